Background: an optimization exercise with open tools, aiming at small area and a short achievable clock period. Do not read the settings as production practice. Where RTL was checked, it was by simulation tests only, not by an equivalence proof against the original. Order is by start time. A run may have started before the one above it ended, and the first run may already hold edits. Not every run is shown, and edits may drop behaviour that the tests do not exercise. Function not checked in runs 5 to 7, 9 to 12, 17, 24, 27 to 30, 40 and 41: the RTL went through the layout flow alone. In runs 34 to 53 the design's own scripts or RTL, not TritonCTS, make the clock network. No driver is modelled on the clock port, so clock power and skew are understated where the tree is cut down; a real chip needs a root buffer or a tree. Power and IR drop assume default switching activity.

<file path="flow/config.mk">
export PLATFORM = sky130hd
export DESIGN_NAME = alu
export DESIGN_NICKNAME = alu
export VERILOG_FILES = /design/flow/design.v
export SDC_FILE = /design/flow/constraint.sdc
export NUM_CORES = 4
export LEC_CHECK = 0
export CAP_MARGIN = 20
export CORE_MARGIN = 2
export CORE_UTILIZATION = 45
export SLEW_MARGIN = 20
</file>
<file path="flow/constraint.sdc">
create_clock -name core_clock -period 9.5 [get_ports {clk}]
set_input_delay 1.9000 -clock core_clock [delete_from_list [all_inputs] [get_ports {clk}]]
set_output_delay 1.9000 -clock core_clock [all_outputs]
set_load 0.01 [all_outputs]
</file>
<file path="flow/design.v">
module alu #(parameter DATA_WIDTH = 32, OP = 3)
(
    input wire start,
    input wire clk,
    input wire reset_n,
    input wire [DATA_WIDTH - 1 : 0] A,
    input wire [DATA_WIDTH - 1 : 0] B,
    input wire [OP - 1 : 0] op,
    output reg [DATA_WIDTH - 1 : 0] result,
    output reg done
);
  localparam AND = 3'b000;   
  localparam OR  = 3'b001;   
  localparam ADD = 3'b010;   
  localparam NOP = 3'b011;   
  localparam SUB = 3'b100;   
  localparam MUL = 3'b101;   
  localparam SLT = 3'b110;   
  reg done_reg;
  reg [DATA_WIDTH - 1 : 0] result_reg;
  always @(posedge clk or negedge reset_n) begin
    if (!reset_n) begin
      result_reg <= 32'h00000000;
    end
    else begin
      if(start) begin
        case (op)
          AND: result_reg <=  A & B;
          OR : result_reg <=  A | B;
          ADD: result_reg <=  A + B;
          SUB: result_reg <=  A - B;
          MUL: result_reg <=  A * B;
          SLT: result_reg <= (A < B) ? 32'b1 : 32'b0;
          default: result_reg <= 32'h00000000;
        endcase
      end
    end
  end
  always @(posedge clk or negedge reset_n) begin
    if(!reset_n) begin
      done_reg <= 1'b0;
    end
    else begin
      if(start && (op != NOP)) begin
        done_reg <= 1'b1;
      end
      else begin
        done_reg <= 1'b0;
      end
    end
  end
  always @(posedge clk or negedge reset_n) begin
    if (!reset_n) begin
      done <= 1'b0;
    end
    else begin
      done <= done_reg;
    end
  end
  always @(posedge clk or negedge reset_n) begin
    if (!reset_n) begin
      result <= 32'h00000000;
    end
    else begin
      result <= result_reg;
    end
  end
endmodule
</file>
<file path="flow/run.sh">
#!/bin/bash
# synth_recipe.tcl (not shown) runs the flow's synth.tcl, then flattens the netlist and writes it again
# the make line also repeats each setting of config.mk as NAME=value (left out here)
make -C /OpenROAD-flow-scripts/flow DESIGN_CONFIG=/design/flow/config.mk WORK_HOME=/design/flow/orfs CLKGATE_MAP_FILE= SYNTH_SCRIPT=/design/flow/synth_recipe.tcl finish
</file>
==> results.sh, run 1 <==
export IMPL_hp_start="done_reg"
export IMPL_crit_buf_inv=5
export IMPL_antenna_found_initial=3
export IMPL_final_nets=3484
export IMPL_die_x_um=225.0
export IMPL_syn_avg_cell_area_um2=8.388
export IMPL_placed_cell_area_um2=24710
export IMPL_report_final_slew_viol_count=0
export IMPL_cp_top_family="adder cells"
export IMPL_dieHeight_um=225.0
export IMPL_wirelength_um=87820
export IMPL_drt_vias_per_instance=5.825
export IMPL_synth_area_leaders="fa_1 37%, ha_1 12%, inv_1 7.8%, dfrtp_1 7.5%, nor2_1 6.6%"
export IMPL_yosysUniqueCellTypes=80
export IMPL_status="no timing/DRC/antenna violations"
export IMPL_rsz0062_at_grt="no"
export IMPL_setup_violations=0
export IMPL_r2r_end="result_reg[31]"
export IMPL_portBuffers=102
export IMPL_max_slew_margin=0.1994
export IMPL_io_pins=103
export IMPL_endpoint_kind="flop"
export IMPL_yosys_area_top_type="fa_1"
export IMPL_grt_remaining_overflow=0
export IMPL_clk_path_buf_depth=2
export IMPL_drive_above_1_share=0.08280
export IMPL_grt_first_pass_wirelength_um=132300
export IMPL_placementRows=81
export IMPL_crit_top_cell="fa_1"
export IMPL_n_fill_cell=4660
export IMPL_layout_commonest_cell="inv_1"
export IMPL_ys_ff_latch=66
export IMPL_grt_max_degree=67
export IMPL_postCtsHoldBufs=0
export IMPL_ant_nets=0
export IMPL_clkSinkCount=66
export IMPL_ff2ff_path_depth=6
export IMPL_syn_inst=2621
export IMPL_yosysWarnings=1
export IMPL_worstSetupPathType="input port to flop"
export IMPL_maxCapViolCount=0
export IMPL_place_congestion=1.030
export IMPL_slowest_delay_ns=0.57
export IMPL_area_delta_synth_final_pct=13.82
export IMPL_synth_edf_count=0
export IMPL_htree_levels=3
export IMPL_num_vias=19870
export IMPL_holdPathStages=0
export IMPL_whs_endpoint="done"
export IMPL_crit_path_start_kind="input port"
export IMPL_worstPathCellList="clkdlybuf4s50_1 -> inv_1 -> buf_4 -> nor2_1 -> fa_1 -> fa_1 -> fa_1 -> inv_1 -> fa_1 -> inv_1 -> fa_1 -> fa_1 -> fa_1 -> fa_1 -> ha_1 -> a211oi_1 -> o21ai_0 -> a211oi_1 -> o31ai_1 -> a211o_1 -> and3_1 -> or3_1 -> a31oi_1 -> a32oi_1"
export IMPL_postSynth_asyncResetShare=1.000
export IMPL_layout_setup_ws_ns=0.3879
export IMPL_hold_viol_final=0
export IMPL_tritoncts="yes"
export IMPL_yosys_area_top_type_share=0.3733
export IMPL_cp_max_fo=9
export IMPL_r2r_start="result_reg[31]"
export IMPL_layout_common_cells="457 x inv_1, 410 x fa_1, 384 x nor2_1"
export IMPL_period_needed_ns=9.112
export IMPL_arrival_ns=9.30
export IMPL_clock_latency_ns=0.35
export IMPL_drc=0
export IMPL_hpwl_um=73630
export IMPL_min_period_over_period=0.9592
export IMPL_place_ws_ns=-0.1203
export IMPL_track_usage=0.3573
export IMPL_clk_root_buffer_cell="clkbuf_16"
export IMPL_fin_tns_setup_ns=0
export IMPL_tightestPinTransition_ns=1.197
export IMPL_antenna_cells=0
export IMPL_fin_area_um2=25030
export IMPL_ys_seq_area_frac=0.07512
export IMPL_holdCritPathClass="flop to flop"
export IMPL_core_area_um2=48550
export IMPL_grt_pass1_vias=21080
export IMPL_fmaxAchievable_mhz=109.7
export IMPL_cp_required_ns=9.68
export IMPL_cts_buffers=9
export IMPL_path_clk_slew_ns=0.06
export IMPL_syn_cell_area_um2=21990
export IMPL_die_area_um2=50640
export IMPL_crit_path_top_delay_cell="fa_1"
export IMPL_largest_reg_flops=64
export IMPL_first_pass_iters=5
export IMPL_r2r_slack_ns=7.89
export IMPL_start_util=0.4529
export IMPL_synth_ff_type="dfrtp_1"
export IMPL_finClkSkew_ns=0.01307
export IMPL_wl_per_cell_um=25.74
export IMPL_drt_iter0_markers=1850
==> Yosys cell counts (11+ instances only) <==
cell	instances
a211oi_1	18
a21o_1	21
a21oi_1	99
a221oi_1	11
a22oi_1	20
and3_1	13
buf_1	16
clkbuf_1	104
clkinv_1	13
dfrtp_1	66
fa_1	410
ha_1	219
inv_1	457
nand2_1	289
nand3_1	22
nor2_1	384
nor2b_1	13
nor3_1	25
o211ai_1	11
o21a_1	11
o21ai_0	76
o221ai_1	11
o22ai_1	13
xnor2_1	71
xor2_1	25
==> kinds of logic (layout without fill, tap and decap cells) <==
logic type | after synthesis | count (layout) | share of synthesized area
muxes | 13 | 13 | 0.006089
DFF | 66 | 66 | 0.07512
and+or+nand+nor | 810 | 810 | 0.1533
buffers and inverters | 605 | 774 | 0.1041
xor gates and xnor gates | 96 | 96 | 0.03824
adders and majority gates | 629 | 629 | 0.4980
AOI/OAI and AO/OA | 402 | 402 | 0.1252
==> worst max-delay path by stage <==
stage | startpoint | end | slack, ns | depth (start not counted)
floorplan | B[2] | result_reg[23] | 0.58 | 26
global placement | A[8] | result_reg[25] | 0.04 | 25
detailed placement | A[8] | result_reg[31] | -0.12 | 25
CTS | A[8] | result_reg[31] | 0.21 | 25
global route | B[7] | result_reg[31] | 0.06 | 25
finish | B[5] | result_reg[30] | 0.39 | 24
==> repair_timing <==
item,4_1_cts,5_1_grt
setup buffers,0,0
gates resized for setup,0,3
setup endpoints to repair,0,4
==> area by class of cell <==
cell class | count | area [um^2] | area share
clock buffer | 12 | 256.5 | 0.01025
clock inverter | 4 | 50.05 | 0.002000
inverter | 476 | 1787 | 0.07140
multi-input combinational | 1950 | 18060 | 0.7215
sequential | 66 | 1652 | 0.06600
tap | 622 | 778.2 | 0.03110
timing repair buffer | 282 | 2446 | 0.09775
==> metrics by stage <==
stage / std cells / util / hold WS [ns]
global placement: 3395 / 0.5088 / 0.3331
detailed placement: 3396 / 0.5090 / 0.3484
finish: 3412 / 0.5155 / 0.3559
global route: 3412 / 0.5155 / 0.3602
CTS: 3412 / 0.5153 / 0.3600
floorplan: 2621 / - / 0.3312
==> worst reg2reg max path, cell delays in order, from the launching register on <==
cell and delay, ns:
dfrtp_1 0.40, nor2b_1 0.17, a221oi_1 0.28, o221ai_1 0.17, a21oi_1 0.15, a31o_2 0.20
o311ai_1 0.10
==> routing by layer <==
layer  GRT usage  vias to the layer above  part of all wire
met5           0                        -           0.00015
met4      0.1737                        2             0.058
met3     0.06206                      235             0.081
met2      0.5872                      983              0.47
met1      0.4572                    10080              0.39
li1            -                     8570                 -
Power of run 1 is left out: the tool's default activity adds up to more than one toggle a clock period on the data nets, which glitch-free logic cannot reach.
--- run 2: outline of the changes from run 1 ---
flow/design.v: 68 -> 1321 lines; modules unchanged: 0
  alu: edited, 68 -> 1321 lines, shown in part
==> module alu, changes in run 2, first 28 of 1366 lines <==
@@ -8,61 +8,1314 @@
     input wire [OP - 1 : 0] op,
-    output reg [DATA_WIDTH - 1 : 0] result,
+    output wire [DATA_WIDTH - 1 : 0] result,
     output reg done
 );
-  localparam AND = 3'b000;   
-  localparam OR  = 3'b001;   
-  localparam ADD = 3'b010;   
-  localparam NOP = 3'b011;   
-  localparam SUB = 3'b100;   
-  localparam MUL = 3'b101;   
-  localparam SLT = 3'b110;   
-  reg done_reg;
-  reg [DATA_WIDTH - 1 : 0] result_reg;
-  always @(posedge clk or negedge reset_n) begin
-    if (!reset_n) begin
-      result_reg <= 32'h00000000;
-    end
-    else begin
-      if(start) begin
-        case (op)
-          AND: result_reg <=  A & B;
-          OR : result_reg <=  A | B;
-          ADD: result_reg <=  A + B;
-          SUB: result_reg <=  A - B;
-          MUL: result_reg <=  A * B;
-          SLT: result_reg <= (A < B) ? 32'b1 : 32'b0;
==> results.sh, run 2 <==
export IMPL_wl_per_cell_um=26.48
export IMPL_core_area_um2=48750
export IMPL_rsz0062_at_grt="no"
export IMPL_hpwl_um=68140
export IMPL_crit_path_start_kind="flop"
export IMPL_die_x_um=226.0
export IMPL_cts_repair_resize_count=0
export IMPL_endpoint_kind="flop"
export IMPL_num_vias=23250
export IMPL_holdCritPathClass="flop to flop"
export IMPL_register_area_um2=2679
export IMPL_area_delta_synth_final_pct=8.557
export IMPL_synth_edf_count=0
export IMPL_grt_pass1_vias=21350
export IMPL_cp_max_fo=19
export IMPL_status="no timing/DRC/antenna violations"
export IMPL_grt_first_pass_wirelength_um=139500
export IMPL_yosys_area_top_type="fa_1"
export IMPL_maxCapViolCount=0
export IMPL_top_regs="a_r x32, b_r x32, p_r x32"
export IMPL_ant_nets=0
export IMPL_report_final_slew_viol_count=0
export IMPL_powerDensity_nw_per_um2=305.0
export IMPL_pwr_share_clk=0.097
export IMPL_drt_iter0_markers=3587
export IMPL_finish_utilization=0.4936
export IMPL_seq_power_share=0.112
export IMPL_dieHeight_um=226.0
export IMPL_max_slew_margin=0.2663
export IMPL_drive_above_1_share=0.05533
export IMPL_syn_avg_cell_area_um2=7.335
export IMPL_drt_vias_per_instance=6.504
export IMPL_drc=0
export IMPL_place_congestion=0.9870
export IMPL_min_period_over_period=0.7535
export IMPL_placementRows=81
export IMPL_layout_commonest_cell="a21oi_1"
export IMPL_switching_share=0.5176
export IMPL_worstSetupPathType="flop to flop"
export IMPL_htree_levels=4
export IMPL_tritoncts="yes"
export IMPL_first_pass_iters=9
export IMPL_slowest_delay_ns=0.79
export IMPL_grt_remaining_overflow=0
export IMPL_crit_path_top_delay_cell="clkinv_1"
export IMPL_grt_max_degree=81
export IMPL_portBuffers=102
export IMPL_worstPathCellList="clkinv_1 -> nor2_1 -> a22oi_1 -> o221ai_1 -> fa_1 -> fa_1 -> fa_1 -> inv_1 -> fa_1 -> inv_1 -> fa_1 -> fa_1 -> inv_1 -> ha_1 -> xor2_1 -> xnor2_1 -> xnor2_1 -> xnor2_1 -> xnor2_1 -> xnor2_1 -> xnor2_1 -> a31o_2"
export IMPL_n_fill_cell=4763
export IMPL_synth_area_leaders="fa_1 18%, dfxtp_1 12%, ha_1 8.8%, a21oi_1 7.2%, o21ai_0 6.2%"
export IMPL_path_clk_slew_ns=0.08
export IMPL_syn_cell_area_um2=22170
export IMPL_clk_root_buffer_cell="clkbuf_16"
export IMPL_yosys_area_top_type_share=0.1770
export IMPL_postCtsHoldBufs=0
export IMPL_postSynth_asyncResetShare=0.01515
export IMPL_die_area_um2=51050
export IMPL_yosysMostFrequentCell="a21oi_1"
export IMPL_antenna_cells=0
export IMPL_power_switching_uw=3799
export IMPL_cp_required_ns=9.86
export IMPL_yosysWarnings=1
export IMPL_vdd_drop_max_v=0.0002903
export IMPL_power_leakage_uw=0.01010
export IMPL_start_util=0.4547
export IMPL_clock_latency_ns=0.47
export IMPL_fin_tns_setup_ns=0
export IMPL_syn_inst=3022
export IMPL_setup_violations=0
export IMPL_combPwrFrac=0.791
export IMPL_cts_buffers=17
export IMPL_ys_seq_area_frac=0.1197
export IMPL_yosysUniqueCellTypes=68
export IMPL_arrival_ns=7.51
export IMPL_multi_input_area_um2=17160
export IMPL_ys_ff_latch=132
export IMPL_synth_ff_type="dfxtp_1"
export IMPL_post_cts_buffers=0
export IMPL_p_int_uw=3541
export IMPL_clk_path_buf_depth=2
export IMPL_wirelength_um=94630
export IMPL_finClkSkew_ns=0.02640
export IMPL_io_pins=103
export IMPL_clkSinkCount=132
export IMPL_antenna_found_initial=2
export IMPL_final_nets=3319
export IMPL_tightestPinTransition_ns=1.100
export IMPL_layout_common_cells="317 x a21oi_1, 283 x inv_1, 276 x o21ai_0"
export IMPL_synth_common_cells="317 x a21oi_1, 284 x inv_1, 276 x o21ai_0"
export IMPL_fmaxAchievable_mhz=139.7
export IMPL_period_needed_ns=7.158
export IMPL_track_usage=0.3673
export IMPL_hold_viol_final=0
==> run 2: logic make-up (layout without fill, tap and decap cells) <==
group / after synthesis / after routing / share of synthesized area
buffers and inverters: 628 / 516 / 0.1067
flip-flops: 132 / 132 / 0.1197
AO/OA/AOI/OAI: 1177 / 1177 / 0.3398
multiplexers: 40 / 40 / 0.01817
XOR/XNOR: 106 / 106 / 0.04188
adder cells (fa/ha/maj): 353 / 353 / 0.2655
AND/OR/NAND/NOR: 586 / 586 / 0.1082
==> run 2: layer usage <==
metal,global-route usage,part of all wire,vias to the layer above
met4,0.1923,0.061,4
li1,-,-,10320
met3,0.09160,0.12,316
met1,0.4954,0.40,11020
met5,0,0.00069,-
met2,0.5403,0.42,1583
==> run 2: final timing paths <==
path	from	end	slack, ns	depth (start not counted)
max in group asynchronous	reset_n	done	7.77	1
hold reg to reg	done_reg	done	0.36	0
setup reg to reg	b_r[18]	p_r[31]	2.34	22
min in group asynchronous	reset_n	done_reg	1.61	1
hold / removal	done_reg	done	0.36	0
setup / recovery	b_r[18]	p_r[31]	2.34	22
==> run 2: power groups by stage <==
stage	logic [uW]	clock network (uW)	registers (uW)
after detailed placement	5610	0	827
after global routing	6370	738	832
after CTS	5680	721	814
after floorplan	3590	0	739
after global placement	5580	0	823
final	5810	712	819
==> run 2: worst max-delay path: cells and delay by family, from the launching register on <==
kind | cells | cell delay, ns
fa+ha+maj | 7 | 2.69
xor+xnor | 7 | 1.07
buf+inv | 4 | 0.97
compound gates | 3 | 0.85
flops | 1 | 0.77
simple gates | 1 | 0.69
==> run 2: final cells by class <==
class	instances	area share
Clock buffer	18	0.01825
Tap cell	664	0.03452
Inverter	301	0.04695
Clock inverter	14	0.007279
Sequential cell	132	0.1113
Multi-Input combinational cell	2262	0.7132
Timing Repair Buffer	183	0.06853
==> run 2: metrics by stage <==
stage          area, um^2  worst slack, ns  hold WS [ns]  power [uW]  cells
5_1_grt             24060            2.005        0.3664        7939   3574
3_3_place_gp        23420            2.531        0.3362        6402   3541
3_5_place_dp        23420            2.521        0.3471        6437   3541
4_1_cts             24040            2.552        0.3614        7217   3573
2_1_floorplan       22170            3.496        0.3312        4327   3022
6_report            24060            2.342        0.3554        7340   3574
==> run 3, diff against run 2 <==
--- a/flow/config.mk
+++ b/flow/config.mk
@@ -10,2 +10,3 @@
 export CORE_UTILIZATION = 45
+export SETUP_SLACK_MARGIN = 5
 export SLEW_MARGIN = 20
==> results.sh, run 3 <==
export IMPL_synth_common_cells="317 x a21oi_1, 284 x inv_1, 276 x o21ai_0"
export IMPL_cts_buffers=17
export IMPL_grt_first_pass_wirelength_um=156300
export IMPL_slowest_delay_ns=0.57
export IMPL_drt_vias_per_instance=6.686
export IMPL_pg_seq_uw=821
export IMPL_syn_inst=3022
export IMPL_grt_max_degree=77
export IMPL_dieHeight_um=226.0
export IMPL_fin_tns_setup_ns=0
export IMPL_power_leakage_uw=0.01168
export IMPL_synth_ff_type="dfxtp_1"
export IMPL_cp_max_fo=15
export IMPL_synth_edf_count=0
export IMPL_status="no timing/DRC/antenna violations"
export IMPL_top_power_group="combinational cells"
export IMPL_final_nets=3498
export IMPL_layout_commonest_cell="a21oi_1"
export IMPL_first_pass_iters=8
export IMPL_clk_root_buffer_cell="clkbuf_16"
export IMPL_grt_pass1_vias=23410
export IMPL_cp_required_ns=9.88
export IMPL_tightestPinTransition_ns=0.9906
export IMPL_core_area_um2=48750
export IMPL_endpoint_kind="flop"
export IMPL_hpwl_um=67650
export IMPL_io_pins=103
export IMPL_vdd_drop_max_v=0.0009670
export IMPL_syn_cell_area_um2=22170
export IMPL_portBuffers=102
export IMPL_syn_avg_cell_area_um2=7.335
export IMPL_yosysUniqueCellTypes=68
export IMPL_p_int_uw=5182
export IMPL_report_final_slew_viol_count=0
export IMPL_min_period_over_period=0.5904
export IMPL_max_slew_margin=0.3381
export IMPL_switching_share=0.4825
export IMPL_path_clk_slew_ns=0.07
export IMPL_pwr_share_clk=0.072
export IMPL_finClkSkew_ns=0.03022
export IMPL_p_comb_uw=8470
export IMPL_worstPathCellList="buf_12 -> nand2_2 -> o22ai_1 -> a21oi_1 -> nor2_1 -> a221oi_2 -> fa_1 -> inv_1 -> fa_1 -> fa_1 -> fa_1 -> fa_1 -> inv_2 -> ha_4 -> xor2_1 -> xnor2_1 -> xnor2_1 -> xnor2_1 -> xnor2_1 -> xnor2_1 -> xnor2_1 -> a31o_2"
export IMPL_die_area_um2=51050
export IMPL_yosysMostFrequentCell="a21oi_1"
export IMPL_die_x_um=226.0
export IMPL_rsz0062_at_grt="yes"
export IMPL_wirelength_um=108300
export IMPL_crit_top_cell="xnor2_1"
export IMPL_finish_utilization=0.5874
export IMPL_period_needed_ns=5.609
export IMPL_tritoncts="yes"
export IMPL_setup_violations=0
export IMPL_postCtsHoldBufs=0
export IMPL_maxCapViolCount=0
export IMPL_seq_power_share=0.082
export IMPL_clk_path_buf_depth=2
export IMPL_grt_remaining_overflow=0
export IMPL_top_regs="a_r x32, b_r x32, p_r x32"
export IMPL_holdCritPathClass="flop to flop"
export IMPL_powerDensity_nw_per_um2=349.7
export IMPL_clock_latency_ns=0.50
export IMPL_yosys_area_top_type_share=0.1770
export IMPL_place_congestion=0.9756
export IMPL_htree_levels=4
export IMPL_clkSinkCount=132
export IMPL_track_usage=0.4198
export IMPL_postSynth_asyncResetShare=0.01515
export IMPL_drt_iter0_markers=3920
export IMPL_start_util=0.4547
export IMPL_yosysWarnings=1
export IMPL_ys_seq_area_frac=0.1197
export IMPL_placementRows=81
export IMPL_arrival_ns=5.99
export IMPL_crit_buf_inv=3
export IMPL_area_delta_synth_final_pct=29.18
export IMPL_layout_common_cells="301 x a21oi_1, 232 x nand2_1, 219 x nor2_1"
export IMPL_crit_path_start_kind="flop"
export IMPL_yosys_area_top_type="fa_1"
export IMPL_synth_area_leaders="fa_1 18%, dfxtp_1 12%, ha_1 8.8%, a21oi_1 7.2%, o21ai_0 6.2%"
export IMPL_ant_nets=0
export IMPL_fmaxAchievable_mhz=178.3
export IMPL_antenna_found_initial=4
export IMPL_wl_per_cell_um=28.85
export IMPL_power_switching_uw=4832
export IMPL_cp_top_family="adder cells"
export IMPL_hold_viol_final=0
export IMPL_combPwrFrac=0.846
export IMPL_crit_path_top_delay_cell="fa_1"
export IMPL_drive_above_1_share=0.2502
export IMPL_drc=0
export IMPL_num_vias=25100
export IMPL_ys_ff_latch=132
export IMPL_pg_clk_uw=720
export IMPL_worstSetupPathType="flop to flop"
[run 3: cell types whose count changed in the layout (fill, tap and decap cells not counted), sizes merged, moves of 4 or more]
| cell | change |
|---|---|
| buf | +175 |
| clkdlybuf4s50 | -23 |
| bufbuf | +18 |
| clkinvlp | +10 |
| inv | -7 |
| dlygate4sd2 | +4 |
[run 3: metal layers]
| metal | global-route usage | routed length [um] |
|---|---|---|
| met5 | 0 | 27 |
| met4 | 0.2425 | 7650 |
| met3 | 0.1547 | 15570 |
| met2 | 0.6087 | 44480 |
| met1 | 0.5333 | 40560 |
[run 3: timing repair]
item | 4_1_cts | 5_1_grt
buffers inserted | 149 | 22
resized for setup | 656 | 132
pin swaps | 163 | 121
cloned | 22 | 1
setup endpoints to repair | 70 | 57
[run 3: cell type report]
type | count | area [um^2]
clock buffers | 17 | 425.4
repair buffers | 360 | 4086
diodes | 1 | 2.502
inverters | 301 | 1281
clock inverters | 15 | 185.2
flip-flops and latches | 132 | 2828
fillers | 4355 | 20110
well taps | 664 | 830.8
multi-input cells | 2264 | 19000
[run 3: cell families (layout without fill, tap and decap cells)]
family	count (synthesis)	in the layout	share of synthesized area
muxes	40	40	0.01817
buffers and inverters	628	693	0.1067
other	0	1	0
adders and majority gates	353	353	0.2655
xor gates and xnor gates	106	106	0.04188
and+or+nand+nor	586	588	0.1082
DFF	132	132	0.1197
AOI/OAI and AO/OA	1177	1177	0.3398
[run 3: final timing paths]
kind                            depth (start not counted)  endpoint      from  slack (ns)
worst max-delay path                                   22   p_r[31]    b_r[1]        3.89
worst max register to register                         22   p_r[31]    b_r[1]        3.89
worst min-delay path                                    0      done  done_reg        0.36
min in group asynchronous                               1      done   reset_n        1.58
worst min register to register                          0      done  done_reg        0.36
max in group asynchronous                               1  done_reg   reset_n        7.80
[run 3: metrics by stage]
stage | instance area (um^2) | setup WS, ns | cells | hold WS (ns) | total power [uW]
2_1_floorplan | 22570 | 4.199 | 3022 | 0.3312 | 4406
5_1_grt | 28630 | 3.766 | 3753 | 0.3659 | 10650
4_1_cts | 27940 | 3.947 | 3730 | 0.3618 | 9120
6_report | 28640 | 3.891 | 3754 | 0.3581 | 10010
3_3_place_gp | 23440 | 2.805 | 3527 | 0.3371 | 6446
3_5_place_dp | 23440 | 2.713 | 3527 | 0.3457 | 6480
==> run 4, diff against run 3 <==
--- a/flow/config.mk
+++ b/flow/config.mk
@@ -10,3 +10,3 @@
 export CORE_UTILIZATION = 45
-export SETUP_SLACK_MARGIN = 5
+export SETUP_SLACK_MARGIN = 3
 export SLEW_MARGIN = 20
==> results.sh, run 4 <==
export IMPL_dieHeight_um=226.0
export IMPL_yosysMostFrequentCell="a21oi_1"
export IMPL_synth_ff_type="dfxtp_1"
export IMPL_portBuffers=102
export IMPL_drive_above_1_share=0.07231
export IMPL_combPwrFrac=0.793
export IMPL_worst_path_stages=20
export IMPL_wirelength_um=95600
export IMPL_yosys_area_top_type_share=0.1770
export IMPL_io_pins=103
export IMPL_layout_common_cells="317 x a21oi_1, 279 x inv_1, 276 x o21ai_0"
export IMPL_hpwl_um=68140
export IMPL_crit_top_cell="xnor2_1"
export IMPL_fmaxAchievable_mhz=160.3
export IMPL_drt_iter0_markers=3643
export IMPL_cp_max_fo=29
export IMPL_power_switching_uw=3812
export IMPL_placementRows=81
export IMPL_synth_fa_ha_area_frac=0.2655
export IMPL_holdWs_ns=0.3551
export IMPL_slowest_delay_ns=0.58
export IMPL_first_pass_iters=6
export IMPL_antenna_found_initial=2
export IMPL_htree_levels=4
export IMPL_synth_mux_area_frac=0.01817
export IMPL_status="no timing/DRC/antenna violations"
export IMPL_cp_required_ns=9.85
export IMPL_crit_buf_inv=3
export IMPL_final_nets=3341
export IMPL_vdd_drop_max_v=0.0002967
export IMPL_drc=0
export IMPL_synth_compound_area_share=0.3398
export IMPL_power_uw=7367
export IMPL_n_fill_cell=4754
export IMPL_yosys_area_share_simple=0.1082
export IMPL_worstPathCellList="buf_4 -> inv_2 -> nor2_2 -> a22oi_1 -> o221ai_1 -> fa_1 -> fa_1 -> fa_1 -> fa_1 -> fa_1 -> inv_1 -> ha_1 -> xor2_1 -> xnor2_1 -> xnor2_1 -> xnor2_1 -> xnor2_1 -> xnor2_1 -> xnor2_1 -> a31o_2"
export IMPL_worstSetupPathType="flop to flop"
export IMPL_finClkSkew_ns=0.02319
export IMPL_wl_per_cell_um=26.58
export IMPL_fin_tns_setup_ns=0
export IMPL_r2r_slack_ns=3.26
export IMPL_clk_root_buffer_cell="clkbuf_16"
export IMPL_p_int_uw=3555
export IMPL_tritoncts="yes"
export IMPL_start_util=0.4547
export IMPL_clock_latency_ns=0.46
export IMPL_num_vias=23430
export IMPL_seq_power_share=0.111
export IMPL_core_area_um2=48750
export IMPL_min_period_over_period=0.6565
export IMPL_layout_commonest_cell="a21oi_1"
export IMPL_power_leakage_uw=0.01022
export IMPL_die_area_um2=51050
export IMPL_arrival_ns=6.59
export IMPL_max_slew_margin=0.3445
export IMPL_ys_ff_latch=132
export IMPL_grt_pass1_vias=21360
export IMPL_track_usage=0.3682
export IMPL_r2r_end="p_r[31]"
export IMPL_ys_seq_area_frac=0.1197
export IMPL_crit_path_start_kind="flop"
export IMPL_syn_avg_cell_area_um2=7.335
export IMPL_synth_edf_count=0
export IMPL_path_clk_slew_ns=0.07
export IMPL_syn_inst=3022
export IMPL_grt_max_degree=81
export IMPL_crit_path_end="p_r[31]"
export IMPL_cp_startpoint="b_r[12]"
export IMPL_drt_vias_per_instance=6.516
export IMPL_instances_no_fill=3596
export IMPL_area_delta_synth_final_pct=10.01
export IMPL_synth_top_family_by_area="compound AO/OA/AOI/OAI gates"
export IMPL_r2r_start="b_r[12]"
export IMPL_period_needed_ns=6.237
export IMPL_setup_violations=0
export IMPL_pwr_share_clk=0.096
export IMPL_ff2ff_path_depth=20
export IMPL_tightestPinTransition_ns=0.9796
export IMPL_antenna_cells=0
export IMPL_switching_share=0.5175
export IMPL_postSynth_asyncResetShare=0.01515
export IMPL_yosysUniqueCellTypes=68
export IMPL_placedCellCount=3541
export IMPL_powerDensity_nw_per_um2=302.1
export IMPL_rsz0062_at_grt="no"
export IMPL_endpoint_kind="flop"
export IMPL_die_x_um=226.0
export IMPL_synth_area_leaders="fa_1 18%, dfxtp_1 12%, ha_1 8.8%, a21oi_1 7.2%, o21ai_0 6.2%"
export IMPL_grt_remaining_overflow=0
export IMPL_maxCapViolCount=0
export IMPL_report_final_slew_viol_count=0
export IMPL_hold_viol_final=0
export IMPL_top_regs="a_r x32, b_r x32, p_r x32"
export IMPL_crit_path_top_delay_cell="fa_1"
export IMPL_synth_common_cells="317 x a21oi_1, 284 x inv_1, 276 x o21ai_0"
export IMPL_ant_nets=0
export IMPL_syn_cell_area_um2=22170
export IMPL_grt_first_pass_wirelength_um=139800
export IMPL_yosys_area_top_type="fa_1"
export IMPL_cp_top_family="adder cells"
export IMPL_holdCritPathClass="flop to flop"
export IMPL_place_congestion=0.9870
export IMPL_cts_buffers=17
export IMPL_yosysWarnings=1
export IMPL_clk_path_buf_depth=2
export IMPL_clkSinkCount=132
export IMPL_synth_xor_area_share=0.04188
run 4: cell counts after synthesis:
Identical to the previous run, type by type.
run 4: cells by family after synthesis:
family | after synthesis
fa+ha+maj | 353
simple gates | 586
compound gates | 1177
xor+xnor | 106
buf+inv | 628
mux | 40
flops | 132
run 4: cell type report:
cell class	count	area [um^2]	area share
multi-input combinational	2262	17200	0.7053
inverter	301	1167	0.04787
clock buffer	18	439.2	0.01801
sequential	132	2700	0.1107
timing repair inverter	1	5.005	0.0002052
timing repair buffer	204	1869	0.07665
tap	664	830.8	0.03407
clock inverter	14	175.2	0.007183
run 4: what timing repair did:
item | CTS | global route
endpoints found under the hold margin | 0 | 0
setup endpoints to repair | 2 | 4
cloned | 1 | 0
pin swaps | 0 | 0
buffers inserted | 2 | 20
gates resized for setup | 14 | 42
hold buffers | 0 | 0
run 4: through the flow:
step | cell area (um^2) | setup WS, ns | utilization
after floorplan | 22170 | 3.496 | -
after global placement | 23420 | 2.531 | 0.4805
after detailed placement | 23420 | 2.521 | 0.4805
after CTS | 24090 | 3.005 | 0.4942
after global routing | 24390 | 3.005 | 0.5002
final | 24390 | 3.263 | 0.5002
run 4: metal layers:
layer,wire (um),GRT usage
met5,56,0
met4,5709,0.1820
met3,11130,0.09055
met2,40600,0.5475
met1,38100,0.4966
run 4: how the worst min path moves through the flow:
| stage | start | depth (start not counted) | slack (ns) | end |
|---|---|---|---|---|
| 2_1_floorplan | done_reg | 0 | 0.33 | done |
| 6_report | done_reg | 0 | 0.36 | done |
| 5_1_grt | done_reg | 0 | 0.37 | done |
| 3_5_place_dp | done_reg | 0 | 0.35 | done |
| 4_1_cts | done_reg | 0 | 0.36 | done |
| 3_3_place_gp | done_reg | 0 | 0.34 | done |
run 4: power groups by stage:
stage                     clock [uW]  sequential [uW]  combinational, uW
after detailed placement           0              827               5610
after floorplan                    0              739               3590
after CTS                        721              813               5680
after global placement             0              823               5580
after global routing             738              829               6390
final                            711              817               5840
--- run 5: outline of the changes from run 4 ---
flow/design.v: 1321 -> 1140 lines; modules unchanged: 0
  alu: edited, 1321 -> 64 lines, not shown
  mul_cs: new, 820 lines, shown in part
  csa_fa: new, 4 lines
  pfx_add: new, 252 lines, not shown
==> module mul_cs as of run 5, first 7 of 820 lines <==
module mul_cs (input wire [31:0] a, input wire [15:0] bone, input wire [15:0] btwo,
               input wire [15:0] nneg, output wire [31:0] g, output wire [31:0] p);
  wire [31:0] pn0;
  assign pn0[0] = (bone[0] & a[0]) ^ nneg[0];
  assign pn0[1] = ((bone[0] & a[1]) | (btwo[0] & a[0])) ^ nneg[0];
  assign pn0[2] = ((bone[0] & a[2]) | (btwo[0] & a[1])) ^ nneg[0];
  assign pn0[3] = ((bone[0] & a[3]) | (btwo[0] & a[2])) ^ nneg[0];
==> module csa_fa as of run 5 <==
module csa_fa (input wire a, input wire b, input wire c, output wire s, output wire co);
  assign s  = a ^ b ^ c;
  assign co = (a & b) | (a & c) | (b & c);
endmodule
--- a/flow/config.mk
+++ b/flow/config.mk
@@ -12 +12,3 @@
 export SLEW_MARGIN = 20
+export SYNTH_HIERARCHICAL = 1
+export SYNTH_MINIMUM_KEEP_SIZE = 0
==> results.sh, run 5 <==
export IMPL_status="no timing/DRC/antenna violations"
export IMPL_postCtsHoldBufs=0
export IMPL_num_vias=15480
export IMPL_drive_above_1_share=0.05542
export IMPL_syn_inst=2017
export IMPL_worstPathCellList="a22oi_1 -> xnor2_1 -> fa_1 -> fa_1 -> fa_1 -> fa_1 -> fa_1 -> fa_1 -> inv_1 -> ha_1 -> xnor2_1 -> xnor2_1 -> xnor2_1 -> xnor3_1 -> xnor3_1 -> nand2_1 -> o211ai_1 -> o21ai_1 -> o21ai_1"
export IMPL_crit_path_top_delay_cell="dfxtp_1"
export IMPL_use_met3=0.04746
export IMPL_period_needed_ns=6.077
export IMPL_finClkSkew_ns=0.01459
export IMPL_tightestPinTransition_ns=1.067
export IMPL_start_util=0.4536
export IMPL_cp_required_ns=9.83
export IMPL_hold_viol_final=0
export IMPL_htree_levels=4
export IMPL_setup_violations=0
export IMPL_yosysWarnings=7
export IMPL_wl_per_cell_um=25.45
export IMPL_place_congestion=0.9067
export IMPL_syn_avg_cell_area_um2=9.141
export IMPL_tritoncts="yes"
export IMPL_path_clk_slew_ns=0.07
export IMPL_post_cts_buffers=0
export IMPL_syn_cell_area_um2=18440
export IMPL_worstSetupPathType="flop to flop"
export IMPL_grt_met2_usage=0.4944
export IMPL_r2r_start="btwo_r[0]"
export IMPL_holdCritPathClass="flop to flop"
export IMPL_n_fill_cell=3752
export IMPL_grt_max_degree=82
export IMPL_clkSinkCount=148
export IMPL_cp_top_family="adder cells"
export IMPL_slowest_delay_ns=0.88
export IMPL_hp_start="done_reg"
export IMPL_max_slew_margin=0.2868
export IMPL_antenna_cells=0
export IMPL_grt_remaining_overflow=0
export IMPL_cts_buffers=17
export IMPL_drt_vias_per_instance=6.063
export IMPL_clk_root_buffer_cell="clkbuf_16"
export IMPL_clock_latency_ns=0.46
export IMPL_crit_path_start_kind="flop"
export IMPL_die_x_um=206.4
export IMPL_cp_max_fo=19
export IMPL_grt_first_pass_wirelength_um=98010
export IMPL_report_final_slew_viol_count=0
export IMPL_wirelength_um=64980
export IMPL_cp_startpoint="btwo_r[0]"
export IMPL_top_regs="a_r x32, p_r x32, g_r x31"
export IMPL_drt_iter0_markers=1831
export IMPL_fin_tns_setup_ns=0
export IMPL_rsz0062_at_grt="no"
export IMPL_grt_pass1_vias=15230
export IMPL_area_delta_synth_final_pct=10.35
export IMPL_cts_repair_resize_count=0
export IMPL_grt_use_met1=0.4249
export IMPL_io_pins=103
export IMPL_layout_commonest_cell="xnor2_1"
export IMPL_crit_buf_inv=1
export IMPL_layout_common_cells="315 x xnor2_1, 256 x a22oi_1, 196 x fa_1"
export IMPL_clk_path_buf_depth=2
export IMPL_first_pass_iters=6
export IMPL_endpoint_kind="flop"
export IMPL_dieHeight_um=206.4
export IMPL_min_period_over_period=0.6397
export IMPL_portBuffers=102
export IMPL_final_nets=2429
export IMPL_die_area_um2=42610
export IMPL_ant_nets=0
export IMPL_hpwl_um=47020
export IMPL_fmaxAchievable_mhz=164.6
export IMPL_busiest_layer="met2"
export IMPL_placementRows=74
export IMPL_antenna_found_initial=0
export IMPL_crit_top_cell="fa_1"
export IMPL_core_area_um2=40650
export IMPL_drc=0
export IMPL_track_usage=0.3123
export IMPL_arrival_ns=6.40
export IMPL_maxCapViolCount=0
-- run 5: final cells by class --
cell class | count | area [um^2] | area share
Sequential cell | 148 | 2983 | 0.1466
Clock buffer | 17 | 425.4 | 0.02091
Clock inverter | 15 | 163.9 | 0.008056
Multi-Input combinational cell | 1537 | 14150 | 0.6956
Timing Repair Buffer | 149 | 1374 | 0.06752
Tap cell | 532 | 665.6 | 0.03272
Inverter | 155 | 581.8 | 0.02860
-- run 5: worst reg2reg max path: stages (launching register included) --
cell,delay (ns)
dfxtp_1,0.88
a22oi_1,0.20
xnor2_1,0.20
fa_1,0.54
fa_1,0.45
fa_1,0.45
fa_1,0.41
fa_1,0.48
fa_1,0.50
inv_1,0.04
ha_1,0.18
xnor2_1,0.13
xnor2_1,0.14
xnor2_1,0.25
xnor3_1,0.38
xnor3_1,0.35
nand2_1,0.08
o211ai_1,0.10
o21ai_1,0.12
o21ai_1,0.07
-- run 5: routing by layer --
| layer | part of all wire | routed length (um) |
|---|---|---|
| met5 | 0 | 0 |
| met4 | 0.040 | 2597 |
| met3 | 0.075 | 4871 |
| met2 | 0.46 | 30120 |
| met1 | 0.42 | 27390 |
-- run 5: path summary, 6_finish.rpt --
check	slack (ns)	end	cells after the start
worst max-delay path	3.42	p_r[31]	19
worst min-delay path	0.36	done	0
worst max register to register	3.42	p_r[31]	19
worst min register to register	0.36	done	0
max in group asynchronous	7.78	done_reg	1
min in group asynchronous	1.60	done	1
-- run 5: metrics by stage --
stage	cell area (um^2)	hold slack [ns]	instances	util	worst slack, ns
2_1_floorplan	18440	0.3312	2017	-	3.881
3_3_place_gp	19760	0.3369	2521	0.4861	3.503
6_report	20350	0.3633	2553	0.5006	3.423
4_1_cts	20350	0.3706	2553	0.5006	3.445
5_1_grt	20350	0.3724	2553	0.5006	3.170
3_5_place_dp	19760	0.3547	2521	0.4861	3.463
Power of run 5 is not shown: the default activity estimate is doubtful for this run.
==> run 6: too many edits to list; what changed since run 5 <==
flow/design.v: 1140 -> 1225 lines; modules unchanged: 1
  alu: edited, 64 -> 64 lines, not shown
  mul_cs: edited, 820 -> 892 lines, shown in part
  csa_fx: new, 4 lines, not shown
  csa_x2: new, 3 lines
  csa_xn: new, 3 lines
  pfx_add: edited, 252 -> 255 lines, not shown
==> module mul_cs as of run 6, first 5 of 892 lines <==
module mul_cs (input wire [31:0] a, input wire [15:0] bone, input wire [15:0] btwo,
               input wire [15:0] nneg, output wire [31:0] xn, output wire [31:0] yn);
  wire [31:0] pn0;
  assign pn0[0] = (bone[0] & a[0]) ^ nneg[0];
  assign pn0[1] = ((bone[0] & a[1]) | (btwo[0] & a[0])) ^ nneg[0];
==> module csa_x2 as of run 6 <==
module csa_x2 (input wire a, input wire b, output wire y);
  assign y = a ^ b;
endmodule
==> module csa_xn as of run 6 <==
module csa_xn (input wire a, input wire b, output wire y);
  assign y = ~(a ^ b);
endmodule
--- a/flow/config.mk
+++ b/flow/config.mk
@@ -10,3 +10,3 @@
 export CORE_UTILIZATION = 45
-export SETUP_SLACK_MARGIN = 3
+export SETUP_SLACK_MARGIN = 4.5
 export SLEW_MARGIN = 20
==> results.sh, run 6 <==
export IMPL_status="no timing/DRC/antenna violations"
export IMPL_clkSinkCount=150
export IMPL_r2r_end="x_r[31]"
export IMPL_grt_max_degree=39
export IMPL_crit_buf_inv=3
export IMPL_hold_viol_final=0
export IMPL_wirelength_um=62340
export IMPL_n_fill_cell=3865
export IMPL_maxCapViolCount=0
export IMPL_core_area_um2=41020
export IMPL_rsz0062_at_grt="yes"
export IMPL_wl_per_cell_um=25.91
export IMPL_synth_common_cells="375 x xnor2_1, 203 x a22oi_1, 198 x fa_1"
export IMPL_cts_buffers=17
export IMPL_crit_top_cell="fa_2"
export IMPL_portBuffers=102
export IMPL_area_delta_synth_final_pct=6.807
export IMPL_path_clk_slew_ns=0.06
export IMPL_syn_cell_area_um2=18820
export IMPL_ant_nets=0
export IMPL_report_final_slew_viol_count=0
export IMPL_ys_ff_latch=150
export IMPL_top_regs="a_r x32, x_r x32, y_r x32"
export IMPL_clk_root_buffer_cell="clkbuf_16"
export IMPL_grt_remaining_overflow=0
export IMPL_drt_iter0_markers=1697
export IMPL_grt_first_pass_wirelength_um=93940
export IMPL_clock_latency_ns=0.47
export IMPL_tightestPinTransition_ns=1.125
export IMPL_grt_pass1_vias=15690
export IMPL_finish_utilization=0.4901
export IMPL_max_slew_margin=0.2488
export IMPL_ff2ff_path_depth=10
export IMPL_die_x_um=208.5
export IMPL_yosysUniqueCellTypes=68
export IMPL_yosysWarnings=7
export IMPL_cp_top_family="compound AO/OA/AOI/OAI gates"
export IMPL_postSynth_asyncResetShare=0.01333
export IMPL_num_vias=15280
export IMPL_fmaxAchievable_mhz=193.8
export IMPL_antenna_cells=0
export IMPL_ys_seq_area_frac=0.1601
export IMPL_holdPathStages=0
export IMPL_syn_avg_cell_area_um2=9.808
export IMPL_layout_commonest_cell="xnor2_1"
export IMPL_setup_violations=0
export IMPL_whs_endpoint="done"
export IMPL_start_util=0.4589
export IMPL_dieHeight_um=208.5
export IMPL_yosysMostFrequentCell="xnor2_1"
export IMPL_cp_max_fo=3
export IMPL_first_pass_iters=13
export IMPL_hpwl_um=40320
export IMPL_placementRows=74
export IMPL_drc=0
export IMPL_holdCritPathClass="flop to flop"
export IMPL_drt_vias_per_instance=6.350
export IMPL_postCtsHoldBufs=0
export IMPL_tritoncts="yes"
export IMPL_layout_common_cells="374 x xnor2_1, 203 x a22oi_1, 196 x fa_1"
export IMPL_synth_ff_type="dfxtp_1"
export IMPL_worstSetupPathType="flop to output port"
export IMPL_clk_path_buf_depth=2
export IMPL_worstPathCellList="fa_2 -> fa_2 -> a21o_1 -> a221o_2 -> o211ai_4 -> o211a_1 -> buf_4 -> buf_6 -> nor4_2 -> nor3_2 -> xnor2_1 -> buf_2"
export IMPL_r2r_start="bone_r[7]"
export IMPL_synth_area_leaders="fa_1 21%, xnor2_1 17%, dfxtp_1 16%, a22oi_1 8.1%, ha_1 6.1%"
export IMPL_cp_required_ns=7.60
export IMPL_crit_path_top_delay_cell="fa_2"
export IMPL_htree_levels=4
export IMPL_yosys_area_top_type_share=0.2106
export IMPL_arrival_ns=3.26
export IMPL_endpoint_kind="output port"
export IMPL_yosys_area_top_type="fa_1"
export IMPL_io_pins=103
export IMPL_track_usage=0.2847
export IMPL_slowest_delay_ns=0.40
export IMPL_min_period_over_period=0.5432
export IMPL_syn_inst=1919
export IMPL_final_nets=2221
export IMPL_r2r_slack_ns=4.69
export IMPL_crit_path_start_kind="flop"
export IMPL_synth_edf_count=0
export IMPL_hp_start="done_reg"
export IMPL_antenna_found_initial=0
export IMPL_fin_tns_setup_ns=0
export IMPL_period_needed_ns=5.160
export IMPL_place_congestion=0.8867
export IMPL_finClkSkew_ns=0.02349
export IMPL_die_area_um2=43480
export IMPL_drive_above_1_share=0.1371
## run 6: area by class of cell
type | instances | area [um^2] | area share
multi-input combinational | 1459 | 14080 | 0.7006
tap | 532 | 665.6 | 0.03311
clock inverter | 12 | 166.4 | 0.008278
clock buffer | 20 | 456.7 | 0.02272
inverter | 74 | 277.8 | 0.01382
sequential | 150 | 3023 | 0.1504
timing repair buffer | 159 | 1430 | 0.07114
## run 6: through the flow
step	instance area (um^2)	setup WS [ns]	hold WS, ns	cells
after floorplan	18820	4.980	0.3312	1919
after global placement	19290	4.284	0.3368	2362
after detailed placement	19290	4.268	0.3465	2362
after CTS	20000	4.292	0.3618	2401
after global routing	20100	4.234	0.3707	2406
final	20100	4.340	0.3583	2406
## run 6: worst reg2reg max path, cell delays in order (launching register included)
cell	delay, ns
dfxtp_1	1.05
a22oi_1	0.25
xnor2_1	0.20
fa_1	0.48
fa_1	0.53
fa_1	0.39
fa_1	0.39
fa_1	0.51
fa_1	0.47
or2_2	0.33
a21oi_1	0.13
## run 6: what timing repair did
action                                  CTS  global route
setup buffers                             7             5
pin swaps                                10            13
gates cloned                              0             0
resized for setup                        45            30
endpoints found under the setup margin   19            21
## run 6: worst max path at each step
| stage | start | depth (start not counted) | slack (ns) | end |
|---|---|---|---|---|
| CTS | y_r[0] | 8 | 4.29 | result[10] |
| finish | y_r[0] | 12 | 4.34 | result[26] |
| detailed placement | y_r[0] | 9 | 4.27 | result[30] |
| floorplan | y_r[0] | 8 | 4.98 | result[30] |
| global placement | y_r[0] | 10 | 4.28 | result[24] |
| global route | y_r[0] | 12 | 4.23 | result[26] |
## run 6: kinds of logic (layout without fill, tap and decap cells)
group / after synthesis / count (layout) / share of synthesized area
other: 1 / 1 / 0.0001992
adders and majority gates: 290 / 290 / 0.2718
AOI/OAI and AO/OA: 561 / 561 / 0.2299
and+or+nand+nor: 214 / 214 / 0.05557
buffers and inverters: 310 / 265 / 0.09878
DFF: 150 / 150 / 0.1601
xor gates and xnor gates: 393 / 393 / 0.1837
## run 6: layer usage
metal	vias to the layer above	GRT usage	wire [um]
li1	6461	-	-
met5	-	0	0
met4	0	0.1248	2704
met1	7576	0.3650	24700
met2	1012	0.4535	28200
met3	230	0.07321	6729
## run 6: per-module statistics from Yosys (local to each module, per instance)
module / cell area [um^2] / times used / flip-flops and latches
alu: 6436 / 1 / 150
csa_fa: 20.02 / 196 / 0
csa_xn: 8.758 / 58 / 0
mul_cs: 6198 / 1 / 0
pfx_add: 1755 / 1 / 0
Power of run 6 is not shown: the default activity estimate is doubtful for this run.
==> run 7, diff against run 6 <==
--- a/flow/config.mk
+++ b/flow/config.mk
@@ -10,3 +10,3 @@
 export CORE_UTILIZATION = 45
-export SETUP_SLACK_MARGIN = 4.5
+export SETUP_SLACK_MARGIN = 5
 export SLEW_MARGIN = 20
==> results.sh, run 7 <==
export IMPL_fin_tns_setup_ns=0
export IMPL_antenna_cells=0
export IMPL_clk_path_buf_depth=2
export IMPL_setup_violations=0
export IMPL_wl_per_cell_um=25.85
export IMPL_yosysUniqueCellTypes=68
export IMPL_finish_utilization=0.4992
export IMPL_ys_ff_latch=150
export IMPL_layout_commonest_cell="xnor2_1"
export IMPL_syn_avg_cell_area_um2=9.808
export IMPL_hold_viol_final=0
export IMPL_grt_remaining_overflow=0
export IMPL_drt_vias_per_instance=6.271
export IMPL_track_usage=0.2878
export IMPL_first_pass_iters=6
export IMPL_synth_area_leaders="fa_1 21%, xnor2_1 17%, dfxtp_1 16%, a22oi_1 8.1%, ha_1 6.1%"
export IMPL_synth_common_cells="375 x xnor2_1, 203 x a22oi_1, 198 x fa_1"
export IMPL_tritoncts="yes"
export IMPL_syn_inst=1919
export IMPL_arrival_ns=3.21
export IMPL_drc=0
export IMPL_min_period_over_period=0.5375
export IMPL_max_slew_margin=0.2820
export IMPL_antenna_found_initial=1
export IMPL_postSynth_asyncResetShare=0.01333
export IMPL_area_delta_synth_final_pct=8.781
export IMPL_htree_levels=4
export IMPL_clkSinkCount=150
export IMPL_yosys_area_top_type_share=0.2106
export IMPL_fmaxAchievable_mhz=195.8
export IMPL_postCtsHoldBufs=0
export IMPL_holdWs_ns=0.3540
export IMPL_wirelength_um=62550
export IMPL_die_area_um2=43480
export IMPL_top_regs="a_r x32, x_r x32, y_r x32"
export IMPL_n_fill_cell=3812
export IMPL_hpwl_um=40820
export IMPL_holdCritPathClass="flop to flop"
export IMPL_maxCapViolCount=0
export IMPL_placementRows=74
export IMPL_synth_ff_type="dfxtp_1"
export IMPL_dieHeight_um=208.5
export IMPL_syn_cell_area_um2=18820
export IMPL_drive_above_1_share=0.1743
export IMPL_yosysMostFrequentCell="xnor2_1"
export IMPL_place_congestion=0.8971
export IMPL_portBuffers=102
export IMPL_status="no timing/DRC/antenna violations"
export IMPL_synth_edf_count=0
export IMPL_grt_first_pass_wirelength_um=94800
export IMPL_yosys_area_top_type="fa_1"
export IMPL_die_x_um=208.5
export IMPL_fin_area_um2=20470
export IMPL_cp_max_fo=3
export IMPL_placed_cell_area_um2=19300
export IMPL_ys_seq_area_frac=0.1601
export IMPL_period_needed_ns=5.106
export IMPL_path_clk_slew_ns=0.07
export IMPL_clk_root_buffer_cell="clkbuf_16"
export IMPL_ant_nets=0
export IMPL_clock_latency_ns=0.48
export IMPL_crit_path_start_kind="flop"
export IMPL_grt_max_degree=39
export IMPL_rsz0062_at_grt="yes"
export IMPL_finClkSkew_ns=0.01394
export IMPL_core_area_um2=41020
export IMPL_tightestPinTransition_ns=1.077
export IMPL_grt_pass1_vias=15450
export IMPL_cts_buffers=17
export IMPL_endpoint_kind="output port"
export IMPL_num_vias=15180
export IMPL_layout_common_cells="373 x xnor2_1, 203 x a22oi_1, 196 x fa_1"
export IMPL_drt_iter0_markers=1659
export IMPL_worstSetupPathType="flop to output port"
export IMPL_report_final_slew_viol_count=0
export IMPL_io_pins=103
export IMPL_start_util=0.4589
export IMPL_final_nets=2235
export IMPL_cp_required_ns=7.60
export IMPL_yosysWarnings=7
==> run 7: cell counts after synthesis <==
No cell type changed its count.
==> run 7: kinds of logic after synthesis <==
logic type | share of synthesized area
compound gates | 0.2299
xor+xnor | 0.1837
fa+ha+maj | 0.2718
buf+inv | 0.09878
flops | 0.1601
other cells | 0.0001992
simple gates | 0.05557
==> run 7: worst paths after layout <==
path / start / endpoint / slack (ns) / cells past startpoint
worst min-delay path: done_reg / done / 0.35 / 0
max in group asynchronous: reset_n / done / 7.79 / 1
min in group asynchronous: reset_n / done_reg / 1.59 / 1
worst max-delay path: y_r[0] / result[30] / 4.39 / 11
worst min register to register: done_reg / done / 0.35 / 0
worst max register to register: bone_r[7] / x_r[31] / 5.08 / 10
==> run 7: area by class of cell <==
type	count	area [um^2]	share of cell area
multi-input cells	1459	14320	0.6996
clock buffers	17	425.4	0.02078
clock inverters	15	162.7	0.007944
inverters	74	277.8	0.01357
well taps	532	665.6	0.03251
flip-flops and latches	150	3054	0.1492
repair buffers	173	1565	0.07645
==> run 7: what timing repair did <==
action / CTS / global route
pin swaps: 26 / 18
endpoints found under the setup margin: 34 / 30
resized for setup: 142 / 67
setup buffers: 17 / 10
==> run 7: stage by stage <==
| step | std cells | setup WS, ns |
|---|---|---|
| finish | 2420 | 4.394 |
| floorplan | 1919 | 5.044 |
| global placement | 2360 | 4.273 |
| detailed placement | 2361 | 4.262 |
| CTS | 2410 | 4.330 |
| global route | 2420 | 4.254 |
==> run 7: layer usage <==
layer | part of all wire | up-vias | GRT usage | routed length [um]
met5 | 0.00019 | - | 0 | 12
met4 | 0.046 | 2 | 0.1322 | 2886
met3 | 0.095 | 219 | 0.06219 | 5928
met2 | 0.46 | 940 | 0.4611 | 28660
met1 | 0.40 | 7530 | 0.3719 | 25060
li1 | - | 6486 | - | -
==> run 7: worst max-delay path, cell delays in order, from the launching register on <==
cell,delay (ns)
dfxtp_2,0.33
fa_2,0.40
fa_2,0.35
a21o_1,0.19
a221o_2,0.37
o211ai_4,0.23
o211a_1,0.24
buf_6,0.12
nor4_4,0.04
a211oi_2,0.25
a221oi_2,0.05
buf_2,0.15
==> run 7: modules after synthesis, one instance, submodules excluded <==
module,flops+latches,copies in the design
mul_cs,0,1
pfx_add,0,1
csa_xn,0,58
csa_fa,0,196
alu,150,1
Power of run 7 is not shown: the default activity estimate is doubtful for this run.
==> run 8: too many edits to list; what changed since run 7 <==
flow/design.v: 1225 -> 1527 lines; modules unchanged: 5
  alu: edited, 64 -> 63 lines, not shown
  pfx_add: edited, 255 -> 540 lines, shown in part
  pfx_nand: new, 3 lines
  pfx_nor: new, 3 lines
  pfx_xnor: new, 3 lines, not shown
  pfx_inv: new, 3 lines
  pfx_aoi: new, 3 lines, not shown
  pfx_oai: new, 3 lines, not shown
==> module pfx_add as of run 8, first 9 of 540 lines <==
module pfx_add (input wire [31:0] x, input wire [31:0] y, input wire cinn, input wire lt,
                output wire [31:0] s);
  wire [31:0] gn, pn;
  genvar gi;
  generate for (gi = 0; gi < 32; gi = gi + 1) begin : bitgp
    pfx_nand u_g (.a(x[gi]), .b(y[gi]), .y(gn[gi]));
    pfx_xnor u_p (.a(x[gi]), .b(y[gi]), .y(pn[gi]));
  end endgenerate
  wire G0_0;
==> module pfx_nand as of run 8 <==
module pfx_nand (input wire a, input wire b, output wire y);
  assign y = ~(a & b);
endmodule
==> module pfx_nor as of run 8 <==
module pfx_nor (input wire a, input wire b, output wire y);
  assign y = ~(a | b);
endmodule
==> module pfx_inv as of run 8 <==
module pfx_inv (input wire a, output wire y);
  assign y = ~a;
endmodule
==> results.sh, run 8 <==
export IMPL_placed_cell_area_um2=18700
export IMPL_antenna_cells=0
export IMPL_hpwl_um=41100
export IMPL_crit_path_end="result[28]"
export IMPL_clk_root_buffer_cell="clkbuf_16"
export IMPL_drt_iter0_markers=1907
export IMPL_yosysMostFrequentCell="xnor2_1"
export IMPL_status="no timing/DRC/antenna violations"
export IMPL_num_vias=15520
export IMPL_htree_levels=4
export IMPL_yosysUniqueCellTypes=44
export IMPL_cp_required_ns=7.60
export IMPL_period_needed_ns=4.583
export IMPL_clk_path_buf_depth=2
export IMPL_dieHeight_um=205.5
export IMPL_cp_startpoint="x_r[25]"
export IMPL_place_congestion=0.9499
export IMPL_synth_common_cells="386 x xnor2_1, 202 x a22oi_1, 196 x fa_1"
export IMPL_rsz0062_at_grt="yes"
export IMPL_tightestPinTransition_ns=1.048
export IMPL_layout_common_cells="352 x xnor2_1, 196 x a22oi_1, 191 x fa_1"
export IMPL_layout_commonest_cell="xnor2_1"
export IMPL_fmaxAchievable_mhz=218.2
export IMPL_start_util=0.4576
export IMPL_grt_remaining_overflow=0
export IMPL_drc=0
export IMPL_wirelength_um=64900
export IMPL_antenna_found_initial=1
export IMPL_tritoncts="yes"
export IMPL_ant_nets=0
export IMPL_synth_area_leaders="fa_1 21%, xnor2_1 19%, dfxtp_1 16%, a22oi_1 8.3%, a22oi_2 3.7%"
export IMPL_cts_repair_resize_count=196
export IMPL_ff2ff_path_depth=13
export IMPL_path_clk_slew_ns=0.08
export IMPL_final_nets=2224
export IMPL_cts_buffers=17
export IMPL_clock_latency_ns=0.46
export IMPL_drt_vias_per_instance=6.218
export IMPL_cp_max_fo=4
export IMPL_finClkSkew_ns=0.01517
export IMPL_report_final_slew_viol_count=0
export IMPL_min_period_over_period=0.4824
export IMPL_post_cts_buffers=36
export IMPL_grt_pass1_vias=15760
export IMPL_io_pins=103
export IMPL_endpoint_kind="output port"
export IMPL_die_area_um2=42220
export IMPL_ys_seq_area_frac=0.1661
export IMPL_postSynth_asyncResetShare=0.01325
export IMPL_holdPathStages=0
export IMPL_track_usage=0.2976
export IMPL_holdCritPathClass="flop to flop"
export IMPL_placementRows=73
export IMPL_setup_violations=0
export IMPL_hp_start="done_reg"
export IMPL_wl_per_cell_um=26.00
export IMPL_die_x_um=205.5
export IMPL_arrival_ns=2.68
export IMPL_yosys_area_top_type="fa_1"
export IMPL_n_fill_cell=3516
export IMPL_r2r_end="y_r[30]"
export IMPL_postCtsHoldBufs=0
export IMPL_synth_ff_type="dfxtp_1"
export IMPL_syn_cell_area_um2=18270
export IMPL_fin_tns_setup_ns=0
export IMPL_max_slew_margin=0.2999
export IMPL_top_regs="a_r x32, x_r x32, y_r x32"
export IMPL_hold_viol_final=0
export IMPL_portBuffers=102
export IMPL_fin_area_um2=21580
export IMPL_synth_edf_count=0
export IMPL_grt_first_pass_wirelength_um=93870
export IMPL_r2r_start="bone_r[1]"
export IMPL_clkSinkCount=151
export IMPL_core_area_um2=39910
export IMPL_syn_avg_cell_area_um2=9.343
export IMPL_worstSetupPathType="flop to output port"
export IMPL_whs_endpoint="done"
export IMPL_crit_path_start_kind="flop"
export IMPL_yosysWarnings=7
export IMPL_r2r_slack_ns=5.07
export IMPL_area_delta_synth_final_pct=18.17
export IMPL_yosys_area_top_type_share=0.2148
export IMPL_first_pass_iters=6
export IMPL_maxCapViolCount=0
export IMPL_syn_inst=1955
export IMPL_drive_above_1_share=0.2618
export IMPL_grt_max_degree=67
export IMPL_ys_ff_latch=151
## run 8: cell count changes after synthesis, sizes merged, moves of 22 or more
| cell | before | now |
|---|---|---|
| o22ai | 34 | 0 |
| nand2 | 89 | 174 |
| a221oi | 23 | 0 |
| mux2i | 0 | 32 |
| ha | 92 | 0 |
| nor2 | 37 | 119 |
| xor2 | 18 | 40 |
| a21oi | 117 | 89 |
| or3 | 5 | 36 |
| o21ai | 57 | 110 |
| inv | 74 | 16 |
## run 8: layer usage
layer / GRT usage / wire length, um
met1: 0.3693 / 24860
met2: 0.4832 / 30030
met5: 0.001190 / 0
met4: 0.1557 / 3259
met3: 0.06747 / 6751
## run 8: cells by family after synthesis
family	count (synthesis)	synth area share
AO/OA/AOI/OAI	519	0.2153
adder cells (fa/ha/maj)	196	0.2148
buffers and inverters	253	0.08946
XOR/XNOR	426	0.2051
multiplexers	32	0.01754
AND/OR/NAND/NOR	377	0.09152
other	1	0.0002053
flip-flops	151	0.1661
## run 8: worst max-delay path: stages, from the launching register on
cell and delay, ns:
dfxtp_1 0.51, xnor2_4 0.14, nor2_2 0.18, nand2_1 0.12
nor2_1 0.21, nand2_1 0.10, o21ai_2 0.12, xor2_1 0.31
nor2_4 0.05, clkdlybuf4s50_1 0.48
## run 8: through the flow
step                      hold slack [ns]  std cells  utilization  setup slack [ns]
final                              0.3642       2496       0.5408             4.917
after CTS                          0.3649       2453       0.5120             4.871
after global routing               0.3760       2496       0.5408             4.779
after detailed placement           0.3492       2385       0.4684             4.469
after floorplan                    0.3312       1955            -             5.113
after global placement             0.3415       2385       0.4684             4.507
## run 8: Yosys stat by module, one instance, submodules excluded
module,cells,copies in the design,cell area [um^2],flops+latches
alu,543,1,5413,151
csa_fa,1,196,20.02,0
csa_xn,1,58,8.758,0
mul_cs,776,1,6198,0
pfx_add,69,1,504.2,0
pfx_aoi,1,57,8.758,0
pfx_inv,1,11,3.754,0
pfx_nand,1,78,3.754,0
pfx_nor,1,57,3.754,0
pfx_oai,1,78,5.005,0
pfx_xnor,1,32,8.758,0
## run 8: final cells by class
| class | count | area (um^2) | share of cell area |
|---|---|---|---|
| clock buffer | 17 | 425.4 | 0.01971 |
| inverter | 16 | 60.06 | 0.002782 |
| multi-input combinational | 1551 | 14580 | 0.6754 |
| timing repair buffer | 221 | 2509 | 0.1162 |
| clock inverter | 15 | 162.7 | 0.007536 |
| tap | 525 | 656.9 | 0.03043 |
| sequential | 151 | 3193 | 0.1479 |
Power of run 8 is not shown: the default activity estimate is doubtful for this run.
## Run 9: large edit since run 8, in outline
flow/design.v: 1527 -> 1357 lines; modules unchanged: 11
  alu: edited, 63 -> 71 lines, not shown
  row_mux4: new, 3 lines
  mul_cs: edited, 892 -> 689 lines, shown in part
  csa_or: new, 3 lines
  booth_pp1: new, 4 lines, not shown
  booth_pp3: new, 4 lines, not shown
  booth_pp4: new, 4 lines, not shown
  booth_pp5: new, 4 lines, not shown
  booth_pp04: new, 3 lines, not shown
==> module row_mux4 as of run 9 <==
module row_mux4 (input wire [3:0] seln, input wire [3:0] an, input wire [3:0] bn, output wire [3:0] y);
  assign y = ~((seln | an) & bn);
endmodule
==> module mul_cs as of run 9, first 4 of 689 lines <==
module mul_cs (input wire [31:0] a, input wire [15:0] bone, input wire [15:0] btwo,
               input wire [15:0] nneg, output wire [31:0] xn, output wire [31:0] yn);
  wire [31:0] pn0;
  booth_pp4 u_pp0_1 (.one({4{bone[0]}}), .two({4{btwo[0]}}), .a(a[4:0]), .nneg({4{nneg[0]}}), .ppn(pn0[4:1]));
==> module csa_or as of run 9 <==
module csa_or (input wire a, input wire b, output wire y);
  assign y = a | b;
endmodule
==> results.sh, run 9 <==
export IMPL_yosysUniqueCellTypes=38
export IMPL_worstSetupPathType="flop to output port"
export IMPL_endpoint_kind="output port"
export IMPL_crit_path_start_kind="flop"
export IMPL_final_nets=2137
export IMPL_cp_required_ns=7.60
export IMPL_drive_above_1_share=0.3296
export IMPL_slowest_delay_ns=0.53
export IMPL_grt_first_pass_wirelength_um=91650
export IMPL_rsz0062_at_grt="yes"
export IMPL_synth_common_cells="389 x xnor2_1, 256 x a22oi_2, 196 x fa_1"
export IMPL_core_area_um2=39640
export IMPL_wl_per_cell_um=24.65
export IMPL_first_pass_iters=5
export IMPL_clk_path_buf_depth=2
export IMPL_top_regs="a_r x32, x_r x32, y_r x32"
export IMPL_fin_tns_setup_ns=0
export IMPL_setup_violations=0
export IMPL_tritoncts="yes"
export IMPL_cts_buffers=17
export IMPL_track_usage=0.2909
export IMPL_synth_edf_count=0
export IMPL_drt_vias_per_instance=5.965
export IMPL_clk_root_buffer_cell="clkbuf_16"
export IMPL_vdd_drop_max_v=0.0004047
export IMPL_crit_buf_inv=2
export IMPL_power_leakage_uw=0.007016
export IMPL_yosysWarnings=7
export IMPL_crit_path_top_delay_cell="clkdlybuf4s50_1"
export IMPL_placementRows=73
export IMPL_hpwl_um=39190
export IMPL_arrival_ns=2.77
export IMPL_ys_seq_area_frac=0.1684
export IMPL_path_clk_slew_ns=0.07
export IMPL_drt_iter0_markers=1206
export IMPL_tightestPinTransition_ns=0.9447
export IMPL_die_area_um2=41650
export IMPL_r2r_slack_ns=5.10
export IMPL_io_pins=103
export IMPL_fin_area_um2=21240
export IMPL_wirelength_um=59410
export IMPL_ys_ff_latch=151
export IMPL_layout_setup_ws_ns=4.828
export IMPL_layout_commonest_cell="xnor2_1"
export IMPL_finClkSkew_ns=0.02210
export IMPL_start_util=0.4544
export IMPL_cp_top_family="compound AO/OA/AOI/OAI gates"
export IMPL_ant_nets=0
export IMPL_portBuffers=102
export IMPL_place_ws_ns=4.764
export IMPL_synth_area_leaders="fa_1 22%, xnor2_1 19%, a22oi_2 18%, dfxtp_1 17%, o21ai_1 3.9%"
export IMPL_grt_pass1_vias=15120
export IMPL_clkSinkCount=151
export IMPL_yosys_area_top_type="fa_1"
export IMPL_holdCritPathClass="flop to flop"
export IMPL_placed_cell_area_um2=19330
export IMPL_antenna_found_initial=2
export IMPL_place_congestion=0.8909
export IMPL_placedCellCount=2329
export IMPL_drc=0
export IMPL_min_period_over_period=0.4918
export IMPL_instances_no_fill=2410
export IMPL_syn_cell_area_um2=18010
export IMPL_grt_max_degree=68
export IMPL_maxCapViolCount=0
export IMPL_status="no timing/DRC/antenna violations"
export IMPL_fmaxAchievable_mhz=214.1
export IMPL_postSynth_asyncResetShare=0.01325
export IMPL_powerDensity_nw_per_um2=415.7
export IMPL_num_vias=14380
export IMPL_worstPathCellList="xnor2_2 -> o21ai_2 -> a21oi_2 -> buf_4 -> o21ai_2 -> a21oi_2 -> o21ai_4 -> xor2_4 -> nor2_4 -> clkdlybuf4s50_1"
export IMPL_area_delta_synth_final_pct=17.91
export IMPL_hold_viol_final=0
export IMPL_report_final_slew_viol_count=0
export IMPL_die_x_um=204.1
export IMPL_layout_common_cells="360 x xnor2_1, 256 x a22oi_2, 196 x fa_1"
export IMPL_max_slew_margin=0.3687
export IMPL_yosysMostFrequentCell="xnor2_1"
export IMPL_syn_avg_cell_area_um2=10.28
export IMPL_synth_ff_type="dfxtp_1"
export IMPL_period_needed_ns=4.672
export IMPL_cp_max_fo=4
export IMPL_yosys_area_top_type_share=0.2178
export IMPL_grt_remaining_overflow=0
export IMPL_htree_levels=4
export IMPL_syn_inst=1753
export IMPL_clock_latency_ns=0.46
export IMPL_dieHeight_um=204.1
## run 9: cell type report
class | instances | area (um^2)
fillers | 3539 | 18400
diodes | 1 | 2.502
multi-input cells | 1487 | 15030
inverters | 28 | 105.1
repair buffers | 186 | 1748
flip-flops and latches | 151 | 3117
clock inverters | 13 | 133.9
clock buffers | 19 | 442.9
well taps | 525 | 656.9
## run 9: metal layers
layer,wire length [um],track usage,up-vias,share of wire
li1,-,-,6319,-
met1,24620,0.3738,7254,0.41
met2,28220,0.4829,642,0.47
met3,4314,0.05724,161,0.073
met4,2261,0.1128,0,0.038
met5,0,0,-,0
## run 9: path summary, 6_finish.rpt
kind                            from         end  depth (start not counted)
min in group asynchronous    reset_n        done                          1
setup reg to reg           bone_r[5]     x_r[31]                         10
hold / removal              done_reg        done                          0
max in group asynchronous    reset_n    done_reg                          1
hold reg to reg             done_reg        done                          0
setup / recovery              y_r[2]  result[25]                         10
## run 9: kinds of logic (layout without fill, tap and decap cells)
kind of cell	after synthesis	after routing	share of synthesized area
AO/OA/AOI/OAI	551	551	0.2875
XOR/XNOR	426	426	0.2071
AND/OR/NAND/NOR	313	313	0.07578
adder cells (fa/ha/maj)	196	196	0.2178
flip-flops	151	151	0.1684
buffers and inverters	115	246	0.04320
other	1	2	0.0002082
## run 9: power breakdown
part | leakage, uW | internal, uW | switching, uW
Clock | 0.000274 | 375 | 320
Sequential | 0.00128 | 768 | 232
Combinational | 0.00546 | 3520 | 3610
## run 9: Yosys stat by module, one instance, submodules excluded, excerpt
module,flops+latches,cell area [um^2],cells
row_mux4,0,20.02,4
pfx_oai,0,5.005,1
pfx_nor,0,3.754,1
alu,151,4751,418
pfx_aoi,0,8.758,1
csa_or,0,6.256,1
booth_pp4,0,85.08,8
booth_pp04,0,50.05,8
csa_xn,0,8.758,1
pfx_nand,0,3.754,1
## run 9: stage by stage
step,utilization,total power (uW),hold slack (ns)
final,0.5358,8829,0.3605
after floorplan,-,8089,0.3312
after global routing,0.5357,9632,0.3643
after CTS,0.5234,8651,0.3633
after global placement,0.4875,7607,0.3393
after detailed placement,0.4876,7702,0.3478
## run 9: what timing repair did
action,4_1_cts,5_1_grt
resized for setup,131,91
pin swaps,29,22
endpoints found under the setup margin,34,28
buffers inserted,33,15
endpoints found under the hold margin,0,0
hold buffers,0,0
gates cloned,0,0
--- run 10: outline of the changes from run 9 ---
flow/design.v: 1357 -> 1349 lines; modules unchanged: 14
  mul_cs: edited, 689 -> 636 lines, not shown
  booth_row2: new, 4 lines, not shown
  booth_row4: new, 4 lines, not shown
  booth_row6: new, 4 lines, not shown
  booth_row8: new, 4 lines, not shown
  booth_row10: new, 4 lines, not shown
  booth_row12: new, 4 lines, not shown
  booth_row14: new, 4 lines, not shown
  booth_row16: new, 4 lines, not shown
  booth_row18: new, 4 lines, not shown
  booth_row20: new, 4 lines, not shown
  booth_row22: new, 4 lines, not shown
  booth_row24: new, 4 lines, not shown
  booth_row26: new, 4 lines, not shown
  booth_row28: new, 4 lines, not shown
  booth_row30: new, 4 lines, not shown
  booth_row32: new, 4 lines, not shown
  removed: booth_pp1, booth_pp3, booth_pp4, booth_pp5, booth_pp04
==> results.sh, run 10 <==
export IMPL_grt_pass1_vias=15220
export IMPL_grt_max_degree=69
export IMPL_track_usage=0.2852
export IMPL_drt_iter0_markers=1263
export IMPL_die_x_um=205.0
export IMPL_synth_ff_type="dfxtp_1"
export IMPL_die_area_um2=42030
export IMPL_endpoint_kind="output port"
export IMPL_crit_top_cell="o21ai_2"
export IMPL_min_period_over_period=0.4891
export IMPL_cp_required_ns=7.60
export IMPL_setup_violations=0
export IMPL_slowest_delay_ns=0.53
export IMPL_worst_path_stages=10
export IMPL_synth_compound_area_share=0.2519
export IMPL_ys_ff_latch=151
export IMPL_crit_buf_inv=2
export IMPL_portBuffers=102
export IMPL_rsz0062_at_grt="yes"
export IMPL_num_vias=14490
export IMPL_n_fill_cell=3758
export IMPL_holdPathStages=0
export IMPL_postSynth_asyncResetShare=0.01325
export IMPL_placementRows=73
export IMPL_final_nets=2144
export IMPL_worstSetupPathType="flop to output port"
export IMPL_grt_remaining_overflow=0
export IMPL_worstPathCellList="xnor2_2 -> buf_4 -> o21ai_2 -> a21oi_2 -> o21ai_2 -> a21oi_2 -> o21ai_2 -> xor2_2 -> nor2_4 -> clkdlybuf4s50_1"
export IMPL_layout_common_cells="358 x xnor2_1, 196 x fa_1, 146 x nand2_1"
export IMPL_syn_avg_cell_area_um2=9.903
export IMPL_dieHeight_um=205.0
export IMPL_holdWs_ns=0.3526
export IMPL_clkSinkCount=151
export IMPL_yosys_area_share_simple=0.07508
export IMPL_grt_first_pass_wirelength_um=90090
export IMPL_cp_max_fo=3
export IMPL_finClkSkew_ns=0.01082
export IMPL_arrival_ns=2.75
export IMPL_area_delta_synth_final_pct=12.86
export IMPL_drc=0
export IMPL_finish_utilization=0.5153
export IMPL_yosys_area_top_type_share=0.2158
export IMPL_synth_top_family_by_area="compound AO/OA/AOI/OAI gates"
export IMPL_syn_cell_area_um2=18180
export IMPL_postCtsHoldBufs=0
export IMPL_wirelength_um=59090
export IMPL_tritoncts="yes"
export IMPL_period_needed_ns=4.647
export IMPL_ant_nets=0
export IMPL_wl_per_cell_um=24.46
export IMPL_clk_root_buffer_cell="clkbuf_16"
export IMPL_top_regs="a_r x32, x_r x32, y_r x32"
export IMPL_clk_path_buf_depth=2
export IMPL_hpwl_um=39890
export IMPL_core_area_um2=39820
export IMPL_ff2ff_path_depth=10
export IMPL_status="no timing/DRC/antenna violations"
export IMPL_ys_seq_area_frac=0.1668
export IMPL_report_final_slew_viol_count=0
export IMPL_placed_cell_area_um2=18760
export IMPL_fin_area_um2=20520
export IMPL_synth_mux_area_frac=0
export IMPL_synth_common_cells="389 x xnor2_1, 196 x fa_1, 155 x nand2_1"
export IMPL_crit_path_top_delay_cell="clkdlybuf4s50_1"
export IMPL_yosysMostFrequentCell="xnor2_1"
export IMPL_synth_area_leaders="fa_1 22%, xnor2_1 19%, dfxtp_1 16%, a22oi_2 9.0%, a22oi_1 5.1%"
export IMPL_place_congestion=0.9296
export IMPL_layout_commonest_cell="xnor2_1"
export IMPL_max_slew_margin=0.3242
export IMPL_hold_viol_final=0
export IMPL_yosys_area_top_type="fa_1"
export IMPL_holdCritPathClass="flop to flop"
export IMPL_path_clk_slew_ns=0.07
export IMPL_yosysWarnings=7
export IMPL_syn_inst=1836
export IMPL_drive_above_1_share=0.2554
export IMPL_tightestPinTransition_ns=1.011
export IMPL_cp_top_family="compound AO/OA/AOI/OAI gates"
export IMPL_drt_vias_per_instance=5.996
export IMPL_antenna_found_initial=0
export IMPL_antenna_cells=0
export IMPL_fmaxAchievable_mhz=215.2
export IMPL_crit_path_start_kind="flop"
export IMPL_htree_levels=4
export IMPL_io_pins=103
export IMPL_clock_latency_ns=0.47
export IMPL_maxCapViolCount=0
export IMPL_cts_buffers=17
export IMPL_fin_tns_setup_ns=0
export IMPL_first_pass_iters=6
export IMPL_synth_fa_ha_area_frac=0.2158
export IMPL_yosysUniqueCellTypes=41
export IMPL_synth_xor_area_share=0.2052
export IMPL_start_util=0.4565
export IMPL_synth_edf_count=0
==> run 10: cell types whose count changed in the layout (fill, tap and decap cells not counted), moves of 4 or more <==
cell     previous run  this run
a22oi_1             0       123
a22oi_2           256       131
buf_4              73        87
dfxtp_1           100       120
dfxtp_2            40        29
dfxtp_4             9         0
nor2_2             37        33
==> run 10: per-module statistics from Yosys, one instance, submodules excluded, excerpt <==
| module | cell area (um^2) | flip-flops and latches | times used |
|---|---|---|---|
| booth_row18 | 412.9 | 0 | 1 |
| booth_row6 | 103.8 | 0 | 1 |
| booth_row30 | 605.6 | 0 | 1 |
| booth_row32 | 590.6 | 0 | 1 |
| pfx_oai | 5.005 | 0 | 78 |
| booth_row12 | 261.5 | 0 | 1 |
| booth_row2 | 33.78 | 0 | 1 |
| booth_row4 | 76.32 | 0 | 1 |
==> run 10: path summary, 6_finish.rpt <==
check	startpoint	slack [ns]	endpoint
worst min register to register	done_reg	0.35	done
worst max register to register	bone_r[4]	5.06	x_r[24]
worst max-delay path	y_r[13]	4.85	result[24]
worst min-delay path	done_reg	0.35	done
max in group asynchronous	reset_n	7.80	done_reg
min in group asynchronous	reset_n	1.59	done
==> run 10: cells by family (layout without fill, tap and decap cells) <==
group / Yosys count / in the layout
other: 1 / 1
AOI/OAI and AO/OA: 551 / 551
xor gates and xnor gates: 426 / 426
adders and majority gates: 196 / 196
and+or+nand+nor: 313 / 313
buffers and inverters: 198 / 253
DFF: 151 / 151
==> run 10: timing repair <==
action / CTS / global route
buffers inserted: 26 / 21
resized for setup: 109 / 96
pin swaps: 24 / 30
setup endpoints to repair: 35 / 26
==> run 10: layer usage <==
metal,global-route usage,wire length (um),up-vias
li1,-,-,6330
met1,0.3608,23560,7272
met2,0.4835,28730,708
met3,0.03691,4324,176
met4,0.1328,2481,0
met5,0,0,-
==> run 10: cell type report <==
type                    instances  area [um^2]  share of cell area
repair buffers                193         1718             0.08372
flip-flops and latches        151         3069              0.1496
multi-input cells            1487        14400              0.7018
well taps                     525        656.9             0.03201
clock inverters                14        141.4            0.006890
inverters                      28        105.1            0.005122
clock buffers                  18        429.2             0.02091
==> run 10: stage by stage <==
step | cells | worst slack, ns
floorplan | 1836 | 5.017
finish | 2416 | 4.854
CTS | 2395 | 4.800
detailed placement | 2337 | 4.889
global route | 2416 | 4.789
global placement | 2337 | 4.917
Power of run 10 is not shown: the default activity estimate is doubtful for this run.
==> run 11, diff against run 10 <==
==> flow/flow/run.sh (new file) <==
#!/bin/bash
# The standard layout flow (standard.sh, ORFS with the standard flow's config), with two changes:
#  - the ports are buffered with buf_2 cells (ORFS would pick clkdlybuf4s50_1 delay cells);
#  - repair_timing aims at a setup slack margin of 5 ns.
export BUFFER_PORTS_ARGS="-buffer_cell sky130_fd_sc_hd__buf_2"
bash standard.sh SETUP_SLACK_MARGIN=5 finish > standard.log 2>&1
==> flow/standard.sh (new file) <==
#!/bin/bash
# synth_recipe.tcl (not shown) runs the flow's synth.tcl, then flattens the netlist and writes it again
# the make line also repeats each setting of config.mk as NAME=value (left out here)
make -C /OpenROAD-flow-scripts/flow DESIGN_CONFIG=/design/flow/config.mk WORK_HOME=/design/flow/orfs CLKGATE_MAP_FILE= SYNTH_SCRIPT=/design/flow/synth_recipe.tcl "${@:-finish}"
removed: flow/run.sh
==> results.sh, run 11 <==
export IMPL_drt_vias_per_instance=5.957
export IMPL_finClkSkew_ns=0.01523
export IMPL_grt_max_degree=70
export IMPL_r2r_end="x_r[30]"
export IMPL_start_util=0.4565
export IMPL_yosysMostFrequentCell="xnor2_1"
export IMPL_synth_area_leaders="fa_1 22%, xnor2_1 19%, dfxtp_1 16%, a22oi_2 9.0%, a22oi_1 5.1%"
export IMPL_yosys_area_top_type="fa_1"
export IMPL_yosysWarnings=7
export IMPL_grt_remaining_overflow=0
export IMPL_synth_edf_count=0
export IMPL_crit_path_start_kind="flop"
export IMPL_yosys_area_top_type_share=0.2158
export IMPL_clkSinkCount=151
export IMPL_rsz0062_at_grt="yes"
export IMPL_wl_per_cell_um=24.11
export IMPL_drt_iter0_markers=1296
export IMPL_die_x_um=205.0
export IMPL_setup_violations=0
export IMPL_yosysUniqueCellTypes=41
export IMPL_wirelength_um=57160
export IMPL_clock_latency_ns=0.45
export IMPL_dieHeight_um=205.0
export IMPL_ant_nets=0
export IMPL_crit_path_end="result[30]"
export IMPL_place_ws_ns=5.008
export IMPL_ys_ff_latch=151
export IMPL_fin_tns_setup_ns=0
export IMPL_synth_common_cells="389 x xnor2_1, 196 x fa_1, 155 x nand2_1"
export IMPL_drive_above_1_share=0.2428
export IMPL_area_delta_synth_final_pct=5.292
export IMPL_hpwl_um=39390
export IMPL_grt_pass1_vias=14650
export IMPL_register_area_um2=3057
export IMPL_postSynth_asyncResetShare=0.01325
export IMPL_status="no timing/DRC/antenna violations"
export IMPL_r2r_start="btwo_r[2]"
export IMPL_layout_common_cells="362 x xnor2_1, 196 x fa_1, 155 x nand2_1"
export IMPL_io_pins=103
export IMPL_die_area_um2=42030
export IMPL_num_vias=14120
export IMPL_max_slew_margin=0.4000
export IMPL_cts_buffers=17
export IMPL_syn_avg_cell_area_um2=9.903
export IMPL_clk_root_buffer_cell="clkbuf_16"
export IMPL_report_final_slew_viol_count=0
export IMPL_min_period_over_period=0.4640
export IMPL_postCtsHoldBufs=0
export IMPL_fmaxAchievable_mhz=226.8
export IMPL_holdCritPathClass="flop to flop"
export IMPL_tritoncts="yes"
export IMPL_n_fill_cell=3877
export IMPL_core_area_um2=39820
export IMPL_path_clk_slew_ns=0.08
export IMPL_maxCapViolCount=0
export IMPL_finish_utilization=0.4807
export IMPL_cp_startpoint="y_r[21]"
export IMPL_htree_levels=4
export IMPL_layout_commonest_cell="xnor2_1"
export IMPL_r2r_slack_ns=5.17
export IMPL_top_regs="a_r x32, x_r x32, y_r x32"
export IMPL_layout_setup_ws_ns=5.092
export IMPL_portBuffers=102
export IMPL_clk_path_buf_depth=2
export IMPL_multi_input_area_um2=13880
export IMPL_endpoint_kind="output port"
export IMPL_tightestPinTransition_ns=0.8979
export IMPL_worstSetupPathType="flop to output port"
export IMPL_synth_ff_type="dfxtp_1"
export IMPL_cp_max_fo=4
export IMPL_syn_cell_area_um2=18180
export IMPL_first_pass_iters=5
export IMPL_placementRows=73
export IMPL_drc=0
export IMPL_antenna_found_initial=0
export IMPL_syn_inst=1836
export IMPL_ff2ff_path_depth=11
export IMPL_place_congestion=0.9130
export IMPL_placedCellCount=2338
export IMPL_arrival_ns=2.51
export IMPL_track_usage=0.2764
export IMPL_instances_no_fill=2371
export IMPL_grt_first_pass_wirelength_um=87610
export IMPL_period_needed_ns=4.408
export IMPL_post_cts_buffers=0
export IMPL_ys_seq_area_frac=0.1668
export IMPL_cp_required_ns=7.60
export IMPL_final_nets=2098
export IMPL_hold_viol_final=0
[run 11: cell counts after synthesis]
No cell type changed its count.
[run 11: routing by layer]
| layer | wire length [um] | vias up | track usage |
|---|---|---|---|
| met5 | 0 | - | 0 |
| met4 | 2235 | 0 | 0.1071 |
| met3 | 4555 | 155 | 0.05202 |
| met2 | 27340 | 707 | 0.4614 |
| met1 | 23030 | 7018 | 0.3537 |
| li1 | - | 6244 | - |
[run 11: critical path: stages (launching register included)]
cell     delay (ns)
dfxtp_1        0.32
xnor2_1        0.44
o21ai_1        0.23
a21oi_2        0.18
o21ai_1        0.14
a21oi_2        0.14
o21ai_1        0.10
xor2_1         0.34
nor2_4         0.04
buf_2          0.14
[run 11: how the worst min path moves through the flow]
| stage | from | endpoint | slack, ns | cells past startpoint |
|---|---|---|---|---|
| floorplan | done_reg | done | 0.33 | 0 |
| global placement | done_reg | done | 0.34 | 0 |
| detailed placement | done_reg | done | 0.35 | 0 |
| CTS | done_reg | done | 0.37 | 0 |
| global route | done_reg | done | 0.38 | 0 |
| finish | done_reg | done | 0.37 | 0 |
[run 11: Yosys stat by module (local to each module, per instance), excerpt]
module       flops+latches  times used  cell area, um^2  cells
alu                    151           1             4751    418
booth_row22              0           1            510.5     51
booth_row14              0           1            299.0     32
booth_row10              0           1            242.7     23
booth_row2               0           1            33.78      4
csa_xn                   0          58            8.758      1
pfx_nand                 0          78            3.754      1
[run 11: metrics by stage]
step                cell area [um^2]  hold WS (ns)
floorplan                      18180        0.3312
global placement               18260        0.3376
detailed placement             18260        0.3459
CTS                            18930        0.3721
global route                   19140        0.3825
finish                         19140        0.3677
[run 11: final cells by class]
cell class / instances / area share
multi-input cells: 1487 / 0.7252
flip-flops and latches: 151 / 0.1597
repair buffers: 147 / 0.04529
well taps: 525 / 0.03431
clock buffers: 18 / 0.02294
clock inverters: 14 / 0.006993
inverters: 28 / 0.005490
diodes: 1 / 0.0001307
[run 11: logic make-up after synthesis]
| kind of cell | synth area share |
|---|---|
| other cells | 0.0002063 |
| simple gates | 0.07508 |
| xor+xnor | 0.2052 |
| compound gates | 0.2519 |
| buf+inv | 0.08492 |
| fa+ha+maj | 0.2158 |
| flops | 0.1668 |
[run 11: what timing repair did]
action	4_1_cts	5_1_grt
endpoints found under the setup margin	10	25
gates resized for setup	15	47
cloned	0	0
Power of run 11 is not shown: the default activity estimate is doubtful for this run.
==> run 12, diff against run 11 <==
==> flow/flow/run.sh (replaced) <==
#!/bin/bash
# The standard layout flow (standard.sh, ORFS with the standard flow's config), with two changes:
#  - the ports are buffered with buf_2 cells (ORFS would pick clkdlybuf4s50_1 delay cells);
#  - repair_timing aims at a setup slack margin of 5.5 ns.
export BUFFER_PORTS_ARGS="-buffer_cell sky130_fd_sc_hd__buf_2"
bash standard.sh SETUP_SLACK_MARGIN=5.5 finish > standard.log 2>&1
==> results.sh, run 12 <==
export IMPL_placementRows=73
export IMPL_yosysUniqueCellTypes=41
export IMPL_status="no timing/DRC/antenna violations"
export IMPL_power_switching_uw=4433
export IMPL_tightestPinTransition_ns=0.9270
export IMPL_r2r_slack_ns=5.56
export IMPL_final_nets=2299
export IMPL_io_pins=103
export IMPL_layout_commonest_cell="xnor2_1"
export IMPL_maxCapViolCount=0
export IMPL_layout_common_cells="328 x xnor2_1, 170 x buf_4, 162 x fa_1"
export IMPL_drt_iter0_markers=1404
export IMPL_min_period_over_period=0.4443
export IMPL_drc=0
export IMPL_htree_levels=4
export IMPL_first_pass_iters=5
export IMPL_die_x_um=205.0
export IMPL_ff2ff_path_depth=12
export IMPL_crit_path_end="result[16]"
export IMPL_rsz0062_at_grt="yes"
export IMPL_syn_cell_area_um2=18180
export IMPL_die_area_um2=42030
export IMPL_ant_nets=0
export IMPL_crit_path_start_kind="flop"
export IMPL_cp_top_family="simple AND/OR/NAND/NOR gates"
export IMPL_synth_ff_type="dfxtp_1"
export IMPL_pwr_share_clk=0.074
export IMPL_powerDensity_nw_per_um2=407.2
export IMPL_p_int_uw=4981
export IMPL_power_leakage_uw=0.008332
export IMPL_worstPathCellList="xnor2_4 -> nor2_4 -> nand2_2 -> nor2_2 -> nand2_1 -> o21ai_2 -> xor2_1 -> nor2_1 -> buf_2"
export IMPL_syn_avg_cell_area_um2=9.903
export IMPL_switching_share=0.4709
export IMPL_slowest_delay_ns=0.35
export IMPL_core_area_um2=39820
export IMPL_synth_common_cells="389 x xnor2_1, 196 x fa_1, 155 x nand2_1"
export IMPL_tritoncts="yes"
export IMPL_wl_per_cell_um=25.87
export IMPL_synth_area_leaders="fa_1 22%, xnor2_1 19%, dfxtp_1 16%, a22oi_2 9.0%, a22oi_1 5.1%"
export IMPL_grt_first_pass_wirelength_um=97680
export IMPL_vdd_drop_max_v=0.0005846
export IMPL_yosysMostFrequentCell="xnor2_1"
export IMPL_clkSinkCount=151
export IMPL_top_regs="a_r x32, x_r x32, y_r x32"
export IMPL_ys_seq_area_frac=0.1668
export IMPL_num_vias=15530
export IMPL_antenna_found_initial=1
export IMPL_drt_vias_per_instance=6.035
export IMPL_crit_buf_inv=1
export IMPL_place_congestion=0.9298
export IMPL_syn_inst=1836
export IMPL_report_final_slew_viol_count=0
export IMPL_holdCritPathClass="flop to flop"
export IMPL_cp_required_ns=7.60
export IMPL_hold_viol_final=0
export IMPL_combPwrFrac=0.818
export IMPL_arrival_ns=2.32
export IMPL_area_delta_synth_final_pct=27.18
export IMPL_period_needed_ns=4.221
export IMPL_hpwl_um=40060
export IMPL_r2r_start="bone_r[2]"
export IMPL_clk_path_buf_depth=2
export IMPL_worst_path_stages=9
export IMPL_endpoint_kind="output port"
export IMPL_finClkSkew_ns=0.01319
export IMPL_drive_above_1_share=0.4560
export IMPL_wirelength_um=66580
export IMPL_yosysWarnings=7
export IMPL_fmaxAchievable_mhz=236.9
export IMPL_grt_pass1_vias=15840
export IMPL_yosys_area_top_type="fa_1"
export IMPL_grt_max_degree=70
export IMPL_cp_startpoint="x_r[15]"
export IMPL_grt_remaining_overflow=0
export IMPL_portBuffers=102
export IMPL_max_slew_margin=0.3805
export IMPL_cp_max_fo=4
export IMPL_ys_ff_latch=151
export IMPL_dieHeight_um=205.0
export IMPL_r2r_end="y_r[20]"
export IMPL_yosys_area_top_type_share=0.2158
export IMPL_clock_latency_ns=0.45
export IMPL_synth_edf_count=0
export IMPL_seq_power_share=0.108
export IMPL_track_usage=0.3136
export IMPL_fin_tns_setup_ns=0
export IMPL_path_clk_slew_ns=0.07
export IMPL_cts_buffers=17
export IMPL_holdWs_ns=0.3615
export IMPL_setup_violations=0
export IMPL_start_util=0.4565
export IMPL_crit_path_top_delay_cell="dfxtp_2"
export IMPL_worstSetupPathType="flop to output port"
export IMPL_clk_root_buffer_cell="clkbuf_16"
export IMPL_postSynth_asyncResetShare=0.01325
run 12: cell counts after synthesis:
No cell type changed its count.
run 12: per-layer routing:
metal  GRT usage  wire length [um]
met2      0.5141             31420
met4      0.1860              4091
met3     0.07397              6198
met5           0                17
met1      0.3745             24850
run 12: layout make-up:
type                            instances  area (um^2)
Fill cell                            3363        16700
Multi-Input combinational cell       1487        15240
Sequential cell                       151         3314
Timing Repair Buffer                  348         3223
Tap cell                              525        656.9
Clock buffer                           22        475.5
Clock inverter                         10        105.1
Inverter                               28        105.1
Antenna cell                            2        5.005
run 12: cell families (layout without fill, tap and decap cells):
group                      after synthesis  after routing  synth area share
xor gates and xnor gates               426            426            0.2052
buffers and inverters                  198            408           0.08492
AOI/OAI and AO/OA                      551            551            0.2519
DFF                                    151            151            0.1668
adders and majority gates              196            196            0.2158
other                                    1              3         0.0002063
and+or+nand+nor                        313            313           0.07508
run 12: power groups by stage:
stage               Clock, uW  Sequential [uW]  Combinational, uW
detailed placement          0              968               6580
global route              735             1030               8380
floorplan                   0              880               7250
global placement            0              964               6490
CTS                       704             1010               7170
finish                    698             1020               7700
run 12: metrics by stage:
step	setup WS [ns]	cell area (um^2)	power, uW	utilization	instances
after global routing	5.191	23120	10150	0.5805	2571
after CTS	5.265	21650	8881	0.5438	2477
after floorplan	5.467	18290	8126	-	1836
final	5.279	23120	9414	0.5806	2573
after detailed placement	5.034	18230	7553	0.4577	2321
after global placement	5.100	18230	7458	0.4577	2321
run 12: repair_timing:
action	4_1_cts	5_1_grt
hold buffers	0	0
pin swaps	53	105
setup endpoints to repair	54	45
cloned	8	2
resized for setup	348	160
buffers inserted	116	92
run 12: worst min-delay path by stage:
stage / slack (ns) / cells past startpoint / to / startpoint
global route: 0.38 / 0 / done / done_reg
finish: 0.36 / 0 / done / done_reg
detailed placement: 0.34 / 0 / done / done_reg
CTS: 0.36 / 0 / done / done_reg
floorplan: 0.33 / 0 / done / done_reg
global placement: 0.33 / 0 / done / done_reg
run 12: per-module statistics from Yosys, one instance, submodules excluded, a selection:
module	copies in the design	cells
alu	1	418
booth_row28	1	65
booth_row26	1	61
pfx_add	1	69
booth_row24	1	55
booth_row20	1	46
booth_row18	1	42
booth_row14	1	32
booth_row10	1	23
booth_row8	1	18
booth_row6	1	13
booth_row4	1	9
booth_row2	1	4
csa_fa	196	1
row_mux4	16	4
==> run 13, diff against run 12 <==
--- a/flow/design.v
+++ b/flow/design.v
@@ -38,4 +38,2 @@
   end endgenerate
-  wire [31:0] mxn, myn;
-  mul_cs u_mul (.a(a_r), .bone(bone_r), .btwo(btwo_r), .nneg(nneg_r), .xn(mxn), .yn(myn));
   wire is_and = (op_r == 3'b000);
@@ -53,7 +51,4 @@
   wire [31:0] nxn = ~nx, nyn = ~ny;
-  genvar gm;
-  generate for (gm = 0; gm < 32; gm = gm + 4) begin : rowmux
-    row_mux4 u_x (.seln({4{mul_n}}), .an(mxn[gm+3:gm]), .bn(nxn[gm+3:gm]), .y(xd[gm+3:gm]));
-    row_mux4 u_y (.seln({4{mul_n}}), .an(myn[gm+3:gm]), .bn(nyn[gm+3:gm]), .y(yd[gm+3:gm]));
-  end endgenerate
+  mul_cs u_mul (.a(a_r), .bone(bone_r), .btwo(btwo_r), .nneg(nneg_r), .seln(mul_n), .nxn(nxn), .nyn(nyn),
+                .xd(xd), .yd(yd));
   reg        cinn_r, lt_r;
@@ -71,7 +66,11 @@
 endmodule
-module row_mux4 (input wire [3:0] seln, input wire [3:0] an, input wire [3:0] bn, output wire [3:0] y);
-  assign y = ~((seln | an) & bn);
+module row_mux (input wire seln, input wire an, input wire otn, output wire y);
+  assign y = ~((seln | an) & otn);
+endmodule
+module row_mux_or (input wire seln, input wire an, input wire bn, input wire otn, output wire y);
+  assign y = ~((seln | an | bn) & otn);
 endmodule
 module mul_cs (input wire [31:0] a, input wire [15:0] bone, input wire [15:0] btwo,
-               input wire [15:0] nneg, output wire [31:0] xn, output wire [31:0] yn);
+               input wire [15:0] nneg, input wire seln, input wire [31:0] nxn, input wire [31:0] nyn,
+               output wire [31:0] xd, output wire [31:0] yd);
   wire [31:0] pn0;
@@ -110,3 +109,2 @@
   csa_xn u_hs2_0 (.a(nneg[1]), .b(pn0[2]), .y(hs2_0));
-  csa_or u_hc2_0 (.a(nneg[1]), .b(pn0[2]), .y(hc2_0));
   wire hs3_1, hc3_1;
@@ -137,3 +135,2 @@
   csa_xn u_hs7_11 (.a(fc6_7), .b(hc6_8), .y(hs7_11));
-  csa_or u_hc7_11 (.a(fc6_7), .b(hc6_8), .y(hc7_11));
   wire fs8_12, fc8_12;
@@ -155,3 +152,2 @@
   csa_xn u_hs9_19 (.a(fc8_14), .b(hc8_15), .y(hs9_19));
-  csa_or u_hc9_19 (.a(fc8_14), .b(hc8_15), .y(hc9_19));
   wire fs10_20, fc10_20;
@@ -166,3 +162,2 @@
   csa_xn u_hs10_24 (.a(fc9_18), .b(fs10_23), .y(hs10_24));
-  csa_or u_hc10_24 (.a(fc9_18), .b(fs10_23), .y(hc10_24));
   wire fs11_25, fc11_25;
@@ -177,3 +172,2 @@
   csa_xn u_hs11_29 (.a(fc10_23), .b(fs11_28), .y(hs11_29));
-  csa_or u_hc11_29 (.a(fc10_23), .b(fs11_28), .y(hc11_29));
   wire fs12_30, fc12_30;
@@ -203,3 +197,2 @@
   csa_xn u_hs13_41 (.a(fc12_34), .b(hc12_35), .y(hs13_41));
-  csa_or u_hc13_41 (.a(fc12_34), .b(hc12_35), .y(hc13_41));
   wire fs14_42, fc14_42;
@@ -218,3 +211,2 @@
   csa_xn u_hs14_48 (.a(fc13_40), .b(fs14_47), .y(hs14_48));
-  csa_or u_hc14_48 (.a(fc13_40), .b(fs14_47), .y(hc14_48));
   wire fs15_49, fc15_49;
@@ -233,3 +225,2 @@
   csa_xn u_hs15_55 (.a(fc14_47), .b(fs15_54), .y(hs15_55));
-  csa_or u_hc15_55 (.a(fc14_47), .b(fs15_54), .y(hc15_55));
   wire fs16_56, fc16_56;
@@ -250,3 +241,2 @@
   csa_xn u_hs16_63 (.a(fc15_54), .b(fs16_62), .y(hs16_63));
-  csa_or u_hc16_63 (.a(fc15_54), .b(fs16_62), .y(hc16_63));
   wire fs17_64, fc17_64;
@@ -267,3 +257,2 @@
   csa_xn u_hs17_71 (.a(fc16_62), .b(fs17_70), .y(hs17_71));
-  csa_or u_hc17_71 (.a(fc16_62), .b(fs17_70), .y(hc17_71));
   wire fs18_72, fc18_72;
@@ -305,3 +294,2 @@
   csa_xn u_hs19_89 (.a(fc18_79), .b(hc18_80), .y(hs19_89));
-  csa_or u_hc19_89 (.a(fc18_79), .b(hc18_80), .y(hc19_89));
   wire fs20_90, fc20_90;
@@ -326,3 +314,2 @@
   csa_xn u_hs20_99 (.a(fc19_88), .b(fs20_98), .y(hs20_99));
-  csa_or u_hc20_99 (.a(fc19_88), .b(fs20_98), .y(hc20_99));
   wire fs21_100, fc21_100;
@@ -347,3 +334,2 @@
   csa_xn u_hs21_109 (.a(fc20_98), .b(fs21_108), .y(hs21_109));
-  csa_or u_hc21_109 (.a(fc20_98), .b(fs21_108), .y(hc21_109));
   wire fs22_110, fc22_110;
@@ -370,3 +356,2 @@
   csa_xn u_hs22_120 (.a(fc21_108), .b(fs22_119), .y(hs22_120));
-  csa_or u_hc22_120 (.a(fc21_108), .b(fs22_119), .y(hc22_120));
   wire fs23_121, fc23_121;
@@ -393,3 +378,2 @@
   csa_xn u_hs23_131 (.a(fc22_119), .b(fs23_130), .y(hs23_131));
-  csa_or u_hc23_131 (.a(fc22_119), .b(fs23_130), .y(hc23_131));
   wire fs24_132, fc24_132;
@@ -418,3 +402,2 @@
   csa_xn u_hs24_143 (.a(fc23_130), .b(fs24_142), .y(hs24_143));
-  csa_or u_hc24_143 (.a(fc23_130), .b(fs24_142), .y(hc24_143));
   wire fs25_144, fc25_144;
@@ -443,3 +426,2 @@
   csa_xn u_hs25_155 (.a(fc24_142), .b(fs25_154), .y(hs25_155));
-  csa_or u_hc25_155 (.a(fc24_142), .b(fs25_154), .y(hc25_155));
   wire fs26_156, fc26_156;
@@ -470,3 +452,2 @@
   csa_xn u_hs26_168 (.a(fc25_154), .b(fs26_167), .y(hs26_168));
-  csa_or u_hc26_168 (.a(fc25_154), .b(fs26_167), .y(hc26_168));
   wire fs27_169, fc27_169;
@@ -526,3 +507,2 @@
   csa_xn u_hs28_195 (.a(fc27_180), .b(hc27_181), .y(hs28_195));
-  csa_or u_hc28_195 (.a(fc27_180), .b(hc27_181), .y(hc28_195));
   wire fs29_196, fc29_196;
@@ -555,3 +535,2 @@
   csa_xn u_hs29_209 (.a(fc28_194), .b(fs29_208), .y(hs29_209));
-  csa_or u_hc29_209 (.a(fc28_194), .b(fs29_208), .y(hc29_209));
   wire fs30_210, fc30_210;
@@ -586,3 +565,2 @@
   csa_xn u_hs30_224 (.a(fc29_208), .b(fs30_223), .y(hs30_224));
-  csa_or u_hc30_224 (.a(fc29_208), .b(fs30_223), .y(hc30_224));
   wire x31_225;
@@ -645,66 +623,66 @@
   csa_xn u_x31_253 (.a(x31_252), .b(fc30_223), .y(x31_253));
-  assign xn[0] = pn0[0];
-  assign yn[0] = nneg[0];
-  assign xn[1] = pn0[1];
-  assign yn[1] = 1'b1;
-  assign xn[2] = pn1[0];
-  assign yn[2] = hs2_0;
-  assign xn[3] = hc2_0;
-  assign yn[3] = hs3_1;
-  assign xn[4] = fs4_2;
-  assign yn[4] = hs4_3;
-  assign xn[5] = fs5_4;
-  assign yn[5] = hs5_5;
-  assign xn[6] = fs6_7;
-  assign yn[6] = hs6_8;
-  assign xn[7] = fs7_10;
-  assign yn[7] = hs7_11;
-  assign xn[8] = hc7_11;
-  assign yn[8] = hs8_15;
-  assign xn[9] = fs9_18;
-  assign yn[9] = hs9_19;
-  assign xn[10] = hc9_19;
-  assign yn[10] = hs10_24;
-  assign xn[11] = hc10_24;
-  assign yn[11] = hs11_29;
-  assign xn[12] = hc11_29;
-  assign yn[12] = hs12_35;
-  assign xn[13] = fs13_40;
-  assign yn[13] = hs13_41;
-  assign xn[14] = hc13_41;
-  assign yn[14] = hs14_48;
-  assign xn[15] = hc14_48;
-  assign yn[15] = hs15_55;
-  assign xn[16] = hc15_55;
-  assign yn[16] = hs16_63;
-  assign xn[17] = hc16_63;
-  assign yn[17] = hs17_71;
-  assign xn[18] = hc17_71;
-  assign yn[18] = hs18_80;
-  assign xn[19] = fs19_88;
-  assign yn[19] = hs19_89;
-  assign xn[20] = hc19_89;
-  assign yn[20] = hs20_99;
-  assign xn[21] = hc20_99;
-  assign yn[21] = hs21_109;
-  assign xn[22] = hc21_109;
-  assign yn[22] = hs22_120;
-  assign xn[23] = hc22_120;
-  assign yn[23] = hs23_131;
-  assign xn[24] = hc23_131;
-  assign yn[24] = hs24_143;
-  assign xn[25] = hc24_143;
-  assign yn[25] = hs25_155;
-  assign xn[26] = hc25_155;
-  assign yn[26] = hs26_168;
-  assign xn[27] = hc26_168;
-  assign yn[27] = hs27_181;
-  assign xn[28] = fs28_194;
-  assign yn[28] = hs28_195;
-  assign xn[29] = hc28_195;
-  assign yn[29] = hs29_209;
-  assign xn[30] = hc29_209;
-  assign yn[30] = hs30_224;
-  assign xn[31] = hc30_224;
-  assign yn[31] = x31_253;
+  row_mux u_xd0 (.seln(seln), .an(pn0[0]), .otn(nxn[0]), .y(xd[0]));
+  row_mux u_yd0 (.seln(seln), .an(nneg[0]), .otn(nyn[0]), .y(yd[0]));
+  row_mux u_xd1 (.seln(seln), .an(pn0[1]), .otn(nxn[1]), .y(xd[1]));
+  row_mux u_yd1 (.seln(seln), .an(1'b1), .otn(nyn[1]), .y(yd[1]));
+  row_mux u_xd2 (.seln(seln), .an(pn1[0]), .otn(nxn[2]), .y(xd[2]));
+  row_mux u_yd2 (.seln(seln), .an(hs2_0), .otn(nyn[2]), .y(yd[2]));
+  row_mux_or u_xd3 (.seln(seln), .an(nneg[1]), .bn(pn0[2]), .otn(nxn[3]), .y(xd[3]));
+  row_mux u_yd3 (.seln(seln), .an(hs3_1), .otn(nyn[3]), .y(yd[3]));
+  row_mux u_xd4 (.seln(seln), .an(fs4_2), .otn(nxn[4]), .y(xd[4]));
+  row_mux u_yd4 (.seln(seln), .an(hs4_3), .otn(nyn[4]), .y(yd[4]));
+  row_mux u_xd5 (.seln(seln), .an(fs5_4), .otn(nxn[5]), .y(xd[5]));
+  row_mux u_yd5 (.seln(seln), .an(hs5_5), .otn(nyn[5]), .y(yd[5]));
+  row_mux u_xd6 (.seln(seln), .an(fs6_7), .otn(nxn[6]), .y(xd[6]));
+  row_mux u_yd6 (.seln(seln), .an(hs6_8), .otn(nyn[6]), .y(yd[6]));
+  row_mux u_xd7 (.seln(seln), .an(fs7_10), .otn(nxn[7]), .y(xd[7]));
+  row_mux u_yd7 (.seln(seln), .an(hs7_11), .otn(nyn[7]), .y(yd[7]));
+  row_mux_or u_xd8 (.seln(seln), .an(fc6_7), .bn(hc6_8), .otn(nxn[8]), .y(xd[8]));
+  row_mux u_yd8 (.seln(seln), .an(hs8_15), .otn(nyn[8]), .y(yd[8]));
+  row_mux u_xd9 (.seln(seln), .an(fs9_18), .otn(nxn[9]), .y(xd[9]));
+  row_mux u_yd9 (.seln(seln), .an(hs9_19), .otn(nyn[9]), .y(yd[9]));
+  row_mux_or u_xd10 (.seln(seln), .an(fc8_14), .bn(hc8_15), .otn(nxn[10]), .y(xd[10]));
+  row_mux u_yd10 (.seln(seln), .an(hs10_24), .otn(nyn[10]), .y(yd[10]));
+  row_mux_or u_xd11 (.seln(seln), .an(fc9_18), .bn(fs10_23), .otn(nxn[11]), .y(xd[11]));
+  row_mux u_yd11 (.seln(seln), .an(hs11_29), .otn(nyn[11]), .y(yd[11]));
+  row_mux_or u_xd12 (.seln(seln), .an(fc10_23), .bn(fs11_28), .otn(nxn[12]), .y(xd[12]));
+  row_mux u_yd12 (.seln(seln), .an(hs12_35), .otn(nyn[12]), .y(yd[12]));
+  row_mux u_xd13 (.seln(seln), .an(fs13_40), .otn(nxn[13]), .y(xd[13]));
+  row_mux u_yd13 (.seln(seln), .an(hs13_41), .otn(nyn[13]), .y(yd[13]));
+  row_mux_or u_xd14 (.seln(seln), .an(fc12_34), .bn(hc12_35), .otn(nxn[14]), .y(xd[14]));
+  row_mux u_yd14 (.seln(seln), .an(hs14_48), .otn(nyn[14]), .y(yd[14]));
+  row_mux_or u_xd15 (.seln(seln), .an(fc13_40), .bn(fs14_47), .otn(nxn[15]), .y(xd[15]));
+  row_mux u_yd15 (.seln(seln), .an(hs15_55), .otn(nyn[15]), .y(yd[15]));
+  row_mux_or u_xd16 (.seln(seln), .an(fc14_47), .bn(fs15_54), .otn(nxn[16]), .y(xd[16]));
+  row_mux u_yd16 (.seln(seln), .an(hs16_63), .otn(nyn[16]), .y(yd[16]));
+  row_mux_or u_xd17 (.seln(seln), .an(fc15_54), .bn(fs16_62), .otn(nxn[17]), .y(xd[17]));
+  row_mux u_yd17 (.seln(seln), .an(hs17_71), .otn(nyn[17]), .y(yd[17]));
+  row_mux_or u_xd18 (.seln(seln), .an(fc16_62), .bn(fs17_70), .otn(nxn[18]), .y(xd[18]));
+  row_mux u_yd18 (.seln(seln), .an(hs18_80), .otn(nyn[18]), .y(yd[18]));
+  row_mux u_xd19 (.seln(seln), .an(fs19_88), .otn(nxn[19]), .y(xd[19]));
+  row_mux u_yd19 (.seln(seln), .an(hs19_89), .otn(nyn[19]), .y(yd[19]));
+  row_mux_or u_xd20 (.seln(seln), .an(fc18_79), .bn(hc18_80), .otn(nxn[20]), .y(xd[20]));
+  row_mux u_yd20 (.seln(seln), .an(hs20_99), .otn(nyn[20]), .y(yd[20]));
+  row_mux_or u_xd21 (.seln(seln), .an(fc19_88), .bn(fs20_98), .otn(nxn[21]), .y(xd[21]));
+  row_mux u_yd21 (.seln(seln), .an(hs21_109), .otn(nyn[21]), .y(yd[21]));
+  row_mux_or u_xd22 (.seln(seln), .an(fc20_98), .bn(fs21_108), .otn(nxn[22]), .y(xd[22]));
+  row_mux u_yd22 (.seln(seln), .an(hs22_120), .otn(nyn[22]), .y(yd[22]));
+  row_mux_or u_xd23 (.seln(seln), .an(fc21_108), .bn(fs22_119), .otn(nxn[23]), .y(xd[23]));
+  row_mux u_yd23 (.seln(seln), .an(hs23_131), .otn(nyn[23]), .y(yd[23]));
+  row_mux_or u_xd24 (.seln(seln), .an(fc22_119), .bn(fs23_130), .otn(nxn[24]), .y(xd[24]));
+  row_mux u_yd24 (.seln(seln), .an(hs24_143), .otn(nyn[24]), .y(yd[24]));
+  row_mux_or u_xd25 (.seln(seln), .an(fc23_130), .bn(fs24_142), .otn(nxn[25]), .y(xd[25]));
+  row_mux u_yd25 (.seln(seln), .an(hs25_155), .otn(nyn[25]), .y(yd[25]));
+  row_mux_or u_xd26 (.seln(seln), .an(fc24_142), .bn(fs25_154), .otn(nxn[26]), .y(xd[26]));
+  row_mux u_yd26 (.seln(seln), .an(hs26_168), .otn(nyn[26]), .y(yd[26]));
+  row_mux_or u_xd27 (.seln(seln), .an(fc25_154), .bn(fs26_167), .otn(nxn[27]), .y(xd[27]));
+  row_mux u_yd27 (.seln(seln), .an(hs27_181), .otn(nyn[27]), .y(yd[27]));
+  row_mux u_xd28 (.seln(seln), .an(fs28_194), .otn(nxn[28]), .y(xd[28]));
+  row_mux u_yd28 (.seln(seln), .an(hs28_195), .otn(nyn[28]), .y(yd[28]));
+  row_mux_or u_xd29 (.seln(seln), .an(fc27_180), .bn(hc27_181), .otn(nxn[29]), .y(xd[29]));
+  row_mux u_yd29 (.seln(seln), .an(hs29_209), .otn(nyn[29]), .y(yd[29]));
+  row_mux_or u_xd30 (.seln(seln), .an(fc28_194), .bn(fs29_208), .otn(nxn[30]), .y(xd[30]));
+  row_mux u_yd30 (.seln(seln), .an(hs30_224), .otn(nyn[30]), .y(yd[30]));
+  row_mux_or u_xd31 (.seln(seln), .an(fc29_208), .bn(fs30_223), .otn(nxn[31]), .y(xd[31]));
+  row_mux u_yd31 (.seln(seln), .an(x31_253), .otn(nyn[31]), .y(yd[31]));
 endmodule
==> flow/flow/run.sh (replaced) <==
#!/bin/bash
# The standard layout flow (standard.sh, ORFS with the standard flow's config), with two changes:
#  - the ports are buffered with buf_2 cells (ORFS would pick clkdlybuf4s50_1 delay cells);
#  - repair_timing aims at a setup slack margin of 4.6 ns.
export BUFFER_PORTS_ARGS="-buffer_cell sky130_fd_sc_hd__buf_2"
bash standard.sh SETUP_SLACK_MARGIN=4.6 finish > standard.log 2>&1
==> results.sh, run 13 <==
export IMPL_status="no timing/DRC/antenna violations"
export IMPL_rsz0062_at_grt="no"
export IMPL_syn_avg_cell_area_um2=10.12
export IMPL_max_slew_margin=0.2765
export IMPL_yosysMostFrequentCell="xnor2_1"
export IMPL_ys_ff_latch=151
export IMPL_report_final_slew_viol_count=0
export IMPL_maxCapViolCount=0
export IMPL_hold_viol_final=0
export IMPL_crit_path_top_delay_cell="o21ai_1"
export IMPL_r2r_slack_ns=4.97
export IMPL_synth_ff_type="dfxtp_1"
export IMPL_whs_endpoint="done"
export IMPL_drt_iter0_markers=1453
export IMPL_slowest_delay_ns=0.44
export IMPL_clk_path_buf_depth=2
export IMPL_ys_seq_area_frac=0.1709
export IMPL_antenna_found_initial=0
export IMPL_arrival_ns=2.65
export IMPL_final_nets=2075
export IMPL_yosysWarnings=7
export IMPL_place_congestion=0.9117
export IMPL_ff2ff_path_depth=10
export IMPL_cp_top_family="compound AO/OA/AOI/OAI gates"
export IMPL_wl_per_cell_um=24.93
export IMPL_die_x_um=202.6
export IMPL_synth_edf_count=0
export IMPL_io_pins=103
export IMPL_layout_commonest_cell="xnor2_1"
export IMPL_synth_common_cells="389 x xnor2_1, 196 x fa_1, 155 x nand2_1"
export IMPL_holdCritPathClass="flop to flop"
export IMPL_power_leakage_uw=0.006404
export IMPL_yosys_area_top_type="fa_1"
export IMPL_grt_remaining_overflow=0
export IMPL_first_pass_iters=6
export IMPL_num_vias=14020
export IMPL_path_clk_slew_ns=0.07
export IMPL_setup_violations=0
export IMPL_ant_nets=0
export IMPL_tritoncts="yes"
export IMPL_worstPathCellList="xnor2_1 -> o21ai_1 -> a21oi_2 -> o21ai_1 -> a21oi_2 -> o21ai_1 -> xor2_1 -> nor2_1 -> buf_2"
export IMPL_track_usage=0.2861
export IMPL_postCtsHoldBufs=0
export IMPL_worstSetupPathType="flop to output port"
export IMPL_core_area_um2=38830
export IMPL_yosys_area_top_type_share=0.2211
export IMPL_drive_above_1_share=0.2256
export IMPL_postSynth_asyncResetShare=0.01325
export IMPL_period_needed_ns=4.547
export IMPL_portBuffers=102
export IMPL_grt_max_degree=65
export IMPL_fmaxAchievable_mhz=219.9
export IMPL_placed_cell_area_um2=18270
export IMPL_r2r_end="y_r[29]"
export IMPL_grt_first_pass_wirelength_um=89860
export IMPL_post_cts_buffers=0
export IMPL_cts_buffers=17
export IMPL_powerDensity_nw_per_um2=427.8
export IMPL_n_fill_cell=3693
export IMPL_dieHeight_um=202.6
export IMPL_endpoint_kind="output port"
export IMPL_htree_levels=4
export IMPL_clk_root_buffer_cell="clkbuf_16"
export IMPL_synth_area_leaders="fa_1 22%, xnor2_1 19%, dfxtp_1 17%, a22oi_2 9.2%, a22oi_1 5.2%"
export IMPL_syn_cell_area_um2=17750
export IMPL_finClkSkew_ns=0.008647
export IMPL_min_period_over_period=0.4787
export IMPL_top_regs="a_r x32, x_r x32, y_r x32"
export IMPL_clock_latency_ns=0.44
export IMPL_cp_max_fo=5
export IMPL_crit_buf_inv=1
export IMPL_drc=0
export IMPL_die_area_um2=41050
export IMPL_r2r_start="bone_r[7]"
export IMPL_hp_start="done_reg"
export IMPL_holdPathStages=0
export IMPL_tightestPinTransition_ns=1.084
export IMPL_hpwl_um=39960
export IMPL_area_delta_synth_final_pct=5.943
export IMPL_crit_top_cell="o21ai_1"
export IMPL_placementRows=72
export IMPL_cp_required_ns=7.60
export IMPL_grt_pass1_vias=14850
export IMPL_clkSinkCount=151
export IMPL_fin_tns_setup_ns=0
export IMPL_fin_area_um2=18800
export IMPL_wirelength_um=58330
export IMPL_cts_repair_resize_count=0
export IMPL_syn_inst=1754
export IMPL_vdd_drop_max_v=0.0006526
export IMPL_layout_common_cells="389 x xnor2_1, 196 x fa_1, 155 x nand2_1"
export IMPL_drt_vias_per_instance=5.992
export IMPL_antenna_cells=0
export IMPL_start_util=0.4571
export IMPL_yosysUniqueCellTypes=42
export IMPL_crit_path_start_kind="flop"
## run 13: modules after synthesis (local to each module, per instance), a selection
module,area (um^2),flip-flops and latches,copies in the design,cells
booth_row22,510.5,0,1,51
booth_row32,590.6,0,1,74
csa_fa,20.02,0,196,1
pfx_aoi,8.758,0,57,1
row_mux,5.005,0,43,1
row_mux_or,12.51,0,21,1
## run 13: how the worst max path moves through the flow
stage,cells after the start,endpoint,from,slack (ns)
final,9,result[31],x_r[0],4.95
after global routing,9,result[30],y_r[1],4.80
after CTS,9,result[31],x_r[0],4.95
after detailed placement,10,y_r[29],bone_r[7],5.05
after global placement,11,y_r[29],a_r[13],5.07
after floorplan,10,y_r[30],a_r[4],5.13
## run 13: routing by layer
layer	vias up	part of all wire	GRT usage
met4	0	0.037	0.1077
met2	786	0.46	0.4606
met1	6936	0.41	0.3754
li1	6175	-	-
met5	-	0	0
met3	125	0.093	0.06501
## run 13: power breakdown
group	leakage (uW)	internal (uW)	switching (uW)
Combinational	0.00489	3060	3430
Sequential	0.00127	763	152
Clock	0.000242	338	301
## run 13: cell type report
| class | instances | area, um^2 | share of cell area |
|---|---|---|---|
| Multi-Input combinational cell | 1466 | 13650 | 0.7257 |
| Tap cell | 518 | 648.1 | 0.03447 |
| Timing Repair Buffer | 145 | 833.3 | 0.04431 |
| Clock inverter | 12 | 96.34 | 0.005123 |
| Sequential cell | 151 | 3039 | 0.1616 |
| Inverter | 28 | 105.1 | 0.005589 |
| Clock buffer | 20 | 436.7 | 0.02322 |
## run 13: per-stage QoR
stage          utilization  setup slack [ns]  hold WS, ns  total power [uW]  std cells
6_report            0.4843             4.953       0.3575              8044       2340
5_1_grt             0.4843             4.799       0.3681              8738       2340
4_1_cts             0.4843             4.949       0.3594              7991       2340
3_5_place_dp        0.4706             5.054       0.3460              7356       2308
3_3_place_gp        0.4705             5.070       0.3429              7271       2308
2_1_floorplan            -             5.129       0.3312              6105       1754
## run 13: cell families after synthesis
| kind of cell | Yosys count | synth area share |
|---|---|---|
| AOI/OAI and AO/OA | 551 | 0.2670 |
| xor gates and xnor gates | 426 | 0.2102 |
| adders and majority gates | 196 | 0.2211 |
| buffers and inverters | 137 | 0.06119 |
| DFF | 151 | 0.1709 |
| other | 1 | 0.0002113 |
| and+or+nand+nor | 292 | 0.06951 |
==> run 14, diff against run 13 <==
==> flow/flow/run.sh (replaced) <==
#!/bin/bash
# The standard layout flow (standard.sh, ORFS with the standard flow's config), with two changes:
#  - the ports are buffered with buf_2 cells (ORFS would pick clkdlybuf4s50_1 delay cells);
#  - repair_timing aims at a setup slack margin of 5.25 ns.
export BUFFER_PORTS_ARGS="-buffer_cell sky130_fd_sc_hd__buf_2"
bash standard.sh SETUP_SLACK_MARGIN=5.25 finish > standard.log 2>&1
==> results.sh, run 14 <==
export IMPL_status="no timing/DRC/antenna violations"
export IMPL_dieHeight_um=202.6
export IMPL_crit_buf_inv=1
export IMPL_synth_area_leaders="fa_1 22%, xnor2_1 19%, dfxtp_1 17%, a22oi_2 9.2%, a22oi_1 5.2%"
export IMPL_layout_common_cells="354 x xnor2_1, 196 x fa_1, 146 x nand2_1"
export IMPL_hpwl_um=40070
export IMPL_hold_viol_final=0
export IMPL_drt_iter0_markers=1544
export IMPL_worstSetupPathType="flop to output port"
export IMPL_grt_remaining_overflow=0
export IMPL_die_area_um2=41050
export IMPL_ant_nets=0
export IMPL_top_regs="a_r x32, x_r x32, y_r x32"
export IMPL_slowest_delay_ns=0.39
export IMPL_arrival_ns=2.30
export IMPL_start_util=0.4571
export IMPL_tritoncts="yes"
export IMPL_period_needed_ns=4.197
export IMPL_tightestPinTransition_ns=0.9479
export IMPL_final_nets=2104
export IMPL_portBuffers=102
export IMPL_die_x_um=202.6
export IMPL_io_pins=103
export IMPL_syn_cell_area_um2=17750
export IMPL_synth_common_cells="389 x xnor2_1, 196 x fa_1, 155 x nand2_1"
export IMPL_clk_root_buffer_cell="clkbuf_16"
export IMPL_endpoint_kind="output port"
export IMPL_fmaxAchievable_mhz=238.3
export IMPL_max_slew_margin=0.3666
export IMPL_fin_area_um2=20410
export IMPL_placementRows=72
export IMPL_placed_cell_area_um2=18300
export IMPL_yosysWarnings=7
export IMPL_core_area_um2=38830
export IMPL_place_congestion=0.8859
export IMPL_wl_per_cell_um=25.40
export IMPL_rsz0062_at_grt="yes"
export IMPL_ys_ff_latch=151
export IMPL_clkSinkCount=151
export IMPL_drc=0
export IMPL_antenna_cells=0
export IMPL_drt_vias_per_instance=6.079
export IMPL_cp_top_family="compound AO/OA/AOI/OAI gates"
export IMPL_area_delta_synth_final_pct=14.97
export IMPL_grt_first_pass_wirelength_um=91230
export IMPL_yosysMostFrequentCell="xnor2_1"
export IMPL_htree_levels=4
export IMPL_setup_violations=0
export IMPL_drive_above_1_share=0.3366
export IMPL_layout_setup_ws_ns=5.303
export IMPL_yosysUniqueCellTypes=42
export IMPL_path_clk_slew_ns=0.08
export IMPL_cts_buffers=17
export IMPL_cp_required_ns=7.60
export IMPL_clock_latency_ns=0.44
export IMPL_layout_commonest_cell="xnor2_1"
export IMPL_num_vias=14400
export IMPL_cp_max_fo=4
export IMPL_clk_path_buf_depth=2
export IMPL_grt_max_degree=65
export IMPL_min_period_over_period=0.4418
export IMPL_holdCritPathClass="flop to flop"
export IMPL_syn_avg_cell_area_um2=10.12
export IMPL_maxCapViolCount=0
export IMPL_report_final_slew_viol_count=0
export IMPL_r2r_slack_ns=5.31
export IMPL_yosys_area_top_type="fa_1"
export IMPL_track_usage=0.2915
export IMPL_postSynth_asyncResetShare=0.01325
export IMPL_grt_pass1_vias=15060
export IMPL_synth_edf_count=0
export IMPL_crit_path_start_kind="flop"
export IMPL_syn_inst=1754
export IMPL_ys_seq_area_frac=0.1709
export IMPL_crit_path_top_delay_cell="dfxtp_1"
export IMPL_holdWs_ns=0.3640
export IMPL_fin_tns_setup_ns=0
export IMPL_synth_ff_type="dfxtp_1"
export IMPL_first_pass_iters=6
export IMPL_worstPathCellList="xnor2_2 -> nor2_1 -> a21oi_2 -> o21ai_1 -> a21oi_2 -> o21ai_1 -> a21oi_2 -> nand2_1 -> o21ai_0 -> buf_2"
export IMPL_crit_top_cell="a21oi_2"
export IMPL_finClkSkew_ns=0.02128
export IMPL_antenna_found_initial=1
export IMPL_place_ws_ns=4.975
export IMPL_yosys_area_top_type_share=0.2211
export IMPL_wirelength_um=60170
-- run 14: cells by family after synthesis --
| logic type | count (synthesis) | share of synthesized area |
|---|---|---|
| AO/OA/AOI/OAI | 551 | 0.2670 |
| XOR/XNOR | 426 | 0.2102 |
| AND/OR/NAND/NOR | 292 | 0.06951 |
| adder cells (fa/ha/maj) | 196 | 0.2211 |
| flip-flops | 151 | 0.1709 |
| buffers and inverters | 137 | 0.06119 |
| other | 1 | 0.0002113 |
-- run 14: worst reg2reg max path: stages (launching register included) --
cell     delay [ns]
dfxtp_1        0.31
buf_4          0.38
a22oi_2        0.13
xnor2_1        0.16
fa_1           0.57
fa_1           0.53
fa_1           0.40
fa_1           0.53
fa_1           0.46
or2_1          0.29
xnor2_1        0.19
o21ai_1        0.11
-- run 14: path summary, 6_finish.rpt --
path	from	end	depth (start not counted)
setup / recovery	y_r[30]	result[0]	10
hold / removal	done_reg	done	0
setup reg to reg	btwo_r[5]	y_r[28]	11
hold reg to reg	done_reg	done	0
max in group asynchronous	reset_n	done_reg	1
min in group asynchronous	reset_n	done	1
-- run 14: timing repair --
item / 4_1_cts / 5_1_grt
endpoints found under the setup margin: 30 / 28
resized for setup: 81 / 216
cloned: 0 / 1
buffers inserted: 3 / 22
pin swaps: 3 / 34
hold buffers: 0 / 0
-- run 14: final cells by class --
cell class	instances	area, um^2
well taps	518	648.1
clock buffers	20	446.7
flip-flops and latches	151	3138
repair buffers	174	1306
multi-input cells	1466	14600
clock inverters	12	166.4
fillers	3494	18420
inverters	28	105.1
-- run 14: per-stage QoR --
stage               instances    util
floorplan                1754       -
global placement         2311  0.4713
detailed placement       2311  0.4713
CTS                      2346  0.4971
global route             2369  0.5256
finish                   2369  0.5256
-- run 14: Yosys stat by module (local to each module, per instance), a selection --
module / copies in the design / area (um^2) / cells inside / flip-flops and latches
booth_row22: 1 / 510.5 / 51 / 0
booth_row10: 1 / 242.7 / 23 / 0
booth_row4: 1 / 76.32 / 9 / 0
csa_or: 8 / 6.256 / 1 / 0
pfx_oai: 78 / 5.005 / 1 / 0
pfx_inv: 11 / 3.754 / 1 / 0
-- run 14: routing by layer --
| layer | track usage | part of all wire | vias up |
|---|---|---|---|
| met3 | 0.07191 | 0.10 | 137 |
| met2 | 0.4631 | 0.46 | 880 |
| met4 | 0.1105 | 0.031 | 2 |
| met1 | 0.3840 | 0.40 | 7149 |
| met5 | 0 | 0.00020 | - |
| li1 | - | - | 6233 |
Power of run 14 is not shown: the default activity estimate is doubtful for this run.
==> run 15, diff against run 14 <==
==> flow/flow/run.sh (replaced) <==
#!/bin/bash
# The standard layout flow (standard.sh, ORFS with the standard flow's config), with two changes:
#  - the ports are buffered with buf_2 cells (ORFS would pick clkdlybuf4s50_1 delay cells);
#  - repair_timing aims at a setup slack margin of 5 ns.
export BUFFER_PORTS_ARGS="-buffer_cell sky130_fd_sc_hd__buf_2"
bash standard.sh SETUP_SLACK_MARGIN=5 finish > standard.log 2>&1
--- a/flow/config.mk
+++ b/flow/config.mk
@@ -9,3 +9,3 @@
 export CORE_MARGIN = 2
-export CORE_UTILIZATION = 45
+export CORE_UTILIZATION = 60
 export SETUP_SLACK_MARGIN = 5
==> results.sh, run 15 <==
export IMPL_status="no timing/DRC/antenna violations"
export IMPL_placementRows=62
export IMPL_grt_max_degree=70
export IMPL_syn_avg_cell_area_um2=10.12
export IMPL_layout_common_cells="371 x xnor2_1, 196 x fa_1, 155 x nand2_1"
export IMPL_dieHeight_um=176.0
export IMPL_synth_common_cells="389 x xnor2_1, 196 x fa_1, 155 x nand2_1"
export IMPL_syn_cell_area_um2=17750
export IMPL_htree_levels=4
export IMPL_ant_nets=0
export IMPL_place_ws_ns=4.992
export IMPL_syn_inst=1754
export IMPL_crit_path_top_delay_cell="dfxtp_1"
export IMPL_yosysWarnings=7
export IMPL_yosysMostFrequentCell="xnor2_1"
export IMPL_yosys_area_top_type="fa_1"
export IMPL_ys_ff_latch=151
export IMPL_start_util=0.6134
export IMPL_grt_first_pass_wirelength_um=88980
export IMPL_arrival_ns=2.50
export IMPL_report_final_slew_viol_count=0
export IMPL_num_vias=14530
export IMPL_tightestPinTransition_ns=1.019
export IMPL_area_delta_synth_final_pct=6.288
export IMPL_finClkSkew_ns=0.008779
export IMPL_hpwl_um=39780
export IMPL_cts_buffers=17
export IMPL_ys_seq_area_frac=0.1709
export IMPL_n_fill_cell=2429
export IMPL_min_period_over_period=0.4636
export IMPL_slowest_delay_ns=0.43
export IMPL_clock_latency_ns=0.45
export IMPL_antenna_cells=0
export IMPL_clk_path_buf_depth=2
export IMPL_maxCapViolCount=0
export IMPL_synth_edf_count=0
export IMPL_post_cts_buffers=0
export IMPL_drive_above_1_share=0.2467
export IMPL_synth_area_leaders="fa_1 22%, xnor2_1 19%, dfxtp_1 17%, a22oi_2 9.2%, a22oi_1 5.2%"
export IMPL_drc=0
export IMPL_rsz0062_at_grt="yes"
export IMPL_layout_setup_ws_ns=5.096
export IMPL_layout_commonest_cell="xnor2_1"
export IMPL_final_nets=2077
export IMPL_crit_path_start_kind="flop"
export IMPL_io_pins=103
export IMPL_wirelength_um=58530
export IMPL_top_regs="a_r x32, x_r x32, y_r x32"
export IMPL_drt_vias_per_instance=6.580
export IMPL_yosys_area_top_type_share=0.2211
export IMPL_grt_remaining_overflow=0
export IMPL_cp_top_family="simple AND/OR/NAND/NOR gates"
export IMPL_hold_viol_final=0
export IMPL_period_needed_ns=4.404
export IMPL_die_x_um=176.0
export IMPL_cp_max_fo=4
export IMPL_wl_per_cell_um=26.51
export IMPL_synth_ff_type="dfxtp_1"
export IMPL_crit_buf_inv=1
export IMPL_tritoncts="yes"
export IMPL_setup_violations=0
export IMPL_max_slew_margin=0.3100
export IMPL_endpoint_kind="output port"
export IMPL_clk_root_buffer_cell="clkbuf_16"
export IMPL_path_clk_slew_ns=0.07
export IMPL_drt_iter0_markers=1687
export IMPL_antenna_found_initial=0
export IMPL_grt_pass1_vias=14880
export IMPL_worstPathCellList="xnor2_1 -> nor2_1 -> nand2_1 -> nor2_1 -> nand2_1 -> o21ai_1 -> xor2_1 -> nor2_2 -> buf_2"
export IMPL_core_area_um2=28940
export IMPL_holdCritPathClass="flop to flop"
export IMPL_portBuffers=102
export IMPL_first_pass_iters=6
export IMPL_postCtsHoldBufs=0
export IMPL_cp_required_ns=7.60
export IMPL_worstSetupPathType="flop to output port"
export IMPL_yosysUniqueCellTypes=42
export IMPL_fmaxAchievable_mhz=227.1
export IMPL_die_area_um2=30970
export IMPL_fin_tns_setup_ns=0
export IMPL_clkSinkCount=151
export IMPL_postSynth_asyncResetShare=0.01325
export IMPL_place_congestion=0.9493
export IMPL_track_usage=0.3822
-- run 15: cell families (layout without fill, tap and decap cells) --
group	Yosys count	after routing	share of synthesized area
other cells	1	1	0.0002113
simple gates	292	292	0.06951
compound gates	551	551	0.2670
buf+inv	137	207	0.06119
xor+xnor	426	426	0.2102
flops	151	151	0.1709
fa+ha+maj	196	196	0.2211
-- run 15: stage by stage --
stage	util	hold WS (ns)	instances	instance area (um^2)
2_1_floorplan	-	0.3312	1754	17750
3_3_place_gp	0.6260	0.3434	2176	18110
3_5_place_dp	0.6260	0.3386	2176	18110
4_1_cts	0.6469	0.3613	2208	18720
5_1_grt	0.6520	0.3656	2208	18870
6_report	0.6520	0.3595	2208	18870
-- run 15: per-layer routing --
layer | vias to the layer above | global-route usage | wire, um
li1 | 6189 | - | -
met1 | 7187 | 0.5072 | 23580
met2 | 978 | 0.5924 | 26370
met3 | 174 | 0.1118 | 6451
met4 | 0 | 0.1463 | 2129
met5 | - | 0 | 0
-- run 15: timing repair --
action | 4_1_cts | 5_1_grt
pin swaps | 0 | 0
gates resized for setup | 6 | 30
setup endpoints to repair | 8 | 20
-- run 15: cell type report --
cell class / instances / area, um^2 / area share
well taps: 384 / 480.5 / 0.02547
repair buffers: 147 / 852.1 / 0.04517
multi-input cells: 1466 / 13810 / 0.7322
clock buffers: 19 / 452.9 / 0.02401
inverters: 28 / 105.1 / 0.005571
flip-flops and latches: 151 / 3050 / 0.1617
clock inverters: 13 / 111.4 / 0.005903
-- run 15: Yosys stat by module (local to each module, per instance), a selection --
module / times used / flops+latches
alu: 1 / 151
booth_row10: 1 / 0
booth_row12: 1 / 0
booth_row14: 1 / 0
booth_row24: 1 / 0
booth_row4: 1 / 0
csa_fa: 196 / 0
csa_or: 8 / 0
mul_cs: 1 / 0
row_mux: 43 / 0
-- run 15: final timing paths --
| kind | start | to | slack [ns] | depth (start not counted) |
|---|---|---|---|---|
| setup / recovery | y_r[28] | result[29] | 5.10 | 9 |
| hold / removal | done_reg | done | 0.36 | 0 |
| setup reg to reg | a_r[22] | y_r[29] | 5.10 | 10 |
| hold reg to reg | done_reg | done | 0.36 | 0 |
| max in group asynchronous | reset_n | done | 8.18 | 1 |
| min in group asynchronous | reset_n | done_reg | 1.23 | 1 |
Power of run 15 is not shown: the default activity estimate is doubtful for this run.
==> run 16, diff against run 15 <==
--- a/flow/config.mk
+++ b/flow/config.mk
@@ -9,3 +9,3 @@
 export CORE_MARGIN = 2
-export CORE_UTILIZATION = 60
+export CORE_UTILIZATION = 45
 export SETUP_SLACK_MARGIN = 5
==> results.sh, run 16 <==
export IMPL_synth_compound_area_share=0.2670
export IMPL_drive_above_1_share=0.2437
export IMPL_holdPathStages=0
export IMPL_ff2ff_path_depth=9
export IMPL_place_congestion=0.9117
export IMPL_first_pass_iters=5
export IMPL_post_cts_buffers=0
export IMPL_start_util=0.4571
export IMPL_endpoint_kind="output port"
export IMPL_synth_top_family_by_area="compound AO/OA/AOI/OAI gates"
export IMPL_dieHeight_um=202.6
export IMPL_synth_fa_ha_area_frac=0.2211
export IMPL_clock_latency_ns=0.44
export IMPL_tritoncts="yes"
export IMPL_ys_ff_latch=151
export IMPL_hold_viol_final=0
export IMPL_drc=0
export IMPL_powerDensity_nw_per_um2=426.2
export IMPL_fin_tns_setup_ns=0
export IMPL_max_slew_margin=0.2819
export IMPL_drt_vias_per_instance=6.018
export IMPL_placedCellCount=2308
export IMPL_r2r_start="nneg_r[10]"
export IMPL_area_delta_synth_final_pct=6.830
export IMPL_yosysWarnings=7
export IMPL_yosys_area_top_type_share=0.2211
export IMPL_min_period_over_period=0.4633
export IMPL_holdCritPathClass="flop to flop"
export IMPL_core_area_um2=38830
export IMPL_cp_max_fo=4
export IMPL_fmaxAchievable_mhz=227.2
export IMPL_clkSinkCount=151
export IMPL_synth_common_cells="389 x xnor2_1, 196 x fa_1, 155 x nand2_1"
export IMPL_place_ws_ns=5.054
export IMPL_die_x_um=202.6
export IMPL_cp_required_ns=7.60
export IMPL_final_nets=2075
export IMPL_multi_input_area_um2=13780
export IMPL_cts_buffers=17
export IMPL_n_fill_cell=3688
export IMPL_grt_remaining_overflow=0
export IMPL_wl_per_cell_um=24.93
export IMPL_yosys_area_top_type="fa_1"
export IMPL_drt_iter0_markers=1478
export IMPL_clk_root_buffer_cell="clkbuf_16"
export IMPL_maxCapViolCount=0
export IMPL_die_area_um2=41050
export IMPL_period_needed_ns=4.401
export IMPL_placed_cell_area_um2=18270
export IMPL_antenna_found_initial=0
export IMPL_syn_inst=1754
export IMPL_cp_startpoint="y_r[2]"
export IMPL_power_leakage_uw=0.006488
export IMPL_syn_avg_cell_area_um2=10.12
export IMPL_holdWs_ns=0.3559
export IMPL_placementRows=72
export IMPL_register_area_um2=3055
export IMPL_layout_common_cells="373 x xnor2_1, 196 x fa_1, 155 x nand2_1"
export IMPL_num_vias=14080
export IMPL_path_clk_slew_ns=0.07
export IMPL_layout_setup_ws_ns=5.099
export IMPL_grt_pass1_vias=14850
export IMPL_synth_xor_area_share=0.2102
export IMPL_fin_area_um2=18960
export IMPL_tightestPinTransition_ns=1.076
export IMPL_wirelength_um=58340
export IMPL_rsz0062_at_grt="yes"
export IMPL_syn_cell_area_um2=17750
export IMPL_setup_violations=0
export IMPL_top_regs="a_r x32, x_r x32, y_r x32"
export IMPL_track_usage=0.2861
export IMPL_crit_path_start_kind="flop"
export IMPL_portBuffers=102
export IMPL_ant_nets=0
export IMPL_yosys_area_share_simple=0.06951
export IMPL_status="no timing/DRC/antenna violations"
export IMPL_synth_ff_type="dfxtp_1"
export IMPL_postSynth_asyncResetShare=0.01325
export IMPL_report_final_slew_viol_count=0
export IMPL_grt_max_degree=65
export IMPL_antenna_cells=0
export IMPL_hpwl_um=39960
export IMPL_postCtsHoldBufs=0
export IMPL_synth_edf_count=0
export IMPL_instances_no_fill=2340
export IMPL_io_pins=103
export IMPL_yosysMostFrequentCell="xnor2_1"
export IMPL_arrival_ns=2.50
export IMPL_finClkSkew_ns=0.009606
export IMPL_yosysUniqueCellTypes=42
export IMPL_grt_first_pass_wirelength_um=89890
export IMPL_worstSetupPathType="flop to output port"
export IMPL_vdd_drop_max_v=0.0006592
export IMPL_synth_area_leaders="fa_1 22%, xnor2_1 19%, dfxtp_1 17%, a22oi_2 9.2%, a22oi_1 5.2%"
export IMPL_clk_path_buf_depth=2
export IMPL_layout_commonest_cell="xnor2_1"
export IMPL_synth_mux_area_frac=0
export IMPL_htree_levels=4
export IMPL_ys_seq_area_frac=0.1709
export IMPL_hp_start="done_reg"
==> run 16: changes by cell type in the layout (fill, tap and decap cells not counted), moves of 2 or more <==
cell        change
dfxtp_1         -4
clkinvlp_4      +3
clkinv_4        -2
xnor2_2         -2
clkbuf_8        -2
dfxtp_2         +4
o21ai_2         -3
o21ai_1         +3
clkbuf_1        +3
xnor2_1         +2
buf_4           -3
==> run 16: cells by family (layout without fill, tap and decap cells) <==
| family | after synthesis | after routing |
|---|---|---|
| other | 1 | 1 |
| AND/OR/NAND/NOR | 292 | 292 |
| buffers and inverters | 137 | 205 |
| AO/OA/AOI/OAI | 551 | 551 |
| XOR/XNOR | 426 | 426 |
| flip-flops | 151 | 151 |
| adder cells (fa/ha/maj) | 196 | 196 |
==> run 16: layout make-up <==
cell class                 count  share of cell area
tap                          518             0.03418
multi-input combinational   1466              0.7267
clock inverter                12            0.005081
clock buffer                  20             0.02303
sequential                   151              0.1611
timing repair buffer         145             0.04434
inverter                      28            0.005543
==> run 16: metrics by stage <==
step | power [uW] | utilization
2_1_floorplan | 6105 | -
3_3_place_gp | 7271 | 0.4705
3_5_place_dp | 7356 | 0.4706
4_1_cts | 7991 | 0.4844
5_1_grt | 8774 | 0.4884
6_report | 8082 | 0.4884
==> run 16: final timing paths <==
check,slack (ns),endpoint
setup / recovery,5.10,result[28]
max in group asynchronous,8.17,done_reg
min in group asynchronous,1.23,done
hold reg to reg,0.36,done
hold / removal,0.36,done
setup reg to reg,5.10,y_r[30]
==> run 16: worst max-delay path: stages, from the launching register on <==
cell	delay (ns)
dfxtp_1	0.32
xnor2_1	0.33
nor2_1	0.15
a21oi_2	0.19
o21ai_1	0.17
a21oi_2	0.29
o21ai_1	0.16
xor2_1	0.27
nor2_4	0.04
buf_2	0.15
==> run 16: report_power, final <==
group | leakage (uW) | internal, uW | switching (uW) | total [uW]
Combinational | 0.00497 | 3080 | 3430 | 6510
Sequential | 0.00128 | 764 | 164 | 928
Clock | 0.000242 | 338 | 302 | 640
Total | 0.00649 | 4190 | 3900 | 8080
==> run 16: layer usage <==
layer	global-route usage	part of all wire
met5	0	0
met4	0.1069	0.036
met3	0.06517	0.096
met2	0.4609	0.46
met1	0.3755	0.41
==> run 16: what timing repair did <==
| action | in CTS | in global routing |
|---|---|---|
| pin swaps | 0 | 0 |
| setup endpoints to repair | 2 | 22 |
| gates resized for setup | 1 | 34 |
| hold endpoints to repair | 0 | 0 |
## Run 17: large edit since run 16, in outline
flow/design.v: 1327 -> 1381 lines; modules unchanged: 26
  alu: edited, 66 -> 65 lines, not shown
  mul_cs: edited, 616 -> 699 lines, not shown
  gen_mux2: new, 3 lines
  gen_mux3: new, 3 lines
  add_out: new, 513 lines, shown in part
  pfx_xor: new, 3 lines
  removed: row_mux_or, csa_fx, csa_x2, pfx_add
==> module gen_mux2 as of run 17 <==
module gen_mux2 (input wire seln, input wire [1:0] bn, input wire otn, output wire y);
  assign y = ~((seln | (|bn)) & otn);
endmodule
==> module gen_mux3 as of run 17 <==
module gen_mux3 (input wire seln, input wire [2:0] bn, input wire otn, output wire y);
  assign y = ~((seln | (|bn)) & otn);
endmodule
==> module add_out as of run 17, first 10 of 513 lines <==
module add_out (input wire [31:0] g, input wire [31:0] p, input wire lt, output wire [31:0] s);
  wire [31:0] gb, pb;
  genvar gi;
  assign gb = g;
  assign pb = p;
  wire G0_1;
  pfx_aoi u_G0_1 (.g(gb[1]), .p(pb[1]), .gl(gb[0]), .y(G0_1));
  wire G0_2;
  pfx_aoi u_G0_2 (.g(gb[2]), .p(pb[2]), .gl(gb[1]), .y(G0_2));
  wire P0_2;
==> module pfx_xor as of run 17 <==
module pfx_xor (input wire a, input wire b, output wire y);
  assign y = a ^ b;
endmodule
==> results.sh, run 17 <==
export IMPL_syn_cell_area_um2=19030
export IMPL_drt_iter0_markers=1141
export IMPL_synth_common_cells="388 x xnor2_1, 196 x fa_1, 148 x dfxtp_1"
export IMPL_synth_fa_ha_area_frac=0.2482
export IMPL_clock_latency_ns=0.46
export IMPL_crit_path_top_delay_cell="dfxtp_1"
export IMPL_drt_vias_per_instance=5.915
export IMPL_io_pins=103
export IMPL_die_x_um=209.7
export IMPL_tritoncts="yes"
export IMPL_antenna_found_initial=0
export IMPL_maxCapViolCount=0
export IMPL_endpoint_kind="output port"
export IMPL_ys_seq_area_frac=0.1583
export IMPL_synth_edf_count=0
export IMPL_synth_ff_type="dfxtp_1"
export IMPL_cp_top_family="compound AO/OA/AOI/OAI gates"
export IMPL_finClkSkew_ns=0.01240
export IMPL_area_delta_synth_final_pct=9.710
export IMPL_report_final_slew_viol_count=0
export IMPL_yosys_area_top_type="fa_1"
export IMPL_cp_max_fo=6
export IMPL_htree_levels=4
export IMPL_period_needed_ns=4.383
export IMPL_syn_avg_cell_area_um2=10.16
export IMPL_layout_commonest_cell="xnor2_1"
export IMPL_track_usage=0.2740
export IMPL_fmaxAchievable_mhz=228.2
export IMPL_yosys_area_share_simple=0.07521
export IMPL_yosysUniqueCellTypes=39
export IMPL_grt_first_pass_wirelength_um=92000
export IMPL_wirelength_um=60660
export IMPL_die_area_um2=43960
export IMPL_place_congestion=0.8740
export IMPL_synth_mux_area_frac=0.01795
export IMPL_rsz0062_at_grt="yes"
export IMPL_clk_path_buf_depth=2
export IMPL_max_slew_margin=0.3809
export IMPL_drc=0
export IMPL_ant_nets=0
export IMPL_cts_buffers=17
export IMPL_fin_tns_setup_ns=0
export IMPL_clkSinkCount=150
export IMPL_grt_max_degree=70
export IMPL_crit_buf_inv=1
export IMPL_hold_viol_final=0
export IMPL_start_util=0.4547
export IMPL_holdCritPathClass="flop to flop"
export IMPL_tightestPinTransition_ns=0.9286
export IMPL_r2r_slack_ns=5.14
export IMPL_worstPathCellList="a21oi_2 -> o21ai_2 -> a21oi_2 -> o21ai_1 -> a21oi_2 -> mux2_1 -> buf_2"
export IMPL_synth_compound_area_share=0.2417
export IMPL_portBuffers=102
export IMPL_drive_above_1_share=0.2537
export IMPL_min_period_over_period=0.4614
export IMPL_layout_common_cells="384 x xnor2_1, 194 x fa_1, 132 x nand2_1, 132 x a22oi_2, 122 x a22oi_1"
export IMPL_grt_pass1_vias=15340
export IMPL_yosysMostFrequentCell="xnor2_1"
export IMPL_grt_remaining_overflow=0
export IMPL_placementRows=75
export IMPL_crit_top_cell="a21oi_2"
export IMPL_core_area_um2=41850
export IMPL_setup_violations=0
export IMPL_slowest_delay_ns=0.53
export IMPL_yosys_area_top_type_share=0.2062
export IMPL_antenna_cells=0
export IMPL_ys_ff_latch=150
export IMPL_cp_required_ns=7.60
export IMPL_synth_area_leaders="fa_1 21%, xnor2_1 18%, dfxtp_1 16%, a22oi_2 8.6%, a22oi_1 4.9%"
export IMPL_path_clk_slew_ns=0.07
export IMPL_hpwl_um=41440
export IMPL_num_vias=14780
export IMPL_synth_xor_area_share=0.1951
export IMPL_worstSetupPathType="flop to output port"
export IMPL_postSynth_asyncResetShare=0.01333
export IMPL_crit_path_start_kind="flop"
export IMPL_syn_inst=1873
export IMPL_clk_root_buffer_cell="clkbuf_16"
export IMPL_status="no timing/DRC/antenna violations"
export IMPL_yosysWarnings=7
export IMPL_first_pass_iters=5
export IMPL_final_nets=2276
export IMPL_wl_per_cell_um=24.28
export IMPL_dieHeight_um=209.7
export IMPL_arrival_ns=2.48
export IMPL_synth_top_family_by_area="adder cells"
export IMPL_top_regs="a_r x32, g_r x32, p_r x32"
## run 17: cell count changes in the layout (fill, tap and decap cells not counted), moves of 32 or more
cell      delta
mux2i_1     +33
ha_1        +64
o21ai_1     -34
nand3b_1    +32
dfxtp_1     -32
a21o_1      -32
inv_1       +46
## run 17: final timing paths
check / start / end / cells past startpoint
max: g_r[0] / result[0] / 7
min: done_reg / done / 0
max reg2reg: a_r[20] / p_r[30] / 11
min reg2reg: done_reg / done / 0
max in group asynchronous: reset_n / done_reg / 1
min in group asynchronous: reset_n / done / 1
## run 17: per-module statistics from Yosys (local to each module, per instance), a selection
module | flip-flops and latches | cells inside
booth_row18 | 0 | 42
mul_cs | 0 | 1
gen_mux2 | 0 | 1
pfx_oai | 0 | 1
pfx_aoi | 0 | 1
booth_row24 | 0 | 55
csa_or | 0 | 1
## run 17: cell type report
class	instances	area (um^2)
clock buffers	17	425.4
clock inverters	15	161.4
fillers	3887	20970
inverters	74	277.8
multi-input cells	1539	14870
flip-flops and latches	150	3109
well taps	539	674.4
repair buffers	164	1360
## run 17: cell families (layout without fill, tap and decap cells)
group / Yosys count / count (layout)
AO/OA/AOI/OAI: 511 / 511
XOR/XNOR: 424 / 424
AND/OR/NAND/NOR: 309 / 309
adder cells (fa/ha/maj): 260 / 260
buffers and inverters: 184 / 270
flip-flops: 150 / 150
multiplexers: 34 / 34
other: 1 / 1
## run 17: routing by layer
| layer | up-vias | global-route usage | share of wire |
|---|---|---|---|
| met5 | - | 0 | 0 |
| met4 | 0 | 0.09709 | 0.033 |
| met3 | 141 | 0.04968 | 0.082 |
| met2 | 700 | 0.4433 | 0.46 |
| met1 | 7380 | 0.3685 | 0.43 |
| li1 | 6554 | - | - |
## run 17: per-stage QoR
| step | instances | util | setup slack [ns] | hold slack, ns | area [um^2] |
|---|---|---|---|---|---|
| 6_report | 2498 | 0.4989 | 5.117 | 0.3485 | 20880 |
| 5_1_grt | 2498 | 0.4989 | 4.994 | 0.3729 | 20880 |
| 4_1_cts | 2478 | 0.4857 | 5.007 | 0.3515 | 20330 |
| 3_5_place_dp | 2446 | 0.4691 | 4.651 | 0.3358 | 19630 |
| 3_3_place_gp | 2446 | 0.4691 | 4.683 | 0.3325 | 19630 |
| 2_1_floorplan | 1873 | - | 5.012 | 0.3312 | 19040 |
## run 17: repair_timing
action,4_1_cts,5_1_grt
pin swaps,0,5
setup buffers,0,15
gates resized for setup,43,96
endpoints found under the setup margin,18,9
cloned,0,5
hold buffers,0,0
Power of run 17 is not shown: the default activity estimate is doubtful for this run.
==> run 18, diff against run 17 <==
==> flow/design.v: back to that of run 13 <==
==> flow/flow/run.sh (replaced) <==
#!/bin/bash
# The standard layout flow (standard.sh, ORFS with the standard flow's config), with three changes:
#  - after floorplan, combinational cells are set to drive strength 1 (downsize.tcl), so that
#    the resizer, which sees the placement, chooses the sizes instead of synthesis;
#  - the ports are buffered with buf_2 cells (ORFS would pick clkdlybuf4s50_1 delay cells);
#  - repair_timing aims at a setup slack margin of 5.3 ns.
set -e
export BUFFER_PORTS_ARGS="-buffer_cell sky130_fd_sc_hd__buf_2"
bash standard.sh SETUP_SLACK_MARGIN=5.3 floorplan > standard_floorplan.log 2>&1
ODB_IN=$(ls -d orfs/results/*/alu/base)/2_floorplan.odb openroad -no_splash -exit flow/downsize.tcl > downsize.log 2>&1
bash standard.sh SETUP_SLACK_MARGIN=5.3 finish > standard.log 2>&1
==> flow/flow/downsize.tcl (new file) <==
# Set every combinational cell that synthesis gave a larger drive strength back to its
# drive-1 version; placement's repair_design and repair_timing then size cells for the
# actual loads and wires. Registers and other sequential cells are left as they are.
read_db $::env(ODB_IN)
set db [ord::get_db]
set n 0
foreach inst [[ord::get_db_block] getInsts] {
  set m [$inst getMaster]
  set name [$m getName]
  if {[$m isSequential]} { continue }
  if {[regexp {^(sky130_fd_sc_hd__[a-z0-9]+)_([0-9]+)$} $name -> base size] && $size > 1} {
    if {[string match "*df*" $base] || [string match "*dl*" $base] || [string match "*clk*" $base]} { continue }
    set new [$db findMaster ${base}_1]
    if {$new ne "NULL"} {
      $inst swapMaster $new
      incr n
    }
  }
}
puts "downsized $n instances"
write_db $::env(ODB_IN)
==> results.sh, run 18 <==
export IMPL_maxCapViolCount=0
export IMPL_clk_root_buffer_cell="clkbuf_16"
export IMPL_cts_buffers=17
export IMPL_clock_latency_ns=0.45
export IMPL_synth_edf_count=0
export IMPL_whs_endpoint="done"
export IMPL_area_delta_synth_final_pct=9.566
export IMPL_max_slew_margin=0.2734
export IMPL_antenna_cells=0
export IMPL_drive_above_1_share=0.2322
export IMPL_clk_path_buf_depth=2
export IMPL_instances_no_fill=2400
export IMPL_cp_max_fo=4
export IMPL_place_congestion=0.9641
export IMPL_tritoncts="yes"
export IMPL_top_layer="met4"
export IMPL_powerDensity_nw_per_um2=433.5
export IMPL_crit_path_start_kind="flop"
export IMPL_drt_iter0_markers=1570
export IMPL_syn_cell_area_um2=17750
export IMPL_use_met3=0.06388
export IMPL_ys_seq_area_frac=0.1709
export IMPL_die_x_um=202.6
export IMPL_yosys_area_top_type="fa_1"
export IMPL_yosysUniqueCellTypes=42
export IMPL_crit_top_cell="nor2_1"
export IMPL_wirelength_um=60260
export IMPL_worstSetupPathType="flop to output port"
export IMPL_synth_ff_type="dfxtp_1"
export IMPL_endpoint_kind="output port"
export IMPL_grt_remaining_overflow=0
export IMPL_final_nets=2135
export IMPL_crit_path_top_delay_cell="dfxtp_1"
export IMPL_drc=0
export IMPL_synth_common_cells="389 x xnor2_1, 196 x fa_1, 155 x nand2_1"
export IMPL_drt_vias_per_instance=6.079
export IMPL_arrival_ns=2.33
export IMPL_layout_common_cells="355 x xnor2_1, 255 x a22oi_1, 195 x fa_1"
export IMPL_cp_required_ns=7.60
export IMPL_grt_pass1_vias=14690
export IMPL_r2r_slack_ns=5.38
export IMPL_syn_inst=1754
export IMPL_antenna_found_initial=0
export IMPL_holdPathStages=0
export IMPL_r2r_start="nneg_r[5]"
export IMPL_synth_area_leaders="fa_1 22%, xnor2_1 19%, dfxtp_1 17%, a22oi_2 9.2%, a22oi_1 5.2%"
export IMPL_ff2ff_path_depth=10
export IMPL_portBuffers=102
export IMPL_postSynth_asyncResetShare=0.01325
export IMPL_wl_met2_um=28140
export IMPL_ant_nets=0
export IMPL_fmaxAchievable_mhz=236.2
export IMPL_grt_first_pass_wirelength_um=87900
export IMPL_period_needed_ns=4.233
export IMPL_hpwl_um=39540
export IMPL_track_usage=0.2819
export IMPL_min_period_over_period=0.4456
export IMPL_power_uw=8431
export IMPL_clkSinkCount=151
export IMPL_r2r_end="y_r[29]"
export IMPL_wl_per_cell_um=25.11
export IMPL_layout_commonest_cell="xnor2_1"
export IMPL_place_ws_ns=5.024
export IMPL_hold_viol_final=0
export IMPL_met3_length_um=6066
export IMPL_power_leakage_uw=0.006955
export IMPL_top_regs="a_r x32, x_r x32, y_r x32"
export IMPL_n_fill_cell=3658
export IMPL_finClkSkew_ns=0.01331
export IMPL_num_vias=14590
export IMPL_busiest_layer="met2"
export IMPL_syn_avg_cell_area_um2=10.12
export IMPL_yosys_area_top_type_share=0.2211
export IMPL_grt_max_degree=70
export IMPL_placedCellCount=2299
export IMPL_rsz0062_at_grt="yes"
export IMPL_io_pins=103
export IMPL_slowest_delay_ns=0.33
export IMPL_vdd_drop_max_v=0.0004407
export IMPL_layout_setup_ws_ns=5.267
export IMPL_grt_use_met1=0.3628
export IMPL_yosysWarnings=7
export IMPL_fin_tns_setup_ns=0
export IMPL_wl_met1_um=23540
export IMPL_dieHeight_um=202.6
export IMPL_setup_violations=0
export IMPL_holdCritPathClass="flop to flop"
export IMPL_report_final_slew_viol_count=0
export IMPL_core_area_um2=38830
export IMPL_die_area_um2=41050
export IMPL_hp_start="done_reg"
export IMPL_ys_ff_latch=151
export IMPL_htree_levels=4
export IMPL_cp_startpoint="y_r[14]"
export IMPL_status="no timing/DRC/antenna violations"
export IMPL_tightestPinTransition_ns=1.088
export IMPL_start_util=0.4571
export IMPL_worstPathCellList="xnor2_2 -> nor2_1 -> nand2_1 -> nor2_1 -> nand2_1 -> o21ai_1 -> xor2_1 -> nor2_1 -> buf_2"
export IMPL_postCtsHoldBufs=0
export IMPL_yosysMostFrequentCell="xnor2_1"
export IMPL_first_pass_iters=7
export IMPL_placementRows=72
export IMPL_grt_met2_usage=0.4582
export IMPL_path_clk_slew_ns=0.07
run 18: area by class of cell:
type                            instances  area [um^2]  share of cell area
Inverter                               28        105.1            0.005404
Clock inverter                         14        136.4            0.007013
Multi-Input combinational cell       1466        13350              0.6862
Clock buffer                           18        429.2             0.02207
Tap cell                              518        648.1             0.03333
Sequential cell                       151         3178              0.1634
Timing Repair Buffer                  205         1605             0.08255
run 18: report_power, final:
group	leakage [uW]	internal [uW]	switching, uW
sequential	0.00129	769	211
clock	0.000274	346	321
combinational	0.00539	3280	3500
run 18: cells by family (layout without fill, tap and decap cells):
| kind of cell | count (synthesis) | in the layout | share of synthesized area |
|---|---|---|---|
| AND/OR/NAND/NOR | 292 | 292 | 0.06951 |
| adder cells (fa/ha/maj) | 196 | 196 | 0.2211 |
| flip-flops | 151 | 151 | 0.1709 |
| buffers and inverters | 137 | 265 | 0.06119 |
| XOR/XNOR | 426 | 426 | 0.2102 |
| other | 1 | 1 | 0.0002113 |
| AO/OA/AOI/OAI | 551 | 551 | 0.2670 |
run 18: worst max path at each step:
stage	endpoint	slack (ns)
2_1_floorplan	y_r[30]	5.30
3_3_place_gp	x_r[23]	5.05
3_5_place_dp	y_r[29]	5.02
4_1_cts	result[27]	5.26
5_1_grt	result[0]	5.12
6_report	result[25]	5.27
run 18: Yosys stat by module (local to each module, per instance), excerpt:
module       flip-flops and latches  cells inside  times used
booth_row28                       0            65           1
booth_row22                       0            51           1
row_mux                           0             1          43
pfx_add                           0            69           1
booth_row24                       0            55           1
pfx_aoi                           0             1          57
row_mux_or                        0             1          21
run 18: repair_timing:
action,in CTS,in global routing
setup endpoints to repair,46,35
gates resized for setup,109,169
cloned,0,5
pin swaps,22,35
setup buffers,32,32
run 18: stage by stage:
| stage | area (um^2) | hold slack (ns) | util |
|---|---|---|---|
| 3_5_place_dp | 17110 | 0.3427 | 0.4406 |
| 6_report | 19450 | 0.3458 | 0.5009 |
| 5_1_grt | 19450 | 0.3617 | 0.5009 |
| 2_1_floorplan | 17760 | 0.3312 | - |
| 3_3_place_gp | 17110 | 0.3352 | 0.4406 |
| 4_1_cts | 18400 | 0.3509 | 0.4738 |
run 18: worst max-delay path: cells and delay by family (launching register included):
family	cells	cell delay, ns
AOI/OAI and AO/OA	1	0.20
xor gates and xnor gates	2	0.35
buffers and inverters	1	0.18
DFF	1	0.33
and+or+nand+nor	5	0.82
==> run 19, diff against run 18 <==
--- a/flow/flow/run.sh
+++ b/flow/flow/run.sh
@@ -5,7 +5,7 @@
 #  - the ports are buffered with buf_2 cells (ORFS would pick clkdlybuf4s50_1 delay cells);
-#  - repair_timing aims at a setup slack margin of 5.3 ns.
+#  - repair_timing aims at a setup slack margin of 5.15 ns.
 set -e
 export BUFFER_PORTS_ARGS="-buffer_cell sky130_fd_sc_hd__buf_2"
-bash standard.sh SETUP_SLACK_MARGIN=5.3 floorplan > standard_floorplan.log 2>&1
+bash standard.sh SETUP_SLACK_MARGIN=5.15 floorplan > standard_floorplan.log 2>&1
 ODB_IN=$(ls -d orfs/results/*/alu/base)/2_floorplan.odb openroad -no_splash -exit flow/downsize.tcl > downsize.log 2>&1
-bash standard.sh SETUP_SLACK_MARGIN=5.3 finish > standard.log 2>&1
+bash standard.sh SETUP_SLACK_MARGIN=5.15 finish > standard.log 2>&1
==> results.sh, run 19 <==
export IMPL_yosysUniqueCellTypes=42
export IMPL_clock_latency_ns=0.45
export IMPL_ys_seq_area_frac=0.1709
export IMPL_die_x_um=202.6
export IMPL_postSynth_asyncResetShare=0.01325
export IMPL_synth_common_cells="389 x xnor2_1, 196 x fa_1, 155 x nand2_1"
export IMPL_tightestPinTransition_ns=0.7567
export IMPL_finClkSkew_ns=0.007819
export IMPL_place_congestion=0.9236
export IMPL_layout_commonest_cell="xnor2_1"
export IMPL_holdCritPathClass="flop to flop"
export IMPL_drive_above_1_share=0.1813
export IMPL_ant_nets=0
export IMPL_wirelength_um=58430
export IMPL_cp_required_ns=7.60
export IMPL_synth_area_leaders="fa_1 22%, xnor2_1 19%, dfxtp_1 17%, a22oi_2 9.2%, a22oi_1 5.2%"
export IMPL_drt_iter0_markers=1822
export IMPL_rsz0062_at_grt="yes"
export IMPL_status="no timing/DRC/antenna violations"
export IMPL_setup_violations=0
export IMPL_dieHeight_um=202.6
export IMPL_placementRows=72
export IMPL_first_pass_iters=8
export IMPL_place_ws_ns=5.034
export IMPL_cts_repair_resize_count=55
export IMPL_antenna_cells=0
export IMPL_vdd_drop_max_v=0.0003798
export IMPL_drc=0
export IMPL_n_fill_cell=3726
export IMPL_top_regs="a_r x32, x_r x32, y_r x32"
export IMPL_syn_avg_cell_area_um2=10.12
export IMPL_ys_ff_latch=151
export IMPL_wl_per_cell_um=24.53
export IMPL_placedCellCount=2308
export IMPL_clk_root_buffer_cell="clkbuf_16"
export IMPL_arrival_ns=2.40
export IMPL_cts_buffers=17
export IMPL_path_clk_slew_ns=0.07
export IMPL_clkSinkCount=151
export IMPL_postCtsHoldBufs=0
export IMPL_layout_common_cells="357 x xnor2_1, 256 x a22oi_1, 196 x fa_1"
export IMPL_grt_first_pass_wirelength_um=88640
export IMPL_hold_viol_final=0
export IMPL_io_pins=103
export IMPL_yosys_area_top_type_share=0.2211
export IMPL_layout_setup_ws_ns=5.199
export IMPL_num_vias=14410
export IMPL_fmaxAchievable_mhz=232.5
export IMPL_hpwl_um=38900
export IMPL_power_leakage_uw=0.006708
export IMPL_cp_max_fo=3
export IMPL_antenna_found_initial=0
export IMPL_period_needed_ns=4.301
export IMPL_max_slew_margin=0.4955
export IMPL_track_usage=0.2846
export IMPL_synth_edf_count=0
export IMPL_portBuffers=102
export IMPL_finish_utilization=0.4821
export IMPL_area_delta_synth_final_pct=5.463
export IMPL_power_uw=8296
export IMPL_holdWs_ns=0.3589
export IMPL_placed_cell_area_um2=17160
export IMPL_fin_tns_setup_ns=0
export IMPL_min_period_over_period=0.4527
export IMPL_fin_area_um2=18720
export IMPL_maxCapViolCount=0
export IMPL_worstSetupPathType="flop to output port"
export IMPL_drt_vias_per_instance=6.050
export IMPL_start_util=0.4571
export IMPL_syn_cell_area_um2=17750
export IMPL_instances_no_fill=2382
export IMPL_grt_remaining_overflow=0
export IMPL_grt_pass1_vias=14730
export IMPL_tritoncts="yes"
export IMPL_report_final_slew_viol_count=0
export IMPL_core_area_um2=38830
export IMPL_endpoint_kind="output port"
export IMPL_clk_path_buf_depth=2
export IMPL_post_cts_buffers=8
export IMPL_yosysMostFrequentCell="xnor2_1"
export IMPL_powerDensity_nw_per_um2=443.2
export IMPL_synth_ff_type="dfxtp_1"
export IMPL_yosys_area_top_type="fa_1"
export IMPL_crit_path_start_kind="flop"
export IMPL_final_nets=2117
export IMPL_yosysWarnings=7
export IMPL_grt_max_degree=70
export IMPL_syn_inst=1754
export IMPL_htree_levels=4
export IMPL_die_area_um2=41050
[run 19: cell counts after synthesis]
Identical to the previous run, type by type.
[run 19: per-module statistics from Yosys, one instance, submodules excluded, excerpt]
| module | cells inside | flops+latches |
|---|---|---|
| booth_row28 | 65 | 0 |
| booth_row26 | 61 | 0 |
| booth_row30 | 70 | 0 |
| pfx_add | 69 | 0 |
| booth_row24 | 55 | 0 |
| booth_row20 | 46 | 0 |
| booth_row14 | 32 | 0 |
| booth_row12 | 27 | 0 |
| booth_row8 | 18 | 0 |
| booth_row6 | 13 | 0 |
| csa_fa | 1 | 0 |
| pfx_xnor | 1 | 0 |
| row_mux | 1 | 0 |
| pfx_inv | 1 | 0 |
| pfx_nand | 1 | 0 |
[run 19: area by class of cell]
class	count	area (um^2)	share of cell area
Tap cell	518	648.1	0.03462
Clock inverter	13	185.2	0.009892
Inverter	28	105.1	0.005615
Multi-Input combinational cell	1466	13080	0.6987
Sequential cell	151	3075	0.1643
Clock buffer	19	432.9	0.02313
Timing Repair Buffer	187	1194	0.06377
[run 19: kinds of logic (layout without fill, tap and decap cells)]
group / after synthesis / in the layout / share of synthesized area
buf+inv: 137 / 247 / 0.06119
simple gates: 292 / 292 / 0.06951
compound gates: 551 / 551 / 0.2670
xor+xnor: 426 / 426 / 0.2102
fa+ha+maj: 196 / 196 / 0.2211
flops: 151 / 151 / 0.1709
other cells: 1 / 1 / 0.0002113
[run 19: worst paths after layout]
path                       startpoint          to  slack [ns]  cells after the start
max                            y_r[7]  result[31]        5.20                     10
min                          done_reg        done        0.36                      0
max reg2reg                 nneg_r[2]     y_r[30]        5.27                     10
min reg2reg                  done_reg        done        0.36                      0
max in group asynchronous     reset_n    done_reg        8.19                      1
min in group asynchronous     reset_n        done        1.22                      1
[run 19: critical path: stages (launching register included)]
cell     delay, ns
dfxtp_1       0.33
xnor2_2       0.17
buf_4         0.16
nor2_2        0.16
nand2_1       0.17
nor2_1        0.24
a21oi_2       0.11
o21ai_2       0.23
xor2_1        0.16
nor2_1        0.05
buf_2         0.16
[run 19: metal layers]
metal  track usage  up-vias  routed length [um]
li1              -     6254                   -
met1        0.3707     7090               23380
met2        0.4545      904               27220
met3       0.05714      164                5565
met4        0.1348        0                2274
met5             0        -                   0
[run 19: power breakdown]
part / total, uW / leakage (uW) / internal [uW] / switching [uW]
sequential: 952 / 0.00128 / 767 / 185
clock: 731 / 0.000296 / 423 / 308
combinational: 6610 / 0.00513 / 3200 / 3420
==> run 20, diff against run 19 <==
==> flow/flow/run.sh (replaced) <==
#!/bin/bash
# The standard layout flow (standard.sh: ORFS with the standard flow's config and standard synthesis),
# with these changes:
#  - after floorplan, prep.tcl sets combinational cells to drive strength 1 and changes the
#    full adders on the slowest paths to the faster fah_1 cell;
#  - the ports are buffered with buf_2 cells (ORFS would pick clkdlybuf4s50_1 delay cells);
#  - repair_timing aims at a setup slack margin of 5 ns.
set -e
export BUFFER_PORTS_ARGS="-buffer_cell sky130_fd_sc_hd__buf_2"
bash standard.sh SETUP_SLACK_MARGIN=5 floorplan > standard_floorplan.log 2>&1
res=$(ls -d orfs/results/*/alu/base)
ODB_IN=$res/2_floorplan.odb SDC_IN=$res/2_floorplan.sdc \
  LIB_FILE=$FLOW_HOME/platforms/sky130hd/lib/sky130_fd_sc_hd__tt_025C_1v80.lib \
  FAH_WINDOW=0.3 FAH_ROUNDS=1 \
  openroad -no_splash -exit flow/prep.tcl > prep.log 2>&1
bash standard.sh SETUP_SLACK_MARGIN=5 finish > standard.log 2>&1
==> flow/flow/prep.tcl (new file) <==
# Runs on the floorplan database, before placement:
#  1. every combinational cell that synthesis gave a larger drive strength is set back to
#     its drive-1 version; the resizer, which sees the placement, sizes cells afterwards;
#  2. the full adders (fa_1) on the slowest register-to-register paths are changed to the
#     faster full-adder cell fah_1 (same function; its carry input pin is named CI).
# Registers and other sequential cells are left as they are.
read_db $::env(ODB_IN)
read_liberty $::env(LIB_FILE)
read_sdc $::env(SDC_IN)
set db [ord::get_db]
set block [ord::get_db_block]
set n 0
foreach inst [$block getInsts] {
  set m [$inst getMaster]
  set name [$m getName]
  if {[$m isSequential]} { continue }
  if {[regexp {^(sky130_fd_sc_hd__[a-z0-9]+)_([0-9]+)$} $name -> base size] && $size > 1} {
    if {[string match "*df*" $base] || [string match "*dl*" $base] || [string match "*clk*" $base]} { continue }
    set new [$db findMaster ${base}_1]
    if {$new ne "NULL"} { $inst swapMaster $new; incr n }
  }
}
puts "downsized $n instances"

proc fa_to_fah {inst} {
  set block [ord::get_db_block]
  set fahm [[ord::get_db] findMaster sky130_fd_sc_hd__fah_1]
  set name [$inst getName]
  set conns {}
  foreach it [$inst getITerms] {
    set net [$it getNet]
    if {$net ne "NULL"} { lappend conns [[$it getMTerm] getName] $net }
  }
  odb::dbInst_destroy $inst
  set new [odb::dbInst_create $block $fahm $name]
  foreach {mt net} $conns {
    if {$mt eq "CIN"} { set mt CI }
    [$new findITerm $mt] connect $net
  }
}
set window $::env(FAH_WINDOW)
set rounds $::env(FAH_ROUNDS)
set total 0
for {set r 0} {$r < $rounds} {incr r} {
  set fas {}
  foreach inst [$block getInsts] {
    if {[[$inst getMaster] getName] eq "sky130_fd_sc_hd__fa_1"} {
      set nm [$inst getName]
      set s [expr {min([get_property [get_pins $nm/SUM] slack_max], [get_property [get_pins $nm/COUT] slack_max])}]
      lappend fas [list $s $inst]
    }
  }
  if {[llength $fas] == 0} { break }
  set fas [lsort -real -index 0 $fas]
  set worst [lindex $fas 0 0]
  set k 0
  foreach e $fas {
    if {[lindex $e 0] < $worst + $window} { fa_to_fah [lindex $e 1]; incr k }
  }
  incr total $k
  puts "round $r: worst fa slack $worst, changed $k full adders"
}
puts "changed $total full adders to fah_1"
report_checks -from [all_registers -clock_pins] -to [all_registers -data_pins] -format end
report_design_area
write_db $::env(ODB_IN)
removed: flow/flow/downsize.tcl
==> results.sh, run 20 <==
export IMPL_ant_nets=0
export IMPL_postCtsHoldBufs=0
export IMPL_grt_met2_usage=0.4442
export IMPL_tightestPinTransition_ns=1.211
export IMPL_max_slew_margin=0.1918
export IMPL_synth_common_cells="389 x xnor2_1, 196 x fa_1, 155 x nand2_1"
export IMPL_drt_vias_per_instance=6.079
export IMPL_holdPathStages=0
export IMPL_placedCellCount=2307
export IMPL_fmaxAchievable_mhz=227.8
export IMPL_power_leakage_uw=0.007332
export IMPL_postSynth_asyncResetShare=0.01325
export IMPL_yosysWarnings=7
export IMPL_ys_seq_area_frac=0.1709
export IMPL_grt_max_degree=65
export IMPL_yosysUniqueCellTypes=42
export IMPL_ys_ff_latch=151
export IMPL_post_cts_buffers=0
export IMPL_layout_setup_ws_ns=5.110
export IMPL_cts_buffers=17
export IMPL_syn_avg_cell_area_um2=10.12
export IMPL_vdd_drop_max_v=0.0004106
export IMPL_die_x_um=202.6
export IMPL_top_regs="a_r x32, x_r x32, y_r x32"
export IMPL_core_area_um2=38830
export IMPL_portBuffers=102
export IMPL_clock_latency_ns=0.48
export IMPL_grt_remaining_overflow=0
export IMPL_hold_viol_final=0
export IMPL_hpwl_um=39240
export IMPL_layout_common_cells="364 x xnor2_1, 256 x a22oi_1, 156 x nand2_1"
export IMPL_wirelength_um=58400
export IMPL_fin_area_um2=19010
export IMPL_period_needed_ns=4.390
export IMPL_drive_above_1_share=0.1218
export IMPL_start_util=0.4571
export IMPL_powerDensity_nw_per_um2=469.5
export IMPL_place_congestion=0.9179
export IMPL_drc=0
export IMPL_fin_tns_setup_ns=0
export IMPL_num_vias=14230
export IMPL_r2r_end="y_r[22]"
export IMPL_report_final_slew_viol_count=0
export IMPL_yosysMostFrequentCell="xnor2_1"
export IMPL_crit_path_start_kind="flop"
export IMPL_placementRows=72
export IMPL_syn_cell_area_um2=17750
export IMPL_yosys_area_top_type="fa_1"
export IMPL_finish_utilization=0.4895
export IMPL_synth_edf_count=0
export IMPL_met3_length_um=5357
export IMPL_drt_iter0_markers=1501
export IMPL_yosys_area_top_type_share=0.2211
export IMPL_tritoncts="yes"
export IMPL_slowest_delay_ns=0.34
export IMPL_dieHeight_um=202.6
export IMPL_grt_pass1_vias=14790
export IMPL_arrival_ns=2.49
export IMPL_die_area_um2=41050
export IMPL_finClkSkew_ns=0.01565
export IMPL_use_met3=0.05570
export IMPL_grt_use_met1=0.3940
export IMPL_top_layer="met4"
export IMPL_htree_levels=4
export IMPL_status="no timing/DRC/antenna violations"
export IMPL_place_ws_ns=5.317
export IMPL_grt_first_pass_wirelength_um=89090
export IMPL_wl_met1_um=25090
export IMPL_endpoint_kind="output port"
export IMPL_first_pass_iters=6
export IMPL_crit_buf_inv=1
export IMPL_track_usage=0.2869
export IMPL_r2r_start="a_r[12]"
export IMPL_clkSinkCount=151
export IMPL_cp_top_family="compound AO/OA/AOI/OAI gates"
export IMPL_antenna_found_initial=2
export IMPL_crit_top_cell="o21ai_1"
export IMPL_r2r_slack_ns=5.26
export IMPL_placed_cell_area_um2=18110
export IMPL_area_delta_synth_final_pct=7.085
export IMPL_final_nets=2076
export IMPL_cp_required_ns=7.60
export IMPL_worstPathCellList="xnor2_2 -> o21ai_1 -> a21oi_1 -> o21ai_1 -> a21oi_1 -> o21ai_1 -> xor2_1 -> nor2_1 -> buf_2"
export IMPL_n_fill_cell=3623
export IMPL_instances_no_fill=2341
export IMPL_holdCritPathClass="flop to flop"
export IMPL_maxCapViolCount=0
export IMPL_min_period_over_period=0.4621
export IMPL_whs_endpoint="done"
export IMPL_syn_inst=1754
export IMPL_io_pins=103
export IMPL_rsz0062_at_grt="yes"
export IMPL_wl_met2_um=26020
export IMPL_crit_path_top_delay_cell="dfxtp_1"
export IMPL_layout_commonest_cell="xnor2_1"
export IMPL_cp_max_fo=4
export IMPL_synth_area_leaders="fa_1 22%, xnor2_1 19%, dfxtp_1 17%, a22oi_2 9.2%, a22oi_1 5.2%"
export IMPL_busiest_layer="met2"
export IMPL_synth_ff_type="dfxtp_1"
export IMPL_worstSetupPathType="flop to output port"
export IMPL_clk_root_buffer_cell="clkbuf_16"
export IMPL_path_clk_slew_ns=0.07
export IMPL_ff2ff_path_depth=9
export IMPL_hp_start="done_reg"
export IMPL_cts_repair_resize_count=12
export IMPL_antenna_cells=0
export IMPL_wl_per_cell_um=24.95
export IMPL_clk_path_buf_depth=2
export IMPL_setup_violations=0
-- run 20: cell counts after synthesis --
Identical to the previous run, type by type.
-- run 20: how the worst max path moves through the flow --
| stage | from | to | slack, ns | depth (start not counted) |
|---|---|---|---|---|
| CTS | y_r[14] | result[31] | 4.97 | 9 |
| floorplan | a_r[4] | y_r[30] | 5.13 | 10 |
| global placement | cinn_r | result[31] | 5.29 | 8 |
| finish | y_r[14] | result[31] | 5.11 | 9 |
| global route | y_r[9] | result[26] | 4.96 | 9 |
| detailed placement | cinn_r | result[31] | 5.32 | 8 |
-- run 20: cell type report --
class	instances	area (um^2)	area share
Clock buffer	17	425.4	0.02238
Clock inverter	15	191.4	0.01007
Inverter	28	105.1	0.005530
Multi-Input combinational cell	1466	13760	0.7237
Sequential cell	151	3040	0.1600
Tap cell	518	648.1	0.03410
Timing Repair Buffer	146	840.8	0.04424
-- run 20: through the flow --
stage	power, uW	hold WS [ns]
4_1_cts	8831	0.3558
2_1_floorplan	6105	0.3312
5_1_grt	9650	0.3706
3_5_place_dp	8072	0.3403
6_report	8923	0.3536
3_3_place_gp	7870	0.3375
-- run 20: cells by family (layout without fill, tap and decap cells) --
group / count (synthesis) / count (layout) / share of synthesized area
buffers and inverters: 137 / 206 / 0.06119
AO/OA/AOI/OAI: 551 / 551 / 0.2670
AND/OR/NAND/NOR: 292 / 292 / 0.06951
XOR/XNOR: 426 / 426 / 0.2102
flip-flops: 151 / 151 / 0.1709
other: 1 / 1 / 0.0002113
adder cells (fa/ha/maj): 196 / 196 / 0.2211
-- run 20: per-module statistics from Yosys (local to each module, per instance), a selection --
module / copies in the design / area [um^2] / cells / flip-flops and latches
booth_row30: 1 / 605.6 / 70 / 0
booth_row20: 1 / 434.2 / 46 / 0
booth_row8: 1 / 147.6 / 18 / 0
booth_row16: 1 / 369.1 / 37 / 0
pfx_oai: 78 / 5.005 / 1 / 0
mul_cs: 1 / 3.754 / 1 / 0
csa_or: 8 / 6.256 / 1 / 0
pfx_inv: 11 / 3.754 / 1 / 0
booth_row28: 1 / 654.4 / 65 / 0
booth_row4: 1 / 76.32 / 9 / 0
booth_row2: 1 / 33.78 / 4 / 0
-- run 20: where the power goes --
part	switching (uW)	internal, uW	leakage [uW]	total (uW)
Combinational	3390	3860	0.00576	7250
Sequential	171	763	0.00127	935
Clock	317	419	0.000302	736
Total	3880	5040	0.00733	8920
==> run 21, diff against run 20 <==
==> flow/flow/run.sh (replaced) <==
#!/bin/bash
# The standard layout flow (standard.sh, ORFS with the standard flow's config), with three changes:
#  - after floorplan, combinational cells are set to drive strength 1 (downsize.tcl), so that
#    the resizer, which sees the placement, chooses the sizes instead of synthesis;
#  - the ports are buffered with buf_2 cells (ORFS would pick clkdlybuf4s50_1 delay cells);
#  - repair_timing aims at a setup slack margin of 4.8 ns.
set -e
export BUFFER_PORTS_ARGS="-buffer_cell sky130_fd_sc_hd__buf_2"
bash standard.sh SETUP_SLACK_MARGIN=4.8 floorplan > standard_floorplan.log 2>&1
ODB_IN=$(ls -d orfs/results/*/alu/base)/2_floorplan.odb openroad -no_splash -exit flow/downsize.tcl > downsize.log 2>&1
bash standard.sh SETUP_SLACK_MARGIN=4.8 finish > standard.log 2>&1
==> flow/flow/downsize.tcl (new file) <==
# Set every combinational cell that synthesis gave a larger drive strength back to its
# drive-1 version; placement's repair_design and repair_timing then size cells for the
# actual loads and wires. Registers and other sequential cells are left as they are.
read_db $::env(ODB_IN)
set db [ord::get_db]
set n 0
foreach inst [[ord::get_db_block] getInsts] {
  set m [$inst getMaster]
  set name [$m getName]
  if {[$m isSequential]} { continue }
  if {[regexp {^(sky130_fd_sc_hd__[a-z0-9]+)_([0-9]+)$} $name -> base size] && $size > 1} {
    if {[string match "*df*" $base] || [string match "*dl*" $base] || [string match "*clk*" $base]} { continue }
    set new [$db findMaster ${base}_1]
    if {$new ne "NULL"} {
      $inst swapMaster $new
      incr n
    }
  }
}
puts "downsized $n instances"
write_db $::env(ODB_IN)
removed: flow/flow/prep.tcl
==> results.sh, run 21 <==
export IMPL_start_util=0.4571
export IMPL_clk_root_buffer_cell="clkbuf_16"
export IMPL_vdd_drop_max_v=0.0005383
export IMPL_endpoint_kind="output port"
export IMPL_portBuffers=102
export IMPL_antenna_found_initial=0
export IMPL_rsz0062_at_grt="yes"
export IMPL_synth_common_cells="389 x xnor2_1, 196 x fa_1, 155 x nand2_1"
export IMPL_yosysWarnings=7
export IMPL_num_vias=14180
export IMPL_area_delta_synth_final_pct=0.6343
export IMPL_grt_remaining_overflow=0
export IMPL_cts_buffers=17
export IMPL_powerDensity_nw_per_um2=446.0
export IMPL_fmaxAchievable_mhz=216.8
export IMPL_clock_latency_ns=0.46
export IMPL_setup_violations=0
export IMPL_syn_cell_area_um2=17750
export IMPL_instances_no_fill=2340
export IMPL_yosysMostFrequentCell="xnor2_1"
export IMPL_htree_levels=4
export IMPL_grt_max_degree=70
export IMPL_track_usage=0.2838
export IMPL_layout_common_cells="382 x xnor2_1, 256 x a22oi_1, 196 x fa_1"
export IMPL_max_slew_margin=0.2631
export IMPL_syn_avg_cell_area_um2=10.12
export IMPL_yosys_area_top_type_share=0.2211
export IMPL_arrival_ns=2.71
export IMPL_die_area_um2=41050
export IMPL_hold_viol_final=0
export IMPL_report_final_slew_viol_count=0
export IMPL_drc=0
export IMPL_period_needed_ns=4.613
export IMPL_status="no timing/DRC/antenna violations"
export IMPL_drt_vias_per_instance=6.062
export IMPL_postSynth_asyncResetShare=0.01325
export IMPL_tritoncts="yes"
export IMPL_syn_inst=1754
export IMPL_worstSetupPathType="flop to output port"
export IMPL_ys_seq_area_frac=0.1709
export IMPL_placementRows=72
export IMPL_drive_above_1_share=0.1065
export IMPL_crit_path_start_kind="flop"
export IMPL_dieHeight_um=202.6
export IMPL_power_leakage_uw=0.006341
export IMPL_clkSinkCount=151
export IMPL_synth_edf_count=0
export IMPL_r2r_slack_ns=5.03
export IMPL_layout_setup_ws_ns=4.887
export IMPL_hpwl_um=38740
export IMPL_finClkSkew_ns=0.01031
export IMPL_yosys_area_top_type="fa_1"
export IMPL_place_ws_ns=5.089
export IMPL_cp_max_fo=5
export IMPL_core_area_um2=38830
export IMPL_synth_ff_type="dfxtp_1"
export IMPL_n_fill_cell=3786
export IMPL_io_pins=103
export IMPL_holdCritPathClass="flop to flop"
export IMPL_fin_tns_setup_ns=0
export IMPL_final_nets=2075
export IMPL_postCtsHoldBufs=0
export IMPL_wirelength_um=57820
export IMPL_grt_first_pass_wirelength_um=87890
export IMPL_placedCellCount=2308
export IMPL_first_pass_iters=7
export IMPL_top_regs="a_r x32, x_r x32, y_r x32"
export IMPL_cts_repair_resize_count=2
export IMPL_antenna_cells=0
export IMPL_wl_per_cell_um=24.71
export IMPL_grt_pass1_vias=14420
export IMPL_post_cts_buffers=0
export IMPL_place_congestion=0.9498
export IMPL_min_period_over_period=0.4856
export IMPL_drt_iter0_markers=1567
export IMPL_holdWs_ns=0.3555
export IMPL_finish_utilization=0.4600
export IMPL_tightestPinTransition_ns=1.104
export IMPL_ys_ff_latch=151
export IMPL_cp_required_ns=7.60
export IMPL_clk_path_buf_depth=2
export IMPL_die_x_um=202.6
export IMPL_ant_nets=0
export IMPL_maxCapViolCount=0
export IMPL_yosysUniqueCellTypes=42
export IMPL_synth_area_leaders="fa_1 22%, xnor2_1 19%, dfxtp_1 17%, a22oi_2 9.2%, a22oi_1 5.2%"
export IMPL_path_clk_slew_ns=0.07
export IMPL_layout_commonest_cell="xnor2_1"
## run 21: cell counts after synthesis
No cell type changed its count.
## run 21: report_power, final
group / internal, uW / switching [uW]
logic: 2970 / 3340
clock network: 447 / 302
registers: 764 / 141
total: 4180 / 3780
## run 21: path summary, 6_finish.rpt
check	end	depth (start not counted)	start
max in group asynchronous	done_reg	1	reset_n
min in group asynchronous	done	1	reset_n
max reg2reg	x_r[24]	8	a_r[21]
max	result[31]	9	y_r[0]
min	done	0	done_reg
min reg2reg	done	0	done_reg
## run 21: cells by family after synthesis
| group | count (synthesis) | synth area share |
|---|---|---|
| flip-flops | 151 | 0.1709 |
| AND/OR/NAND/NOR | 292 | 0.06951 |
| adder cells (fa/ha/maj) | 196 | 0.2211 |
| XOR/XNOR | 426 | 0.2102 |
| buffers and inverters | 137 | 0.06119 |
| other | 1 | 0.0002113 |
| AO/OA/AOI/OAI | 551 | 0.2670 |
## run 21: layout make-up
| type | count | area [um^2] | share of cell area |
|---|---|---|---|
| clock inverters | 14 | 210.2 | 0.01177 |
| multi-input cells | 1466 | 12600 | 0.7052 |
| flip-flops and latches | 151 | 3039 | 0.1701 |
| clock buffers | 18 | 429.2 | 0.02403 |
| inverters | 28 | 105.1 | 0.005884 |
| repair buffers | 145 | 833.3 | 0.04665 |
| well taps | 518 | 648.1 | 0.03628 |
## run 21: metrics by stage
step	total power [uW]	area [um^2]
final	7966	17860
after global routing	8607	17860
after CTS	7886	17810
after detailed placement	7131	17160
after global placement	7036	17160
after floorplan	6105	17750
## run 21: worst max-delay path, stage by stage (launching register included)
cell and delay (ns):
dfxtp_1 0.32, xnor2_1 0.17, o21ai_1 0.39, a21oi_2 0.19, o21ai_1 0.32, a21oi_1 0.15, o21ai_1 0.32, xor2_1 0.20
nor2_1 0.05, buf_2 0.16
## run 21: per-layer routing
layer / GRT usage / vias up / wire, um
met1: 0.3699 / 6927 / 23230
met4: 0.1397 / 0 / 2905
met3: 0.07014 / 202 / 5782
met2: 0.4402 / 879 / 25900
met5: 0 / - / 0
li1: - / 6176 / -
==> run 22, diff against run 21 <==
--- a/flow/flow/run.sh
+++ b/flow/flow/run.sh
@@ -5,7 +5,7 @@
 #  - the ports are buffered with buf_2 cells (ORFS would pick clkdlybuf4s50_1 delay cells);
-#  - repair_timing aims at a setup slack margin of 4.8 ns.
+#  - repair_timing aims at a setup slack margin of 5 ns.
 set -e
 export BUFFER_PORTS_ARGS="-buffer_cell sky130_fd_sc_hd__buf_2"
-bash standard.sh SETUP_SLACK_MARGIN=4.8 floorplan > standard_floorplan.log 2>&1
+bash standard.sh SETUP_SLACK_MARGIN=5 floorplan > standard_floorplan.log 2>&1
 ODB_IN=$(ls -d orfs/results/*/alu/base)/2_floorplan.odb openroad -no_splash -exit flow/downsize.tcl > downsize.log 2>&1
-bash standard.sh SETUP_SLACK_MARGIN=4.8 finish > standard.log 2>&1
+bash standard.sh SETUP_SLACK_MARGIN=5 finish > standard.log 2>&1
==> results.sh, run 22 <==
export IMPL_io_pins=103
export IMPL_yosys_area_top_type="fa_1"
export IMPL_busiest_layer="met2"
export IMPL_placementRows=72
export IMPL_path_clk_slew_ns=0.07
export IMPL_synth_area_leaders="fa_1 22%, xnor2_1 19%, dfxtp_1 17%, a22oi_2 9.2%, a22oi_1 5.2%"
export IMPL_yosysMostFrequentCell="xnor2_1"
export IMPL_synth_edf_count=0
export IMPL_antenna_cells=0
export IMPL_power_leakage_uw=0.006490
export IMPL_drt_vias_per_instance=6.064
export IMPL_register_area_um2=3055
export IMPL_holdCritPathClass="flop to flop"
export IMPL_clk_path_buf_depth=2
export IMPL_multi_input_area_um2=12810
export IMPL_wl_per_cell_um=24.63
export IMPL_grt_pass1_vias=14470
export IMPL_report_final_slew_viol_count=0
export IMPL_yosysWarnings=7
export IMPL_hold_viol_final=0
export IMPL_vdd_drop_max_v=0.0005401
export IMPL_ys_seq_area_frac=0.1709
export IMPL_r2r_end="y_r[29]"
export IMPL_grt_met2_usage=0.4426
export IMPL_drive_above_1_share=0.1334
export IMPL_finish_utilization=0.4674
export IMPL_portBuffers=102
export IMPL_dieHeight_um=202.6
export IMPL_htree_levels=4
export IMPL_combPwrFrac=0.792
export IMPL_hpwl_um=38740
export IMPL_post_cts_buffers=0
export IMPL_top_regs="a_r x32, x_r x32, y_r x32"
export IMPL_clock_latency_ns=0.46
export IMPL_grt_use_met1=0.3696
export IMPL_endpoint_kind="output port"
export IMPL_fin_tns_setup_ns=0
export IMPL_grt_first_pass_wirelength_um=88130
export IMPL_tightestPinTransition_ns=0.9416
export IMPL_ant_nets=0
export IMPL_fmaxAchievable_mhz=228.0
export IMPL_yosysUniqueCellTypes=42
export IMPL_pwr_share_clk=0.093
export IMPL_power_switching_uw=3814
export IMPL_first_pass_iters=8
export IMPL_switching_share=0.4734
export IMPL_final_nets=2082
export IMPL_place_congestion=0.9498
export IMPL_core_area_um2=38830
export IMPL_min_period_over_period=0.4616
export IMPL_setup_violations=0
export IMPL_syn_cell_area_um2=17750
export IMPL_synth_ff_type="dfxtp_1"
export IMPL_tritoncts="yes"
export IMPL_max_slew_margin=0.3714
export IMPL_die_area_um2=41050
export IMPL_worstSetupPathType="flop to output port"
export IMPL_cp_required_ns=7.60
export IMPL_finClkSkew_ns=0.01047
export IMPL_crit_path_end="result[31]"
export IMPL_track_usage=0.2844
export IMPL_r2r_slack_ns=5.16
export IMPL_postCtsHoldBufs=0
export IMPL_syn_inst=1754
export IMPL_layout_commonest_cell="xnor2_1"
export IMPL_powerDensity_nw_per_um2=444.0
export IMPL_synth_common_cells="389 x xnor2_1, 196 x fa_1, 155 x nand2_1"
export IMPL_arrival_ns=2.49
export IMPL_power_uw=8058
export IMPL_maxCapViolCount=0
export IMPL_num_vias=14230
export IMPL_drt_iter0_markers=1669
export IMPL_syn_avg_cell_area_um2=10.12
export IMPL_cp_max_fo=2
export IMPL_clkSinkCount=151
export IMPL_ys_ff_latch=151
export IMPL_placedCellCount=2308
export IMPL_wirelength_um=57800
export IMPL_grt_max_degree=70
export IMPL_r2r_start="btwo_r[7]"
export IMPL_period_needed_ns=4.386
export IMPL_p_int_uw=4244
export IMPL_yosys_area_top_type_share=0.2211
export IMPL_crit_path_start_kind="flop"
export IMPL_start_util=0.4571
export IMPL_drc=0
export IMPL_instances_no_fill=2347
export IMPL_cp_startpoint="y_r[7]"
export IMPL_clk_root_buffer_cell="clkbuf_16"
export IMPL_antenna_found_initial=0
export IMPL_seq_power_share=0.115
export IMPL_n_fill_cell=3758
export IMPL_rsz0062_at_grt="yes"
export IMPL_use_met3=0.07111
export IMPL_cts_repair_resize_count=25
export IMPL_status="no timing/DRC/antenna violations"
export IMPL_die_x_um=202.6
export IMPL_grt_remaining_overflow=0
export IMPL_layout_common_cells="360 x xnor2_1, 256 x a22oi_1, 196 x fa_1"
export IMPL_cts_buffers=17
export IMPL_area_delta_synth_final_pct=2.249
export IMPL_postSynth_asyncResetShare=0.01325
export IMPL_ff2ff_path_depth=10
run 22: layout make-up:
class,count,share of cell area
clock buffer,18,0.02365
clock inverter,14,0.01158
inverter,28,0.005791
multi-input combinational,1466,0.7059
sequential,151,0.1684
tap,518,0.03571
timing repair buffer,152,0.04902
run 22: metrics by stage:
step | hold WS (ns) | area, um^2 | setup WS, ns
after floorplan | 0.3312 | 17750 | 5.129
after global placement | 0.3332 | 17160 | 5.122
after detailed placement | 0.3412 | 17160 | 5.089
after CTS | 0.3573 | 17970 | 4.975
after global routing | 0.3655 | 18150 | 4.935
final | 0.3555 | 18150 | 5.114
run 22: how the worst min path moves through the flow:
| stage | start | to | slack (ns) | depth (start not counted) |
|---|---|---|---|---|
| finish | done_reg | done | 0.36 | 0 |
| floorplan | done_reg | done | 0.33 | 0 |
| detailed placement | done_reg | done | 0.34 | 0 |
| global route | done_reg | done | 0.37 | 0 |
| CTS | done_reg | done | 0.36 | 0 |
| global placement | done_reg | done | 0.33 | 0 |
run 22: cells by family (layout without fill, tap and decap cells):
kind of cell               count (synthesis)  in the layout  share of synthesized area
xor gates and xnor gates                 426            426                     0.2102
AOI/OAI and AO/OA                        551            551                     0.2670
and+or+nand+nor                          292            292                    0.06951
buffers and inverters                    137            212                    0.06119
adders and majority gates                196            196                     0.2211
DFF                                      151            151                     0.1709
other                                      1              1                  0.0002113
run 22: per-module statistics from Yosys (local to each module, per instance), excerpt:
module	cells inside	times used	area (um^2)	flip-flops and latches
booth_row26	61	1	631.9	0
booth_row28	65	1	654.4	0
booth_row20	46	1	434.2	0
mul_cs	1	1	3.754	0
alu	418	1	4751	151
booth_row10	23	1	242.7	0
booth_row16	37	1	369.1	0
booth_row22	51	1	510.5	0
run 22: per-layer routing:
layer  up-vias  part of all wire
met5         -                 0
met4         0             0.048
met3       190             0.097
met2       851              0.45
met1      7001              0.40
li1       6191                 -
run 22: power groups by stage:
stage | combinational, uW | sequential (uW) | clock, uW
global placement | 6130 | 907 | 0
finish | 6380 | 926 | 750
detailed placement | 6220 | 911 | 0
floorplan | 5230 | 880 | 0
CTS | 6260 | 911 | 761
global route | 6960 | 941 | 791
run 22: worst max-delay path, stage by stage (launching register included):
cell and delay [ns]:
dfxtp_1 0.43, nand2_1 0.11, o21ai_1 0.35, a21oi_1 0.18, o21ai_1 0.22, a21oi_1 0.10, o21ai_2 0.24, xor2_1 0.18
nor2_1 0.05, buf_2 0.16
==> run 23, diff against run 22 <==
--- a/flow/config.mk
+++ b/flow/config.mk
@@ -10,2 +10,3 @@
 export CORE_UTILIZATION = 45
+export CTS_BUF_LIST = sky130_fd_sc_hd__clkbuf_4 sky130_fd_sc_hd__clkbuf_8
 export SETUP_SLACK_MARGIN = 5
==> results.sh, run 23 <==
export IMPL_instances_no_fill=2355
export IMPL_crit_path_start_kind="flop"
export IMPL_synth_area_leaders="fa_1 22%, xnor2_1 19%, dfxtp_1 17%, a22oi_2 9.2%, a22oi_1 5.2%"
export IMPL_wl_met1_um=23340
export IMPL_io_pins=103
export IMPL_clkSinkCount=151
export IMPL_grt_remaining_overflow=0
export IMPL_period_needed_ns=4.394
export IMPL_hp_start="done_reg"
export IMPL_place_congestion=0.9498
export IMPL_syn_inst=1754
export IMPL_yosysMostFrequentCell="xnor2_1"
export IMPL_vdd_drop_max_v=0.0005377
export IMPL_synth_compound_area_share=0.2670
export IMPL_top_layer="met4"
export IMPL_antenna_cells=0
export IMPL_drive_above_1_share=0.1421
export IMPL_fin_tns_setup_ns=0
export IMPL_postCtsHoldBufs=0
export IMPL_syn_cell_area_um2=17750
export IMPL_wl_met2_um=26550
export IMPL_arrival_ns=2.49
export IMPL_r2r_start="btwo_r[7]"
export IMPL_holdPathStages=0
export IMPL_cp_max_fo=3
export IMPL_area_delta_synth_final_pct=1.734
export IMPL_min_period_over_period=0.4626
export IMPL_track_usage=0.2833
export IMPL_htree_levels=4
export IMPL_ys_ff_latch=151
export IMPL_die_area_um2=41050
export IMPL_core_area_um2=38830
export IMPL_die_x_um=202.6
export IMPL_cp_top_family="compound AO/OA/AOI/OAI gates"
export IMPL_tightestPinTransition_ns=0.9498
export IMPL_yosysWarnings=7
export IMPL_syn_avg_cell_area_um2=10.12
export IMPL_setup_violations=0
export IMPL_ff2ff_path_depth=10
export IMPL_layout_common_cells="357 x xnor2_1, 256 x a22oi_1, 196 x fa_1"
export IMPL_drt_vias_per_instance=6.043
export IMPL_synth_common_cells="389 x xnor2_1, 196 x fa_1, 155 x nand2_1"
export IMPL_grt_first_pass_wirelength_um=88020
export IMPL_max_slew_margin=0.3659
export IMPL_maxCapViolCount=0
export IMPL_report_final_slew_viol_count=0
export IMPL_synth_edf_count=0
export IMPL_num_vias=14230
export IMPL_layout_commonest_cell="xnor2_1"
export IMPL_synth_ff_type="dfxtp_1"
export IMPL_yosys_area_top_type="fa_1"
export IMPL_synth_fa_ha_area_frac=0.2211
export IMPL_fmaxAchievable_mhz=227.6
export IMPL_whs_endpoint="done"
export IMPL_hpwl_um=38740
export IMPL_final_nets=2090
export IMPL_first_pass_iters=6
export IMPL_met3_length_um=5537
export IMPL_placedCellCount=2308
export IMPL_start_util=0.4571
export IMPL_ant_nets=0
export IMPL_holdCritPathClass="flop to flop"
export IMPL_yosys_area_share_simple=0.06951
export IMPL_path_clk_slew_ns=0.10
export IMPL_dieHeight_um=202.6
export IMPL_postSynth_asyncResetShare=0.01325
export IMPL_r2r_end="y_r[30]"
export IMPL_yosys_area_top_type_share=0.2211
export IMPL_top_regs="a_r x32, x_r x32, y_r x32"
export IMPL_crit_buf_inv=2
export IMPL_wl_per_cell_um=24.67
export IMPL_wirelength_um=58100
export IMPL_clock_latency_ns=0.50
export IMPL_n_fill_cell=3763
export IMPL_yosysUniqueCellTypes=42
export IMPL_finClkSkew_ns=0.02022
export IMPL_drc=0
export IMPL_grt_max_degree=70
export IMPL_status="no timing/DRC/antenna violations"
export IMPL_slowest_delay_ns=0.34
export IMPL_portBuffers=102
export IMPL_drt_iter0_markers=1500
export IMPL_tritoncts="yes"
export IMPL_crit_path_top_delay_cell="dfxtp_1"
export IMPL_synth_top_family_by_area="compound AO/OA/AOI/OAI gates"
export IMPL_cp_required_ns=7.60
export IMPL_r2r_slack_ns=5.17
export IMPL_clk_path_buf_depth=2
export IMPL_rsz0062_at_grt="yes"
export IMPL_cts_buffers=17
export IMPL_grt_pass1_vias=14480
export IMPL_hold_viol_final=0
export IMPL_antenna_found_initial=1
export IMPL_ys_seq_area_frac=0.1709
export IMPL_powerDensity_nw_per_um2=439.1
export IMPL_worstSetupPathType="flop to output port"
export IMPL_synth_mux_area_frac=0
export IMPL_placementRows=72
export IMPL_power_leakage_uw=0.006458
export IMPL_synth_xor_area_share=0.2102
export IMPL_clk_root_buffer_cell="clkbuf_8"
export IMPL_worstPathCellList="xnor2_2 -> buf_4 -> nor2_1 -> a21oi_1 -> o21ai_1 -> a21oi_1 -> o21ai_1 -> xor2_1 -> nor2_1 -> buf_2"
export IMPL_endpoint_kind="output port"
## run 23: changes by cell type in the layout (fill, tap and decap cells not counted), sizes merged
| cell | before | now |
|---|---|---|
| buf | 152 | 160 |
## run 23: worst reg2reg max path, stage by stage, from the launching register on
cell	delay, ns
dfxtp_1	0.89
a22oi_1	0.19
xnor2_1	0.19
fa_1	0.46
fa_1	0.50
fa_1	0.40
fa_1	0.39
fa_1	0.51
fa_1	0.45
xnor2_1	0.17
o21ai_1	0.08
## run 23: routing by layer
| metal | vias up | GRT usage |
|---|---|---|
| met5 | - | 0 |
| met4 | 0 | 0.1392 |
| met3 | 187 | 0.06308 |
| met2 | 895 | 0.4437 |
| met1 | 6949 | 0.3701 |
| li1 | 6200 | - |
## run 23: timing repair
item                       4_1_cts  5_1_grt
gates resized for setup         31       33
gates cloned                     0        0
buffers inserted                 1       14
setup endpoints to repair       18       25
pin swaps                        1       10
## run 23: how the worst max path moves through the flow
stage / from / depth (start not counted) / slack, ns / end
finish: x_r[6] / 10 / 5.11 / result[24]
floorplan: a_r[4] / 10 / 5.13 / y_r[30]
detailed placement: a_r[13] / 10 / 5.09 / y_r[30]
CTS: y_r[10] / 9 / 4.96 / result[31]
global route: x_r[6] / 10 / 4.95 / result[24]
global placement: a_r[13] / 10 / 5.12 / y_r[30]
## run 23: area by class of cell
class / instances / area, um^2 / share of cell area
inverters: 28 / 105.1 / 0.005820
clock inverters: 14 / 210.2 / 0.01164
flip-flops and latches: 151 / 3055 / 0.1692
repair buffers: 160 / 949.7 / 0.05259
well taps: 518 / 648.1 / 0.03589
clock buffers: 18 / 241.5 / 0.01337
multi-input cells: 1466 / 12850 / 0.7115
## run 23: cell families after synthesis
group,Yosys count
simple gates,292
flops,151
compound gates,551
fa+ha+maj,196
buf+inv,137
xor+xnor,426
other cells,1
## run 23: through the flow
stage	power [uW]	hold slack, ns	cell area (um^2)	setup WS [ns]	util
after floorplan	6105	0.3312	17750	5.129	-
after global placement	7036	0.3332	17160	5.122	0.4419
after detailed placement	7131	0.3412	17160	5.089	0.4419
after CTS	7760	0.3642	17820	4.957	0.4588
after global routing	8550	0.3729	18060	4.946	0.4651
final	7930	0.3629	18060	5.106	0.4651
## run 23: power by group
group	internal, uW	total (uW)	switching (uW)	leakage, uW
sequential	764	928	164	0.00128
clock	297	576	280	0.000223
combinational	3060	6430	3370	0.00496
--- run 24: outline of the changes from run 23 ---
flow/design.v: 1327 -> 1399 lines; modules unchanged: 26
  alu: edited, 66 -> 70 lines, not shown
  mul_cs: edited, 616 -> 699 lines, not shown
  gen_mux2: new, 3 lines, not shown
  gen_mux3: new, 3 lines, not shown
  add_out: new, 513 lines, shown in part
  pfx_xor: new, 3 lines
  nm_gp: new, 7 lines, not shown
  res0_mux: new, 3 lines, not shown
  res0_muxn: new, 3 lines, not shown
  removed: row_mux_or, csa_fx, csa_x2, pfx_add
==> module add_out as of run 24, first 8 of 513 lines <==
module add_out (input wire [31:0] g, input wire [31:0] p, input wire lt, output wire [31:0] s);
  wire [31:0] gb, pb;
  genvar gi;
  assign gb = g;
  assign pb = p;
  wire G0_1;
  pfx_aoi u_G0_1 (.g(gb[1]), .p(pb[1]), .gl(gb[0]), .y(G0_1));
  wire G0_2;
==> module pfx_xor as of run 24 <==
module pfx_xor (input wire a, input wire b, output wire y);
  assign y = a ^ b;
endmodule
--- a/flow/config.mk
+++ b/flow/config.mk
@@ -10,3 +10,2 @@
 export CORE_UTILIZATION = 45
-export CTS_BUF_LIST = sky130_fd_sc_hd__clkbuf_4 sky130_fd_sc_hd__clkbuf_8
 export SETUP_SLACK_MARGIN = 5
==> results.sh, run 24 <==
export IMPL_r2r_end="p_r[28]"
export IMPL_drive_above_1_share=0.1255
export IMPL_grt_first_pass_wirelength_um=86400
export IMPL_dieHeight_um=204.0
export IMPL_report_final_slew_viol_count=0
export IMPL_drt_vias_per_instance=6.020
export IMPL_drc=0
export IMPL_layout_common_cells="387 x xnor2_1, 286 x a22oi_1, 196 x fa_1"
export IMPL_grt_met2_usage=0.4372
export IMPL_postCtsHoldBufs=0
export IMPL_grt_pass1_vias=14320
export IMPL_clkSinkCount=150
export IMPL_start_util=0.4539
export IMPL_max_slew_margin=0.2811
export IMPL_met3_length_um=5562
export IMPL_die_area_um2=41600
export IMPL_clk_root_buffer_cell="clkbuf_16"
export IMPL_yosys_area_top_type="fa_1"
export IMPL_ys_seq_area_frac=0.1675
export IMPL_cts_repair_resize_count=15
export IMPL_yosys_area_top_type_share=0.2181
export IMPL_htree_levels=4
export IMPL_rsz0062_at_grt="yes"
export IMPL_worstSetupPathType="flop to flop"
export IMPL_wl_per_cell_um=24.51
export IMPL_status="no timing/DRC/antenna violations"
export IMPL_crit_path_start_kind="flop"
export IMPL_fin_tns_setup_ns=0
export IMPL_ys_ff_latch=150
export IMPL_portBuffers=102
export IMPL_whs_endpoint="done"
export IMPL_maxCapViolCount=0
export IMPL_fmaxAchievable_mhz=229.1
export IMPL_use_met3=0.05979
export IMPL_syn_avg_cell_area_um2=10.47
export IMPL_top_regs="a_r x32, g_r x32, p_r x32"
export IMPL_syn_cell_area_um2=17990
export IMPL_holdCritPathClass="flop to flop"
export IMPL_die_x_um=204.0
export IMPL_n_fill_cell=3862
export IMPL_ff2ff_path_depth=12
export IMPL_io_pins=103
export IMPL_tritoncts="yes"
export IMPL_antenna_cells=0
export IMPL_grt_max_degree=65
export IMPL_layout_commonest_cell="xnor2_1"
export IMPL_arrival_ns=4.68
export IMPL_cp_required_ns=9.81
export IMPL_cp_max_fo=28
export IMPL_area_delta_synth_final_pct=1.829
export IMPL_grt_remaining_overflow=0
export IMPL_yosysWarnings=7
export IMPL_yosysMostFrequentCell="xnor2_1"
export IMPL_wirelength_um=57000
export IMPL_syn_inst=1718
export IMPL_track_usage=0.2734
export IMPL_placementRows=73
export IMPL_hold_viol_final=0
export IMPL_cp_startpoint="a_r[5]"
export IMPL_synth_edf_count=0
export IMPL_period_needed_ns=4.365
export IMPL_path_clk_slew_ns=0.07
export IMPL_clock_latency_ns=0.45
export IMPL_hpwl_um=38730
export IMPL_core_area_um2=39640
export IMPL_num_vias=14000
export IMPL_hp_start="done_reg"
export IMPL_synth_ff_type="dfxtp_1"
export IMPL_final_nets=2087
export IMPL_postSynth_asyncResetShare=0.01333
export IMPL_ant_nets=0
export IMPL_post_cts_buffers=0
export IMPL_endpoint_kind="flop"
export IMPL_synth_area_leaders="fa_1 22%, xnor2_1 19%, dfxtp_1 16%, a22oi_2 11%, a22oi_1 5.1%"
export IMPL_holdPathStages=0
export IMPL_busiest_layer="met2"
export IMPL_min_period_over_period=0.4595
export IMPL_place_congestion=0.8842
export IMPL_setup_violations=0
export IMPL_tightestPinTransition_ns=1.078
export IMPL_clk_path_buf_depth=2
export IMPL_fin_area_um2=18320
export IMPL_first_pass_iters=7
export IMPL_antenna_found_initial=0
export IMPL_placed_cell_area_um2=17310
export IMPL_yosysUniqueCellTypes=40
export IMPL_wl_met1_um=23920
export IMPL_top_layer="met4"
export IMPL_wl_met2_um=26060
export IMPL_r2r_start="a_r[5]"
export IMPL_drt_iter0_markers=1764
export IMPL_finClkSkew_ns=0.01389
export IMPL_synth_common_cells="389 x xnor2_1, 196 x fa_1, 162 x a22oi_2"
export IMPL_cts_buffers=17
export IMPL_r2r_slack_ns=5.13
export IMPL_grt_use_met1=0.3701
[run 24: cell types whose count changed in the layout (fill, tap and decap cells not counted), moves of 20 or more]
cell,change
a21oi_1,+27
dfxtp_1,-27
xnor2_1,+30
a21o_1,-32
a22oi_1,+30
xnor2_2,-31
clkbuf_16,+20
nand2_1,-24
o311ai_1,-30
buf_4,-50
o21ai_1,-30
o41ai_1,+21
ha_1,+32
or2_1,+20
[run 24: kinds of logic (layout without fill, tap and decap cells)]
family,Yosys count,in the layout,share of synthesized area
fa+ha+maj,228,228,0.2404
compound gates,516,516,0.2659
other cells,1,1,0.0002084
flops,150,150,0.1675
xor+xnor,425,425,0.2069
simple gates,276,276,0.06530
mux,1,1,0.0005564
buf+inv,121,204,0.05327
[run 24: per-stage QoR]
| step | setup slack [ns] | util | instances | hold slack (ns) |
|---|---|---|---|---|
| after detailed placement | 4.905 | 0.4366 | 2291 | 0.3365 |
| after floorplan | 5.016 | - | 1718 | 0.3312 |
| after CTS | 5.005 | 0.4526 | 2322 | 0.3575 |
| after global placement | 4.933 | 0.4366 | 2291 | 0.3350 |
| after global routing | 4.990 | 0.4622 | 2326 | 0.3740 |
| final | 5.135 | 0.4622 | 2326 | 0.3608 |
[run 24: area by class of cell]
class / instances / area [um^2] / area share
Clock buffer: 19 / 442.9 / 0.02418
Clock inverter: 12 / 167.7 / 0.009152
Inverter: 29 / 108.9 / 0.005942
Multi-Input combinational cell: 1447 / 12740 / 0.6952
Sequential cell: 150 / 3093 / 0.1688
Tap cell: 525 / 656.9 / 0.03586
Timing Repair Buffer: 144 / 1115 / 0.06085
[run 24: critical path: stages, from the launching register on]
cell	delay, ns
dfxtp_2	0.32
buf_6	0.30
a22oi_1	0.14
xnor2_1	0.28
fa_1	0.51
fa_1	0.49
fa_1	0.40
fa_1	0.54
fa_1	0.44
or2_1	0.29
xnor2_1	0.25
xnor2_1	0.15
o21ai_1	0.08
[run 24: modules after synthesis, one instance, submodules excluded, excerpt]
module	cells	copies in the design
booth_row30	70	1
booth_row18	42	1
add_out	66	1
gen_mux2	1	11
csa_xn	1	89
booth_row10	23	1
row_mux	1	32
booth_row22	51	1
pfx_nand	1	54
[run 24: worst max path at each step]
stage	to	slack [ns]	cells after the start
after floorplan	p_r[30]	5.02	11
after global placement	p_r[30]	4.93	11
after detailed placement	p_r[29]	4.90	11
after CTS	p_r[29]	5.01	11
after global routing	g_r[30]	4.99	11
final	p_r[28]	5.13	12
Power of run 24 is not shown: the default activity estimate is doubtful for this run.
==> run 25, diff against run 24 <==
==> flow/design.v: back to that of run 13 <==
==> flow/flow/run.sh (replaced) <==
#!/bin/bash
# The standard layout flow (standard.sh: ORFS with the standard flow's config and standard synthesis),
# with these changes:
#  - after floorplan, prep.tcl sets combinational cells to drive strength 1 and changes the
#    full adders on the slowest paths to the faster fah_1 cell;
#  - the ports are buffered with buf_2 cells (ORFS would pick clkdlybuf4s50_1 delay cells);
#  - repair_timing aims at a setup slack margin of 5.15 ns.
set -e
export BUFFER_PORTS_ARGS="-buffer_cell sky130_fd_sc_hd__buf_2"
bash standard.sh SETUP_SLACK_MARGIN=5.15 floorplan > standard_floorplan.log 2>&1
res=$(ls -d orfs/results/*/alu/base)
ODB_IN=$res/2_floorplan.odb SDC_IN=$res/2_floorplan.sdc \
  LIB_FILE=$FLOW_HOME/platforms/sky130hd/lib/sky130_fd_sc_hd__tt_025C_1v80.lib \
  FAH_WINDOW=0.3 FAH_ROUNDS=1 \
  openroad -no_splash -exit flow/prep.tcl > prep.log 2>&1
bash standard.sh SETUP_SLACK_MARGIN=5.15 finish > standard.log 2>&1
==> flow/flow/prep.tcl (new file) <==
# Runs on the floorplan database, before placement:
#  1. every combinational cell that synthesis gave a larger drive strength is set back to
#     its drive-1 version; the resizer, which sees the placement, sizes cells afterwards;
#  2. the full adders (fa_1) on the slowest register-to-register paths are changed to the
#     faster full-adder cell fah_1 (same function; its carry input pin is named CI).
# Registers and other sequential cells are left as they are.
read_db $::env(ODB_IN)
read_liberty $::env(LIB_FILE)
read_sdc $::env(SDC_IN)
set db [ord::get_db]
set block [ord::get_db_block]
set n 0
foreach inst [$block getInsts] {
  set m [$inst getMaster]
  set name [$m getName]
  if {[$m isSequential]} { continue }
  if {[regexp {^(sky130_fd_sc_hd__[a-z0-9]+)_([0-9]+)$} $name -> base size] && $size > 1} {
    if {[string match "*df*" $base] || [string match "*dl*" $base] || [string match "*clk*" $base]} { continue }
    set new [$db findMaster ${base}_1]
    if {$new ne "NULL"} { $inst swapMaster $new; incr n }
  }
}
puts "downsized $n instances"

proc fa_to_fah {inst} {
  set block [ord::get_db_block]
  set fahm [[ord::get_db] findMaster sky130_fd_sc_hd__fah_1]
  set name [$inst getName]
  set conns {}
  foreach it [$inst getITerms] {
    set net [$it getNet]
    if {$net ne "NULL"} { lappend conns [[$it getMTerm] getName] $net }
  }
  odb::dbInst_destroy $inst
  set new [odb::dbInst_create $block $fahm $name]
  foreach {mt net} $conns {
    if {$mt eq "CIN"} { set mt CI }
    [$new findITerm $mt] connect $net
  }
}
set window $::env(FAH_WINDOW)
set rounds $::env(FAH_ROUNDS)
set total 0
for {set r 0} {$r < $rounds} {incr r} {
  set fas {}
  foreach inst [$block getInsts] {
    if {[[$inst getMaster] getName] eq "sky130_fd_sc_hd__fa_1"} {
      set nm [$inst getName]
      set s [expr {min([get_property [get_pins $nm/SUM] slack_max], [get_property [get_pins $nm/COUT] slack_max])}]
      lappend fas [list $s $inst]
    }
  }
  if {[llength $fas] == 0} { break }
  set fas [lsort -real -index 0 $fas]
  set worst [lindex $fas 0 0]
  set k 0
  foreach e $fas {
    if {[lindex $e 0] < $worst + $window} { fa_to_fah [lindex $e 1]; incr k }
  }
  incr total $k
  puts "round $r: worst fa slack $worst, changed $k full adders"
}
puts "changed $total full adders to fah_1"
report_checks -from [all_registers -clock_pins] -to [all_registers -data_pins] -format end
report_design_area
write_db $::env(ODB_IN)
--- a/flow/config.mk
+++ b/flow/config.mk
@@ -10,2 +10,3 @@
 export CORE_UTILIZATION = 45
+export CTS_BUF_LIST = sky130_fd_sc_hd__clkbuf_4 sky130_fd_sc_hd__clkbuf_8
 export SETUP_SLACK_MARGIN = 5
removed: flow/flow/downsize.tcl
==> results.sh, run 25 <==
export IMPL_ant_nets=0
export IMPL_clk_path_buf_depth=2
export IMPL_power_uw=9008
export IMPL_placed_cell_area_um2=18060
export IMPL_synth_fa_ha_area_frac=0.2211
export IMPL_r2r_end="y_r[22]"
export IMPL_layout_common_cells="359 x xnor2_1, 256 x a22oi_1, 143 x nand2_1"
export IMPL_grt_met2_usage=0.4190
export IMPL_antenna_found_initial=0
export IMPL_crit_path_start_kind="flop"
export IMPL_fmaxAchievable_mhz=232.6
export IMPL_use_met3=0.08026
export IMPL_grt_max_degree=65
export IMPL_cp_max_fo=4
export IMPL_maxCapViolCount=0
export IMPL_power_leakage_uw=0.007509
export IMPL_finClkSkew_ns=0.03109
export IMPL_antenna_cells=0
export IMPL_drc=0
export IMPL_wl_per_cell_um=24.07
export IMPL_grt_remaining_overflow=0
export IMPL_yosysUniqueCellTypes=42
export IMPL_status="no timing/DRC/antenna violations"
export IMPL_ff2ff_path_depth=9
export IMPL_setup_violations=0
export IMPL_worstSetupPathType="flop to output port"
export IMPL_core_area_um2=38830
export IMPL_rsz0062_at_grt="yes"
export IMPL_cp_startpoint="y_r[24]"
export IMPL_synth_edf_count=0
export IMPL_layout_commonest_cell="xnor2_1"
export IMPL_synth_xor_area_share=0.2102
export IMPL_portBuffers=102
export IMPL_dieHeight_um=202.6
export IMPL_htree_levels=4
export IMPL_r2r_slack_ns=5.24
export IMPL_die_area_um2=41050
export IMPL_layout_setup_ws_ns=5.200
export IMPL_track_usage=0.2760
export IMPL_period_needed_ns=4.300
export IMPL_synth_ff_type="dfxtp_1"
export IMPL_yosysWarnings=7
export IMPL_holdCritPathClass="flop to flop"
export IMPL_report_final_slew_viol_count=0
export IMPL_first_pass_iters=6
export IMPL_endpoint_kind="output port"
export IMPL_clock_latency_ns=0.51
export IMPL_num_vias=14120
export IMPL_grt_use_met1=0.3806
export IMPL_syn_cell_area_um2=17750
export IMPL_synth_top_family_by_area="compound AO/OA/AOI/OAI gates"
export IMPL_path_clk_slew_ns=0.12
export IMPL_grt_pass1_vias=14270
export IMPL_holdPathStages=0
export IMPL_vdd_drop_max_v=0.0004426
export IMPL_tightestPinTransition_ns=1.212
export IMPL_cts_buffers=17
export IMPL_area_delta_synth_final_pct=11.19
export IMPL_final_nets=2107
export IMPL_fin_area_um2=19740
export IMPL_postSynth_asyncResetShare=0.01325
export IMPL_tritoncts="yes"
export IMPL_clkSinkCount=151
export IMPL_powerDensity_nw_per_um2=456.4
export IMPL_syn_inst=1754
export IMPL_fin_tns_setup_ns=0
export IMPL_holdWs_ns=0.3558
export IMPL_clk_root_buffer_cell="clkbuf_8"
export IMPL_min_period_over_period=0.4526
export IMPL_cp_required_ns=7.60
export IMPL_arrival_ns=2.40
export IMPL_ys_ff_latch=151
export IMPL_io_pins=103
export IMPL_synth_mux_area_frac=0
export IMPL_max_slew_margin=0.1911
export IMPL_yosys_area_share_simple=0.06951
export IMPL_hold_viol_final=0
export IMPL_synth_common_cells="389 x xnor2_1, 196 x fa_1, 155 x nand2_1"
export IMPL_drive_above_1_share=0.2157
export IMPL_busiest_layer="met2"
export IMPL_wirelength_um=57100
export IMPL_placementRows=72
export IMPL_instances_no_fill=2372
export IMPL_finish_utilization=0.5083
export IMPL_yosys_area_top_type="fa_1"
export IMPL_synth_area_leaders="fa_1 22%, xnor2_1 19%, dfxtp_1 17%, a22oi_2 9.2%, a22oi_1 5.2%"
export IMPL_synth_compound_area_share=0.2670
export IMPL_place_congestion=0.9302
export IMPL_syn_avg_cell_area_um2=10.12
export IMPL_start_util=0.4571
export IMPL_die_x_um=202.6
export IMPL_r2r_start="bone_r[7]"
export IMPL_top_regs="a_r x32, x_r x32, y_r x32"
export IMPL_yosysMostFrequentCell="xnor2_1"
export IMPL_ys_seq_area_frac=0.1709
export IMPL_hpwl_um=38960
export IMPL_crit_path_end="result[25]"
export IMPL_yosys_area_top_type_share=0.2211
export IMPL_place_ws_ns=5.295
export IMPL_grt_first_pass_wirelength_um=85910
export IMPL_placedCellCount=2301
export IMPL_drt_iter0_markers=1572
export IMPL_postCtsHoldBufs=0
export IMPL_drt_vias_per_instance=5.953
-- run 25: cell count changes after synthesis, sizes merged, moves of 3 or more --
cell	previous run	this run
or2	29	9
nor2	91	105
o41ai	21	0
o311ai	0	32
buf	83	97
ha	32	0
a22oi	287	256
clkbuf	9	12
o31ai	12	21
o21ai	104	137
nand2	132	156
a21o	0	32
a21oi	75	57
-- run 25: Yosys stat by module (local to each module, per instance), a selection --
module,flip-flops and latches,cell area [um^2],cells,times used
booth_row20,0,434.2,46,1
booth_row26,0,631.9,61,1
booth_row30,0,605.6,70,1
booth_row32,0,590.6,74,1
booth_row4,0,76.32,9,1
csa_or,0,6.256,1,8
-- run 25: what timing repair did --
action | 4_1_cts | 5_1_grt
endpoints found under the setup margin | 26 | 25
gates resized for setup | 38 | 183
endpoints found under the hold margin | 0 | 0
pin swaps | 5 | 50
setup buffers | 4 | 35
-- run 25: kinds of logic (layout without fill, tap and decap cells) --
kind of cell | count (synthesis) | count (layout)
and+or+nand+nor | 292 | 292
buffers and inverters | 137 | 237
DFF | 151 | 151
other | 1 | 1
adders and majority gates | 196 | 196
xor gates and xnor gates | 426 | 426
AOI/OAI and AO/OA | 551 | 551
-- run 25: per-layer routing --
metal / vias up / part of all wire
met5: - / 0
met4: 0 / 0.026
met3: 117 / 0.090
met2: 674 / 0.45
met1: 7021 / 0.44
li1: 6309 / -
-- run 25: worst max-delay path: stages (launching register included) --
cell,delay (ns)
dfxtp_1,0.36
xnor2_2,0.29
nor2_1,0.12
a21oi_1,0.21
o21ai_1,0.12
a21oi_1,0.19
o21ai_2,0.11
xor2_1,0.22
nor2_1,0.08
buf_2,0.19
-- run 25: power breakdown --
| group | internal (uW) | switching [uW] | total [uW] |
|---|---|---|---|
| registers | 766 | 206 | 972 |
| logic | 4030 | 3490 | 7520 |
| clock network | 227 | 291 | 519 |
-- run 25: final cells by class --
type | count | area, um^2
tap | 518 | 648.1
timing repair buffer | 177 | 1086
fill | 3576 | 19090
sequential | 151 | 3069
multi-input combinational | 1466 | 14430
inverter | 28 | 105.1
clock inverter | 13 | 133.9
clock buffer | 19 | 261.5
-- run 25: how the worst min path moves through the flow --
| stage | to | start |
|---|---|---|
| floorplan | done | done_reg |
| global placement | done | done_reg |
| detailed placement | done | done_reg |
| CTS | done | done_reg |
| global route | done | done_reg |
| finish | done | done_reg |
==> run 26, diff against run 25 <==
--- a/flow/flow/run.sh
+++ b/flow/flow/run.sh
@@ -6,6 +6,6 @@
 #  - the ports are buffered with buf_2 cells (ORFS would pick clkdlybuf4s50_1 delay cells);
-#  - repair_timing aims at a setup slack margin of 5.15 ns.
+#  - repair_timing aims at a setup slack margin of 5.3 ns.
 set -e
 export BUFFER_PORTS_ARGS="-buffer_cell sky130_fd_sc_hd__buf_2"
-bash standard.sh SETUP_SLACK_MARGIN=5.15 floorplan > standard_floorplan.log 2>&1
+bash standard.sh SETUP_SLACK_MARGIN=5.3 floorplan > standard_floorplan.log 2>&1
 res=$(ls -d orfs/results/*/alu/base)
@@ -15,2 +15,2 @@
   openroad -no_splash -exit flow/prep.tcl > prep.log 2>&1
-bash standard.sh SETUP_SLACK_MARGIN=5.15 finish > standard.log 2>&1
+bash standard.sh SETUP_SLACK_MARGIN=5.3 finish > standard.log 2>&1
==> results.sh, run 26 <==
export IMPL_status="no timing/DRC/antenna violations"
export IMPL_hpwl_um=38910
export IMPL_postCtsHoldBufs=0
export IMPL_synth_compound_area_share=0.2670
export IMPL_dieHeight_um=202.6
export IMPL_synth_ff_type="dfxtp_1"
export IMPL_whs_endpoint="done"
export IMPL_core_area_um2=38830
export IMPL_num_vias=14510
export IMPL_worstSetupPathType="flop to output port"
export IMPL_r2r_start="a_r[8]"
export IMPL_powerDensity_nw_per_um2=456.1
export IMPL_fin_tns_setup_ns=0
export IMPL_hp_start="done_reg"
export IMPL_finClkSkew_ns=0.02691
export IMPL_clock_latency_ns=0.53
export IMPL_htree_levels=4
export IMPL_slowest_delay_ns=0.34
export IMPL_endpoint_kind="output port"
export IMPL_syn_avg_cell_area_um2=10.12
export IMPL_period_needed_ns=4.271
export IMPL_crit_path_start_kind="flop"
export IMPL_layout_common_cells="356 x xnor2_1, 256 x a22oi_1, 142 x nand2_1"
export IMPL_cp_top_family="compound AO/OA/AOI/OAI gates"
export IMPL_yosysUniqueCellTypes=42
export IMPL_synth_fa_ha_area_frac=0.2211
export IMPL_final_nets=2122
export IMPL_yosysWarnings=7
export IMPL_tritoncts="yes"
export IMPL_grt_remaining_overflow=0
export IMPL_ff2ff_path_depth=9
export IMPL_die_area_um2=41050
export IMPL_wirelength_um=58790
export IMPL_antenna_cells=0
export IMPL_report_final_slew_viol_count=0
export IMPL_grt_pass1_vias=14870
export IMPL_syn_inst=1754
export IMPL_holdPathStages=0
export IMPL_synth_common_cells="389 x xnor2_1, 196 x fa_1, 155 x nand2_1"
export IMPL_power_leakage_uw=0.007641
export IMPL_start_util=0.4571
export IMPL_holdCritPathClass="flop to flop"
export IMPL_power_uw=9126
export IMPL_synth_area_leaders="fa_1 22%, xnor2_1 19%, dfxtp_1 17%, a22oi_2 9.2%, a22oi_1 5.2%"
export IMPL_cp_required_ns=7.60
export IMPL_placementRows=72
export IMPL_cts_buffers=17
export IMPL_setup_violations=0
export IMPL_place_congestion=0.9235
export IMPL_arrival_ns=2.37
export IMPL_cp_startpoint="x_r[21]"
export IMPL_die_x_um=202.6
export IMPL_r2r_slack_ns=5.45
export IMPL_grt_first_pass_wirelength_um=89050
export IMPL_fmaxAchievable_mhz=234.1
export IMPL_crit_path_top_delay_cell="dfxtp_1"
export IMPL_synth_xor_area_share=0.2102
export IMPL_layout_setup_ws_ns=5.229
export IMPL_worstPathCellList="xnor2_2 -> nor2_1 -> a21oi_1 -> o21ai_1 -> a21oi_1 -> o21ai_1 -> xor2_1 -> nor2_1 -> buf_2"
export IMPL_hold_viol_final=0
export IMPL_r2r_end="y_r[22]"
export IMPL_drc=0
export IMPL_yosys_area_top_type="fa_1"
export IMPL_clkSinkCount=151
export IMPL_rsz0062_at_grt="yes"
export IMPL_io_pins=103
export IMPL_path_clk_slew_ns=0.08
export IMPL_ys_seq_area_frac=0.1709
export IMPL_first_pass_iters=5
export IMPL_maxCapViolCount=0
export IMPL_grt_max_degree=65
export IMPL_cp_max_fo=4
export IMPL_yosys_area_share_simple=0.06951
export IMPL_synth_top_family_by_area="compound AO/OA/AOI/OAI gates"
export IMPL_ys_ff_latch=151
export IMPL_top_regs="a_r x32, x_r x32, y_r x32"
export IMPL_ant_nets=0
export IMPL_drt_iter0_markers=1592
export IMPL_synth_edf_count=0
export IMPL_synth_mux_area_frac=0
export IMPL_tightestPinTransition_ns=1.019
export IMPL_place_ws_ns=5.303
export IMPL_drt_vias_per_instance=6.082
export IMPL_layout_commonest_cell="xnor2_1"
export IMPL_track_usage=0.2867
export IMPL_drive_above_1_share=0.2377
export IMPL_portBuffers=102
export IMPL_postSynth_asyncResetShare=0.01325
export IMPL_yosys_area_top_type_share=0.2211
export IMPL_wl_per_cell_um=24.64
export IMPL_antenna_found_initial=1
export IMPL_clk_root_buffer_cell="clkbuf_8"
export IMPL_syn_cell_area_um2=17750
export IMPL_vdd_drop_max_v=0.0004451
export IMPL_area_delta_synth_final_pct=12.74
export IMPL_crit_buf_inv=1
export IMPL_max_slew_margin=0.3199
export IMPL_min_period_over_period=0.4496
export IMPL_yosysMostFrequentCell="xnor2_1"
export IMPL_clk_path_buf_depth=2
-- run 26: metrics by stage --
step / std cells / utilization / hold WS [ns] / cell area (um^2)
CTS: 2379 / 0.5019 / 0.3678 / 19490
global placement: 2294 / 0.4641 / 0.3371 / 18020
global route: 2386 / 0.5154 / 0.3834 / 20010
finish: 2386 / 0.5154 / 0.3597 / 20010
detailed placement: 2294 / 0.4641 / 0.3478 / 18020
floorplan: 1754 / - / 0.3312 / 17760
-- run 26: report_power, final --
part / switching [uW] / internal (uW) / total (uW)
clock network: 283 / 238 / 520
logic: 3530 / 4090 / 7620
registers: 219 / 769 / 988
-- run 26: what timing repair did --
item,4_1_cts,5_1_grt
pin swaps,47,31
buffers inserted,54,7
gates resized for setup,156,112
endpoints found under the setup margin,31,43
-- run 26: cell type report --
class | instances | area (um^2)
fill | 3500 | 18820
multi-input combinational | 1466 | 14550
sequential | 151 | 3122
timing repair buffer | 192 | 1197
tap | 518 | 648.1
clock buffer | 18 | 241.5
clock inverter | 13 | 147.6
inverter | 28 | 105.1
-- run 26: worst max-delay path by stage --
stage	to	slack (ns)	cells after the start
after CTS	result[30]	5.24	10
final	result[30]	5.23	9
after global placement	x_r[25]	5.37	8
after floorplan	y_r[30]	5.30	10
after global routing	result[24]	5.08	9
after detailed placement	y_r[24]	5.30	9
-- run 26: layer usage --
layer / wire [um] / track usage
met3: 5607 / 0.07014
met1: 25200 / 0.3987
met4: 1714 / 0.09984
met5: 0 / 0
met2: 26270 / 0.4369
-- run 26: logic make-up after synthesis --
group / count (synthesis)
compound gates: 551
xor+xnor: 426
fa+ha+maj: 196
buf+inv: 137
flops: 151
other cells: 1
simple gates: 292
-- run 26: modules after synthesis, one instance, submodules excluded, excerpt --
| module | area (um^2) | flip-flops and latches | cells | copies in the design |
|---|---|---|---|---|
| alu | 4751 | 151 | 418 | 1 |
| booth_row28 | 654.4 | 0 | 65 | 1 |
| pfx_add | 504.2 | 0 | 69 | 1 |
| booth_row24 | 439.2 | 0 | 55 | 1 |
| booth_row14 | 299.0 | 0 | 32 | 1 |
| booth_row10 | 242.7 | 0 | 23 | 1 |
| booth_row6 | 103.8 | 0 | 13 | 1 |
| booth_row2 | 33.78 | 0 | 4 | 1 |
| csa_xn | 8.758 | 0 | 1 | 58 |
| pfx_xnor | 8.758 | 0 | 1 | 32 |
| row_mux | 5.005 | 0 | 1 | 43 |
| mul_cs | 3.754 | 0 | 1 | 1 |
| pfx_inv | 3.754 | 0 | 1 | 11 |
==> run 27, diff against run 26 <==
==> flow/design.v: back to that of run 24 <==
--- a/flow/flow/run.sh
+++ b/flow/flow/run.sh
@@ -6,6 +6,6 @@
 #  - the ports are buffered with buf_2 cells (ORFS would pick clkdlybuf4s50_1 delay cells);
-#  - repair_timing aims at a setup slack margin of 5.3 ns.
+#  - repair_timing aims at a setup slack margin of 5.2 ns.
 set -e
 export BUFFER_PORTS_ARGS="-buffer_cell sky130_fd_sc_hd__buf_2"
-bash standard.sh SETUP_SLACK_MARGIN=5.3 floorplan > standard_floorplan.log 2>&1
+bash standard.sh SETUP_SLACK_MARGIN=5.2 floorplan > standard_floorplan.log 2>&1
 res=$(ls -d orfs/results/*/alu/base)
@@ -15,2 +15,2 @@
   openroad -no_splash -exit flow/prep.tcl > prep.log 2>&1
-bash standard.sh SETUP_SLACK_MARGIN=5.3 finish > standard.log 2>&1
+bash standard.sh SETUP_SLACK_MARGIN=5.2 finish > standard.log 2>&1
==> results.sh, run 27 <==
export IMPL_layout_commonest_cell="xnor2_1"
export IMPL_placementRows=73
export IMPL_yosysUniqueCellTypes=40
export IMPL_use_met3=0.06537
export IMPL_clk_path_buf_depth=2
export IMPL_grt_pass1_vias=14190
export IMPL_synth_area_leaders="fa_1 22%, xnor2_1 19%, dfxtp_1 16%, a22oi_2 11%, a22oi_1 5.1%"
export IMPL_dieHeight_um=204.0
export IMPL_syn_cell_area_um2=17990
export IMPL_tritoncts="yes"
export IMPL_drive_above_1_share=0.1296
export IMPL_max_slew_margin=0.2749
export IMPL_track_usage=0.2767
export IMPL_first_pass_iters=6
export IMPL_r2r_end="g_r[21]"
export IMPL_hp_start="done_reg"
export IMPL_worstPathCellList="nand2_1 -> nor2_1 -> nand2_1 -> o21ai_2 -> a21oi_1 -> xor2_1 -> nor2_1 -> buf_2"
export IMPL_fin_tns_setup_ns=0
export IMPL_grt_max_degree=65
export IMPL_cp_required_ns=7.60
export IMPL_htree_levels=4
export IMPL_clk_root_buffer_cell="clkbuf_8"
export IMPL_portBuffers=102
export IMPL_worst_path_stages=8
export IMPL_path_clk_slew_ns=0.09
export IMPL_yosysWarnings=7
export IMPL_place_congestion=0.8846
export IMPL_clock_latency_ns=0.55
export IMPL_maxCapViolCount=0
export IMPL_slowest_delay_ns=0.47
export IMPL_hpwl_um=39560
export IMPL_grt_met2_usage=0.4155
export IMPL_holdPathStages=0
export IMPL_arrival_ns=2.27
export IMPL_synth_edf_count=0
export IMPL_grt_first_pass_wirelength_um=85970
export IMPL_drt_iter0_markers=1429
export IMPL_crit_buf_inv=1
export IMPL_crit_path_top_delay_cell="dfxtp_1"
export IMPL_synth_ff_type="dfxtp_1"
export IMPL_ant_nets=0
export IMPL_area_delta_synth_final_pct=4.180
export IMPL_final_nets=2068
export IMPL_holdCritPathClass="flop to flop"
export IMPL_die_area_um2=41600
export IMPL_ff2ff_path_depth=10
export IMPL_syn_inst=1718
export IMPL_postCtsHoldBufs=0
export IMPL_finClkSkew_ns=0.02088
export IMPL_cp_max_fo=4
export IMPL_ys_ff_latch=150
export IMPL_drt_vias_per_instance=6.016
export IMPL_die_x_um=204.0
export IMPL_min_period_over_period=0.4385
export IMPL_period_needed_ns=4.166
export IMPL_r2r_start="bone_r[1]"
export IMPL_cp_top_family="simple AND/OR/NAND/NOR gates"
export IMPL_r2r_slack_ns=5.34
export IMPL_yosysMostFrequentCell="xnor2_1"
export IMPL_rsz0062_at_grt="yes"
export IMPL_tightestPinTransition_ns=1.085
export IMPL_status="no timing/DRC/antenna violations"
export IMPL_clkSinkCount=150
export IMPL_synth_common_cells="389 x xnor2_1, 196 x fa_1, 162 x a22oi_2"
export IMPL_num_vias=13890
export IMPL_fmaxAchievable_mhz=240.0
export IMPL_worstSetupPathType="flop to output port"
export IMPL_yosys_area_top_type="fa_1"
export IMPL_busiest_layer="met2"
export IMPL_core_area_um2=39640
export IMPL_fin_area_um2=18740
export IMPL_drc=0
export IMPL_grt_remaining_overflow=0
export IMPL_layout_common_cells="388 x xnor2_1, 287 x a22oi_1, 132 x nand2_1"
export IMPL_placed_cell_area_um2=18120
export IMPL_antenna_cells=0
export IMPL_ys_seq_area_frac=0.1675
export IMPL_grt_use_met1=0.3846
export IMPL_syn_avg_cell_area_um2=10.47
export IMPL_endpoint_kind="output port"
export IMPL_crit_path_start_kind="flop"
export IMPL_postSynth_asyncResetShare=0.01333
export IMPL_wirelength_um=56530
export IMPL_hold_viol_final=0
export IMPL_antenna_found_initial=0
export IMPL_setup_violations=0
export IMPL_report_final_slew_viol_count=0
export IMPL_io_pins=103
export IMPL_cts_buffers=17
export IMPL_whs_endpoint="done"
export IMPL_wl_per_cell_um=24.49
export IMPL_yosys_area_top_type_share=0.2181
export IMPL_top_regs="a_r x32, g_r x32, p_r x32"
export IMPL_start_util=0.4539
==> run 27: worst max-delay path by stage <==
stage / slack [ns] / end / startpoint
detailed placement: 5.11 / g_r[24] / bone_r[6]
floorplan: 5.18 / p_r[30] / a_r[4]
finish: 5.33 / result[29] / p_r[10]
CTS: 5.17 / result[29] / p_r[2]
global route: 5.15 / result[25] / p_r[6]
global placement: 5.21 / p_r[24] / bone_r[6]
==> run 27: logic make-up after synthesis <==
kind of cell,share of synthesized area
fa+ha+maj,0.2404
flops,0.1675
other cells,0.0002084
xor+xnor,0.2069
simple gates,0.06530
mux,0.0005564
buf+inv,0.05327
compound gates,0.2659
==> run 27: layout make-up <==
type                            count  area [um^2]
Inverter                           29        108.9
Clock inverter                     15        156.4
Timing Repair Buffer              125        720.7
Clock buffer                       17        234.0
Multi-Input combinational cell   1447        13760
Sequential cell                   150         3107
Fill cell                        3804        20900
Tap cell                          525        656.9
==> run 27: modules after synthesis (local to each module, per instance), excerpt <==
module | cells inside | area, um^2 | flip-flops and latches
alu | 314 | 3991 | 150
booth_row14 | 32 | 299.0 | 0
booth_row12 | 27 | 261.5 | 0
booth_row10 | 23 | 242.7 | 0
nm_gp | 3 | 28.78 | 0
gen_mux3 | 1 | 16.27 | 0
res0_muxn | 2 | 8.758 | 0
csa_xn | 1 | 8.758 | 0
row_mux | 1 | 5.005 | 0
pfx_oai | 1 | 5.005 | 0
==> run 27: metrics by stage <==
stage | worst slack [ns] | utilization | hold WS (ns) | cells
4_1_cts | 5.168 | 0.4682 | 0.3685 | 2308
2_1_floorplan | 5.184 | - | 0.3312 | 1718
6_report | 5.334 | 0.4728 | 0.3617 | 2308
3_3_place_gp | 5.209 | 0.4570 | 0.3350 | 2276
3_5_place_dp | 5.108 | 0.4570 | 0.3465 | 2276
5_1_grt | 5.151 | 0.4728 | 0.3861 | 2308
==> run 27: routing by layer <==
metal / vias up / wire length (um) / share of wire
met5: - / 0 / 0
met4: 0 / 1872 / 0.033
met3: 150 / 5119 / 0.091
met2: 728 / 24930 / 0.44
met1: 6854 / 24600 / 0.44
li1: 6153 / - / -
==> run 27: timing repair <==
| action | in CTS | in global routing |
|---|---|---|
| setup buffers | 0 | 0 |
| gates resized for setup | 16 | 64 |
| setup endpoints to repair | 25 | 32 |
| gates cloned | 0 | 0 |
Power of run 27 is not shown: the default activity estimate is doubtful for this run.
==> run 28, diff against run 27 <==
--- a/flow/flow/run.sh
+++ b/flow/flow/run.sh
@@ -6,6 +6,6 @@
 #  - the ports are buffered with buf_2 cells (ORFS would pick clkdlybuf4s50_1 delay cells);
-#  - repair_timing aims at a setup slack margin of 5.2 ns.
+#  - repair_timing aims at a setup slack margin of 5 ns.
 set -e
 export BUFFER_PORTS_ARGS="-buffer_cell sky130_fd_sc_hd__buf_2"
-bash standard.sh SETUP_SLACK_MARGIN=5.2 floorplan > standard_floorplan.log 2>&1
+bash standard.sh SETUP_SLACK_MARGIN=5 floorplan > standard_floorplan.log 2>&1
 res=$(ls -d orfs/results/*/alu/base)
@@ -15,2 +15,2 @@
   openroad -no_splash -exit flow/prep.tcl > prep.log 2>&1
-bash standard.sh SETUP_SLACK_MARGIN=5.2 finish > standard.log 2>&1
+bash standard.sh SETUP_SLACK_MARGIN=5 finish > standard.log 2>&1
==> results.sh, run 28 <==
export IMPL_status="no timing/DRC/antenna violations"
export IMPL_path_clk_slew_ns=0.09
export IMPL_die_area_um2=41600
export IMPL_report_final_slew_viol_count=0
export IMPL_slowest_delay_ns=0.85
export IMPL_synth_edf_count=0
export IMPL_arrival_ns=4.84
export IMPL_dieHeight_um=204.0
export IMPL_wl_per_cell_um=24.24
export IMPL_instances_no_fill=2311
export IMPL_fin_area_um2=18610
export IMPL_clk_root_buffer_cell="clkbuf_8"
export IMPL_start_util=0.4539
export IMPL_htree_levels=4
export IMPL_syn_avg_cell_area_um2=10.47
export IMPL_ys_seq_area_frac=0.1675
export IMPL_tightestPinTransition_ns=1.086
export IMPL_place_ws_ns=5.090
export IMPL_syn_cell_area_um2=17990
export IMPL_io_pins=103
export IMPL_portBuffers=102
export IMPL_yosysMostFrequentCell="xnor2_1"
export IMPL_drt_iter0_markers=1495
export IMPL_maxCapViolCount=0
export IMPL_cp_top_family="adder cells"
export IMPL_tritoncts="yes"
export IMPL_cp_max_fo=28
export IMPL_worstPathCellList="a22oi_1 -> xnor2_1 -> fa_1 -> fa_1 -> fa_1 -> fa_1 -> fa_1 -> xnor2_1 -> o41ai_1"
export IMPL_layout_common_cells="388 x xnor2_1, 287 x a22oi_1, 132 x nand2_1"
export IMPL_top_regs="a_r x32, g_r x32, p_r x32"
export IMPL_track_usage=0.2741
export IMPL_drive_above_1_share=0.1058
export IMPL_crit_top_cell="fa_1"
export IMPL_synth_common_cells="389 x xnor2_1, 196 x fa_1, 162 x a22oi_2"
export IMPL_max_slew_margin=0.2763
export IMPL_area_delta_synth_final_pct=3.449
export IMPL_clk_path_buf_depth=2
export IMPL_crit_path_top_delay_cell="dfxtp_2"
export IMPL_placed_cell_area_um2=18130
export IMPL_drt_vias_per_instance=5.928
export IMPL_cp_required_ns=9.91
export IMPL_yosysUniqueCellTypes=40
export IMPL_finClkSkew_ns=0.02634
export IMPL_layout_setup_ws_ns=5.069
export IMPL_period_needed_ns=4.431
export IMPL_holdCritPathClass="flop to flop"
export IMPL_grt_first_pass_wirelength_um=85280
export IMPL_drc=0
export IMPL_rsz0062_at_grt="yes"
export IMPL_grt_remaining_overflow=0
export IMPL_hold_viol_final=0
export IMPL_placementRows=73
export IMPL_yosysWarnings=7
export IMPL_synth_ff_type="dfxtp_1"
export IMPL_num_vias=13700
export IMPL_wirelength_um=56010
export IMPL_clock_latency_ns=0.54
export IMPL_yosys_area_top_type_share=0.2181
export IMPL_grt_pass1_vias=14080
export IMPL_placedCellCount=2279
export IMPL_ys_ff_latch=150
export IMPL_ant_nets=0
export IMPL_synth_area_leaders="fa_1 22%, xnor2_1 19%, dfxtp_1 16%, a22oi_2 11%, a22oi_1 5.1%"
export IMPL_hpwl_um=39390
export IMPL_postSynth_asyncResetShare=0.01333
export IMPL_fin_tns_setup_ns=0
export IMPL_core_area_um2=39640
export IMPL_setup_violations=0
export IMPL_die_x_um=204.0
export IMPL_cts_buffers=17
export IMPL_endpoint_kind="flop"
export IMPL_clkSinkCount=150
export IMPL_holdWs_ns=0.3541
export IMPL_min_period_over_period=0.4664
export IMPL_fmaxAchievable_mhz=225.7
export IMPL_yosys_area_top_type="fa_1"
export IMPL_antenna_cells=0
export IMPL_crit_path_start_kind="flop"
export IMPL_crit_buf_inv=0
export IMPL_syn_inst=1718
export IMPL_place_congestion=0.9221
export IMPL_finish_utilization=0.4695
export IMPL_first_pass_iters=6
export IMPL_layout_commonest_cell="xnor2_1"
export IMPL_final_nets=2071
export IMPL_worstSetupPathType="flop to flop"
export IMPL_grt_max_degree=65
export IMPL_antenna_found_initial=0
==> run 28: layout make-up <==
cell class / instances / area [um^2]
inverter: 29 / 108.9
timing repair buffer: 128 / 705.7
tap: 525 / 656.9
sequential: 150 / 3050
multi-input combinational: 1447 / 13650
clock inverter: 15 / 207.7
clock buffer: 17 / 234.0
fill: 3783 / 21030
==> run 28: what timing repair did <==
action	CTS	global route
resized for setup	1	16
buffers inserted	0	0
setup endpoints to repair	1	25
pin swaps	0	0
hold buffers	0	0
==> run 28: kinds of logic (layout without fill, tap and decap cells) <==
kind of cell | after synthesis | in the layout | synth area share
compound gates | 516 | 516 | 0.2659
fa+ha+maj | 228 | 228 | 0.2404
mux | 1 | 1 | 0.0005564
flops | 150 | 150 | 0.1675
buf+inv | 121 | 189 | 0.05327
xor+xnor | 425 | 425 | 0.2069
other cells | 1 | 1 | 0.0002084
simple gates | 276 | 276 | 0.06530
==> run 28: per-module statistics from Yosys (local to each module, per instance), a selection <==
module,cells,area [um^2],copies in the design,flops+latches
nm_gp,3,28.78,31,0
booth_row24,55,439.2,1,0
mul_cs,1,3.754,1,0
booth_row18,42,412.9,1,0
booth_row32,74,590.6,1,0
booth_row16,37,369.1,1,0
pfx_nand,1,3.754,54,0
booth_row12,27,261.5,1,0
booth_row20,46,434.2,1,0
booth_row22,51,510.5,1,0
gen_mux2,1,12.51,11,0
gen_mux3,1,16.27,21,0
pfx_nor,1,3.754,44,0
pfx_inv,1,3.754,10,0
res0_muxn,2,8.758,1,0
booth_row28,65,654.4,1,0
==> run 28: layer usage <==
| layer | part of all wire | vias up | GRT usage | wire length [um] |
|---|---|---|---|---|
| met4 | 0.025 | 0 | 0.08411 | 1377 |
| met3 | 0.083 | 93 | 0.05804 | 4622 |
| li1 | - | 6162 | - | - |
| met5 | 0 | - | 0 | 0 |
| met1 | 0.44 | 6777 | 0.3820 | 24690 |
| met2 | 0.45 | 667 | 0.4277 | 25330 |
==> run 28: worst paths after layout <==
kind                           from        to  slack [ns]  cells after the start
setup reg to reg             a_r[5]   g_r[20]        5.07                      9
setup / recovery             a_r[5]   g_r[20]        5.07                      9
max in group asynchronous   reset_n  done_reg        8.26                      1
hold reg to reg            done_reg      done        0.35                      0
hold / removal             done_reg      done        0.35                      0
min in group asynchronous   reset_n      done        1.15                      1
Power of run 28 is not shown: the default activity estimate is doubtful for this run.
==> run 29, diff against run 28 <==
--- a/flow/flow/run.sh
+++ b/flow/flow/run.sh
@@ -6,6 +6,6 @@
 #  - the ports are buffered with buf_2 cells (ORFS would pick clkdlybuf4s50_1 delay cells);
-#  - repair_timing aims at a setup slack margin of 5 ns.
+#  - repair_timing aims at a setup slack margin of 5.35 ns.
 set -e
 export BUFFER_PORTS_ARGS="-buffer_cell sky130_fd_sc_hd__buf_2"
-bash standard.sh SETUP_SLACK_MARGIN=5 floorplan > standard_floorplan.log 2>&1
+bash standard.sh SETUP_SLACK_MARGIN=5.35 floorplan > standard_floorplan.log 2>&1
 res=$(ls -d orfs/results/*/alu/base)
@@ -15,2 +15,2 @@
   openroad -no_splash -exit flow/prep.tcl > prep.log 2>&1
-bash standard.sh SETUP_SLACK_MARGIN=5 finish > standard.log 2>&1
+bash standard.sh SETUP_SLACK_MARGIN=5.35 finish > standard.log 2>&1
==> results.sh, run 29 <==
export IMPL_status="no timing/DRC/antenna violations"
export IMPL_period_needed_ns=4.074
export IMPL_path_clk_slew_ns=0.10
export IMPL_layout_setup_ws_ns=5.426
export IMPL_antenna_found_initial=0
export IMPL_postCtsHoldBufs=0
export IMPL_synth_common_cells="389 x xnor2_1, 196 x fa_1, 162 x a22oi_2"
export IMPL_n_fill_cell=3735
export IMPL_placedCellCount=2275
export IMPL_place_congestion=0.9107
export IMPL_die_area_um2=41600
export IMPL_r2r_slack_ns=5.43
export IMPL_grt_first_pass_wirelength_um=86470
export IMPL_syn_cell_area_um2=17990
export IMPL_holdPathStages=0
export IMPL_num_vias=14020
export IMPL_ys_ff_latch=150
export IMPL_synth_area_leaders="fa_1 22%, xnor2_1 19%, dfxtp_1 16%, a22oi_2 11%, a22oi_1 5.1%"
export IMPL_instances_no_fill=2325
export IMPL_hpwl_um=39490
export IMPL_portBuffers=102
export IMPL_ant_nets=0
export IMPL_rsz0062_at_grt="yes"
export IMPL_yosysUniqueCellTypes=40
export IMPL_hp_start="done_reg"
export IMPL_setup_violations=0
export IMPL_core_area_um2=39640
export IMPL_drive_above_1_share=0.1878
export IMPL_grt_max_degree=65
export IMPL_layout_commonest_cell="xnor2_1"
export IMPL_place_ws_ns=5.032
export IMPL_slowest_delay_ns=0.58
export IMPL_final_nets=2085
export IMPL_worstPathCellList="buf_4 -> a22oi_1 -> xnor2_1 -> fa_1 -> fa_1 -> fa_1 -> fa_1 -> fa_1 -> or2_1 -> xnor2_1 -> o21ai_1"
export IMPL_cp_max_fo=23
export IMPL_drt_vias_per_instance=6.031
export IMPL_yosysWarnings=7
export IMPL_synth_edf_count=0
export IMPL_yosysMostFrequentCell="xnor2_1"
export IMPL_first_pass_iters=5
export IMPL_fin_tns_setup_ns=0
export IMPL_clkSinkCount=150
export IMPL_clock_latency_ns=0.53
export IMPL_max_slew_margin=0.2868
export IMPL_crit_path_top_delay_cell="fa_1"
export IMPL_clk_root_buffer_cell="clkbuf_8"
export IMPL_layout_common_cells="385 x xnor2_1, 287 x a22oi_1, 130 x nand2_1"
export IMPL_antenna_cells=0
export IMPL_min_period_over_period=0.4289
export IMPL_maxCapViolCount=0
export IMPL_drt_iter0_markers=1551
export IMPL_register_area_um2=3164
export IMPL_holdWs_ns=0.3624
export IMPL_crit_top_cell="fa_1"
export IMPL_wl_per_cell_um=25.55
export IMPL_crit_path_start_kind="flop"
export IMPL_report_final_slew_viol_count=0
export IMPL_wirelength_um=59390
export IMPL_clk_path_buf_depth=2
export IMPL_endpoint_kind="flop"
export IMPL_drc=0
export IMPL_ys_seq_area_frac=0.1675
export IMPL_r2r_end="p_r[25]"
export IMPL_tightestPinTransition_ns=1.070
export IMPL_grt_remaining_overflow=0
export IMPL_finClkSkew_ns=0.009889
export IMPL_yosys_area_top_type_share=0.2181
export IMPL_worstSetupPathType="flop to flop"
export IMPL_grt_pass1_vias=14100
export IMPL_yosys_area_top_type="fa_1"
export IMPL_io_pins=103
export IMPL_fmaxAchievable_mhz=245.4
export IMPL_syn_inst=1718
export IMPL_area_delta_synth_final_pct=8.652
export IMPL_start_util=0.4539
export IMPL_cts_buffers=17
export IMPL_postSynth_asyncResetShare=0.01333
export IMPL_arrival_ns=4.47
export IMPL_multi_input_area_um2=14130
export IMPL_die_x_um=204.0
export IMPL_hold_viol_final=0
export IMPL_ff2ff_path_depth=11
export IMPL_tritoncts="yes"
export IMPL_cp_required_ns=9.90
export IMPL_placementRows=73
export IMPL_dieHeight_um=204.0
export IMPL_htree_levels=4
export IMPL_top_regs="a_r x32, g_r x32, p_r x32"
export IMPL_syn_avg_cell_area_um2=10.47
export IMPL_track_usage=0.2787
export IMPL_r2r_start="btwo_r[4]"
export IMPL_holdCritPathClass="flop to flop"
export IMPL_whs_endpoint="done"
export IMPL_synth_ff_type="dfxtp_1"
run 29: cell counts after synthesis:
Identical to the previous run, type by type.
run 29: worst max-delay path by stage:
stage                       endpoint  startpoint  depth (start not counted)
after floorplan              p_r[30]   bone_r[3]                         13
after global placement       p_r[24]   bone_r[0]                         10
after detailed placement     g_r[22]   bone_r[0]                          9
after CTS                 result[31]      p_r[9]                          8
after global routing      result[30]      p_r[7]                          8
final                        p_r[25]   btwo_r[4]                         11
run 29: kinds of logic (layout without fill, tap and decap cells):
logic type	after synthesis	after routing	share of synthesized area
AND/OR/NAND/NOR	276	276	0.06530
flip-flops	150	150	0.1675
other	1	1	0.0002084
adder cells (fa/ha/maj)	228	228	0.2404
AO/OA/AOI/OAI	516	516	0.2659
XOR/XNOR	425	425	0.2069
multiplexers	1	1	0.0005564
buffers and inverters	121	203	0.05327
run 29: worst max-delay path: cells and delay by family, from the launching register on:
kind            cells  cell delay (ns)
simple gates        1             0.29
xor+xnor            2             0.40
flops               1             0.32
fa+ha+maj           5             2.35
compound gates      2             0.24
buf+inv             1             0.33
run 29: final cells by class:
type / instances / area share
clock inverter: 15 / 0.008897
clock buffer: 17 / 0.01197
timing repair buffer: 142 / 0.05543
inverter: 29 / 0.005569
multi-input combinational: 1447 / 0.7226
sequential: 150 / 0.1619
tap: 525 / 0.03360
run 29: repair_timing:
| action | CTS | global route |
|---|---|---|
| cloned | 0 | 1 |
| gates resized for setup | 69 | 124 |
| setup buffers | 5 | 12 |
| pin swaps | 5 | 11 |
| setup endpoints to repair | 50 | 34 |
run 29: Yosys stat by module, one instance, submodules excluded, a selection:
module	times used	area [um^2]	cells inside
booth_row16	1	369.1	37
booth_row24	1	439.2	55
booth_row30	1	605.6	70
booth_row4	1	76.32	9
csa_or	29	6.256	1
csa_xn	89	8.758	1
pfx_inv	10	3.754	1
pfx_nand	54	3.754	1
pfx_nor	44	3.754	1
run 29: stage by stage:
stage,instance area [um^2],utilization
final,19550,0.4931
after detailed placement,18180,0.4587
after floorplan,18100,-
after global routing,19550,0.4931
after CTS,18850,0.4754
after global placement,18180,0.4587
run 29: routing by layer:
| metal | part of all wire | vias to the layer above | routed length, um | global-route usage |
|---|---|---|---|---|
| met5 | 0 | - | 0 | 0 |
| met4 | 0.039 | 0 | 2304 | 0.1048 |
| met3 | 0.096 | 124 | 5715 | 0.06409 |
| met2 | 0.44 | 792 | 26050 | 0.4233 |
| met1 | 0.43 | 6920 | 25330 | 0.3874 |
| li1 | - | 6185 | - | - |
Power of run 29 is not shown: the default activity estimate is doubtful for this run.
==> run 30, diff against run 29 <==
--- a/flow/flow/run.sh
+++ b/flow/flow/run.sh
@@ -6,6 +6,8 @@
 #  - the ports are buffered with buf_2 cells (ORFS would pick clkdlybuf4s50_1 delay cells);
-#  - repair_timing aims at a setup slack margin of 5.35 ns.
+#  - clock tree synthesis uses clkbuf_4 / clkbuf_8 and adds no dummy loads;
+#  - repair_timing aims at a setup slack margin of 5.2 ns.
 set -e
 export BUFFER_PORTS_ARGS="-buffer_cell sky130_fd_sc_hd__buf_2"
-bash standard.sh SETUP_SLACK_MARGIN=5.35 floorplan > standard_floorplan.log 2>&1
+export CTS_ARGS="-sink_clustering_enable -repair_clock_nets -dont_use_dummy_load -buf_list {sky130_fd_sc_hd__clkbuf_4 sky130_fd_sc_hd__clkbuf_8}"
+bash standard.sh SETUP_SLACK_MARGIN=5.2 floorplan > standard_floorplan.log 2>&1
 res=$(ls -d orfs/results/*/alu/base)
@@ -15,2 +17,2 @@
   openroad -no_splash -exit flow/prep.tcl > prep.log 2>&1
-bash standard.sh SETUP_SLACK_MARGIN=5.35 finish > standard.log 2>&1
+bash standard.sh SETUP_SLACK_MARGIN=5.2 finish > standard.log 2>&1
==> results.sh, run 30 <==
export IMPL_status="no timing/DRC/antenna violations"
export IMPL_htree_levels=4
export IMPL_cp_startpoint="p_r[10]"
export IMPL_yosysWarnings=7
export IMPL_hold_viol_final=0
export IMPL_area_delta_synth_final_pct=3.109
export IMPL_hp_start="done_reg"
export IMPL_num_vias=13740
export IMPL_holdCritPathClass="flop to flop"
export IMPL_final_nets=2068
export IMPL_drive_above_1_share=0.1205
export IMPL_antenna_found_initial=0
export IMPL_layout_common_cells="388 x xnor2_1, 287 x a22oi_1, 132 x nand2_1"
export IMPL_syn_cell_area_um2=17990
export IMPL_synth_common_cells="389 x xnor2_1, 196 x fa_1, 162 x a22oi_2"
export IMPL_setup_violations=0
export IMPL_yosys_area_top_type="fa_1"
export IMPL_r2r_start="bone_r[0]"
export IMPL_placementRows=73
export IMPL_postCtsHoldBufs=0
export IMPL_clkSinkCount=150
export IMPL_dieHeight_um=204.0
export IMPL_tightestPinTransition_ns=1.127
export IMPL_synth_ff_type="dfxtp_1"
export IMPL_grt_pass1_vias=14130
export IMPL_drc=0
export IMPL_fmaxAchievable_mhz=239.2
export IMPL_worstSetupPathType="flop to output port"
export IMPL_io_pins=103
export IMPL_min_period_over_period=0.4402
export IMPL_synth_area_leaders="fa_1 22%, xnor2_1 19%, dfxtp_1 16%, a22oi_2 11%, a22oi_1 5.1%"
export IMPL_cp_required_ns=7.60
export IMPL_track_usage=0.2758
export IMPL_post_cts_buffers=0
export IMPL_tritoncts="yes"
export IMPL_postSynth_asyncResetShare=0.01333
export IMPL_register_area_um2=3097
export IMPL_antenna_cells=0
export IMPL_synth_edf_count=0
export IMPL_period_needed_ns=4.181
export IMPL_report_final_slew_viol_count=0
export IMPL_clk_path_buf_depth=2
export IMPL_place_congestion=0.8846
export IMPL_arrival_ns=2.28
export IMPL_yosys_area_top_type_share=0.2181
export IMPL_portBuffers=102
export IMPL_ys_ff_latch=150
export IMPL_wirelength_um=56370
export IMPL_first_pass_iters=5
export IMPL_maxCapViolCount=0
export IMPL_finClkSkew_ns=0.03113
export IMPL_die_area_um2=41600
export IMPL_top_regs="a_r x32, g_r x32, p_r x32"
export IMPL_yosysUniqueCellTypes=40
export IMPL_clock_latency_ns=0.53
export IMPL_yosysMostFrequentCell="xnor2_1"
export IMPL_core_area_um2=39640
export IMPL_hpwl_um=39560
export IMPL_die_x_um=204.0
export IMPL_grt_remaining_overflow=0
export IMPL_max_slew_margin=0.2488
export IMPL_rsz0062_at_grt="yes"
export IMPL_grt_max_degree=65
export IMPL_drt_iter0_markers=1381
export IMPL_syn_inst=1718
export IMPL_wl_per_cell_um=24.58
export IMPL_ant_nets=0
export IMPL_n_fill_cell=3813
export IMPL_drt_vias_per_instance=5.993
export IMPL_endpoint_kind="output port"
export IMPL_start_util=0.4539
export IMPL_fin_tns_setup_ns=0
export IMPL_cts_repair_resize_count=11
export IMPL_multi_input_area_um2=13740
export IMPL_clk_root_buffer_cell="clkbuf_8"
export IMPL_layout_commonest_cell="xnor2_1"
export IMPL_ys_seq_area_frac=0.1675
export IMPL_cp_max_fo=4
export IMPL_grt_first_pass_wirelength_um=85660
export IMPL_cts_buffers=17
export IMPL_syn_avg_cell_area_um2=10.47
export IMPL_crit_path_start_kind="flop"
export IMPL_path_clk_slew_ns=0.08
[run 30: Yosys stat by module, one instance, submodules excluded, a selection]
module	area, um^2	times used	flops+latches	cells inside
booth_row28	654.4	1	0	65
booth_row16	369.1	1	0	37
booth_row10	242.7	1	0	23
booth_row8	147.6	1	0	18
booth_row2	33.78	1	0	4
gen_mux2	12.51	11	0	1
csa_or	6.256	29	0	1
pfx_oai	5.005	54	0	1
mul_cs	3.754	1	0	1
[run 30: worst max-delay path, stage by stage, from the launching register on]
cell	delay (ns)
dfxtp_1	0.39
a21oi_1	0.25
o21ai_1	0.13
a21oi_1	0.23
o21ai_1	0.16
a21oi_1	0.23
xor2_1	0.16
nor2_1	0.05
buf_2	0.16
[run 30: cell type report]
type,count,share of cell area
Multi-Input combinational cell,1447,0.7407
Sequential cell,150,0.1669
Timing Repair Buffer,125,0.03845
Tap cell,525,0.03541
Clock buffer,17,0.01261
Inverter,29,0.005868
[run 30: routing by layer]
layer / vias to the layer above / global-route usage / wire length (um)
met3: 135 / 0.06138 / 4796
met4: 0 / 0.1071 / 1734
li1: 6131 / - / -
met5: - / 0 / 0
met1: 6789 / 0.3844 / 24900
met2: 687 / 0.4178 / 24940
[run 30: cells by family (layout without fill, tap and decap cells)]
kind of cell,Yosys count,after routing,share of synthesized area
multiplexers,1,1,0.0005564
AND/OR/NAND/NOR,276,276,0.06530
XOR/XNOR,425,425,0.2069
AO/OA/AOI/OAI,516,516,0.2659
flip-flops,150,150,0.1675
buffers and inverters,121,171,0.05327
other,1,1,0.0002084
adder cells (fa/ha/maj),228,228,0.2404
[run 30: through the flow]
| stage | setup slack (ns) | hold WS [ns] | instances | utilization | area [um^2] |
|---|---|---|---|---|---|
| floorplan | 5.184 | 0.3312 | 1718 | - | 18010 |
| global placement | 5.209 | 0.3350 | 2276 | 0.4570 | 18120 |
| detailed placement | 5.108 | 0.3465 | 2276 | 0.4570 | 18120 |
| CTS | 5.200 | 0.3629 | 2293 | 0.4637 | 18380 |
| global route | 5.156 | 0.3808 | 2293 | 0.4680 | 18550 |
| finish | 5.319 | 0.3562 | 2293 | 0.4680 | 18550 |
[run 30: final timing paths]
check / end / slack, ns / cells after the start
max in group asynchronous: done_reg / 8.25 / 1
min in group asynchronous: done / 1.15 / 1
setup reg to reg: g_r[24] / 5.35 / 10
hold reg to reg: done / 0.36 / 0
hold / removal: done / 0.36 / 0
setup / recovery: result[31] / 5.32 / 8
Power of run 30 is not shown: the default activity estimate is doubtful for this run.
==> run 31, diff against run 30 <==
==> flow/design.v: back to that of run 13 <==
==> flow/flow/run.sh (replaced) <==
#!/bin/bash
# The standard layout flow (standard.sh: ORFS with the standard flow's config and standard synthesis),
# with these changes:
#  - after floorplan, combinational cells are set to drive strength 1 (downsize.tcl), so that
#    the resizer, which sees the placement, chooses the sizes instead of synthesis;
#  - the ports are buffered with buf_2 cells (ORFS would pick clkdlybuf4s50_1 delay cells);
#  - clock tree synthesis uses clkbuf_4 / clkbuf_8 and adds no dummy loads;
#  - repair_timing aims at a setup slack margin of 5 ns.
set -e
export BUFFER_PORTS_ARGS="-buffer_cell sky130_fd_sc_hd__buf_2"
export CTS_ARGS="-sink_clustering_enable -repair_clock_nets -dont_use_dummy_load -buf_list {sky130_fd_sc_hd__clkbuf_4 sky130_fd_sc_hd__clkbuf_8}"
bash standard.sh SETUP_SLACK_MARGIN=5 floorplan > standard_floorplan.log 2>&1
ODB_IN=$(ls -d orfs/results/*/alu/base)/2_floorplan.odb openroad -no_splash -exit flow/downsize.tcl > downsize.log 2>&1
bash standard.sh SETUP_SLACK_MARGIN=5 finish > standard.log 2>&1
==> flow/flow/downsize.tcl (new file) <==
# Set every combinational cell that synthesis gave a larger drive strength back to its
# drive-1 version; placement's repair_design and repair_timing then size cells for the
# actual loads and wires. Registers and other sequential cells are left as they are.
read_db $::env(ODB_IN)
set db [ord::get_db]
set n 0
foreach inst [[ord::get_db_block] getInsts] {
  set m [$inst getMaster]
  set name [$m getName]
  if {[$m isSequential]} { continue }
  if {[regexp {^(sky130_fd_sc_hd__[a-z0-9]+)_([0-9]+)$} $name -> base size] && $size > 1} {
    if {[string match "*df*" $base] || [string match "*dl*" $base] || [string match "*clk*" $base]} { continue }
    set new [$db findMaster ${base}_1]
    if {$new ne "NULL"} {
      $inst swapMaster $new
      incr n
    }
  }
}
puts "downsized $n instances"
write_db $::env(ODB_IN)
--- a/flow/config.mk
+++ b/flow/config.mk
@@ -10,3 +10,2 @@
 export CORE_UTILIZATION = 45
-export CTS_BUF_LIST = sky130_fd_sc_hd__clkbuf_4 sky130_fd_sc_hd__clkbuf_8
 export SETUP_SLACK_MARGIN = 5
removed: flow/flow/prep.tcl
==> results.sh, run 31 <==
export IMPL_clkSinkCount=151
export IMPL_crit_top_cell="o21ai_2"
export IMPL_power_leakage_uw=0.006331
export IMPL_ys_ff_latch=151
export IMPL_grt_remaining_overflow=0
export IMPL_track_usage=0.2833
export IMPL_status="no timing/DRC/antenna violations"
export IMPL_path_clk_slew_ns=0.09
export IMPL_top_regs="a_r x32, x_r x32, y_r x32"
export IMPL_yosysWarnings=7
export IMPL_finClkSkew_ns=0.03078
export IMPL_hpwl_um=38740
export IMPL_die_area_um2=41050
export IMPL_cp_required_ns=7.60
export IMPL_finish_utilization=0.4585
export IMPL_tightestPinTransition_ns=0.9290
export IMPL_max_slew_margin=0.3798
export IMPL_area_delta_synth_final_pct=0.2889
export IMPL_holdCritPathClass="flop to flop"
export IMPL_holdPathStages=0
export IMPL_fin_area_um2=17800
export IMPL_yosys_area_top_type="fa_1"
export IMPL_layout_commonest_cell="xnor2_1"
export IMPL_wl_per_cell_um=24.73
export IMPL_die_x_um=202.6
export IMPL_drt_iter0_markers=1460
export IMPL_ant_nets=0
export IMPL_antenna_found_initial=1
export IMPL_min_period_over_period=0.4622
export IMPL_fin_tns_setup_ns=0
export IMPL_grt_max_degree=70
export IMPL_first_pass_iters=8
export IMPL_ys_seq_area_frac=0.1709
export IMPL_final_nets=2086
export IMPL_hold_viol_final=0
export IMPL_drt_vias_per_instance=6.080
export IMPL_grt_first_pass_wirelength_um=88000
export IMPL_syn_cell_area_um2=17750
export IMPL_placed_cell_area_um2=17160
export IMPL_dieHeight_um=202.6
export IMPL_postCtsHoldBufs=0
export IMPL_portBuffers=102
export IMPL_worstSetupPathType="flop to output port"
export IMPL_htree_levels=4
export IMPL_holdWs_ns=0.3610
export IMPL_tritoncts="yes"
export IMPL_r2r_end="y_r[29]"
export IMPL_wirelength_um=57790
export IMPL_arrival_ns=2.49
export IMPL_place_congestion=0.9498
export IMPL_instances_no_fill=2337
export IMPL_yosys_area_top_type_share=0.2211
export IMPL_report_final_slew_viol_count=0
export IMPL_clk_root_buffer_cell="clkbuf_8"
export IMPL_fmaxAchievable_mhz=227.7
export IMPL_postSynth_asyncResetShare=0.01325
export IMPL_syn_inst=1754
export IMPL_powerDensity_nw_per_um2=432.0
export IMPL_io_pins=103
export IMPL_rsz0062_at_grt="yes"
export IMPL_synth_area_leaders="fa_1 22%, xnor2_1 19%, dfxtp_1 17%, a22oi_2 9.2%, a22oi_1 5.2%"
export IMPL_clock_latency_ns=0.50
export IMPL_ff2ff_path_depth=10
export IMPL_start_util=0.4571
export IMPL_hp_start="done_reg"
export IMPL_whs_endpoint="done"
export IMPL_synth_common_cells="389 x xnor2_1, 196 x fa_1, 155 x nand2_1"
export IMPL_r2r_start="btwo_r[7]"
export IMPL_vdd_drop_max_v=0.0005379
export IMPL_drc=0
export IMPL_crit_path_start_kind="flop"
export IMPL_grt_pass1_vias=14470
export IMPL_crit_path_top_delay_cell="dfxtp_1"
export IMPL_placementRows=72
export IMPL_layout_common_cells="359 x xnor2_1, 256 x a22oi_1, 196 x fa_1"
export IMPL_cp_max_fo=5
export IMPL_worstPathCellList="xnor2_2 -> o21ai_2 -> inv_1 -> o21ai_2 -> a21oi_2 -> o21ai_1 -> xor2_1 -> nor2_1 -> buf_2"
export IMPL_r2r_slack_ns=5.21
export IMPL_num_vias=14210
export IMPL_period_needed_ns=4.391
export IMPL_synth_edf_count=0
export IMPL_clk_path_buf_depth=2
export IMPL_slowest_delay_ns=0.35
export IMPL_syn_avg_cell_area_um2=10.12
export IMPL_placedCellCount=2308
export IMPL_synth_ff_type="dfxtp_1"
export IMPL_yosysUniqueCellTypes=42
export IMPL_cts_buffers=17
export IMPL_endpoint_kind="output port"
export IMPL_yosysMostFrequentCell="xnor2_1"
export IMPL_setup_violations=0
export IMPL_core_area_um2=38830
export IMPL_drive_above_1_share=0.1337
export IMPL_maxCapViolCount=0
-- run 31: routing by layer --
metal  GRT usage  vias up  share of wire
met4      0.1416        2          0.047
met5           0        -        0.00014
met1      0.3676     6953           0.40
met3     0.06581      174           0.10
met2      0.4439      893           0.46
li1            -     6186              -
-- run 31: report_power, final --
group | internal, uW | total [uW] | switching [uW]
clock | 157 | 375 | 218
combinational | 3040 | 6390 | 3350
sequential | 764 | 926 | 162
total | 3960 | 7690 | 3730
-- run 31: final cells by class --
type | instances | area [um^2]
fillers | 3782 | 21030
diodes | 1 | 2.502
clock buffers | 17 | 234.0
well taps | 518 | 648.1
inverters | 28 | 105.1
multi-input cells | 1466 | 12840
flip-flops and latches | 151 | 3055
repair buffers | 156 | 919.6
-- run 31: timing repair --
action	4_1_cts	5_1_grt
resized for setup	31	33
gates cloned	0	0
hold endpoints to repair	0	0
setup buffers	1	10
pin swaps	1	10
setup endpoints to repair	18	18
-- run 31: worst max-delay path, delay by kind of cell, from the launching register on --
| kind | cells | cell delay [ns] |
|---|---|---|
| compound gates | 4 | 0.92 |
| xor+xnor | 2 | 0.39 |
| buf+inv | 2 | 0.27 |
| flops | 1 | 0.35 |
| simple gates | 1 | 0.06 |
-- run 31: worst max-delay path by stage --
stage	slack [ns]	cells after the start	from	endpoint
floorplan	5.13	10	a_r[4]	y_r[30]
global route	4.96	9	y_r[28]	result[31]
global placement	5.12	10	a_r[13]	y_r[30]
finish	5.11	9	y_r[0]	result[29]
detailed placement	5.09	10	a_r[13]	y_r[30]
CTS	4.97	9	y_r[10]	result[31]
-- run 31: cell families after synthesis --
family                     share of synthesized area
and+or+nand+nor                              0.06951
other                                      0.0002113
DFF                                           0.1709
buffers and inverters                        0.06119
adders and majority gates                     0.2211
AOI/OAI and AO/OA                             0.2670
xor gates and xnor gates                      0.2102
-- run 31: metrics by stage --
step,power [uW],setup slack [ns]
after floorplan,6105,5.129
after global placement,7036,5.122
after detailed placement,7131,5.089
after CTS,7561,4.968
after global routing,8324,4.962
final,7690,5.109
==> run 32, diff against run 31 <==
--- a/flow/flow/run.sh
+++ b/flow/flow/run.sh
@@ -6,3 +6,3 @@
 #  - the ports are buffered with buf_2 cells (ORFS would pick clkdlybuf4s50_1 delay cells);
-#  - clock tree synthesis uses clkbuf_4 / clkbuf_8 and adds no dummy loads;
+#  - clock tree synthesis: no dummy loads, other buffer list and sink clustering (CTS_ARGS);
 #  - repair_timing aims at a setup slack margin of 5 ns.
@@ -10,3 +10,3 @@
 export BUFFER_PORTS_ARGS="-buffer_cell sky130_fd_sc_hd__buf_2"
-export CTS_ARGS="-sink_clustering_enable -repair_clock_nets -dont_use_dummy_load -buf_list {sky130_fd_sc_hd__clkbuf_4 sky130_fd_sc_hd__clkbuf_8}"
+export CTS_ARGS="-sink_clustering_enable -repair_clock_nets -dont_use_dummy_load -buf_list {sky130_fd_sc_hd__clkbuf_8 sky130_fd_sc_hd__clkbuf_16} -sink_clustering_size 50 -sink_clustering_max_diameter 300"
 bash standard.sh SETUP_SLACK_MARGIN=5 floorplan > standard_floorplan.log 2>&1
==> results.sh, run 32 <==
export IMPL_status="no timing/DRC/antenna violations"
export IMPL_worstPathCellList="nand2_1 -> o21ai_1 -> a21oi_1 -> o21ai_1 -> a21oi_2 -> o21ai_2 -> xor2_1 -> nor2_1 -> buf_2"
export IMPL_wirelength_um=57610
export IMPL_setup_violations=0
export IMPL_die_area_um2=41050
export IMPL_tightestPinTransition_ns=0.9391
export IMPL_drt_iter0_markers=1548
export IMPL_ys_seq_area_frac=0.1709
export IMPL_clk_path_buf_depth=2
export IMPL_r2r_end="y_r[29]"
export IMPL_cp_top_family="compound AO/OA/AOI/OAI gates"
export IMPL_powerDensity_nw_per_um2=437.2
export IMPL_fmaxAchievable_mhz=229.6
export IMPL_finClkSkew_ns=0.02037
export IMPL_r2r_start="btwo_r[7]"
export IMPL_n_fill_cell=3763
export IMPL_layout_common_cells="360 x xnor2_1, 256 x a22oi_1, 196 x fa_1"
export IMPL_portBuffers=102
export IMPL_clock_latency_ns=0.45
export IMPL_top_regs="a_r x32, x_r x32, y_r x32"
export IMPL_syn_inst=1754
export IMPL_holdPathStages=0
export IMPL_yosys_area_top_type_share=0.2211
export IMPL_start_util=0.4571
export IMPL_endpoint_kind="output port"
export IMPL_min_period_over_period=0.4584
export IMPL_die_x_um=202.6
export IMPL_grt_remaining_overflow=0
export IMPL_syn_cell_area_um2=17750
export IMPL_cp_startpoint="y_r[7]"
export IMPL_yosysMostFrequentCell="xnor2_1"
export IMPL_place_ws_ns=5.089
export IMPL_power_leakage_uw=0.006393
export IMPL_io_pins=103
export IMPL_ant_nets=0
export IMPL_holdWs_ns=0.3552
export IMPL_synth_common_cells="389 x xnor2_1, 196 x fa_1, 155 x nand2_1"
export IMPL_postCtsHoldBufs=0
export IMPL_crit_top_cell="o21ai_1"
export IMPL_vdd_drop_max_v=0.0005380
export IMPL_core_area_um2=38830
export IMPL_placementRows=72
export IMPL_drt_vias_per_instance=6.094
export IMPL_synth_area_leaders="fa_1 22%, xnor2_1 19%, dfxtp_1 17%, a22oi_2 9.2%, a22oi_1 5.2%"
export IMPL_layout_setup_ws_ns=5.145
export IMPL_yosysWarnings=7
export IMPL_grt_max_degree=70
export IMPL_drive_above_1_share=0.1268
export IMPL_grt_pass1_vias=14500
export IMPL_report_final_slew_viol_count=0
export IMPL_synth_edf_count=0
export IMPL_whs_endpoint="done"
export IMPL_rsz0062_at_grt="no"
export IMPL_clkSinkCount=151
export IMPL_hp_start="done_reg"
export IMPL_layout_commonest_cell="xnor2_1"
export IMPL_fin_area_um2=17940
export IMPL_track_usage=0.2823
export IMPL_instances_no_fill=2333
export IMPL_cts_buffers=17
export IMPL_drc=0
export IMPL_crit_path_start_kind="flop"
export IMPL_place_congestion=0.9498
export IMPL_hold_viol_final=0
export IMPL_finish_utilization=0.4620
export IMPL_ff2ff_path_depth=10
export IMPL_final_nets=2082
export IMPL_holdCritPathClass="flop to flop"
export IMPL_postSynth_asyncResetShare=0.01325
export IMPL_period_needed_ns=4.355
export IMPL_path_clk_slew_ns=0.07
export IMPL_placedCellCount=2308
export IMPL_htree_levels=4
export IMPL_fin_tns_setup_ns=0
export IMPL_worstSetupPathType="flop to output port"
export IMPL_arrival_ns=2.45
export IMPL_ys_ff_latch=151
export IMPL_tritoncts="yes"
export IMPL_max_slew_margin=0.3731
export IMPL_antenna_found_initial=1
export IMPL_placed_cell_area_um2=17160
export IMPL_area_delta_synth_final_pct=1.057
export IMPL_cp_required_ns=7.60
export IMPL_yosys_area_top_type="fa_1"
export IMPL_crit_path_top_delay_cell="dfxtp_1"
export IMPL_clk_root_buffer_cell="clkbuf_16"
export IMPL_cp_max_fo=2
export IMPL_dieHeight_um=202.6
export IMPL_maxCapViolCount=0
export IMPL_r2r_slack_ns=5.15
export IMPL_yosysUniqueCellTypes=42
export IMPL_slowest_delay_ns=0.43
export IMPL_syn_avg_cell_area_um2=10.12
export IMPL_first_pass_iters=9
export IMPL_synth_ff_type="dfxtp_1"
export IMPL_num_vias=14220
export IMPL_crit_buf_inv=1
export IMPL_grt_first_pass_wirelength_um=87690
export IMPL_wl_per_cell_um=24.69
export IMPL_hpwl_um=38740
export IMPL_power_uw=7842
-- run 32: cell type report --
cell class / instances / area (um^2) / share of cell area
antenna: 1 / 2.502 / 0.0001395
clock buffer: 17 / 425.4 / 0.02372
inverter: 28 / 105.1 / 0.005859
multi-input combinational: 1466 / 12810 / 0.7142
sequential: 151 / 3055 / 0.1703
tap: 518 / 648.1 / 0.03613
timing repair buffer: 152 / 889.6 / 0.04960
-- run 32: how the worst max path moves through the flow --
stage	slack [ns]	depth (start not counted)	endpoint
after floorplan	5.13	10	y_r[30]
after global placement	5.12	10	y_r[30]
after detailed placement	5.09	10	y_r[30]
after CTS	4.98	9	result[31]
after global routing	4.96	9	result[29]
final	5.15	9	result[31]
-- run 32: worst reg2reg max path, delay by kind of cell, from the launching register on --
family,cells,cell delay (ns)
DFF,1,0.87
adders and majority gates,6,2.66
AOI/OAI and AO/OA,2,0.29
xor gates and xnor gates,2,0.40
-- run 32: cell families (layout without fill, tap and decap cells) --
kind of cell | Yosys count | count (layout) | share of synthesized area
AO/OA/AOI/OAI | 551 | 551 | 0.2670
other | 1 | 2 | 0.0002113
adder cells (fa/ha/maj) | 196 | 196 | 0.2211
XOR/XNOR | 426 | 426 | 0.2102
buffers and inverters | 137 | 197 | 0.06119
AND/OR/NAND/NOR | 292 | 292 | 0.06951
flip-flops | 151 | 151 | 0.1709
-- run 32: what timing repair did --
item                                   4_1_cts  5_1_grt
setup buffers                                0        7
setup endpoints to repair                   12       19
resized for setup                           19       37
endpoints found under the hold margin        0        0
pin swaps                                    0        6
-- run 32: routing by layer --
metal / global-route usage / share of wire
met5: 0 / 0.00016
met4: 0.1264 / 0.044
met3: 0.06661 / 0.099
met2: 0.4448 / 0.46
met1: 0.3689 / 0.40
-- run 32: per-module statistics from Yosys (local to each module, per instance), a selection --
module / copies in the design / cells / flip-flops and latches
booth_row8: 1 / 18 / 0
alu: 1 / 418 / 151
booth_row16: 1 / 37 / 0
mul_cs: 1 / 1 / 0
booth_row22: 1 / 51 / 0
booth_row28: 1 / 65 / 0
row_mux_or: 21 / 1 / 0
booth_row20: 1 / 46 / 0
pfx_add: 1 / 69 / 0
pfx_oai: 78 / 1 / 0
csa_xn: 58 / 1 / 0
csa_or: 8 / 1 / 0
booth_row26: 1 / 61 / 0
booth_row18: 1 / 42 / 0
booth_row24: 1 / 55 / 0
booth_row30: 1 / 70 / 0
-- run 32: power by group --
group          switching, uW  internal [uW]
sequential               161            766
clock                    237            309
combinational           3340           3030
==> run 33, diff against run 32 <==
--- a/flow/flow/run.sh
+++ b/flow/flow/run.sh
@@ -10,3 +10,3 @@
 export BUFFER_PORTS_ARGS="-buffer_cell sky130_fd_sc_hd__buf_2"
-export CTS_ARGS="-sink_clustering_enable -repair_clock_nets -dont_use_dummy_load -buf_list {sky130_fd_sc_hd__clkbuf_8 sky130_fd_sc_hd__clkbuf_16} -sink_clustering_size 50 -sink_clustering_max_diameter 300"
+export CTS_ARGS="-sink_clustering_enable -repair_clock_nets -dont_use_dummy_load -buf_list {sky130_fd_sc_hd__clkbuf_4 sky130_fd_sc_hd__clkbuf_8} -sink_clustering_size 30 -sink_clustering_max_diameter 150"
 bash standard.sh SETUP_SLACK_MARGIN=5 floorplan > standard_floorplan.log 2>&1
==> results.sh, run 33 <==
export IMPL_status="no timing/DRC/antenna violations"
export IMPL_clkSinkCount=151
export IMPL_pwr_share_clk=0.049
export IMPL_cts_buffers=17
export IMPL_synth_fa_ha_area_frac=0.2211
export IMPL_first_pass_iters=8
export IMPL_power_uw=7690
export IMPL_crit_path_top_delay_cell="dfxtp_1"
export IMPL_syn_avg_cell_area_um2=10.12
export IMPL_fin_tns_setup_ns=0
export IMPL_min_period_over_period=0.4622
export IMPL_track_usage=0.2833
export IMPL_syn_cell_area_um2=17750
export IMPL_core_area_um2=38830
export IMPL_combPwrFrac=0.831
export IMPL_n_fill_cell=3782
export IMPL_syn_inst=1754
export IMPL_wl_met1_um=22860
export IMPL_postSynth_asyncResetShare=0.01325
export IMPL_final_nets=2086
export IMPL_vdd_drop_max_v=0.0005379
export IMPL_worst_path_stages=9
export IMPL_synth_xor_area_share=0.2102
export IMPL_power_leakage_uw=0.006331
export IMPL_multi_input_area_um2=12840
export IMPL_clk_root_buffer_cell="clkbuf_8"
export IMPL_place_ws_ns=5.089
export IMPL_power_switching_uw=3728
export IMPL_area_delta_synth_final_pct=0.2889
export IMPL_clock_latency_ns=0.50
export IMPL_register_area_um2=3055
export IMPL_worstSetupPathType="flop to output port"
export IMPL_top_layer="met5"
export IMPL_holdCritPathClass="flop to flop"
export IMPL_postCtsHoldBufs=0
export IMPL_grt_pass1_vias=14470
export IMPL_ys_ff_latch=151
export IMPL_grt_first_pass_wirelength_um=88000
export IMPL_drt_iter0_markers=1460
export IMPL_arrival_ns=2.49
export IMPL_crit_buf_inv=2
export IMPL_worstPathCellList="xnor2_2 -> o21ai_2 -> inv_1 -> o21ai_2 -> a21oi_2 -> o21ai_1 -> xor2_1 -> nor2_1 -> buf_2"
export IMPL_drt_vias_per_instance=6.080
export IMPL_synth_common_cells="389 x xnor2_1, 196 x fa_1, 155 x nand2_1"
export IMPL_ys_seq_area_frac=0.1709
export IMPL_slowest_delay_ns=0.35
export IMPL_yosysWarnings=7
export IMPL_clk_path_buf_depth=2
export IMPL_max_slew_margin=0.3798
export IMPL_yosysUniqueCellTypes=42
export IMPL_cp_required_ns=7.60
export IMPL_tightestPinTransition_ns=0.9290
export IMPL_antenna_found_initial=1
export IMPL_grt_remaining_overflow=0
export IMPL_report_final_slew_viol_count=0
export IMPL_setup_violations=0
export IMPL_io_pins=103
export IMPL_wirelength_um=57790
export IMPL_drc=0
export IMPL_hold_viol_final=0
export IMPL_synth_compound_area_share=0.2670
export IMPL_period_needed_ns=4.391
export IMPL_placed_cell_area_um2=17160
export IMPL_synth_top_family_by_area="compound AO/OA/AOI/OAI gates"
export IMPL_place_congestion=0.9498
export IMPL_wl_per_cell_um=24.73
export IMPL_grt_max_degree=70
export IMPL_holdPathStages=0
export IMPL_num_vias=14210
export IMPL_synth_mux_area_frac=0
export IMPL_switching_share=0.4848
export IMPL_rsz0062_at_grt="yes"
export IMPL_die_x_um=202.6
export IMPL_dieHeight_um=202.6
export IMPL_finish_utilization=0.4585
export IMPL_ant_nets=0
export IMPL_p_int_uw=3962
export IMPL_ff2ff_path_depth=10
export IMPL_met3_length_um=5832
export IMPL_endpoint_kind="output port"
export IMPL_yosys_area_top_type="fa_1"
export IMPL_maxCapViolCount=0
export IMPL_placementRows=72
export IMPL_synth_edf_count=0
export IMPL_yosys_area_top_type_share=0.2211
export IMPL_layout_setup_ws_ns=5.109
export IMPL_finClkSkew_ns=0.03078
export IMPL_synth_area_leaders="fa_1 22%, xnor2_1 19%, dfxtp_1 17%, a22oi_2 9.2%, a22oi_1 5.2%"
export IMPL_crit_top_cell="o21ai_2"
export IMPL_die_area_um2=41050
export IMPL_cp_top_family="compound AO/OA/AOI/OAI gates"
export IMPL_powerDensity_nw_per_um2=432.0
export IMPL_synth_ff_type="dfxtp_1"
export IMPL_layout_common_cells="359 x xnor2_1, 256 x a22oi_1, 196 x fa_1"
export IMPL_hpwl_um=38740
export IMPL_start_util=0.4571
export IMPL_tritoncts="yes"
export IMPL_wl_met2_um=26400
export IMPL_fmaxAchievable_mhz=227.7
export IMPL_top_regs="a_r x32, x_r x32, y_r x32"
export IMPL_portBuffers=102
export IMPL_path_clk_slew_ns=0.09
export IMPL_fin_area_um2=17800
export IMPL_layout_commonest_cell="xnor2_1"
export IMPL_crit_path_start_kind="flop"
export IMPL_seq_power_share=0.120
export IMPL_htree_levels=4
export IMPL_r2r_slack_ns=5.21
export IMPL_cp_max_fo=5
export IMPL_yosys_area_share_simple=0.06951
export IMPL_drive_above_1_share=0.1337
export IMPL_yosysMostFrequentCell="xnor2_1"
run 33: changes by cell type in the layout (fill, tap and decap cells not counted), sizes merged:
cell | previous run | this run
buf | 152 | 156
run 33: Yosys stat by module (local to each module, per instance), excerpt:
module | area, um^2 | cells inside | copies in the design
booth_row16 | 369.1 | 37 | 1
booth_row32 | 590.6 | 74 | 1
booth_row2 | 33.78 | 4 | 1
booth_row6 | 103.8 | 13 | 1
booth_row18 | 412.9 | 42 | 1
alu | 4751 | 418 | 1
csa_or | 6.256 | 1 | 8
booth_row14 | 299.0 | 32 | 1
pfx_inv | 3.754 | 1 | 11
row_mux | 5.005 | 1 | 43
booth_row10 | 242.7 | 23 | 1
pfx_aoi | 8.758 | 1 | 57
row_mux_or | 12.51 | 1 | 21
pfx_xnor | 8.758 | 1 | 32
run 33: cell type report:
type | instances | share of cell area
antenna | 1 | 0.0001406
clock buffer | 17 | 0.01314
inverter | 28 | 0.005904
multi-input combinational | 1466 | 0.7211
sequential | 151 | 0.1716
tap | 518 | 0.03641
timing repair buffer | 156 | 0.05166
run 33: metrics by stage:
| step | hold slack (ns) | std cells |
|---|---|---|
| floorplan | 0.3312 | 1754 |
| global placement | 0.3332 | 2308 |
| detailed placement | 0.3412 | 2308 |
| CTS | 0.3634 | 2326 |
| global route | 0.3718 | 2336 |
| finish | 0.3610 | 2337 |
run 33: final timing paths:
path,from,end
min in group asynchronous,reset_n,done
min reg2reg,done_reg,done
min,done_reg,done
max,y_r[0],result[29]
max in group asynchronous,reset_n,done_reg
max reg2reg,btwo_r[7],y_r[29]
run 33: kinds of logic (layout without fill, tap and decap cells):
family	Yosys count	after routing
compound gates	551	551
xor+xnor	426	426
fa+ha+maj	196	196
buf+inv	137	201
flops	151	151
other cells	1	2
simple gates	292	292
run 33: routing by layer:
metal / vias up / track usage
met1: 6953 / 0.3676
met5: - / 0
met4: 2 / 0.1416
met2: 893 / 0.4439
li1: 6186 / -
met3: 174 / 0.06581
run 33: repair_timing:
action	4_1_cts	5_1_grt
hold endpoints to repair	0	0
setup endpoints to repair	18	18
buffers inserted	1	10
gates resized for setup	31	33
pin swaps	1	10
run 33: power groups by stage:
stage | clock [uW] | sequential (uW) | combinational, uW
floorplan | 0 | 880 | 5230
global placement | 0 | 907 | 6130
detailed placement | 0 | 911 | 6220
CTS | 386 | 912 | 6260
global route | 411 | 942 | 6970
finish | 375 | 926 | 6390
==> run 34, diff against run 33 <==
==> flow/flow/run.sh (replaced) <==
#!/bin/bash
# The standard layout flow (standard.sh: ORFS with the standard flow's config and standard synthesis),
# with these changes:
#  - after floorplan, prep.tcl sets combinational cells to drive strength 1 (and gives
#    registers with a large fanout a stronger drive), so that the resizer, which sees the
#    placement, chooses the sizes;
#  - the ports are buffered with buf_2 cells (ORFS would pick clkdlybuf4s50_1 delay cells);
#  - the clock tree is two levels of clkbuf_16 buffers: 4 driven by the clock port, 8 leaf
#    buffers each at the centre of a group of registers (clock_tree.tcl, run by ORFS's cts
#    step in place of TritonCTS);
#  - repair_timing aims at a setup slack margin of 5 ns.
set -e
export BUFFER_PORTS_ARGS="-buffer_cell sky130_fd_sc_hd__buf_2"
export PRE_CTS_TCL=$(pwd)/flow/clock_tree.tcl
export CLK_GROUPS=8
export CLK_ROOTS=4
bash standard.sh SETUP_SLACK_MARGIN=5 floorplan > standard_floorplan.log 2>&1
ODB_IN=$(ls -d orfs/results/*/alu/base)/2_floorplan.odb FLOP_FANOUT=8 openroad -no_splash -exit flow/prep.tcl > prep.log 2>&1
bash standard.sh SETUP_SLACK_MARGIN=5 finish > standard.log 2>&1
==> flow/flow/clock_tree.tcl (new file) <==
# Clock tree built directly, in two levels: the clock port drives CLK_ROOTS clkbuf_16
# buffers, which drive CLK_GROUPS clkbuf_16 leaf buffers, each placed at the centre of one
# group of registers (the registers split by position) and driving that group's clock pins.
# Used in place of TritonCTS through the PRE_CTS_TCL hook of ORFS's cts step; the rest of the
# step (placement legalization, timing repair) runs as usual.
rename clock_tree_synthesis __orfs_clock_tree_synthesis
proc split_groups {items n} {
  set groups [list $items]
  set axis 0
  while {[llength $groups] < $n} {
    set new {}
    foreach g $groups {
      set g [lsort -integer -index $axis $g]
      set h [expr {[llength $g] / 2}]
      lappend new [lrange $g 0 [expr {$h - 1}]] [lrange $g $h end]
    }
    set groups $new
    set axis [expr {1 - $axis}]
  }
  return $groups
}
proc centre {g} {
  set sx 0; set sy 0
  foreach s $g { incr sx [lindex $s 0]; incr sy [lindex $s 1] }
  return [list [expr {$sx / [llength $g]}] [expr {$sy / [llength $g]}]]
}
proc clock_tree_synthesis {args} {
  set block [ord::get_db_block]
  set bufm [[ord::get_db] findMaster sky130_fd_sc_hd__clkbuf_16]
  set clknet [$block findNet clk]
  set sinks {}
  foreach it [$clknet getITerms] {
    set bb [[$it getInst] getBBox]
    lappend sinks [list [expr {([$bb xMin] + [$bb xMax]) / 2}] [expr {([$bb yMin] + [$bb yMax]) / 2}] $it]
  }
  # leaf buffers
  set leaves {}
  set i 0
  foreach g [split_groups $sinks $::env(CLK_GROUPS)] {
    lassign [centre $g] cx cy
    set buf [odb::dbInst_create $block $bufm "clkbuf_leaf_$i"]
    $buf setLocation $cx $cy
    $buf setPlacementStatus PLACED
    set net [odb::dbNet_create $block "clknet_leaf_$i"]
    $net setSigType CLOCK
    [$buf findITerm X] connect $net
    foreach s $g {
      set it [lindex $s 2]
      $it disconnect
      $it connect $net
    }
    lappend leaves [list $cx $cy [$buf findITerm A]]
    puts "clock leaf $i: [llength $g] registers at $cx $cy"
    incr i
  }
  # root buffers, driven by the clock port
  set i 0
  foreach g [split_groups $leaves $::env(CLK_ROOTS)] {
    lassign [centre $g] cx cy
    set buf [odb::dbInst_create $block $bufm "clkbuf_root_$i"]
    $buf setLocation $cx $cy
    $buf setPlacementStatus PLACED
    set net [odb::dbNet_create $block "clknet_root_$i"]
    $net setSigType CLOCK
    [$buf findITerm A] connect $clknet
    [$buf findITerm X] connect $net
    foreach s $g { [lindex $s 2] connect $net }
    puts "clock root $i: [llength $g] leaf buffers at $cx $cy"
    incr i
  }
  $clknet setSigType CLOCK
  global_connect
}
==> flow/flow/prep.tcl (new file) <==
# Set every combinational cell that synthesis gave a larger drive strength back to its
# drive-1 version; placement's repair_design and repair_timing then size cells for the
# actual loads and wires. Registers and other sequential cells are left as they are.
read_db $::env(ODB_IN)
set db [ord::get_db]
set n 0
foreach inst [[ord::get_db_block] getInsts] {
  set m [$inst getMaster]
  set name [$m getName]
  if {[$m isSequential]} { continue }
  if {[regexp {^(sky130_fd_sc_hd__[a-z0-9]+)_([0-9]+)$} $name -> base size] && $size > 1} {
    if {[string match "*df*" $base] || [string match "*dl*" $base] || [string match "*clk*" $base]} { continue }
    set new [$db findMaster ${base}_1]
    if {$new ne "NULL"} {
      $inst swapMaster $new
      incr n
    }
  }
}
puts "downsized $n instances"
write_db $::env(ODB_IN)
removed: flow/flow/downsize.tcl
==> results.sh, run 34 <==
export IMPL_endpoint_kind="output port"
export IMPL_switching_share=0.4819
export IMPL_worstSetupPathType="flop to output port"
export IMPL_r2r_slack_ns=5.14
export IMPL_synth_ff_type="dfxtp_1"
export IMPL_seq_power_share=0.118
export IMPL_layout_common_cells="381 x xnor2_1, 256 x a22oi_1, 196 x fa_1"
export IMPL_drt_vias_per_instance=6.072
export IMPL_crit_path_start_kind="flop"
export IMPL_num_vias=14090
export IMPL_die_area_um2=41050
export IMPL_holdCritPathClass="flop to flop"
export IMPL_vdd_drop_max_v=0.0005375
export IMPL_wirelength_um=57660
export IMPL_r2r_start="btwo_r[7]"
export IMPL_synth_common_cells="389 x xnor2_1, 196 x fa_1, 155 x nand2_1"
export IMPL_antenna_found_initial=1
export IMPL_layout_commonest_cell="xnor2_1"
export IMPL_area_delta_synth_final_pct=-1.078
export IMPL_yosysMostFrequentCell="xnor2_1"
export IMPL_whs_endpoint="done"
export IMPL_place_congestion=0.9498
export IMPL_power_uw=7648
export IMPL_syn_inst=1754
export IMPL_r2r_end="y_r[30]"
export IMPL_path_clk_slew_ns=0.09
export IMPL_yosysWarnings=7
export IMPL_drt_iter0_markers=1496
export IMPL_report_final_slew_viol_count=0
export IMPL_yosysUniqueCellTypes=42
export IMPL_core_area_um2=38830
export IMPL_fmaxAchievable_mhz=228.9
export IMPL_dieHeight_um=202.6
export IMPL_min_period_over_period=0.4598
export IMPL_finClkSkew_ns=0.03365
export IMPL_yosys_area_top_type="fa_1"
export IMPL_die_x_um=202.6
export IMPL_postSynth_asyncResetShare=0.01325
export IMPL_wl_per_cell_um=24.86
export IMPL_holdPathStages=0
export IMPL_track_usage=0.2766
export IMPL_p_int_uw=3962
export IMPL_finish_utilization=0.4522
export IMPL_yosys_area_top_type_share=0.2211
export IMPL_first_pass_iters=6
export IMPL_ff2ff_path_depth=10
export IMPL_io_pins=103
export IMPL_arrival_ns=2.47
export IMPL_fin_tns_setup_ns=0
export IMPL_placed_cell_area_um2=17160
export IMPL_powerDensity_nw_per_um2=435.6
export IMPL_final_nets=2070
export IMPL_synth_area_leaders="fa_1 22%, xnor2_1 19%, dfxtp_1 17%, a22oi_2 9.2%, a22oi_1 5.2%"
export IMPL_max_slew_margin=0.3775
export IMPL_ys_seq_area_frac=0.1709
export IMPL_clock_latency_ns=0.30
export IMPL_cp_max_fo=4
export IMPL_ys_ff_latch=151
export IMPL_holdWs_ns=0.3486
export IMPL_maxCapViolCount=0
export IMPL_status="no timing/DRC/antenna violations"
export IMPL_fin_area_um2=17560
export IMPL_drc=0
export IMPL_period_needed_ns=4.368
export IMPL_power_switching_uw=3686
export IMPL_grt_max_degree=70
export IMPL_portBuffers=102
export IMPL_hp_start="done_reg"
export IMPL_tightestPinTransition_ns=0.9324
export IMPL_power_leakage_uw=0.006191
export IMPL_synth_edf_count=0
export IMPL_grt_first_pass_wirelength_um=87740
export IMPL_drive_above_1_share=0.1060
export IMPL_syn_cell_area_um2=17750
export IMPL_placementRows=72
export IMPL_grt_remaining_overflow=0
export IMPL_rsz0062_at_grt="yes"
export IMPL_setup_violations=0
export IMPL_ant_nets=0
export IMPL_syn_avg_cell_area_um2=10.12
export IMPL_hpwl_um=38740
export IMPL_antenna_cells=0
export IMPL_top_regs="a_r x32, x_r x32, y_r x32"
export IMPL_cp_required_ns=7.60
export IMPL_grt_pass1_vias=14380
export IMPL_hold_viol_final=0
export IMPL_combPwrFrac=0.825
export IMPL_start_util=0.4571
export IMPL_pwr_share_clk=0.056
run 34: cell counts after synthesis:
Identical to the previous run, type by type.
run 34: cells by family after synthesis:
| group | count (synthesis) | share of synthesized area |
|---|---|---|
| AO/OA/AOI/OAI | 551 | 0.2670 |
| XOR/XNOR | 426 | 0.2102 |
| AND/OR/NAND/NOR | 292 | 0.06951 |
| adder cells (fa/ha/maj) | 196 | 0.2211 |
| flip-flops | 151 | 0.1709 |
| buffers and inverters | 137 | 0.06119 |
| other | 1 | 0.0002113 |
run 34: final cells by class:
type | instances | area, um^2
Multi-Input combinational cell | 1466 | 12610
Buffer | 12 | 300.3
Inverter | 28 | 105.1
Timing Repair Buffer | 145 | 837.1
Tap cell | 518 | 648.1
Sequential cell | 151 | 3055
Fill cell | 3813 | 21270
run 34: repair_timing:
action | 4_1_cts | 5_1_grt
gates resized for setup | 0 | 27
buffers inserted | 0 | 0
endpoints found under the setup margin | 0 | 23
hold buffers | 0 | 0
run 34: worst max-delay path: stages (launching register included):
cell     delay [ns]
dfxtp_1        0.33
xnor2_1        0.45
nor2_1         0.16
a21oi_1        0.28
o21ai_1        0.14
a21oi_1        0.20
o21ai_1        0.18
xor2_1         0.20
nor2_1         0.11
buf_2          0.13
run 34: worst max-delay path by stage:
| stage | startpoint | to | cells past startpoint |
|---|---|---|---|
| after global placement | a_r[13] | y_r[30] | 10 |
| final | x_r[9] | result[31] | 9 |
| after floorplan | a_r[4] | y_r[30] | 10 |
| after detailed placement | a_r[13] | y_r[30] | 10 |
| after global routing | y_r[2] | result[31] | 9 |
| after CTS | a_r[13] | y_r[30] | 10 |
run 34: power groups by stage:
stage / Clock [uW] / Sequential (uW) / Combinational, uW
5_1_grt: 469 / 920 / 6890
4_1_cts: 341 / 911 / 6230
2_1_floorplan: 0 / 880 / 5230
6_report: 431 / 905 / 6310
3_3_place_gp: 0 / 907 / 6130
3_5_place_dp: 0 / 911 / 6220
run 34: routing by layer:
layer,routed length [um],up-vias,global-route usage,share of wire
met5,13,-,0,0.00023
met4,2533,2,0.1139,0.044
met2,26430,835,0.4446,0.46
met1,23220,6949,0.3668,0.40
li1,-,6146,-,-
met3,5468,154,0.05152,0.095
run 34: per-stage QoR:
stage / setup slack (ns) / cells
2_1_floorplan: 5.129 / 1754
3_3_place_gp: 5.122 / 2308
3_5_place_dp: 5.089 / 2308
4_1_cts: 5.088 / 2320
5_1_grt: 4.923 / 2320
6_report: 5.132 / 2320
==> run 35, diff against run 34 <==
--- a/flow/flow/run.sh
+++ b/flow/flow/run.sh
@@ -10,3 +10,3 @@
 #    step in place of TritonCTS);
-#  - repair_timing aims at a setup slack margin of 5 ns.
+#  - repair_timing aims at a setup slack margin of 5.2 ns.
 set -e
@@ -16,4 +16,4 @@
 export CLK_ROOTS=4
-bash standard.sh SETUP_SLACK_MARGIN=5 floorplan > standard_floorplan.log 2>&1
+bash standard.sh SETUP_SLACK_MARGIN=5.2 floorplan > standard_floorplan.log 2>&1
 ODB_IN=$(ls -d orfs/results/*/alu/base)/2_floorplan.odb FLOP_FANOUT=8 openroad -no_splash -exit flow/prep.tcl > prep.log 2>&1
-bash standard.sh SETUP_SLACK_MARGIN=5 finish > standard.log 2>&1
+bash standard.sh SETUP_SLACK_MARGIN=5.2 finish > standard.log 2>&1
==> flow/flow/prep.tcl (replaced) <==
# Runs on the floorplan database, before placement:
#  1. every combinational cell that synthesis gave a larger drive strength is set back to
#     its drive-1 version; the resizer, which sees the placement, sizes cells afterwards;
#  2. registers whose output drives more than FLOP_FANOUT pins get the drive-4 version of
#     their cell (same cell type, larger drive strength).
read_db $::env(ODB_IN)
set db [ord::get_db]
set block [ord::get_db_block]
set n 0
set f 0
foreach inst [$block getInsts] {
  set m [$inst getMaster]
  set name [$m getName]
  if {[$m isSequential]} {
    if {[regexp {^(sky130_fd_sc_hd__dfxtp)_([0-9]+)$} $name -> base size]} {
      set q [$inst findITerm Q]
      set net [$q getNet]
      if {$net ne "NULL" && [llength [$net getITerms]] - 1 > $::env(FLOP_FANOUT)} {
        $inst swapMaster [$db findMaster ${base}_4]
        incr f
      }
    }
    continue
  }
  if {[regexp {^(sky130_fd_sc_hd__[a-z0-9]+)_([0-9]+)$} $name -> base size] && $size > 1} {
    if {[string match "*df*" $base] || [string match "*dl*" $base] || [string match "*clk*" $base]} { continue }
    set new [$db findMaster ${base}_1]
    if {$new ne "NULL"} { $inst swapMaster $new; incr n }
  }
}
puts "downsized $n instances, upsized $f registers"
write_db $::env(ODB_IN)
==> results.sh, run 35 <==
export IMPL_status="no timing/DRC/antenna violations"
export IMPL_instances_no_fill=2317
export IMPL_clock_latency_ns=0.29
export IMPL_wl_met2_um=26580
export IMPL_antenna_cells=0
export IMPL_period_needed_ns=4.232
export IMPL_wirelength_um=56900
export IMPL_worstSetupPathType="flop to output port"
export IMPL_holdPathStages=0
export IMPL_grt_max_degree=70
export IMPL_die_area_um2=41050
export IMPL_multi_input_area_um2=12930
export IMPL_postSynth_asyncResetShare=0.01325
export IMPL_r2r_start="bone_r[2]"
export IMPL_endpoint_kind="output port"
export IMPL_crit_path_start_kind="flop"
export IMPL_synth_common_cells="389 x xnor2_1, 196 x fa_1, 155 x nand2_1"
export IMPL_powerDensity_nw_per_um2=424.6
export IMPL_yosysUniqueCellTypes=42
export IMPL_final_nets=2067
export IMPL_path_clk_slew_ns=0.09
export IMPL_layout_common_cells="357 x xnor2_1, 256 x a22oi_1, 196 x fa_1"
export IMPL_yosysWarnings=7
export IMPL_synth_ff_type="dfxtp_1"
export IMPL_grt_first_pass_wirelength_um=85480
export IMPL_arrival_ns=2.33
export IMPL_layout_commonest_cell="xnor2_1"
export IMPL_placementRows=72
export IMPL_track_usage=0.2667
export IMPL_max_slew_margin=0.3332
export IMPL_fin_tns_setup_ns=0
export IMPL_syn_inst=1754
export IMPL_drt_vias_per_instance=6.049
export IMPL_drc=0
export IMPL_top_layer="met4"
export IMPL_portBuffers=102
export IMPL_cp_max_fo=4
export IMPL_hold_viol_final=0
export IMPL_hp_start="done_reg"
export IMPL_placed_cell_area_um2=17140
export IMPL_drive_above_1_share=0.1429
export IMPL_dieHeight_um=202.6
export IMPL_synth_area_leaders="fa_1 22%, xnor2_1 19%, dfxtp_1 17%, a22oi_2 9.2%, a22oi_1 5.2%"
export IMPL_start_util=0.4571
export IMPL_rsz0062_at_grt="yes"
export IMPL_ys_seq_area_frac=0.1709
export IMPL_ys_ff_latch=151
export IMPL_power_leakage_uw=0.006380
export IMPL_syn_avg_cell_area_um2=10.12
export IMPL_holdCritPathClass="flop to flop"
export IMPL_num_vias=14020
export IMPL_yosys_area_top_type_share=0.2211
export IMPL_wl_met1_um=22510
export IMPL_yosysMostFrequentCell="xnor2_1"
export IMPL_yosys_area_top_type="fa_1"
export IMPL_synth_edf_count=0
export IMPL_maxCapViolCount=0
export IMPL_fmaxAchievable_mhz=236.3
export IMPL_holdWs_ns=0.3577
export IMPL_fin_area_um2=18110
export IMPL_cp_required_ns=7.60
export IMPL_met3_length_um=5361
export IMPL_cp_startpoint="y_r[11]"
export IMPL_syn_cell_area_um2=17750
export IMPL_place_congestion=0.9331
export IMPL_drt_iter0_markers=1376
export IMPL_first_pass_iters=6
export IMPL_io_pins=103
export IMPL_finClkSkew_ns=0.01962
export IMPL_hpwl_um=38720
export IMPL_ant_nets=0
export IMPL_die_x_um=202.6
export IMPL_antenna_found_initial=0
export IMPL_setup_violations=0
export IMPL_grt_remaining_overflow=0
export IMPL_postCtsHoldBufs=0
export IMPL_ff2ff_path_depth=11
export IMPL_register_area_um2=3158
export IMPL_placedCellCount=2291
export IMPL_wl_per_cell_um=24.56
export IMPL_tightestPinTransition_ns=0.9988
export IMPL_core_area_um2=38830
export IMPL_top_regs="a_r x32, x_r x32, y_r x32"
export IMPL_n_fill_cell=3667
export IMPL_min_period_over_period=0.4454
export IMPL_report_final_slew_viol_count=0
export IMPL_vdd_drop_max_v=0.0004189
export IMPL_area_delta_synth_final_pct=2.030
export IMPL_grt_pass1_vias=14240
[run 35: path summary, 6_finish.rpt]
kind	endpoint	slack [ns]
max in group asynchronous	done	8.02
min in group asynchronous	done_reg	1.39
min	done	0.36
max reg2reg	y_r[30]	5.35
min reg2reg	done	0.36
max	result[19]	5.27
[run 35: cell families (layout without fill, tap and decap cells)]
group | after synthesis | after routing | synth area share
compound gates | 551 | 551 | 0.2670
xor+xnor | 426 | 426 | 0.2102
simple gates | 292 | 292 | 0.06951
fa+ha+maj | 196 | 196 | 0.2211
flops | 151 | 151 | 0.1709
buf+inv | 137 | 182 | 0.06119
other cells | 1 | 1 | 0.0002113
[run 35: per-layer routing]
| layer | up-vias | global-route usage |
|---|---|---|
| li1 | 6152 | - |
| met5 | - | 0 |
| met2 | 816 | 0.4431 |
| met1 | 6888 | 0.3540 |
| met4 | 0 | 0.09750 |
| met3 | 159 | 0.03772 |
[run 35: repair_timing]
item / CTS / global route
setup endpoints to repair: 5 / 41
pin swaps: 0 / 7
gates resized for setup: 4 / 89
setup buffers: 0 / 14
[run 35: power breakdown]
| part | switching [uW] | leakage, uW | internal (uW) |
|---|---|---|---|
| Sequential | 222 | 0.00129 | 762 |
| Clock | 199 | 0.000148 | 226 |
| Combinational | 3220 | 0.00495 | 3070 |
| Total | 3640 | 0.00638 | 4050 |
[run 35: stage by stage]
| step | util | total power [uW] | worst slack [ns] |
|---|---|---|---|
| 6_report | 0.4664 | 7690 | 5.268 |
| 5_1_grt | 0.4664 | 8357 | 5.044 |
| 4_1_cts | 0.4492 | 7439 | 5.168 |
| 3_5_place_dp | 0.4414 | 7093 | 5.078 |
| 3_3_place_gp | 0.4414 | 7020 | 5.134 |
| 2_1_floorplan | - | 6106 | 5.207 |
[run 35: cell type report]
class                      count  area share
buffer                        12     0.01658
inverter                      28    0.005804
multi-input combinational   1466      0.7139
sequential                   151      0.1744
tap                          518     0.03579
timing repair buffer         142     0.05354
[run 35: Yosys stat by module, one instance, submodules excluded, excerpt]
module | cells | copies in the design
booth_row28 | 65 | 1
booth_row22 | 51 | 1
booth_row12 | 27 | 1
booth_row10 | 23 | 1
pfx_nand | 1 | 78
booth_row14 | 32 | 1
mul_cs | 1 | 1
[run 35: critical path: stages, from the launching register on]
cell and delay, ns:
dfxtp_1 0.34, xnor2_2 0.19, nor2_1 0.29, nand2_1 0.14
nor2_1 0.31, nand2_1 0.09, o21ai_1 0.27, xor2_1 0.18
nor2_1 0.05, buf_2 0.18
==> run 36, diff against run 35 <==
--- a/flow/flow/run.sh
+++ b/flow/flow/run.sh
@@ -10,3 +10,3 @@
 #    step in place of TritonCTS);
-#  - repair_timing aims at a setup slack margin of 5.2 ns.
+#  - repair_timing aims at a setup slack margin of 5.4 ns.
 set -e
@@ -16,4 +16,4 @@
 export CLK_ROOTS=4
-bash standard.sh SETUP_SLACK_MARGIN=5.2 floorplan > standard_floorplan.log 2>&1
+bash standard.sh SETUP_SLACK_MARGIN=5.4 floorplan > standard_floorplan.log 2>&1
 ODB_IN=$(ls -d orfs/results/*/alu/base)/2_floorplan.odb FLOP_FANOUT=8 openroad -no_splash -exit flow/prep.tcl > prep.log 2>&1
-bash standard.sh SETUP_SLACK_MARGIN=5.2 finish > standard.log 2>&1
+bash standard.sh SETUP_SLACK_MARGIN=5.4 finish > standard.log 2>&1
==> results.sh, run 36 <==
export IMPL_status="no timing/DRC/antenna violations"
export IMPL_track_usage=0.2705
export IMPL_synth_mux_area_frac=0
export IMPL_fin_area_um2=19690
export IMPL_hp_start="done_reg"
export IMPL_cts_repair_resize_count=32
export IMPL_min_period_over_period=0.4316
export IMPL_path_clk_slew_ns=0.08
export IMPL_crit_buf_inv=1
export IMPL_rsz0062_at_grt="yes"
export IMPL_n_fill_cell=3512
export IMPL_layout_common_cells="355 x xnor2_1, 250 x a22oi_1, 191 x fa_1"
export IMPL_whs_endpoint="done"
export IMPL_maxCapViolCount=0
export IMPL_yosys_area_top_type_share=0.2211
export IMPL_syn_avg_cell_area_um2=10.12
export IMPL_slowest_delay_ns=0.35
export IMPL_worst_path_stages=9
export IMPL_yosysUniqueCellTypes=42
export IMPL_synth_edf_count=0
export IMPL_num_vias=14590
export IMPL_portBuffers=102
export IMPL_grt_first_pass_wirelength_um=86420
export IMPL_yosysWarnings=7
export IMPL_period_needed_ns=4.100
export IMPL_yosysMostFrequentCell="xnor2_1"
export IMPL_synth_compound_area_share=0.2670
export IMPL_powerDensity_nw_per_um2=410.7
export IMPL_final_nets=2143
export IMPL_ff2ff_path_depth=12
export IMPL_layout_commonest_cell="xnor2_1"
export IMPL_core_area_um2=38830
export IMPL_finish_utilization=0.5070
export IMPL_top_regs="a_r x32, x_r x32, y_r x32"
export IMPL_drt_iter0_markers=1672
export IMPL_setup_violations=0
export IMPL_pwr_share_clk=0.053
export IMPL_placedCellCount=2291
export IMPL_grt_pass1_vias=14320
export IMPL_r2r_start="bone_r[0]"
export IMPL_synth_xor_area_share=0.2102
export IMPL_syn_cell_area_um2=17750
export IMPL_wl_per_cell_um=25.59
export IMPL_ys_ff_latch=151
export IMPL_r2r_end="y_r[20]"
export IMPL_yosys_area_top_type="fa_1"
export IMPL_yosys_area_share_simple=0.06951
export IMPL_syn_inst=1754
export IMPL_placementRows=72
export IMPL_switching_share=0.4720
export IMPL_grt_remaining_overflow=0
export IMPL_layout_setup_ws_ns=5.400
export IMPL_place_congestion=0.9331
export IMPL_holdWs_ns=0.3570
export IMPL_ys_seq_area_frac=0.1709
export IMPL_arrival_ns=2.20
export IMPL_fmaxAchievable_mhz=243.9
export IMPL_postCtsHoldBufs=0
export IMPL_hold_viol_final=0
export IMPL_seq_power_share=0.123
export IMPL_fin_tns_setup_ns=0
export IMPL_start_util=0.4571
export IMPL_hpwl_um=38720
export IMPL_postSynth_asyncResetShare=0.01325
export IMPL_power_leakage_uw=0.006993
export IMPL_finClkSkew_ns=0.02144
export IMPL_synth_top_family_by_area="compound AO/OA/AOI/OAI gates"
export IMPL_holdCritPathClass="flop to flop"
export IMPL_cp_max_fo=4
export IMPL_place_ws_ns=5.078
export IMPL_placed_cell_area_um2=17140
export IMPL_r2r_slack_ns=5.49
export IMPL_power_uw=8084
export IMPL_synth_fa_ha_area_frac=0.2211
export IMPL_dieHeight_um=202.6
export IMPL_cp_top_family="simple AND/OR/NAND/NOR gates"
export IMPL_area_delta_synth_final_pct=10.90
export IMPL_die_area_um2=41050
export IMPL_synth_area_leaders="fa_1 22%, xnor2_1 19%, dfxtp_1 17%, a22oi_2 9.2%, a22oi_1 5.2%"
export IMPL_drc=0
export IMPL_vdd_drop_max_v=0.0004233
export IMPL_die_x_um=202.6
export IMPL_drive_above_1_share=0.2453
export IMPL_grt_max_degree=70
export IMPL_clock_latency_ns=0.29
export IMPL_instances_no_fill=2393
export IMPL_tightestPinTransition_ns=1.046
export IMPL_ant_nets=0
export IMPL_report_final_slew_viol_count=0
export IMPL_drt_vias_per_instance=6.097
export IMPL_cp_required_ns=7.60
export IMPL_worstPathCellList="xnor2_2 -> nor2_2 -> nand2_1 -> nor2_1 -> nand2_1 -> o21ai_2 -> xor2_1 -> nor2_1 -> buf_2"
export IMPL_crit_path_start_kind="flop"
export IMPL_wirelength_um=61230
export IMPL_holdPathStages=0
export IMPL_max_slew_margin=0.3016
export IMPL_synth_ff_type="dfxtp_1"
export IMPL_io_pins=103
export IMPL_post_cts_buffers=4
export IMPL_p_int_uw=4268
export IMPL_power_switching_uw=3816
export IMPL_antenna_cells=0
export IMPL_combPwrFrac=0.824
export IMPL_antenna_found_initial=0
export IMPL_worstSetupPathType="flop to output port"
export IMPL_synth_common_cells="389 x xnor2_1, 196 x fa_1, 155 x nand2_1"
export IMPL_crit_path_top_delay_cell="dfxtp_1"
export IMPL_endpoint_kind="output port"
export IMPL_first_pass_iters=7
## run 36: cell count changes in the layout (fill, tap and decap cells not counted), sizes merged
cell,change
clkbuf,+10
buf,+66
## run 36: how the worst max path moves through the flow
stage,start,to,slack (ns)
final,x_r[4],result[16],5.40
after CTS,btwo_r[0],y_r[30],5.34
after global routing,x_r[4],result[16],5.26
after detailed placement,bone_r[7],y_r[30],5.08
after floorplan,a_r[14],y_r[28],5.41
after global placement,btwo_r[6],y_r[30],5.13
## run 36: final cells by class
| cell class | instances | area, um^2 | share of cell area |
|---|---|---|---|
| multi-input cells | 1466 | 13450 | 0.6833 |
| flip-flops and latches | 151 | 3241 | 0.1646 |
| plain buffers | 12 | 300.3 | 0.01525 |
| inverters | 28 | 105.1 | 0.005339 |
| well taps | 518 | 648.1 | 0.03292 |
| repair buffers | 218 | 1939 | 0.09852 |
## run 36: cell families after synthesis
group,Yosys count
AND/OR/NAND/NOR,292
AO/OA/AOI/OAI,551
XOR/XNOR,426
other,1
adder cells (fa/ha/maj),196
flip-flops,151
buffers and inverters,137
## run 36: power groups by stage
stage                     Combinational [uW]  Sequential [uW]  Clock, uW
after floorplan                         5230              881          0
after global placement                  6070              952          0
after detailed placement                6140              958          0
after CTS                               6160              959        341
after global routing                    7250             1010        458
final                                   6660              998        427
## run 36: Yosys stat by module, one instance, submodules excluded, a selection
module	cells inside	area, um^2	flip-flops and latches	copies in the design
row_mux	1	5.005	0	43
booth_row32	74	590.6	0	1
booth_row2	4	33.78	0	1
csa_xn	1	8.758	0	58
mul_cs	1	3.754	0	1
csa_or	1	6.256	0	8
csa_fa	1	20.02	0	196
booth_row24	55	439.2	0	1
booth_row22	51	510.5	0	1
pfx_inv	1	3.754	0	11
pfx_xnor	1	8.758	0	32
booth_row6	13	103.8	0	1
pfx_nand	1	3.754	0	78
pfx_oai	1	5.005	0	78
## run 36: worst register-to-register path, cell delays in order (launching register included)
cell	delay, ns
dfxtp_4	0.38
buf_12	0.15
buf_4	0.16
buf_4	0.15
a22oi_1	0.20
xnor2_1	0.13
fa_1	0.46
fa_1	0.40
fa_1	0.42
fa_1	0.53
fa_1	0.46
xnor2_1	0.17
o21ai_1	0.30
## run 36: metal layers
metal	GRT usage	part of all wire	vias to the layer above	wire, um
met1	0.3597	0.38	7077	23490
li1	-	-	6321	-
met4	0.1139	0.059	0	3630
met3	0.03804	0.099	225	6070
met5	0	0	-	0
met2	0.4419	0.46	966	28040
==> run 37, diff against run 36 <==
--- a/flow/flow/run.sh
+++ b/flow/flow/run.sh
@@ -10,3 +10,3 @@
 #    step in place of TritonCTS);
-#  - repair_timing aims at a setup slack margin of 5.4 ns.
+#  - repair_timing aims at a setup slack margin of 5.0 ns.
 set -e
@@ -16,4 +16,4 @@
 export CLK_ROOTS=4
-bash standard.sh SETUP_SLACK_MARGIN=5.4 floorplan > standard_floorplan.log 2>&1
+bash standard.sh SETUP_SLACK_MARGIN=5.0 floorplan > standard_floorplan.log 2>&1
 ODB_IN=$(ls -d orfs/results/*/alu/base)/2_floorplan.odb FLOP_FANOUT=8 openroad -no_splash -exit flow/prep.tcl > prep.log 2>&1
-bash standard.sh SETUP_SLACK_MARGIN=5.4 finish > standard.log 2>&1
+bash standard.sh SETUP_SLACK_MARGIN=5.0 finish > standard.log 2>&1
==> results.sh, run 37 <==
export IMPL_yosys_area_top_type_share=0.2211
export IMPL_hold_viol_final=0
export IMPL_maxCapViolCount=0
export IMPL_crit_path_start_kind="flop"
export IMPL_ant_nets=0
export IMPL_hpwl_um=38720
export IMPL_holdPathStages=0
export IMPL_report_final_slew_viol_count=0
export IMPL_tightestPinTransition_ns=1.008
export IMPL_synth_area_leaders="fa_1 22%, xnor2_1 19%, dfxtp_1 17%, a22oi_2 9.2%, a22oi_1 5.2%"
export IMPL_worstSetupPathType="flop to flop"
export IMPL_place_ws_ns=5.078
export IMPL_yosysUniqueCellTypes=42
export IMPL_core_area_um2=38830
export IMPL_drc=0
export IMPL_max_slew_margin=0.3268
export IMPL_synth_edf_count=0
export IMPL_yosys_area_top_type="fa_1"
export IMPL_grt_max_degree=70
export IMPL_track_usage=0.2667
export IMPL_yosysWarnings=7
export IMPL_r2r_start="bone_r[3]"
export IMPL_powerDensity_nw_per_um2=430.2
export IMPL_place_congestion=0.9331
export IMPL_syn_avg_cell_area_um2=10.12
export IMPL_final_nets=2053
export IMPL_drt_iter0_markers=1630
export IMPL_period_needed_ns=4.401
export IMPL_finish_utilization=0.4535
export IMPL_wirelength_um=55700
export IMPL_placedCellCount=2291
export IMPL_clock_latency_ns=0.29
export IMPL_endpoint_kind="flop"
export IMPL_holdCritPathClass="flop to flop"
export IMPL_ys_seq_area_frac=0.1709
export IMPL_first_pass_iters=8
export IMPL_postCtsHoldBufs=0
export IMPL_placementRows=72
export IMPL_top_regs="a_r x32, x_r x32, y_r x32"
export IMPL_fin_tns_setup_ns=0
export IMPL_finClkSkew_ns=0.02146
export IMPL_drt_vias_per_instance=5.991
export IMPL_synth_ff_type="dfxtp_1"
export IMPL_layout_common_cells="369 x xnor2_1, 256 x a22oi_1, 196 x fa_1"
export IMPL_rsz0062_at_grt="yes"
export IMPL_num_vias=13800
export IMPL_antenna_found_initial=0
export IMPL_r2r_slack_ns=5.10
export IMPL_syn_cell_area_um2=17750
export IMPL_fmaxAchievable_mhz=227.2
export IMPL_yosysMostFrequentCell="xnor2_1"
export IMPL_instances_no_fill=2303
export IMPL_ff2ff_path_depth=11
export IMPL_holdWs_ns=0.3562
export IMPL_io_pins=103
export IMPL_power_uw=7575
export IMPL_synth_common_cells="389 x xnor2_1, 196 x fa_1, 155 x nand2_1"
export IMPL_area_delta_synth_final_pct=-0.7894
export IMPL_grt_first_pass_wirelength_um=85570
export IMPL_wl_per_cell_um=24.18
export IMPL_fin_area_um2=17610
export IMPL_grt_pass1_vias=14260
export IMPL_start_util=0.4571
export IMPL_setup_violations=0
export IMPL_placed_cell_area_um2=17140
export IMPL_ys_ff_latch=151
export IMPL_power_leakage_uw=0.006177
export IMPL_layout_setup_ws_ns=5.099
export IMPL_portBuffers=102
export IMPL_post_cts_buffers=0
export IMPL_status="no timing/DRC/antenna violations"
export IMPL_hp_start="done_reg"
export IMPL_min_period_over_period=0.4632
export IMPL_drive_above_1_share=0.1143
export IMPL_cts_repair_resize_count=0
export IMPL_die_area_um2=41050
export IMPL_cp_required_ns=9.65
export IMPL_whs_endpoint="done"
export IMPL_cp_max_fo=19
export IMPL_path_clk_slew_ns=0.08
export IMPL_r2r_end="y_r[28]"
export IMPL_antenna_cells=0
export IMPL_die_x_um=202.6
export IMPL_vdd_drop_max_v=0.0004197
export IMPL_layout_commonest_cell="xnor2_1"
export IMPL_arrival_ns=4.55
export IMPL_dieHeight_um=202.6
export IMPL_syn_inst=1754
export IMPL_grt_remaining_overflow=0
export IMPL_postSynth_asyncResetShare=0.01325
## run 37: cell counts after synthesis
Identical to the previous run, type by type.
## run 37: where the power goes
| part | switching (uW) | internal (uW) |
|---|---|---|
| logic | 3190 | 2990 |
| clock network | 201 | 226 |
| registers | 207 | 761 |
## run 37: routing by layer
layer | vias up | part of all wire | routed length [um] | global-route usage
li1 | 6110 | - | - | -
met1 | 6761 | 0.40 | 22550 | 0.3537
met2 | 766 | 0.47 | 26170 | 0.4434
met3 | 160 | 0.087 | 4867 | 0.03868
met4 | 0 | 0.038 | 2112 | 0.09645
met5 | - | 0 | 0 | 0
## run 37: logic make-up after synthesis
| logic type | count (synthesis) | share of synthesized area |
|---|---|---|
| DFF | 151 | 0.1709 |
| adders and majority gates | 196 | 0.2211 |
| xor gates and xnor gates | 426 | 0.2102 |
| buffers and inverters | 137 | 0.06119 |
| AOI/OAI and AO/OA | 551 | 0.2670 |
| and+or+nand+nor | 292 | 0.06951 |
| other | 1 | 0.0002113 |
## run 37: worst max path at each step
| stage | startpoint | endpoint | cells after the start |
|---|---|---|---|
| 2_1_floorplan | a_r[4] | y_r[30] | 10 |
| 3_3_place_gp | btwo_r[6] | y_r[30] | 10 |
| 3_5_place_dp | bone_r[7] | y_r[30] | 10 |
| 4_1_cts | bone_r[7] | y_r[30] | 10 |
| 5_1_grt | y_r[4] | result[30] | 9 |
| 6_report | bone_r[3] | y_r[28] | 11 |
## run 37: area by class of cell
class	count	area (um^2)
flip-flops and latches	151	3147
fillers	3685	21220
multi-input cells	1466	12700
repair buffers	128	705.7
plain buffers	12	300.3
well taps	518	648.1
inverters	28	105.1
## run 37: worst max-delay path: stages, from the launching register on
cell and delay, ns:
dfxtp_1 0.67, buf_4 0.39, a22oi_1 0.15, xnor2_1 0.24, fa_1 0.48, fa_1 0.42, fa_1 0.43, fa_1 0.47
fa_1 0.50, or2_1 0.27, xnor2_1 0.16, o21ai_1 0.08
## run 37: per-module statistics from Yosys, one instance, submodules excluded, excerpt
module       cells inside  cell area [um^2]  flops+latches
csa_fa                  1             20.02              0
pfx_add                69             504.2              0
booth_row24            55             439.2              0
booth_row8             18             147.6              0
mul_cs                  1             3.754              0
booth_row16            37             369.1              0
booth_row12            27             261.5              0
==> run 38, diff against run 37 <==
--- a/flow/flow/run.sh
+++ b/flow/flow/run.sh
@@ -6,2 +6,3 @@
 #    placement, chooses the sizes;
+#    (prep.tcl also changes the full adders on the slowest paths to the faster fah_1 cell);
 #  - the ports are buffered with buf_2 cells (ORFS would pick clkdlybuf4s50_1 delay cells);
@@ -10,3 +11,3 @@
 #    step in place of TritonCTS);
-#  - repair_timing aims at a setup slack margin of 5.0 ns.
+#  - repair_timing aims at a setup slack margin of 5.1 ns.
 set -e
@@ -16,4 +17,6 @@
 export CLK_ROOTS=4
-bash standard.sh SETUP_SLACK_MARGIN=5.0 floorplan > standard_floorplan.log 2>&1
-ODB_IN=$(ls -d orfs/results/*/alu/base)/2_floorplan.odb FLOP_FANOUT=8 openroad -no_splash -exit flow/prep.tcl > prep.log 2>&1
-bash standard.sh SETUP_SLACK_MARGIN=5.0 finish > standard.log 2>&1
+bash standard.sh SETUP_SLACK_MARGIN=5.1 floorplan > standard_floorplan.log 2>&1
+res=$(ls -d orfs/results/*/alu/base)
+ODB_IN=$res/2_floorplan.odb SDC_IN=$res/2_floorplan.sdc FLOP_FANOUT=8 FAH_WINDOW=0.3 FAH_ROUNDS=1 \
+  LIB_FILE=$FLOW_HOME/platforms/sky130hd/lib/sky130_fd_sc_hd__tt_025C_1v80.lib openroad -no_splash -exit flow/prep.tcl > prep.log 2>&1
+bash standard.sh SETUP_SLACK_MARGIN=5.1 finish > standard.log 2>&1
--- a/flow/flow/prep.tcl
+++ b/flow/flow/prep.tcl
@@ -4,3 +4,5 @@
 #  2. registers whose output drives more than FLOP_FANOUT pins get the drive-4 version of
-#     their cell (same cell type, larger drive strength).
+#     their cell (same cell type, larger drive strength);
+#  3. the full adders (fa_1) on the slowest register-to-register paths are changed to the
+#     faster full-adder cell fah_1 (same function; its carry input pin is named CI).
 read_db $::env(ODB_IN)
@@ -31,2 +33,45 @@
 puts "downsized $n instances, upsized $f registers"
+read_liberty $::env(LIB_FILE)
+read_sdc $::env(SDC_IN)
+proc fa_to_fah {inst} {
+  set block [ord::get_db_block]
+  set fahm [[ord::get_db] findMaster sky130_fd_sc_hd__fah_1]
+  set name [$inst getName]
+  set conns {}
+  foreach it [$inst getITerms] {
+    set net [$it getNet]
+    if {$net ne "NULL"} { lappend conns [[$it getMTerm] getName] $net }
+  }
+  odb::dbInst_destroy $inst
+  set new [odb::dbInst_create $block $fahm $name]
+  foreach {mt net} $conns {
+    if {$mt eq "CIN"} { set mt CI }
+    [$new findITerm $mt] connect $net
+  }
+}
+set window $::env(FAH_WINDOW)
+set rounds $::env(FAH_ROUNDS)
+set total 0
+for {set r 0} {$r < $rounds} {incr r} {
+  set fas {}
+  foreach inst [$block getInsts] {
+    if {[[$inst getMaster] getName] eq "sky130_fd_sc_hd__fa_1"} {
+      set nm [$inst getName]
+      set s [expr {min([get_property [get_pins $nm/SUM] slack_max], [get_property [get_pins $nm/COUT] slack_max])}]
+      lappend fas [list $s $inst]
+    }
+  }
+  if {[llength $fas] == 0} { break }
+  set fas [lsort -real -index 0 $fas]
+  set worst [lindex $fas 0 0]
+  set k 0
+  foreach e $fas {
+    if {[lindex $e 0] < $worst + $window} { fa_to_fah [lindex $e 1]; incr k }
+  }
+  incr total $k
+  puts "round $r: worst fa slack $worst, changed $k full adders"
+}
+puts "changed $total full adders to fah_1"
+report_checks -from [all_registers -clock_pins] -to [all_registers -data_pins] -format end
+report_design_area
 write_db $::env(ODB_IN)
==> results.sh, run 38 <==
export IMPL_fmaxAchievable_mhz=232.4
export IMPL_ys_ff_latch=151
export IMPL_top_regs="a_r x32, x_r x32, y_r x32"
export IMPL_drc=0
export IMPL_vdd_drop_max_v=0.0003859
export IMPL_yosysUniqueCellTypes=42
export IMPL_report_final_slew_viol_count=0
export IMPL_power_uw=8537
export IMPL_wl_per_cell_um=24.81
export IMPL_cp_required_ns=7.60
export IMPL_die_area_um2=41050
export IMPL_yosysWarnings=7
export IMPL_io_pins=103
export IMPL_status="no timing/DRC/antenna violations"
export IMPL_n_fill_cell=3678
export IMPL_place_congestion=0.9311
export IMPL_track_usage=0.2760
export IMPL_drt_vias_per_instance=6.064
export IMPL_max_slew_margin=0.2492
export IMPL_syn_cell_area_um2=17750
export IMPL_area_delta_synth_final_pct=4.652
export IMPL_first_pass_iters=7
export IMPL_setup_violations=0
export IMPL_synth_ff_type="dfxtp_1"
export IMPL_arrival_ns=2.40
export IMPL_combPwrFrac=0.834
export IMPL_placementRows=72
export IMPL_die_x_um=202.6
export IMPL_ff2ff_path_depth=9
export IMPL_syn_inst=1754
export IMPL_yosys_area_top_type_share=0.2211
export IMPL_layout_commonest_cell="xnor2_1"
export IMPL_seq_power_share=0.113
export IMPL_postCtsHoldBufs=0
export IMPL_hpwl_um=39360
export IMPL_syn_avg_cell_area_um2=10.12
export IMPL_min_period_over_period=0.4530
export IMPL_synth_edf_count=0
export IMPL_maxCapViolCount=0
export IMPL_grt_use_met1=0.3930
export IMPL_final_nets=2052
export IMPL_grt_remaining_overflow=0
export IMPL_drt_iter0_markers=1434
export IMPL_crit_path_end="result[30]"
export IMPL_rsz0062_at_grt="yes"
export IMPL_switching_share=0.4369
export IMPL_clock_latency_ns=0.31
export IMPL_yosysMostFrequentCell="xnor2_1"
export IMPL_ant_nets=0
export IMPL_drive_above_1_share=0.1143
export IMPL_dieHeight_um=202.6
export IMPL_ys_seq_area_frac=0.1709
export IMPL_yosys_area_top_type="fa_1"
export IMPL_r2r_slack_ns=5.26
export IMPL_placed_cell_area_um2=18070
export IMPL_power_leakage_uw=0.007070
export IMPL_hp_start="done_reg"
export IMPL_portBuffers=102
export IMPL_tightestPinTransition_ns=1.125
export IMPL_num_vias=13960
export IMPL_busiest_layer="met2"
export IMPL_layout_common_cells="365 x xnor2_1, 256 x a22oi_1, 156 x nand2_1"
export IMPL_post_cts_buffers=0
export IMPL_worstSetupPathType="flop to output port"
export IMPL_p_int_uw=4807
export IMPL_wirelength_um=57110
export IMPL_period_needed_ns=4.304
export IMPL_holdCritPathClass="flop to flop"
export IMPL_antenna_cells=0
export IMPL_cts_repair_resize_count=0
export IMPL_r2r_end="y_r[22]"
export IMPL_core_area_um2=38830
export IMPL_antenna_found_initial=0
export IMPL_cp_max_fo=4
export IMPL_instances_no_fill=2302
export IMPL_fin_area_um2=18580
export IMPL_synth_common_cells="389 x xnor2_1, 196 x fa_1, 155 x nand2_1"
export IMPL_postSynth_asyncResetShare=0.01325
export IMPL_path_clk_slew_ns=0.09
export IMPL_grt_max_degree=65
export IMPL_fin_tns_setup_ns=0
export IMPL_use_met3=0.05570
export IMPL_placedCellCount=2290
export IMPL_grt_met2_usage=0.4286
export IMPL_grt_first_pass_wirelength_um=87330
export IMPL_hold_viol_final=0
export IMPL_crit_path_start_kind="flop"
export IMPL_powerDensity_nw_per_um2=459.6
export IMPL_finClkSkew_ns=0.03457
export IMPL_start_util=0.4571
export IMPL_cp_startpoint="y_r[1]"
export IMPL_pwr_share_clk=0.052
export IMPL_r2r_start="bone_r[7]"
export IMPL_power_switching_uw=3729
export IMPL_synth_area_leaders="fa_1 22%, xnor2_1 19%, dfxtp_1 17%, a22oi_2 9.2%, a22oi_1 5.2%"
export IMPL_grt_pass1_vias=14180
export IMPL_endpoint_kind="output port"
run 38: cell counts after synthesis:
No cell type changed its count.
run 38: final cells by class:
class / instances / area [um^2] / share of cell area
inverter: 28 / 105.1 / 0.005658
buffer: 12 / 300.3 / 0.01617
sequential: 151 / 3142 / 0.1691
multi-input combinational: 1466 / 13680 / 0.7366
tap: 518 / 648.1 / 0.03489
timing repair buffer: 127 / 698.2 / 0.03759
run 38: stage by stage:
step,hold slack [ns],utilization,setup WS (ns)
2_1_floorplan,0.3312,-,5.129
3_3_place_gp,0.3359,0.4655,5.342
3_5_place_dp,0.3458,0.4655,5.255
4_1_cts,0.3458,0.4732,5.258
5_1_grt,0.3752,0.4784,5.049
6_report,0.3558,0.4784,5.196
run 38: logic make-up after synthesis:
family                     synth area share
adders and majority gates            0.2211
other                             0.0002113
and+or+nand+nor                     0.06951
buffers and inverters               0.06119
DFF                                  0.1709
AOI/OAI and AO/OA                    0.2670
xor gates and xnor gates             0.2102
run 38: worst max-delay path, cell delays in order (launching register included):
cell     delay [ns]
dfxtp_1        0.34
xnor2_2        0.26
nor2_1         0.12
a21oi_2        0.27
o21ai_1        0.19
a21oi_1        0.30
o21ai_1        0.18
xor2_1         0.19
nor2_1         0.12
buf_2          0.15
run 38: worst min-delay path by stage:
stage / slack [ns] / depth (start not counted) / to
2_1_floorplan: 0.33 / 0 / done
3_3_place_gp: 0.34 / 0 / done
3_5_place_dp: 0.35 / 0 / done
4_1_cts: 0.35 / 0 / done
5_1_grt: 0.38 / 0 / done
6_report: 0.36 / 0 / done
run 38: routing by layer:
| metal | up-vias | part of all wire |
|---|---|---|
| met4 | 0 | 0.028 |
| li1 | 6179 | - |
| met2 | 780 | 0.44 |
| met3 | 118 | 0.10 |
| met1 | 6882 | 0.43 |
| met5 | - | 0 |
run 38: power groups by stage:
| stage | combinational, uW | clock, uW | sequential, uW |
|---|---|---|---|
| final | 7120 | 446 | 968 |
| after CTS | 7070 | 341 | 959 |
| after detailed placement | 7060 | 0 | 959 |
| after global routing | 7760 | 487 | 986 |
| after global placement | 6940 | 0 | 954 |
| after floorplan | 5230 | 0 | 880 |
==> run 39, diff against run 38 <==
--- a/flow/flow/run.sh
+++ b/flow/flow/run.sh
@@ -6,3 +6,2 @@
 #    placement, chooses the sizes;
-#    (prep.tcl also changes the full adders on the slowest paths to the faster fah_1 cell);
 #  - the ports are buffered with buf_2 cells (ORFS would pick clkdlybuf4s50_1 delay cells);
@@ -18,5 +17,3 @@
 bash standard.sh SETUP_SLACK_MARGIN=5.1 floorplan > standard_floorplan.log 2>&1
-res=$(ls -d orfs/results/*/alu/base)
-ODB_IN=$res/2_floorplan.odb SDC_IN=$res/2_floorplan.sdc FLOP_FANOUT=8 FAH_WINDOW=0.3 FAH_ROUNDS=1 \
-  LIB_FILE=$FLOW_HOME/platforms/sky130hd/lib/sky130_fd_sc_hd__tt_025C_1v80.lib openroad -no_splash -exit flow/prep.tcl > prep.log 2>&1
+ODB_IN=$(ls -d orfs/results/*/alu/base)/2_floorplan.odb FLOP_FANOUT=8 openroad -no_splash -exit flow/prep.tcl > prep.log 2>&1
 bash standard.sh SETUP_SLACK_MARGIN=5.1 finish > standard.log 2>&1
==> flow/flow/prep.tcl (replaced) <==
# Runs on the floorplan database, before placement:
#  1. every combinational cell that synthesis gave a larger drive strength is set back to
#     its drive-1 version; the resizer, which sees the placement, sizes cells afterwards;
#  2. registers whose output drives more than FLOP_FANOUT pins get the drive-4 version of
#     their cell (same cell type, larger drive strength).
read_db $::env(ODB_IN)
set db [ord::get_db]
set block [ord::get_db_block]
set n 0
set f 0
foreach inst [$block getInsts] {
  set m [$inst getMaster]
  set name [$m getName]
  if {[$m isSequential]} {
    if {[regexp {^(sky130_fd_sc_hd__dfxtp)_([0-9]+)$} $name -> base size]} {
      set q [$inst findITerm Q]
      set net [$q getNet]
      if {$net ne "NULL" && [llength [$net getITerms]] - 1 > $::env(FLOP_FANOUT)} {
        $inst swapMaster [$db findMaster ${base}_4]
        incr f
      }
    }
    continue
  }
  if {[regexp {^(sky130_fd_sc_hd__[a-z0-9]+)_([0-9]+)$} $name -> base size] && $size > 1} {
    if {[string match "*df*" $base] || [string match "*dl*" $base] || [string match "*clk*" $base]} { continue }
    set new [$db findMaster ${base}_1]
    if {$new ne "NULL"} { $inst swapMaster $new; incr n }
  }
}
puts "downsized $n instances, upsized $f registers"
write_db $::env(ODB_IN)
==> results.sh, run 39 <==
export IMPL_status="no timing/DRC/antenna violations"
export IMPL_min_period_over_period=0.4473
export IMPL_crit_top_cell="fa_1"
export IMPL_instances_no_fill=2303
export IMPL_layout_common_cells="358 x xnor2_1, 256 x a22oi_1, 196 x fa_1"
export IMPL_syn_cell_area_um2=17750
export IMPL_worst_path_stages=10
export IMPL_switching_share=0.4750
export IMPL_worstSetupPathType="flop to flop"
export IMPL_placedCellCount=2291
export IMPL_finClkSkew_ns=0.02124
export IMPL_p_int_uw=4001
export IMPL_endpoint_kind="flop"
export IMPL_dieHeight_um=202.6
export IMPL_core_area_um2=38830
export IMPL_period_needed_ns=4.249
export IMPL_ys_seq_area_frac=0.1709
export IMPL_place_congestion=0.9331
export IMPL_cp_required_ns=9.65
export IMPL_grt_pass1_vias=14260
export IMPL_pwr_share_clk=0.056
export IMPL_postCtsHoldBufs=0
export IMPL_drt_vias_per_instance=6.030
export IMPL_portBuffers=102
export IMPL_syn_inst=1754
export IMPL_syn_avg_cell_area_um2=10.12
export IMPL_antenna_cells=0
export IMPL_synth_common_cells="389 x xnor2_1, 196 x fa_1, 155 x nand2_1"
export IMPL_top_regs="a_r x32, x_r x32, y_r x32"
export IMPL_tightestPinTransition_ns=1.008
export IMPL_yosysUniqueCellTypes=42
export IMPL_clock_latency_ns=0.29
export IMPL_power_leakage_uw=0.006235
export IMPL_ff2ff_path_depth=10
export IMPL_grt_first_pass_wirelength_um=85570
export IMPL_antenna_found_initial=0
export IMPL_grt_remaining_overflow=0
export IMPL_drc=0
export IMPL_path_clk_slew_ns=0.08
export IMPL_n_fill_cell=3685
export IMPL_crit_buf_inv=0
export IMPL_powerDensity_nw_per_um2=429.9
export IMPL_seq_power_share=0.129
export IMPL_fin_tns_setup_ns=0
export IMPL_track_usage=0.2667
export IMPL_holdCritPathClass="flop to flop"
export IMPL_cp_max_fo=28
export IMPL_crit_path_start_kind="flop"
export IMPL_arrival_ns=4.40
export IMPL_post_cts_buffers=0
export IMPL_area_delta_synth_final_pct=-0.1337
export IMPL_cts_repair_resize_count=1
export IMPL_postSynth_asyncResetShare=0.01325
export IMPL_maxCapViolCount=0
export IMPL_cp_top_family="adder cells"
export IMPL_synth_ff_type="dfxtp_1"
export IMPL_ys_ff_latch=151
export IMPL_worstPathCellList="a22oi_1 -> xnor2_1 -> fa_1 -> fa_1 -> fa_1 -> fa_1 -> fa_1 -> fa_1 -> xnor2_1 -> o21ai_1"
export IMPL_r2r_slack_ns=5.25
export IMPL_combPwrFrac=0.816
export IMPL_rsz0062_at_grt="yes"
export IMPL_ant_nets=0
export IMPL_report_final_slew_viol_count=0
export IMPL_die_x_um=202.6
export IMPL_synth_edf_count=0
export IMPL_hpwl_um=38720
export IMPL_max_slew_margin=0.3269
export IMPL_placementRows=72
export IMPL_cp_startpoint="a_r[5]"
export IMPL_slowest_delay_ns=0.67
export IMPL_start_util=0.4571
export IMPL_die_area_um2=41050
export IMPL_vdd_drop_max_v=0.0004180
export IMPL_synth_area_leaders="fa_1 22%, xnor2_1 19%, dfxtp_1 17%, a22oi_2 9.2%, a22oi_1 5.2%"
export IMPL_drive_above_1_share=0.1244
export IMPL_yosys_area_top_type="fa_1"
export IMPL_layout_commonest_cell="xnor2_1"
export IMPL_io_pins=103
export IMPL_setup_violations=0
export IMPL_yosys_area_top_type_share=0.2211
export IMPL_wirelength_um=55650
export IMPL_r2r_start="a_r[5]"
export IMPL_first_pass_iters=6
export IMPL_finish_utilization=0.4565
export IMPL_hold_viol_final=0
export IMPL_grt_max_degree=70
export IMPL_drt_iter0_markers=1580
export IMPL_final_nets=2053
export IMPL_power_switching_uw=3619
export IMPL_hp_start="done_reg"
export IMPL_holdPathStages=0
export IMPL_wl_per_cell_um=24.16
export IMPL_register_area_um2=3154
export IMPL_fmaxAchievable_mhz=235.3
export IMPL_yosysWarnings=7
export IMPL_crit_path_top_delay_cell="dfxtp_4"
export IMPL_yosysMostFrequentCell="xnor2_1"
export IMPL_num_vias=13890
export IMPL_multi_input_area_um2=12800
[run 39: cell types whose count changed in the layout (fill, tap and decap cells not counted), moves of 2 or more]
cell,change
buf_4,-2
buf_6,+3
dfxtp_1,-10
dfxtp_2,+10
fa_1,+69
fah_1,-69
xnor2_1,-7
xnor2_2,+6
[run 39: Yosys stat by module, one instance, submodules excluded, a selection]
module       cells  times used
pfx_add         69           1
booth_row16     37           1
booth_row8      18           1
booth_row2       4           1
row_mux_or       1          21
pfx_oai          1          78
pfx_nand         1          78
[run 39: final cells by class]
cell class | count | share of cell area
Buffer | 12 | 0.01694
Tap cell | 518 | 0.03656
Timing Repair Buffer | 128 | 0.04045
Multi-Input combinational cell | 1466 | 0.7222
Sequential cell | 151 | 0.1779
Inverter | 28 | 0.005929
[run 39: worst paths after layout]
check	to
min in group asynchronous	done_reg
max reg2reg	y_r[29]
min	done
max	y_r[29]
min reg2reg	done
max in group asynchronous	done
[run 39: power groups by stage]
stage,Sequential (uW),Combinational (uW),Clock [uW]
2_1_floorplan,880,5230,0
3_3_place_gp,952,6070,0
3_5_place_dp,958,6140,0
4_1_cts,958,6140,341
5_1_grt,994,6810,457
6_report,980,6210,426
[run 39: metrics by stage]
| step | cell area (um^2) | power [uW] | hold slack, ns | worst slack [ns] |
|---|---|---|---|---|
| after floorplan | 17750 | 6105 | 0.3312 | 5.129 |
| after global placement | 17140 | 7020 | 0.3366 | 5.134 |
| after detailed placement | 17140 | 7093 | 0.3442 | 5.078 |
| after CTS | 17440 | 7439 | 0.3442 | 5.120 |
| after global routing | 17730 | 8261 | 0.3740 | 5.028 |
| final | 17730 | 7619 | 0.3561 | 5.251 |
[run 39: logic make-up (layout without fill, tap and decap cells)]
group / Yosys count / in the layout / synth area share
AO/OA/AOI/OAI: 551 / 551 / 0.2670
XOR/XNOR: 426 / 426 / 0.2102
adder cells (fa/ha/maj): 196 / 196 / 0.2211
buffers and inverters: 137 / 168 / 0.06119
flip-flops: 151 / 151 / 0.1709
other: 1 / 1 / 0.0002113
AND/OR/NAND/NOR: 292 / 292 / 0.06951
[run 39: per-layer routing]
layer,up-vias,wire (um),track usage
met2,814,26100,0.4434
met1,6793,22300,0.3537
li1,6115,-,-
met4,0,2165,0.09645
met5,-,0,0
met3,166,5083,0.03868
==> run 40, diff against run 39 <==
==> flow/design.v: back to that of run 24 <==
--- a/flow/flow/run.sh
+++ b/flow/flow/run.sh
@@ -6,2 +6,3 @@
 #    placement, chooses the sizes;
+#    (prep.tcl also changes the full adders on the slowest paths to the faster fah_1 cell);
 #  - the ports are buffered with buf_2 cells (ORFS would pick clkdlybuf4s50_1 delay cells);
@@ -17,3 +18,5 @@
 bash standard.sh SETUP_SLACK_MARGIN=5.1 floorplan > standard_floorplan.log 2>&1
-ODB_IN=$(ls -d orfs/results/*/alu/base)/2_floorplan.odb FLOP_FANOUT=8 openroad -no_splash -exit flow/prep.tcl > prep.log 2>&1
+res=$(ls -d orfs/results/*/alu/base)
+ODB_IN=$res/2_floorplan.odb SDC_IN=$res/2_floorplan.sdc FLOP_FANOUT=8 FAH_WINDOW=0.3 FAH_ROUNDS=1 \
+  LIB_FILE=$FLOW_HOME/platforms/sky130hd/lib/sky130_fd_sc_hd__tt_025C_1v80.lib openroad -no_splash -exit flow/prep.tcl > prep.log 2>&1
 bash standard.sh SETUP_SLACK_MARGIN=5.1 finish > standard.log 2>&1
--- a/flow/flow/prep.tcl
+++ b/flow/flow/prep.tcl
@@ -4,3 +4,5 @@
 #  2. registers whose output drives more than FLOP_FANOUT pins get the drive-4 version of
-#     their cell (same cell type, larger drive strength).
+#     their cell (same cell type, larger drive strength);
+#  3. the full adders (fa_1) on the slowest register-to-register paths are changed to the
+#     faster full-adder cell fah_1 (same function; its carry input pin is named CI).
 read_db $::env(ODB_IN)
@@ -31,2 +33,45 @@
 puts "downsized $n instances, upsized $f registers"
+read_liberty $::env(LIB_FILE)
+read_sdc $::env(SDC_IN)
+proc fa_to_fah {inst} {
+  set block [ord::get_db_block]
+  set fahm [[ord::get_db] findMaster sky130_fd_sc_hd__fah_1]
+  set name [$inst getName]
+  set conns {}
+  foreach it [$inst getITerms] {
+    set net [$it getNet]
+    if {$net ne "NULL"} { lappend conns [[$it getMTerm] getName] $net }
+  }
+  odb::dbInst_destroy $inst
+  set new [odb::dbInst_create $block $fahm $name]
+  foreach {mt net} $conns {
+    if {$mt eq "CIN"} { set mt CI }
+    [$new findITerm $mt] connect $net
+  }
+}
+set window $::env(FAH_WINDOW)
+set rounds $::env(FAH_ROUNDS)
+set total 0
+for {set r 0} {$r < $rounds} {incr r} {
+  set fas {}
+  foreach inst [$block getInsts] {
+    if {[[$inst getMaster] getName] eq "sky130_fd_sc_hd__fa_1"} {
+      set nm [$inst getName]
+      set s [expr {min([get_property [get_pins $nm/SUM] slack_max], [get_property [get_pins $nm/COUT] slack_max])}]
+      lappend fas [list $s $inst]
+    }
+  }
+  if {[llength $fas] == 0} { break }
+  set fas [lsort -real -index 0 $fas]
+  set worst [lindex $fas 0 0]
+  set k 0
+  foreach e $fas {
+    if {[lindex $e 0] < $worst + $window} { fa_to_fah [lindex $e 1]; incr k }
+  }
+  incr total $k
+  puts "round $r: worst fa slack $worst, changed $k full adders"
+}
+puts "changed $total full adders to fah_1"
+report_checks -from [all_registers -clock_pins] -to [all_registers -data_pins] -format end
+report_design_area
 write_db $::env(ODB_IN)
==> results.sh, run 40 <==
export IMPL_status="no timing/DRC/antenna violations"
export IMPL_synth_ff_type="dfxtp_1"
export IMPL_multi_input_area_um2=13630
export IMPL_core_area_um2=39640
export IMPL_track_usage=0.2683
export IMPL_io_pins=103
export IMPL_r2r_slack_ns=5.21
export IMPL_yosysMostFrequentCell="xnor2_1"
export IMPL_synth_mux_area_frac=0.0005564
export IMPL_first_pass_iters=6
export IMPL_postSynth_asyncResetShare=0.01333
export IMPL_tightestPinTransition_ns=1.056
export IMPL_synth_area_leaders="fa_1 22%, xnor2_1 19%, dfxtp_1 16%, a22oi_2 11%, a22oi_1 5.1%"
export IMPL_arrival_ns=4.44
export IMPL_crit_path_start_kind="flop"
export IMPL_synth_top_family_by_area="compound AO/OA/AOI/OAI gates"
export IMPL_min_period_over_period=0.4514
export IMPL_dieHeight_um=204.0
export IMPL_holdPathStages=0
export IMPL_grt_pass1_vias=14130
export IMPL_max_slew_margin=0.2953
export IMPL_layout_commonest_cell="xnor2_1"
export IMPL_yosys_area_top_type_share=0.2181
export IMPL_synth_common_cells="389 x xnor2_1, 196 x fa_1, 162 x a22oi_2"
export IMPL_start_util=0.4539
export IMPL_drt_vias_per_instance=5.976
export IMPL_syn_cell_area_um2=17990
export IMPL_holdCritPathClass="flop to flop"
export IMPL_fin_tns_setup_ns=0
export IMPL_ff2ff_path_depth=10
export IMPL_top_regs="a_r x32, g_r x32, p_r x32"
export IMPL_ys_ff_latch=150
export IMPL_register_area_um2=3118
export IMPL_antenna_cells=0
export IMPL_synth_xor_area_share=0.2069
export IMPL_period_needed_ns=4.288
export IMPL_r2r_end="g_r[21]"
export IMPL_yosys_area_share_simple=0.06530
export IMPL_synth_compound_area_share=0.2659
export IMPL_rsz0062_at_grt="no"
export IMPL_hold_viol_final=0
export IMPL_r2r_start="bone_r[1]"
export IMPL_cp_max_fo=31
export IMPL_whs_endpoint="done"
export IMPL_yosys_area_top_type="fa_1"
export IMPL_wirelength_um=56430
export IMPL_finClkSkew_ns=0.03684
export IMPL_placementRows=73
export IMPL_ys_seq_area_frac=0.1675
export IMPL_worstSetupPathType="flop to flop"
export IMPL_fmaxAchievable_mhz=233.2
export IMPL_yosysUniqueCellTypes=40
export IMPL_post_cts_buffers=0
export IMPL_grt_first_pass_wirelength_um=85730
export IMPL_layout_common_cells="387 x xnor2_1, 287 x a22oi_1, 132 x nand2_1"
export IMPL_antenna_found_initial=0
export IMPL_final_nets=2064
export IMPL_synth_edf_count=0
export IMPL_area_delta_synth_final_pct=2.893
export IMPL_path_clk_slew_ns=0.08
export IMPL_syn_inst=1718
export IMPL_yosysWarnings=7
export IMPL_place_congestion=0.9231
export IMPL_ant_nets=0
export IMPL_setup_violations=0
export IMPL_report_final_slew_viol_count=0
export IMPL_n_fill_cell=3804
export IMPL_endpoint_kind="flop"
export IMPL_maxCapViolCount=0
export IMPL_grt_max_degree=65
export IMPL_hpwl_um=39760
export IMPL_synth_fa_ha_area_frac=0.2404
export IMPL_drc=0
export IMPL_hp_start="done_reg"
export IMPL_die_x_um=204.0
export IMPL_clock_latency_ns=0.31
export IMPL_drt_iter0_markers=1508
export IMPL_num_vias=13680
export IMPL_wl_per_cell_um=24.65
export IMPL_drive_above_1_share=0.1015
export IMPL_die_area_um2=41600
export IMPL_syn_avg_cell_area_um2=10.47
export IMPL_postCtsHoldBufs=0
export IMPL_cts_repair_resize_count=0
export IMPL_grt_remaining_overflow=0
export IMPL_portBuffers=102
export IMPL_cp_required_ns=9.65
[run 40: cell types whose count changed in the layout (fill, tap and decap cells not counted), sizes merged, moves of 18 or more]
cell	change
a21o	-32
a21oi	+18
a22oi	+31
fa	-66
fah	+66
ha	+32
nand2	-24
o21ai	-33
o311ai	-32
o41ai	+21
or2	+20
[run 40: cell families (layout without fill, tap and decap cells)]
kind of cell,after synthesis,count (layout)
flops,150,150
mux,1,1
simple gates,276,276
buf+inv,121,167
other cells,1,1
compound gates,516,516
fa+ha+maj,228,228
xor+xnor,425,425
[run 40: modules after synthesis, one instance, submodules excluded, a selection]
module,copies in the design,flip-flops and latches,cells,cell area [um^2]
alu,1,150,314,3991
booth_row10,1,0,23,242.7
booth_row14,1,0,32,299.0
booth_row30,1,0,70,605.6
booth_row4,1,0,9,76.32
booth_row8,1,0,18,147.6
csa_fa,196,0,1,20.02
csa_xn,89,0,1,8.758
gen_mux3,21,0,1,16.27
pfx_aoi,75,0,1,8.758
[run 40: critical path: stages, from the launching register on]
cell     delay [ns]
dfxtp_1        0.31
buf_4          0.40
a22oi_1        0.20
xnor2_1        0.30
fa_1           0.49
fa_1           0.41
fa_1           0.44
fa_1           0.43
fa_1           0.53
xnor2_1        0.19
o41ai_1        0.43
[run 40: how the worst max path moves through the flow]
stage,startpoint,end,slack [ns],depth (start not counted)
finish,bone_r[1],g_r[21],5.21,10
global route,btwo_r[7],g_r[22],5.10,9
CTS,bone_r[0],g_r[22],5.14,10
detailed placement,bone_r[6],p_r[24],5.14,10
global placement,bone_r[6],p_r[25],5.24,10
floorplan,a_r[13],p_r[30],5.08,11
[run 40: per-layer routing]
metal  vias up  GRT usage  share of wire
li1       6121          -              -
met3       116    0.04416          0.089
met5         -          0              0
met2       684     0.4233           0.44
met4         0    0.06004          0.022
met1      6757     0.3869           0.44
[run 40: per-stage QoR]
stage          cells  cell area [um^2]  hold slack, ns    util  setup slack [ns]
3_5_place_dp    2277             18180          0.3411  0.4587             5.143
3_3_place_gp    2277             18180          0.3356  0.4587             5.237
2_1_floorplan   1718             18010          0.3312       -             5.076
4_1_cts         2289             18490          0.3411  0.4663             5.138
5_1_grt         2289             18510          0.3734  0.4670             5.101
6_report        2289             18510          0.3555  0.4670             5.212
[run 40: cell type report]
cell class | count | area share
Timing Repair Buffer | 126 | 0.03751
Multi-Input combinational cell | 1447 | 0.7365
Sequential cell | 150 | 0.1684
Tap cell | 525 | 0.03548
Inverter | 29 | 0.005880
Buffer | 12 | 0.01622
Power of run 40 is not shown: the default activity estimate is doubtful for this run.
==> run 41, diff against run 40 <==
--- a/flow/flow/run.sh
+++ b/flow/flow/run.sh
@@ -6,3 +6,2 @@
 #    placement, chooses the sizes;
-#    (prep.tcl also changes the full adders on the slowest paths to the faster fah_1 cell);
 #  - the ports are buffered with buf_2 cells (ORFS would pick clkdlybuf4s50_1 delay cells);
@@ -18,5 +17,3 @@
 bash standard.sh SETUP_SLACK_MARGIN=5.1 floorplan > standard_floorplan.log 2>&1
-res=$(ls -d orfs/results/*/alu/base)
-ODB_IN=$res/2_floorplan.odb SDC_IN=$res/2_floorplan.sdc FLOP_FANOUT=8 FAH_WINDOW=0.3 FAH_ROUNDS=1 \
-  LIB_FILE=$FLOW_HOME/platforms/sky130hd/lib/sky130_fd_sc_hd__tt_025C_1v80.lib openroad -no_splash -exit flow/prep.tcl > prep.log 2>&1
+ODB_IN=$(ls -d orfs/results/*/alu/base)/2_floorplan.odb FLOP_FANOUT=8 openroad -no_splash -exit flow/prep.tcl > prep.log 2>&1
 bash standard.sh SETUP_SLACK_MARGIN=5.1 finish > standard.log 2>&1
==> flow/flow/prep.tcl (replaced) <==
# Runs on the floorplan database, before placement:
#  1. every combinational cell that synthesis gave a larger drive strength is set back to
#     its drive-1 version; the resizer, which sees the placement, sizes cells afterwards;
#  2. registers whose output drives more than FLOP_FANOUT pins get the drive-4 version of
#     their cell (same cell type, larger drive strength).
read_db $::env(ODB_IN)
set db [ord::get_db]
set block [ord::get_db_block]
set n 0
set f 0
foreach inst [$block getInsts] {
  set m [$inst getMaster]
  set name [$m getName]
  if {[$m isSequential]} {
    if {[regexp {^(sky130_fd_sc_hd__dfxtp)_([0-9]+)$} $name -> base size]} {
      set q [$inst findITerm Q]
      set net [$q getNet]
      if {$net ne "NULL" && [llength [$net getITerms]] - 1 > $::env(FLOP_FANOUT)} {
        $inst swapMaster [$db findMaster ${base}_4]
        incr f
      }
    }
    continue
  }
  if {[regexp {^(sky130_fd_sc_hd__[a-z0-9]+)_([0-9]+)$} $name -> base size] && $size > 1} {
    if {[string match "*df*" $base] || [string match "*dl*" $base] || [string match "*clk*" $base]} { continue }
    set new [$db findMaster ${base}_1]
    if {$new ne "NULL"} { $inst swapMaster $new; incr n }
  }
}
puts "downsized $n instances, upsized $f registers"
write_db $::env(ODB_IN)
==> results.sh, run 41 <==
export IMPL_status="no timing/DRC/antenna violations"
export IMPL_area_delta_synth_final_pct=2.191
export IMPL_crit_buf_inv=1
export IMPL_ant_nets=0
export IMPL_synth_edf_count=0
export IMPL_synth_common_cells="389 x xnor2_1, 196 x fa_1, 162 x a22oi_2"
export IMPL_yosys_area_top_type="fa_1"
export IMPL_arrival_ns=4.48
export IMPL_core_area_um2=39640
export IMPL_yosys_area_top_type_share=0.2181
export IMPL_ys_seq_area_frac=0.1675
export IMPL_antenna_found_initial=0
export IMPL_placementRows=73
export IMPL_place_congestion=0.9133
export IMPL_postCtsHoldBufs=0
export IMPL_rsz0062_at_grt="yes"
export IMPL_final_nets=2101
export IMPL_register_area_um2=3142
export IMPL_period_needed_ns=4.321
export IMPL_hp_start="done_reg"
export IMPL_r2r_start="nneg_r[2]"
export IMPL_fin_area_um2=18390
export IMPL_drive_above_1_share=0.1299
export IMPL_hpwl_um=39030
export IMPL_io_pins=103
export IMPL_ff2ff_path_depth=11
export IMPL_r2r_slack_ns=5.18
export IMPL_antenna_cells=0
export IMPL_top_layer="met4"
export IMPL_path_clk_slew_ns=0.10
export IMPL_portBuffers=102
export IMPL_r2r_end="p_r[30]"
export IMPL_whs_endpoint="done"
export IMPL_synth_fa_ha_area_frac=0.2404
export IMPL_hold_viol_final=0
export IMPL_cp_required_ns=9.66
export IMPL_crit_top_cell="fa_1"
export IMPL_multi_input_area_um2=12740
export IMPL_die_area_um2=41600
export IMPL_wirelength_um=60530
export IMPL_fmaxAchievable_mhz=231.4
export IMPL_drc=0
export IMPL_worst_path_stages=11
export IMPL_met3_length_um=7056
export IMPL_endpoint_kind="flop"
export IMPL_holdPathStages=0
export IMPL_synth_xor_area_share=0.2069
export IMPL_finClkSkew_ns=0.02923
export IMPL_grt_first_pass_wirelength_um=87280
export IMPL_n_fill_cell=3832
export IMPL_synth_ff_type="dfxtp_1"
export IMPL_num_vias=14240
export IMPL_maxCapViolCount=0
export IMPL_tightestPinTransition_ns=1.008
export IMPL_drt_vias_per_instance=6.122
export IMPL_min_period_over_period=0.4548
export IMPL_instances_no_fill=2326
export IMPL_syn_cell_area_um2=17990
export IMPL_dieHeight_um=204.0
export IMPL_cp_max_fo=30
export IMPL_yosysMostFrequentCell="xnor2_1"
export IMPL_yosysWarnings=7
export IMPL_track_usage=0.2730
export IMPL_placed_cell_area_um2=17330
export IMPL_slowest_delay_ns=0.51
export IMPL_fin_tns_setup_ns=0
export IMPL_syn_avg_cell_area_um2=10.47
export IMPL_placedCellCount=2285
export IMPL_cp_top_family="adder cells"
export IMPL_syn_inst=1718
export IMPL_start_util=0.4539
export IMPL_report_final_slew_viol_count=0
export IMPL_wl_met2_um=27120
export IMPL_grt_pass1_vias=14460
export IMPL_ys_ff_latch=150
export IMPL_setup_violations=0
export IMPL_drt_iter0_markers=1663
export IMPL_max_slew_margin=0.3271
export IMPL_crit_path_end="p_r[30]"
export IMPL_yosysUniqueCellTypes=40
export IMPL_synth_top_family_by_area="compound AO/OA/AOI/OAI gates"
export IMPL_synth_compound_area_share=0.2659
export IMPL_layout_common_cells="386 x xnor2_1, 284 x a22oi_1, 194 x fa_1"
export IMPL_layout_commonest_cell="xnor2_1"
export IMPL_holdCritPathClass="flop to flop"
export IMPL_worstPathCellList="clkbuf_8 -> xnor2_1 -> fa_1 -> fa_1 -> fa_1 -> fa_1 -> fa_1 -> fa_1 -> or2_1 -> xnor2_1 -> o21ai_1"
export IMPL_first_pass_iters=7
export IMPL_yosys_area_share_simple=0.06530
export IMPL_crit_path_top_delay_cell="fa_1"
export IMPL_grt_remaining_overflow=0
export IMPL_worstSetupPathType="flop to flop"
export IMPL_top_regs="a_r x32, g_r x32, p_r x32"
export IMPL_cp_startpoint="nneg_r[2]"
export IMPL_synth_mux_area_frac=0.0005564
export IMPL_wl_per_cell_um=26.02
export IMPL_clock_latency_ns=0.30
export IMPL_wl_met1_um=23510
export IMPL_die_x_um=204.0
export IMPL_synth_area_leaders="fa_1 22%, xnor2_1 19%, dfxtp_1 16%, a22oi_2 11%, a22oi_1 5.1%"
export IMPL_postSynth_asyncResetShare=0.01333
export IMPL_grt_max_degree=65
export IMPL_crit_path_start_kind="flop"
[run 41: cell counts after synthesis]
No cell type changed its count.
[run 41: per-stage QoR]
step / util / setup WS, ns / hold WS [ns]
2_1_floorplan: - / 5.076 / 0.3312
3_3_place_gp: 0.4372 / 5.015 / 0.3334
3_5_place_dp: 0.4372 / 4.968 / 0.3425
4_1_cts: 0.4477 / 5.106 / 0.3425
5_1_grt: 0.4638 / 5.041 / 0.3590
6_report: 0.4638 / 5.179 / 0.3496
[run 41: timing repair]
| action | 4_1_cts | 5_1_grt |
|---|---|---|
| gates cloned | 0 | 7 |
| buffers inserted | 3 | 19 |
| endpoints found under the setup margin | 7 | 10 |
| resized for setup | 23 | 58 |
| pin swaps | 0 | 7 |
| hold endpoints to repair | 0 | 0 |
[run 41: area by class of cell]
cell class / instances / share of cell area
Timing Repair Buffer: 163 / 0.07799
Tap cell: 525 / 0.03573
Buffer: 12 / 0.01633
Sequential cell: 150 / 0.1709
Inverter: 29 / 0.005921
Multi-Input combinational cell: 1447 / 0.6931
[run 41: cells by family (layout without fill, tap and decap cells)]
logic type               after synthesis  after routing
other                                  1              1
flip-flops                           150            150
buffers and inverters                121            204
adder cells (fa/ha/maj)              228            228
multiplexers                           1              1
XOR/XNOR                             425            425
AND/OR/NAND/NOR                      276            276
AO/OA/AOI/OAI                        516            516
[run 41: routing by layer]
metal,vias to the layer above,GRT usage
li1,6135,-
met1,6973,0.3601
met2,931,0.4472
met3,200,0.05596
met4,0,0.09058
met5,-,0.001190
[run 41: per-module statistics from Yosys, one instance, submodules excluded, excerpt]
module | cells | cell area [um^2] | times used
booth_row12 | 27 | 261.5 | 1
booth_row14 | 32 | 299.0 | 1
booth_row16 | 37 | 369.1 | 1
booth_row18 | 42 | 412.9 | 1
booth_row2 | 4 | 33.78 | 1
booth_row20 | 46 | 434.2 | 1
booth_row22 | 51 | 510.5 | 1
booth_row30 | 70 | 605.6 | 1
booth_row32 | 74 | 590.6 | 1
csa_fa | 1 | 20.02 | 196
csa_or | 1 | 6.256 | 29
csa_xn | 1 | 8.758 | 89
mul_cs | 1 | 3.754 | 1
nm_gp | 3 | 28.78 | 31
pfx_inv | 1 | 3.754 | 10
pfx_nor | 1 | 3.754 | 44
Power of run 41 is not shown: the default activity estimate is doubtful for this run.
==> run 42, diff against run 41 <==
==> flow/design.v: back to that of run 13 <==
--- a/flow/flow/run.sh
+++ b/flow/flow/run.sh
@@ -7,3 +7,3 @@
 #  - the ports are buffered with buf_2 cells (ORFS would pick clkdlybuf4s50_1 delay cells);
-#  - the clock tree is two levels of clkbuf_16 buffers: 4 driven by the clock port, 8 leaf
+#  - the clock tree is two levels of clkbuf_16 buffers: 4 driven by the clock port, 12 leaf
 #    buffers each at the centre of a group of registers (clock_tree.tcl, run by ORFS's cts
@@ -14,3 +14,3 @@
 export PRE_CTS_TCL=$(pwd)/flow/clock_tree.tcl
-export CLK_GROUPS=8
+export CLK_GROUPS=12
 export CLK_ROOTS=4
==> results.sh, run 42 <==
export IMPL_die_area_um2=41050
export IMPL_max_slew_margin=0.3277
export IMPL_dieHeight_um=202.6
export IMPL_report_final_slew_viol_count=0
export IMPL_clock_latency_ns=0.30
export IMPL_drc=0
export IMPL_final_nets=2061
export IMPL_yosys_area_top_type_share=0.2211
export IMPL_portBuffers=102
export IMPL_setup_violations=0
export IMPL_yosysMostFrequentCell="xnor2_1"
export IMPL_grt_remaining_overflow=0
export IMPL_track_usage=0.2682
export IMPL_synth_common_cells="389 x xnor2_1, 196 x fa_1, 155 x nand2_1"
export IMPL_maxCapViolCount=0
export IMPL_layout_common_cells="358 x xnor2_1, 256 x a22oi_1, 196 x fa_1"
export IMPL_status="no timing/DRC/antenna violations"
export IMPL_ant_nets=0
export IMPL_period_needed_ns=4.245
export IMPL_hold_viol_final=0
export IMPL_crit_path_start_kind="flop"
export IMPL_drt_iter0_markers=1529
export IMPL_powerDensity_nw_per_um2=434.9
export IMPL_worstSetupPathType="flop to output port"
export IMPL_grt_first_pass_wirelength_um=85860
export IMPL_synth_ff_type="dfxtp_1"
export IMPL_synth_area_leaders="fa_1 22%, xnor2_1 19%, dfxtp_1 17%, a22oi_2 9.2%, a22oi_1 5.2%"
export IMPL_place_congestion=0.9331
export IMPL_area_delta_synth_final_pct=0.9796
export IMPL_postCtsHoldBufs=0
export IMPL_yosysWarnings=7
export IMPL_fmaxAchievable_mhz=235.6
export IMPL_core_area_um2=38830
export IMPL_path_clk_slew_ns=0.06
export IMPL_grt_max_degree=70
export IMPL_r2r_start="nneg_r[0]"
export IMPL_cp_required_ns=7.60
export IMPL_yosys_area_top_type="fa_1"
export IMPL_start_util=0.4571
export IMPL_drive_above_1_share=0.1272
export IMPL_r2r_slack_ns=5.27
export IMPL_min_period_over_period=0.4468
export IMPL_drt_vias_per_instance=5.994
export IMPL_vdd_drop_max_v=0.0004296
export IMPL_fin_tns_setup_ns=0
export IMPL_grt_pass1_vias=14310
export IMPL_arrival_ns=2.34
export IMPL_layout_setup_ws_ns=5.255
export IMPL_wl_per_cell_um=24.21
export IMPL_num_vias=13850
export IMPL_layout_commonest_cell="xnor2_1"
export IMPL_place_ws_ns=5.078
export IMPL_wirelength_um=55950
export IMPL_ys_seq_area_frac=0.1709
export IMPL_syn_inst=1754
export IMPL_syn_cell_area_um2=17750
export IMPL_ys_ff_latch=151
export IMPL_cp_startpoint="y_r[12]"
export IMPL_finClkSkew_ns=0.01838
export IMPL_yosysUniqueCellTypes=42
export IMPL_top_regs="a_r x32, x_r x32, y_r x32"
export IMPL_placementRows=72
export IMPL_holdCritPathClass="flop to flop"
export IMPL_postSynth_asyncResetShare=0.01325
export IMPL_antenna_cells=0
export IMPL_antenna_found_initial=0
export IMPL_tightestPinTransition_ns=1.007
export IMPL_cp_max_fo=4
export IMPL_rsz0062_at_grt="yes"
export IMPL_syn_avg_cell_area_um2=10.12
export IMPL_hpwl_um=38720
export IMPL_first_pass_iters=6
export IMPL_holdWs_ns=0.3513
export IMPL_synth_edf_count=0
export IMPL_io_pins=103
export IMPL_die_x_um=202.6
export IMPL_hp_start="done_reg"
export IMPL_endpoint_kind="output port"
export IMPL_power_leakage_uw=0.006333
export IMPL_finish_utilization=0.4616
## run 42: power by group
group | switching [uW] | internal, uW
registers | 218 | 764
logic | 3200 | 3010
clock network | 238 | 370
total | 3650 | 4140
## run 42: kinds of logic (layout without fill, tap and decap cells)
family	after synthesis	after routing	synth area share
XOR/XNOR	426	426	0.2102
flip-flops	151	151	0.1709
buffers and inverters	137	176	0.06119
AO/OA/AOI/OAI	551	551	0.2670
adder cells (fa/ha/maj)	196	196	0.2211
other	1	1	0.0002113
AND/OR/NAND/NOR	292	292	0.06951
## run 42: layout make-up
type                       count  area (um^2)
fill                        3682        20900
multi-input combinational   1466        12800
sequential                   151         3152
timing repair buffer         128        716.9
tap                          518        648.1
buffer                        20        500.5
inverter                      28        105.1
## run 42: layer usage
metal | vias to the layer above | part of all wire | global-route usage
met5 | - | 0 | 0
met4 | 0 | 0.043 | 0.1061
met3 | 183 | 0.093 | 0.04189
met2 | 774 | 0.46 | 0.4404
met1 | 6766 | 0.40 | 0.3549
li1 | 6129 | - | -
## run 42: stage by stage
stage	total power, uW	cells	area (um^2)
CTS	7606	2311	17640
detailed placement	7093	2291	17140
floorplan	6105	1754	17750
global placement	7020	2291	17140
global route	8453	2311	17920
finish	7795	2311	17920
## run 42: critical path: stages (launching register included)
cell     delay [ns]
dfxtp_1        0.33
xnor2_2        0.19
nor2_1         0.29
nand2_1        0.14
nor2_1         0.32
nand2_1        0.09
o21ai_1        0.27
xor2_1         0.18
nor2_1         0.05
buf_2          0.18
## run 42: final timing paths
| check | end | cells after the start |
|---|---|---|
| setup / recovery | result[19] | 9 |
| hold / removal | done | 0 |
| setup reg to reg | y_r[30] | 10 |
| hold reg to reg | done | 0 |
| max in group asynchronous | done | 1 |
| min in group asynchronous | done_reg | 1 |
## run 42: repair_timing
action	4_1_cts	5_1_grt
pin swaps	0	1
resized for setup	1	49
setup buffers	0	0
endpoints found under the setup margin	2	31
## run 42: Yosys stat by module (local to each module, per instance), a selection
module       cells  flops+latches
booth_row2       4              0
booth_row12     27              0
booth_row6      13              0
pfx_inv          1              0
csa_or           1              0
pfx_nor          1              0
booth_row14     32              0
pfx_nand         1              0
booth_row4       9              0
booth_row18     42              0
pfx_aoi          1              0
booth_row16     37              0
booth_row26     61              0
alu            418            151
==> run 43, diff against run 42 <==
--- a/flow/flow/run.sh
+++ b/flow/flow/run.sh
@@ -7,3 +7,3 @@
 #  - the ports are buffered with buf_2 cells (ORFS would pick clkdlybuf4s50_1 delay cells);
-#  - the clock tree is two levels of clkbuf_16 buffers: 4 driven by the clock port, 12 leaf
+#  - the clock tree is two levels of clkbuf_16 buffers: 4 driven by the clock port, 8 leaf
 #    buffers each at the centre of a group of registers (clock_tree.tcl, run by ORFS's cts
@@ -14,3 +14,3 @@
 export PRE_CTS_TCL=$(pwd)/flow/clock_tree.tcl
-export CLK_GROUPS=12
+export CLK_GROUPS=8
 export CLK_ROOTS=4
--- a/flow/config.mk
+++ b/flow/config.mk
@@ -9,3 +9,3 @@
 export CORE_MARGIN = 2
-export CORE_UTILIZATION = 45
+export CORE_UTILIZATION = 55
 export SETUP_SLACK_MARGIN = 5
==> results.sh, run 43 <==
export IMPL_yosysMostFrequentCell="xnor2_1"
export IMPL_layout_commonest_cell="xnor2_1"
export IMPL_wl_met1_um=22740
export IMPL_synth_edf_count=0
export IMPL_min_period_over_period=0.4530
export IMPL_largest_cell_class="multi-input combinational cells"
export IMPL_wl_met2_um=26620
export IMPL_drt_vias_per_instance=6.375
export IMPL_synth_ff_type="dfxtp_1"
export IMPL_area_delta_synth_final_pct=-0.7754
export IMPL_start_util=0.5610
export IMPL_max_slew_margin=0.3594
export IMPL_powerDensity_nw_per_um2=434.4
export IMPL_rsz0062_at_grt="yes"
export IMPL_holdWs_ns=0.3897
export IMPL_die_x_um=183.6
export IMPL_grt_met2_usage=0.5528
export IMPL_core_area_um2=31640
export IMPL_syn_cell_area_um2=17750
export IMPL_cp_required_ns=7.60
export IMPL_placementRows=65
export IMPL_power_leakage_uw=0.006224
export IMPL_cp_max_fo=4
export IMPL_endpoint_kind="output port"
export IMPL_die_area_um2=33730
export IMPL_grt_pass1_vias=14020
export IMPL_antenna_cells=0
export IMPL_grt_max_degree=70
export IMPL_busiest_layer="met2"
export IMPL_fmaxAchievable_mhz=232.4
export IMPL_track_usage=0.3319
export IMPL_top_regs="a_r x32, x_r x32, y_r x32"
export IMPL_fin_tns_setup_ns=0
export IMPL_vdd_drop_max_v=0.0004926
export IMPL_yosys_area_top_type_share=0.2211
export IMPL_seq_area_frac=0.1795
export IMPL_multi_input_area_share=0.7272
export IMPL_wirelength_um=56510
export IMPL_hpwl_um=39030
export IMPL_syn_avg_cell_area_um2=10.12
export IMPL_path_clk_slew_ns=0.10
export IMPL_report_final_slew_viol_count=0
export IMPL_num_vias=13940
export IMPL_io_pins=103
export IMPL_seq_cells=151
export IMPL_period_needed_ns=4.304
export IMPL_portBuffers=102
export IMPL_holdCritPathClass="flop to flop"
export IMPL_synth_area_leaders="fa_1 22%, xnor2_1 19%, dfxtp_1 17%, a22oi_2 9.2%, a22oi_1 5.2%"
export IMPL_maxCapViolCount=0
export IMPL_multi_input_area_um2=12810
export IMPL_multi_input_cells=1466
export IMPL_wl_per_cell_um=25.84
export IMPL_dieHeight_um=183.6
export IMPL_finClkSkew_ns=0.03585
export IMPL_grt_remaining_overflow=0
export IMPL_drive_above_1_share=0.1266
export IMPL_crit_path_start_kind="flop"
export IMPL_ys_ff_latch=151
export IMPL_tightestPinTransition_ns=0.9596
export IMPL_hold_viol_final=0
export IMPL_n_all_inverters=28
export IMPL_grt_use_met1=0.4307
export IMPL_ys_seq_area_frac=0.1709
export IMPL_place_congestion=0.9427
export IMPL_use_met3=0.05626
export IMPL_drt_iter0_markers=1377
export IMPL_yosysWarnings=7
export IMPL_register_area_um2=3161
export IMPL_tap_cells=402
export IMPL_syn_inst=1754
export IMPL_ant_nets=0
export IMPL_yosysUniqueCellTypes=42
export IMPL_met3_length_um=4818
export IMPL_final_nets=2053
export IMPL_postSynth_asyncResetShare=0.01325
export IMPL_n_fill_cell=2913
export IMPL_antenna_found_initial=0
export IMPL_status="no timing/DRC/antenna violations"
export IMPL_setup_violations=0
export IMPL_synth_common_cells="389 x xnor2_1, 196 x fa_1, 155 x nand2_1"
export IMPL_top_layer="met4"
export IMPL_grt_first_pass_wirelength_um=85250
export IMPL_arrival_ns=2.40
export IMPL_yosys_area_top_type="fa_1"
export IMPL_worstSetupPathType="flop to output port"
export IMPL_clock_latency_ns=0.30
export IMPL_first_pass_iters=6
export IMPL_layout_common_cells="362 x xnor2_1, 256 x a22oi_1, 196 x fa_1"
export IMPL_drc=0
## run 43: cell counts after synthesis
Identical to the previous run, type by type.
## run 43: where the power goes
group / total (uW) / switching, uW / internal, uW / leakage [uW]
clock: 437 / 211 / 226 / 0.000148
sequential: 975 / 213 / 762 / 0.00129
combinational: 6240 / 3240 / 3000 / 0.00479
## run 43: metrics by stage
stage	setup slack, ns	total power (uW)	area [um^2]	instances	util
2_1_floorplan	5.129	6105	17750	1754	-
3_3_place_gp	4.942	7025	16980	2174	0.5368
3_5_place_dp	4.985	7099	16980	2174	0.5368
4_1_cts	5.079	7445	17290	2186	0.5466
5_1_grt	5.078	8359	17610	2187	0.5567
6_report	5.196	7651	17610	2187	0.5567
## run 43: cell families after synthesis
kind of cell               Yosys count  synth area share
adders and majority gates          196            0.2211
AOI/OAI and AO/OA                  551            0.2670
xor gates and xnor gates           426            0.2102
buffers and inverters              137           0.06119
and+or+nand+nor                    292           0.06951
DFF                                151            0.1709
other                                1         0.0002113
## run 43: per-module statistics from Yosys (local to each module, per instance), excerpt
module       copies in the design  cell area [um^2]
pfx_xnor                       32             8.758
booth_row22                     1             510.5
pfx_aoi                        57             8.758
booth_row28                     1             654.4
booth_row32                     1             590.6
alu                             1              4751
booth_row24                     1             439.2
pfx_nand                       78             3.754
csa_xn                         58             8.758
mul_cs                          1             3.754
booth_row8                      1             147.6
booth_row12                     1             261.5
pfx_add                         1             504.2
booth_row14                     1             299.0
booth_row30                     1             605.6
pfx_inv                        11             3.754
## run 43: timing repair
action | in CTS | in global routing
pin swaps | 0 | 0
buffers inserted | 0 | 1
resized for setup | 3 | 59
setup endpoints to repair | 4 | 30
hold buffers | 0 | 0
cloned | 0 | 0
## run 43: worst max-delay path, stage by stage, from the launching register on
cell	delay, ns
dfxtp_1	0.35
xnor2_2	0.21
nor2_1	0.29
nand2_1	0.18
nor2_1	0.40
nand2_1	0.10
o21ai_1	0.20
xor2_1	0.16
nor2_1	0.04
buf_2	0.17
## run 43: final timing paths
| kind | start | slack (ns) | to | cells after the start |
|---|---|---|---|---|
| worst max-delay path | y_r[11] | 5.20 | result[17] | 9 |
| worst min-delay path | done_reg | 0.39 | done | 0 |
| worst max register to register | a_r[2] | 5.26 | y_r[30] | 10 |
| worst min register to register | done_reg | 0.39 | done | 0 |
| max in group asynchronous | reset_n | 8.00 | done | 1 |
| min in group asynchronous | reset_n | 1.40 | done_reg | 1 |
==> run 44, diff against run 43 <==
--- a/flow/design.v
+++ b/flow/design.v
@@ -771,3 +771,3 @@
                 output wire [31:0] s);
-  wire [31:0] gn, pn;
+  wire [31:0] gn, pn, tn;
   genvar gi;
@@ -776,129 +776,130 @@
     pfx_xnor u_p (.a(x[gi]), .b(y[gi]), .y(pn[gi]));
+    pfx_nor u_t (.a(x[gi]), .b(y[gi]), .y(tn[gi]));
   end endgenerate
   wire G0_0;
-  pfx_oai u_G0_0 (.gn(gn[0]), .pn(pn[0]), .gln(cinn), .y(G0_0));
+  pfx_oai u_G0_0 (.gn(gn[0]), .pn(tn[0]), .gln(cinn), .y(G0_0));
   wire G0_1;
-  pfx_oai u_G0_1 (.gn(gn[1]), .pn(pn[1]), .gln(gn[0]), .y(G0_1));
+  pfx_oai u_G0_1 (.gn(gn[1]), .pn(tn[1]), .gln(gn[0]), .y(G0_1));
   wire P0_1;
-  pfx_nor u_P0_1 (.a(pn[1]), .b(pn[0]), .y(P0_1));
+  pfx_nor u_P0_1 (.a(tn[1]), .b(tn[0]), .y(P0_1));
   wire G0_2;
-  pfx_oai u_G0_2 (.gn(gn[2]), .pn(pn[2]), .gln(gn[1]), .y(G0_2));
+  pfx_oai u_G0_2 (.gn(gn[2]), .pn(tn[2]), .gln(gn[1]), .y(G0_2));
   wire P0_2;
-  pfx_nor u_P0_2 (.a(pn[2]), .b(pn[1]), .y(P0_2));
+  pfx_nor u_P0_2 (.a(tn[2]), .b(tn[1]), .y(P0_2));
   wire G0_3;
-  pfx_oai u_G0_3 (.gn(gn[3]), .pn(pn[3]), .gln(gn[2]), .y(G0_3));
+  pfx_oai u_G0_3 (.gn(gn[3]), .pn(tn[3]), .gln(gn[2]), .y(G0_3));
   wire P0_3;
-  pfx_nor u_P0_3 (.a(pn[3]), .b(pn[2]), .y(P0_3));
+  pfx_nor u_P0_3 (.a(tn[3]), .b(tn[2]), .y(P0_3));
   wire G0_4;
-  pfx_oai u_G0_4 (.gn(gn[4]), .pn(pn[4]), .gln(gn[3]), .y(G0_4));
+  pfx_oai u_G0_4 (.gn(gn[4]), .pn(tn[4]), .gln(gn[3]), .y(G0_4));
   wire P0_4;
-  pfx_nor u_P0_4 (.a(pn[4]), .b(pn[3]), .y(P0_4));
+  pfx_nor u_P0_4 (.a(tn[4]), .b(tn[3]), .y(P0_4));
   wire G0_5;
-  pfx_oai u_G0_5 (.gn(gn[5]), .pn(pn[5]), .gln(gn[4]), .y(G0_5));
+  pfx_oai u_G0_5 (.gn(gn[5]), .pn(tn[5]), .gln(gn[4]), .y(G0_5));
   wire P0_5;
-  pfx_nor u_P0_5 (.a(pn[5]), .b(pn[4]), .y(P0_5));
+  pfx_nor u_P0_5 (.a(tn[5]), .b(tn[4]), .y(P0_5));
   wire G0_6;
-  pfx_oai u_G0_6 (.gn(gn[6]), .pn(pn[6]), .gln(gn[5]), .y(G0_6));
+  pfx_oai u_G0_6 (.gn(gn[6]), .pn(tn[6]), .gln(gn[5]), .y(G0_6));
   wire P0_6;
-  pfx_nor u_P0_6 (.a(pn[6]), .b(pn[5]), .y(P0_6));
+  pfx_nor u_P0_6 (.a(tn[6]), .b(tn[5]), .y(P0_6));
   wire G0_7;
-  pfx_oai u_G0_7 (.gn(gn[7]), .pn(pn[7]), .gln(gn[6]), .y(G0_7));
+  pfx_oai u_G0_7 (.gn(gn[7]), .pn(tn[7]), .gln(gn[6]), .y(G0_7));
   wire P0_7;
-  pfx_nor u_P0_7 (.a(pn[7]), .b(pn[6]), .y(P0_7));
+  pfx_nor u_P0_7 (.a(tn[7]), .b(tn[6]), .y(P0_7));
   wire G0_8;
-  pfx_oai u_G0_8 (.gn(gn[8]), .pn(pn[8]), .gln(gn[7]), .y(G0_8));
+  pfx_oai u_G0_8 (.gn(gn[8]), .pn(tn[8]), .gln(gn[7]), .y(G0_8));
   wire P0_8;
-  pfx_nor u_P0_8 (.a(pn[8]), .b(pn[7]), .y(P0_8));
+  pfx_nor u_P0_8 (.a(tn[8]), .b(tn[7]), .y(P0_8));
   wire G0_9;
-  pfx_oai u_G0_9 (.gn(gn[9]), .pn(pn[9]), .gln(gn[8]), .y(G0_9));
+  pfx_oai u_G0_9 (.gn(gn[9]), .pn(tn[9]), .gln(gn[8]), .y(G0_9));
   wire P0_9;
-  pfx_nor u_P0_9 (.a(pn[9]), .b(pn[8]), .y(P0_9));
+  pfx_nor u_P0_9 (.a(tn[9]), .b(tn[8]), .y(P0_9));
   wire G0_10;
-  pfx_oai u_G0_10 (.gn(gn[10]), .pn(pn[10]), .gln(gn[9]), .y(G0_10));
+  pfx_oai u_G0_10 (.gn(gn[10]), .pn(tn[10]), .gln(gn[9]), .y(G0_10));
   wire P0_10;
-  pfx_nor u_P0_10 (.a(pn[10]), .b(pn[9]), .y(P0_10));
+  pfx_nor u_P0_10 (.a(tn[10]), .b(tn[9]), .y(P0_10));
   wire G0_11;
-  pfx_oai u_G0_11 (.gn(gn[11]), .pn(pn[11]), .gln(gn[10]), .y(G0_11));
+  pfx_oai u_G0_11 (.gn(gn[11]), .pn(tn[11]), .gln(gn[10]), .y(G0_11));
   wire P0_11;
-  pfx_nor u_P0_11 (.a(pn[11]), .b(pn[10]), .y(P0_11));
+  pfx_nor u_P0_11 (.a(tn[11]), .b(tn[10]), .y(P0_11));
   wire G0_12;
-  pfx_oai u_G0_12 (.gn(gn[12]), .pn(pn[12]), .gln(gn[11]), .y(G0_12));
+  pfx_oai u_G0_12 (.gn(gn[12]), .pn(tn[12]), .gln(gn[11]), .y(G0_12));
   wire P0_12;
-  pfx_nor u_P0_12 (.a(pn[12]), .b(pn[11]), .y(P0_12));
+  pfx_nor u_P0_12 (.a(tn[12]), .b(tn[11]), .y(P0_12));
   wire G0_13;
-  pfx_oai u_G0_13 (.gn(gn[13]), .pn(pn[13]), .gln(gn[12]), .y(G0_13));
+  pfx_oai u_G0_13 (.gn(gn[13]), .pn(tn[13]), .gln(gn[12]), .y(G0_13));
   wire P0_13;
-  pfx_nor u_P0_13 (.a(pn[13]), .b(pn[12]), .y(P0_13));
+  pfx_nor u_P0_13 (.a(tn[13]), .b(tn[12]), .y(P0_13));
   wire G0_14;
-  pfx_oai u_G0_14 (.gn(gn[14]), .pn(pn[14]), .gln(gn[13]), .y(G0_14));
+  pfx_oai u_G0_14 (.gn(gn[14]), .pn(tn[14]), .gln(gn[13]), .y(G0_14));
   wire P0_14;
-  pfx_nor u_P0_14 (.a(pn[14]), .b(pn[13]), .y(P0_14));
+  pfx_nor u_P0_14 (.a(tn[14]), .b(tn[13]), .y(P0_14));
   wire G0_15;
-  pfx_oai u_G0_15 (.gn(gn[15]), .pn(pn[15]), .gln(gn[14]), .y(G0_15));
+  pfx_oai u_G0_15 (.gn(gn[15]), .pn(tn[15]), .gln(gn[14]), .y(G0_15));
   wire P0_15;
-  pfx_nor u_P0_15 (.a(pn[15]), .b(pn[14]), .y(P0_15));
+  pfx_nor u_P0_15 (.a(tn[15]), .b(tn[14]), .y(P0_15));
   wire G0_16;
-  pfx_oai u_G0_16 (.gn(gn[16]), .pn(pn[16]), .gln(gn[15]), .y(G0_16));
+  pfx_oai u_G0_16 (.gn(gn[16]), .pn(tn[16]), .gln(gn[15]), .y(G0_16));
   wire P0_16;
-  pfx_nor u_P0_16 (.a(pn[16]), .b(pn[15]), .y(P0_16));
+  pfx_nor u_P0_16 (.a(tn[16]), .b(tn[15]), .y(P0_16));
   wire G0_17;
-  pfx_oai u_G0_17 (.gn(gn[17]), .pn(pn[17]), .gln(gn[16]), .y(G0_17));
+  pfx_oai u_G0_17 (.gn(gn[17]), .pn(tn[17]), .gln(gn[16]), .y(G0_17));
   wire P0_17;
-  pfx_nor u_P0_17 (.a(pn[17]), .b(pn[16]), .y(P0_17));
+  pfx_nor u_P0_17 (.a(tn[17]), .b(tn[16]), .y(P0_17));
   wire G0_18;
-  pfx_oai u_G0_18 (.gn(gn[18]), .pn(pn[18]), .gln(gn[17]), .y(G0_18));
+  pfx_oai u_G0_18 (.gn(gn[18]), .pn(tn[18]), .gln(gn[17]), .y(G0_18));
   wire P0_18;
-  pfx_nor u_P0_18 (.a(pn[18]), .b(pn[17]), .y(P0_18));
+  pfx_nor u_P0_18 (.a(tn[18]), .b(tn[17]), .y(P0_18));
   wire G0_19;
-  pfx_oai u_G0_19 (.gn(gn[19]), .pn(pn[19]), .gln(gn[18]), .y(G0_19));
+  pfx_oai u_G0_19 (.gn(gn[19]), .pn(tn[19]), .gln(gn[18]), .y(G0_19));
   wire P0_19;
-  pfx_nor u_P0_19 (.a(pn[19]), .b(pn[18]), .y(P0_19));
+  pfx_nor u_P0_19 (.a(tn[19]), .b(tn[18]), .y(P0_19));
   wire G0_20;
-  pfx_oai u_G0_20 (.gn(gn[20]), .pn(pn[20]), .gln(gn[19]), .y(G0_20));
+  pfx_oai u_G0_20 (.gn(gn[20]), .pn(tn[20]), .gln(gn[19]), .y(G0_20));
   wire P0_20;
-  pfx_nor u_P0_20 (.a(pn[20]), .b(pn[19]), .y(P0_20));
+  pfx_nor u_P0_20 (.a(tn[20]), .b(tn[19]), .y(P0_20));
   wire G0_21;
-  pfx_oai u_G0_21 (.gn(gn[21]), .pn(pn[21]), .gln(gn[20]), .y(G0_21));
+  pfx_oai u_G0_21 (.gn(gn[21]), .pn(tn[21]), .gln(gn[20]), .y(G0_21));
   wire P0_21;
-  pfx_nor u_P0_21 (.a(pn[21]), .b(pn[20]), .y(P0_21));
+  pfx_nor u_P0_21 (.a(tn[21]), .b(tn[20]), .y(P0_21));
   wire G0_22;
-  pfx_oai u_G0_22 (.gn(gn[22]), .pn(pn[22]), .gln(gn[21]), .y(G0_22));
+  pfx_oai u_G0_22 (.gn(gn[22]), .pn(tn[22]), .gln(gn[21]), .y(G0_22));
   wire P0_22;
-  pfx_nor u_P0_22 (.a(pn[22]), .b(pn[21]), .y(P0_22));
+  pfx_nor u_P0_22 (.a(tn[22]), .b(tn[21]), .y(P0_22));
   wire G0_23;
-  pfx_oai u_G0_23 (.gn(gn[23]), .pn(pn[23]), .gln(gn[22]), .y(G0_23));
+  pfx_oai u_G0_23 (.gn(gn[23]), .pn(tn[23]), .gln(gn[22]), .y(G0_23));
   wire P0_23;
-  pfx_nor u_P0_23 (.a(pn[23]), .b(pn[22]), .y(P0_23));
+  pfx_nor u_P0_23 (.a(tn[23]), .b(tn[22]), .y(P0_23));
   wire G0_24;
-  pfx_oai u_G0_24 (.gn(gn[24]), .pn(pn[24]), .gln(gn[23]), .y(G0_24));
+  pfx_oai u_G0_24 (.gn(gn[24]), .pn(tn[24]), .gln(gn[23]), .y(G0_24));
   wire P0_24;
-  pfx_nor u_P0_24 (.a(pn[24]), .b(pn[23]), .y(P0_24));
+  pfx_nor u_P0_24 (.a(tn[24]), .b(tn[23]), .y(P0_24));
   wire G0_25;
-  pfx_oai u_G0_25 (.gn(gn[25]), .pn(pn[25]), .gln(gn[24]), .y(G0_25));
+  pfx_oai u_G0_25 (.gn(gn[25]), .pn(tn[25]), .gln(gn[24]), .y(G0_25));
   wire P0_25;
-  pfx_nor u_P0_25 (.a(pn[25]), .b(pn[24]), .y(P0_25));
+  pfx_nor u_P0_25 (.a(tn[25]), .b(tn[24]), .y(P0_25));
   wire G0_26;
-  pfx_oai u_G0_26 (.gn(gn[26]), .pn(pn[26]), .gln(gn[25]), .y(G0_26));
+  pfx_oai u_G0_26 (.gn(gn[26]), .pn(tn[26]), .gln(gn[25]), .y(G0_26));
   wire P0_26;
-  pfx_nor u_P0_26 (.a(pn[26]), .b(pn[25]), .y(P0_26));
+  pfx_nor u_P0_26 (.a(tn[26]), .b(tn[25]), .y(P0_26));
   wire G0_27;
-  pfx_oai u_G0_27 (.gn(gn[27]), .pn(pn[27]), .gln(gn[26]), .y(G0_27));
+  pfx_oai u_G0_27 (.gn(gn[27]), .pn(tn[27]), .gln(gn[26]), .y(G0_27));
   wire P0_27;
-  pfx_nor u_P0_27 (.a(pn[27]), .b(pn[26]), .y(P0_27));
+  pfx_nor u_P0_27 (.a(tn[27]), .b(tn[26]), .y(P0_27));
   wire G0_28;
-  pfx_oai u_G0_28 (.gn(gn[28]), .pn(pn[28]), .gln(gn[27]), .y(G0_28));
+  pfx_oai u_G0_28 (.gn(gn[28]), .pn(tn[28]), .gln(gn[27]), .y(G0_28));
   wire P0_28;
-  pfx_nor u_P0_28 (.a(pn[28]), .b(pn[27]), .y(P0_28));
+  pfx_nor u_P0_28 (.a(tn[28]), .b(tn[27]), .y(P0_28));
   wire G0_29;
-  pfx_oai u_G0_29 (.gn(gn[29]), .pn(pn[29]), .gln(gn[28]), .y(G0_29));
+  pfx_oai u_G0_29 (.gn(gn[29]), .pn(tn[29]), .gln(gn[28]), .y(G0_29));
   wire P0_29;
-  pfx_nor u_P0_29 (.a(pn[29]), .b(pn[28]), .y(P0_29));
+  pfx_nor u_P0_29 (.a(tn[29]), .b(tn[28]), .y(P0_29));
   wire G0_30;
-  pfx_oai u_G0_30 (.gn(gn[30]), .pn(pn[30]), .gln(gn[29]), .y(G0_30));
+  pfx_oai u_G0_30 (.gn(gn[30]), .pn(tn[30]), .gln(gn[29]), .y(G0_30));
   wire P0_30;
-  pfx_nor u_P0_30 (.a(pn[30]), .b(pn[29]), .y(P0_30));
+  pfx_nor u_P0_30 (.a(tn[30]), .b(tn[29]), .y(P0_30));
   wire G0_31;
-  pfx_oai u_G0_31 (.gn(gn[31]), .pn(pn[31]), .gln(gn[30]), .y(G0_31));
+  pfx_oai u_G0_31 (.gn(gn[31]), .pn(tn[31]), .gln(gn[30]), .y(G0_31));
   wire P0_31;
-  pfx_nor u_P0_31 (.a(pn[31]), .b(pn[30]), .y(P0_31));
+  pfx_nor u_P0_31 (.a(tn[31]), .b(tn[30]), .y(P0_31));
   wire iv1;
--- a/flow/config.mk
+++ b/flow/config.mk
@@ -9,3 +9,3 @@
 export CORE_MARGIN = 2
-export CORE_UTILIZATION = 55
+export CORE_UTILIZATION = 45
 export SETUP_SLACK_MARGIN = 5
==> results.sh, run 44 <==
export IMPL_register_area_um2=3147
export IMPL_synth_fa_ha_area_frac=0.2196
export IMPL_clock_latency_ns=0.30
export IMPL_use_met3=0.05241
export IMPL_synth_top_family_by_area="compound AO/OA/AOI/OAI gates"
export IMPL_wl_per_cell_um=24.73
export IMPL_fin_tns_setup_ns=0
export IMPL_instances_no_fill=2338
export IMPL_rsz0062_at_grt="yes"
export IMPL_busiest_layer="met2"
export IMPL_ys_ff_latch=151
export IMPL_final_nets=2088
export IMPL_grt_max_degree=70
export IMPL_synth_compound_area_share=0.2652
export IMPL_synth_edf_count=0
export IMPL_worstSetupPathType="flop to output port"
export IMPL_drive_above_1_share=0.1022
export IMPL_max_slew_margin=0.4299
export IMPL_grt_met2_usage=0.4554
export IMPL_ys_seq_area_frac=0.1697
export IMPL_antenna_found_initial=0
export IMPL_synth_ff_type="dfxtp_1"
export IMPL_die_area_um2=41320
export IMPL_yosysWarnings=7
export IMPL_holdWs_ns=0.3656
export IMPL_portBuffers=102
export IMPL_setup_violations=0
export IMPL_r2r_start="a_r[3]"
export IMPL_tightestPinTransition_ns=0.8540
export IMPL_n_fill_cell=3813
export IMPL_yosysUniqueCellTypes=42
export IMPL_drt_vias_per_instance=6.074
export IMPL_fmaxAchievable_mhz=231.1
export IMPL_start_util=0.4592
export IMPL_holdCritPathClass="flop to flop"
export IMPL_placedCellCount=2326
export IMPL_antenna_cells=0
export IMPL_report_final_slew_viol_count=0
export IMPL_path_clk_slew_ns=0.09
export IMPL_worstPathCellList="nor2_1 -> nor2_1 -> nand2_1 -> nor2_1 -> nand2_1 -> o21ai_1 -> xor2_1 -> nor2_1 -> buf_2"
export IMPL_r2r_end="y_r[29]"
export IMPL_first_pass_iters=6
export IMPL_maxCapViolCount=0
export IMPL_grt_use_met1=0.3608
export IMPL_crit_path_top_delay_cell="dfxtp_1"
export IMPL_place_congestion=0.9381
export IMPL_status="no timing/DRC/antenna violations"
export IMPL_multi_input_area_um2=12660
export IMPL_grt_remaining_overflow=0
export IMPL_ant_nets=0
export IMPL_yosys_area_share_simple=0.07576
export IMPL_slowest_delay_ns=0.38
export IMPL_cp_max_fo=3
export IMPL_endpoint_kind="output port"
export IMPL_grt_pass1_vias=14620
export IMPL_top_regs="a_r x32, x_r x32, y_r x32"
export IMPL_crit_top_cell="nor2_1"
export IMPL_wirelength_um=57830
export IMPL_yosys_area_top_type="fa_1"
export IMPL_postCtsHoldBufs=0
export IMPL_finClkSkew_ns=0.02883
export IMPL_cp_required_ns=7.60
export IMPL_layout_common_cells="389 x xnor2_1, 256 x a22oi_1, 196 x fa_1"
export IMPL_syn_avg_cell_area_um2=10.01
export IMPL_dieHeight_um=203.3
export IMPL_placementRows=72
export IMPL_period_needed_ns=4.328
export IMPL_hold_viol_final=0
export IMPL_num_vias=14200
export IMPL_io_pins=103
export IMPL_arrival_ns=2.43
export IMPL_syn_inst=1786
export IMPL_powerDensity_nw_per_um2=429.4
export IMPL_synth_common_cells="389 x xnor2_1, 196 x fa_1, 155 x nand2_1"
export IMPL_postSynth_asyncResetShare=0.01325
export IMPL_hpwl_um=39890
export IMPL_power_leakage_uw=0.006186
export IMPL_crit_path_end="result[17]"
export IMPL_synth_mux_area_frac=0
export IMPL_yosysMostFrequentCell="xnor2_1"
export IMPL_min_period_over_period=0.4556
export IMPL_layout_commonest_cell="xnor2_1"
export IMPL_cp_startpoint="x_r[9]"
export IMPL_yosys_area_top_type_share=0.2196
export IMPL_area_delta_synth_final_pct=-1.484
export IMPL_finish_utilization=0.4524
export IMPL_core_area_um2=38920
export IMPL_ff2ff_path_depth=10
export IMPL_r2r_slack_ns=5.25
export IMPL_synth_xor_area_share=0.2088
export IMPL_crit_path_start_kind="flop"
export IMPL_track_usage=0.2769
export IMPL_synth_area_leaders="fa_1 22%, xnor2_1 19%, dfxtp_1 17%, a22oi_2 9.2%, a22oi_1 5.2%"
export IMPL_die_x_um=203.3
export IMPL_drc=0
export IMPL_drt_iter0_markers=1404
export IMPL_vdd_drop_max_v=0.0004253
export IMPL_grt_first_pass_wirelength_um=88600
export IMPL_syn_cell_area_um2=17870
## run 44: cell count changes after synthesis, sizes merged
cell | previous run | this run
nor2 | 105 | 137
## run 44: kinds of logic (layout without fill, tap and decap cells)
logic type               count (synthesis)  in the layout
flip-flops                             151            151
XOR/XNOR                               426            426
adder cells (fa/ha/maj)                196            196
AO/OA/AOI/OAI                          551            551
other                                    1              1
AND/OR/NAND/NOR                        324            324
buffers and inverters                  137            171
## run 44: final cells by class
class,count,area share
flip-flops and latches,151,0.1787
inverters,28,0.005970
well taps,518,0.03682
plain buffers,12,0.01706
multi-input cells,1498,0.7194
repair buffers,131,0.04200
## run 44: metal layers
| metal | vias to the layer above | wire, um |
|---|---|---|
| met5 | - | 0 |
| met4 | 0 | 2515 |
| met3 | 176 | 5643 |
| met2 | 850 | 26530 |
| met1 | 6952 | 23140 |
| li1 | 6223 | - |
## run 44: report_power, final
group / switching (uW) / internal [uW]
combinational: 3180 / 2970
sequential: 213 / 761
clock: 205 / 226
total: 3600 / 3960
## run 44: repair_timing
action | in CTS | in global routing
resized for setup | 0 | 11
buffers inserted | 0 | 0
setup endpoints to repair | 0 | 10
## run 44: worst min-delay path by stage
stage	startpoint	endpoint	cells past startpoint	slack, ns
final	done_reg	done	0	0.37
after global routing	done_reg	done	0	0.38
after CTS	done_reg	done	0	0.35
after detailed placement	done_reg	done	0	0.35
after global placement	done_reg	done	0	0.34
after floorplan	done_reg	done	0	0.33
## run 44: per-stage QoR
step	instance area, um^2	setup WS, ns	power (uW)
after floorplan	17870	5.129	6130
after global placement	17270	5.218	7005
after detailed placement	17270	5.179	7114
after CTS	17570	5.179	7464
after global routing	17600	5.012	8233
final	17600	5.172	7560
## run 44: modules after synthesis, one instance, submodules excluded, excerpt
module,flops+latches,times used,cells
alu,151,1,418
booth_row10,0,1,23
booth_row12,0,1,27
booth_row2,0,1,4
booth_row22,0,1,51
booth_row24,0,1,55
booth_row26,0,1,61
booth_row30,0,1,70
booth_row32,0,1,74
booth_row4,0,1,9
booth_row8,0,1,18
csa_fa,0,196,1
pfx_xnor,0,32,1
## run 44: worst max-delay path: cells and delay by family, from the launching register on
family	cells	cell delay (ns)
and+or+nand+nor	6	1.05
xor gates and xnor gates	1	0.20
buffers and inverters	1	0.16
DFF	1	0.38
AOI/OAI and AO/OA	1	0.34
==> run 45, diff against run 44 <==
--- a/flow/flow/run.sh
+++ b/flow/flow/run.sh
@@ -10,3 +10,3 @@
 #    step in place of TritonCTS);
-#  - repair_timing aims at a setup slack margin of 5.1 ns.
+#  - repair_timing aims at a setup slack margin of 5.35 ns.
 set -e
@@ -16,4 +16,4 @@
 export CLK_ROOTS=4
-bash standard.sh SETUP_SLACK_MARGIN=5.1 floorplan > standard_floorplan.log 2>&1
+bash standard.sh SETUP_SLACK_MARGIN=5.35 floorplan > standard_floorplan.log 2>&1
 ODB_IN=$(ls -d orfs/results/*/alu/base)/2_floorplan.odb FLOP_FANOUT=8 openroad -no_splash -exit flow/prep.tcl > prep.log 2>&1
-bash standard.sh SETUP_SLACK_MARGIN=5.1 finish > standard.log 2>&1
+bash standard.sh SETUP_SLACK_MARGIN=5.35 finish > standard.log 2>&1
==> results.sh, run 45 <==
export IMPL_holdCritPathClass="flop to flop"
export IMPL_synth_ff_type="dfxtp_1"
export IMPL_ys_seq_area_frac=0.1697
export IMPL_grt_met2_usage=0.4522
export IMPL_finish_utilization=0.4738
export IMPL_setup_violations=0
export IMPL_power_leakage_uw=0.006511
export IMPL_io_pins=103
export IMPL_ant_nets=0
export IMPL_area_delta_synth_final_pct=3.193
export IMPL_yosysMostFrequentCell="xnor2_1"
export IMPL_tightestPinTransition_ns=0.7248
export IMPL_placementRows=72
export IMPL_die_area_um2=41320
export IMPL_place_congestion=0.9381
export IMPL_yosysUniqueCellTypes=42
export IMPL_first_pass_iters=6
export IMPL_start_util=0.4592
export IMPL_period_needed_ns=4.140
export IMPL_drt_iter0_markers=1420
export IMPL_place_ws_ns=5.179
export IMPL_yosys_area_top_type="fa_1"
export IMPL_layout_common_cells="388 x xnor2_1, 251 x a22oi_1, 195 x fa_1"
export IMPL_fin_area_um2=18440
export IMPL_path_clk_slew_ns=0.09
export IMPL_num_vias=14460
export IMPL_drc=0
export IMPL_worstSetupPathType="flop to output port"
export IMPL_placed_cell_area_um2=17270
export IMPL_arrival_ns=2.24
export IMPL_cp_required_ns=7.60
export IMPL_fin_tns_setup_ns=0
export IMPL_clock_latency_ns=0.30
export IMPL_use_met3=0.05337
export IMPL_syn_avg_cell_area_um2=10.01
export IMPL_maxCapViolCount=0
export IMPL_grt_max_degree=70
export IMPL_antenna_found_initial=0
export IMPL_ys_ff_latch=151
export IMPL_layout_commonest_cell="xnor2_1"
export IMPL_synth_area_leaders="fa_1 22%, xnor2_1 19%, dfxtp_1 17%, a22oi_2 9.2%, a22oi_1 5.2%"
export IMPL_placedCellCount=2326
export IMPL_antenna_cells=0
export IMPL_grt_first_pass_wirelength_um=88690
export IMPL_crit_path_start_kind="flop"
export IMPL_top_regs="a_r x32, x_r x32, y_r x32"
export IMPL_synth_common_cells="389 x xnor2_1, 196 x fa_1, 155 x nand2_1"
export IMPL_grt_remaining_overflow=0
export IMPL_rsz0062_at_grt="yes"
export IMPL_postSynth_asyncResetShare=0.01325
export IMPL_syn_cell_area_um2=17870
export IMPL_dieHeight_um=203.3
export IMPL_status="no timing/DRC/antenna violations"
export IMPL_min_period_over_period=0.4358
export IMPL_vdd_drop_max_v=0.0004268
export IMPL_holdWs_ns=0.3662
export IMPL_drt_vias_per_instance=6.123
export IMPL_grt_use_met1=0.3626
export IMPL_wirelength_um=60840
export IMPL_syn_inst=1786
export IMPL_finClkSkew_ns=0.02791
export IMPL_busiest_layer="met2"
export IMPL_core_area_um2=38920
export IMPL_track_usage=0.2777
export IMPL_die_x_um=203.3
export IMPL_instances_no_fill=2362
export IMPL_report_final_slew_viol_count=0
export IMPL_synth_edf_count=0
export IMPL_postCtsHoldBufs=0
export IMPL_layout_setup_ws_ns=5.360
export IMPL_power_uw=7674
export IMPL_powerDensity_nw_per_um2=416.2
export IMPL_yosys_area_top_type_share=0.2196
export IMPL_hpwl_um=39890
export IMPL_drive_above_1_share=0.1437
export IMPL_yosysWarnings=7
export IMPL_n_fill_cell=3733
export IMPL_hold_viol_final=0
export IMPL_final_nets=2112
export IMPL_fmaxAchievable_mhz=241.6
export IMPL_wl_per_cell_um=25.76
export IMPL_max_slew_margin=0.5168
export IMPL_grt_pass1_vias=14650
export IMPL_portBuffers=102
export IMPL_endpoint_kind="output port"
export IMPL_cp_max_fo=3
## run 45: critical path, stage by stage, from the launching register on
cell     delay (ns)
dfxtp_1        0.38
nand2_1        0.09
o21ai_1        0.34
a21oi_1        0.16
o21ai_1        0.34
a21oi_1        0.10
o21ai_2        0.13
xor2_1         0.19
nor2_1         0.06
buf_2          0.16
## run 45: area by class of cell
| type | instances | area [um^2] | area share |
|---|---|---|---|
| Sequential cell | 151 | 3188 | 0.1729 |
| Tap cell | 518 | 648.1 | 0.03515 |
| Multi-Input combinational cell | 1498 | 12820 | 0.6951 |
| Buffer | 12 | 300.3 | 0.01628 |
| Timing Repair Buffer | 155 | 1380 | 0.07484 |
| Inverter | 28 | 105.1 | 0.005700 |
## run 45: logic make-up (layout without fill, tap and decap cells)
| kind of cell | after synthesis | count (layout) | synth area share |
|---|---|---|---|
| other | 1 | 1 | 0.0002099 |
| XOR/XNOR | 426 | 426 | 0.2088 |
| flip-flops | 151 | 151 | 0.1697 |
| AND/OR/NAND/NOR | 324 | 324 | 0.07576 |
| buffers and inverters | 137 | 195 | 0.06078 |
| adder cells (fa/ha/maj) | 196 | 196 | 0.2196 |
| AO/OA/AOI/OAI | 551 | 551 | 0.2652 |
## run 45: per-module statistics from Yosys (local to each module, per instance), a selection
| module | cell area (um^2) | cells |
|---|---|---|
| booth_row16 | 369.1 | 37 |
| booth_row26 | 631.9 | 61 |
| booth_row30 | 605.6 | 70 |
| booth_row6 | 103.8 | 13 |
| csa_xn | 8.758 | 1 |
| mul_cs | 3.754 | 1 |
| pfx_nor | 3.754 | 1 |
## run 45: power breakdown
group | switching, uW | internal (uW)
logic | 3240 | 3030
clock network | 206 | 226
registers | 208 | 763
## run 45: worst paths after layout
kind	startpoint	cells past startpoint	slack, ns	end
worst min-delay path	done_reg	0	0.37	done
max in group asynchronous	reset_n	1	8.03	done_reg
worst max register to register	btwo_r[1]	10	5.36	x_r[23]
worst min register to register	done_reg	0	0.37	done
worst max-delay path	x_r[9]	9	5.36	result[17]
min in group asynchronous	reset_n	1	1.38	done
## run 45: repair_timing
action | in CTS | in global routing
cloned | 0 | 7
endpoints found under the setup margin | 8 | 29
pin swaps | 0 | 8
setup buffers | 2 | 15
gates resized for setup | 14 | 110
## run 45: per-layer routing
metal  routed length (um)  vias up
met1                23710     7079
li1                     -     6285
met3                 6271      211
met5                    0        -
met2                27630      888
met4                 3219        0
==> run 46, diff against run 45 <==
--- a/flow/flow/run.sh
+++ b/flow/flow/run.sh
@@ -10,3 +10,3 @@
 #    step in place of TritonCTS);
-#  - repair_timing aims at a setup slack margin of 5.35 ns.
+#  - repair_timing aims at a setup slack margin of 5.25 ns.
 set -e
@@ -16,4 +16,4 @@
 export CLK_ROOTS=4
-bash standard.sh SETUP_SLACK_MARGIN=5.35 floorplan > standard_floorplan.log 2>&1
+bash standard.sh SETUP_SLACK_MARGIN=5.25 floorplan > standard_floorplan.log 2>&1
 ODB_IN=$(ls -d orfs/results/*/alu/base)/2_floorplan.odb FLOP_FANOUT=8 openroad -no_splash -exit flow/prep.tcl > prep.log 2>&1
-bash standard.sh SETUP_SLACK_MARGIN=5.35 finish > standard.log 2>&1
+bash standard.sh SETUP_SLACK_MARGIN=5.25 finish > standard.log 2>&1
==> results.sh, run 46 <==
export IMPL_status="no timing/DRC/antenna violations"
export IMPL_placementRows=72
export IMPL_layout_common_cells="389 x xnor2_1, 256 x a22oi_1, 196 x fa_1"
export IMPL_ant_nets=0
export IMPL_p_int_uw=3985
export IMPL_pwr_share_clk=0.057
export IMPL_final_nets=2097
export IMPL_synth_ff_type="dfxtp_1"
export IMPL_pg_clk_uw=431
export IMPL_syn_avg_cell_area_um2=10.01
export IMPL_area_delta_synth_final_pct=0.2802
export IMPL_drive_above_1_share=0.1170
export IMPL_worstSetupPathType="flop to output port"
export IMPL_power_uw=7607
export IMPL_ys_seq_area_frac=0.1697
export IMPL_top_power_group="combinational cells"
export IMPL_max_slew_margin=0.4925
export IMPL_fin_tns_setup_ns=0
export IMPL_die_area_um2=41320
export IMPL_fmaxAchievable_mhz=239.9
export IMPL_yosysMostFrequentCell="xnor2_1"
export IMPL_die_x_um=203.3
export IMPL_drt_iter0_markers=1464
export IMPL_hpwl_um=39890
export IMPL_pg_seq_uw=968
export IMPL_placedCellCount=2326
export IMPL_wl_per_cell_um=25.14
export IMPL_finClkSkew_ns=0.03101
export IMPL_rsz0062_at_grt="yes"
export IMPL_report_final_slew_viol_count=0
export IMPL_num_vias=14270
export IMPL_first_pass_iters=6
export IMPL_io_pins=103
export IMPL_postSynth_asyncResetShare=0.01325
export IMPL_yosys_area_top_type="fa_1"
export IMPL_top_regs="a_r x32, x_r x32, y_r x32"
export IMPL_syn_inst=1786
export IMPL_finish_utilization=0.4605
export IMPL_layout_setup_ws_ns=5.331
export IMPL_cp_max_fo=3
export IMPL_portBuffers=102
export IMPL_hold_viol_final=0
export IMPL_power_leakage_uw=0.006312
export IMPL_core_area_um2=38920
export IMPL_endpoint_kind="output port"
export IMPL_synth_common_cells="389 x xnor2_1, 196 x fa_1, 155 x nand2_1"
export IMPL_cp_required_ns=7.60
export IMPL_holdCritPathClass="flop to flop"
export IMPL_crit_path_start_kind="flop"
export IMPL_synth_edf_count=0
export IMPL_r2r_start="nneg_r[12]"
export IMPL_cp_startpoint="x_r[13]"
export IMPL_holdWs_ns=0.3659
export IMPL_placed_cell_area_um2=17270
export IMPL_grt_remaining_overflow=0
export IMPL_instances_no_fill=2347
export IMPL_p_comb_uw=6210
export IMPL_powerDensity_nw_per_um2=424.5
export IMPL_fin_area_um2=17920
export IMPL_min_period_over_period=0.4388
export IMPL_yosysUniqueCellTypes=42
export IMPL_clock_latency_ns=0.30
export IMPL_layout_commonest_cell="xnor2_1"
export IMPL_period_needed_ns=4.169
export IMPL_antenna_cells=0
export IMPL_combPwrFrac=0.816
export IMPL_tightestPinTransition_ns=0.7602
export IMPL_path_clk_slew_ns=0.10
export IMPL_wirelength_um=59000
export IMPL_vdd_drop_max_v=0.0004259
export IMPL_power_switching_uw=3622
export IMPL_syn_cell_area_um2=17870
export IMPL_place_congestion=0.9381
export IMPL_hp_start="done_reg"
export IMPL_drt_vias_per_instance=6.081
export IMPL_place_ws_ns=5.179
export IMPL_maxCapViolCount=0
export IMPL_yosys_area_top_type_share=0.2196
export IMPL_start_util=0.4592
export IMPL_grt_pass1_vias=14620
export IMPL_track_usage=0.2769
export IMPL_antenna_found_initial=0
export IMPL_drc=0
export IMPL_ys_ff_latch=151
export IMPL_grt_first_pass_wirelength_um=88600
export IMPL_synth_area_leaders="fa_1 22%, xnor2_1 19%, dfxtp_1 17%, a22oi_2 9.2%, a22oi_1 5.2%"
export IMPL_setup_violations=0
export IMPL_arrival_ns=2.27
export IMPL_grt_max_degree=70
export IMPL_seq_power_share=0.127
export IMPL_yosysWarnings=7
export IMPL_dieHeight_um=203.3
export IMPL_switching_share=0.4762
## run 46: cell counts after synthesis
No cell type changed its count.
## run 46: worst paths after layout
kind                                   end  slack [ns]  depth (start not counted)
worst max-delay path            result[17]        5.33                          9
worst min-delay path                  done        0.37                          0
worst max register to register     y_r[30]        5.36                          9
worst min register to register        done        0.37                          0
max in group asynchronous         done_reg        8.03                          1
min in group asynchronous             done        1.38                          1
## run 46: cell families after synthesis
| group | Yosys count | share of synthesized area |
|---|---|---|
| adders and majority gates | 196 | 0.2196 |
| AOI/OAI and AO/OA | 551 | 0.2652 |
| DFF | 151 | 0.1697 |
| other | 1 | 0.0002099 |
| and+or+nand+nor | 324 | 0.07576 |
| buffers and inverters | 137 | 0.06078 |
| xor gates and xnor gates | 426 | 0.2088 |
## run 46: repair_timing
action | 4_1_cts | 5_1_grt
gates resized for setup | 3 | 50
gates cloned | 0 | 1
endpoints found under the setup margin | 4 | 22
pin swaps | 0 | 2
buffers inserted | 0 | 8
hold buffers | 0 | 0
## run 46: metal layers
| layer | GRT usage | share of wire | vias up |
|---|---|---|---|
| li1 | - | - | 6249 |
| met1 | 0.3608 | 0.40 | 6992 |
| met2 | 0.4554 | 0.46 | 867 |
| met3 | 0.05241 | 0.094 | 164 |
| met4 | 0.1069 | 0.043 | 0 |
| met5 | 0 | 0 | - |
## run 46: final cells by class
type / instances / area, um^2
timing repair buffer: 140 / 1006
buffer: 12 / 300.3
sequential: 151 / 3157
inverter: 28 / 105.1
multi-input combinational: 1498 / 12700
tap: 518 / 648.1
fill: 3794 / 21000
## run 46: per-module statistics from Yosys (local to each module, per instance), excerpt
module | cell area, um^2 | times used
booth_row10 | 242.7 | 1
booth_row18 | 412.9 | 1
booth_row20 | 434.2 | 1
booth_row26 | 631.9 | 1
booth_row28 | 654.4 | 1
booth_row4 | 76.32 | 1
booth_row6 | 103.8 | 1
mul_cs | 3.754 | 1
pfx_aoi | 8.758 | 57
pfx_inv | 3.754 | 11
pfx_nand | 3.754 | 78
row_mux | 5.005 | 43
## run 46: worst max-delay path, stage by stage, from the launching register on
cell and delay (ns):
dfxtp_1 0.37, nor2_1 0.09, nor2_1 0.26, nand2_1 0.16
nor2_1 0.31, nand2_1 0.12, o21ai_2 0.24, xor2_1 0.19
nor2_1 0.06, buf_2 0.16
==> run 47, diff against run 46 <==
--- a/flow/flow/run.sh
+++ b/flow/flow/run.sh
@@ -17,3 +17,3 @@
 bash standard.sh SETUP_SLACK_MARGIN=5.25 floorplan > standard_floorplan.log 2>&1
-ODB_IN=$(ls -d orfs/results/*/alu/base)/2_floorplan.odb FLOP_FANOUT=8 openroad -no_splash -exit flow/prep.tcl > prep.log 2>&1
+ODB_IN=$(ls -d orfs/results/*/alu/base)/2_floorplan.odb FLOP_FANOUT=4 openroad -no_splash -exit flow/prep.tcl > prep.log 2>&1
 bash standard.sh SETUP_SLACK_MARGIN=5.25 finish > standard.log 2>&1
==> results.sh, run 47 <==
export IMPL_grt_max_degree=70
export IMPL_clock_latency_ns=0.30
export IMPL_fmaxAchievable_mhz=241.1
export IMPL_drt_vias_per_instance=6.098
export IMPL_period_needed_ns=4.147
export IMPL_cp_required_ns=7.60
export IMPL_grt_first_pass_wirelength_um=88700
export IMPL_ff2ff_path_depth=10
export IMPL_first_pass_iters=7
export IMPL_top_layer="met4"
export IMPL_yosysMostFrequentCell="xnor2_1"
export IMPL_yosys_area_top_type_share=0.2196
export IMPL_die_area_um2=41320
export IMPL_power_uw=7619
export IMPL_placementRows=72
export IMPL_hpwl_um=39950
export IMPL_multi_input_area_um2=12700
export IMPL_crit_path_start_kind="flop"
export IMPL_post_cts_buffers=0
export IMPL_powerDensity_nw_per_um2=424.2
export IMPL_core_area_um2=38920
export IMPL_hp_start="done_reg"
export IMPL_cp_startpoint="x_r[16]"
export IMPL_worstSetupPathType="flop to output port"
export IMPL_synth_edf_count=0
export IMPL_yosys_area_top_type="fa_1"
export IMPL_place_ws_ns=5.076
export IMPL_fin_tns_setup_ns=0
export IMPL_n_fill_cell=3856
export IMPL_endpoint_kind="output port"
export IMPL_cts_repair_resize_count=3
export IMPL_grt_remaining_overflow=0
export IMPL_synth_ff_type="dfxtp_1"
export IMPL_yosysUniqueCellTypes=42
export IMPL_max_slew_margin=0.4608
export IMPL_vdd_drop_max_v=0.0004966
export IMPL_met3_length_um=5639
export IMPL_register_area_um2=3228
export IMPL_drc=0
export IMPL_die_x_um=203.3
export IMPL_holdCritPathClass="flop to flop"
export IMPL_dieHeight_um=203.3
export IMPL_syn_cell_area_um2=17870
export IMPL_hold_viol_final=0
export IMPL_finClkSkew_ns=0.02963
export IMPL_place_congestion=0.9263
export IMPL_antenna_found_initial=0
export IMPL_wl_met1_um=23700
export IMPL_ant_nets=0
export IMPL_yosysWarnings=7
export IMPL_syn_avg_cell_area_um2=10.01
export IMPL_final_nets=2095
export IMPL_ys_seq_area_frac=0.1697
export IMPL_layout_commonest_cell="xnor2_1"
export IMPL_track_usage=0.2790
export IMPL_r2r_end="y_r[30]"
export IMPL_power_leakage_uw=0.006299
export IMPL_area_delta_synth_final_pct=0.5040
export IMPL_postSynth_asyncResetShare=0.01325
export IMPL_synth_common_cells="389 x xnor2_1, 196 x fa_1, 155 x nand2_1"
export IMPL_cp_max_fo=3
export IMPL_wl_per_cell_um=25.49
export IMPL_r2r_slack_ns=5.36
export IMPL_portBuffers=102
export IMPL_maxCapViolCount=0
export IMPL_rsz0062_at_grt="yes"
export IMPL_arrival_ns=2.25
export IMPL_synth_area_leaders="fa_1 22%, xnor2_1 19%, dfxtp_1 17%, a22oi_2 9.2%, a22oi_1 5.2%"
export IMPL_min_period_over_period=0.4365
export IMPL_fin_area_um2=17960
export IMPL_path_clk_slew_ns=0.10
export IMPL_layout_common_cells="389 x xnor2_1, 256 x a22oi_1, 196 x fa_1"
export IMPL_r2r_start="bone_r[5]"
export IMPL_ys_ff_latch=151
export IMPL_tightestPinTransition_ns=0.8089
export IMPL_report_final_slew_viol_count=0
export IMPL_crit_path_end="result[17]"
export IMPL_antenna_cells=0
export IMPL_grt_pass1_vias=14630
export IMPL_drive_above_1_share=0.1253
export IMPL_layout_setup_ws_ns=5.353
export IMPL_num_vias=14300
export IMPL_wl_met2_um=27800
export IMPL_wirelength_um=59760
export IMPL_io_pins=103
export IMPL_setup_violations=0
export IMPL_start_util=0.4592
export IMPL_syn_inst=1786
export IMPL_placed_cell_area_um2=17300
export IMPL_postCtsHoldBufs=0
export IMPL_drt_iter0_markers=1581
export IMPL_top_regs="a_r x32, x_r x32, y_r x32"
export IMPL_status="no timing/DRC/antenna violations"
## run 47: cell type report
class	instances	area share
multi-input combinational	1498	0.7073
sequential	151	0.1797
timing repair buffer	138	0.05434
tap	518	0.03609
buffer	12	0.01672
inverter	28	0.005852
## run 47: report_power, final
| part | internal (uW) | switching [uW] | leakage (uW) |
|---|---|---|---|
| combinational | 2990 | 3200 | 0.00486 |
| sequential | 762 | 230 | 0.00129 |
| clock | 226 | 211 | 0.000148 |
| total | 3980 | 3640 | 0.00630 |
## run 47: worst max-delay path, stage by stage, from the launching register on
cell     delay, ns
dfxtp_1       0.40
nor2_1        0.09
nor2_1        0.22
nand2_1       0.20
nor2_2        0.23
nand2_1       0.08
o21ai_1       0.33
xor2_1        0.20
nor2_1        0.05
buf_2         0.16
## run 47: how the worst min path moves through the flow
stage,endpoint,slack (ns),cells past startpoint
floorplan,done,0.33,0
global placement,done,0.34,0
detailed placement,done,0.33,0
CTS,done,0.33,0
global route,done,0.36,0
finish,done,0.35,0
## run 47: logic make-up (layout without fill, tap and decap cells)
kind of cell	count (synthesis)	count (layout)	synth area share
AOI/OAI and AO/OA	551	551	0.2652
xor gates and xnor gates	426	426	0.2088
adders and majority gates	196	196	0.2196
buffers and inverters	137	178	0.06078
DFF	151	151	0.1697
other	1	1	0.0002099
and+or+nand+nor	324	324	0.07576
## run 47: stage by stage
stage / cells / hold slack (ns) / utilization
after CTS: 2332 / 0.3347 / 0.4524
after global routing: 2345 / 0.3609 / 0.4615
final: 2345 / 0.3466 / 0.4615
after detailed placement: 2320 / 0.3347 / 0.4445
after global placement: 2320 / 0.3353 / 0.4445
after floorplan: 1786 / 0.3312 / -
## run 47: layer usage
layer / track usage / vias to the layer above
met5: 0 / -
met4: 0.1056 / 0
met3: 0.05066 / 194
met2: 0.4610 / 855
met1: 0.3640 / 7007
li1: - / 6244
## run 47: per-module statistics from Yosys, one instance, submodules excluded, a selection
module / copies in the design / flops+latches / cell area (um^2)
pfx_aoi: 57 / 0 / 8.758
booth_row32: 1 / 0 / 590.6
booth_row24: 1 / 0 / 439.2
booth_row22: 1 / 0 / 510.5
booth_row26: 1 / 0 / 631.9
booth_row28: 1 / 0 / 654.4
mul_cs: 1 / 0 / 3.754
pfx_nand: 78 / 0 / 3.754
pfx_inv: 11 / 0 / 3.754
==> run 48, diff against run 47 <==
--- a/flow/flow/run.sh
+++ b/flow/flow/run.sh
@@ -10,3 +10,3 @@
 #    step in place of TritonCTS);
-#  - repair_timing aims at a setup slack margin of 5.25 ns.
+#  - repair_timing aims at a setup slack margin of 5.35 ns.
 set -e
@@ -16,4 +16,4 @@
 export CLK_ROOTS=4
-bash standard.sh SETUP_SLACK_MARGIN=5.25 floorplan > standard_floorplan.log 2>&1
+bash standard.sh SETUP_SLACK_MARGIN=5.35 floorplan > standard_floorplan.log 2>&1
 ODB_IN=$(ls -d orfs/results/*/alu/base)/2_floorplan.odb FLOP_FANOUT=4 openroad -no_splash -exit flow/prep.tcl > prep.log 2>&1
-bash standard.sh SETUP_SLACK_MARGIN=5.25 finish > standard.log 2>&1
+bash standard.sh SETUP_SLACK_MARGIN=5.35 finish > standard.log 2>&1
==> results.sh, run 48 <==
export IMPL_status="no timing/DRC/antenna violations"
export IMPL_finClkSkew_ns=0.02914
export IMPL_endpoint_kind="flop"
export IMPL_layout_common_cells="388 x xnor2_1, 255 x a22oi_1, 195 x fa_1"
export IMPL_grt_max_degree=70
export IMPL_worstSetupPathType="flop to flop"
export IMPL_drc=0
export IMPL_drive_above_1_share=0.1521
export IMPL_holdPathStages=0
export IMPL_finish_utilization=0.4744
export IMPL_start_util=0.4592
export IMPL_synth_area_leaders="fa_1 22%, xnor2_1 19%, dfxtp_1 17%, a22oi_2 9.2%, a22oi_1 5.2%"
export IMPL_tightestPinTransition_ns=0.7814
export IMPL_fin_tns_setup_ns=0
export IMPL_met3_length_um=6329
export IMPL_fmaxAchievable_mhz=247.1
export IMPL_r2r_end="y_r[30]"
export IMPL_worstPathCellList="buf_12 -> a22oi_1 -> xnor2_1 -> fa_1 -> fa_1 -> fa_1 -> fa_1 -> fa_1 -> fa_1 -> xnor2_1 -> o21ai_1"
export IMPL_grt_first_pass_wirelength_um=89490
export IMPL_yosys_area_top_type_share=0.2196
export IMPL_cp_max_fo=29
export IMPL_crit_path_top_delay_cell="fa_1"
export IMPL_power_leakage_uw=0.006505
export IMPL_max_slew_margin=0.4791
export IMPL_vdd_drop_max_v=0.0005185
export IMPL_placementRows=72
export IMPL_ys_seq_area_frac=0.1697
export IMPL_layout_commonest_cell="xnor2_1"
export IMPL_ant_nets=0
export IMPL_path_clk_slew_ns=0.08
export IMPL_top_regs="a_r x32, x_r x32, y_r x32"
export IMPL_drt_iter0_markers=1590
export IMPL_placedCellCount=2320
export IMPL_synth_edf_count=0
export IMPL_rsz0062_at_grt="yes"
export IMPL_syn_inst=1786
export IMPL_maxCapViolCount=0
export IMPL_yosysUniqueCellTypes=42
export IMPL_holdCritPathClass="flop to flop"
export IMPL_grt_pass1_vias=14690
export IMPL_top_layer="met5"
export IMPL_wirelength_um=61810
export IMPL_slowest_delay_ns=0.50
export IMPL_instances_no_fill=2366
export IMPL_die_x_um=203.3
export IMPL_wl_met2_um=28390
export IMPL_ys_ff_latch=151
export IMPL_die_area_um2=41320
export IMPL_min_period_over_period=0.4259
export IMPL_io_pins=103
export IMPL_track_usage=0.2823
export IMPL_synth_ff_type="dfxtp_1"
export IMPL_grt_remaining_overflow=0
export IMPL_core_area_um2=38920
export IMPL_whs_endpoint="done"
export IMPL_num_vias=14630
export IMPL_hp_start="done_reg"
export IMPL_place_congestion=0.9263
export IMPL_r2r_slack_ns=5.45
export IMPL_cp_required_ns=9.65
export IMPL_clock_latency_ns=0.30
export IMPL_arrival_ns=4.20
export IMPL_power_uw=7720
export IMPL_crit_top_cell="fa_1"
export IMPL_yosysWarnings=7
export IMPL_crit_path_start_kind="flop"
export IMPL_hpwl_um=39950
export IMPL_report_final_slew_viol_count=0
export IMPL_wl_per_cell_um=26.12
export IMPL_final_nets=2115
export IMPL_wl_met1_um=24130
export IMPL_postSynth_asyncResetShare=0.01325
export IMPL_yosys_area_top_type="fa_1"
export IMPL_period_needed_ns=4.046
export IMPL_yosysMostFrequentCell="xnor2_1"
export IMPL_antenna_found_initial=1
export IMPL_setup_violations=0
export IMPL_r2r_start="bone_r[3]"
export IMPL_powerDensity_nw_per_um2=418.1
export IMPL_portBuffers=102
export IMPL_ff2ff_path_depth=11
export IMPL_hold_viol_final=0
export IMPL_syn_avg_cell_area_um2=10.01
export IMPL_dieHeight_um=203.3
export IMPL_area_delta_synth_final_pct=3.319
export IMPL_first_pass_iters=5
export IMPL_synth_common_cells="389 x xnor2_1, 196 x fa_1, 155 x nand2_1"
export IMPL_drt_vias_per_instance=6.185
export IMPL_syn_cell_area_um2=17870
run 48: repair_timing:
action                     4_1_cts  5_1_grt
setup endpoints to repair       16       30
pin swaps                        0        7
gates cloned                     0        4
hold buffers                     0        0
setup buffers                    6       23
resized for setup               15       82
run 48: routing by layer:
| metal | vias to the layer above | GRT usage |
|---|---|---|
| met2 | 969 | 0.4629 |
| li1 | 6291 | - |
| met1 | 7150 | 0.3642 |
| met4 | 2 | 0.1124 |
| met3 | 222 | 0.05880 |
| met5 | - | 0 |
run 48: how the worst max path moves through the flow:
stage | startpoint | endpoint | cells after the start
2_1_floorplan | a_r[13] | y_r[30] | 10
3_3_place_gp | bone_r[7] | y_r[30] | 10
3_5_place_dp | bone_r[7] | y_r[28] | 10
4_1_cts | a_r[1] | y_r[30] | 10
5_1_grt | x_r[11] | result[29] | 9
6_report | bone_r[3] | y_r[30] | 11
run 48: cell families after synthesis:
kind of cell,share of synthesized area
other,0.0002099
and+or+nand+nor,0.07576
AOI/OAI and AO/OA,0.2652
DFF,0.1697
buffers and inverters,0.06078
xor gates and xnor gates,0.2088
adders and majority gates,0.2196
run 48: stage by stage:
stage          area, um^2  hold WS, ns  worst slack, ns
2_1_floorplan       17880       0.3312            5.351
3_5_place_dp        17300       0.3347            5.076
5_1_grt             18460       0.3610            5.283
6_report            18460       0.3432            5.454
3_3_place_gp        17300       0.3353            5.078
4_1_cts             17740       0.3347            5.361
run 48: area by class of cell:
class / count / area (um^2)
inverter: 28 / 105.1
buffer: 12 / 300.3
tap: 518 / 648.1
fill: 3794 / 20450
antenna: 1 / 2.502
multi-input combinational: 1498 / 12800
sequential: 151 / 3246
timing repair buffer: 158 / 1364
run 48: power breakdown:
part           internal, uW  switching (uW)
logic                  3030            3270
registers               762             219
clock network           226             212
total                  4010            3710
run 48: critical path: cells and delay by family, from the launching register on:
family,cells,cell delay (ns)
buffers and inverters,1,0.24
adders and majority gates,6,2.72
DFF,1,0.37
AOI/OAI and AO/OA,2,0.22
xor gates and xnor gates,2,0.34
run 48: modules after synthesis, one instance, submodules excluded, a selection:
module       times used  cell area [um^2]  flip-flops and latches  cells inside
booth_row24           1             439.2                       0            55
booth_row18           1             412.9                       0            42
pfx_inv              11             3.754                       0             1
booth_row8            1             147.6                       0            18
row_mux_or           21             12.51                       0             1
csa_or                8             6.256                       0             1
booth_row32           1             590.6                       0            74
## Run 49: large edit since run 48, in outline
flow/design.v: 1328 -> 1262 lines; modules unchanged: 14
  alu: edited, 66 -> 68 lines, not shown
  mul_cs: edited, 616 -> 548 lines, not shown
  mul_row2: new, 4 lines, not shown
  mul_row4: new, 4 lines, not shown
  mul_row6: new, 4 lines, not shown
  mul_row8: new, 4 lines, not shown
  and 12 more new or edited modules, 0 of them shown
  removed: booth_row2, booth_row4, booth_row6, booth_row8, booth_row10, booth_row12 and 10 more
--- a/flow/flow/run.sh
+++ b/flow/flow/run.sh
@@ -10,3 +10,3 @@
 #    step in place of TritonCTS);
-#  - repair_timing aims at a setup slack margin of 5.35 ns.
+#  - repair_timing aims at a setup slack margin of 5.25 ns.
 set -e
@@ -16,4 +16,4 @@
 export CLK_ROOTS=4
-bash standard.sh SETUP_SLACK_MARGIN=5.35 floorplan > standard_floorplan.log 2>&1
-ODB_IN=$(ls -d orfs/results/*/alu/base)/2_floorplan.odb FLOP_FANOUT=4 openroad -no_splash -exit flow/prep.tcl > prep.log 2>&1
-bash standard.sh SETUP_SLACK_MARGIN=5.35 finish > standard.log 2>&1
+bash standard.sh SETUP_SLACK_MARGIN=5.25 floorplan > standard_floorplan.log 2>&1
+ODB_IN=$(ls -d orfs/results/*/alu/base)/2_floorplan.odb FLOP_FANOUT=8 openroad -no_splash -exit flow/prep.tcl > prep.log 2>&1
+bash standard.sh SETUP_SLACK_MARGIN=5.25 finish > standard.log 2>&1
==> results.sh, run 49 <==
export IMPL_layout_commonest_cell="a222oi_1"
export IMPL_min_period_over_period=0.4509
export IMPL_yosysMostFrequentCell="a222oi_1"
export IMPL_rsz0062_at_grt="yes"
export IMPL_fin_tns_setup_ns=0
export IMPL_arrival_ns=4.41
export IMPL_postCtsHoldBufs=0
export IMPL_final_nets=2038
export IMPL_hp_start="done_reg"
export IMPL_finClkSkew_ns=0.03603
export IMPL_antenna_found_initial=1
export IMPL_num_vias=16090
export IMPL_wirelength_um=64900
export IMPL_status="no timing/DRC/antenna violations"
export IMPL_placed_cell_area_um2=17130
export IMPL_worstPathCellList="a222oi_1 -> fa_1 -> fa_1 -> fa_1 -> fa_1 -> fa_1 -> o31ai_1"
export IMPL_wl_per_cell_um=29.22
export IMPL_finish_utilization=0.4775
export IMPL_hold_viol_final=0
export IMPL_synth_ff_type="dfxtp_1"
export IMPL_setup_violations=0
export IMPL_core_area_um2=36790
export IMPL_holdPathStages=0
export IMPL_drt_iter0_markers=3691
export IMPL_fmaxAchievable_mhz=233.4
export IMPL_ys_seq_area_frac=0.2167
export IMPL_start_util=0.4584
export IMPL_instances_no_fill=2221
export IMPL_cp_required_ns=9.63
export IMPL_whs_endpoint="done"
export IMPL_dieHeight_um=197.6
export IMPL_worstSetupPathType="flop to flop"
export IMPL_layout_common_cells="256 x a222oi_1, 183 x fa_1, 163 x nor2_1"
export IMPL_synth_area_leaders="fa_1 22%, dfxtp_1 21%, a222oi_1 15%, xnor2_1 5.7%, o21ai_1 3.8%"
export IMPL_placedCellCount=2206
export IMPL_register_area_um2=3836
export IMPL_yosysUniqueCellTypes=67
export IMPL_holdCritPathClass="flop to flop"
export IMPL_crit_path_top_delay_cell="dfxtp_1"
export IMPL_drive_above_1_share=0.1266
export IMPL_powerDensity_nw_per_um2=275.0
export IMPL_grt_max_degree=65
export IMPL_track_usage=0.3237
export IMPL_yosysWarnings=7
export IMPL_synth_common_cells="256 x a222oi_1, 183 x fa_1, 180 x dfxtp_1"
export IMPL_area_delta_synth_final_pct=4.170
export IMPL_die_area_um2=39040
export IMPL_syn_inst=1724
export IMPL_n_fill_cell=3529
export IMPL_hpwl_um=44370
export IMPL_power_uw=4831
export IMPL_portBuffers=102
export IMPL_grt_first_pass_wirelength_um=97500
export IMPL_slowest_delay_ns=0.89
export IMPL_yosys_area_top_type_share=0.2173
export IMPL_r2r_slack_ns=5.22
export IMPL_antenna_cells=0
export IMPL_cp_max_fo=16
export IMPL_first_pass_iters=22
export IMPL_period_needed_ns=4.284
export IMPL_ant_nets=0
export IMPL_r2r_start="s3_r[8]"
export IMPL_r2r_end="x_r[31]"
export IMPL_power_leakage_uw=0.006102
export IMPL_drt_vias_per_instance=7.244
export IMPL_cp_top_family="adder cells"
export IMPL_placementRows=70
export IMPL_crit_path_start_kind="flop"
export IMPL_place_congestion=0.9368
export IMPL_io_pins=103
export IMPL_grt_pass1_vias=16080
export IMPL_multi_input_area_um2=12000
export IMPL_synth_edf_count=0
export IMPL_yosys_area_top_type="fa_1"
export IMPL_path_clk_slew_ns=0.09
export IMPL_report_final_slew_viol_count=0
export IMPL_maxCapViolCount=0
export IMPL_syn_avg_cell_area_um2=9.781
export IMPL_drc=0
export IMPL_top_regs="a3_r x32, x_r x32, y_r x32"
export IMPL_tightestPinTransition_ns=0.9335
export IMPL_postSynth_asyncResetShare=0.01099
export IMPL_clock_latency_ns=0.31
export IMPL_syn_cell_area_um2=16860
export IMPL_ys_ff_latch=182
export IMPL_max_slew_margin=0.3763
export IMPL_die_x_um=197.6
export IMPL_ff2ff_path_depth=7
export IMPL_crit_buf_inv=0
export IMPL_fin_area_um2=17570
export IMPL_endpoint_kind="flop"
export IMPL_crit_top_cell="fa_1"
export IMPL_vdd_drop_max_v=0.0001669
export IMPL_grt_remaining_overflow=0
[run 49: how the worst max path moves through the flow]
stage          startpoint       end  slack (ns)  depth (start not counted)
2_1_floorplan     a3_r[0]   y_r[27]        5.31                          8
3_3_place_gp         A[1]  a3_r[27]        4.88                         10
3_5_place_dp         A[1]  a3_r[27]        4.87                         10
4_1_cts              A[1]  a3_r[17]        5.27                         11
5_1_grt          s1_r[10]   x_r[31]        5.21                          7
6_report          s3_r[8]   x_r[31]        5.22                          7
[run 49: timing repair]
action                                  4_1_cts  5_1_grt
endpoints found under the setup margin       12       20
setup buffers                                 3        0
pin swaps                                     3        6
resized for setup                             8       25
[run 49: routing by layer]
metal | global-route usage | wire (um) | part of all wire | up-vias
met2 | 0.5173 | 28450 | 0.44 | 1356
met1 | 0.4102 | 24220 | 0.37 | 7617
met4 | 0.1423 | 3582 | 0.055 | 0
met5 | 0 | 0 | 0 | -
met3 | 0.08861 | 8644 | 0.13 | 322
li1 | - | - | - | 6793
[run 49: Yosys stat by module (local to each module, per instance), excerpt]
module | flops+latches | cell area (um^2)
mul_row16 | 0 | 181.4
mul_row8 | 0 | 86.33
mul_row30 | 0 | 354.1
mul_row2 | 0 | 17.52
mul_row24 | 0 | 280.3
mul_row4 | 0 | 37.54
pfx_inv | 0 | 3.754
[run 49: logic make-up after synthesis]
group,Yosys count,synth area share
compound gates,670,0.3208
simple gates,369,0.09468
fa+ha+maj,213,0.2395
flops,182,0.2167
buf+inv,145,0.05328
xor+xnor,143,0.07427
other cells,1,0.0002224
mux,1,0.0005936
[run 49: where the power goes]
part           internal [uW]  switching (uW)  total, uW
sequential               895             305       1200
clock                    227             238        465
combinational           1440            1730       3170
total                   2560            2270       4830
[run 49: area by class of cell]
cell class | instances | share of cell area
multi-input combinational | 1398 | 0.6829
sequential | 182 | 0.2184
timing repair buffer | 130 | 0.04167
tap | 468 | 0.03334
buffer | 12 | 0.01710
inverter | 31 | 0.006624
[run 49: per-stage QoR]
| step | hold WS, ns | setup WS, ns |
|---|---|---|
| 4_1_cts | 0.3386 | 5.269 |
| 6_report | 0.3582 | 5.216 |
| 3_5_place_dp | 0.3386 | 4.867 |
| 3_3_place_gp | 0.3339 | 4.884 |
| 5_1_grt | 0.3664 | 5.206 |
| 2_1_floorplan | 0.3312 | 5.305 |
==> run 50, diff against run 49 <==
==> flow/design.v: back to that of run 44 <==
--- a/flow/flow/run.sh
+++ b/flow/flow/run.sh
@@ -17,3 +17,3 @@
 bash standard.sh SETUP_SLACK_MARGIN=5.25 floorplan > standard_floorplan.log 2>&1
-ODB_IN=$(ls -d orfs/results/*/alu/base)/2_floorplan.odb FLOP_FANOUT=8 openroad -no_splash -exit flow/prep.tcl > prep.log 2>&1
+ODB_IN=$(ls -d orfs/results/*/alu/base)/2_floorplan.odb FLOP_FANOUT=6 LIB_FILE=$FLOW_HOME/platforms/sky130hd/lib/sky130_fd_sc_hd__tt_025C_1v80.lib openroad -no_splash -exit flow/prep.tcl > prep.log 2>&1
 bash standard.sh SETUP_SLACK_MARGIN=5.25 finish > standard.log 2>&1
--- a/flow/flow/prep.tcl
+++ b/flow/flow/prep.tcl
@@ -1,2 +1,3 @@
 # Runs on the floorplan database, before placement:
+#  0. synthesis buffers are removed;
 #  1. every combinational cell that synthesis gave a larger drive strength is set back to
@@ -6,2 +7,6 @@
 read_db $::env(ODB_IN)
+read_liberty $::env(LIB_FILE)
+# synthesis buffers go first (placement would remove them anyway), so that register
+# fanouts are counted as placement will see them
+remove_buffers
 set db [ord::get_db]
==> results.sh, run 50 <==
export IMPL_ys_ff_latch=151
export IMPL_min_period_over_period=0.4396
export IMPL_period_needed_ns=4.176
export IMPL_wirelength_um=55510
export IMPL_endpoint_kind="output port"
export IMPL_postSynth_asyncResetShare=0.01325
export IMPL_cp_max_fo=3
export IMPL_report_final_slew_viol_count=0
export IMPL_start_util=0.4592
export IMPL_fmaxAchievable_mhz=239.4
export IMPL_placementRows=72
export IMPL_ant_nets=0
export IMPL_syn_cell_area_um2=17870
export IMPL_tightestPinTransition_ns=0.7636
export IMPL_hp_start="done_reg"
export IMPL_top_regs="a_r x32, x_r x32, y_r x32"
export IMPL_synth_edf_count=0
export IMPL_yosysWarnings=7
export IMPL_hpwl_um=39490
export IMPL_first_pass_iters=6
export IMPL_io_pins=103
export IMPL_antenna_found_initial=0
export IMPL_hold_viol_final=0
export IMPL_synth_ff_type="dfxtp_1"
export IMPL_rsz0062_at_grt="yes"
export IMPL_grt_pass1_vias=14190
export IMPL_ff2ff_path_depth=9
export IMPL_die_area_um2=41320
export IMPL_grt_first_pass_wirelength_um=85030
export IMPL_drive_above_1_share=0.1287
export IMPL_clock_latency_ns=0.30
export IMPL_max_slew_margin=0.4909
export IMPL_r2r_end="x_r[29]"
export IMPL_final_nets=2071
export IMPL_worstSetupPathType="flop to output port"
export IMPL_synth_area_leaders="fa_1 22%, xnor2_1 19%, dfxtp_1 17%, a22oi_2 9.2%, a22oi_1 5.2%"
export IMPL_antenna_cells=0
export IMPL_setup_violations=0
export IMPL_arrival_ns=2.28
export IMPL_fin_tns_setup_ns=0
export IMPL_path_clk_slew_ns=0.08
export IMPL_drt_iter0_markers=1439
export IMPL_crit_path_start_kind="flop"
export IMPL_r2r_slack_ns=5.36
export IMPL_drt_vias_per_instance=6.036
export IMPL_n_fill_cell=3871
export IMPL_die_x_um=203.3
export IMPL_core_area_um2=38920
export IMPL_synth_common_cells="389 x xnor2_1, 196 x fa_1, 155 x nand2_1"
export IMPL_cp_startpoint="y_r[13]"
export IMPL_grt_remaining_overflow=0
export IMPL_track_usage=0.2636
export IMPL_maxCapViolCount=0
export IMPL_crit_path_end="result[16]"
export IMPL_holdPathStages=0
export IMPL_postCtsHoldBufs=0
export IMPL_status="no timing/DRC/antenna violations"
export IMPL_dieHeight_um=203.3
export IMPL_yosys_area_top_type="fa_1"
export IMPL_syn_inst=1786
export IMPL_finish_utilization=0.4558
export IMPL_syn_avg_cell_area_um2=10.01
export IMPL_yosysMostFrequentCell="xnor2_1"
export IMPL_ys_seq_area_frac=0.1697
export IMPL_yosys_area_top_type_share=0.2196
export IMPL_grt_max_degree=70
export IMPL_yosysUniqueCellTypes=42
export IMPL_wl_per_cell_um=23.92
export IMPL_layout_common_cells="389 x xnor2_1, 256 x a22oi_1, 196 x fa_1"
export IMPL_finClkSkew_ns=0.03155
export IMPL_num_vias=14010
export IMPL_holdCritPathClass="flop to flop"
export IMPL_area_delta_synth_final_pct=-0.7350
export IMPL_layout_commonest_cell="xnor2_1"
export IMPL_cp_required_ns=7.60
export IMPL_place_congestion=0.9563
export IMPL_portBuffers=102
export IMPL_drc=0
export IMPL_r2r_start="bone_r[6]"
-- run 50: worst min path at each step --
stage / end / slack, ns
after detailed placement: done / 0.35
after floorplan: done / 0.33
after global placement: done / 0.34
after global routing: done / 0.39
final: done / 0.37
after CTS: done / 0.35
-- run 50: area by class of cell --
| type | instances | area, um^2 | share of cell area |
|---|---|---|---|
| flip-flops and latches | 151 | 3303 | 0.1862 |
| inverters | 28 | 105.1 | 0.005925 |
| multi-input cells | 1498 | 12760 | 0.7193 |
| repair buffers | 114 | 623.1 | 0.03513 |
| well taps | 518 | 648.1 | 0.03654 |
| plain buffers | 12 | 300.3 | 0.01693 |
-- run 50: per-stage QoR --
stage | setup slack (ns) | instances | hold WS (ns) | cell area (um^2)
6_report | 5.324 | 2321 | 0.3652 | 17740
5_1_grt | 5.232 | 2321 | 0.3857 | 17740
4_1_cts | 5.297 | 2314 | 0.3466 | 17560
3_5_place_dp | 5.315 | 2302 | 0.3466 | 17260
3_3_place_gp | 5.330 | 2302 | 0.3385 | 17260
2_1_floorplan | 5.303 | 1786 | 0.3312 | 17880
-- run 50: cells by family after synthesis --
kind of cell,count (synthesis),synth area share
fa+ha+maj,196,0.2196
simple gates,324,0.07576
buf+inv,137,0.06078
xor+xnor,426,0.2088
flops,151,0.1697
other cells,1,0.0002099
compound gates,551,0.2652
-- run 50: worst max-delay path, stage by stage (launching register included) --
cell and delay, ns:
dfxtp_1 0.35, nor2_1 0.21, o21ai_1 0.13, a21oi_1 0.34, o21ai_1 0.16, a21oi_1 0.19, o21ai_1 0.19, xor2_1 0.20
nor2_1 0.09, buf_2 0.13
-- run 50: layer usage --
layer | routed length, um | up-vias | part of all wire | track usage
li1 | - | 6174 | - | -
met1 | 22900 | 6952 | 0.41 | 0.3521
met2 | 26260 | 737 | 0.47 | 0.4460
met3 | 4199 | 146 | 0.076 | 0.02876
met4 | 2153 | 0 | 0.039 | 0.08759
met5 | 0 | - | 0 | 0
-- run 50: timing repair --
item / in CTS / in global routing
gates resized for setup: 0 / 31
setup buffers: 0 / 7
endpoints found under the setup margin: 0 / 17
Power of run 50 is not shown: the default activity estimate is doubtful for this run.
==> run 51, diff against run 50 <==
--- a/flow/flow/run.sh
+++ b/flow/flow/run.sh
@@ -10,3 +10,3 @@
 #    step in place of TritonCTS);
-#  - repair_timing aims at a setup slack margin of 5.25 ns.
+#  - repair_timing aims at a setup slack margin of 5.35 ns.
 set -e
@@ -16,4 +16,4 @@
 export CLK_ROOTS=4
-bash standard.sh SETUP_SLACK_MARGIN=5.25 floorplan > standard_floorplan.log 2>&1
+bash standard.sh SETUP_SLACK_MARGIN=5.35 floorplan > standard_floorplan.log 2>&1
 ODB_IN=$(ls -d orfs/results/*/alu/base)/2_floorplan.odb FLOP_FANOUT=6 LIB_FILE=$FLOW_HOME/platforms/sky130hd/lib/sky130_fd_sc_hd__tt_025C_1v80.lib openroad -no_splash -exit flow/prep.tcl > prep.log 2>&1
-bash standard.sh SETUP_SLACK_MARGIN=5.25 finish > standard.log 2>&1
+bash standard.sh SETUP_SLACK_MARGIN=5.35 finish > standard.log 2>&1
==> results.sh, run 51 <==
export IMPL_ant_nets=0
export IMPL_cp_max_fo=28
export IMPL_wl_per_cell_um=24.87
export IMPL_cp_startpoint="nneg_r[3]"
export IMPL_arrival_ns=4.28
export IMPL_hold_viol_final=0
export IMPL_die_area_um2=41320
export IMPL_die_x_um=203.3
export IMPL_area_delta_synth_final_pct=2.696
export IMPL_layout_common_cells="389 x xnor2_1, 256 x a22oi_1, 196 x fa_1"
export IMPL_finClkSkew_ns=0.03204
export IMPL_postSynth_asyncResetShare=0.01325
export IMPL_core_area_um2=38920
export IMPL_ff2ff_path_depth=8
export IMPL_syn_avg_cell_area_um2=10.01
export IMPL_worstPathCellList="xnor2_1 -> fa_1 -> fa_1 -> fa_1 -> fa_1 -> fa_1 -> or2_1 -> o31ai_1"
export IMPL_postCtsHoldBufs=0
export IMPL_worstSetupPathType="flop to flop"
export IMPL_first_pass_iters=8
export IMPL_place_ws_ns=5.315
export IMPL_syn_inst=1786
export IMPL_setup_violations=0
export IMPL_ys_seq_area_frac=0.1697
export IMPL_grt_first_pass_wirelength_um=85010
export IMPL_r2r_start="nneg_r[3]"
export IMPL_tightestPinTransition_ns=0.7678
export IMPL_r2r_slack_ns=5.38
export IMPL_yosysUniqueCellTypes=42
export IMPL_placementRows=72
export IMPL_ys_ff_latch=151
export IMPL_crit_path_top_delay_cell="dfxtp_4"
export IMPL_slowest_delay_ns=0.71
export IMPL_status="no timing/DRC/antenna violations"
export IMPL_drive_above_1_share=0.1740
export IMPL_max_slew_margin=0.4881
export IMPL_track_usage=0.2636
export IMPL_drt_vias_per_instance=6.117
export IMPL_fmaxAchievable_mhz=243.0
export IMPL_synth_top_family_by_area="compound AO/OA/AOI/OAI gates"
export IMPL_antenna_cells=0
export IMPL_yosysWarnings=7
export IMPL_synth_mux_area_frac=0
export IMPL_holdCritPathClass="flop to flop"
export IMPL_crit_path_start_kind="flop"
export IMPL_drc=0
export IMPL_io_pins=103
export IMPL_finish_utilization=0.4715
export IMPL_hpwl_um=39490
export IMPL_crit_buf_inv=0
export IMPL_fin_tns_setup_ns=0
export IMPL_drt_iter0_markers=1608
export IMPL_final_nets=2101
export IMPL_synth_compound_area_share=0.2652
export IMPL_grt_pass1_vias=14180
export IMPL_yosys_area_share_simple=0.07576
export IMPL_grt_remaining_overflow=0
export IMPL_dieHeight_um=203.3
export IMPL_top_regs="a_r x32, x_r x32, y_r x32"
export IMPL_maxCapViolCount=0
export IMPL_place_congestion=0.9563
export IMPL_synth_edf_count=0
export IMPL_portBuffers=102
export IMPL_synth_xor_area_share=0.2088
export IMPL_layout_commonest_cell="xnor2_1"
export IMPL_clock_latency_ns=0.30
export IMPL_synth_area_leaders="fa_1 22%, xnor2_1 19%, dfxtp_1 17%, a22oi_2 9.2%, a22oi_1 5.2%"
export IMPL_yosys_area_top_type="fa_1"
export IMPL_grt_max_degree=70
export IMPL_num_vias=14380
export IMPL_endpoint_kind="flop"
export IMPL_cp_top_family="adder cells"
export IMPL_report_final_slew_viol_count=0
export IMPL_crit_top_cell="fa_1"
export IMPL_wirelength_um=58470
export IMPL_path_clk_slew_ns=0.08
export IMPL_hp_start="done_reg"
export IMPL_synth_ff_type="dfxtp_1"
export IMPL_whs_endpoint="done"
export IMPL_start_util=0.4592
export IMPL_rsz0062_at_grt="yes"
export IMPL_antenna_found_initial=0
export IMPL_holdPathStages=0
export IMPL_period_needed_ns=4.116
export IMPL_cp_required_ns=9.67
export IMPL_syn_cell_area_um2=17870
export IMPL_min_period_over_period=0.4333
export IMPL_yosysMostFrequentCell="xnor2_1"
export IMPL_synth_common_cells="389 x xnor2_1, 196 x fa_1, 155 x nand2_1"
export IMPL_synth_fa_ha_area_frac=0.2196
export IMPL_r2r_end="x_r[29]"
export IMPL_yosys_area_top_type_share=0.2196
export IMPL_layout_setup_ws_ns=5.384
[run 51: cell counts after synthesis]
Identical to the previous run, type by type.
[run 51: kinds of logic after synthesis]
logic type | count (synthesis)
AOI/OAI and AO/OA | 551
other | 1
buffers and inverters | 137
DFF | 151
and+or+nand+nor | 324
adders and majority gates | 196
xor gates and xnor gates | 426
[run 51: area by class of cell]
cell class                      instances  area, um^2
Fill cell                            3828       20570
Multi-Input combinational cell       1498       12950
Sequential cell                       151        3308
Timing Repair Buffer                  144        1039
Tap cell                              518       648.1
Buffer                                 12       300.3
Inverter                               28       105.1
[run 51: modules after synthesis, one instance, submodules excluded, excerpt]
module       cells inside  cell area [um^2]  times used  flip-flops and latches
booth_row22            51             510.5           1                       0
pfx_nand                1             3.754          78                       0
pfx_add                69             504.2           1                       0
booth_row20            46             434.2           1                       0
pfx_aoi                 1             8.758          57                       0
pfx_xnor                1             8.758          32                       0
booth_row18            42             412.9           1                       0
csa_xn                  1             8.758          58                       0
pfx_nor                 1             3.754          89                       0
booth_row16            37             369.1           1                       0
csa_or                  1             6.256           8                       0
booth_row6             13             103.8           1                       0
row_mux                 1             5.005          43                       0
booth_row24            55             439.2           1                       0
row_mux_or              1             12.51          21                       0
[run 51: worst max path at each step]
stage,end,cells past startpoint
CTS,y_r[29],10
floorplan,y_r[30],10
global route,result[26],9
finish,x_r[29],8
detailed placement,result[31],9
global placement,result[31],9
[run 51: stage by stage]
step / hold WS, ns / instance area, um^2 / instances
floorplan: 0.3312 / 17880 / 1786
global placement: 0.3385 / 17260 / 2302
detailed placement: 0.3466 / 17260 / 2302
CTS: 0.3466 / 17560 / 2314
global route: 0.3857 / 18350 / 2351
finish: 0.3653 / 18350 / 2351
[run 51: routing by layer]
metal / vias up / routed length [um] / track usage
met1: 7061 / 23400 / 0.3533
met4: 0 / 2844 / 0.08759
li1: 6240 / - / -
met5: - / 0 / 0
met2: 885 / 27070 / 0.4445
met3: 196 / 5152 / 0.02892
[run 51: timing repair]
action | in CTS | in global routing
endpoints found under the setup margin | 1 | 26
buffers inserted | 0 | 37
pin swaps | 0 | 11
resized for setup | 1 | 90
Power of run 51 is not shown: the default activity estimate is doubtful for this run.
==> run 52, diff against run 51 <==
==> flow/design.v: back to that of run 49 <==
--- a/flow/flow/run.sh
+++ b/flow/flow/run.sh
@@ -10,3 +10,3 @@
 #    step in place of TritonCTS);
-#  - repair_timing aims at a setup slack margin of 5.35 ns.
+#  - repair_timing aims at a setup slack margin of 5.25 ns.
 set -e
@@ -16,4 +16,4 @@
 export CLK_ROOTS=4
-bash standard.sh SETUP_SLACK_MARGIN=5.35 floorplan > standard_floorplan.log 2>&1
+bash standard.sh SETUP_SLACK_MARGIN=5.25 floorplan > standard_floorplan.log 2>&1
 ODB_IN=$(ls -d orfs/results/*/alu/base)/2_floorplan.odb FLOP_FANOUT=6 LIB_FILE=$FLOW_HOME/platforms/sky130hd/lib/sky130_fd_sc_hd__tt_025C_1v80.lib openroad -no_splash -exit flow/prep.tcl > prep.log 2>&1
-bash standard.sh SETUP_SLACK_MARGIN=5.35 finish > standard.log 2>&1
+bash standard.sh SETUP_SLACK_MARGIN=5.25 finish > standard.log 2>&1
==> results.sh, run 52 <==
export IMPL_synth_area_leaders="fa_1 22%, dfxtp_1 21%, a222oi_1 15%, xnor2_1 5.7%, o21ai_1 3.8%"
export IMPL_power_switching_uw=2257
export IMPL_synth_mux_area_frac=0.0005936
export IMPL_antenna_found_initial=0
export IMPL_synth_edf_count=0
export IMPL_ys_ff_latch=182
export IMPL_synth_top_family_by_area="compound AO/OA/AOI/OAI gates"
export IMPL_endpoint_kind="flop"
export IMPL_place_congestion=0.9647
export IMPL_slowest_delay_ns=0.51
export IMPL_first_pass_iters=20
export IMPL_yosys_area_top_type="fa_1"
export IMPL_start_util=0.4584
export IMPL_fin_tns_setup_ns=0
export IMPL_tap_cells=468
export IMPL_cp_max_fo=33
export IMPL_synth_compound_area_share=0.3208
export IMPL_die_area_um2=39040
export IMPL_seq_cells=182
export IMPL_seq_area_frac=0.2272
export IMPL_io_pins=103
export IMPL_register_area_um2=3999
export IMPL_hold_viol_final=0
export IMPL_max_slew_margin=0.5156
export IMPL_combPwrFrac=0.644
export IMPL_hpwl_um=43810
export IMPL_maxCapViolCount=0
export IMPL_synth_common_cells="256 x a222oi_1, 183 x fa_1, 180 x dfxtp_1"
export IMPL_multi_input_area_um2=12000
export IMPL_postSynth_asyncResetShare=0.01099
export IMPL_fmaxAchievable_mhz=243.1
export IMPL_crit_buf_inv=0
export IMPL_worstSetupPathType="flop to flop"
export IMPL_n_all_inverters=31
export IMPL_num_vias=15890
export IMPL_syn_inst=1724
export IMPL_grt_max_degree=65
export IMPL_grt_first_pass_wirelength_um=95790
export IMPL_power_uw=4823
export IMPL_postCtsHoldBufs=0
export IMPL_cts_repair_resize_count=10
export IMPL_synth_xor_area_share=0.07427
export IMPL_layout_commonest_cell="a222oi_1"
export IMPL_syn_cell_area_um2=16860
export IMPL_min_period_over_period=0.4330
export IMPL_multi_input_area_share=0.6817
export IMPL_largest_cell_class="multi-input combinational cells"
export IMPL_finClkSkew_ns=0.03808
export IMPL_crit_top_cell="fa_1"
export IMPL_yosys_area_top_type_share=0.2173
export IMPL_synth_fa_ha_area_frac=0.2395
export IMPL_final_nets=2020
export IMPL_cp_required_ns=9.70
export IMPL_drc=0
export IMPL_worstPathCellList="a222oi_1 -> fa_1 -> fa_1 -> fa_1 -> fa_1 -> fa_1 -> fa_1 -> o21ai_2"
export IMPL_track_usage=0.3183
export IMPL_pwr_share_clk=0.096
export IMPL_die_x_um=197.6
export IMPL_drt_vias_per_instance=7.214
export IMPL_drt_iter0_markers=3654
export IMPL_syn_avg_cell_area_um2=9.781
export IMPL_yosysUniqueCellTypes=67
export IMPL_yosys_area_share_simple=0.09468
export IMPL_seq_power_share=0.261
export IMPL_placementRows=70
export IMPL_period_needed_ns=4.113
export IMPL_cp_top_family="adder cells"
export IMPL_arrival_ns=4.31
export IMPL_path_clk_slew_ns=0.09
export IMPL_tightestPinTransition_ns=0.7265
export IMPL_powerDensity_nw_per_um2=274.1
export IMPL_holdCritPathClass="flop to flop"
export IMPL_dieHeight_um=197.6
export IMPL_drive_above_1_share=0.1366
export IMPL_yosysMostFrequentCell="a222oi_1"
export IMPL_n_fill_cell=3495
export IMPL_wl_per_cell_um=28.98
export IMPL_post_cts_buffers=2
export IMPL_area_delta_synth_final_pct=4.363
export IMPL_antenna_cells=0
export IMPL_crit_path_start_kind="flop"
export IMPL_p_int_uw=2566
export IMPL_synth_ff_type="dfxtp_1"
export IMPL_yosysWarnings=7
export IMPL_top_regs="a3_r x32, x_r x32, y_r x32"
export IMPL_power_leakage_uw=0.006025
export IMPL_multi_input_cells=1398
export IMPL_report_final_slew_viol_count=0
export IMPL_layout_common_cells="256 x a222oi_1, 182 x fa_1, 166 x nor2_1"
export IMPL_ys_seq_area_frac=0.2167
export IMPL_ant_nets=0
export IMPL_status="no timing/DRC/antenna violations"
export IMPL_crit_path_top_delay_cell="dfxtp_4"
export IMPL_core_area_um2=36790
export IMPL_switching_share=0.4680
export IMPL_rsz0062_at_grt="yes"
export IMPL_vdd_drop_max_v=0.0002000
export IMPL_wirelength_um=63850
export IMPL_grt_pass1_vias=15870
export IMPL_clock_latency_ns=0.31
export IMPL_grt_remaining_overflow=0
export IMPL_portBuffers=102
export IMPL_setup_violations=0
## run 52: changes by cell type in the layout (fill, tap and decap cells not counted), moves of 19 or more
cell,before,now
o221ai_1,0,32
dfxtp_4,72,92
a22oi_1,256,17
a21oi_1,36,86
ha_1,0,30
o21ai_1,98,125
o21ai_2,23,4
o311ai_1,30,0
o21a_1,1,35
a222oi_1,0,256
nor2_2,36,0
nor2_1,99,166
xnor2_1,389,110
o21ai_0,16,35
## run 52: path summary, 6_finish.rpt
kind	cells past startpoint	to	startpoint	slack, ns
setup / recovery	8	y_r[29]	s1_r[1]	5.39
hold / removal	0	done	done_reg	0.36
setup reg to reg	8	y_r[29]	s1_r[1]	5.39
hold reg to reg	0	done	done_reg	0.36
max in group asynchronous	1	done_reg	reset_n	8.02
min in group asynchronous	1	done	reset_n	1.39
## run 52: layer usage
layer	share of wire	vias up	GRT usage
met1	0.39	7620	0.4207
met5	0	-	0
li1	-	6756	-
met2	0.44	1305	0.5020
met4	0.044	0	0.1161
met3	0.13	211	0.08366
## run 52: through the flow
| stage | area [um^2] | utilization | cells | setup slack, ns | hold slack [ns] |
|---|---|---|---|---|---|
| 2_1_floorplan | 16870 | - | 1725 | 5.305 | 0.3312 |
| 3_3_place_gp | 17150 | 0.4662 | 2187 | 4.887 | 0.3357 |
| 5_1_grt | 17600 | 0.4784 | 2203 | 5.192 | 0.3750 |
| 3_5_place_dp | 17150 | 0.4662 | 2187 | 4.850 | 0.3426 |
| 4_1_cts | 17520 | 0.4764 | 2201 | 5.268 | 0.3426 |
| 6_report | 17600 | 0.4784 | 2203 | 5.387 | 0.3607 |
## run 52: power groups by stage
stage | clock, uW | combinational (uW) | sequential (uW)
4_1_cts | 361 | 3020 | 1250
3_5_place_dp | 0 | 3000 | 1250
2_1_floorplan | 0 | 2470 | 1040
5_1_grt | 500 | 3420 | 1260
3_3_place_gp | 0 | 2970 | 1250
6_report | 461 | 3100 | 1260
## run 52: worst register-to-register path: cells and delay by family, from the launching register on
kind	cells	cell delay [ns]
compound gates	2	0.73
flops	1	0.51
fa+ha+maj	6	2.79
## run 52: modules after synthesis, one instance, submodules excluded, excerpt
module | cells | times used | flops+latches | cell area (um^2)
pfx_add | 69 | 1 | 0 | 504.2
mul_row22 | 28 | 1 | 0 | 260.2
mul_row10 | 13 | 1 | 0 | 125.1
row_mux | 1 | 50 | 0 | 5.005
pfx_inv | 1 | 11 | 0 | 3.754
pfx_nand | 1 | 78 | 0 | 3.754
==> run 53, diff against run 52 <==
--- a/flow/flow/run.sh
+++ b/flow/flow/run.sh
@@ -10,3 +10,3 @@
 #    step in place of TritonCTS);
-#  - repair_timing aims at a setup slack margin of 5.25 ns.
+#  - repair_timing aims at a setup slack margin of 5.4 ns.
 set -e
@@ -16,4 +16,4 @@
 export CLK_ROOTS=4
-bash standard.sh SETUP_SLACK_MARGIN=5.25 floorplan > standard_floorplan.log 2>&1
+bash standard.sh SETUP_SLACK_MARGIN=5.4 floorplan > standard_floorplan.log 2>&1
 ODB_IN=$(ls -d orfs/results/*/alu/base)/2_floorplan.odb FLOP_FANOUT=6 LIB_FILE=$FLOW_HOME/platforms/sky130hd/lib/sky130_fd_sc_hd__tt_025C_1v80.lib openroad -no_splash -exit flow/prep.tcl > prep.log 2>&1
-bash standard.sh SETUP_SLACK_MARGIN=5.25 finish > standard.log 2>&1
+bash standard.sh SETUP_SLACK_MARGIN=5.4 finish > standard.log 2>&1
==> results.sh, run 53 <==
export IMPL_final_nets=2057
export IMPL_synth_fa_ha_area_frac=0.2395
export IMPL_cp_top_family="compound AO/OA/AOI/OAI gates"
export IMPL_dieHeight_um=197.6
export IMPL_synth_area_leaders="fa_1 22%, dfxtp_1 21%, a222oi_1 15%, xnor2_1 5.7%, o21ai_1 3.8%"
export IMPL_arrival_ns=2.15
export IMPL_synth_xor_area_share=0.07427
export IMPL_num_vias=16270
export IMPL_placementRows=70
export IMPL_synth_top_family_by_area="compound AO/OA/AOI/OAI gates"
export IMPL_slowest_delay_ns=0.34
export IMPL_synth_ff_type="dfxtp_1"
export IMPL_pwr_share_clk=0.094
export IMPL_p_int_uw=2610
export IMPL_holdCritPathClass="flop to flop"
export IMPL_cp_max_fo=4
export IMPL_antenna_cells=0
export IMPL_syn_cell_area_um2=16860
export IMPL_yosys_area_share_simple=0.09468
export IMPL_synth_compound_area_share=0.3208
export IMPL_crit_path_start_kind="flop"
export IMPL_maxCapViolCount=0
export IMPL_portBuffers=102
export IMPL_place_congestion=0.9647
export IMPL_seq_power_share=0.251
export IMPL_power_leakage_uw=0.006301
export IMPL_grt_pass1_vias=15920
export IMPL_ys_ff_latch=182
export IMPL_die_x_um=197.6
export IMPL_io_pins=103
export IMPL_power_switching_uw=2322
export IMPL_r2r_slack_ns=5.46
export IMPL_syn_inst=1724
export IMPL_combPwrFrac=0.655
export IMPL_period_needed_ns=4.049
export IMPL_power_uw=4932
export IMPL_drt_iter0_markers=3669
export IMPL_rsz0062_at_grt="yes"
export IMPL_whs_endpoint="done"
export IMPL_hp_start="done_reg"
export IMPL_layout_commonest_cell="a222oi_1"
export IMPL_synth_edf_count=0
export IMPL_report_final_slew_viol_count=0
export IMPL_yosys_area_top_type="fa_1"
export IMPL_clock_latency_ns=0.31
export IMPL_fmaxAchievable_mhz=247.0
export IMPL_postSynth_asyncResetShare=0.01099
export IMPL_drc=0
export IMPL_switching_share=0.4708
export IMPL_setup_violations=0
export IMPL_cp_required_ns=7.60
export IMPL_yosys_area_top_type_share=0.2173
export IMPL_die_area_um2=39040
export IMPL_powerDensity_nw_per_um2=269.5
export IMPL_drive_above_1_share=0.1953
export IMPL_start_util=0.4584
export IMPL_path_clk_slew_ns=0.08
export IMPL_yosysWarnings=7
export IMPL_layout_common_cells="256 x a222oi_1, 182 x fa_1, 141 x nand2_1"
export IMPL_grt_first_pass_wirelength_um=95920
export IMPL_status="no timing/DRC/antenna violations"
export IMPL_top_regs="a3_r x32, x_r x32, y_r x32"
export IMPL_crit_buf_inv=1
export IMPL_fin_area_um2=18300
export IMPL_finClkSkew_ns=0.03924
export IMPL_tightestPinTransition_ns=0.7302
export IMPL_core_area_um2=36790
export IMPL_worstPathCellList="nor2_2 -> nor2_1 -> a21oi_2 -> o21ai_4 -> a21oi_2 -> o21ai_1 -> xor2_1 -> nor2_1 -> buf_2"
export IMPL_postCtsHoldBufs=0
export IMPL_synth_mux_area_frac=0.0005936
export IMPL_r2r_end="y_r[27]"
export IMPL_worstSetupPathType="flop to output port"
export IMPL_grt_max_degree=65
export IMPL_ant_nets=0
export IMPL_antenna_found_initial=0
export IMPL_grt_remaining_overflow=0
export IMPL_r2r_start="a_r[12]"
export IMPL_hpwl_um=43810
export IMPL_holdPathStages=0
export IMPL_max_slew_margin=0.5132
export IMPL_ys_seq_area_frac=0.2167
export IMPL_placed_cell_area_um2=17150
export IMPL_track_usage=0.3188
export IMPL_syn_avg_cell_area_um2=9.781
export IMPL_crit_path_top_delay_cell="dfxtp_1"
export IMPL_vdd_drop_max_v=0.0001942
export IMPL_endpoint_kind="output port"
export IMPL_yosysUniqueCellTypes=67
export IMPL_synth_common_cells="256 x a222oi_1, 183 x fa_1, 180 x dfxtp_1"
export IMPL_wl_per_cell_um=29.98
export IMPL_drt_vias_per_instance=7.261
export IMPL_wirelength_um=67150
export IMPL_yosysMostFrequentCell="a222oi_1"
export IMPL_area_delta_synth_final_pct=8.518
export IMPL_fin_tns_setup_ns=0
export IMPL_first_pass_iters=21
export IMPL_ff2ff_path_depth=8
export IMPL_hold_viol_final=0
export IMPL_min_period_over_period=0.4263
export IMPL_n_fill_cell=3465
-- run 53: cell counts after synthesis --
Identical to the previous run, type by type.
-- run 53: power groups by stage --
stage	Clock, uW	Combinational [uW]	Sequential [uW]
final	462	3230	1240
after global routing	499	3530	1240
after CTS	361	3040	1250
after detailed placement	0	3000	1250
after global placement	0	2970	1250
after floorplan	0	2470	1040
-- run 53: kinds of logic after synthesis --
family	count (synthesis)
compound gates	670
xor+xnor	143
fa+ha+maj	213
buf+inv	145
flops	182
mux	1
other cells	1
simple gates	369
-- run 53: timing repair --
item / 4_1_cts / 5_1_grt
setup buffers: 5 / 36
resized for setup: 21 / 86
setup endpoints to repair: 17 / 28
hold endpoints to repair: 0 / 0
pin swaps: 7 / 22
-- run 53: Yosys stat by module, one instance, submodules excluded, a selection --
module | copies in the design | area [um^2]
mul_row14 | 1 | 161.4
mul_row26 | 1 | 347.8
mul_row30 | 1 | 354.1
mul_row24 | 1 | 280.3
mul_row16 | 1 | 181.4
mul_row18 | 1 | 236.5
mul_cs | 1 | 3.754
mul_row6 | 1 | 57.56
row_mux | 50 | 5.005
mul_row32 | 1 | 381.6
mul_row12 | 1 | 141.4
pfx_nor | 89 | 3.754
pfx_aoi | 57 | 8.758
mul_row28 | 1 | 360.3
-- run 53: worst max path at each step --
stage | start | slack [ns] | cells after the start | endpoint
2_1_floorplan | s2_r[1] | 5.56 | 10 | y_r[29]
3_3_place_gp | A[1] | 4.89 | 10 | a3_r[27]
3_5_place_dp | A[1] | 4.85 | 10 | a3_r[27]
4_1_cts | A[0] | 5.38 | 10 | a3_r[29]
5_1_grt | y_r[6] | 5.34 | 9 | result[30]
6_report | y_r[1] | 5.45 | 9 | result[30]
-- run 53: stage by stage --
stage	hold slack, ns	setup slack, ns	instances	util
finish	0.3600	5.451	2240	0.4974
global route	0.3750	5.341	2240	0.4974
CTS	0.3426	5.382	2204	0.4784
detailed placement	0.3426	4.850	2187	0.4662
global placement	0.3357	4.887	2187	0.4662
floorplan	0.3312	5.555	1725	-
-- run 53: layout make-up --
cell class,count,area (um^2),area share
inverter,31,116.4,0.006359
multi-input combinational,1398,12290,0.6715
tap,468,585.6,0.03200
timing repair buffer,149,1011,0.05525
buffer,12,300.3,0.01641
sequential,182,3999,0.2185
-- run 53: layer usage --
metal  vias to the layer above  GRT usage  part of all wire
li1                       6827          -                 -
met1                      7735     0.4206              0.37
met2                      1392     0.5018              0.42
met3                       311    0.08315              0.13
met4                         0     0.1209             0.071
met5                         -          0                 0

==> what the ideal ports hide <==
Ports are ideal in the flow. The routed layouts listed here were re-timed in OpenROAD. Step 1: set_driving_cell puts a clkbuf_16 on clk and a buf_2 on each other input, an assumption about the parent block. Step 2 moves the port delays by t, midway between the first and last clock arrival at a register: inputs arrive t later, outputs are due t later. That takes back most of the time a late clock gives input paths. a / b / c = ideal / step 1 / step 2; a / b = the first two.
| run | t (ns) | setup slack, ns | worst data-port slew with drivers (ns) |
|---|---|---|---|
| run 1 | 0.378 | 0.388 / 0.389 / 0.012 | 0.07 |
| run 2 | 0.504 | 2.342 / 2.342 / 2.342 | 0.05 |
| run 3 | 0.542 | 3.891 / 3.891 / 3.891 | 0.07 |
| run 4 | 0.502 | 3.263 / 3.263 / 3.263 | 0.05 |
| run 5 | 0.512 | 3.423 / 3.423 / 3.423 | 0.07 |
| run 6 | 0.513 | 4.340 / 4.285 / 4.691 | 0.05 |
| run 7 | 0.525 | 4.394 / 4.338 / 4.863 | 0.05 |
| run 8 | 0.502 | 4.917 / 4.866 / 5.071 | 0.05 |
| run 9 | 0.506 | 4.828 / 4.774 / 5.096 | 0.05 |
| run 10 | 0.516 | 4.854 / 4.798 / 5.057 | 0.11 |
| run 11 | 0.489 | 5.092 / 5.040 / 5.166 | 0.09 |
| run 12 | 0.495 | 5.279 / 5.224 / 5.561 | 0.10 |
| run 13 | 0.483 | 4.953 / 4.902 / 4.974 | 0.04 |
| run 14 | 0.481 | 5.303 / 5.252 / 5.314 | 0.04 |
| run 15 | 0.491 | 5.096 / 5.044 / 5.098 | 0.05 |
| run 16 | 0.481 | 5.099 / 5.050 / 5.099 | 0.04 |
| run 17 | 0.506 | 5.117 / 5.063 / 5.143 | 0.06 |
| run 18 | 0.494 | 5.267 / 5.213 / 5.383 | 0.06 |
| run 19 | 0.505 | 5.199 / 5.145 / 5.270 | 0.05 |
| run 20 | 0.523 | 5.110 / 5.054 / 5.260 | 0.05 |
| run 21 | 0.512 | 4.887 / 4.830 / 5.028 | 0.06 |
| run 22 | 0.512 | 5.114 / 5.057 / 5.161 | 0.05 |
| run 23 | 0.542 | 5.106 / 5.056 / 5.169 | 0.05 |
| run 24 | 0.497 | 5.135 / 5.135 / 5.135 | 0.06 |
| run 25 | 0.547 | 5.200 / 5.149 / 5.245 | 0.06 |
| run 26 | 0.573 | 5.229 / 5.170 / 5.454 | 0.05 |
| run 27 | 0.591 | 5.334 / 5.285 / 5.340 | 0.11 |
| run 28 | 0.579 | 5.069 / 5.069 / 5.069 | 0.13 |
| run 29 | 0.579 | 5.426 / 5.387 / 5.426 | 0.04 |
| run 30 | 0.571 | 5.319 / 5.267 / 5.353 | 0.09 |
| run 31 | 0.534 | 5.109 / 5.058 / 5.205 | 0.05 |
| run 32 | 0.502 | 5.145 / 5.086 / 5.148 | 0.05 |
| run 33 | 0.534 | 5.109 / 5.058 / 5.205 | 0.05 |
| run 34 | 0.405 | 5.132 / 5.008 / 5.144 | 0.06 |
| run 35 | 0.402 | 5.268 / 5.144 / 5.354 | 0.05 |
| run 36 | 0.407 | 5.400 / 5.272 / 5.491 | 0.05 |
| run 37 | 0.402 | 5.099 / 5.026 / 5.099 | 0.05 |
| run 38 | 0.419 | 5.196 / 5.069 / 5.258 | 0.05 |
| run 39 | 0.404 | 5.251 / 5.138 / 5.251 | 0.05 |
| run 40 | 0.413 | 5.212 / 5.202 / 5.212 | 0.07 |
| run 41 | 0.404 | 5.179 / 5.179 / 5.179 | 0.05 |
| run 42 | 0.415 | 5.255 / 5.129 / 5.267 | 0.04 |
| run 43 | 0.402 | 5.196 / 5.078 / 5.259 | 0.05 |
| run 44 | 0.400 | 5.172 / 5.056 / 5.255 | 0.06 |
| run 45 | 0.401 | 5.360 / 5.243 / 5.365 | 0.06 |
| run 46 | 0.401 | 5.331 / 5.215 / 5.364 | 0.06 |
| run 47 | 0.411 | 5.353 / 5.227 / 5.362 | 0.04 |
| run 48 | 0.413 | 5.454 / 5.325 / 5.454 | 0.04 |
| run 49 | 0.419 | 5.216 / 5.196 / 5.216 | 0.04 |
| run 50 | 0.402 | 5.324 / 5.202 / 5.358 | 0.05 |
| run 51 | 0.407 | 5.384 / 5.303 / 5.384 | 0.05 |
| run 52 | 0.399 | 5.387 / 5.286 / 5.248 | 0.04 |
| run 53 | 0.398 | 5.451 / 5.347 / 5.339 | 0.05 |
After both steps setup and hold are still met in every run listed. For run 1, which loses most, drivers alone change the setup slack by +0.001 ns; drivers and shift together by -0.376 ns.
